What follows belongs to an exercise in optimizing a design on an open flow for small area and a short achievable clock period; a production flow would make more cautious choices. Where RTL was checked, it was by simulation tests only, not by an equivalence proof against the original. Order is by start time. A run may have started before the one above it ended, and the first run may already hold edits. Some runs may be left out. An edit can pass the tests and still lose a function that they never use. No functional check of the RTL was part of runs 2 to 5, 7, 16, 21, 25, 30 and 31.

`flow/design.v`:
```
module bitonic_comp #(parameter DATA_WIDTH = 8, POLARITY = 0)
(clk, reset, valid, A, B, H, L, done);
input clk;
input reset;
input valid;
input [DATA_WIDTH-1:0] A;
input [DATA_WIDTH-1:0] B;
output [DATA_WIDTH-1:0] H;
output [DATA_WIDTH-1:0] L;
output done;
reg [DATA_WIDTH-1:0] H_r;
reg [DATA_WIDTH-1:0] L_r;
reg done_r;
wire comp;
assign comp = A < B;
assign H = H_r;
assign L = L_r;
assign done = done_r;
always @(posedge clk) begin
	if(reset) begin
		H_r <= 0;
		L_r <= 0;
		done_r <= 0;
	end else if(valid) begin
		if(POLARITY) begin
			H_r <= comp ? B : A;
			L_r <= comp ? A : B;
		end else begin
			H_r <= comp ? A : B;
			L_r <= comp ? B : A;
		end
		done_r <= 1;
	end else begin
		H_r <= 0;
		L_r <= 0;
		done_r <= 0;
	end
end
endmodule
module bitonic_node #(parameter DATA_WIDTH = 8, NODE_ORDER = 1, NODE_DWIDTH = 8, POLARITY = 1)
(clk, reset, valid, data_in, done, data_out);
input clk;
input reset;
input valid;
input [NODE_DWIDTH-1:0] data_in;
output done;
output [NODE_DWIDTH-1:0] data_out;
localparam NUM_COMP = 2**(NODE_ORDER-1);
genvar i_comp;
wire [NUM_COMP-1:0] nodes_done;
assign done = &nodes_done;
generate for(i_comp = 0; i_comp < NUM_COMP; i_comp = i_comp + 1) begin : comp_gen
	wire [DATA_WIDTH-1:0] A;
	wire [DATA_WIDTH-1:0] B;
	wire [DATA_WIDTH-1:0] H;
	wire [DATA_WIDTH-1:0] L;
	assign A = data_in[DATA_WIDTH*(i_comp + 1)-1-:DATA_WIDTH];
	assign B = data_in[DATA_WIDTH*(i_comp + 1 + NUM_COMP)-1-:DATA_WIDTH];
	assign data_out[DATA_WIDTH*(i_comp + 1)-1-:DATA_WIDTH] = H;
	assign data_out[DATA_WIDTH*(i_comp + 1 + NUM_COMP)-1-:DATA_WIDTH] = L;
	bitonic_comp #(.DATA_WIDTH(DATA_WIDTH), .POLARITY(POLARITY)) comp_constr (.clk(clk), .reset(reset), .valid(valid), .A(A), .B(B), .H(H), .L(L), .done(nodes_done[i_comp]));
end endgenerate
endmodule
module bitonic_block
#(parameter DATA_WIDTH = 8, BLOCK_DEPTH = 1, POLARITY = 0)
(clk, reset, data_in, valid, done, data_out);
input clk;
input reset;
input [2**BLOCK_DEPTH*DATA_WIDTH-1:0] data_in;
input valid;
output done;
output [2**BLOCK_DEPTH*DATA_WIDTH-1:0] data_out;
localparam T_WIDTH = 2**BLOCK_DEPTH*DATA_WIDTH;
localparam STATE_NUMS = $clog2(BLOCK_DEPTH + 1);
wire [T_WIDTH-1:0] bstage_outs [BLOCK_DEPTH:0];
wire [BLOCK_DEPTH:0] bstage_ready;
assign bstage_outs[0] = data_in;
assign bstage_ready[0] = valid;
assign done = bstage_ready[BLOCK_DEPTH] == 1;
assign data_out = done ? bstage_outs[BLOCK_DEPTH] : 0;
genvar i_bstage;
genvar i_node;
generate for(i_bstage = 0; i_bstage < BLOCK_DEPTH; i_bstage = i_bstage + 1) begin : bstage_gen
	localparam n_nodes = 2**i_bstage;
	wire [n_nodes-1:0] nodes_ready;
	assign bstage_ready[i_bstage + 1] = &nodes_ready;
	for(i_node = 0; i_node < n_nodes; i_node = i_node + 1) begin : node_gen
		localparam NODE_DWIDTH = DATA_WIDTH * 2**(BLOCK_DEPTH - i_bstage);
		wire [NODE_DWIDTH-1:0] node_data_in;
		assign node_data_in = bstage_outs[i_bstage][NODE_DWIDTH*(i_node+1)-1-:NODE_DWIDTH];
		wire [NODE_DWIDTH-1:0] node_data_out;
		bitonic_node #(.DATA_WIDTH(DATA_WIDTH), .NODE_ORDER(BLOCK_DEPTH - i_bstage), .NODE_DWIDTH(NODE_DWIDTH), .POLARITY(POLARITY)) node_constr (.clk(clk), .reset(reset), .valid(bstage_ready[i_bstage]), .data_in(node_data_in), .done(nodes_ready[i_node]), .data_out(node_data_out));
		assign bstage_outs[i_bstage+1][NODE_DWIDTH*(i_node+1)-1-:NODE_DWIDTH] = node_data_out;
	end
end endgenerate
endmodule
module bitonic_top
#(parameter NUM_INPUT = 16, DATA_WIDTH = 8)
(clk, reset, data_in, valid, done, data_out);
input clk;
input reset;
input [NUM_INPUT * DATA_WIDTH - 1:0] data_in;
input valid;
output done;
output [NUM_INPUT * DATA_WIDTH - 1:0] data_out;
localparam STAGES = $clog2(NUM_INPUT);
localparam ALL_WIDTH = NUM_INPUT * DATA_WIDTH;
wire [ALL_WIDTH - 1:0] stage_data [STAGES:0];
wire [STAGES:0] stage_ready;
assign stage_data[0] = data_in;
assign stage_ready[0] = valid;
assign done = stage_ready[STAGES] == 1;
assign data_out = stage_data[STAGES];
genvar i_stage;
genvar i_block;
generate for(i_stage = 0; i_stage < STAGES; i_stage = i_stage + 1) begin : stages_gen
	localparam BLOCK_COUNT = NUM_INPUT/(2**(i_stage+1));
	localparam BLOCK_DWIDTH = DATA_WIDTH*2**(i_stage+1);
	localparam BLOCK_DEPTH = i_stage + 1;
	wire [BLOCK_COUNT - 1:0] blks_done;
	assign stage_ready[i_stage+1] = &blks_done;
	for(i_block = 0; i_block < BLOCK_COUNT; i_block = i_block + 1) begin
		wire [BLOCK_DWIDTH-1:0] block_in;
		wire [BLOCK_DWIDTH-1:0] block_out;
		assign block_in = stage_data[i_stage][BLOCK_DWIDTH*(i_block+1)-1-:BLOCK_DWIDTH];
		assign stage_data[i_stage+1][BLOCK_DWIDTH*(i_block+1)-1-:BLOCK_DWIDTH] = block_out;
		bitonic_block #(.DATA_WIDTH(DATA_WIDTH), .BLOCK_DEPTH(BLOCK_DEPTH), .POLARITY(i_block%2)) blk_const (.clk(clk), .reset(reset), .data_in(block_in), .data_out(block_out), .done(blks_done[i_block]), .valid(stage_ready[i_stage]));
	end
end endgenerate
endmodule
```
`flow/run.sh`:
```
#!/bin/bash
# synth_recipe.tcl (not shown) runs the flow's synth.tcl, then flattens the netlist and writes it again
# the make line also repeats each setting of config.mk as NAME=value (left out here)
make -C /OpenROAD-flow-scripts/flow DESIGN_CONFIG=/design/flow/config.mk WORK_HOME=/design/flow/orfs CLKGATE_MAP_FILE= SYNTH_SCRIPT=/design/flow/synth_recipe.tcl finish
```
`flow/config.mk`:
```
export PLATFORM = sky130hd
export DESIGN_NAME = bitonic_top
export DESIGN_NICKNAME = bitonic_top
export VERILOG_FILES = /design/flow/design.v
export SDC_FILE = /design/flow/constraint.sdc
export NUM_CORES = 4
export LEC_CHECK = 0
export CAP_MARGIN = 20
export CORE_MARGIN = 2
export CORE_UTILIZATION = 40
export SLEW_MARGIN = 20
```
`flow/constraint.sdc`:
```
create_clock -name core_clock -period 3.0 [get_ports {clk}]
set_input_delay 0.6000 -clock core_clock [delete_from_list [all_inputs] [get_ports {clk}]]
set_output_delay 0.6000 -clock core_clock [all_outputs]
set_load 0.01 [all_outputs]
```
==> flow_summary.json, run 1 <==
{
  "outcome": "finished clean",
  "synth.net_count": 9218,
  "io_pins": 260,
  "syn_inst": 8527,
  "num_vias": 64700,
  "layout-drive-gt1-share_pct": 11.5,
  "worst_pin_slew_ns": 1.04,
  "post-route-min-period_ns": 2.80,
  "yosysMostFrequentCell": "dfxtp_1",
  "synth_top_area_share_pct": 34.2,
  "routedWlPerCell_um": 18.5,
  "coreArea_mm2": 0.188,
  "netlist_area_mm2": 0.0755,
  "vias_per_cell": 5.83,
  "cts_max_level": 4,
  "grt_start_max_net_pins": 130,
  "synth.top_cells.by_count": "dfxtp_1, nand3_1, nand2_1",
  "die_x_um": 438,
  "async_flop_share_pct": 0,
  "cp_max_fo": 129,
  "grt_pass1_wl_um": 329000,
  "antenna_found_initial": 2,
  "postCtsResizedCells": 0,
  "antenna_left": 0,
  "synth_edf_count": 0,
  "final-hold-violation-count": 0,
  "cap_violations": 0,
  "finalWeightedCongestion": 0.933,
  "max_slew_margin_pct": 30.4,
  "rrSetupSlack_ns": 0.27,
  "endpoint_kind": "output port",
  "cts.sinks": 1290,
  "drtIter0Drc": 5216,
  "placementRows": 159,
  "ctsHoldBuffers": 0,
  "port_buffers": 259,
  "syn_avg_cell_area_um2": 8.85,
  "max_freq_mhz": 358,
  "min-delay-path-class": "in -> reg",
  "yosysUniqueCellTypes": 52,
  "min_period_over_period_pct": 93.2,
  "crit_required_ns": 2.40,
  "start_util_pct": 40.2,
  "post_cts_buffers": 0,
  "crit_arrival_ns": 2.20,
  "yosysWarnings": 10,
  "yosysTopAreaCell": "dfxtp_1",
  "rsz0062_at_grt": "no",
  "clk_pin_slew_ns": 0.06,
  "place_hpwl_um": 155000,
  "finalWirelength_um": 206000,
  "cts_tree": "done",
  "ys_ff_latch": 1290,
  "finish.net_count": 9190,
  "min_from": "data_in[61]",
  "tns_ns": 0,
  "min_path_cells": 3,
  "cts_buffer_depth": 3,
  "cts_made_buffers": 144,
  "synth_area_leaders": "dfxtp_1, ha_1, nand3_1, o211ai_1, mux2i_1",
  "clk_latency_ns": 0.80,
  "worstSetupPathType": "reg -> out",
  "finalSetupViolCount": 0,
  "drc": 0,
  "synthFlopType": "dfxtp_1",
  "dieArea_mm2": 0.192,
  "critPathLaunchType": "flip-flop",
  "grt_pass1_vias": 59500,
  "seq_area_frac_synth_pct": 34.2,
  "die_h_um": 438,
  "slew_violations": 0,
  "skew_ns": 0.0262,
  "drt-pass1-iter-count": 6,
  "cts_root_buffer": "clkbuf_16",
  "reg2reg_depth": 7,
  "overflow": 0,
  "grt_usage_pct": 20.7,
  "area_growth_pct": 12.7
}
==> area by class of cell <==
class	instances	area, um^2
clock buffers	187	3980
clock inverters	78	1140
well taps	2495	3120
repair buffers	537	5170
multi-input cells	6102	44200
fillers	17900	103000
inverters	424	1620
diodes	1	2.50
flip-flops and latches	1290	25800
==> cell families (layout without fill, tap and decap cells) <==
kind of cell | Yosys count | count (layout) | share of synthesized area, %
compound gates | 2045 | 2045 | 18.8
fa+ha+maj | 560 | 560 | 9.29
buf+inv | 1135 | 1226 | 7.29
flops | 1290 | 1290 | 34.2
mux | 585 | 585 | 8.25
other cells | 0 | 1 | 0
simple gates | 2912 | 2912 | 22.1
==> stage by stage <==
step                      setup slack, ns  hold slack, ns  utilization, %  instance area (um^2)  cells
after global placement              0.144           0.477            42.6                 79900  10800
after global routing               0.0132           0.446            45.3                 85000  11100
final                               0.204           0.442            45.3                 85000  11100
after CTS                          0.0859           0.383            45.3                 85000  11100
after floorplan                     0.303           0.453               -                 75500   8527
after detailed placement           0.0877           0.479            42.6                 79900  10800
==> metal layers <==
metal | global-route usage [%] | wire, um | vias to the layer above
met2 | 34.0 | 95800 | 2045
met5 | 0 | 25 | -
met3 | 2.58 | 10200 | 322
met1 | 27.5 | 92300 | 30700
li1 | - | - | 31700
met4 | 7.96 | 7510 | 2
==> worst max-delay path, stage by stage (launching register included) <==
cell and delay [ns]:
dfxtp_2 0.34, buf_12 0.30, and2_1 0.20, clkdlybuf4s50_1 0.53
==> cells in the final DEF, fill, tap and decap left out, types with 16 or more instances in the layout <==
cell / instances
and3_4: 18
nor2_1: 24
nand4b_1: 300
buf_12: 39
o21ai_1: 26
bufinv_16: 20
nor2b_1: 48
nor3_2: 33
a21o_1: 64
o211ai_1: 533
or3_1: 241
and2_1: 296
nand3_1: 1199
inv_1: 419
a31oi_4: 33
dfxtp_1: 1286
clkdlybuf4s50_1: 259
mux2_2: 198
nand2_1: 600
ha_1: 559
o21a_2: 17
a32oi_1: 297
buf_4: 239
and3_1: 16
nand4_1: 44
a21oi_1: 532
o21ai_0: 408
mux2i_1: 354
clkinv_2: 22
nor4_2: 24
clkbuf_1: 23
a221o_1: 34
o211ai_2: 55
clkbuf_8: 19
clkbuf_16: 145
mux2_4: 21
==> how the worst max path moves through the flow <==
stage / end / slack, ns / cells after the start
final: data_out[125] / 0.20 / 3
after global routing: flip-flop / 0.01 / 8
after CTS: data_out[126] / 0.09 / 3
after detailed placement: flip-flop / 0.09 / 9
after global placement: flip-flop / 0.14 / 9
after floorplan: flip-flop / 0.30 / 13
Power of run 1 is not shown: the default activity estimate is doubtful for this run.
==> run 2, diff against run 1 <==
==> flow/design.v (replaced) <==
module bitonic_comp (A, B, lt);
input [7:0] A;
input [7:0] B;
output lt;
wire [7:0] g1 = A & ~B;
wire [7:0] p1 = A | ~B;
wire [3:0] g2, p2;
wire [1:0] g3, p3;
genvar i;
generate for (i = 0; i < 4; i = i + 1) begin : t2
	assign g2[i] = g1[2*i+1] | (p1[2*i+1] & g1[2*i]);
	assign p2[i] = g1[2*i+1] | (p1[2*i+1] & p1[2*i]);
end
for (i = 0; i < 2; i = i + 1) begin : t3
	assign g3[i] = g2[2*i+1] | (p2[2*i+1] & g2[2*i]);
	assign p3[i] = g2[2*i+1] | (p2[2*i+1] & p2[2*i]);
end endgenerate
assign lt = g3[1] | (p3[1] & g3[0]);
endmodule
module bitonic_top #(parameter NUM_INPUT = 16, DATA_WIDTH = 8)
(clk, reset, data_in, valid, done, data_out);
input clk;
input reset;
input [127:0] data_in;
input valid;
output done;
output [127:0] data_out;
reg [7:0] r0_0, r0_1, r0_2, r0_3, r0_4, r0_5, r0_6, r0_7, r0_8, r0_9, r0_10, r0_11, r0_12, r0_13, r0_14, r0_15;
always @(posedge clk) begin
	r0_0 <= data_in[7:0];
	r0_1 <= data_in[15:8];
	r0_2 <= data_in[23:16];
	r0_3 <= data_in[31:24];
	r0_4 <= data_in[39:32];
	r0_5 <= data_in[47:40];
	r0_6 <= data_in[55:48];
	r0_7 <= data_in[63:56];
	r0_8 <= data_in[71:64];
	r0_9 <= data_in[79:72];
	r0_10 <= data_in[87:80];
	r0_11 <= data_in[95:88];
	r0_12 <= data_in[103:96];
	r0_13 <= data_in[111:104];
	r0_14 <= data_in[119:112];
	r0_15 <= data_in[127:120];
end
wire c1_0_13;
bitonic_comp u1_0_13 (.A(r0_0), .B(r0_13), .lt(c1_0_13));
wire [7:0] w1_0 = c1_0_13 ? r0_13 : r0_0;
wire [7:0] w1_13 = c1_0_13 ? r0_0 : r0_13;
wire c1_1_12;
bitonic_comp u1_1_12 (.A(r0_1), .B(r0_12), .lt(c1_1_12));
wire [7:0] w1_1 = c1_1_12 ? r0_12 : r0_1;
wire [7:0] w1_12 = c1_1_12 ? r0_1 : r0_12;
wire c1_2_15;
bitonic_comp u1_2_15 (.A(r0_2), .B(r0_15), .lt(c1_2_15));
wire [7:0] w1_2 = c1_2_15 ? r0_15 : r0_2;
wire [7:0] w1_15 = c1_2_15 ? r0_2 : r0_15;
wire c1_3_14;
bitonic_comp u1_3_14 (.A(r0_3), .B(r0_14), .lt(c1_3_14));
wire [7:0] w1_3 = c1_3_14 ? r0_14 : r0_3;
wire [7:0] w1_14 = c1_3_14 ? r0_3 : r0_14;
wire c1_4_8;
bitonic_comp u1_4_8 (.A(r0_4), .B(r0_8), .lt(c1_4_8));
wire [7:0] w1_4 = c1_4_8 ? r0_8 : r0_4;
wire [7:0] w1_8 = c1_4_8 ? r0_4 : r0_8;
wire c1_5_6;
bitonic_comp u1_5_6 (.A(r0_5), .B(r0_6), .lt(c1_5_6));
wire [7:0] w1_5 = c1_5_6 ? r0_6 : r0_5;
wire [7:0] w1_6 = c1_5_6 ? r0_5 : r0_6;
wire c1_7_11;
bitonic_comp u1_7_11 (.A(r0_7), .B(r0_11), .lt(c1_7_11));
wire [7:0] w1_7 = c1_7_11 ? r0_11 : r0_7;
wire [7:0] w1_11 = c1_7_11 ? r0_7 : r0_11;
wire c1_9_10;
bitonic_comp u1_9_10 (.A(r0_9), .B(r0_10), .lt(c1_9_10));
wire [7:0] w1_9 = c1_9_10 ? r0_10 : r0_9;
wire [7:0] w1_10 = c1_9_10 ? r0_9 : r0_10;
wire c2_0_5;
bitonic_comp u2_0_5 (.A(w1_0), .B(w1_5), .lt(c2_0_5));
wire [7:0] w2_0 = c2_0_5 ? w1_5 : w1_0;
wire [7:0] w2_5 = c2_0_5 ? w1_0 : w1_5;
wire c2_1_7;
bitonic_comp u2_1_7 (.A(w1_1), .B(w1_7), .lt(c2_1_7));
wire [7:0] w2_1 = c2_1_7 ? w1_7 : w1_1;
wire [7:0] w2_7 = c2_1_7 ? w1_1 : w1_7;
wire c2_2_9;
bitonic_comp u2_2_9 (.A(w1_2), .B(w1_9), .lt(c2_2_9));
wire [7:0] w2_2 = c2_2_9 ? w1_9 : w1_2;
wire [7:0] w2_9 = c2_2_9 ? w1_2 : w1_9;
wire c2_3_4;
bitonic_comp u2_3_4 (.A(w1_3), .B(w1_4), .lt(c2_3_4));
wire [7:0] w2_3 = c2_3_4 ? w1_4 : w1_3;
wire [7:0] w2_4 = c2_3_4 ? w1_3 : w1_4;
wire c2_6_13;
bitonic_comp u2_6_13 (.A(w1_6), .B(w1_13), .lt(c2_6_13));
wire [7:0] w2_6 = c2_6_13 ? w1_13 : w1_6;
wire [7:0] w2_13 = c2_6_13 ? w1_6 : w1_13;
wire c2_8_14;
bitonic_comp u2_8_14 (.A(w1_8), .B(w1_14), .lt(c2_8_14));
wire [7:0] w2_8 = c2_8_14 ? w1_14 : w1_8;
wire [7:0] w2_14 = c2_8_14 ? w1_8 : w1_14;
wire c2_10_15;
bitonic_comp u2_10_15 (.A(w1_10), .B(w1_15), .lt(c2_10_15));
wire [7:0] w2_10 = c2_10_15 ? w1_15 : w1_10;
wire [7:0] w2_15 = c2_10_15 ? w1_10 : w1_15;
wire c2_11_12;
bitonic_comp u2_11_12 (.A(w1_11), .B(w1_12), .lt(c2_11_12));
wire [7:0] w2_11 = c2_11_12 ? w1_12 : w1_11;
wire [7:0] w2_12 = c2_11_12 ? w1_11 : w1_12;
reg [7:0] r2_0, r2_1, r2_2, r2_3, r2_4, r2_5, r2_6, r2_7, r2_8, r2_9, r2_10, r2_11, r2_12, r2_13, r2_14, r2_15;
always @(posedge clk) begin
	r2_0 <= w2_0;
	r2_1 <= w2_1;
	r2_2 <= w2_2;
	r2_3 <= w2_3;
	r2_4 <= w2_4;
	r2_5 <= w2_5;
	r2_6 <= w2_6;
	r2_7 <= w2_7;
	r2_8 <= w2_8;
	r2_9 <= w2_9;
	r2_10 <= w2_10;
	r2_11 <= w2_11;
	r2_12 <= w2_12;
	r2_13 <= w2_13;
	r2_14 <= w2_14;
	r2_15 <= w2_15;
end
wire c3_0_1;
bitonic_comp u3_0_1 (.A(r2_0), .B(r2_1), .lt(c3_0_1));
wire [7:0] w3_0 = c3_0_1 ? r2_1 : r2_0;
wire [7:0] w3_1 = c3_0_1 ? r2_0 : r2_1;
wire c3_2_3;
bitonic_comp u3_2_3 (.A(r2_2), .B(r2_3), .lt(c3_2_3));
wire [7:0] w3_2 = c3_2_3 ? r2_3 : r2_2;
wire [7:0] w3_3 = c3_2_3 ? r2_2 : r2_3;
wire c3_4_5;
bitonic_comp u3_4_5 (.A(r2_4), .B(r2_5), .lt(c3_4_5));
wire [7:0] w3_4 = c3_4_5 ? r2_5 : r2_4;
wire [7:0] w3_5 = c3_4_5 ? r2_4 : r2_5;
wire c3_6_8;
bitonic_comp u3_6_8 (.A(r2_6), .B(r2_8), .lt(c3_6_8));
wire [7:0] w3_6 = c3_6_8 ? r2_8 : r2_6;
wire [7:0] w3_8 = c3_6_8 ? r2_6 : r2_8;
wire c3_7_9;
bitonic_comp u3_7_9 (.A(r2_7), .B(r2_9), .lt(c3_7_9));
wire [7:0] w3_7 = c3_7_9 ? r2_9 : r2_7;
wire [7:0] w3_9 = c3_7_9 ? r2_7 : r2_9;
wire c3_10_11;
bitonic_comp u3_10_11 (.A(r2_10), .B(r2_11), .lt(c3_10_11));
wire [7:0] w3_10 = c3_10_11 ? r2_11 : r2_10;
wire [7:0] w3_11 = c3_10_11 ? r2_10 : r2_11;
wire c3_12_13;
bitonic_comp u3_12_13 (.A(r2_12), .B(r2_13), .lt(c3_12_13));
wire [7:0] w3_12 = c3_12_13 ? r2_13 : r2_12;
wire [7:0] w3_13 = c3_12_13 ? r2_12 : r2_13;
wire c3_14_15;
bitonic_comp u3_14_15 (.A(r2_14), .B(r2_15), .lt(c3_14_15));
wire [7:0] w3_14 = c3_14_15 ? r2_15 : r2_14;
wire [7:0] w3_15 = c3_14_15 ? r2_14 : r2_15;
wire c4_0_2;
bitonic_comp u4_0_2 (.A(w3_0), .B(w3_2), .lt(c4_0_2));
wire [7:0] w4_0 = c4_0_2 ? w3_2 : w3_0;
wire [7:0] w4_2 = c4_0_2 ? w3_0 : w3_2;
wire c4_1_3;
bitonic_comp u4_1_3 (.A(w3_1), .B(w3_3), .lt(c4_1_3));
wire [7:0] w4_1 = c4_1_3 ? w3_3 : w3_1;
wire [7:0] w4_3 = c4_1_3 ? w3_1 : w3_3;
wire c4_4_10;
bitonic_comp u4_4_10 (.A(w3_4), .B(w3_10), .lt(c4_4_10));
wire [7:0] w4_4 = c4_4_10 ? w3_10 : w3_4;
wire [7:0] w4_10 = c4_4_10 ? w3_4 : w3_10;
wire c4_5_11;
bitonic_comp u4_5_11 (.A(w3_5), .B(w3_11), .lt(c4_5_11));
wire [7:0] w4_5 = c4_5_11 ? w3_11 : w3_5;
wire [7:0] w4_11 = c4_5_11 ? w3_5 : w3_11;
wire c4_6_7;
bitonic_comp u4_6_7 (.A(w3_6), .B(w3_7), .lt(c4_6_7));
wire [7:0] w4_6 = c4_6_7 ? w3_7 : w3_6;
wire [7:0] w4_7 = c4_6_7 ? w3_6 : w3_7;
wire c4_8_9;
bitonic_comp u4_8_9 (.A(w3_8), .B(w3_9), .lt(c4_8_9));
wire [7:0] w4_8 = c4_8_9 ? w3_9 : w3_8;
wire [7:0] w4_9 = c4_8_9 ? w3_8 : w3_9;
wire c4_12_14;
bitonic_comp u4_12_14 (.A(w3_12), .B(w3_14), .lt(c4_12_14));
wire [7:0] w4_12 = c4_12_14 ? w3_14 : w3_12;
wire [7:0] w4_14 = c4_12_14 ? w3_12 : w3_14;
wire c4_13_15;
bitonic_comp u4_13_15 (.A(w3_13), .B(w3_15), .lt(c4_13_15));
wire [7:0] w4_13 = c4_13_15 ? w3_15 : w3_13;
wire [7:0] w4_15 = c4_13_15 ? w3_13 : w3_15;
reg [7:0] r4_0, r4_1, r4_2, r4_3, r4_4, r4_5, r4_6, r4_7, r4_8, r4_9, r4_10, r4_11, r4_12, r4_13, r4_14, r4_15;
always @(posedge clk) begin
	r4_0 <= w4_0;
	r4_1 <= w4_1;
	r4_2 <= w4_2;
	r4_3 <= w4_3;
	r4_4 <= w4_4;
	r4_5 <= w4_5;
	r4_6 <= w4_6;
	r4_7 <= w4_7;
	r4_8 <= w4_8;
	r4_9 <= w4_9;
	r4_10 <= w4_10;
	r4_11 <= w4_11;
	r4_12 <= w4_12;
	r4_13 <= w4_13;
	r4_14 <= w4_14;
	r4_15 <= w4_15;
end
wire c5_1_2;
bitonic_comp u5_1_2 (.A(r4_1), .B(r4_2), .lt(c5_1_2));
wire [7:0] w5_1 = c5_1_2 ? r4_2 : r4_1;
wire [7:0] w5_2 = c5_1_2 ? r4_1 : r4_2;
wire c5_3_12;
bitonic_comp u5_3_12 (.A(r4_3), .B(r4_12), .lt(c5_3_12));
wire [7:0] w5_3 = c5_3_12 ? r4_12 : r4_3;
wire [7:0] w5_12 = c5_3_12 ? r4_3 : r4_12;
wire c5_4_6;
bitonic_comp u5_4_6 (.A(r4_4), .B(r4_6), .lt(c5_4_6));
wire [7:0] w5_4 = c5_4_6 ? r4_6 : r4_4;
wire [7:0] w5_6 = c5_4_6 ? r4_4 : r4_6;
wire c5_5_7;
bitonic_comp u5_5_7 (.A(r4_5), .B(r4_7), .lt(c5_5_7));
wire [7:0] w5_5 = c5_5_7 ? r4_7 : r4_5;
wire [7:0] w5_7 = c5_5_7 ? r4_5 : r4_7;
wire c5_8_10;
bitonic_comp u5_8_10 (.A(r4_8), .B(r4_10), .lt(c5_8_10));
wire [7:0] w5_8 = c5_8_10 ? r4_10 : r4_8;
wire [7:0] w5_10 = c5_8_10 ? r4_8 : r4_10;
wire c5_9_11;
bitonic_comp u5_9_11 (.A(r4_9), .B(r4_11), .lt(c5_9_11));
wire [7:0] w5_9 = c5_9_11 ? r4_11 : r4_9;
wire [7:0] w5_11 = c5_9_11 ? r4_9 : r4_11;
wire c5_13_14;
bitonic_comp u5_13_14 (.A(r4_13), .B(r4_14), .lt(c5_13_14));
wire [7:0] w5_13 = c5_13_14 ? r4_14 : r4_13;
wire [7:0] w5_14 = c5_13_14 ? r4_13 : r4_14;
wire c6_1_4;
bitonic_comp u6_1_4 (.A(w5_1), .B(w5_4), .lt(c6_1_4));
wire [7:0] w6_1 = c6_1_4 ? w5_4 : w5_1;
wire [7:0] w6_4 = c6_1_4 ? w5_1 : w5_4;
wire c6_2_6;
bitonic_comp u6_2_6 (.A(w5_2), .B(w5_6), .lt(c6_2_6));
wire [7:0] w6_2 = c6_2_6 ? w5_6 : w5_2;
wire [7:0] w6_6 = c6_2_6 ? w5_2 : w5_6;
wire c6_5_8;
bitonic_comp u6_5_8 (.A(w5_5), .B(w5_8), .lt(c6_5_8));
wire [7:0] w6_5 = c6_5_8 ? w5_8 : w5_5;
wire [7:0] w6_8 = c6_5_8 ? w5_5 : w5_8;
wire c6_7_10;
bitonic_comp u6_7_10 (.A(w5_7), .B(w5_10), .lt(c6_7_10));
wire [7:0] w6_7 = c6_7_10 ? w5_10 : w5_7;
wire [7:0] w6_10 = c6_7_10 ? w5_7 : w5_10;
wire c6_9_13;
bitonic_comp u6_9_13 (.A(w5_9), .B(w5_13), .lt(c6_9_13));
wire [7:0] w6_9 = c6_9_13 ? w5_13 : w5_9;
wire [7:0] w6_13 = c6_9_13 ? w5_9 : w5_13;
wire c6_11_14;
bitonic_comp u6_11_14 (.A(w5_11), .B(w5_14), .lt(c6_11_14));
wire [7:0] w6_11 = c6_11_14 ? w5_14 : w5_11;
wire [7:0] w6_14 = c6_11_14 ? w5_11 : w5_14;
reg [7:0] r6_0, r6_1, r6_2, r6_3, r6_4, r6_5, r6_6, r6_7, r6_8, r6_9, r6_10, r6_11, r6_12, r6_13, r6_14, r6_15;
always @(posedge clk) begin
	r6_0 <= r4_0;
	r6_1 <= w6_1;
	r6_2 <= w6_2;
	r6_3 <= w5_3;
	r6_4 <= w6_4;
	r6_5 <= w6_5;
	r6_6 <= w6_6;
	r6_7 <= w6_7;
	r6_8 <= w6_8;
	r6_9 <= w6_9;
	r6_10 <= w6_10;
	r6_11 <= w6_11;
	r6_12 <= w5_12;
	r6_13 <= w6_13;
	r6_14 <= w6_14;
	r6_15 <= r4_15;
end
wire c7_2_4;
bitonic_comp u7_2_4 (.A(r6_2), .B(r6_4), .lt(c7_2_4));
wire [7:0] w7_2 = c7_2_4 ? r6_4 : r6_2;
wire [7:0] w7_4 = c7_2_4 ? r6_2 : r6_4;
wire c7_3_6;
bitonic_comp u7_3_6 (.A(r6_3), .B(r6_6), .lt(c7_3_6));
wire [7:0] w7_3 = c7_3_6 ? r6_6 : r6_3;
wire [7:0] w7_6 = c7_3_6 ? r6_3 : r6_6;
wire c7_9_12;
bitonic_comp u7_9_12 (.A(r6_9), .B(r6_12), .lt(c7_9_12));
wire [7:0] w7_9 = c7_9_12 ? r6_12 : r6_9;
wire [7:0] w7_12 = c7_9_12 ? r6_9 : r6_12;
wire c7_11_13;
bitonic_comp u7_11_13 (.A(r6_11), .B(r6_13), .lt(c7_11_13));
wire [7:0] w7_11 = c7_11_13 ? r6_13 : r6_11;
wire [7:0] w7_13 = c7_11_13 ? r6_11 : r6_13;
wire c8_3_5;
bitonic_comp u8_3_5 (.A(w7_3), .B(r6_5), .lt(c8_3_5));
wire [7:0] w8_3 = c8_3_5 ? r6_5 : w7_3;
wire [7:0] w8_5 = c8_3_5 ? w7_3 : r6_5;
wire c8_6_8;
bitonic_comp u8_6_8 (.A(w7_6), .B(r6_8), .lt(c8_6_8));
wire [7:0] w8_6 = c8_6_8 ? r6_8 : w7_6;
wire [7:0] w8_8 = c8_6_8 ? w7_6 : r6_8;
wire c8_7_9;
bitonic_comp u8_7_9 (.A(r6_7), .B(w7_9), .lt(c8_7_9));
wire [7:0] w8_7 = c8_7_9 ? w7_9 : r6_7;
wire [7:0] w8_9 = c8_7_9 ? r6_7 : w7_9;
wire c8_10_12;
bitonic_comp u8_10_12 (.A(r6_10), .B(w7_12), .lt(c8_10_12));
wire [7:0] w8_10 = c8_10_12 ? w7_12 : r6_10;
wire [7:0] w8_12 = c8_10_12 ? r6_10 : w7_12;
reg [7:0] r8_0, r8_1, r8_2, r8_3, r8_4, r8_5, r8_6, r8_7, r8_8, r8_9, r8_10, r8_11, r8_12, r8_13, r8_14, r8_15;
always @(posedge clk) begin
	r8_0 <= r6_0;
	r8_1 <= r6_1;
	r8_2 <= w7_2;
	r8_3 <= w8_3;
	r8_4 <= w7_4;
	r8_5 <= w8_5;
	r8_6 <= w8_6;
	r8_7 <= w8_7;
	r8_8 <= w8_8;
	r8_9 <= w8_9;
	r8_10 <= w8_10;
	r8_11 <= w7_11;
	r8_12 <= w8_12;
	r8_13 <= w7_13;
	r8_14 <= r6_14;
	r8_15 <= r6_15;
end
wire c9_3_4;
bitonic_comp u9_3_4 (.A(r8_3), .B(r8_4), .lt(c9_3_4));
wire [7:0] w9_3 = c9_3_4 ? r8_4 : r8_3;
wire [7:0] w9_4 = c9_3_4 ? r8_3 : r8_4;
wire c9_5_6;
bitonic_comp u9_5_6 (.A(r8_5), .B(r8_6), .lt(c9_5_6));
wire [7:0] w9_5 = c9_5_6 ? r8_6 : r8_5;
wire [7:0] w9_6 = c9_5_6 ? r8_5 : r8_6;
wire c9_7_8;
bitonic_comp u9_7_8 (.A(r8_7), .B(r8_8), .lt(c9_7_8));
wire [7:0] w9_7 = c9_7_8 ? r8_8 : r8_7;
wire [7:0] w9_8 = c9_7_8 ? r8_7 : r8_8;
wire c9_9_10;
bitonic_comp u9_9_10 (.A(r8_9), .B(r8_10), .lt(c9_9_10));
wire [7:0] w9_9 = c9_9_10 ? r8_10 : r8_9;
wire [7:0] w9_10 = c9_9_10 ? r8_9 : r8_10;
wire c9_11_12;
bitonic_comp u9_11_12 (.A(r8_11), .B(r8_12), .lt(c9_11_12));
wire [7:0] w9_11 = c9_11_12 ? r8_12 : r8_11;
wire [7:0] w9_12 = c9_11_12 ? r8_11 : r8_12;
wire c10_6_7;
bitonic_comp u10_6_7 (.A(w9_6), .B(w9_7), .lt(c10_6_7));
wire [7:0] w10_6 = c10_6_7 ? w9_7 : w9_6;
wire [7:0] w10_7 = c10_6_7 ? w9_6 : w9_7;
wire c10_8_9;
bitonic_comp u10_8_9 (.A(w9_8), .B(w9_9), .lt(c10_8_9));
wire [7:0] w10_8 = c10_8_9 ? w9_9 : w9_8;
wire [7:0] w10_9 = c10_8_9 ? w9_8 : w9_9;
reg [7:0] r10_0, r10_1, r10_2, r10_3, r10_4, r10_5, r10_6, r10_7, r10_8, r10_9, r10_10, r10_11, r10_12, r10_13, r10_14, r10_15;
always @(posedge clk) begin
	r10_0 <= r8_0;
	r10_1 <= r8_1;
	r10_2 <= r8_2;
	r10_3 <= w9_3;
	r10_4 <= w9_4;
	r10_5 <= w9_5;
	r10_6 <= w10_6;
	r10_7 <= w10_7;
	r10_8 <= w10_8;
	r10_9 <= w10_9;
	r10_10 <= w9_10;
	r10_11 <= w9_11;
	r10_12 <= w9_12;
	r10_13 <= r8_13;
	r10_14 <= r8_14;
	r10_15 <= r8_15;
end
reg [5:0] vpipe;
always @(posedge clk) begin
	if (reset) vpipe <= 0;
	else vpipe <= {vpipe[4:0], valid};
end
assign done = vpipe[5];
assign data_out = {r10_15, r10_14, r10_13, r10_12, r10_11, r10_10, r10_9, r10_8, r10_7, r10_6, r10_5, r10_4, r10_3, r10_2, r10_1, r10_0};
endmodule
==> flow_summary.json, run 2 <==
{
  "outcome": "failed layout checks",
  "so.violations": "negative setup slack",
  "vias_per_cell": 5.21,
  "grt_start_max_net_pins": 17,
  "grt_pass1_vias": 33700,
  "min_period_over_period_pct": 114,
  "area_growth_pct": 63.6,
  "regArea_mm2": 0.0156,
  "rsz0062_at_grt": "yes",
  "multi_input_area_mm2": 0.0249,
  "cts_root_buffer": "clkbuf_16",
  "endpoint_kind": "flip-flop",
  "grt_usage_pct": 23.8,
  "seq_area_frac_synth_pct": 42.7,
  "ctsHoldBuffers": 0,
  "min-delay-path-class": "reg -> reg",
  "ys_ff_latch": 774,
  "cts_buffer_depth": 3,
  "cap_violations": 0,
  "yosysMostFrequentCell": "dfxtp_1",
  "grt_pass1_wl_um": 178000,
  "crit_family": "adder cells",
  "layout-drive-gt1-share_pct": 46.7,
  "overflow": 0,
  "clk_pin_slew_ns": 0.06,
  "drc": 0,
  "async_flop_share_pct": 0,
  "netlist_area_mm2": 0.0363,
  "synth_edf_count": 0,
  "drt-pass1-iter-count": 6,
  "critPathBufInv": 0,
  "dp.cells": 6256,
  "finalWirelength_um": 119000,
  "cp_common_cell": "maj3_2",
  "die_h_um": 305,
  "synth.top_cells.by_count": "dfxtp_1, mux2i_1, a21oi_1",
  "cts_made_buffers": 84,
  "fillers": 7125,
  "cts_tree": "done",
  "io_pins": 260,
  "hold-worst-slack_ns": 0.318,
  "critPathLaunchType": "flip-flop",
  "dieArea_mm2": 0.0931,
  "antenna_left": 0,
  "min_from": "r8_14[0]",
  "post-route-min-period_ns": 3.42,
  "finalWeightedCongestion": 0.926,
  "final-hold-violation-count": 0,
  "synth.net_count": 3993,
  "worst_pin_slew_ns": 0.901,
  "synthFlopType": "dfxtp_1",
  "final_util_pct": 65.9,
  "min_path_cells": 0,
  "r2r_start": "r6_12[4]",
  "synth_top_area_share_pct": 42.7,
  "port_buffers": 259,
  "syn_avg_cell_area_um2": 9.39,
  "finalSetupViolCount": 301,
  "worstSetupPathType": "reg -> reg",
  "reg2reg_depth": 11,
  "crit_chain": "nand2b_4 > maj3_2 > maj3_2 > o211a_4 > mux2_4 > a2111oi_4 > o2bb2a_4 > o22ai_2 > maj3_2 > maj3_2 > mux2_4",
  "finish.net_count": 5555,
  "placementRows": 110,
  "clk_latency_ns": 0.66,
  "antenna_found_initial": 3,
  "instances_no_fill": 6666,
  "yosysWarnings": 1,
  "num_vias": 34700,
  "routedWlPerCell_um": 17.8,
  "max_freq_mhz": 292,
  "place_ws_ns": -0.607,
  "mostFrequentLayoutCell": "buf_4",
  "start_util_pct": 40.3,
  "yosysTopAreaCell": "dfxtp_1",
  "cp_slowest_stage_delay_ns": 0.40,
  "final_cell_mix": "buf_4, dfxtp_1, mux2i_1, clkdlybuf4s50_1",
  "cts.sinks": 774,
  "coreArea_mm2": 0.0900,
  "cts_max_level": 3,
  "crit_required_ns": 3.54,
  "max_slew_margin_pct": 39.3,
  "synth_area_leaders": "dfxtp_1, mux2i_1, mux2_2, maj3_1, a21oi_1",
  "holdPathEnd": "r10_14[0]",
  "die_x_um": 305,
  "slew_violations": 0,
  "yosysUniqueCellTypes": 90,
  "crit_arrival_ns": 3.97,
  "syn_inst": 3862,
  "slowest_stage": "maj3_2",
  "regToRegEndpoint": "r8_9[4]",
  "fin_ws_ns": -0.424,
  "cp_max_fo": 5,
  "place_hpwl_um": 86600,
  "rrSetupSlack_ns": -0.42,
  "drtIter0Drc": 1738,
  "skew_ns": 0.0280
}
==> run 2: how the worst max path moves through the flow <==
| stage | to | slack [ns] | cells past startpoint | start |
|---|---|---|---|---|
| floorplan | r8_7[0] | -0.34 | 12 | r6_12[4] |
| global placement | r2_4[3] | -0.54 | 13 | r0_14[1] |
| detailed placement | r2_11[2] | -0.61 | 11 | r0_12[4] |
| CTS | r8_9[1] | -0.44 | 12 | r6_12[4] |
| global route | r8_10[4] | -0.56 | 14 | r6_12[4] |
| finish | r8_9[4] | -0.42 | 11 | r6_12[4] |
==> run 2: final cells by class <==
| class | count | share of cell area [%] |
|---|---|---|
| Inverter | 232 | 1.48 |
| Multi-Input combinational cell | 2773 | 42.0 |
| Antenna cell | 1 | 0.00422 |
| Timing Repair Buffer | 1559 | 22.5 |
| Clock buffer | 105 | 4.01 |
| Tap cell | 1176 | 2.48 |
| Clock inverter | 46 | 1.18 |
| Sequential cell | 774 | 26.4 |
==> run 2: repair_timing <==
action	4_1_cts	5_1_grt
setup endpoints to repair	431	444
gates resized for setup	635	620
cloned	36	7
buffers inserted	176	108
pin swaps	239	296
==> run 2: metrics by stage <==
stage | TNS [ns] | instance area (um^2)
5_1_grt | -85.98 | 59300
4_1_cts | -38.85 | 56100
3_3_place_gp | -82.83 | 49000
3_5_place_dp | -89.97 | 49000
6_report | -47.02 | 59300
2_1_floorplan | -11.78 | 37600
==> run 2: cells by family (layout without fill, tap and decap cells) <==
logic type,count (synthesis),after routing,synth area share (%)
fa+ha+maj,161,175,4.47
compound gates,999,1000,18.2
flops,774,774,42.7
mux,623,623,17.8
simple gates,970,975,13.0
other cells,0,1,0
buf+inv,335,1942,3.81
==> run 2: metal layers <==
layer,wire [um],vias to the layer above,track usage (%)
met2,60000,782,43.0
li1,-,17200,-
met5,23,-,0
met4,4470,4,8.94
met1,50100,16500,28.7
met3,4240,243,3.12
==> run 2: worst register-to-register path: cells and delay by family, from the launching register on <==
family | cells | cell delay, ns
AND/OR/NAND/NOR | 1 | 0.12
multiplexers | 2 | 0.63
adder cells (fa/ha/maj) | 4 | 1.39
AO/OA/AOI/OAI | 4 | 0.87
flip-flops | 1 | 0.31
Power of run 2 is not shown: the default activity estimate is doubtful for this run.
## Run 3: large edit since run 2, in outline
flow/design.v: 389 -> 3676 lines; modules unchanged: 0
  bitonic_comp: edited, 19 -> 18 lines
  bitonic_top: edited, 370 -> 3658 lines, shown in part
==> module bitonic_comp as of run 3 <==
module bitonic_comp #(parameter W = 8) (A, B, gt);
input [W-1:0] A;
input [W-1:0] B;
output gt;
function automatic [1:0] gp(input integer lo, input integer n, input [W-1:0] a, input [W-1:0] b);
	reg [1:0] h, l;
	begin
		if (n == 1) gp = {a[lo] & ~b[lo], a[lo] | ~b[lo]};
		else begin
			h = gp(lo + n/2, n - n/2, a, b);
			l = gp(lo, n/2, a, b);
			gp = {h[1] | (h[0] & l[1]), h[1] | (h[0] & l[0])};
		end
	end
endfunction
wire [1:0] r = gp(0, W, A, B);
assign gt = r[1];
endmodule
==> module bitonic_top, changes in run 3, first 50 of 4010 lines <==
@@ -6,365 +6,3653 @@
 input valid;
 output done;
 output [127:0] data_out;
-reg [7:0] r0_0, r0_1, r0_2, r0_3, r0_4, r0_5, r0_6, r0_7, r0_8, r0_9, r0_10, r0_11, r0_12, r0_13, r0_14, r0_15;
+wire [0:0] in0_0 = data_in[7:7];
+wire [0:0] in0_1 = data_in[6:6];
+wire [0:0] in0_2 = data_in[5:5];
+wire [0:0] in0_3 = data_in[4:4];
+wire [0:0] in0_4 = data_in[3:3];
+wire [0:0] in0_5 = data_in[2:2];
+wire [0:0] in0_6 = data_in[1:1];
+wire [0:0] in0_7 = data_in[0:0];
+wire [0:0] in1_0 = data_in[15:15];
+wire [0:0] in1_1 = data_in[14:14];
+wire [0:0] in1_2 = data_in[13:13];
+wire [0:0] in1_3 = data_in[12:12];
+wire [0:0] in1_4 = data_in[11:11];
+wire [0:0] in1_5 = data_in[10:10];
+wire [0:0] in1_6 = data_in[9:9];
+wire [0:0] in1_7 = data_in[8:8];
+wire [0:0] in2_0 = data_in[23:23];
+wire [0:0] in2_1 = data_in[22:22];
+wire [0:0] in2_2 = data_in[21:21];
+wire [0:0] in2_3 = data_in[20:20];
+wire [0:0] in2_4 = data_in[19:19];
+wire [0:0] in2_5 = data_in[18:18];
+wire [0:0] in2_6 = data_in[17:17];
+wire [0:0] in2_7 = data_in[16:16];
+wire [0:0] in3_0 = data_in[31:31];
+wire [0:0] in3_1 = data_in[30:30];
+wire [0:0] in3_2 = data_in[29:29];
+wire [0:0] in3_3 = data_in[28:28];
+wire [0:0] in3_4 = data_in[27:27];
+wire [0:0] in3_5 = data_in[26:26];
+wire [0:0] in3_6 = data_in[25:25];
+wire [0:0] in3_7 = data_in[24:24];
+wire [0:0] in4_0 = data_in[39:39];
+wire [0:0] in4_1 = data_in[38:38];
+wire [0:0] in4_2 = data_in[37:37];
+wire [0:0] in4_3 = data_in[36:36];
+wire [0:0] in4_4 = data_in[35:35];
+wire [0:0] in4_5 = data_in[34:34];
+wire [0:0] in4_6 = data_in[33:33];
+wire [0:0] in4_7 = data_in[32:32];
+wire [0:0] in5_0 = data_in[47:47];
+wire [0:0] in5_1 = data_in[46:46];
+wire [0:0] in5_2 = data_in[45:45];
+wire [0:0] in5_3 = data_in[44:44];
+wire [0:0] in5_4 = data_in[43:43];
==> flow_summary.json, run 3 <==
{
  "endpoint_kind": "flip-flop",
  "seq_area_frac_synth_pct": 40.2,
  "grt_start_max_net_pins": 23,
  "place_hpwl_um": 102000,
  "finish.net_count": 5586,
  "routedWlPerCell_um": 18.6,
  "synth.net_count": 5393,
  "cap_violations": 0,
  "critPathLaunchType": "flip-flop",
  "cts_root_buffer": "clkbuf_16",
  "worstSetupPathType": "reg -> reg",
  "slowest_stage": "o22ai_1",
  "final-hold-violation-count": 0,
  "finalSetupViolCount": 0,
  "yosysUniqueCellTypes": 80,
  "hold-worst-slack_ns": 0.323,
  "ys_ff_latch": 861,
  "crit_arrival_ns": 3.15,
  "muxShareOfSynthArea_pct": 0.0497,
  "min_period_over_period_pct": 85.9,
  "crit_chain": "o22ai_1 > a22o_1 > o221ai_1 > a22oi_1 > a221o_1 > or3b_2 > and3_1",
  "placementRows": 120,
  "finalWirelength_um": 129000,
  "cts_made_buffers": 94,
  "max_freq_mhz": 388,
  "syn_inst": 5262,
  "layout-drive-gt1-share_pct": 6.63,
  "outcome": "finished clean",
  "synth_top_area_share_pct": 40.2,
  "slew_violations": 0,
  "area_growth_pct": 16.5,
  "min-delay-path-class": "reg -> reg",
  "final_cell_mix": "dfxtp_1, nor2_1, nand2_1, a21oi_1, inv_1",
  "die_h_um": 331,
  "synth_adder_area_share_pct": 1.99,
  "mostFrequentLayoutCell": "dfxtp_1",
  "synth-simple-area-share_pct": 21.1,
  "crit_required_ns": 3.58,
  "postCtsResizedCells": 0,
  "ctsHoldBuffers": 0,
  "start_util_pct": 40.2,
  "drt-pass1-iter-count": 6,
  "instances_no_fill": 6940,
  "antenna_found_initial": 8,
  "dp.cells": 6762,
  "clk_latency_ns": 0.69,
  "grt_pass1_vias": 35200,
  "die_x_um": 331,
  "syn_avg_cell_area_um2": 8.14,
  "worst_pin_slew_ns": 1.00,
  "final_cell_area_mm2": 0.0499,
  "skew_ns": 0.0281,
  "synth_xor_area_share_pct": 0,
  "io_pins": 260,
  "vias_per_cell": 5.71,
  "drtIter0Drc": 3492,
  "antenna_left": 0,
  "rsz0062_at_grt": "no",
  "synth_edf_count": 0,
  "cts.sinks": 861,
  "yosysTopAreaCell": "dfxtp_1",
  "num_vias": 39600,
  "clk_pin_slew_ns": 0.07,
  "overflow": 0,
  "final_util_pct": 46.8,
  "synth.top_cells.by_count": "dfxtp_1, nor2_1, nand2_1",
  "cp_max_fo": 5,
  "dieArea_mm2": 0.110,
  "netlist_area_mm2": 0.0428,
  "synth_top_family_by_area": "compound AO/OA/AOI/OAI gates",
  "largest_register_ffs": 5,
  "cts_buffer_depth": 3,
  "synth_area_leaders": "dfxtp_1, a21oi_1, nor2_1, nand2_1, o22ai_1",
  "synth_compound_area_share_pct": 30.5,
  "post_cts_buffers": 0,
  "cp_slowest_stage_delay_ns": 0.65,
  "yosysWarnings": 1,
  "post-route-min-period_ns": 2.58,
  "top_register": "vpipe",
  "grt_pass1_wl_um": 196000,
  "drc": 0,
  "cts_max_level": 3,
  "coreArea_mm2": 0.107,
  "placed_area_mm2": 0.0464,
  "synthFlopType": "dfxtp_1",
  "cts_tree": "done",
  "finalWeightedCongestion": 0.926,
  "max_slew_margin_pct": 32.5,
  "async_flop_share_pct": 0,
  "grt_usage_pct": 22.4,
  "yosysMostFrequentCell": "dfxtp_1",
  "port_buffers": 259
}
run 3: kinds of logic after synthesis:
kind of cell	count (synthesis)
AO/OA/AOI/OAI	1919
AND/OR/NAND/NOR	1825
flip-flops	861
buffers and inverters	570
adder cells (fa/ha/maj)	85
multiplexers	2
run 3: path summary, 6_finish.rpt:
check / from / end / slack [ns] / cells past startpoint
max: l1_0_13_6_y_p2 / l4_1_3_7_hi_p3 / 0.42 / 7
min: l4_13_15_0_hi_p2 / l4_13_15_0_hi_p3 / 0.32 / 0
min reg2reg: l4_13_15_0_hi_p2 / l4_13_15_0_hi_p3 / 0.32 / 0
max reg2reg: l1_0_13_6_y_p2 / l4_1_3_7_hi_p3 / 0.42 / 7
run 3: routing by layer:
| layer | global-route usage, % | vias up | routed length [um] |
|---|---|---|---|
| met3 | 2.77 | 232 | 7740 |
| met4 | 9.29 | 4 | 5270 |
| met5 | 0 | - | 27 |
| met2 | 37.4 | 1293 | 58800 |
| li1 | - | 19600 | - |
| met1 | 29.3 | 18500 | 57600 |
run 3: layout make-up:
| cell class | count | area [um^2] |
|---|---|---|
| flip-flops and latches | 861 | 17200 |
| clock inverters | 50 | 757 |
| well taps | 1403 | 1760 |
| repair buffers | 352 | 3290 |
| clock buffers | 126 | 2710 |
| fillers | 10300 | 56700 |
| multi-input cells | 3831 | 23000 |
| diodes | 2 | 5.00 |
| inverters | 315 | 1180 |
run 3: critical path: cells and delay by family (launching register included):
family	cells	cell delay, ns
DFF	1	0.30
AOI/OAI and AO/OA	5	1.55
and+or+nand+nor	2	0.62
run 3: metrics by stage:
| stage | setup slack [ns] | setup TNS [ns] |
|---|---|---|
| after detailed placement | 0.391 | 0 |
| after global routing | 0.224 | 0 |
| after global placement | -0.879 | -0.879 |
| after floorplan | 0.671 | 0 |
| final | 0.423 | 0 |
| after CTS | 0.426 | 0 |
Power of run 3 is not shown: the default activity estimate is doubtful for this run.
==> run 4, diff against run 3 <==
==> flow/design.v (replaced) <==
module bitonic_comp #(parameter W = 8) (A, B, gt);
input [W-1:0] A;
input [W-1:0] B;
output gt;
function automatic [1:0] gp(input integer lo, input integer n, input [W-1:0] a, input [W-1:0] b);
	reg [1:0] h, l;
	begin
		if (n == 1) gp = {a[lo] & ~b[lo], a[lo] | ~b[lo]};
		else begin
			h = gp(lo + n/2, n - n/2, a, b);
			l = gp(lo, n/2, a, b);
			gp = {h[1] | (h[0] & l[1]), h[1] | (h[0] & l[0])};
		end
	end
endfunction
wire [1:0] r = gp(0, W, A, B);
assign gt = r[1];
endmodule
module bitonic_top #(parameter NUM_INPUT = 16, DATA_WIDTH = 8)
(clk, reset, data_in, valid, done, data_out);
input clk;
input reset;
input [127:0] data_in;
input valid;
output done;
output [127:0] data_out;
wire [7:0] in0_0 = data_in[7:0];
wire [7:0] in1_0 = data_in[15:8];
wire [7:0] in2_0 = data_in[23:16];
wire [7:0] in3_0 = data_in[31:24];
wire [7:0] in4_0 = data_in[39:32];
wire [7:0] in5_0 = data_in[47:40];
wire [7:0] in6_0 = data_in[55:48];
wire [7:0] in7_0 = data_in[63:56];
wire [7:0] in8_0 = data_in[71:64];
wire [7:0] in9_0 = data_in[79:72];
wire [7:0] in10_0 = data_in[87:80];
wire [7:0] in11_0 = data_in[95:88];
wire [7:0] in12_0 = data_in[103:96];
wire [7:0] in13_0 = data_in[111:104];
wire [7:0] in14_0 = data_in[119:112];
wire [7:0] in15_0 = data_in[127:120];
wire l1_0_13_0_g, l1_0_13_0_l;
bitonic_comp #(.W(8)) l1_0_13_0_cg (.A(in13_0), .B(in0_0), .gt(l1_0_13_0_g));
wire [7:0] l1_0_13_0_hi = l1_0_13_0_g ? in13_0 : in0_0;
wire [7:0] l1_0_13_0_lo = l1_0_13_0_g ? in0_0 : in13_0;
wire l1_1_12_0_g, l1_1_12_0_l;
bitonic_comp #(.W(8)) l1_1_12_0_cg (.A(in12_0), .B(in1_0), .gt(l1_1_12_0_g));
wire [7:0] l1_1_12_0_hi = l1_1_12_0_g ? in12_0 : in1_0;
wire [7:0] l1_1_12_0_lo = l1_1_12_0_g ? in1_0 : in12_0;
wire l1_2_15_0_g, l1_2_15_0_l;
bitonic_comp #(.W(8)) l1_2_15_0_cg (.A(in15_0), .B(in2_0), .gt(l1_2_15_0_g));
wire [7:0] l1_2_15_0_hi = l1_2_15_0_g ? in15_0 : in2_0;
wire [7:0] l1_2_15_0_lo = l1_2_15_0_g ? in2_0 : in15_0;
wire l1_3_14_0_g, l1_3_14_0_l;
bitonic_comp #(.W(8)) l1_3_14_0_cg (.A(in14_0), .B(in3_0), .gt(l1_3_14_0_g));
wire [7:0] l1_3_14_0_hi = l1_3_14_0_g ? in14_0 : in3_0;
wire [7:0] l1_3_14_0_lo = l1_3_14_0_g ? in3_0 : in14_0;
wire l1_4_8_0_g, l1_4_8_0_l;
bitonic_comp #(.W(8)) l1_4_8_0_cg (.A(in8_0), .B(in4_0), .gt(l1_4_8_0_g));
wire [7:0] l1_4_8_0_hi = l1_4_8_0_g ? in8_0 : in4_0;
wire [7:0] l1_4_8_0_lo = l1_4_8_0_g ? in4_0 : in8_0;
wire l1_5_6_0_g, l1_5_6_0_l;
bitonic_comp #(.W(8)) l1_5_6_0_cg (.A(in6_0), .B(in5_0), .gt(l1_5_6_0_g));
wire [7:0] l1_5_6_0_hi = l1_5_6_0_g ? in6_0 : in5_0;
wire [7:0] l1_5_6_0_lo = l1_5_6_0_g ? in5_0 : in6_0;
wire l1_7_11_0_g, l1_7_11_0_l;
bitonic_comp #(.W(8)) l1_7_11_0_cg (.A(in11_0), .B(in7_0), .gt(l1_7_11_0_g));
wire [7:0] l1_7_11_0_hi = l1_7_11_0_g ? in11_0 : in7_0;
wire [7:0] l1_7_11_0_lo = l1_7_11_0_g ? in7_0 : in11_0;
wire l1_9_10_0_g, l1_9_10_0_l;
bitonic_comp #(.W(8)) l1_9_10_0_cg (.A(in10_0), .B(in9_0), .gt(l1_9_10_0_g));
wire [7:0] l1_9_10_0_hi = l1_9_10_0_g ? in10_0 : in9_0;
wire [7:0] l1_9_10_0_lo = l1_9_10_0_g ? in9_0 : in10_0;
wire l2_0_5_0_g, l2_0_5_0_l;
bitonic_comp #(.W(8)) l2_0_5_0_cg (.A(l1_5_6_0_lo_p1), .B(l1_0_13_0_lo_p1), .gt(l2_0_5_0_g));
wire [7:0] l2_0_5_0_hi = l2_0_5_0_g ? l1_5_6_0_lo_p1 : l1_0_13_0_lo_p1;
wire [7:0] l2_0_5_0_lo = l2_0_5_0_g ? l1_0_13_0_lo_p1 : l1_5_6_0_lo_p1;
wire l2_1_7_0_g, l2_1_7_0_l;
bitonic_comp #(.W(8)) l2_1_7_0_cg (.A(l1_7_11_0_lo_p1), .B(l1_1_12_0_lo_p1), .gt(l2_1_7_0_g));
wire [7:0] l2_1_7_0_hi = l2_1_7_0_g ? l1_7_11_0_lo_p1 : l1_1_12_0_lo_p1;
wire [7:0] l2_1_7_0_lo = l2_1_7_0_g ? l1_1_12_0_lo_p1 : l1_7_11_0_lo_p1;
wire l2_2_9_0_g, l2_2_9_0_l;
bitonic_comp #(.W(8)) l2_2_9_0_cg (.A(l1_9_10_0_lo_p1), .B(l1_2_15_0_lo_p1), .gt(l2_2_9_0_g));
wire [7:0] l2_2_9_0_hi = l2_2_9_0_g ? l1_9_10_0_lo_p1 : l1_2_15_0_lo_p1;
wire [7:0] l2_2_9_0_lo = l2_2_9_0_g ? l1_2_15_0_lo_p1 : l1_9_10_0_lo_p1;
wire l2_3_4_0_g, l2_3_4_0_l;
bitonic_comp #(.W(8)) l2_3_4_0_cg (.A(l1_4_8_0_lo_p1), .B(l1_3_14_0_lo_p1), .gt(l2_3_4_0_g));
wire [7:0] l2_3_4_0_hi = l2_3_4_0_g ? l1_4_8_0_lo_p1 : l1_3_14_0_lo_p1;
wire [7:0] l2_3_4_0_lo = l2_3_4_0_g ? l1_3_14_0_lo_p1 : l1_4_8_0_lo_p1;
wire l2_6_13_0_g, l2_6_13_0_l;
bitonic_comp #(.W(8)) l2_6_13_0_cg (.A(l1_0_13_0_hi_p1), .B(l1_5_6_0_hi_p1), .gt(l2_6_13_0_g));
wire [7:0] l2_6_13_0_hi = l2_6_13_0_g ? l1_0_13_0_hi_p1 : l1_5_6_0_hi_p1;
wire [7:0] l2_6_13_0_lo = l2_6_13_0_g ? l1_5_6_0_hi_p1 : l1_0_13_0_hi_p1;
wire l2_8_14_0_g, l2_8_14_0_l;
bitonic_comp #(.W(8)) l2_8_14_0_cg (.A(l1_3_14_0_hi_p1), .B(l1_4_8_0_hi_p1), .gt(l2_8_14_0_g));
wire [7:0] l2_8_14_0_hi = l2_8_14_0_g ? l1_3_14_0_hi_p1 : l1_4_8_0_hi_p1;
wire [7:0] l2_8_14_0_lo = l2_8_14_0_g ? l1_4_8_0_hi_p1 : l1_3_14_0_hi_p1;
wire l2_10_15_0_g, l2_10_15_0_l;
bitonic_comp #(.W(8)) l2_10_15_0_cg (.A(l1_2_15_0_hi_p1), .B(l1_9_10_0_hi_p1), .gt(l2_10_15_0_g));
wire [7:0] l2_10_15_0_hi = l2_10_15_0_g ? l1_2_15_0_hi_p1 : l1_9_10_0_hi_p1;
wire [7:0] l2_10_15_0_lo = l2_10_15_0_g ? l1_9_10_0_hi_p1 : l1_2_15_0_hi_p1;
wire l2_11_12_0_g, l2_11_12_0_l;
bitonic_comp #(.W(8)) l2_11_12_0_cg (.A(l1_1_12_0_hi_p1), .B(l1_7_11_0_hi_p1), .gt(l2_11_12_0_g));
wire [7:0] l2_11_12_0_hi = l2_11_12_0_g ? l1_1_12_0_hi_p1 : l1_7_11_0_hi_p1;
wire [7:0] l2_11_12_0_lo = l2_11_12_0_g ? l1_7_11_0_hi_p1 : l1_1_12_0_hi_p1;
wire l3_0_1_0_g, l3_0_1_0_l;
bitonic_comp #(.W(8)) l3_0_1_0_cg (.A(l2_1_7_0_lo_p2), .B(l2_0_5_0_lo_p2), .gt(l3_0_1_0_g));
wire [7:0] l3_0_1_0_hi = l3_0_1_0_g ? l2_1_7_0_lo_p2 : l2_0_5_0_lo_p2;
wire [7:0] l3_0_1_0_lo = l3_0_1_0_g ? l2_0_5_0_lo_p2 : l2_1_7_0_lo_p2;
wire l3_2_3_0_g, l3_2_3_0_l;
bitonic_comp #(.W(8)) l3_2_3_0_cg (.A(l2_3_4_0_lo_p2), .B(l2_2_9_0_lo_p2), .gt(l3_2_3_0_g));
wire [7:0] l3_2_3_0_hi = l3_2_3_0_g ? l2_3_4_0_lo_p2 : l2_2_9_0_lo_p2;
wire [7:0] l3_2_3_0_lo = l3_2_3_0_g ? l2_2_9_0_lo_p2 : l2_3_4_0_lo_p2;
wire l3_4_5_0_g, l3_4_5_0_l;
bitonic_comp #(.W(8)) l3_4_5_0_cg (.A(l2_0_5_0_hi_p2), .B(l2_3_4_0_hi_p2), .gt(l3_4_5_0_g));
wire [7:0] l3_4_5_0_hi = l3_4_5_0_g ? l2_0_5_0_hi_p2 : l2_3_4_0_hi_p2;
wire [7:0] l3_4_5_0_lo = l3_4_5_0_g ? l2_3_4_0_hi_p2 : l2_0_5_0_hi_p2;
wire l3_6_8_0_g, l3_6_8_0_l;
bitonic_comp #(.W(8)) l3_6_8_0_cg (.A(l2_8_14_0_lo_p2), .B(l2_6_13_0_lo_p2), .gt(l3_6_8_0_g));
wire [7:0] l3_6_8_0_hi = l3_6_8_0_g ? l2_8_14_0_lo_p2 : l2_6_13_0_lo_p2;
wire [7:0] l3_6_8_0_lo = l3_6_8_0_g ? l2_6_13_0_lo_p2 : l2_8_14_0_lo_p2;
wire l3_7_9_0_g, l3_7_9_0_l;
bitonic_comp #(.W(8)) l3_7_9_0_cg (.A(l2_2_9_0_hi_p2), .B(l2_1_7_0_hi_p2), .gt(l3_7_9_0_g));
wire [7:0] l3_7_9_0_hi = l3_7_9_0_g ? l2_2_9_0_hi_p2 : l2_1_7_0_hi_p2;
wire [7:0] l3_7_9_0_lo = l3_7_9_0_g ? l2_1_7_0_hi_p2 : l2_2_9_0_hi_p2;
wire l3_10_11_0_g, l3_10_11_0_l;
bitonic_comp #(.W(8)) l3_10_11_0_cg (.A(l2_11_12_0_lo_p2), .B(l2_10_15_0_lo_p2), .gt(l3_10_11_0_g));
wire [7:0] l3_10_11_0_hi = l3_10_11_0_g ? l2_11_12_0_lo_p2 : l2_10_15_0_lo_p2;
wire [7:0] l3_10_11_0_lo = l3_10_11_0_g ? l2_10_15_0_lo_p2 : l2_11_12_0_lo_p2;
wire l3_12_13_0_g, l3_12_13_0_l;
bitonic_comp #(.W(8)) l3_12_13_0_cg (.A(l2_6_13_0_hi_p2), .B(l2_11_12_0_hi_p2), .gt(l3_12_13_0_g));
wire [7:0] l3_12_13_0_hi = l3_12_13_0_g ? l2_6_13_0_hi_p2 : l2_11_12_0_hi_p2;
wire [7:0] l3_12_13_0_lo = l3_12_13_0_g ? l2_11_12_0_hi_p2 : l2_6_13_0_hi_p2;
wire l3_14_15_0_g, l3_14_15_0_l;
bitonic_comp #(.W(8)) l3_14_15_0_cg (.A(l2_10_15_0_hi_p2), .B(l2_8_14_0_hi_p2), .gt(l3_14_15_0_g));
wire [7:0] l3_14_15_0_hi = l3_14_15_0_g ? l2_10_15_0_hi_p2 : l2_8_14_0_hi_p2;
wire [7:0] l3_14_15_0_lo = l3_14_15_0_g ? l2_8_14_0_hi_p2 : l2_10_15_0_hi_p2;
wire l4_0_2_0_g, l4_0_2_0_l;
bitonic_comp #(.W(8)) l4_0_2_0_cg (.A(l3_2_3_0_lo_p3), .B(l3_0_1_0_lo_p3), .gt(l4_0_2_0_g));
wire [7:0] l4_0_2_0_hi = l4_0_2_0_g ? l3_2_3_0_lo_p3 : l3_0_1_0_lo_p3;
wire [7:0] l4_0_2_0_lo = l4_0_2_0_g ? l3_0_1_0_lo_p3 : l3_2_3_0_lo_p3;
wire l4_1_3_0_g, l4_1_3_0_l;
bitonic_comp #(.W(8)) l4_1_3_0_cg (.A(l3_2_3_0_hi_p3), .B(l3_0_1_0_hi_p3), .gt(l4_1_3_0_g));
wire [7:0] l4_1_3_0_hi = l4_1_3_0_g ? l3_2_3_0_hi_p3 : l3_0_1_0_hi_p3;
wire [7:0] l4_1_3_0_lo = l4_1_3_0_g ? l3_0_1_0_hi_p3 : l3_2_3_0_hi_p3;
wire l4_4_10_0_g, l4_4_10_0_l;
bitonic_comp #(.W(8)) l4_4_10_0_cg (.A(l3_10_11_0_lo_p3), .B(l3_4_5_0_lo_p3), .gt(l4_4_10_0_g));
wire [7:0] l4_4_10_0_hi = l4_4_10_0_g ? l3_10_11_0_lo_p3 : l3_4_5_0_lo_p3;
wire [7:0] l4_4_10_0_lo = l4_4_10_0_g ? l3_4_5_0_lo_p3 : l3_10_11_0_lo_p3;
wire l4_5_11_0_g, l4_5_11_0_l;
bitonic_comp #(.W(8)) l4_5_11_0_cg (.A(l3_10_11_0_hi_p3), .B(l3_4_5_0_hi_p3), .gt(l4_5_11_0_g));
wire [7:0] l4_5_11_0_hi = l4_5_11_0_g ? l3_10_11_0_hi_p3 : l3_4_5_0_hi_p3;
wire [7:0] l4_5_11_0_lo = l4_5_11_0_g ? l3_4_5_0_hi_p3 : l3_10_11_0_hi_p3;
wire l4_6_7_0_g, l4_6_7_0_l;
bitonic_comp #(.W(8)) l4_6_7_0_cg (.A(l3_7_9_0_lo_p3), .B(l3_6_8_0_lo_p3), .gt(l4_6_7_0_g));
wire [7:0] l4_6_7_0_hi = l4_6_7_0_g ? l3_7_9_0_lo_p3 : l3_6_8_0_lo_p3;
wire [7:0] l4_6_7_0_lo = l4_6_7_0_g ? l3_6_8_0_lo_p3 : l3_7_9_0_lo_p3;
wire l4_8_9_0_g, l4_8_9_0_l;
bitonic_comp #(.W(8)) l4_8_9_0_cg (.A(l3_7_9_0_hi_p3), .B(l3_6_8_0_hi_p3), .gt(l4_8_9_0_g));
wire [7:0] l4_8_9_0_hi = l4_8_9_0_g ? l3_7_9_0_hi_p3 : l3_6_8_0_hi_p3;
wire [7:0] l4_8_9_0_lo = l4_8_9_0_g ? l3_6_8_0_hi_p3 : l3_7_9_0_hi_p3;
wire l4_12_14_0_g, l4_12_14_0_l;
bitonic_comp #(.W(8)) l4_12_14_0_cg (.A(l3_14_15_0_lo_p3), .B(l3_12_13_0_lo_p3), .gt(l4_12_14_0_g));
wire [7:0] l4_12_14_0_hi = l4_12_14_0_g ? l3_14_15_0_lo_p3 : l3_12_13_0_lo_p3;
wire [7:0] l4_12_14_0_lo = l4_12_14_0_g ? l3_12_13_0_lo_p3 : l3_14_15_0_lo_p3;
wire l4_13_15_0_g, l4_13_15_0_l;
bitonic_comp #(.W(8)) l4_13_15_0_cg (.A(l3_14_15_0_hi_p3), .B(l3_12_13_0_hi_p3), .gt(l4_13_15_0_g));
wire [7:0] l4_13_15_0_hi = l4_13_15_0_g ? l3_14_15_0_hi_p3 : l3_12_13_0_hi_p3;
wire [7:0] l4_13_15_0_lo = l4_13_15_0_g ? l3_12_13_0_hi_p3 : l3_14_15_0_hi_p3;
wire l5_1_2_0_g, l5_1_2_0_l;
bitonic_comp #(.W(8)) l5_1_2_0_cg (.A(l4_0_2_0_hi_p4), .B(l4_1_3_0_lo_p4), .gt(l5_1_2_0_g));
wire [7:0] l5_1_2_0_hi = l5_1_2_0_g ? l4_0_2_0_hi_p4 : l4_1_3_0_lo_p4;
wire [7:0] l5_1_2_0_lo = l5_1_2_0_g ? l4_1_3_0_lo_p4 : l4_0_2_0_hi_p4;
wire l5_3_12_0_g, l5_3_12_0_l;
bitonic_comp #(.W(8)) l5_3_12_0_cg (.A(l4_12_14_0_lo_p4), .B(l4_1_3_0_hi_p4), .gt(l5_3_12_0_g));
wire [7:0] l5_3_12_0_hi = l5_3_12_0_g ? l4_12_14_0_lo_p4 : l4_1_3_0_hi_p4;
wire [7:0] l5_3_12_0_lo = l5_3_12_0_g ? l4_1_3_0_hi_p4 : l4_12_14_0_lo_p4;
wire l5_4_6_0_g, l5_4_6_0_l;
bitonic_comp #(.W(8)) l5_4_6_0_cg (.A(l4_6_7_0_lo_p4), .B(l4_4_10_0_lo_p4), .gt(l5_4_6_0_g));
wire [7:0] l5_4_6_0_hi = l5_4_6_0_g ? l4_6_7_0_lo_p4 : l4_4_10_0_lo_p4;
wire [7:0] l5_4_6_0_lo = l5_4_6_0_g ? l4_4_10_0_lo_p4 : l4_6_7_0_lo_p4;
wire l5_5_7_0_g, l5_5_7_0_l;
bitonic_comp #(.W(8)) l5_5_7_0_cg (.A(l4_6_7_0_hi_p4), .B(l4_5_11_0_lo_p4), .gt(l5_5_7_0_g));
wire [7:0] l5_5_7_0_hi = l5_5_7_0_g ? l4_6_7_0_hi_p4 : l4_5_11_0_lo_p4;
wire [7:0] l5_5_7_0_lo = l5_5_7_0_g ? l4_5_11_0_lo_p4 : l4_6_7_0_hi_p4;
wire l5_8_10_0_g, l5_8_10_0_l;
bitonic_comp #(.W(8)) l5_8_10_0_cg (.A(l4_4_10_0_hi_p4), .B(l4_8_9_0_lo_p4), .gt(l5_8_10_0_g));
wire [7:0] l5_8_10_0_hi = l5_8_10_0_g ? l4_4_10_0_hi_p4 : l4_8_9_0_lo_p4;
wire [7:0] l5_8_10_0_lo = l5_8_10_0_g ? l4_8_9_0_lo_p4 : l4_4_10_0_hi_p4;
wire l5_9_11_0_g, l5_9_11_0_l;
bitonic_comp #(.W(8)) l5_9_11_0_cg (.A(l4_5_11_0_hi_p4), .B(l4_8_9_0_hi_p4), .gt(l5_9_11_0_g));
wire [7:0] l5_9_11_0_hi = l5_9_11_0_g ? l4_5_11_0_hi_p4 : l4_8_9_0_hi_p4;
wire [7:0] l5_9_11_0_lo = l5_9_11_0_g ? l4_8_9_0_hi_p4 : l4_5_11_0_hi_p4;
wire l5_13_14_0_g, l5_13_14_0_l;
bitonic_comp #(.W(8)) l5_13_14_0_cg (.A(l4_12_14_0_hi_p4), .B(l4_13_15_0_lo_p4), .gt(l5_13_14_0_g));
wire [7:0] l5_13_14_0_hi = l5_13_14_0_g ? l4_12_14_0_hi_p4 : l4_13_15_0_lo_p4;
wire [7:0] l5_13_14_0_lo = l5_13_14_0_g ? l4_13_15_0_lo_p4 : l4_12_14_0_hi_p4;
wire l6_1_4_0_g, l6_1_4_0_l;
bitonic_comp #(.W(8)) l6_1_4_0_cg (.A(l5_4_6_0_lo_p5), .B(l5_1_2_0_lo_p5), .gt(l6_1_4_0_g));
wire [7:0] l6_1_4_0_hi = l6_1_4_0_g ? l5_4_6_0_lo_p5 : l5_1_2_0_lo_p5;
wire [7:0] l6_1_4_0_lo = l6_1_4_0_g ? l5_1_2_0_lo_p5 : l5_4_6_0_lo_p5;
wire l6_2_6_0_g, l6_2_6_0_l;
bitonic_comp #(.W(8)) l6_2_6_0_cg (.A(l5_4_6_0_hi_p5), .B(l5_1_2_0_hi_p5), .gt(l6_2_6_0_g));
wire [7:0] l6_2_6_0_hi = l6_2_6_0_g ? l5_4_6_0_hi_p5 : l5_1_2_0_hi_p5;
wire [7:0] l6_2_6_0_lo = l6_2_6_0_g ? l5_1_2_0_hi_p5 : l5_4_6_0_hi_p5;
wire l6_5_8_0_g, l6_5_8_0_l;
bitonic_comp #(.W(8)) l6_5_8_0_cg (.A(l5_8_10_0_lo_p5), .B(l5_5_7_0_lo_p5), .gt(l6_5_8_0_g));
wire [7:0] l6_5_8_0_hi = l6_5_8_0_g ? l5_8_10_0_lo_p5 : l5_5_7_0_lo_p5;
wire [7:0] l6_5_8_0_lo = l6_5_8_0_g ? l5_5_7_0_lo_p5 : l5_8_10_0_lo_p5;
wire l6_7_10_0_g, l6_7_10_0_l;
bitonic_comp #(.W(8)) l6_7_10_0_cg (.A(l5_8_10_0_hi_p5), .B(l5_5_7_0_hi_p5), .gt(l6_7_10_0_g));
wire [7:0] l6_7_10_0_hi = l6_7_10_0_g ? l5_8_10_0_hi_p5 : l5_5_7_0_hi_p5;
wire [7:0] l6_7_10_0_lo = l6_7_10_0_g ? l5_5_7_0_hi_p5 : l5_8_10_0_hi_p5;
wire l6_9_13_0_g, l6_9_13_0_l;
bitonic_comp #(.W(8)) l6_9_13_0_cg (.A(l5_13_14_0_lo_p5), .B(l5_9_11_0_lo_p5), .gt(l6_9_13_0_g));
wire [7:0] l6_9_13_0_hi = l6_9_13_0_g ? l5_13_14_0_lo_p5 : l5_9_11_0_lo_p5;
wire [7:0] l6_9_13_0_lo = l6_9_13_0_g ? l5_9_11_0_lo_p5 : l5_13_14_0_lo_p5;
wire l6_11_14_0_g, l6_11_14_0_l;
bitonic_comp #(.W(8)) l6_11_14_0_cg (.A(l5_13_14_0_hi_p5), .B(l5_9_11_0_hi_p5), .gt(l6_11_14_0_g));
wire [7:0] l6_11_14_0_hi = l6_11_14_0_g ? l5_13_14_0_hi_p5 : l5_9_11_0_hi_p5;
wire [7:0] l6_11_14_0_lo = l6_11_14_0_g ? l5_9_11_0_hi_p5 : l5_13_14_0_hi_p5;
wire l7_2_4_0_g, l7_2_4_0_l;
bitonic_comp #(.W(8)) l7_2_4_0_cg (.A(l6_1_4_0_hi_p6), .B(l6_2_6_0_lo_p6), .gt(l7_2_4_0_g));
wire [7:0] l7_2_4_0_hi = l7_2_4_0_g ? l6_1_4_0_hi_p6 : l6_2_6_0_lo_p6;
wire [7:0] l7_2_4_0_lo = l7_2_4_0_g ? l6_2_6_0_lo_p6 : l6_1_4_0_hi_p6;
wire l7_3_6_0_g, l7_3_6_0_l;
bitonic_comp #(.W(8)) l7_3_6_0_cg (.A(l6_2_6_0_hi_p6), .B(l5_3_12_0_lo_p6), .gt(l7_3_6_0_g));
wire [7:0] l7_3_6_0_hi = l7_3_6_0_g ? l6_2_6_0_hi_p6 : l5_3_12_0_lo_p6;
wire [7:0] l7_3_6_0_lo = l7_3_6_0_g ? l5_3_12_0_lo_p6 : l6_2_6_0_hi_p6;
wire l7_9_12_0_g, l7_9_12_0_l;
bitonic_comp #(.W(8)) l7_9_12_0_cg (.A(l5_3_12_0_hi_p6), .B(l6_9_13_0_lo_p6), .gt(l7_9_12_0_g));
wire [7:0] l7_9_12_0_hi = l7_9_12_0_g ? l5_3_12_0_hi_p6 : l6_9_13_0_lo_p6;
wire [7:0] l7_9_12_0_lo = l7_9_12_0_g ? l6_9_13_0_lo_p6 : l5_3_12_0_hi_p6;
wire l7_11_13_0_g, l7_11_13_0_l;
bitonic_comp #(.W(8)) l7_11_13_0_cg (.A(l6_9_13_0_hi_p6), .B(l6_11_14_0_lo_p6), .gt(l7_11_13_0_g));
wire [7:0] l7_11_13_0_hi = l7_11_13_0_g ? l6_9_13_0_hi_p6 : l6_11_14_0_lo_p6;
wire [7:0] l7_11_13_0_lo = l7_11_13_0_g ? l6_11_14_0_lo_p6 : l6_9_13_0_hi_p6;
wire l8_3_5_0_g, l8_3_5_0_l;
bitonic_comp #(.W(8)) l8_3_5_0_cg (.A(l6_5_8_0_lo_p7), .B(l7_3_6_0_lo_p7), .gt(l8_3_5_0_g));
wire [7:0] l8_3_5_0_hi = l8_3_5_0_g ? l6_5_8_0_lo_p7 : l7_3_6_0_lo_p7;
wire [7:0] l8_3_5_0_lo = l8_3_5_0_g ? l7_3_6_0_lo_p7 : l6_5_8_0_lo_p7;
wire l8_6_8_0_g, l8_6_8_0_l;
bitonic_comp #(.W(8)) l8_6_8_0_cg (.A(l6_5_8_0_hi_p7), .B(l7_3_6_0_hi_p7), .gt(l8_6_8_0_g));
wire [7:0] l8_6_8_0_hi = l8_6_8_0_g ? l6_5_8_0_hi_p7 : l7_3_6_0_hi_p7;
wire [7:0] l8_6_8_0_lo = l8_6_8_0_g ? l7_3_6_0_hi_p7 : l6_5_8_0_hi_p7;
wire l8_7_9_0_g, l8_7_9_0_l;
bitonic_comp #(.W(8)) l8_7_9_0_cg (.A(l7_9_12_0_lo_p7), .B(l6_7_10_0_lo_p7), .gt(l8_7_9_0_g));
wire [7:0] l8_7_9_0_hi = l8_7_9_0_g ? l7_9_12_0_lo_p7 : l6_7_10_0_lo_p7;
wire [7:0] l8_7_9_0_lo = l8_7_9_0_g ? l6_7_10_0_lo_p7 : l7_9_12_0_lo_p7;
wire l8_10_12_0_g, l8_10_12_0_l;
bitonic_comp #(.W(8)) l8_10_12_0_cg (.A(l7_9_12_0_hi_p7), .B(l6_7_10_0_hi_p7), .gt(l8_10_12_0_g));
wire [7:0] l8_10_12_0_hi = l8_10_12_0_g ? l7_9_12_0_hi_p7 : l6_7_10_0_hi_p7;
wire [7:0] l8_10_12_0_lo = l8_10_12_0_g ? l6_7_10_0_hi_p7 : l7_9_12_0_hi_p7;
wire l9_3_4_0_g, l9_3_4_0_l;
bitonic_comp #(.W(8)) l9_3_4_0_cg (.A(l7_2_4_0_hi_p8), .B(l8_3_5_0_lo_p8), .gt(l9_3_4_0_g));
wire [7:0] l9_3_4_0_hi = l9_3_4_0_g ? l7_2_4_0_hi_p8 : l8_3_5_0_lo_p8;
wire [7:0] l9_3_4_0_lo = l9_3_4_0_g ? l8_3_5_0_lo_p8 : l7_2_4_0_hi_p8;
wire l9_5_6_0_g, l9_5_6_0_l;
bitonic_comp #(.W(8)) l9_5_6_0_cg (.A(l8_6_8_0_lo_p8), .B(l8_3_5_0_hi_p8), .gt(l9_5_6_0_g));
wire [7:0] l9_5_6_0_hi = l9_5_6_0_g ? l8_6_8_0_lo_p8 : l8_3_5_0_hi_p8;
wire [7:0] l9_5_6_0_lo = l9_5_6_0_g ? l8_3_5_0_hi_p8 : l8_6_8_0_lo_p8;
wire l9_7_8_0_g, l9_7_8_0_l;
bitonic_comp #(.W(8)) l9_7_8_0_cg (.A(l8_6_8_0_hi_p8), .B(l8_7_9_0_lo_p8), .gt(l9_7_8_0_g));
wire [7:0] l9_7_8_0_hi = l9_7_8_0_g ? l8_6_8_0_hi_p8 : l8_7_9_0_lo_p8;
wire [7:0] l9_7_8_0_lo = l9_7_8_0_g ? l8_7_9_0_lo_p8 : l8_6_8_0_hi_p8;
wire l9_9_10_0_g, l9_9_10_0_l;
bitonic_comp #(.W(8)) l9_9_10_0_cg (.A(l8_10_12_0_lo_p8), .B(l8_7_9_0_hi_p8), .gt(l9_9_10_0_g));
wire [7:0] l9_9_10_0_hi = l9_9_10_0_g ? l8_10_12_0_lo_p8 : l8_7_9_0_hi_p8;
wire [7:0] l9_9_10_0_lo = l9_9_10_0_g ? l8_7_9_0_hi_p8 : l8_10_12_0_lo_p8;
wire l9_11_12_0_g, l9_11_12_0_l;
bitonic_comp #(.W(8)) l9_11_12_0_cg (.A(l8_10_12_0_hi_p8), .B(l7_11_13_0_lo_p8), .gt(l9_11_12_0_g));
wire [7:0] l9_11_12_0_hi = l9_11_12_0_g ? l8_10_12_0_hi_p8 : l7_11_13_0_lo_p8;
wire [7:0] l9_11_12_0_lo = l9_11_12_0_g ? l7_11_13_0_lo_p8 : l8_10_12_0_hi_p8;
wire l10_6_7_0_g, l10_6_7_0_l;
bitonic_comp #(.W(8)) l10_6_7_0_cg (.A(l9_7_8_0_lo_p9), .B(l9_5_6_0_hi_p9), .gt(l10_6_7_0_g));
wire [7:0] l10_6_7_0_hi = l10_6_7_0_g ? l9_7_8_0_lo_p9 : l9_5_6_0_hi_p9;
wire [7:0] l10_6_7_0_lo = l10_6_7_0_g ? l9_5_6_0_hi_p9 : l9_7_8_0_lo_p9;
wire l10_8_9_0_g, l10_8_9_0_l;
bitonic_comp #(.W(8)) l10_8_9_0_cg (.A(l9_9_10_0_lo_p9), .B(l9_7_8_0_hi_p9), .gt(l10_8_9_0_g));
wire [7:0] l10_8_9_0_hi = l10_8_9_0_g ? l9_9_10_0_lo_p9 : l9_7_8_0_hi_p9;
wire [7:0] l10_8_9_0_lo = l10_8_9_0_g ? l9_7_8_0_hi_p9 : l9_9_10_0_lo_p9;
reg [7:0] l1_5_6_0_lo_p1;
reg [7:0] l1_0_13_0_lo_p1;
reg [7:0] l1_7_11_0_lo_p1;
reg [7:0] l1_1_12_0_lo_p1;
reg [7:0] l1_9_10_0_lo_p1;
reg [7:0] l1_2_15_0_lo_p1;
reg [7:0] l1_4_8_0_lo_p1;
reg [7:0] l1_3_14_0_lo_p1;
reg [7:0] l1_0_13_0_hi_p1;
reg [7:0] l1_5_6_0_hi_p1;
reg [7:0] l1_3_14_0_hi_p1;
reg [7:0] l1_4_8_0_hi_p1;
reg [7:0] l1_2_15_0_hi_p1;
reg [7:0] l1_9_10_0_hi_p1;
reg [7:0] l1_1_12_0_hi_p1;
reg [7:0] l1_7_11_0_hi_p1;
reg [7:0] l2_1_7_0_lo_p2;
reg [7:0] l2_0_5_0_lo_p2;
reg [7:0] l2_3_4_0_lo_p2;
reg [7:0] l2_2_9_0_lo_p2;
reg [7:0] l2_0_5_0_hi_p2;
reg [7:0] l2_3_4_0_hi_p2;
reg [7:0] l2_8_14_0_lo_p2;
reg [7:0] l2_6_13_0_lo_p2;
reg [7:0] l2_2_9_0_hi_p2;
reg [7:0] l2_1_7_0_hi_p2;
reg [7:0] l2_11_12_0_lo_p2;
reg [7:0] l2_10_15_0_lo_p2;
reg [7:0] l2_6_13_0_hi_p2;
reg [7:0] l2_11_12_0_hi_p2;
reg [7:0] l2_10_15_0_hi_p2;
reg [7:0] l2_8_14_0_hi_p2;
reg [7:0] l3_2_3_0_lo_p3;
reg [7:0] l3_0_1_0_lo_p3;
reg [7:0] l3_2_3_0_hi_p3;
reg [7:0] l3_0_1_0_hi_p3;
reg [7:0] l3_10_11_0_lo_p3;
reg [7:0] l3_4_5_0_lo_p3;
reg [7:0] l3_10_11_0_hi_p3;
reg [7:0] l3_4_5_0_hi_p3;
reg [7:0] l3_7_9_0_lo_p3;
reg [7:0] l3_6_8_0_lo_p3;
reg [7:0] l3_7_9_0_hi_p3;
reg [7:0] l3_6_8_0_hi_p3;
reg [7:0] l3_14_15_0_lo_p3;
reg [7:0] l3_12_13_0_lo_p3;
reg [7:0] l3_14_15_0_hi_p3;
reg [7:0] l3_12_13_0_hi_p3;
reg [7:0] l4_0_2_0_hi_p4;
reg [7:0] l4_1_3_0_lo_p4;
reg [7:0] l4_12_14_0_lo_p4;
reg [7:0] l4_1_3_0_hi_p4;
reg [7:0] l4_6_7_0_lo_p4;
reg [7:0] l4_4_10_0_lo_p4;
reg [7:0] l4_6_7_0_hi_p4;
reg [7:0] l4_5_11_0_lo_p4;
reg [7:0] l4_4_10_0_hi_p4;
reg [7:0] l4_8_9_0_lo_p4;
reg [7:0] l4_5_11_0_hi_p4;
reg [7:0] l4_8_9_0_hi_p4;
reg [7:0] l4_12_14_0_hi_p4;
reg [7:0] l4_13_15_0_lo_p4;
reg [7:0] l5_4_6_0_lo_p5;
reg [7:0] l5_1_2_0_lo_p5;
reg [7:0] l5_4_6_0_hi_p5;
reg [7:0] l5_1_2_0_hi_p5;
reg [7:0] l5_8_10_0_lo_p5;
reg [7:0] l5_5_7_0_lo_p5;
reg [7:0] l5_8_10_0_hi_p5;
reg [7:0] l5_5_7_0_hi_p5;
reg [7:0] l5_13_14_0_lo_p5;
reg [7:0] l5_9_11_0_lo_p5;
reg [7:0] l5_13_14_0_hi_p5;
reg [7:0] l5_9_11_0_hi_p5;
reg [7:0] l6_1_4_0_hi_p6;
reg [7:0] l6_2_6_0_lo_p6;
reg [7:0] l6_2_6_0_hi_p6;
reg [7:0] l5_3_12_0_lo_p5;
reg [7:0] l5_3_12_0_lo_p6;
reg [7:0] l5_3_12_0_hi_p5;
reg [7:0] l5_3_12_0_hi_p6;
reg [7:0] l6_9_13_0_lo_p6;
reg [7:0] l6_9_13_0_hi_p6;
reg [7:0] l6_11_14_0_lo_p6;
reg [7:0] l6_5_8_0_lo_p6;
reg [7:0] l6_5_8_0_lo_p7;
reg [7:0] l7_3_6_0_lo_p7;
reg [7:0] l6_5_8_0_hi_p6;
reg [7:0] l6_5_8_0_hi_p7;
reg [7:0] l7_3_6_0_hi_p7;
reg [7:0] l7_9_12_0_lo_p7;
reg [7:0] l6_7_10_0_lo_p6;
reg [7:0] l6_7_10_0_lo_p7;
reg [7:0] l7_9_12_0_hi_p7;
reg [7:0] l6_7_10_0_hi_p6;
reg [7:0] l6_7_10_0_hi_p7;
reg [7:0] l7_2_4_0_hi_p7;
reg [7:0] l7_2_4_0_hi_p8;
reg [7:0] l8_3_5_0_lo_p8;
reg [7:0] l8_6_8_0_lo_p8;
reg [7:0] l8_3_5_0_hi_p8;
reg [7:0] l8_6_8_0_hi_p8;
reg [7:0] l8_7_9_0_lo_p8;
reg [7:0] l8_10_12_0_lo_p8;
reg [7:0] l8_7_9_0_hi_p8;
reg [7:0] l8_10_12_0_hi_p8;
reg [7:0] l7_11_13_0_lo_p7;
reg [7:0] l7_11_13_0_lo_p8;
reg [7:0] l9_7_8_0_lo_p9;
reg [7:0] l9_5_6_0_hi_p9;
reg [7:0] l9_9_10_0_lo_p9;
reg [7:0] l9_7_8_0_hi_p9;
reg [7:0] l4_0_2_0_lo_p4;
reg [7:0] l4_0_2_0_lo_p5;
reg [7:0] l4_0_2_0_lo_p6;
reg [7:0] l4_0_2_0_lo_p7;
reg [7:0] l4_0_2_0_lo_p8;
reg [7:0] l4_0_2_0_lo_p9;
reg [7:0] l4_0_2_0_lo_p10;
reg [7:0] l6_1_4_0_lo_p6;
reg [7:0] l6_1_4_0_lo_p7;
reg [7:0] l6_1_4_0_lo_p8;
reg [7:0] l6_1_4_0_lo_p9;
reg [7:0] l6_1_4_0_lo_p10;
reg [7:0] l7_2_4_0_lo_p7;
reg [7:0] l7_2_4_0_lo_p8;
reg [7:0] l7_2_4_0_lo_p9;
reg [7:0] l7_2_4_0_lo_p10;
reg [7:0] l9_3_4_0_lo_p9;
reg [7:0] l9_3_4_0_lo_p10;
reg [7:0] l9_3_4_0_hi_p9;
reg [7:0] l9_3_4_0_hi_p10;
reg [7:0] l9_5_6_0_lo_p9;
reg [7:0] l9_5_6_0_lo_p10;
reg [7:0] l10_6_7_0_lo_p10;
reg [7:0] l10_6_7_0_hi_p10;
reg [7:0] l10_8_9_0_lo_p10;
reg [7:0] l10_8_9_0_hi_p10;
reg [7:0] l9_9_10_0_hi_p9;
reg [7:0] l9_9_10_0_hi_p10;
reg [7:0] l9_11_12_0_lo_p9;
reg [7:0] l9_11_12_0_lo_p10;
reg [7:0] l9_11_12_0_hi_p9;
reg [7:0] l9_11_12_0_hi_p10;
reg [7:0] l7_11_13_0_hi_p7;
reg [7:0] l7_11_13_0_hi_p8;
reg [7:0] l7_11_13_0_hi_p9;
reg [7:0] l7_11_13_0_hi_p10;
reg [7:0] l6_11_14_0_hi_p6;
reg [7:0] l6_11_14_0_hi_p7;
reg [7:0] l6_11_14_0_hi_p8;
reg [7:0] l6_11_14_0_hi_p9;
reg [7:0] l6_11_14_0_hi_p10;
reg [7:0] l4_13_15_0_hi_p4;
reg [7:0] l4_13_15_0_hi_p5;
reg [7:0] l4_13_15_0_hi_p6;
reg [7:0] l4_13_15_0_hi_p7;
reg [7:0] l4_13_15_0_hi_p8;
reg [7:0] l4_13_15_0_hi_p9;
reg [7:0] l4_13_15_0_hi_p10;
always @(posedge clk) begin
	l1_5_6_0_lo_p1 <= l1_5_6_0_lo;
	l1_0_13_0_lo_p1 <= l1_0_13_0_lo;
	l1_7_11_0_lo_p1 <= l1_7_11_0_lo;
	l1_1_12_0_lo_p1 <= l1_1_12_0_lo;
	l1_9_10_0_lo_p1 <= l1_9_10_0_lo;
	l1_2_15_0_lo_p1 <= l1_2_15_0_lo;
	l1_4_8_0_lo_p1 <= l1_4_8_0_lo;
	l1_3_14_0_lo_p1 <= l1_3_14_0_lo;
	l1_0_13_0_hi_p1 <= l1_0_13_0_hi;
	l1_5_6_0_hi_p1 <= l1_5_6_0_hi;
	l1_3_14_0_hi_p1 <= l1_3_14_0_hi;
	l1_4_8_0_hi_p1 <= l1_4_8_0_hi;
	l1_2_15_0_hi_p1 <= l1_2_15_0_hi;
	l1_9_10_0_hi_p1 <= l1_9_10_0_hi;
	l1_1_12_0_hi_p1 <= l1_1_12_0_hi;
	l1_7_11_0_hi_p1 <= l1_7_11_0_hi;
	l2_1_7_0_lo_p2 <= l2_1_7_0_lo;
	l2_0_5_0_lo_p2 <= l2_0_5_0_lo;
	l2_3_4_0_lo_p2 <= l2_3_4_0_lo;
	l2_2_9_0_lo_p2 <= l2_2_9_0_lo;
	l2_0_5_0_hi_p2 <= l2_0_5_0_hi;
	l2_3_4_0_hi_p2 <= l2_3_4_0_hi;
	l2_8_14_0_lo_p2 <= l2_8_14_0_lo;
	l2_6_13_0_lo_p2 <= l2_6_13_0_lo;
	l2_2_9_0_hi_p2 <= l2_2_9_0_hi;
	l2_1_7_0_hi_p2 <= l2_1_7_0_hi;
	l2_11_12_0_lo_p2 <= l2_11_12_0_lo;
	l2_10_15_0_lo_p2 <= l2_10_15_0_lo;
	l2_6_13_0_hi_p2 <= l2_6_13_0_hi;
	l2_11_12_0_hi_p2 <= l2_11_12_0_hi;
	l2_10_15_0_hi_p2 <= l2_10_15_0_hi;
	l2_8_14_0_hi_p2 <= l2_8_14_0_hi;
	l3_2_3_0_lo_p3 <= l3_2_3_0_lo;
	l3_0_1_0_lo_p3 <= l3_0_1_0_lo;
	l3_2_3_0_hi_p3 <= l3_2_3_0_hi;
	l3_0_1_0_hi_p3 <= l3_0_1_0_hi;
	l3_10_11_0_lo_p3 <= l3_10_11_0_lo;
	l3_4_5_0_lo_p3 <= l3_4_5_0_lo;
	l3_10_11_0_hi_p3 <= l3_10_11_0_hi;
	l3_4_5_0_hi_p3 <= l3_4_5_0_hi;
	l3_7_9_0_lo_p3 <= l3_7_9_0_lo;
	l3_6_8_0_lo_p3 <= l3_6_8_0_lo;
	l3_7_9_0_hi_p3 <= l3_7_9_0_hi;
	l3_6_8_0_hi_p3 <= l3_6_8_0_hi;
	l3_14_15_0_lo_p3 <= l3_14_15_0_lo;
	l3_12_13_0_lo_p3 <= l3_12_13_0_lo;
	l3_14_15_0_hi_p3 <= l3_14_15_0_hi;
	l3_12_13_0_hi_p3 <= l3_12_13_0_hi;
	l4_0_2_0_hi_p4 <= l4_0_2_0_hi;
	l4_1_3_0_lo_p4 <= l4_1_3_0_lo;
	l4_12_14_0_lo_p4 <= l4_12_14_0_lo;
	l4_1_3_0_hi_p4 <= l4_1_3_0_hi;
	l4_6_7_0_lo_p4 <= l4_6_7_0_lo;
	l4_4_10_0_lo_p4 <= l4_4_10_0_lo;
	l4_6_7_0_hi_p4 <= l4_6_7_0_hi;
	l4_5_11_0_lo_p4 <= l4_5_11_0_lo;
	l4_4_10_0_hi_p4 <= l4_4_10_0_hi;
	l4_8_9_0_lo_p4 <= l4_8_9_0_lo;
	l4_5_11_0_hi_p4 <= l4_5_11_0_hi;
	l4_8_9_0_hi_p4 <= l4_8_9_0_hi;
	l4_12_14_0_hi_p4 <= l4_12_14_0_hi;
	l4_13_15_0_lo_p4 <= l4_13_15_0_lo;
	l5_4_6_0_lo_p5 <= l5_4_6_0_lo;
	l5_1_2_0_lo_p5 <= l5_1_2_0_lo;
	l5_4_6_0_hi_p5 <= l5_4_6_0_hi;
	l5_1_2_0_hi_p5 <= l5_1_2_0_hi;
	l5_8_10_0_lo_p5 <= l5_8_10_0_lo;
	l5_5_7_0_lo_p5 <= l5_5_7_0_lo;
	l5_8_10_0_hi_p5 <= l5_8_10_0_hi;
	l5_5_7_0_hi_p5 <= l5_5_7_0_hi;
	l5_13_14_0_lo_p5 <= l5_13_14_0_lo;
	l5_9_11_0_lo_p5 <= l5_9_11_0_lo;
	l5_13_14_0_hi_p5 <= l5_13_14_0_hi;
	l5_9_11_0_hi_p5 <= l5_9_11_0_hi;
	l6_1_4_0_hi_p6 <= l6_1_4_0_hi;
	l6_2_6_0_lo_p6 <= l6_2_6_0_lo;
	l6_2_6_0_hi_p6 <= l6_2_6_0_hi;
	l5_3_12_0_lo_p5 <= l5_3_12_0_lo;
	l5_3_12_0_lo_p6 <= l5_3_12_0_lo_p5;
	l5_3_12_0_hi_p5 <= l5_3_12_0_hi;
	l5_3_12_0_hi_p6 <= l5_3_12_0_hi_p5;
	l6_9_13_0_lo_p6 <= l6_9_13_0_lo;
	l6_9_13_0_hi_p6 <= l6_9_13_0_hi;
	l6_11_14_0_lo_p6 <= l6_11_14_0_lo;
	l6_5_8_0_lo_p6 <= l6_5_8_0_lo;
	l6_5_8_0_lo_p7 <= l6_5_8_0_lo_p6;
	l7_3_6_0_lo_p7 <= l7_3_6_0_lo;
	l6_5_8_0_hi_p6 <= l6_5_8_0_hi;
	l6_5_8_0_hi_p7 <= l6_5_8_0_hi_p6;
	l7_3_6_0_hi_p7 <= l7_3_6_0_hi;
	l7_9_12_0_lo_p7 <= l7_9_12_0_lo;
	l6_7_10_0_lo_p6 <= l6_7_10_0_lo;
	l6_7_10_0_lo_p7 <= l6_7_10_0_lo_p6;
	l7_9_12_0_hi_p7 <= l7_9_12_0_hi;
	l6_7_10_0_hi_p6 <= l6_7_10_0_hi;
	l6_7_10_0_hi_p7 <= l6_7_10_0_hi_p6;
	l7_2_4_0_hi_p7 <= l7_2_4_0_hi;
	l7_2_4_0_hi_p8 <= l7_2_4_0_hi_p7;
	l8_3_5_0_lo_p8 <= l8_3_5_0_lo;
	l8_6_8_0_lo_p8 <= l8_6_8_0_lo;
	l8_3_5_0_hi_p8 <= l8_3_5_0_hi;
	l8_6_8_0_hi_p8 <= l8_6_8_0_hi;
	l8_7_9_0_lo_p8 <= l8_7_9_0_lo;
	l8_10_12_0_lo_p8 <= l8_10_12_0_lo;
	l8_7_9_0_hi_p8 <= l8_7_9_0_hi;
	l8_10_12_0_hi_p8 <= l8_10_12_0_hi;
	l7_11_13_0_lo_p7 <= l7_11_13_0_lo;
	l7_11_13_0_lo_p8 <= l7_11_13_0_lo_p7;
	l9_7_8_0_lo_p9 <= l9_7_8_0_lo;
	l9_5_6_0_hi_p9 <= l9_5_6_0_hi;
	l9_9_10_0_lo_p9 <= l9_9_10_0_lo;
	l9_7_8_0_hi_p9 <= l9_7_8_0_hi;
	l4_0_2_0_lo_p4 <= l4_0_2_0_lo;
	l4_0_2_0_lo_p5 <= l4_0_2_0_lo_p4;
	l4_0_2_0_lo_p6 <= l4_0_2_0_lo_p5;
	l4_0_2_0_lo_p7 <= l4_0_2_0_lo_p6;
	l4_0_2_0_lo_p8 <= l4_0_2_0_lo_p7;
	l4_0_2_0_lo_p9 <= l4_0_2_0_lo_p8;
	l4_0_2_0_lo_p10 <= l4_0_2_0_lo_p9;
	l6_1_4_0_lo_p6 <= l6_1_4_0_lo;
	l6_1_4_0_lo_p7 <= l6_1_4_0_lo_p6;
	l6_1_4_0_lo_p8 <= l6_1_4_0_lo_p7;
	l6_1_4_0_lo_p9 <= l6_1_4_0_lo_p8;
	l6_1_4_0_lo_p10 <= l6_1_4_0_lo_p9;
	l7_2_4_0_lo_p7 <= l7_2_4_0_lo;
	l7_2_4_0_lo_p8 <= l7_2_4_0_lo_p7;
	l7_2_4_0_lo_p9 <= l7_2_4_0_lo_p8;
	l7_2_4_0_lo_p10 <= l7_2_4_0_lo_p9;
	l9_3_4_0_lo_p9 <= l9_3_4_0_lo;
	l9_3_4_0_lo_p10 <= l9_3_4_0_lo_p9;
	l9_3_4_0_hi_p9 <= l9_3_4_0_hi;
	l9_3_4_0_hi_p10 <= l9_3_4_0_hi_p9;
	l9_5_6_0_lo_p9 <= l9_5_6_0_lo;
	l9_5_6_0_lo_p10 <= l9_5_6_0_lo_p9;
	l10_6_7_0_lo_p10 <= l10_6_7_0_lo;
	l10_6_7_0_hi_p10 <= l10_6_7_0_hi;
	l10_8_9_0_lo_p10 <= l10_8_9_0_lo;
	l10_8_9_0_hi_p10 <= l10_8_9_0_hi;
	l9_9_10_0_hi_p9 <= l9_9_10_0_hi;
	l9_9_10_0_hi_p10 <= l9_9_10_0_hi_p9;
	l9_11_12_0_lo_p9 <= l9_11_12_0_lo;
	l9_11_12_0_lo_p10 <= l9_11_12_0_lo_p9;
	l9_11_12_0_hi_p9 <= l9_11_12_0_hi;
	l9_11_12_0_hi_p10 <= l9_11_12_0_hi_p9;
	l7_11_13_0_hi_p7 <= l7_11_13_0_hi;
	l7_11_13_0_hi_p8 <= l7_11_13_0_hi_p7;
	l7_11_13_0_hi_p9 <= l7_11_13_0_hi_p8;
	l7_11_13_0_hi_p10 <= l7_11_13_0_hi_p9;
	l6_11_14_0_hi_p6 <= l6_11_14_0_hi;
	l6_11_14_0_hi_p7 <= l6_11_14_0_hi_p6;
	l6_11_14_0_hi_p8 <= l6_11_14_0_hi_p7;
	l6_11_14_0_hi_p9 <= l6_11_14_0_hi_p8;
	l6_11_14_0_hi_p10 <= l6_11_14_0_hi_p9;
	l4_13_15_0_hi_p4 <= l4_13_15_0_hi;
	l4_13_15_0_hi_p5 <= l4_13_15_0_hi_p4;
	l4_13_15_0_hi_p6 <= l4_13_15_0_hi_p5;
	l4_13_15_0_hi_p7 <= l4_13_15_0_hi_p6;
	l4_13_15_0_hi_p8 <= l4_13_15_0_hi_p7;
	l4_13_15_0_hi_p9 <= l4_13_15_0_hi_p8;
	l4_13_15_0_hi_p10 <= l4_13_15_0_hi_p9;
end
reg [9:0] vpipe;
always @(posedge clk) begin
	if (reset) vpipe <= 0;
	else vpipe <= {vpipe[8:0], valid};
end
assign done = vpipe[9];
assign data_out = {l4_13_15_0_hi_p10, l6_11_14_0_hi_p10, l7_11_13_0_hi_p10, l9_11_12_0_hi_p10, l9_11_12_0_lo_p10, l9_9_10_0_hi_p10, l10_8_9_0_hi_p10, l10_8_9_0_lo_p10, l10_6_7_0_hi_p10, l10_6_7_0_lo_p10, l9_5_6_0_lo_p10, l9_3_4_0_hi_p10, l9_3_4_0_lo_p10, l7_2_4_0_lo_p10, l6_1_4_0_lo_p10, l4_0_2_0_lo_p10};
endmodule
==> flow_summary.json, run 4 <==
{
  "outcome": "finished clean",
  "synth_edf_count": 0,
  "regToRegEndpoint": "l2_3_4_0_hi_p2[0]",
  "cp_slowest_stage_delay_ns": 0.59,
  "io_pins": 260,
  "port_buffers": 259,
  "cp_max_fo": 12,
  "final_cell_area_mm2": 0.0558,
  "finalWeightedCongestion": 0.820,
  "netlist_area_mm2": 0.0466,
  "area_growth_pct": 19.9,
  "syn_avg_cell_area_um2": 12.1,
  "yosysWarnings": 2,
  "cts.sinks": 1290,
  "synth_top_family_by_area": "multiplexers",
  "slew_violations": 0,
  "worstSetupPathType": "reg -> reg",
  "coreArea_mm2": 0.116,
  "drc": 0,
  "muxShareOfSynthArea_pct": 20.8,
  "max_slew_margin_pct": 49.5,
  "critPathBufInv": 1,
  "antenna_left": 0,
  "grt_pass1_wl_um": 153000,
  "tns_ns": 0,
  "reg2reg_depth": 5,
  "place_hpwl_um": 73900,
  "start_util_pct": 40.2,
  "yosysTopAreaCell": "dfxtp_1",
  "final_cell_mix": "dfxtp_1, mux2_2, inv_1, clkdlybuf4s50_1, nor2b_1",
  "antenna_found_initial": 0,
  "cts_max_level": 4,
  "slowest_stage": "a221o_1",
  "synth_area_leaders": "dfxtp_1, mux2_2, mux2_4, maj3_1, nor2b_1",
  "postCtsResizedCells": 0,
  "rrSetupSlack_ns": 0.75,
  "grt_start_max_net_pins": 17,
  "largest_register_ffs": 10,
  "drtIter0Drc": 1263,
  "cts_tree": "done",
  "synthFlopType": "dfxtp_1",
  "overflow": 0,
  "dieArea_mm2": 0.119,
  "worst_pin_slew_ns": 0.755,
  "cts_made_buffers": 138,
  "num_vias": 27800,
  "rsz0062_at_grt": "no",
  "cts_buffer_depth": 3,
  "critPathLaunchType": "flip-flop",
  "cp.depth": 5,
  "min-delay-path-class": "reg -> reg",
  "synth.top_cells.by_count": "dfxtp_1, mux2_2, inv_1",
  "setup.worst_path.end": "l2_3_4_0_hi_p2[0]",
  "synth_xor_area_share_pct": 0,
  "endpoint_kind": "flip-flop",
  "vias_per_cell": 4.75,
  "crit_required_ns": 3.61,
  "async_flop_share_pct": 0,
  "top_register": "vpipe",
  "layout-drive-gt1-share_pct": 27.8,
  "min_period_over_period_pct": 75.1,
  "final-hold-violation-count": 0,
  "synth-simple-area-share_pct": 8.37,
  "mostFrequentLayoutCell": "dfxtp_1",
  "grt_pass1_vias": 27700,
  "die_h_um": 345,
  "die_x_um": 345,
  "synth_compound_area_share_pct": 7.51,
  "skew_ns": 0.0262,
  "startpoint": "l1_4_8_0_lo_p1[2]",
  "max_freq_mhz": 444,
  "post_cts_buffers": 0,
  "ys_ff_latch": 1290,
  "placed_area_mm2": 0.0509,
  "crit_arrival_ns": 2.87,
  "clk_pin_slew_ns": 0.06,
  "r2r_start": "l1_4_8_0_lo_p1[2]",
  "ctsHoldBuffers": 0,
  "finish.net_count": 4355,
  "min_path_cells": 0,
  "synth_top_area_share_pct": 55.4,
  "syn_inst": 3860,
  "clk_latency_ns": 0.73,
  "drt-pass1-iter-count": 5,
  "finalWirelength_um": 97200,
  "synth.net_count": 3991,
  "crit_chain": "inv_1 > a222oi_1 > a221o_1 > a221o_1 > mux2_2",
  "cap_violations": 0,
  "cp_common_cell": "a221o_1",
  "routedWlPerCell_um": 16.6,
  "yosysMostFrequentCell": "dfxtp_1",
  "cts_root_buffer": "clkbuf_16",
  "yosysUniqueCellTypes": 37,
  "crit_family": "compound AO/OA/AOI/OAI gates",
  "seq_area_frac_synth_pct": 55.4,
  "finalSetupViolCount": 0,
  "placementRows": 125,
  "grt_usage_pct": 16.1,
  "post-route-min-period_ns": 2.25,
  "synth_adder_area_share_pct": 4.41
}
==> run 4: layout make-up <==
class                           count  area (um^2)
Clock buffer                      178         3930
Tap cell                         1524         1910
Inverter                          318         1190
Fill cell                       10400        60000
Antenna cell                        1         2.50
Clock inverter                     69          947
Timing Repair Buffer              284         2780
Multi-Input combinational cell   2192        19300
Sequential cell                  1290        25800
==> run 4: per-stage QoR <==
stage	hold WS, ns	util (%)	setup slack, ns	cells
finish	0.312	48.2	0.747	5856
CTS	0.316	48.1	0.586	5855
detailed placement	0.312	43.9	0.0464	5608
global placement	0.311	43.8	0.103	5601
floorplan	0.310	-	0.779	3860
global route	0.323	48.2	0.629	5855
==> run 4: logic make-up after synthesis <==
logic type	count (synthesis)
buffers and inverters	378
adders and majority gates	201
muxes	802
AOI/OAI and AO/OA	515
and+or+nand+nor	674
DFF	1290
==> run 4: routing by layer <==
layer / wire (um) / part of all wire [%] / track usage, %
met3: 3590 / 3.7 / 2.92
met2: 46100 / 47 / 27.4
met4: 2600 / 2.7 / 5.82
met1: 44900 / 46 / 20.4
met5: 0 / 0 / 0
==> run 4: how the worst min path moves through the flow <==
stage	startpoint	to	slack, ns
after floorplan	l4_0_2_0_lo_p9[0]	l4_0_2_0_lo_p10[0]	0.31
after global placement	l7_11_13_0_lo_p7[1]	l7_11_13_0_lo_p8[1]	0.31
after detailed placement	l4_0_2_0_lo_p9[0]	l4_0_2_0_lo_p10[0]	0.31
after CTS	l7_2_4_0_lo_p8[3]	l7_2_4_0_lo_p9[3]	0.32
after global routing	l5_3_12_0_hi_p5[2]	l5_3_12_0_hi_p6[2]	0.32
final	l7_2_4_0_lo_p8[3]	l7_2_4_0_lo_p9[3]	0.31
Power of run 4 is not shown: the default activity estimate is doubtful for this run.
==> run 5, diff against run 4 <==
==> flow/design.v: back to that of run 3 <==
--- a/flow/config.mk
+++ b/flow/config.mk
@@ -7,5 +7,6 @@
 export LEC_CHECK = 0
 export CAP_MARGIN = 20
 export CORE_MARGIN = 2
-export CORE_UTILIZATION = 40
+export CORE_UTILIZATION = 55
+export SETUP_SLACK_MARGIN = 1.0
 export SLEW_MARGIN = 20
==> flow_summary.json, run 5 <==
{
  "dieArea_mm2": 0.0801,
  "synth_edf_count": 0,
  "slew_violations": 0,
  "critPathLaunchType": "flip-flop",
  "cap_violations": 0,
  "io_pins": 260,
  "port_buffers": 259,
  "yosysTopAreaCell": "dfxtp_1",
  "top_register": "vpipe",
  "crit_chain": "o22a_1 > nor4_1 > a22oi_1 > nand2_1 > nand2_1 > maj3_1 > o21bai_2",
  "min-delay-path-class": "reg -> reg",
  "layout-drive-gt1-share_pct": 27.3,
  "seq_area_frac_synth_pct": 40.2,
  "placed_area_mm2": 0.0461,
  "antenna_left": 0,
  "cts.sinks": 861,
  "finish.net_count": 5764,
  "yosysUniqueCellTypes": 80,
  "synth.top_cells.by_count": "dfxtp_1, nor2_1, nand2_1",
  "syn_inst": 5262,
  "rsz0062_at_grt": "yes",
  "drc": 0,
  "max_freq_mhz": 460,
  "synth.net_count": 5393,
  "fillers": 5862,
  "grt_start_max_net_pins": 23,
  "post-route-min-period_ns": 2.17,
  "yosysWarnings": 1,
  "die_x_um": 283,
  "synth_area_leaders": "dfxtp_1, a21oi_1, nor2_1, nand2_1, o22ai_1",
  "final_cell_mix": "dfxtp_1, nor2_1, nand2_1, inv_1, a21oi_1",
  "critPathBufInv": 0,
  "largest_register_ffs": 5,
  "cts_made_buffers": 88,
  "vias_per_cell": 6.21,
  "worst_pin_slew_ns": 0.970,
  "final-hold-violation-count": 0,
  "finalWirelength_um": 137000,
  "cp_max_fo": 10,
  "crit_required_ns": 3.58,
  "drt-pass1-iter-count": 6,
  "grt_pass1_wl_um": 200000,
  "cts_max_level": 3,
  "endpoint_kind": "flip-flop",
  "skew_ns": 0.0290,
  "cp_common_cell": "nand2_1",
  "min_period_over_period_pct": 72.4,
  "final_cell_area_mm2": 0.0563,
  "coreArea_mm2": 0.0773,
  "mostFrequentLayoutCell": "dfxtp_1",
  "ctsHoldBuffers": 0,
  "crit_arrival_ns": 2.75,
  "grt_usage_pct": 31.0,
  "finalSetupViolCount": 0,
  "netlist_area_mm2": 0.0428,
  "clk_latency_ns": 0.66,
  "outcome": "finished clean",
  "place_ws_ns": 0.0488,
  "antenna_found_initial": 5,
  "grt_pass1_vias": 36600,
  "clk_pin_slew_ns": 0.07,
  "syn_avg_cell_area_um2": 8.14,
  "die_h_um": 283,
  "finalWeightedCongestion": 0.953,
  "start_util_pct": 55.4,
  "overflow": 0,
  "max_slew_margin_pct": 35.3,
  "cp_slowest_stage_delay_ns": 0.42,
  "slowest_stage": "nor4_1",
  "ys_ff_latch": 861,
  "async_flop_share_pct": 0,
  "num_vias": 41900,
  "synth_top_area_share_pct": 40.2,
  "drtIter0Drc": 3506,
  "synthFlopType": "dfxtp_1",
  "area_growth_pct": 31.4,
  "placementRows": 102,
  "cts_buffer_depth": 3,
  "routedWlPerCell_um": 20.3,
  "fin_ws_ns": 0.828,
  "place_hpwl_um": 99800,
  "yosysMostFrequentCell": "dfxtp_1",
  "cts_tree": "done",
  "worstSetupPathType": "reg -> reg",
  "crit_family": "compound AO/OA/AOI/OAI gates",
  "cts_root_buffer": "clkbuf_16"
}
==> run 5: cell type report <==
type | instances | area, um^2 | area share [%]
multi-input cells | 3831 | 28200 | 50.2
inverters | 315 | 1180 | 2.10
clock buffers | 110 | 2430 | 4.33
repair buffers | 536 | 4640 | 8.24
flip-flops and latches | 861 | 17800 | 31.6
diodes | 4 | 10.0 | 0.0178
well taps | 1040 | 1300 | 2.31
clock inverters | 52 | 716 | 1.27
==> run 5: routing by layer <==
| layer | GRT usage [%] | vias to the layer above | part of all wire, % |
|---|---|---|---|
| li1 | - | 20000 | - |
| met1 | 39.0 | 19800 | 40 |
| met3 | 4.01 | 397 | 6.3 |
| met4 | 15.1 | 2 | 5.9 |
| met5 | 0 | - | 0.0095 |
| met2 | 52.3 | 1649 | 47 |
==> run 5: cell families (layout without fill, tap and decap cells) <==
group / after synthesis / in the layout / synth area share [%]
muxes: 2 / 2 / 0.0497
AOI/OAI and AO/OA: 1919 / 1919 / 30.5
other: 0 / 4 / 0
DFF: 861 / 861 / 40.2
adders and majority gates: 85 / 85 / 1.99
and+or+nand+nor: 1825 / 1825 / 21.1
buffers and inverters: 570 / 1013 / 6.13
==> run 5: worst reg2reg max path: stages, from the launching register on <==
cell	delay, ns
dfxtp_4	0.40
o22a_1	0.32
nor4_1	0.42
a22oi_1	0.18
nand2_1	0.16
nand2_1	0.07
maj3_1	0.38
o21bai_2	0.17
==> run 5: stage by stage <==
step                      TNS (ns)  utilization [%]  hold WS [ns]  instances
after global placement     -0.0175             59.6         0.310       6397
after floorplan                  0                -         0.310       5262
final                            0             72.8         0.318       6749
after global routing             0             72.8         0.326       6746
after detailed placement         0             59.6         0.312       6397
after CTS                        0             67.4         0.314       6634
==> run 5: worst paths after layout <==
kind                     from               end  cells after the start  slack (ns)
max            l1_9_10_2_x_p1     l3_7_9_4_y_p2                      7        0.83
min          l6_11_14_6_hi_p4  l6_11_14_6_hi_p5                      0        0.32
max reg2reg    l1_9_10_2_x_p1     l3_7_9_4_y_p2                      7        0.83
min reg2reg  l6_11_14_6_hi_p4  l6_11_14_6_hi_p5                      0        0.32
==> run 5: what timing repair did <==
item | 4_1_cts | 5_1_grt
pin swaps | 92 | 187
resized for setup | 786 | 779
setup buffers | 75 | 110
cloned | 0 | 1
setup endpoints to repair | 416 | 303
Power of run 5 is not shown: the default activity estimate is doubtful for this run.
## Run 6: large edit since run 5, in outline
flow/design.v: 3676 -> 4056 lines; modules unchanged: 1
  bitonic_top: edited, 3658 -> 4038 lines, shown in part
==> module bitonic_top, changes in run 6, first 24 of 6135 lines <==
@@ -142,28 +142,28 @@
 wire l1_0_13_1_lo = (in13_1 | l1_0_13_0_x) & (in0_1 | l1_0_13_0_y);
 wire l1_0_13_1_x = l1_0_13_0_x | (~l1_0_13_0_y & in13_1 & ~in0_1);
 wire l1_0_13_1_y = l1_0_13_0_y | (~l1_0_13_0_x & in0_1 & ~in13_1);
-wire l1_0_13_2_hi = (in13_2 & ~l1_0_13_1_y) | (in0_2 & ~l1_0_13_1_x);
-wire l1_0_13_2_lo = (in13_2 | l1_0_13_1_x) & (in0_2 | l1_0_13_1_y);
-wire l1_0_13_2_x = l1_0_13_1_x | (~l1_0_13_1_y & in13_2 & ~in0_2);
-wire l1_0_13_2_y = l1_0_13_1_y | (~l1_0_13_1_x & in0_2 & ~in13_2);
-wire l1_0_13_3_hi = (in13_3_p1 & ~l1_0_13_2_y_p1) | (in0_3_p1 & ~l1_0_13_2_x_p1);
-wire l1_0_13_3_lo = (in13_3_p1 | l1_0_13_2_x_p1) & (in0_3_p1 | l1_0_13_2_y_p1);
-wire l1_0_13_3_x = l1_0_13_2_x_p1 | (~l1_0_13_2_y_p1 & in13_3_p1 & ~in0_3_p1);
-wire l1_0_13_3_y = l1_0_13_2_y_p1 | (~l1_0_13_2_x_p1 & in0_3_p1 & ~in13_3_p1);
+wire l1_0_13_2_hi = (in13_2_p1 & ~l1_0_13_1_y_p1) | (in0_2_p1 & ~l1_0_13_1_x_p1);
+wire l1_0_13_2_lo = (in13_2_p1 | l1_0_13_1_x_p1) & (in0_2_p1 | l1_0_13_1_y_p1);
+wire l1_0_13_2_x = l1_0_13_1_x_p1 | (~l1_0_13_1_y_p1 & in13_2_p1 & ~in0_2_p1);
+wire l1_0_13_2_y = l1_0_13_1_y_p1 | (~l1_0_13_1_x_p1 & in0_2_p1 & ~in13_2_p1);
+wire l1_0_13_3_hi = (in13_3_p1 & ~l1_0_13_2_y) | (in0_3_p1 & ~l1_0_13_2_x);
+wire l1_0_13_3_lo = (in13_3_p1 | l1_0_13_2_x) & (in0_3_p1 | l1_0_13_2_y);
+wire l1_0_13_3_x = l1_0_13_2_x | (~l1_0_13_2_y & in13_3_p1 & ~in0_3_p1);
+wire l1_0_13_3_y = l1_0_13_2_y | (~l1_0_13_2_x & in0_3_p1 & ~in13_3_p1);
 wire l1_0_13_4_hi = (in13_4_p1 & ~l1_0_13_3_y) | (in0_4_p1 & ~l1_0_13_3_x);
 wire l1_0_13_4_lo = (in13_4_p1 | l1_0_13_3_x) & (in0_4_p1 | l1_0_13_3_y);
 wire l1_0_13_4_x = l1_0_13_3_x | (~l1_0_13_3_y & in13_4_p1 & ~in0_4_p1);
 wire l1_0_13_4_y = l1_0_13_3_y | (~l1_0_13_3_x & in0_4_p1 & ~in13_4_p1);
==> flow_summary.json, run 6 <==
{
  "cts_made_buffers": 105,
  "drtIter0Drc": 2966,
  "finalWirelength_um": 125000,
  "synth-simple-area-share_pct": 18.8,
  "syn_inst": 5182,
  "synth_xor_area_share_pct": 0.0385,
  "ys_ff_latch": 1052,
  "yosysTopAreaCell": "dfxtp_1",
  "grt-busiest-layer": "met2",
  "async_flop_share_pct": 0,
  "synth.net_count": 5313,
  "grt_pass1_vias": 35100,
  "antenna_found_initial": 3,
  "grt_usage_pct": 28.4,
  "layout-drive-gt1-share_pct": 7.12,
  "outcome": "finished clean",
  "min_period_over_period_pct": 67.4,
  "yosysWarnings": 1,
  "port_buffers": 259,
  "min_from": "l9_5_6_1_lo_p4",
  "reg2reg_depth": 5,
  "yosysMostFrequentCell": "dfxtp_1",
  "holdPathEnd": "l9_5_6_1_lo_p5",
  "die_x_um": 292,
  "max_freq_mhz": 494,
  "cap_violations": 0,
  "grt_use_met1_pct": 35.7,
  "dieArea_mm2": 0.0851,
  "clk_pin_slew_ns": 0.06,
  "cts_buffer_depth": 3,
  "cts_root_buffer": "clkbuf_16",
  "netlist_area_mm2": 0.0455,
  "placed_area_mm2": 0.0482,
  "rrSetupSlack_ns": 0.98,
  "slew_violations": 0,
  "antenna_left": 0,
  "critPathLaunchType": "flip-flop",
  "placementRows": 105,
  "r2r_start": "l3_6_8_2_hi_p2",
  "final_util_pct": 63.4,
  "drt-pass1-iter-count": 6,
  "crit_required_ns": 3.53,
  "synth_adder_area_share_pct": 0.352,
  "synth_edf_count": 0,
  "endpoint_kind": "flip-flop",
  "cts_tree": "done",
  "worstSetupPathType": "reg -> reg",
  "io_pins": 260,
  "routedWlPerCell_um": 19.4,
  "max_slew_margin_pct": 39.2,
  "vias_per_cell": 6.06,
  "synth_area_leaders": "dfxtp_1, nor2_1, o22ai_1, a21oi_1, nand2b_1",
  "tns_ns": 0,
  "muxShareOfSynthArea_pct": 0.0440,
  "final_cell_mix": "dfxtp_1, nor2_1, nand2_1, inv_1, a21oi_1",
  "min_path_cells": 0,
  "synth.top_cells.by_count": "dfxtp_1, nor2_1, nand2_1",
  "drc": 0,
  "worst_pin_slew_ns": 0.906,
  "final-hold-violation-count": 0,
  "min-delay-path-class": "reg -> reg",
  "seq_area_frac_synth_pct": 46.2,
  "grt_pass1_wl_um": 192000,
  "finalSetupViolCount": 0,
  "synthFlopType": "dfxtp_1",
  "overflow": 0,
  "rsz0062_at_grt": "yes",
  "finalWeightedCongestion": 0.961,
  "top_register": "vpipe",
  "start_util_pct": 55.5,
  "cp_max_fo": 6,
  "syn_avg_cell_area_um2": 8.79,
  "cts_max_level": 3,
  "place_ws_ns": 0.760,
  "yosysUniqueCellTypes": 90,
  "post-route-min-period_ns": 2.02,
  "mostFrequentLayoutCell": "dfxtp_1",
  "finish.net_count": 5449,
  "area_growth_pct": 14.2,
  "final_cell_area_mm2": 0.0520,
  "skew_ns": 0.0191,
  "fin_ws_ns": 0.977,
  "cts.sinks": 1052,
  "largest_register_ffs": 6,
  "grt_start_max_net_pins": 24,
  "crit_arrival_ns": 2.55,
  "use_met3_pct": 3.31,
  "synth_top_family_by_area": "compound AO/OA/AOI/OAI gates",
  "place_hpwl_um": 98300,
  "synth_compound_area_share_pct": 28.8,
  "grtUsageMet2_pct": 48.8,
  "regToRegEndpoint": "l5_9_11_3_lo_p3",
  "clk_latency_ns": 0.68,
  "coreArea_mm2": 0.0820,
  "die_h_um": 292,
  "synth_top_area_share_pct": 46.2,
  "num_vias": 39300,
  "fillers": 7024
}
-- run 6: through the flow --
stage | instances | hold slack (ns)
2_1_floorplan | 5182 | 0.310
3_3_place_gp | 6274 | 0.310
3_5_place_dp | 6274 | 0.312
4_1_cts | 6470 | 0.323
5_1_grt | 6475 | 0.320
6_report | 6477 | 0.319
-- run 6: timing repair --
action | in CTS | in global routing
gates resized for setup | 143 | 69
pin swaps | 1 | 3
buffers inserted | 2 | 5
cloned | 0 | 0
hold buffers | 0 | 0
endpoints found under the setup margin | 148 | 75
-- run 6: worst max-delay path, stage by stage (launching register included) --
cell,delay [ns]
dfxtp_1,0.42
nor2b_1,0.23
nor2_1,0.12
o41ai_1,0.54
nand2b_1,0.18
a21boi_0,0.38
-- run 6: per-layer routing --
layer | share of wire [%] | vias to the layer above | routed length, um
li1 | - | 19400 | -
met1 | 43 | 18400 | 53300
met2 | 47 | 1286 | 59300
met3 | 5.7 | 226 | 7150
met4 | 4.4 | 2 | 5550
met5 | 0.010 | - | 13
-- run 6: how the worst max path moves through the flow --
| stage | slack, ns | endpoint | depth (start not counted) | from |
|---|---|---|---|---|
| 6_report | 0.98 | l5_9_11_3_lo_p3 | 5 | l3_6_8_2_hi_p2 |
| 5_1_grt | 0.90 | l5_9_11_3_lo_p3 | 5 | l3_6_8_2_hi_p2 |
| 4_1_cts | 0.97 | l4_4_10_1_x_p2 | 5 | l2_3_4_0_hi_p1 |
| 3_5_place_dp | 0.76 | l4_5_11_1_y_p2 | 5 | l1_3_14_1_lo_p1 |
| 3_3_place_gp | 0.87 | l4_5_11_1_y_p2 | 5 | l1_3_14_1_lo_p1 |
| 2_1_floorplan | 1.21 | l6_7_10_2_y_p3 | 6 | l4_8_9_1_y_p2 |
-- run 6: final cells by class --
cell class | instances | area, um^2 | share of cell area [%]
Timing Repair Buffer | 283 | 2610 | 5.02
Inverter | 303 | 1140 | 2.19
Clock inverter | 59 | 673 | 1.29
Multi-Input combinational cell | 3573 | 22200 | 42.7
Tap cell | 1070 | 1340 | 2.57
Sequential cell | 1052 | 21100 | 40.5
Clock buffer | 135 | 2940 | 5.65
Antenna cell | 2 | 5.00 | 0.00962
-- run 6: kinds of logic after synthesis --
family / after synthesis
fa+ha+maj: 16
xor+xnor: 2
compound gates: 1849
buf+inv: 557
simple gates: 1704
flops: 1052
mux: 2
Power of run 6 is not shown: the default activity estimate is doubtful for this run.
==> run 7: too many edits to list; what changed since run 6 <==
flow/design.v: 4056 -> 3484 lines; modules unchanged: 1
  bitonic_top: edited, 4038 -> 3466 lines, shown in part
==> module bitonic_top as of run 7, first 54 of 3466 lines <==
module bitonic_top #(parameter NUM_INPUT = 16, DATA_WIDTH = 8)
(clk, reset, data_in, valid, done, data_out);
input clk;
input reset;
input [127:0] data_in;
input valid;
output done;
output [127:0] data_out;
wire [0:0] in0_0 = data_in[7:7];
wire [0:0] in0_1 = data_in[6:6];
wire [0:0] in0_2 = data_in[5:5];
wire [0:0] in0_3 = data_in[4:4];
wire [0:0] in0_4 = data_in[3:3];
wire [0:0] in0_5 = data_in[2:2];
wire [0:0] in0_6 = data_in[1:1];
wire [0:0] in0_7 = data_in[0:0];
wire [0:0] in1_0 = data_in[15:15];
wire [0:0] in1_1 = data_in[14:14];
wire [0:0] in1_2 = data_in[13:13];
wire [0:0] in1_3 = data_in[12:12];
wire [0:0] in1_4 = data_in[11:11];
wire [0:0] in1_5 = data_in[10:10];
wire [0:0] in1_6 = data_in[9:9];
wire [0:0] in1_7 = data_in[8:8];
wire [0:0] in2_0 = data_in[23:23];
wire [0:0] in2_1 = data_in[22:22];
wire [0:0] in2_2 = data_in[21:21];
wire [0:0] in2_3 = data_in[20:20];
wire [0:0] in2_4 = data_in[19:19];
wire [0:0] in2_5 = data_in[18:18];
wire [0:0] in2_6 = data_in[17:17];
wire [0:0] in2_7 = data_in[16:16];
wire [0:0] in3_0 = data_in[31:31];
wire [0:0] in3_1 = data_in[30:30];
wire [0:0] in3_2 = data_in[29:29];
wire [0:0] in3_3 = data_in[28:28];
wire [0:0] in3_4 = data_in[27:27];
wire [0:0] in3_5 = data_in[26:26];
wire [0:0] in3_6 = data_in[25:25];
wire [0:0] in3_7 = data_in[24:24];
wire [0:0] in4_0 = data_in[39:39];
wire [0:0] in4_1 = data_in[38:38];
wire [0:0] in4_2 = data_in[37:37];
wire [0:0] in4_3 = data_in[36:36];
wire [0:0] in4_4 = data_in[35:35];
wire [0:0] in4_5 = data_in[34:34];
wire [0:0] in4_6 = data_in[33:33];
wire [0:0] in4_7 = data_in[32:32];
wire [0:0] in5_0 = data_in[47:47];
wire [0:0] in5_1 = data_in[46:46];
wire [0:0] in5_2 = data_in[45:45];
wire [0:0] in5_3 = data_in[44:44];
wire [0:0] in5_4 = data_in[43:43];
wire [0:0] in5_5 = data_in[42:42];
removed: flow/run.sh
==> flow/flow/run.sh (new file) <==
#!/bin/bash
# Own layout flow: the standard layout, except that the synthesis maps the
# combinational logic with flow/abc.script (an area-recovering ABC script) in place of
# ORFS's speed script. Registers, their names and everything after synthesis are as in
# the standard flow.
set -euo pipefail
W=$(pwd)
{
  head -n 1 synth_recipe.tcl
  cat <<EOF
proc abc {args} {
  set i [lsearch -exact \$args -script]
  if { \$i >= 0 } { set args [lreplace \$args [expr {\$i+1}] [expr {\$i+1}] $W/flow/abc.script] }
  yosys abc {*}\$args
}
EOF
  tail -n +2 synth_recipe.tcl
} > my_synth.tcl
sed "s#SYNTH_SCRIPT=[^ ]*#SYNTH_SCRIPT=$W/my_synth.tcl#" standard.sh > my_standard.sh
grep -q "SYNTH_SCRIPT=$W/my_synth.tcl" my_standard.sh
bash my_standard.sh > flow.log 2>&1
==> flow/flow/abc.script (new file) <==
strash
dc2
strash
&get -n
&dch -f
&nf {D}
&put
==> flow/standard.sh (new file) <==
#!/bin/bash
# synth_recipe.tcl (not shown) runs the flow's synth.tcl, then flattens the netlist and writes it again
# the make line also repeats each setting of config.mk as NAME=value (left out here)
make -C /OpenROAD-flow-scripts/flow DESIGN_CONFIG=/design/flow/config.mk WORK_HOME=/design/flow/orfs CLKGATE_MAP_FILE= SYNTH_SCRIPT=/design/flow/synth_recipe.tcl "${@:-finish}"
==> flow_summary.json, run 7 <==
{
  "finalSetupViolCount": 0,
  "synth_area_leaders": "dfxtp_1, nand2_1, nor2_1, a21oi_1, o21ai_0",
  "slew_violations": 0,
  "grt_pass1_vias": 27100,
  "crit_chain": "buf_12 > nor3b_4 > nor3_4 > a21boi_2 > o31a_1 > o31ai_4 > or3_1 > a32oi_1",
  "synth_edf_count": 0,
  "num_vias": 31200,
  "synth.top_cells.by_count": "dfxtp_1, nand2_1, nor2_1",
  "clk_latency_ns": 0.63,
  "cp_max_fo": 5,
  "slowest_stage": "o31a_1",
  "overflow": 0,
  "finalWirelength_um": 101000,
  "synth_top_area_share_pct": 46.1,
  "finalWeightedCongestion": 0.970,
  "drt-pass1-iter-count": 6,
  "cts_made_buffers": 78,
  "cts_max_level": 3,
  "drc": 0,
  "largest_register_ffs": 5,
  "worst_pin_slew_ns": 0.917,
  "finish.net_count": 4556,
  "endpoint_kind": "flip-flop",
  "min_period_over_period_pct": 74.3,
  "vias_per_cell": 5.93,
  "worstSetupPathType": "reg -> reg",
  "crit_arrival_ns": 2.78,
  "outcome": "finished clean",
  "cts.sinks": 765,
  "die_h_um": 250,
  "netlist_area_mm2": 0.0333,
  "clk_pin_slew_ns": 0.06,
  "max_freq_mhz": 448,
  "cap_violations": 0,
  "critPathBufInv": 1,
  "antenna_left": 0,
  "yosysTopAreaCell": "dfxtp_1",
  "synthFlopType": "dfxtp_1",
  "post-route-min-period_ns": 2.23,
  "critPathLaunchType": "flip-flop",
  "grt_usage_pct": 28.8,
  "die_x_um": 250,
  "ys_ff_latch": 765,
  "yosysUniqueCellTypes": 59,
  "coreArea_mm2": 0.0600,
  "max_slew_margin_pct": 38.2,
  "port_buffers": 259,
  "final_cell_mix": "dfxtp_1, nand2_1, nor2_1, clkinv_1, buf_4",
  "tns_ns": 0,
  "seq_area_frac_synth_pct": 46.1,
  "final-hold-violation-count": 0,
  "synth.net_count": 4084,
  "layout-drive-gt1-share_pct": 27.5,
  "io_pins": 260,
  "syn_avg_cell_area_um2": 8.41,
  "crit_required_ns": 3.55,
  "area_growth_pct": 38.6,
  "start_util_pct": 55.4,
  "cts_buffer_depth": 3,
  "cp_slowest_stage_delay_ns": 0.36,
  "place_hpwl_um": 70000,
  "min-delay-path-class": "reg -> reg",
  "antenna_found_initial": 3,
  "crit_family": "compound AO/OA/AOI/OAI gates",
  "drtIter0Drc": 2048,
  "cts_root_buffer": "clkbuf_16",
  "mostFrequentLayoutCell": "dfxtp_1",
  "rsz0062_at_grt": "yes",
  "grt_pass1_wl_um": 143000,
  "cts_tree": "done",
  "yosysMostFrequentCell": "dfxtp_1",
  "placementRows": 90,
  "async_flop_share_pct": 0,
  "fillers": 4145,
  "routedWlPerCell_um": 19.3,
  "top_register": "vpipe",
  "syn_inst": 3953,
  "yosysWarnings": 1,
  "grt_start_max_net_pins": 17,
  "skew_ns": 0.0229,
  "dieArea_mm2": 0.0624
}
run 7: cell types whose count changed after synthesis, moves of 75 or more:
cell,change
o22ai_1,-167
nor2_1,-84
inv_1,-303
o22a_1,-75
nand2b_1,-147
dfxtp_1,-287
clkinv_1,+316
clkbuf_1,-108
nand2_1,+106
run 7: final cells by class:
class,count,area (um^2),share of cell area (%)
Inverter,316,1200,2.60
Clock buffer,104,2220,4.82
Antenna cell,1,2.50,0.00543
Tap cell,782,978,2.12
Timing Repair Buffer,520,4600,9.99
Clock inverter,36,482,1.04
Multi-Input combinational cell,2744,21000,45.5
Sequential cell,765,15600,33.9
run 7: final timing paths:
check	cells after the start	endpoint	slack [ns]	start
hold / removal	0	l6_11_14_5_hi_p5	0.32	l6_11_14_5_hi_p4
setup / recovery	8	l2_8_14_7_lo_p2	0.77	l1_4_8_2_hi_p1
setup reg to reg	8	l2_8_14_7_lo_p2	0.77	l1_4_8_2_hi_p1
hold reg to reg	0	l6_11_14_5_hi_p5	0.32	l6_11_14_5_hi_p4
run 7: cell families after synthesis:
logic type | Yosys count | synth area share (%)
buffers and inverters | 444 | 6.46
DFF | 765 | 46.1
AOI/OAI and AO/OA | 1496 | 30.5
and+or+nand+nor | 1248 | 17.0
run 7: metrics by stage:
stage	cells	util (%)	hold WS, ns	area [um^2]	setup slack, ns
after floorplan	3953	-	0.310	33400	0.935
after global placement	4880	60.2	0.310	36100	0.552
after detailed placement	4880	60.2	0.312	36100	0.454
after CTS	5108	69.3	0.325	41600	0.839
after global routing	5267	76.8	0.327	46100	0.693
final	5268	76.8	0.324	46100	0.770
run 7: what timing repair did:
item | in CTS | in global routing
endpoints found under the hold margin | 0 | 0
setup buffers | 88 | 159
setup endpoints to repair | 337 | 211
gates resized for setup | 655 | 770
hold buffers | 0 | 0
pin swaps | 115 | 224
run 7: worst register-to-register path, stage by stage (launching register included):
cell and delay [ns]:
dfxtp_4 0.35, buf_12 0.13, nor3b_4 0.31, nor3_4 0.11, a21boi_2 0.25, o31a_1 0.36, o31ai_4 0.16, or3_1 0.33
a32oi_1 0.17
run 7: routing by layer:
layer  vias up  GRT usage, %  part of all wire [%]  wire length [um]
li1      15200             -                     -                 -
met1     14800          35.5                    41             41200
met2      1023          48.9                    48             48200
met3       265          4.38                   5.9              5950
met4         2          14.6                   6.0              6060
met5         -             0                 0.013                13
Power of run 7 is not shown: the default activity estimate is doubtful for this run.
==> run 8, diff against run 7 <==
==> flow/design.v: back to that of run 6 <==
==> flow_summary.json, run 8 <==
{
  "outcome": "finished clean",
  "largest_register_ffs": 6,
  "reg2reg_depth": 4,
  "grt_pass1_vias": 28100,
  "syn_inst": 4041,
  "use_met3_pct": 3.86,
  "grt-busiest-layer": "met2",
  "fillers": 5933,
  "yosysMostFrequentCell": "dfxtp_1",
  "critPathLaunchType": "flip-flop",
  "cts_tree": "done",
  "tns_ns": 0,
  "placementRows": 98,
  "routedWlPerCell_um": 19.5,
  "num_vias": 30800,
  "min-delay-path-class": "reg -> reg",
  "drc": 0,
  "synth.top_cells.by_count": "dfxtp_1, nor2_1, nand2_1",
  "worst_pin_slew_ns": 0.998,
  "drtIter0Drc": 2226,
  "layout-drive-gt1-share_pct": 4.10,
  "cts_buffer_depth": 3,
  "cts_max_level": 3,
  "drt-pass1-iter-count": 8,
  "max_freq_mhz": 527,
  "post_cts_buffers": 0,
  "mostFrequentLayoutCell": "dfxtp_1",
  "vias_per_cell": 5.79,
  "antenna_left": 0,
  "yosysWarnings": 1,
  "synth_area_leaders": "dfxtp_1, nor2_1, nand2b_1, o22ai_1, nor3b_1",
  "yosysTopAreaCell": "dfxtp_1",
  "final_cell_mix": "dfxtp_1, nor2_1, nand2_1, nand2b_1, a21oi_1",
  "cts_root_buffer": "clkbuf_16",
  "top_register": "vpipe",
  "finalSetupViolCount": 0,
  "min_period_over_period_pct": 63.2,
  "area_growth_pct": 16.0,
  "synth.net_count": 4172,
  "crit_required_ns": 3.57,
  "cap_violations": 0,
  "synth_top_area_share_pct": 52.9,
  "rsz0062_at_grt": "no",
  "crit_arrival_ns": 2.47,
  "slew_violations": 0,
  "overflow": 0,
  "die_x_um": 273,
  "die_h_um": 273,
  "grtUsageMet2_pct": 46.0,
  "worstSetupPathType": "reg -> reg",
  "ys_ff_latch": 1052,
  "port_buffers": 259,
  "cts_made_buffers": 103,
  "yosysUniqueCellTypes": 63,
  "dieArea_mm2": 0.0745,
  "finalWeightedCongestion": 0.948,
  "synthFlopType": "dfxtp_1",
  "coreArea_mm2": 0.0716,
  "grt_pass1_wl_um": 157000,
  "clk_pin_slew_ns": 0.06,
  "synth_edf_count": 0,
  "endpoint_kind": "flip-flop",
  "final-hold-violation-count": 0,
  "max_slew_margin_pct": 32.9,
  "finish.net_count": 4414,
  "place_hpwl_um": 82600,
  "async_flop_share_pct": 0,
  "post-route-min-period_ns": 1.90,
  "grt_start_max_net_pins": 16,
  "finalWirelength_um": 104000,
  "cts.sinks": 1052,
  "seq_area_frac_synth_pct": 52.9,
  "antenna_found_initial": 3,
  "cp_max_fo": 4,
  "postCtsResizedCells": 130,
  "io_pins": 260,
  "netlist_area_mm2": 0.0398,
  "start_util_pct": 55.6,
  "grt_use_met1_pct": 36.2,
  "skew_ns": 0.0217,
  "syn_avg_cell_area_um2": 9.85,
  "clk_latency_ns": 0.67,
  "grt_usage_pct": 27.3,
  "min_path_cells": 0,
  "ctsHoldBuffers": 0
}
-- run 8: cell count changes in the layout (fill, tap and decap cells not counted), moves of 103 or more --
cell / previous run / this run
buf_4: 223 / 6
clkinv_1: 302 / 164
dfxtp_1: 619 / 1052
nand2_1: 433 / 205
nand2b_1: 41 / 198
nor3_1: 10 / 113
nor3b_1: 2 / 132
-- run 8: critical path: stages, from the launching register on --
cell and delay (ns):
dfxtp_1 0.40, nor2b_1 0.21, a2111oi_1 0.62, nor2_1 0.28, o31ai_1 0.31
-- run 8: layout make-up --
| class | count | area, um^2 | area share, % |
|---|---|---|---|
| antenna | 3 | 7.51 | 0.0163 |
| clock buffer | 142 | 2970 | 6.43 |
| clock inverter | 44 | 667 | 1.44 |
| inverter | 164 | 616 | 1.33 |
| multi-input combinational | 2697 | 17200 | 37.2 |
| sequential | 1052 | 21100 | 45.6 |
| tap | 950 | 1190 | 2.57 |
| timing repair buffer | 265 | 2480 | 5.36 |
-- run 8: logic make-up (layout without fill, tap and decap cells) --
| group | Yosys count | count (layout) | share of synthesized area [%] |
|---|---|---|---|
| AOI/OAI and AO/OA | 1373 | 1373 | 25.5 |
| buffers and inverters | 292 | 615 | 3.96 |
| DFF | 1052 | 1052 | 52.9 |
| other | 0 | 3 | 0 |
| and+or+nand+nor | 1324 | 1324 | 17.6 |
-- run 8: per-stage QoR --
step	std cells	setup slack (ns)	cell area, um^2	hold WS (ns)	util [%]
2_1_floorplan	4041	1.45	39800	0.310	-
3_3_place_gp	5128	1.01	42700	0.310	59.6
3_5_place_dp	5128	0.996	42700	0.312	59.6
4_1_cts	5314	1.02	46100	0.319	64.4
5_1_grt	5314	0.974	46200	0.326	64.5
6_report	5317	1.10	46200	0.320	64.5
-- run 8: final timing paths --
| check | slack (ns) | to | start |
|---|---|---|---|
| worst max register to register | 1.10 | l5_1_2_6_x_p4 | l2_1_7_6_lo_p3 |
| worst max-delay path | 1.10 | l5_1_2_6_x_p4 | l2_1_7_6_lo_p3 |
| worst min-delay path | 0.32 | l4_13_15_1_hi_p5 | l4_13_15_1_hi_p4 |
| worst min register to register | 0.32 | l4_13_15_1_hi_p5 | l4_13_15_1_hi_p4 |
-- run 8: routing by layer --
layer / up-vias / share of wire [%]
li1: 15400 / -
met1: 14400 / 45
met2: 807 / 46
met3: 162 / 5.6
met4: 4 / 3.1
met5: - / 0.027
Power of run 8 is not shown: the default activity estimate is doubtful for this run.
==> run 9, diff against run 8 <==
--- a/flow/config.mk
+++ b/flow/config.mk
@@ -7,6 +7,8 @@
 export LEC_CHECK = 0
 export CAP_MARGIN = 20
 export CORE_MARGIN = 2
-export CORE_UTILIZATION = 55
-export SETUP_SLACK_MARGIN = 1.0
+export CORE_UTILIZATION = 65
+export CTS_CLUSTER_DIAMETER = 60
+export CTS_CLUSTER_SIZE = 30
+export SETUP_SLACK_MARGIN = 1.3
 export SLEW_MARGIN = 20
==> flow_summary.json, run 9 <==
{
  "area_growth_pct": 12.3,
  "port_buffers": 259,
  "grt_usage_pct": 30.7,
  "seq_area_frac_synth_pct": 52.9,
  "antenna_left": 0,
  "netlist_area_mm2": 0.0398,
  "cts.sinks": 1052,
  "syn_avg_cell_area_um2": 9.85,
  "critPathLaunchType": "flip-flop",
  "crit_arrival_ns": 2.32,
  "yosysMostFrequentCell": "dfxtp_1",
  "synth.top_cells.by_count": "dfxtp_1, nor2_1, nand2_1",
  "synthFlopType": "dfxtp_1",
  "final_util_pct": 73.9,
  "finalWeightedCongestion": 0.987,
  "endpoint_kind": "flip-flop",
  "final_cell_area_mm2": 0.0447,
  "rsz0062_at_grt": "yes",
  "cts_tree": "done",
  "cts_made_buffers": 51,
  "async_flop_share_pct": 0,
  "ys_ff_latch": 1052,
  "min_from": "l4_13_15_3_hi_p4",
  "min_path_cells": 0,
  "clk_pin_slew_ns": 0.10,
  "skew_ns": 0.0298,
  "largest_register_ffs": 6,
  "place_hpwl_um": 79400,
  "r2r_start": "in10_2_p1",
  "layout-drive-gt1-share_pct": 10.0,
  "cts_max_level": 2,
  "crit_required_ns": 3.56,
  "fin_ws_ns": 1.24,
  "holdPathEnd": "l4_13_15_3_hi_p5",
  "final_cell_mix": "dfxtp_1, nor2_1, nand2_1, nand2b_1, a21oi_1",
  "grt_pass1_wl_um": 152000,
  "drc": 0,
  "dieArea_mm2": 0.0632,
  "slew_violations": 0,
  "yosysUniqueCellTypes": 63,
  "grt_start_max_net_pins": 31,
  "synth_edf_count": 0,
  "overflow": 0,
  "routedWlPerCell_um": 19.9,
  "final-hold-violation-count": 0,
  "regToRegEndpoint": "l1_9_10_4_x_p2",
  "cap_violations": 0,
  "tns_ns": 0,
  "min_period_over_period_pct": 58.6,
  "cp_max_fo": 4,
  "vias_per_cell": 6.19,
  "grt_pass1_vias": 28000,
  "outcome": "finished clean",
  "post-route-min-period_ns": 1.76,
  "max_freq_mhz": 569,
  "start_util_pct": 65.8,
  "drt-pass1-iter-count": 5,
  "cts_buffer_depth": 3,
  "finalSetupViolCount": 0,
  "synth.net_count": 4172,
  "worstSetupPathType": "reg -> reg",
  "max_slew_margin_pct": 35.3,
  "mostFrequentLayoutCell": "dfxtp_1",
  "place_ws_ns": 1.04,
  "syn_inst": 4041,
  "drtIter0Drc": 2181,
  "cts_root_buffer": "clkbuf_16",
  "top_register": "vpipe",
  "finalWirelength_um": 101000,
  "coreArea_mm2": 0.0605,
  "ctsHoldBuffers": 0,
  "synth_area_leaders": "dfxtp_1, nor2_1, nand2b_1, o22ai_1, nor3b_1",
  "placed_area_mm2": 0.0424,
  "num_vias": 31300,
  "io_pins": 260,
  "min-delay-path-class": "reg -> reg",
  "synth_top_area_share_pct": 52.9,
  "yosysWarnings": 1,
  "rrSetupSlack_ns": 1.24,
  "placementRows": 90,
  "worst_pin_slew_ns": 0.962,
  "yosysTopAreaCell": "dfxtp_1",
  "clk_latency_ns": 0.65,
  "reg2reg_depth": 4,
  "antenna_found_initial": 5,
  "finish.net_count": 4364,
  "die_x_um": 251,
  "die_h_um": 251
}
## run 9: cell counts after synthesis
No cell type changed its count.
## run 9: per-stage QoR
stage                     instances  hold WS (ns)
final                          5053         0.315
after global routing           5050         0.328
after CTS                      5046         0.321
after floorplan                4041         0.310
after global placement         4958         0.310
after detailed placement       4958         0.312
## run 9: critical path, stage by stage (launching register included)
cell	delay, ns
dfxtp_1	0.45
nor3b_4	0.30
nor3_1	0.12
a2111oi_1	0.56
a21bo_1	0.26
## run 9: cells by family (layout without fill, tap and decap cells)
family                 count (synthesis)  count (layout)  share of synthesized area [%]
buffers and inverters                292             519                           3.96
other                                  0               3                              0
AND/OR/NAND/NOR                     1324            1324                           17.6
AO/OA/AOI/OAI                       1373            1373                           25.5
flip-flops                          1052            1052                           52.9
## run 9: layout make-up
cell class | count | area, um^2
flip-flops and latches | 1052 | 21200
multi-input cells | 2697 | 17900
fillers | 4381 | 15800
repair buffers | 267 | 2260
clock buffers | 54 | 1300
well taps | 782 | 978
inverters | 164 | 616
clock inverters | 34 | 478
diodes | 3 | 7.51
## run 9: repair_timing
action | CTS | global route
endpoints found under the hold margin | 0 | 0
setup buffers | 0 | 4
pin swaps | 0 | 5
setup endpoints to repair | 218 | 325
gates resized for setup | 629 | 210
## run 9: how the worst max path moves through the flow
stage / from / endpoint / cells after the start
floorplan: l2_0_5_6_lo_p3 / l5_1_2_6_y_p4 / 4
global placement: l1_2_15_1_y_p1 / l1_2_15_4_x_p2 / 4
CTS: l10_6_7_6_hi_p6 / data_out[57] / 1
detailed placement: l1_5_6_1_y_p1 / l2_0_5_3_hi_p2 / 4
finish: in10_2_p1 / l1_9_10_4_x_p2 / 4
global route: in10_2_p1 / l1_9_10_4_x_p2 / 4
## run 9: routing by layer
| metal | vias to the layer above | wire length, um | global-route usage (%) |
|---|---|---|---|
| met5 | - | 0 | 0 |
| met1 | 14700 | 42900 | 40.2 |
| met3 | 201 | 6730 | 4.31 |
| met2 | 1059 | 47200 | 52.1 |
| met4 | 0 | 3830 | 10.9 |
| li1 | 15300 | - | - |
Power of run 9 is not shown: the default activity estimate is doubtful for this run.
==> run 10, diff against run 9 <==
--- a/flow/flow/run.sh
+++ b/flow/flow/run.sh
@@ -2,7 +2,7 @@
 # Own layout flow: the standard layout, except that the synthesis maps the
 # combinational logic with flow/abc.script (an area-recovering ABC script) in place of
 # ORFS's speed script. Registers, their names and everything after synthesis are as in
-# the standard flow.
+# the standard flow. Ports are buffered with buf_2 cells.
 set -euo pipefail
 W=$(pwd)
 {
@@ -18,4 +18,4 @@
 } > my_synth.tcl
 sed "s#SYNTH_SCRIPT=[^ ]*#SYNTH_SCRIPT=$W/my_synth.tcl#" standard.sh > my_standard.sh
 grep -q "SYNTH_SCRIPT=$W/my_synth.tcl" my_standard.sh
-bash my_standard.sh > flow.log 2>&1
+bash my_standard.sh "BUFFER_PORTS_ARGS=-buffer_cell sky130_fd_sc_hd__buf_2" finish > flow.log 2>&1
--- a/flow/config.mk
+++ b/flow/config.mk
@@ -7,8 +7,8 @@
 export LEC_CHECK = 0
 export CAP_MARGIN = 20
 export CORE_MARGIN = 2
-export CORE_UTILIZATION = 65
+export CORE_UTILIZATION = 70
 export CTS_CLUSTER_DIAMETER = 60
 export CTS_CLUSTER_SIZE = 30
-export SETUP_SLACK_MARGIN = 1.3
+export SETUP_SLACK_MARGIN = 1.6
 export SLEW_MARGIN = 20
==> flow_summary.json, run 10 <==
{
  "cts_buffer_depth": 3,
  "placementRows": 87,
  "async_flop_share_pct": 0,
  "grt_start_max_net_pins": 31,
  "placed_area_mm2": 0.0414,
  "outcome": "did not finish",
  "yosysTopAreaCell": "dfxtp_1",
  "error": "[ERROR GRT-0232] Routing congestion too high. Check the congestion heatmap in the GUI.",
  "seq_area_frac_synth_pct": 52.9,
  "synth_area_leaders": "dfxtp_1, nor2_1, nand2b_1, o22ai_1, nor3b_1",
  "synth.top_cells.by_count": "dfxtp_1, nor2_1, nand2_1",
  "io_pins": 260,
  "finalWeightedCongestion": 0.992,
  "synth.net_count": 4172,
  "dp.cells": 4929,
  "port_buffers": 259,
  "yosysWarnings": 1,
  "ys_ff_latch": 1052,
  "cts_made_buffers": 50,
  "syn_inst": 4041,
  "cts_max_level": 2,
  "netlist_area_mm2": 0.0398,
  "stop_stage": "5_1_grt",
  "synth_edf_count": 0,
  "yosysUniqueCellTypes": 63,
  "synthFlopType": "dfxtp_1",
  "cts_root_buffer": "clkbuf_16",
  "endpoint_type": "primary output",
  "place_hpwl_um": 79400,
  "syn_avg_cell_area_um2": 9.85,
  "die_h_um": 242,
  "cts.sinks": 1052,
  "ctsHoldBuffers": 0,
  "synth_top_area_share_pct": 52.9,
  "yosysMostFrequentCell": "dfxtp_1",
  "worstEndpointGrtRepair": "data_out[122]",
  "die_x_um": 242,
  "start_util_pct": 70.7
}
[run 10: cell counts after synthesis]
No cell type changed its count.
[run 10: worst min-delay path by stage]
stage / startpoint / end / slack [ns] / cells after the start
2_1_floorplan: in0_5_p1 / in0_5_p2 / 0.31 / 0
3_3_place_gp: l9_5_6_3_lo_p5 / l9_5_6_3_lo_p6 / 0.31 / 0
3_5_place_dp: in12_7_p1 / in12_7_p2 / 0.31 / 0
4_1_cts: data_in[96] / in12_7_p1 / 0.04 / 1
[run 10: cell families after synthesis]
group	after synthesis	synth area share, %
flip-flops	1052	52.9
AO/OA/AOI/OAI	1373	25.5
AND/OR/NAND/NOR	1324	17.6
buffers and inverters	292	3.96
[run 10: timing repair]
item                                    in CTS
gates resized for setup                   1174
endpoints found under the setup margin     550
setup buffers                              114
pin swaps                                  206
[run 10: through the flow]
stage / hold slack, ns / setup WS (ns)
after floorplan: 0.310 / 1.59
after global placement: 0.310 / 1.03
after detailed placement: 0.312 / 1.13
after CTS: 0.0361 / 1.27
==> run 11, diff against run 10 <==
--- a/flow/config.mk
+++ b/flow/config.mk
@@ -7,8 +7,8 @@
 export LEC_CHECK = 0
 export CAP_MARGIN = 20
 export CORE_MARGIN = 2
-export CORE_UTILIZATION = 70
+export CORE_UTILIZATION = 65
 export CTS_CLUSTER_DIAMETER = 60
 export CTS_CLUSTER_SIZE = 30
-export SETUP_SLACK_MARGIN = 1.6
+export SETUP_SLACK_MARGIN = 1.3
 export SLEW_MARGIN = 20
==> flow_summary.json, run 11 <==
{
  "finalSetupViolCount": 0,
  "regToRegEndpoint": "l4_8_9_1_hi_p2",
  "synth.net_count": 4172,
  "die_x_um": 251,
  "port_buffers": 259,
  "min_path_cells": 1,
  "syn_inst": 4041,
  "io_pins": 260,
  "skew_ns": 0.0346,
  "cts_root_buffer": "clkbuf_16",
  "num_vias": 31200,
  "cap_violations": 0,
  "min-delay-path-class": "in -> reg",
  "place_hpwl_um": 80400,
  "yosysTopAreaCell": "dfxtp_1",
  "r2r_start": "l2_2_9_0_hi_p1",
  "antenna_found_initial": 7,
  "ys_ff_latch": 1052,
  "antenna_left": 0,
  "drt-pass1-iter-count": 6,
  "drc": 0,
  "max_freq_mhz": 569,
  "synth_edf_count": 0,
  "slew_violations": 0,
  "worstSetupPathType": "reg -> reg",
  "vias_per_cell": 6.18,
  "finalWeightedCongestion": 0.956,
  "crit_required_ns": 3.48,
  "yosysMostFrequentCell": "dfxtp_1",
  "critPathLaunchType": "flip-flop",
  "setup.worst_path.end": "l4_8_9_1_hi_p2",
  "slowest_stage": "dfxtp_1",
  "rsz0062_at_grt": "yes",
  "netlist_area_mm2": 0.0398,
  "outcome": "finished clean",
  "start_util_pct": 65.8,
  "crit_arrival_ns": 2.23,
  "ctsHoldBuffers": 0,
  "clk_latency_ns": 0.66,
  "cts.sinks": 1052,
  "cp_slowest_stage_delay_ns": 0.59,
  "synthFlopType": "dfxtp_1",
  "endpoint_kind": "flip-flop",
  "largest_register_ffs": 6,
  "layout-drive-gt1-share_pct": 13.4,
  "drtIter0Drc": 2245,
  "overflow": 0,
  "placementRows": 90,
  "crit_chain": "nand2b_1 > a21boi_0 > nor2_1 > o21ai_0",
  "grt_usage_pct": 31.1,
  "synth_area_leaders": "dfxtp_1, nor2_1, nand2b_1, o22ai_1, nor3b_1",
  "post-route-min-period_ns": 1.76,
  "final-hold-violation-count": 0,
  "yosysWarnings": 1,
  "max_slew_margin_pct": 31.2,
  "mostFrequentLayoutCell": "dfxtp_1",
  "grt_pass1_vias": 28200,
  "clk_pin_slew_ns": 0.10,
  "synth_top_area_share_pct": 52.9,
  "cts_buffer_depth": 3,
  "tns_ns": 0,
  "async_flop_share_pct": 0,
  "syn_avg_cell_area_um2": 9.85,
  "area_growth_pct": 11.0,
  "cts_made_buffers": 52,
  "cts_max_level": 2,
  "finish.net_count": 4362,
  "worst_pin_slew_ns": 1.02,
  "synth.top_cells.by_count": "dfxtp_1, nor2_1, nand2_1",
  "dieArea_mm2": 0.0632,
  "die_h_um": 251,
  "top_register": "vpipe",
  "reg2reg_depth": 4,
  "min_period_over_period_pct": 58.6,
  "cp_max_fo": 10,
  "fillers": 4455,
  "rrSetupSlack_ns": 1.24,
  "coreArea_mm2": 0.0605,
  "grt_pass1_wl_um": 153000,
  "grt_start_max_net_pins": 31,
  "seq_area_frac_synth_pct": 52.9,
  "cts_tree": "done",
  "finalWirelength_um": 102000,
  "routedWlPerCell_um": 20.3,
  "final_cell_mix": "dfxtp_1, nor2_1, buf_2, nand2_1, nand2b_1",
  "startpoint": "l2_2_9_0_hi_p1",
  "yosysUniqueCellTypes": 63
}
run 11: cell counts after synthesis:
No cell type changed its count.
run 11: worst max-delay path: cells and delay by family, from the launching register on:
kind	cells	cell delay, ns
AO/OA/AOI/OAI	2	0.47
flip-flops	1	0.59
AND/OR/NAND/NOR	2	0.52
run 11: per-stage QoR:
| stage | cells | cell area (um^2) | worst slack (ns) | hold WS, ns | utilization, % |
|---|---|---|---|---|---|
| final | 5056 | 44200 | 1.24 | 0.0312 | 73.0 |
| after global routing | 5055 | 44200 | 1.19 | 0.0110 | 73.0 |
| after CTS | 5051 | 43400 | 1.21 | 0.00372 | 71.7 |
| after detailed placement | 4957 | 41100 | 1.06 | 0.312 | 68.0 |
| after global placement | 4957 | 41100 | 1.08 | 0.310 | 68.0 |
| after floorplan | 4041 | 39800 | 1.45 | 0.310 | - |
run 11: final cells by class:
cell class                      count  area, um^2  share of cell area, %
Antenna cell                        3        7.51                 0.0170
Multi-Input combinational cell   2697       18000                   40.7
Tap cell                          782         978                   2.22
Clock buffer                       59        1370                   3.10
Clock inverter                     35         490                   1.11
Inverter                          164         616                   1.39
Sequential cell                  1052       21100                   47.9
Timing Repair Buffer              264        1560                   3.53
run 11: timing repair:
item,CTS,global route
endpoints found under the hold margin,0,0
pin swaps,0,10
buffers inserted,0,2
endpoints found under the setup margin,218,347
gates resized for setup,115,207
run 11: cell families after synthesis:
group	share of synthesized area (%)
buf+inv	3.96
compound gates	25.5
simple gates	17.6
flops	52.9
run 11: how the worst min path moves through the flow:
stage                      startpoint        end  slack (ns)
after floorplan              in0_5_p1   in0_5_p2        0.31
after global routing      data_in[12]   in1_3_p1        0.01
after global placement      in13_7_p1  in13_7_p2        0.31
final                     data_in[60]   in7_3_p1        0.03
after detailed placement    in10_6_p1  in10_6_p2        0.31
after CTS                 data_in[83]  in10_4_p1       0.004
run 11: routing by layer:
metal  track usage [%]  wire length, um  part of all wire (%)  vias to the layer above
met4              12.4             4330                   4.2                        6
met5                 0               32                 0.031                        -
li1                  -                -                     -                    15300
met1              40.2            43800                    43                    14800
met2              52.6            48100                    47                      963
met3              4.53             6130                   6.0                      207
Power of run 11 is not shown: the default activity estimate is doubtful for this run.
==> run 12, diff against run 11 <==
==> flow/flow/abc.script (replaced) <==
strash
dc2
strash
&get -n
&dch -f
&nf -R 100 -p
&put
--- a/flow/config.mk
+++ b/flow/config.mk
@@ -7,8 +7,8 @@
 export LEC_CHECK = 0
 export CAP_MARGIN = 20
 export CORE_MARGIN = 2
-export CORE_UTILIZATION = 65
+export CORE_UTILIZATION = 60
 export CTS_CLUSTER_DIAMETER = 60
 export CTS_CLUSTER_SIZE = 30
-export SETUP_SLACK_MARGIN = 1.3
+export SETUP_SLACK_MARGIN = 1.5
 export SLEW_MARGIN = 20
==> flow_summary.json, run 12 <==
{
  "grt_usage_pct": 26.6,
  "endpoint_kind": "output port",
  "synth.top_cells.by_count": "dfxtp_1, nor2_1, nand2_1",
  "dieArea_mm2": 0.0658,
  "cts.sinks": 1052,
  "top_register": "vpipe",
  "max_slew_margin_pct": 56.0,
  "antenna_found_initial": 3,
  "critPathLaunchType": "flip-flop",
  "die_h_um": 257,
  "syn_avg_cell_area_um2": 8.52,
  "cts_tree": "done",
  "synth_compound_area_share_pct": 20.6,
  "cts_root_buffer": "clkbuf_16",
  "hold-worst-slack_ns": 0.0449,
  "max_freq_mhz": 590,
  "largest_register_ffs": 6,
  "post-route-min-period_ns": 1.69,
  "grt_pass1_vias": 26900,
  "crit_chain": "buf_6",
  "vias_per_cell": 5.41,
  "final-hold-violation-count": 0,
  "cts_max_level": 2,
  "drt-pass1-iter-count": 6,
  "worst_pin_slew_ns": 0.654,
  "clk_pin_slew_ns": 0.11,
  "antenna_left": 0,
  "synth_top_family_by_area": "compound AO/OA/AOI/OAI gates",
  "layout-drive-gt1-share_pct": 22.1,
  "port_buffers": 259,
  "cts_made_buffers": 52,
  "fin_ws_ns": 1.31,
  "critPathBufInv": 1,
  "drtIter0Drc": 1814,
  "coreArea_mm2": 0.0631,
  "synth_top_area_share_pct": 55.0,
  "die_x_um": 257,
  "overflow": 0,
  "cap_violations": 0,
  "grt_pass1_wl_um": 137000,
  "drc": 0,
  "start_util_pct": 60.7,
  "routedWlPerCell_um": 16.7,
  "synth.net_count": 4620,
  "crit_arrival_ns": 1.09,
  "worstSetupPathType": "reg -> out",
  "mostFrequentLayoutCell": "dfxtp_1",
  "finish.net_count": 4834,
  "synth_adder_area_share_pct": 0,
  "crit_family": "flip-flops",
  "cp_slowest_stage_delay_ns": 0.34,
  "cp_max_fo": 1,
  "skew_ns": 0.0316,
  "synth_edf_count": 0,
  "netlist_area_mm2": 0.0383,
  "tns_ns": 0,
  "outcome": "finished clean",
  "num_vias": 30200,
  "fillers": 5016,
  "finalWeightedCongestion": 0.893,
  "cts_buffer_depth": 3,
  "slowest_stage": "dfxtp_2",
  "place_ws_ns": 1.21,
  "yosysMostFrequentCell": "dfxtp_1",
  "syn_inst": 4489,
  "clk_latency_ns": 0.66,
  "finalSetupViolCount": 0,
  "final_cell_mix": "dfxtp_1, nor2_1, nand2_1, clkinv_1, a21oi_1",
  "synth_area_leaders": "dfxtp_1, nor2_1, a21oi_1, nand2_1, o21ai_0",
  "synth_xor_area_share_pct": 0,
  "min-delay-path-class": "in -> reg",
  "place_hpwl_um": 72500,
  "yosysUniqueCellTypes": 37,
  "crit_required_ns": 2.40,
  "slew_violations": 0,
  "area_growth_pct": 16.3,
  "synthFlopType": "dfxtp_1",
  "yosysTopAreaCell": "dfxtp_1",
  "yosysWarnings": 1,
  "placementRows": 92,
  "grt_start_max_net_pins": 31,
  "ys_ff_latch": 1052,
  "rrSetupSlack_ns": 1.49,
  "min_period_over_period_pct": 56.5,
  "synth-simple-area-share_pct": 17.7,
  "finalWirelength_um": 93500,
  "rsz0062_at_grt": "yes",
  "async_flop_share_pct": 0,
  "muxShareOfSynthArea_pct": 0,
  "io_pins": 260,
  "seq_area_frac_synth_pct": 55.0
}
==> run 12: cell count changes after synthesis, sizes merged, moves of 90 or more <==
cell	previous run	this run
nor2	353	623
nor3b	135	1
nand2b	198	105
nor3	113	18
clkinv	164	421
o21ai	109	327
a21o	37	136
a21oi	176	433
o31ai	111	21
nand2	205	539
==> run 12: final cells by class <==
| class | instances | area [um^2] | share of cell area (%) |
|---|---|---|---|
| clock inverter | 38 | 482 | 1.08 |
| sequential | 1052 | 21300 | 48.0 |
| tap | 846 | 1060 | 2.38 |
| multi-input combinational | 2888 | 17000 | 38.1 |
| antenna | 3 | 7.51 | 0.0169 |
| clock buffer | 55 | 1340 | 3.02 |
| inverter | 421 | 1580 | 3.55 |
| timing repair buffer | 288 | 1720 | 3.87 |
==> run 12: kinds of logic (layout without fill, tap and decap cells) <==
logic type | after synthesis | in the layout
compound gates | 1331 | 1331
flops | 1052 | 1052
other cells | 0 | 3
simple gates | 1557 | 1557
buf+inv | 549 | 802
==> run 12: path summary, 6_finish.rpt <==
| path | cells past startpoint | from | to |
|---|---|---|---|
| max | 1 | l4_13_15_6_hi_p6 | data_out[121] |
| min | 1 | data_in[101] | in12_2_p1 |
| max reg2reg | 6 | l3_0_1_2_y_p2 | l4_1_3_4_hi_p3 |
| min reg2reg | 0 | l9_11_12_2_lo_p5 | l9_11_12_2_lo_p6 |
==> run 12: what timing repair did <==
item / in CTS / in global routing
setup endpoints to repair: 316 / 469
cloned: 0 / 0
resized for setup: 228 / 643
hold buffers: 0 / 0
buffers inserted: 2 / 26
pin swaps: 5 / 57
==> run 12: through the flow <==
stage | instance area, um^2 | util, % | std cells
detailed placement | 39700 | 62.9 | 5467
finish | 44500 | 70.5 | 5591
global placement | 39700 | 62.9 | 5467
global route | 44500 | 70.5 | 5590
CTS | 42300 | 67.0 | 5562
floorplan | 38300 | - | 4489
==> run 12: metal layers <==
layer,GRT usage (%),routed length [um],vias up
met4,9.84,3690,2
met2,48.0,46000,679
met3,2.81,3710,177
met5,0,13,-
met1,32.9,40100,13900
li1,-,-,15400
Power of run 12 is not shown: the default activity estimate is doubtful for this run.
==> run 13, diff against run 12 <==
--- a/flow/config.mk
+++ b/flow/config.mk
@@ -7,8 +7,8 @@
 export LEC_CHECK = 0
 export CAP_MARGIN = 20
 export CORE_MARGIN = 2
-export CORE_UTILIZATION = 60
+export CORE_UTILIZATION = 65
 export CTS_CLUSTER_DIAMETER = 60
 export CTS_CLUSTER_SIZE = 30
-export SETUP_SLACK_MARGIN = 1.5
+export SETUP_SLACK_MARGIN = 1.15
 export SLEW_MARGIN = 20
==> flow_summary.json, run 13 <==
{
  "synth-simple-area-share_pct": 17.7,
  "fillers": 4647,
  "regArea_mm2": 0.0211,
  "num_vias": 29900,
  "placed_area_mm2": 0.0396,
  "largest_register_ffs": 6,
  "drt-pass1-iter-count": 6,
  "die_x_um": 247,
  "synth_area_leaders": "dfxtp_1, nor2_1, a21oi_1, nand2_1, o21ai_0",
  "yosysUniqueCellTypes": 37,
  "synth_edf_count": 0,
  "grt_start_max_net_pins": 31,
  "top_register": "vpipe",
  "cts_made_buffers": 50,
  "syn_inst": 4489,
  "worst_pin_slew_ns": 0.670,
  "finalSetupViolCount": 0,
  "finish.net_count": 4804,
  "mostFrequentLayoutCell": "dfxtp_1",
  "cp_max_fo": 3,
  "layout-drive-gt1-share_pct": 7.39,
  "top_layer_used": "met4",
  "antenna_left": 0,
  "place_hpwl_um": 71600,
  "multi_input_area_mm2": 0.0147,
  "antenna_found_initial": 3,
  "max_freq_mhz": 569,
  "regToRegEndpoint": "l6_9_13_5_y_p4",
  "grt_pass1_vias": 27100,
  "crit_arrival_ns": 2.31,
  "netlist_area_mm2": 0.0383,
  "synth_top_area_share_pct": 55.0,
  "syn_avg_cell_area_um2": 8.52,
  "drc": 0,
  "grt_pass1_wl_um": 136000,
  "min-delay-path-class": "in -> reg",
  "clk_pin_slew_ns": 0.11,
  "cts_tree": "done",
  "cts.sinks": 1052,
  "seq_area_frac_synth_pct": 55.0,
  "yosysTopAreaCell": "dfxtp_1",
  "finalWeightedCongestion": 0.924,
  "clk_latency_ns": 0.65,
  "routedWlPerCell_um": 16.3,
  "cp.depth": 6,
  "rrSetupSlack_ns": 1.24,
  "reg2reg_depth": 6,
  "post-route-min-period_ns": 1.76,
  "cp_slowest_stage_delay_ns": 0.45,
  "instances_no_fill": 5474,
  "yosysMostFrequentCell": "dfxtp_1",
  "dp.cells": 5386,
  "synth_top_family_by_area": "compound AO/OA/AOI/OAI gates",
  "grt_usage_pct": 28.9,
  "finalWirelength_um": 89100,
  "skew_ns": 0.0248,
  "placementRows": 88,
  "slew_violations": 0,
  "wl_met2_um": 43200,
  "muxShareOfSynthArea_pct": 0,
  "rsz0062_at_grt": "no",
  "start_util_pct": 66.1,
  "ctsHoldBuffers": 0,
  "coreArea_mm2": 0.0579,
  "synthFlopType": "dfxtp_1",
  "dieArea_mm2": 0.0608,
  "tns_ns": 0,
  "critPathLaunchType": "flip-flop",
  "final_cell_mix": "dfxtp_1, nor2_1, nand2_1, a21oi_1, clkinv_1",
  "cts_root_buffer": "clkbuf_16",
  "area_growth_pct": 8.00,
  "yosysWarnings": 1,
  "ys_ff_latch": 1052,
  "wl_met1_um": 37300,
  "vias_per_cell": 5.46,
  "crit_required_ns": 3.55,
  "wl_met3_um": 4620,
  "min_period_over_period_pct": 58.6,
  "cts_buffer_depth": 3,
  "worstSetupPathType": "reg -> reg",
  "cap_violations": 0,
  "io_pins": 260,
  "critPathBufInv": 0,
  "outcome": "finished clean",
  "final_cell_area_mm2": 0.0413,
  "cts_max_level": 2,
  "crit_chain": "nor2_1 > a21oi_1 > nand2_1 > o21ai_0 > nor2_1 > a21o_1",
  "final-hold-violation-count": 0,
  "synth_compound_area_share_pct": 20.6,
  "slowest_stage": "o21ai_0",
  "synth.net_count": 4620,
  "r2r_start": "l5_13_14_3_lo_p3",
  "cp_common_cell": "nor2_1",
  "crit_family": "compound AO/OA/AOI/OAI gates",
  "die_h_um": 247,
  "drtIter0Drc": 1877,
  "overflow": 0,
  "startpoint": "l5_13_14_3_lo_p3",
  "synth_xor_area_share_pct": 0,
  "endpoint_kind": "flip-flop",
  "async_flop_share_pct": 0,
  "port_buffers": 259,
  "synth_adder_area_share_pct": 0,
  "setup.worst_path.end": "l6_9_13_5_y_p4",
  "max_slew_margin_pct": 54.9,
  "synth.top_cells.by_count": "dfxtp_1, nor2_1, nand2_1"
}
[run 13: logic make-up (layout without fill, tap and decap cells)]
family          count (synthesis)  in the layout
buf+inv                       549            768
flops                        1052           1052
other cells                     0              1
simple gates                 1557           1557
compound gates               1331           1331
[run 13: how the worst min path moves through the flow]
stage	start	end	slack (ns)	depth (start not counted)
6_report	data_in[101]	in12_2_p1	0.04	1
5_1_grt	data_in[13]	in1_2_p1	0.02	1
4_1_cts	data_in[101]	in12_2_p1	0.02	1
3_5_place_dp	in0_6_p1	in0_6_p2	0.31	0
3_3_place_gp	l4_13_15_1_hi_p2	l4_13_15_1_hi_p3	0.31	0
2_1_floorplan	in0_5_p1	in0_5_p2	0.31	0
[run 13: area by class of cell]
| cell class | instances | share of cell area [%] |
|---|---|---|
| inverters | 421 | 3.82 |
| well taps | 765 | 2.32 |
| repair buffers | 260 | 3.15 |
| flip-flops and latches | 1052 | 51.0 |
| clock buffers | 55 | 3.15 |
| clock inverters | 32 | 1.05 |
| multi-input cells | 2888 | 35.5 |
| diodes | 1 | 0.00606 |
[run 13: stage by stage]
step,hold WS (ns),setup slack (ns),util [%]
after global placement,0.310,1.24,68.3
after floorplan,0.310,1.62,-
final,0.0410,1.24,71.4
after global routing,0.0216,1.16,71.4
after CTS,0.0186,1.16,71.3
after detailed placement,0.312,1.19,68.3
[run 13: timing repair]
action | in CTS | in global routing
buffers inserted | 0 | 0
resized for setup | 0 | 5
setup endpoints to repair | 0 | 6
[run 13: routing by layer]
| metal | GRT usage [%] | vias to the layer above |
|---|---|---|
| li1 | - | 15400 |
| met1 | 35.3 | 13500 |
| met2 | 51.4 | 763 |
| met3 | 3.15 | 178 |
| met4 | 12.8 | 0 |
| met5 | 0 | - |
Power of run 13 is not shown: the default activity estimate is doubtful for this run.
==> run 14, diff against run 13 <==
--- a/flow/config.mk
+++ b/flow/config.mk
@@ -10,5 +10,5 @@
 export CORE_UTILIZATION = 65
 export CTS_CLUSTER_DIAMETER = 60
 export CTS_CLUSTER_SIZE = 30
-export SETUP_SLACK_MARGIN = 1.15
+export SETUP_SLACK_MARGIN = 1.3
 export SLEW_MARGIN = 20
==> flow_summary.json, run 14 <==
{
  "place_hpwl_um": 71600,
  "async_flop_share_pct": 0,
  "grt-busiest-layer": "met2",
  "clk_pin_slew_ns": 0.11,
  "finalSetupViolCount": 0,
  "synth.top_cells.by_count": "dfxtp_1, nor2_1, nand2_1",
  "vias_per_cell": 5.49,
  "num_vias": 30000,
  "synthFlopType": "dfxtp_1",
  "post-route-min-period_ns": 1.69,
  "grt_start_max_net_pins": 31,
  "cp_max_fo": 1,
  "io_pins": 260,
  "cts_made_buffers": 50,
  "use_met3_pct": 3.14,
  "syn_avg_cell_area_um2": 8.52,
  "dieArea_mm2": 0.0608,
  "muxShareOfSynthArea_pct": 0,
  "die_x_um": 247,
  "netlist_area_mm2": 0.0383,
  "cap_violations": 0,
  "syn_inst": 4489,
  "start_util_pct": 66.1,
  "outcome": "finished clean",
  "crit_arrival_ns": 1.09,
  "min-delay-path-class": "in -> reg",
  "ctsHoldBuffers": 0,
  "final-hold-violation-count": 0,
  "final_cell_mix": "dfxtp_1, nor2_1, nand2_1, clkinv_1, a21oi_1",
  "post_cts_buffers": 0,
  "placementRows": 88,
  "critPathLaunchType": "flip-flop",
  "synth_xor_area_share_pct": 0,
  "seq_area_frac_synth_pct": 55.0,
  "min_period_over_period_pct": 56.5,
  "max_freq_mhz": 590,
  "grt_use_met1_pct": 35.3,
  "critPathBufInv": 1,
  "grt_usage_pct": 28.9,
  "area_growth_pct": 9.68,
  "synth_area_leaders": "dfxtp_1, nor2_1, a21oi_1, nand2_1, o21ai_0",
  "slowest_stage": "dfxtp_1",
  "grtUsageMet2_pct": 51.4,
  "synth-simple-area-share_pct": 17.7,
  "cp_slowest_stage_delay_ns": 0.33,
  "grt_pass1_wl_um": 136000,
  "max_slew_margin_pct": 56.3,
  "crit_family": "flip-flops",
  "yosysWarnings": 1,
  "overflow": 0,
  "grt_pass1_vias": 27100,
  "coreArea_mm2": 0.0579,
  "synth_adder_area_share_pct": 0,
  "worst_pin_slew_ns": 0.649,
  "port_buffers": 259,
  "mostFrequentLayoutCell": "dfxtp_1",
  "postCtsResizedCells": 43,
  "ys_ff_latch": 1052,
  "finalWeightedCongestion": 0.924,
  "synth_edf_count": 0,
  "clk_latency_ns": 0.65,
  "synth_compound_area_share_pct": 20.6,
  "yosysTopAreaCell": "dfxtp_1",
  "skew_ns": 0.0252,
  "finish.net_count": 4804,
  "largest_register_ffs": 6,
  "slew_violations": 0,
  "routedWlPerCell_um": 16.4,
  "yosysUniqueCellTypes": 37,
  "cts_buffer_depth": 3,
  "drc": 0,
  "yosysMostFrequentCell": "dfxtp_1",
  "drt-pass1-iter-count": 6,
  "cts_max_level": 2,
  "rsz0062_at_grt": "yes",
  "crit_chain": "buf_2",
  "antenna_found_initial": 3,
  "synth_top_area_share_pct": 55.0,
  "worstSetupPathType": "reg -> out",
  "tns_ns": 0,
  "endpoint_kind": "output port",
  "crit_required_ns": 2.40,
  "synth_top_family_by_area": "compound AO/OA/AOI/OAI gates",
  "final_util_pct": 72.5,
  "synth.net_count": 4620,
  "cts.sinks": 1052,
  "antenna_left": 0,
  "die_h_um": 247,
  "finalWirelength_um": 89800,
  "drtIter0Drc": 1937,
  "layout-drive-gt1-share_pct": 9.73,
  "top_register": "vpipe",
  "cts_root_buffer": "clkbuf_16",
  "cts_tree": "done"
}
-- run 14: metrics by stage --
step	instances	setup slack (ns)	hold WS [ns]	instance area [um^2]
floorplan	4489	1.62	0.310	38300
detailed placement	5386	1.19	0.312	39600
global route	5474	1.20	0.0216	42000
finish	5474	1.31	0.0425	42000
CTS	5473	1.27	0.0186	41500
global placement	5386	1.24	0.310	39600
-- run 14: kinds of logic after synthesis --
| family | count (synthesis) |
|---|---|
| AOI/OAI and AO/OA | 1331 |
| and+or+nand+nor | 1557 |
| DFF | 1052 |
| buffers and inverters | 549 |
-- run 14: path summary, 6_finish.rpt --
path                     from               end  slack (ns)  depth (start not counted)
max           l10_8_9_4_lo_p6      data_out[67]        1.31                          1
min              data_in[101]         in12_2_p1        0.04                          1
min reg2reg  l4_13_15_5_hi_p5  l4_13_15_5_hi_p6        0.32                          0
max reg2reg   l3_12_13_2_x_p2  l3_12_13_5_lo_p3        1.33                          6
-- run 14: cell type report --
type / instances / area [um^2]
sequential: 1052 / 21100
fill: 4544 / 15900
multi-input combinational: 2888 / 14900
timing repair buffer: 260 / 1640
inverter: 421 / 1580
clock buffer: 55 / 1300
tap: 765 / 957
clock inverter: 32 / 434
antenna: 1 / 2.50
-- run 14: routing by layer --
metal	up-vias	part of all wire (%)	wire [um]
li1	15400	-	-
met1	13600	41	37100
met2	833	49	43700
met3	189	5.5	4910
met4	0	4.6	4130
met5	-	0	0
Power of run 14 is not shown: the default activity estimate is doubtful for this run.
==> run 15, diff against run 14 <==
--- a/flow/config.mk
+++ b/flow/config.mk
@@ -10,5 +10,5 @@
 export CORE_UTILIZATION = 65
 export CTS_CLUSTER_DIAMETER = 60
 export CTS_CLUSTER_SIZE = 30
-export SETUP_SLACK_MARGIN = 1.3
+export SETUP_SLACK_MARGIN = 1.4
 export SLEW_MARGIN = 20
==> flow_summary.json, run 15 <==
{
  "outcome": "finished clean",
  "overflow": 0,
  "cp_max_fo": 1,
  "yosysTopAreaCell": "dfxtp_1",
  "fillers": 4431,
  "yosysWarnings": 1,
  "start_util_pct": 66.1,
  "cts_made_buffers": 50,
  "synth_top_area_share_pct": 55.0,
  "synthFlopType": "dfxtp_1",
  "netlist_area_mm2": 0.0383,
  "rsz0062_at_grt": "yes",
  "synth_edf_count": 0,
  "syn_inst": 4489,
  "post-route-min-period_ns": 1.70,
  "grt_pass1_vias": 27200,
  "clk_latency_ns": 0.65,
  "grt_start_max_net_pins": 31,
  "port_buffers": 259,
  "crit_arrival_ns": 1.10,
  "rrSetupSlack_ns": 1.37,
  "cp_slowest_stage_delay_ns": 0.33,
  "die_h_um": 247,
  "reg2reg_depth": 5,
  "clk_pin_slew_ns": 0.11,
  "cts.sinks": 1052,
  "antenna_left": 0,
  "yosysUniqueCellTypes": 37,
  "largest_register_ffs": 6,
  "critPathLaunchType": "flip-flop",
  "finalWirelength_um": 90800,
  "ys_ff_latch": 1052,
  "cts_buffer_depth": 3,
  "vias_per_cell": 5.52,
  "slew_violations": 0,
  "cts_root_buffer": "clkbuf_16",
  "worstSetupPathType": "reg -> out",
  "endpoint_kind": "output port",
  "coreArea_mm2": 0.0579,
  "cp.depth": 1,
  "max_freq_mhz": 590,
  "place_hpwl_um": 71600,
  "drtIter0Drc": 1971,
  "slowest_stage": "dfxtp_1",
  "layout-drive-gt1-share_pct": 13.2,
  "setup.worst_path.end": "data_out[67]",
  "drc": 0,
  "cts_tree": "done",
  "crit_family": "flip-flops",
  "io_pins": 260,
  "seq_area_frac_synth_pct": 55.0,
  "top_register": "vpipe",
  "min_period_over_period_pct": 56.5,
  "cts_max_level": 2,
  "antenna_found_initial": 4,
  "drt-pass1-iter-count": 6,
  "final_util_pct": 73.6,
  "worst_pin_slew_ns": 0.667,
  "finish.net_count": 4805,
  "mostFrequentLayoutCell": "dfxtp_1",
  "routedWlPerCell_um": 16.6,
  "cap_violations": 0,
  "ctsHoldBuffers": 0,
  "placementRows": 88,
  "grt_pass1_wl_um": 137000,
  "synth.top_cells.by_count": "dfxtp_1, nor2_1, nand2_1",
  "startpoint": "l10_8_9_4_lo_p6",
  "crit_chain": "buf_2",
  "die_x_um": 247,
  "num_vias": 30200,
  "grt_usage_pct": 29.0,
  "final-hold-violation-count": 0,
  "max_slew_margin_pct": 55.1,
  "dieArea_mm2": 0.0608,
  "synth_area_leaders": "dfxtp_1, nor2_1, a21oi_1, nand2_1, o21ai_0",
  "crit_required_ns": 2.40,
  "min-delay-path-class": "in -> reg",
  "tns_ns": 0,
  "async_flop_share_pct": 0,
  "synth.net_count": 4620,
  "skew_ns": 0.0193,
  "r2r_start": "in9_2_p1",
  "regToRegEndpoint": "l2_2_9_3_y_p2",
  "finalSetupViolCount": 0,
  "regArea_mm2": 0.0212,
  "area_growth_pct": 11.4,
  "critPathBufInv": 1,
  "finalWeightedCongestion": 0.924,
  "multi_input_area_mm2": 0.0155,
  "yosysMostFrequentCell": "dfxtp_1",
  "syn_avg_cell_area_um2": 8.52,
  "final_cell_mix": "dfxtp_1, nor2_1, nand2_1, clkinv_1, a21oi_1"
}
[run 15: final cells by class]
cell class	instances	share of cell area [%]
inverter	421	3.71
sequential	1052	49.6
timing repair buffer	261	3.85
tap	765	2.24
clock buffer	55	3.05
multi-input combinational	2888	36.5
clock inverter	32	1.02
antenna	3	0.0176
[run 15: per-stage QoR]
| stage | worst slack, ns | cell area (um^2) | cells | hold WS, ns |
|---|---|---|---|---|
| final | 1.30 | 42600 | 5477 | 0.0438 |
| after detailed placement | 1.19 | 39600 | 5386 | 0.312 |
| after CTS | 1.27 | 41500 | 5473 | 0.0186 |
| after floorplan | 1.62 | 38300 | 4489 | 0.310 |
| after global placement | 1.24 | 39600 | 5386 | 0.310 |
| after global routing | 1.26 | 42600 | 5475 | 0.0184 |
[run 15: cell families (layout without fill, tap and decap cells)]
group	count (synthesis)	after routing	synth area share (%)
compound gates	1331	1331	20.6
other cells	0	3	0
buf+inv	549	769	6.64
simple gates	1557	1557	17.7
flops	1052	1052	55.0
[run 15: per-layer routing]
layer	share of wire, %	routed length (um)	up-vias	global-route usage (%)
met5	0	0	-	0
met4	4.6	4140	0	12.9
met3	5.1	4650	193	3.14
met2	49	44300	808	51.5
met1	42	37700	13800	35.4
li1	-	-	15400	-
[run 15: how the worst min path moves through the flow]
stage          slack, ns        startpoint          endpoint  cells after the start
2_1_floorplan       0.31          in0_5_p1          in0_5_p2                      0
3_3_place_gp        0.31  l4_13_15_1_hi_p2  l4_13_15_1_hi_p3                      0
3_5_place_dp        0.31          in0_6_p1          in0_6_p2                      0
4_1_cts             0.02      data_in[101]         in12_2_p1                      1
5_1_grt             0.02       data_in[13]          in1_2_p1                      1
6_report            0.04      data_in[101]         in12_2_p1                      1
[run 15: what timing repair did]
| item | CTS | global route |
|---|---|---|
| resized for setup | 67 | 317 |
| buffers inserted | 0 | 1 |
| pin swaps | 0 | 5 |
| setup endpoints to repair | 157 | 358 |
Power of run 15 is not shown: the default activity estimate is doubtful for this run.
==> run 16, diff against run 15 <==
==> flow/design.v: back to that of run 3 <==
==> flow_summary.json, run 16 <==
{
  "synth_area_leaders": "dfxtp_1, nand2_1, nor2_1, a21oi_1, o21ai_0",
  "netlist_area_mm2": 0.0343,
  "error": "[ERROR DPL-0038] Utilization greater than 100%, impossible to legalize",
  "synthFlopType": "dfxtp_1",
  "start_util_pct": 65.5,
  "cts_buffer_depth": 3,
  "synth_top_area_share_pct": 50.3,
  "io_pins": 260,
  "ys_ff_latch": 861,
  "placementRows": 84,
  "place_hpwl_um": 67600,
  "async_flop_share_pct": 0,
  "synth.net_count": 4393,
  "die_h_um": 234,
  "grt_start_max_net_pins": 31,
  "worstEndpointGrtRepair": "l9_9_10_6_y_p4$_DFF_P_/D",
  "yosysUniqueCellTypes": 41,
  "outcome": "did not finish",
  "syn_avg_cell_area_um2": 8.04,
  "cts_max_level": 2,
  "yosysMostFrequentCell": "dfxtp_1",
  "seq_area_frac_synth_pct": 50.3,
  "synth_edf_count": 0,
  "ctsHoldBuffers": 0,
  "yosysWarnings": 1,
  "stop_stage": "5_1_grt",
  "synth.top_cells.by_count": "dfxtp_1, nand2_1, nor2_1",
  "die_x_um": 234,
  "cts_made_buffers": 45,
  "port_buffers": 259,
  "cts_root_buffer": "clkbuf_16",
  "cts.sinks": 861,
  "yosysTopAreaCell": "dfxtp_1",
  "endpoint_type": "register input",
  "finalWeightedCongestion": 0.924,
  "syn_inst": 4262
}
run 16: cell count changes after synthesis, moves of 19 or more:
cell / previous run / this run
a31oi_1: 23 / 42
nand2_1: 539 / 653
nor2_1: 623 / 591
a21oi_1: 433 / 410
nor3_1: 18 / 45
o22ai_1: 238 / 200
nand2b_1: 105 / 134
clkinv_1: 421 / 321
a21o_1: 136 / 52
o21ai_0: 327 / 300
a22o_1: 28 / 6
dfxtp_1: 1052 / 861
run 16: logic make-up after synthesis:
| family | Yosys count | synth area share [%] |
|---|---|---|
| flip-flops | 861 | 50.3 |
| AO/OA/AOI/OAI | 1224 | 21.1 |
| AND/OR/NAND/NOR | 1728 | 22.2 |
| buffers and inverters | 449 | 6.32 |
run 16: worst min path at each step:
stage          slack, ns             start          endpoint
3_5_place_dp        0.31   l10_8_9_1_lo_p3   l10_8_9_1_lo_p4
4_1_cts             0.04       data_in[72]          in9_7_p1
3_3_place_gp        0.31  l7_11_13_1_hi_p4  l7_11_13_1_hi_p5
2_1_floorplan       0.31          in0_7_p1          in0_7_p2
run 16: stage by stage:
step           setup slack (ns)  instances  area [um^2]  hold slack (ns)  utilization [%]
2_1_floorplan              1.26       4262        34400            0.310                -
3_3_place_gp              0.907       5082        35600            0.310             68.0
3_5_place_dp              0.869       5082        35600            0.312             68.0
4_1_cts                    1.19       5371        43800           0.0408             83.7
run 16: what timing repair did:
item / in CTS
gates resized for setup: 1444
setup buffers: 210
endpoints found under the setup margin: 471
pin swaps: 303
==> run 17, diff against run 16 <==
==> flow/design.v: back to that of run 6 <==
--- a/flow/config.mk
+++ b/flow/config.mk
@@ -8,7 +8,7 @@
 export CAP_MARGIN = 20
 export CORE_MARGIN = 2
 export CORE_UTILIZATION = 65
-export CTS_CLUSTER_DIAMETER = 60
-export CTS_CLUSTER_SIZE = 30
+export CTS_CLUSTER_DIAMETER = 45
+export CTS_CLUSTER_SIZE = 25
 export SETUP_SLACK_MARGIN = 1.4
 export SLEW_MARGIN = 20
==> flow_summary.json, run 17 <==
{
  "min-delay-path-class": "in -> reg",
  "hold-worst-slack_ns": 0.0287,
  "die_x_um": 247,
  "grt_start_max_net_pins": 25,
  "endpoint_kind": "output port",
  "synth_edf_count": 0,
  "antenna_left": 0,
  "final-hold-violation-count": 0,
  "r2r_start": "l4_4_10_4_x_p3",
  "min_from": "data_in[17]",
  "min_path_cells": 1,
  "yosysUniqueCellTypes": 37,
  "syn_inst": 4489,
  "synth_top_area_share_pct": 55.0,
  "vias_per_cell": 5.53,
  "regToRegEndpoint": "l4_4_10_7_hi_p4",
  "cap_violations": 0,
  "cts.sinks": 1052,
  "synthFlopType": "dfxtp_1",
  "synth_area_leaders": "dfxtp_1, nor2_1, a21oi_1, nand2_1, o21ai_0",
  "overflow": 0,
  "crit_family": "flip-flops",
  "netlist_area_mm2": 0.0383,
  "area_growth_pct": 16.0,
  "top_register": "vpipe",
  "synth.net_count": 4620,
  "crit_arrival_ns": 1.11,
  "port_buffers": 259,
  "num_vias": 30800,
  "io_pins": 260,
  "finalWeightedCongestion": 0.924,
  "dieArea_mm2": 0.0608,
  "max_slew_margin_pct": 56.7,
  "max_freq_mhz": 586,
  "cts_root_buffer": "clkbuf_16",
  "drc": 0,
  "reg2reg_depth": 5,
  "fin_ws_ns": 1.29,
  "skew_ns": 0.0247,
  "grt_usage_pct": 30.1,
  "tns_ns": 0,
  "worst_pin_slew_ns": 0.644,
  "async_flop_share_pct": 0,
  "worstSetupPathType": "reg -> out",
  "cp_max_fo": 1,
  "mostFrequentLayoutCell": "dfxtp_1",
  "place_ws_ns": 1.19,
  "largest_register_ffs": 6,
  "drt-pass1-iter-count": 6,
  "die_h_um": 247,
  "syn_avg_cell_area_um2": 8.52,
  "min_period_over_period_pct": 56.9,
  "slew_violations": 0,
  "synth.top_cells.by_count": "dfxtp_1, nor2_1, nand2_1",
  "start_util_pct": 66.1,
  "finish.net_count": 4852,
  "holdPathEnd": "in2_6_p1",
  "yosysTopAreaCell": "dfxtp_1",
  "cts_max_level": 3,
  "post-route-min-period_ns": 1.71,
  "final_cell_mix": "dfxtp_1, nor2_1, nand2_1, clkinv_1, a21oi_1",
  "ys_ff_latch": 1052,
  "dp.cells": 5386,
  "cts_buffer_depth": 3,
  "rsz0062_at_grt": "yes",
  "instances_no_fill": 5569,
  "slowest_stage": "dfxtp_1",
  "placementRows": 88,
  "coreArea_mm2": 0.0579,
  "critPathLaunchType": "flip-flop",
  "crit_chain": "buf_2",
  "grt_pass1_vias": 28300,
  "antenna_found_initial": 3,
  "clk_pin_slew_ns": 0.08,
  "cp_slowest_stage_delay_ns": 0.32,
  "routedWlPerCell_um": 17.0,
  "clk_latency_ns": 0.66,
  "grt_pass1_wl_um": 142000,
  "seq_area_frac_synth_pct": 55.0,
  "cts_made_buffers": 96,
  "cts_tree": "done",
  "layout-drive-gt1-share_pct": 14.8,
  "finalWirelength_um": 94400,
  "critPathBufInv": 1,
  "outcome": "finished clean",
  "finalSetupViolCount": 0,
  "yosysMostFrequentCell": "dfxtp_1",
  "place_hpwl_um": 71600,
  "crit_required_ns": 2.40,
  "drtIter0Drc": 2182,
  "rrSetupSlack_ns": 1.41,
  "yosysWarnings": 1
}
==> run 17: cell types whose count changed after synthesis, moves of 29 or more <==
cell / change
nand2b_1: -29
clkinv_1: +100
o22ai_1: +38
dfxtp_1: +191
nor2_1: +32
nand2_1: -114
a21o_1: +84
==> run 17: layer usage <==
metal	global-route usage (%)	wire length, um
met5	0	0
met4	13.2	4290
met3	4.04	4870
met2	54.1	46900
met1	35.8	38400
==> run 17: worst max path at each step <==
stage | from | to | slack [ns] | depth (start not counted)
4_1_cts | l4_13_15_1_hi_p6 | data_out[126] | 1.26 | 1
6_report | l7_11_13_4_hi_p6 | data_out[107] | 1.29 | 1
5_1_grt | l9_11_12_1_hi_p6 | data_out[102] | 1.24 | 1
3_5_place_dp | l5_1_2_0_y_p2 | l5_1_2_3_x_p3 | 1.19 | 6
2_1_floorplan | l4_13_15_1_lo_p2 | l5_13_14_3_x_p3 | 1.62 | 6
3_3_place_gp | l5_1_2_0_y_p2 | l5_1_2_3_x_p3 | 1.24 | 6
==> run 17: cell families after synthesis <==
kind of cell | after synthesis | synth area share [%]
AND/OR/NAND/NOR | 1557 | 17.7
AO/OA/AOI/OAI | 1331 | 20.6
flip-flops | 1052 | 55.0
buffers and inverters | 549 | 6.64
==> run 17: repair_timing <==
item | in CTS | in global routing
pin swaps | 0 | 5
gates resized for setup | 73 | 309
hold buffers | 0 | 0
setup endpoints to repair | 170 | 356
buffers inserted | 0 | 2
==> run 17: area by class of cell <==
class                   instances  area (um^2)
repair buffers                262         1660
fillers                      4118        13500
clock inverters                77         1000
flip-flops and latches       1052        21200
diodes                          1         2.50
well taps                     765          957
multi-input cells            2888        15500
clock buffers                 103         2490
inverters                     421         1580
==> run 17: per-stage QoR <==
stage | instance area, um^2 | util, %
floorplan | 38300 | -
global placement | 39600 | 68.3
detailed placement | 39600 | 68.3
CTS | 43300 | 74.8
global route | 44400 | 76.6
finish | 44400 | 76.6
Power of run 17 is not shown: the default activity estimate is doubtful for this run.
==> run 18, diff against run 17 <==
--- a/flow/config.mk
+++ b/flow/config.mk
@@ -8,7 +8,8 @@
 export CAP_MARGIN = 20
 export CORE_MARGIN = 2
 export CORE_UTILIZATION = 65
-export CTS_CLUSTER_DIAMETER = 45
-export CTS_CLUSTER_SIZE = 25
+export CTS_CLUSTER_DIAMETER = 60
+export CTS_CLUSTER_SIZE = 30
+export PLACE_DENSITY = 0.75
 export SETUP_SLACK_MARGIN = 1.4
 export SLEW_MARGIN = 20
==> flow_summary.json, run 18 <==
{
  "outcome": "finished clean",
  "yosysWarnings": 1,
  "final_cell_area_mm2": 0.0426,
  "synth.top_cells.by_count": "dfxtp_1, nor2_1, nand2_1",
  "drc": 0,
  "cts_max_level": 2,
  "post-route-min-period_ns": 1.70,
  "clk_pin_slew_ns": 0.11,
  "slowest_stage": "dfxtp_1",
  "io_pins": 260,
  "mostFrequentLayoutCell": "dfxtp_1",
  "min-delay-path-class": "in -> reg",
  "grt_pass1_wl_um": 137000,
  "start_util_pct": 66.1,
  "overflow": 0,
  "cts_made_buffers": 50,
  "rsz0062_at_grt": "yes",
  "rrSetupSlack_ns": 1.37,
  "yosysUniqueCellTypes": 37,
  "finalSetupViolCount": 0,
  "drt-pass1-iter-count": 6,
  "placed_area_mm2": 0.0396,
  "crit_required_ns": 2.40,
  "coreArea_mm2": 0.0579,
  "synth.net_count": 4620,
  "yosysMostFrequentCell": "dfxtp_1",
  "die_h_um": 247,
  "cp.depth": 1,
  "top_register": "vpipe",
  "cp_slowest_stage_delay_ns": 0.33,
  "area_growth_pct": 11.4,
  "yosysTopAreaCell": "dfxtp_1",
  "syn_avg_cell_area_um2": 8.52,
  "max_slew_margin_pct": 55.1,
  "finalWirelength_um": 90800,
  "grt_pass1_vias": 27200,
  "crit_family": "flip-flops",
  "cts.sinks": 1052,
  "grt_start_max_net_pins": 31,
  "reg2reg_depth": 5,
  "dieArea_mm2": 0.0608,
  "crit_arrival_ns": 1.10,
  "cts_buffer_depth": 3,
  "largest_register_ffs": 6,
  "finish.net_count": 4805,
  "cap_violations": 0,
  "cp_max_fo": 1,
  "placementRows": 88,
  "async_flop_share_pct": 0,
  "cts_tree": "done",
  "worst_pin_slew_ns": 0.667,
  "antenna_found_initial": 4,
  "place_hpwl_um": 71600,
  "routedWlPerCell_um": 16.6,
  "synth_edf_count": 0,
  "cts_root_buffer": "clkbuf_16",
  "final_util_pct": 73.6,
  "final-hold-violation-count": 0,
  "synth_area_leaders": "dfxtp_1, nor2_1, a21oi_1, nand2_1, o21ai_0",
  "antenna_left": 0,
  "netlist_area_mm2": 0.0383,
  "fillers": 4431,
  "layout-drive-gt1-share_pct": 13.2,
  "vias_per_cell": 5.52,
  "grt_usage_pct": 29.0,
  "syn_inst": 4489,
  "drtIter0Drc": 1971,
  "ctsHoldBuffers": 0,
  "synthFlopType": "dfxtp_1",
  "skew_ns": 0.0193,
  "worstSetupPathType": "reg -> out",
  "die_x_um": 247,
  "final_cell_mix": "dfxtp_1, nor2_1, nand2_1, clkinv_1, a21oi_1",
  "num_vias": 30200,
  "ys_ff_latch": 1052,
  "max_freq_mhz": 590,
  "clk_latency_ns": 0.65,
  "tns_ns": 0,
  "critPathBufInv": 1,
  "endpoint_kind": "output port",
  "seq_area_frac_synth_pct": 55.0,
  "port_buffers": 259,
  "slew_violations": 0,
  "critPathLaunchType": "flip-flop",
  "min_path_cells": 1,
  "finalWeightedCongestion": 0.924,
  "crit_chain": "buf_2",
  "synth_top_area_share_pct": 55.0,
  "min_period_over_period_pct": 56.5
}
run 18: timing repair:
item,4_1_cts,5_1_grt
setup buffers,0,1
endpoints found under the setup margin,157,358
pin swaps,0,5
gates resized for setup,67,317
run 18: per-layer routing:
layer / global-route usage, % / routed length [um] / up-vias
li1: - / - / 15400
met1: 35.4 / 37700 / 13800
met2: 51.5 / 44300 / 808
met3: 3.14 / 4650 / 193
met4: 12.9 / 4140 / 0
met5: 0 / 0 / -
run 18: final timing paths:
check              startpoint               end
max reg2reg          in9_2_p1     l2_2_9_3_y_p2
min              data_in[101]         in12_2_p1
min reg2reg  l4_13_15_5_hi_p5  l4_13_15_5_hi_p6
max           l10_8_9_4_lo_p6      data_out[67]
run 18: through the flow:
stage | setup WS [ns] | cells | hold slack, ns
floorplan | 1.62 | 4489 | 0.310
global placement | 1.24 | 5386 | 0.310
detailed placement | 1.19 | 5386 | 0.312
CTS | 1.27 | 5473 | 0.0186
global route | 1.26 | 5475 | 0.0184
finish | 1.30 | 5477 | 0.0438
run 18: cell families after synthesis:
logic type,synth area share (%)
and+or+nand+nor,17.7
buffers and inverters,6.64
AOI/OAI and AO/OA,20.6
DFF,55.0
run 18: layout make-up:
| type | instances | area, um^2 | share of cell area, % |
|---|---|---|---|
| multi-input cells | 2888 | 15500 | 36.5 |
| flip-flops and latches | 1052 | 21200 | 49.6 |
| inverters | 421 | 1580 | 3.71 |
| repair buffers | 261 | 1640 | 3.85 |
| clock inverters | 32 | 434 | 1.02 |
| clock buffers | 55 | 1300 | 3.05 |
| diodes | 3 | 7.51 | 0.0176 |
| well taps | 765 | 957 | 2.24 |
Power of run 18 is not shown: the default activity estimate is doubtful for this run.
==> run 19, diff against run 18 <==
--- a/flow/config.mk
+++ b/flow/config.mk
@@ -8,8 +8,7 @@
 export CAP_MARGIN = 20
 export CORE_MARGIN = 2
 export CORE_UTILIZATION = 65
-export CTS_CLUSTER_DIAMETER = 60
-export CTS_CLUSTER_SIZE = 30
-export PLACE_DENSITY = 0.75
+export CTS_CLUSTER_DIAMETER = 70
+export CTS_CLUSTER_SIZE = 36
 export SETUP_SLACK_MARGIN = 1.4
 export SLEW_MARGIN = 20
==> flow_summary.json, run 19 <==
{
  "netlist_area_mm2": 0.0383,
  "synthFlopType": "dfxtp_1",
  "rsz0062_at_grt": "yes",
  "syn_inst": 4489,
  "cp_common_cell": "nand2_1",
  "synth.net_count": 4620,
  "slew_violations": 0,
  "placementRows": 88,
  "startpoint": "l1_1_12_1_hi_p1",
  "place_hpwl_um": 71600,
  "crit_required_ns": 3.52,
  "synth.top_cells.by_count": "dfxtp_1, nor2_1, nand2_1",
  "finalSetupViolCount": 0,
  "synth_xor_area_share_pct": 0,
  "async_flop_share_pct": 0,
  "antenna_left": 0,
  "largest_register_ffs": 6,
  "worstSetupPathType": "reg -> reg",
  "port_buffers": 259,
  "endpoint_kind": "flip-flop",
  "tns_ns": 0,
  "drt-pass1-iter-count": 6,
  "cts_max_level": 2,
  "num_vias": 30200,
  "yosysUniqueCellTypes": 37,
  "grt_pass1_wl_um": 136000,
  "grt_start_max_net_pins": 37,
  "vias_per_cell": 5.52,
  "cap_violations": 0,
  "max_slew_margin_pct": 54.1,
  "die_h_um": 247,
  "min-delay-path-class": "in -> reg",
  "muxShareOfSynthArea_pct": 0,
  "die_x_um": 247,
  "start_util_pct": 66.1,
  "coreArea_mm2": 0.0579,
  "synth_edf_count": 0,
  "final_cell_mix": "dfxtp_1, nor2_1, nand2_1, clkinv_1, a21oi_1",
  "skew_ns": 0.0253,
  "grt_pass1_vias": 27100,
  "final-hold-violation-count": 0,
  "io_pins": 260,
  "mostFrequentLayoutCell": "dfxtp_1",
  "cts_made_buffers": 43,
  "finalWirelength_um": 91000,
  "cp_slowest_stage_delay_ns": 0.46,
  "worst_pin_slew_ns": 0.682,
  "critPathLaunchType": "flip-flop",
  "cp_max_fo": 4,
  "drtIter0Drc": 2072,
  "crit_chain": "clkinv_1 > a21oi_2 > nand2_1 > nand2_1 > nand2_1 > o21ai_0",
  "post-route-min-period_ns": 1.69,
  "max_freq_mhz": 592,
  "slowest_stage": "dfxtp_1",
  "routedWlPerCell_um": 16.7,
  "yosysWarnings": 1,
  "layout-drive-gt1-share_pct": 13.2,
  "synth_top_family_by_area": "compound AO/OA/AOI/OAI gates",
  "synth_compound_area_share_pct": 20.6,
  "cts.sinks": 1052,
  "seq_area_frac_synth_pct": 55.0,
  "clk_pin_slew_ns": 0.12,
  "syn_avg_cell_area_um2": 8.52,
  "synth_adder_area_share_pct": 0,
  "outcome": "finished clean",
  "cts_buffer_depth": 3,
  "ys_ff_latch": 1052,
  "yosysMostFrequentCell": "dfxtp_1",
  "drc": 0,
  "grt_usage_pct": 28.9,
  "finalWeightedCongestion": 0.924,
  "crit_arrival_ns": 2.21,
  "min_period_over_period_pct": 56.3,
  "finish.net_count": 4799,
  "synth_area_leaders": "dfxtp_1, nor2_1, a21oi_1, nand2_1, o21ai_0",
  "area_growth_pct": 11.1,
  "yosysTopAreaCell": "dfxtp_1",
  "cts_tree": "done",
  "cts_root_buffer": "clkbuf_16",
  "antenna_found_initial": 2,
  "overflow": 0,
  "synth_top_area_share_pct": 55.0,
  "clk_latency_ns": 0.64,
  "r2r_start": "l1_1_12_1_hi_p1",
  "min_from": "data_in[89]",
  "top_register": "vpipe",
  "synth-simple-area-share_pct": 17.7,
  "dieArea_mm2": 0.0608
}
## run 19: cell types whose count changed in the layout (fill, tap and decap cells not counted), sizes merged
cell      delta
clkbuf       -8
clkinv       -5
clkinvlp     -2
diode        -2
buf          +1
bufinv       +1
inv          -1
## run 19: layout make-up
class,count,area [um^2]
Fill cell,4412,15400
Inverter,421,1580
Sequential cell,1052,21200
Tap cell,765,957
Clock inverter,25,453
Antenna cell,1,2.50
Multi-Input combinational cell,2888,15600
Clock buffer,47,1130
Timing Repair Buffer,262,1630
## run 19: per-stage QoR
| step | cells | setup WS (ns) | area, um^2 | hold slack [ns] | util, % |
|---|---|---|---|---|---|
| final | 5461 | 1.31 | 42500 | 0.0566 | 73.4 |
| after global routing | 5460 | 1.26 | 42500 | 0.0388 | 73.4 |
| after CTS | 5458 | 1.28 | 41400 | 0.0360 | 71.5 |
| after detailed placement | 5386 | 1.19 | 39600 | 0.312 | 68.3 |
| after global placement | 5386 | 1.24 | 39600 | 0.310 | 68.3 |
| after floorplan | 4489 | 1.62 | 38300 | 0.310 | - |
## run 19: kinds of logic (layout without fill, tap and decap cells)
group           Yosys count  count (layout)
flops                  1052            1052
compound gates         1331            1331
other cells               0               1
simple gates           1557            1557
buf+inv                 549             755
## run 19: per-layer routing
metal	GRT usage (%)	up-vias	share of wire (%)
met3	3.06	185	5.1
met5	0	-	0
met2	51.9	796	49
met4	12.2	0	4.5
met1	35.2	13800	42
li1	-	15400	-
## run 19: what timing repair did
action | in CTS | in global routing
pin swaps | 0 | 4
hold buffers | 0 | 0
setup endpoints to repair | 172 | 362
resized for setup | 71 | 326
setup buffers | 0 | 2
## run 19: final timing paths
kind                     endpoint  slack (ns)  cells after the start
hold reg to reg    l4_0_2_3_lo_p5        0.33                      0
setup / recovery  l2_11_12_3_x_p2        1.31                      6
setup reg to reg  l2_11_12_3_x_p2        1.31                      6
hold / removal          in11_6_p1        0.06                      1
## run 19: critical path: cells and delay by family, from the launching register on
| kind | cells | cell delay, ns |
|---|---|---|
| AOI/OAI and AO/OA | 2 | 0.61 |
| buffers and inverters | 1 | 0.18 |
| DFF | 1 | 0.46 |
| and+or+nand+nor | 3 | 0.34 |
Power of run 19 is not shown: the default activity estimate is doubtful for this run.
--- run 20: outline of the changes from run 19 ---
flow/design.v: 4056 -> 3772 lines; modules unchanged: 1
  bitonic_top: edited, 4038 -> 3754 lines, shown in part
==> module bitonic_top as of run 20, first 54 of 3754 lines <==
module bitonic_top #(parameter NUM_INPUT = 16, DATA_WIDTH = 8)
(clk, reset, data_in, valid, done, data_out);
input clk;
input reset;
input [127:0] data_in;
input valid;
output done;
output [127:0] data_out;
wire [0:0] in0_0 = data_in[7:7];
wire [0:0] in0_1 = data_in[6:6];
wire [0:0] in0_2 = data_in[5:5];
wire [0:0] in0_3 = data_in[4:4];
wire [0:0] in0_4 = data_in[3:3];
wire [0:0] in0_5 = data_in[2:2];
wire [0:0] in0_6 = data_in[1:1];
wire [0:0] in0_7 = data_in[0:0];
wire [0:0] in1_0 = data_in[15:15];
wire [0:0] in1_1 = data_in[14:14];
wire [0:0] in1_2 = data_in[13:13];
wire [0:0] in1_3 = data_in[12:12];
wire [0:0] in1_4 = data_in[11:11];
wire [0:0] in1_5 = data_in[10:10];
wire [0:0] in1_6 = data_in[9:9];
wire [0:0] in1_7 = data_in[8:8];
wire [0:0] in2_0 = data_in[23:23];
wire [0:0] in2_1 = data_in[22:22];
wire [0:0] in2_2 = data_in[21:21];
wire [0:0] in2_3 = data_in[20:20];
wire [0:0] in2_4 = data_in[19:19];
wire [0:0] in2_5 = data_in[18:18];
wire [0:0] in2_6 = data_in[17:17];
wire [0:0] in2_7 = data_in[16:16];
wire [0:0] in3_0 = data_in[31:31];
wire [0:0] in3_1 = data_in[30:30];
wire [0:0] in3_2 = data_in[29:29];
wire [0:0] in3_3 = data_in[28:28];
wire [0:0] in3_4 = data_in[27:27];
wire [0:0] in3_5 = data_in[26:26];
wire [0:0] in3_6 = data_in[25:25];
wire [0:0] in3_7 = data_in[24:24];
wire [0:0] in4_0 = data_in[39:39];
wire [0:0] in4_1 = data_in[38:38];
wire [0:0] in4_2 = data_in[37:37];
wire [0:0] in4_3 = data_in[36:36];
wire [0:0] in4_4 = data_in[35:35];
wire [0:0] in4_5 = data_in[34:34];
wire [0:0] in4_6 = data_in[33:33];
wire [0:0] in4_7 = data_in[32:32];
wire [0:0] in5_0 = data_in[47:47];
wire [0:0] in5_1 = data_in[46:46];
wire [0:0] in5_2 = data_in[45:45];
wire [0:0] in5_3 = data_in[44:44];
wire [0:0] in5_4 = data_in[43:43];
wire [0:0] in5_5 = data_in[42:42];
--- a/flow/config.mk
+++ b/flow/config.mk
@@ -8,7 +8,7 @@
 export CAP_MARGIN = 20
 export CORE_MARGIN = 2
 export CORE_UTILIZATION = 65
-export CTS_CLUSTER_DIAMETER = 70
-export CTS_CLUSTER_SIZE = 36
+export CTS_CLUSTER_DIAMETER = 60
+export CTS_CLUSTER_SIZE = 30
 export SETUP_SLACK_MARGIN = 1.4
 export SLEW_MARGIN = 20
==> flow_summary.json, run 20 <==
{
  "outcome": "finished clean",
  "dieArea_mm2": 0.0564,
  "netlist_area_mm2": 0.0354,
  "largest_register_ffs": 5,
  "rsz0062_at_grt": "yes",
  "ctsHoldBuffers": 0,
  "multi_input_area_mm2": 0.0157,
  "layout-drive-gt1-share_pct": 13.5,
  "crit_required_ns": 3.50,
  "yosysWarnings": 1,
  "yosysMostFrequentCell": "dfxtp_1",
  "fillers": 4217,
  "cts_max_level": 2,
  "place_ws_ns": 0.966,
  "cts.sinks": 909,
  "top_register": "vpipe",
  "grt_pass1_wl_um": 133000,
  "async_flop_share_pct": 0,
  "cts_tree": "done",
  "finalWeightedCongestion": 0.952,
  "yosysUniqueCellTypes": 37,
  "final_cell_area_mm2": 0.0396,
  "slowest_stage": "dfxtp_1",
  "synth_area_leaders": "dfxtp_1, nor2_1, a21oi_1, nand2_1, o22ai_1",
  "fin_ws_ns": 1.30,
  "cp_slowest_stage_delay_ns": 0.40,
  "synth_edf_count": 0,
  "finalSetupViolCount": 0,
  "grt_pass1_vias": 26800,
  "max_slew_margin_pct": 44.9,
  "instances_no_fill": 5256,
  "cts_made_buffers": 47,
  "finalWirelength_um": 88100,
  "skew_ns": 0.0263,
  "crit_chain": "nor2_1 > a21oi_1 > nor2b_2 > nand2_1 > a31oi_1",
  "critPathLaunchType": "flip-flop",
  "min-delay-path-class": "in -> reg",
  "vias_per_cell": 5.63,
  "drc": 0,
  "min_period_over_period_pct": 56.7,
  "synthFlopType": "dfxtp_1",
  "worst_pin_slew_ns": 0.819,
  "worstSetupPathType": "reg -> reg",
  "coreArea_mm2": 0.0539,
  "overflow": 0,
  "die_h_um": 238,
  "syn_avg_cell_area_um2": 8.17,
  "cts_root_buffer": "clkbuf_16",
  "max_freq_mhz": 588,
  "start_util_pct": 65.7,
  "cap_violations": 0,
  "dp.cells": 5167,
  "drtIter0Drc": 1924,
  "syn_inst": 4340,
  "clk_pin_slew_ns": 0.10,
  "synth.top_cells.by_count": "dfxtp_1, nor2_1, nand2_1",
  "ys_ff_latch": 909,
  "cts_buffer_depth": 3,
  "grt_usage_pct": 30.2,
  "yosysTopAreaCell": "dfxtp_1",
  "clk_latency_ns": 0.63,
  "final_cell_mix": "dfxtp_1, nor2_1, nand2_1, clkinv_1, a21oi_1",
  "r2r_start": "l3_12_13_4_y_p2",
  "port_buffers": 259,
  "synth_top_area_share_pct": 51.3,
  "min_path_cells": 1,
  "grt_start_max_net_pins": 31,
  "placed_area_mm2": 0.0367,
  "drt-pass1-iter-count": 5,
  "placementRows": 85,
  "regToRegEndpoint": "l3_12_13_7_lo_p3",
  "antenna_found_initial": 5,
  "min_from": "data_in[10]",
  "cp_max_fo": 4,
  "routedWlPerCell_um": 16.8,
  "reg2reg_depth": 5,
  "place_hpwl_um": 70400,
  "endpoint_kind": "flip-flop",
  "regArea_mm2": 0.0183,
  "synth.net_count": 4471,
  "crit_arrival_ns": 2.20,
  "num_vias": 29600,
  "finish.net_count": 4658,
  "tns_ns": 0,
  "final-hold-violation-count": 0,
  "area_growth_pct": 11.6,
  "slew_violations": 0,
  "post-route-min-period_ns": 1.70,
  "io_pins": 260,
  "mostFrequentLayoutCell": "dfxtp_1",
  "die_x_um": 238,
  "antenna_left": 0,
  "holdPathEnd": "in1_5_p1",
  "rrSetupSlack_ns": 1.30,
  "seq_area_frac_synth_pct": 51.3
}
run 20: changes by cell type in the layout (fill, tap and decap cells not counted), sizes merged, moves of 7 or more:
cell,previous run,this run
or2,20,9
o22a,11,22
nand2,539,549
nand2b,105,88
clkbuf,47,54
nor3,18,27
dfxtp,1052,909
a21oi,433,463
a22oi,47,37
clkinv,429,407
o21ai,327,284
nor2b,177,193
run 20: worst max path at each step:
stage	startpoint	endpoint	slack, ns	depth (start not counted)
after detailed placement	data_in[87]	l2_2_9_2_x_p1	0.97	7
after CTS	l4_0_2_4_lo_p5	data_out[3]	1.28	1
final	l3_12_13_4_y_p2	l3_12_13_7_lo_p3	1.30	5
after global placement	data_in[7]	l1_0_13_3_x_p1	1.02	9
after floorplan	data_in[103]	l2_11_12_2_y_p1	1.36	6
after global routing	l3_12_13_4_x_p2	l3_12_13_7_lo_p3	1.25	6
run 20: repair_timing:
action / in CTS / in global routing
endpoints found under the setup margin: 172 / 305
setup buffers: 2 / 5
cloned: 0 / 0
resized for setup: 84 / 274
pin swaps: 4 / 12
run 20: layout make-up:
cell class                      count  area share (%)
Tap cell                          696            2.20
Clock buffer                       54            3.20
Timing Repair Buffer              266            3.99
Inverter                          398            3.78
Antenna cell                        2          0.0126
Clock inverter                     26           0.844
Multi-Input combinational cell   2905            39.7
Sequential cell                   909            46.2
run 20: stage by stage:
step                      utilization [%]  hold WS [ns]
final                                73.4        0.0664
after global routing                 73.4        0.0444
after CTS                            71.5        0.0431
after detailed placement             68.0         0.312
after global placement               68.0         0.310
after floorplan                         -         0.310
run 20: cell families (layout without fill, tap and decap cells):
group	Yosys count	count (layout)	share of synthesized area (%)
AND/OR/NAND/NOR	1563	1563	19.1
AO/OA/AOI/OAI	1342	1342	22.6
flip-flops	909	909	51.3
buffers and inverters	526	744	6.93
other	0	2	0
run 20: layer usage:
| layer | GRT usage [%] | vias to the layer above | part of all wire [%] |
|---|---|---|---|
| li1 | - | 15000 | - |
| met1 | 36.3 | 13500 | 41 |
| met2 | 54.5 | 816 | 49 |
| met3 | 4.23 | 191 | 5.6 |
| met4 | 12.2 | 6 | 4.3 |
| met5 | 0 | - | 0.039 |
run 20: worst max-delay path: cells and delay by family (launching register included):
family          cells  cell delay [ns]
compound gates      2             0.71
simple gates        3             0.46
flops               1             0.40
Power of run 20 is not shown: the default activity estimate is doubtful for this run.
--- run 21: outline of the changes from run 20 ---
flow/design.v: 3772 -> 3708 lines; modules unchanged: 1
  bitonic_top: edited, 3754 -> 3690 lines, shown in part
==> module bitonic_top, changes in run 21, first 28 of 4466 lines <==
@@ -162,8 +162,8 @@
 wire l1_0_13_6_lo = (in13_6_p1 | l1_0_13_5_x) & (in0_6_p1 | l1_0_13_5_y);
 wire l1_0_13_6_x = l1_0_13_5_x | (~l1_0_13_5_y & in13_6_p1 & ~in0_6_p1);
 wire l1_0_13_6_y = l1_0_13_5_y | (~l1_0_13_5_x & in0_6_p1 & ~in13_6_p1);
-wire l1_0_13_7_hi = (in13_7_p2 & ~l1_0_13_6_y_p2) | (in0_7_p2 & ~l1_0_13_6_x_p2);
-wire l1_0_13_7_lo = (in13_7_p2 | l1_0_13_6_x_p2) & (in0_7_p2 | l1_0_13_6_y_p2);
+wire l1_0_13_7_hi = (in13_7_p1 & ~l1_0_13_6_y) | (in0_7_p1 & ~l1_0_13_6_x);
+wire l1_0_13_7_lo = (in13_7_p1 | l1_0_13_6_x) & (in0_7_p1 | l1_0_13_6_y);
 wire l1_1_12_0_hi = in12_0 | in1_0;
 wire l1_1_12_0_lo = in12_0 & in1_0;
 wire l1_1_12_0_x = in12_0 & ~in1_0;
@@ -192,8 +192,8 @@
 wire l1_1_12_6_lo = (in12_6_p1 | l1_1_12_5_x) & (in1_6_p1 | l1_1_12_5_y);
 wire l1_1_12_6_x = l1_1_12_5_x | (~l1_1_12_5_y & in12_6_p1 & ~in1_6_p1);
 wire l1_1_12_6_y = l1_1_12_5_y | (~l1_1_12_5_x & in1_6_p1 & ~in12_6_p1);
-wire l1_1_12_7_hi = (in12_7_p2 & ~l1_1_12_6_y_p2) | (in1_7_p2 & ~l1_1_12_6_x_p2);
-wire l1_1_12_7_lo = (in12_7_p2 | l1_1_12_6_x_p2) & (in1_7_p2 | l1_1_12_6_y_p2);
+wire l1_1_12_7_hi = (in12_7_p1 & ~l1_1_12_6_y) | (in1_7_p1 & ~l1_1_12_6_x);
+wire l1_1_12_7_lo = (in12_7_p1 | l1_1_12_6_x) & (in1_7_p1 | l1_1_12_6_y);
 wire l1_2_15_0_hi = in15_0 | in2_0;
 wire l1_2_15_0_lo = in15_0 & in2_0;
 wire l1_2_15_0_x = in15_0 & ~in2_0;
@@ -222,8 +222,8 @@
 wire l1_2_15_6_lo = (in15_6_p1 | l1_2_15_5_x) & (in2_6_p1 | l1_2_15_5_y);
 wire l1_2_15_6_x = l1_2_15_5_x | (~l1_2_15_5_y & in15_6_p1 & ~in2_6_p1);
 wire l1_2_15_6_y = l1_2_15_5_y | (~l1_2_15_5_x & in2_6_p1 & ~in15_6_p1);
-wire l1_2_15_7_hi = (in15_7_p2 & ~l1_2_15_6_y_p2) | (in2_7_p2 & ~l1_2_15_6_x_p2);
-wire l1_2_15_7_lo = (in15_7_p2 | l1_2_15_6_x_p2) & (in2_7_p2 | l1_2_15_6_y_p2);
==> flow_summary.json, run 21 <==
{
  "outcome": "did not finish",
  "stop_stage": "5_1_grt",
  "error": "[ERROR GRT-0232] Routing congestion too high. Check the congestion heatmap in the GUI.",
  "yosysMostFrequentCell": "dfxtp_1",
  "placementRows": 84,
  "cts_max_level": 2,
  "cts_root_buffer": "clkbuf_16",
  "synth_top_area_share_pct": 50.6,
  "place_ws_ns": 0.712,
  "port_buffers": 259,
  "endpoint_type": "register input",
  "synth_edf_count": 0,
  "cts.sinks": 877,
  "async_flop_share_pct": 0,
  "yosysWarnings": 1,
  "finalWeightedCongestion": 0.907,
  "synthFlopType": "dfxtp_1",
  "place_hpwl_um": 69400,
  "io_pins": 260,
  "dp.cells": 5149,
  "synth.net_count": 4460,
  "synth.top_cells.by_count": "dfxtp_1, nand2_1, nor2_1",
  "yosysUniqueCellTypes": 38,
  "worstEndpointGrtRepair": "l2_1_7_6_lo_p2$_DFF_P_/D",
  "yosysTopAreaCell": "dfxtp_1",
  "cts_made_buffers": 48,
  "synth_area_leaders": "dfxtp_1, nand2_1, nor2_1, a21oi_1, o21ai_0",
  "cts_buffer_depth": 3,
  "netlist_area_mm2": 0.0347,
  "syn_inst": 4329,
  "syn_avg_cell_area_um2": 8.01,
  "seq_area_frac_synth_pct": 50.6,
  "die_x_um": 235,
  "grt_start_max_net_pins": 31,
  "placed_area_mm2": 0.0359,
  "die_h_um": 235,
  "ys_ff_latch": 877,
  "start_util_pct": 65.8
}
==> run 21: how the worst max path moves through the flow <==
stage,start,end,slack [ns],cells after the start
2_1_floorplan,l3_7_9_1_lo_p1,l4_6_7_4_x_p2,1.37,8
3_3_place_gp,data_in[87],l3_10_11_1_y_p1,0.71,7
3_5_place_dp,data_in[79],l3_10_11_1_y_p1,0.71,7
4_1_cts,l3_7_9_1_lo_p1,l4_6_7_4_x_p2,1.24,8
==> run 21: through the flow <==
| step | util (%) | hold WS (ns) |
|---|---|---|
| after global placement | 68.2 | 0.310 |
| after CTS | 77.4 | 0.0276 |
| after detailed placement | 68.2 | 0.312 |
| after floorplan | - | 0.310 |
==> run 21: cells by family after synthesis <==
family                 after synthesis  synth area share [%]
and+or+nand+nor                   1680                  21.0
DFF                                877                  50.6
buffers and inverters              514                  6.95
AOI/OAI and AO/OA                 1258                  21.4
==> run 21: timing repair <==
action	4_1_cts
resized for setup	730
hold buffers	0
endpoints found under the setup margin	315
pin swaps	119
setup buffers	94
endpoints found under the hold margin	0
==> run 22, diff against run 21 <==
==> flow/design.v: back to that of run 20 <==
--- a/flow/config.mk
+++ b/flow/config.mk
@@ -10,5 +10,5 @@
 export CORE_UTILIZATION = 65
 export CTS_CLUSTER_DIAMETER = 60
 export CTS_CLUSTER_SIZE = 30
-export SETUP_SLACK_MARGIN = 1.4
+export SETUP_SLACK_MARGIN = 1.5
 export SLEW_MARGIN = 20
==> flow_summary.json, run 22 <==
{
  "endpoint_kind": "output port",
  "drc": 0,
  "synth.top_cells.by_count": "dfxtp_1, nor2_1, nand2_1",
  "seq_area_frac_synth_pct": 51.3,
  "routedWlPerCell_um": 17.6,
  "multi_input_area_mm2": 0.0173,
  "grt_pass1_wl_um": 138000,
  "final_cell_mix": "dfxtp_1, nand2_1, nor2_1, clkinv_1, a21oi_1",
  "cts.sinks": 909,
  "num_antenna_cells": 0,
  "cp_slowest_stage_delay_ns": 0.34,
  "synth.net_count": 4471,
  "finalSetupViolCount": 0,
  "die_x_um": 238,
  "synth_edf_count": 0,
  "grt_start_max_net_pins": 31,
  "clk_latency_ns": 0.63,
  "ctsHoldBuffers": 0,
  "max_slew_margin_pct": 45.6,
  "post-route-min-period_ns": 1.68,
  "vias_per_cell": 5.70,
  "layout-drive-gt1-share_pct": 23.5,
  "regArea_mm2": 0.0184,
  "tns_ns": 0,
  "yosysMostFrequentCell": "dfxtp_1",
  "finalWirelength_um": 93000,
  "final-hold-violation-count": 0,
  "top_register": "vpipe",
  "syn_avg_cell_area_um2": 8.17,
  "clk_pin_slew_ns": 0.10,
  "min-delay-path-class": "in -> reg",
  "yosysWarnings": 1,
  "antenna_left": 0,
  "yosysUniqueCellTypes": 37,
  "critPathLaunchType": "flip-flop",
  "start_util_pct": 65.7,
  "overflow": 0,
  "port_buffers": 259,
  "max_freq_mhz": 595,
  "rsz0062_at_grt": "yes",
  "io_pins": 260,
  "slew_violations": 0,
  "yosysTopAreaCell": "dfxtp_1",
  "place_hpwl_um": 71000,
  "slowest_stage": "dfxtp_2",
  "placementRows": 85,
  "syn_inst": 4340,
  "worstSetupPathType": "reg -> out",
  "worst_pin_slew_ns": 0.809,
  "synthFlopType": "dfxtp_1",
  "cts_root_buffer": "clkbuf_16",
  "coreArea_mm2": 0.0539,
  "synth_top_area_share_pct": 51.3,
  "async_flop_share_pct": 0,
  "netlist_area_mm2": 0.0354,
  "cp_max_fo": 1,
  "drtIter0Drc": 1961,
  "critPathBufInv": 1,
  "num_vias": 30200,
  "min_period_over_period_pct": 56.0,
  "cts_made_buffers": 47,
  "antenna_found_initial": 3,
  "largest_register_ffs": 5,
  "crit_arrival_ns": 1.08,
  "dieArea_mm2": 0.0564,
  "outcome": "finished clean",
  "cts_buffer_depth": 3,
  "grt_usage_pct": 31.4,
  "cap_violations": 0,
  "cts_max_level": 2,
  "grt_pass1_vias": 27600,
  "drt-pass1-iter-count": 5,
  "crit_chain": "buf_6",
  "ys_ff_latch": 909,
  "synth_area_leaders": "dfxtp_1, nor2_1, a21oi_1, nand2_1, o22ai_1",
  "finalWeightedCongestion": 0.918,
  "finish.net_count": 4696,
  "mostFrequentLayoutCell": "dfxtp_1",
  "crit_family": "flip-flops",
  "cts_tree": "done",
  "area_growth_pct": 17.6,
  "crit_required_ns": 2.40,
  "skew_ns": 0.0207,
  "fillers": 3795,
  "die_h_um": 238
}
==> run 22: changes by cell type after synthesis, sizes merged, moves of 12 or more <==
| cell | before | now |
|---|---|---|
| a21o | 90 | 141 |
| a21oi | 434 | 463 |
| a22o | 14 | 29 |
| a31oi | 30 | 18 |
| clkinv | 386 | 398 |
| dfxtp | 877 | 909 |
| nand2 | 629 | 549 |
| nand2b | 113 | 88 |
| nor2b | 174 | 193 |
| nor3 | 51 | 27 |
| o21ai | 308 | 284 |
| o22ai | 204 | 242 |
==> run 22: timing repair <==
action | 4_1_cts | 5_1_grt
resized for setup | 233 | 603
buffers inserted | 12 | 33
hold endpoints to repair | 0 | 0
endpoints found under the setup margin | 275 | 410
pin swaps | 15 | 74
==> run 22: kinds of logic after synthesis <==
group | after synthesis | share of synthesized area [%]
buffers and inverters | 526 | 6.93
AO/OA/AOI/OAI | 1342 | 22.6
flip-flops | 909 | 51.3
AND/OR/NAND/NOR | 1563 | 19.1
==> run 22: final cells by class <==
| type | count | area share (%) |
|---|---|---|
| multi-input cells | 2905 | 41.6 |
| clock inverters | 31 | 1.00 |
| flip-flops and latches | 909 | 44.2 |
| clock buffers | 53 | 3.05 |
| well taps | 696 | 2.09 |
| repair buffers | 304 | 4.42 |
| inverters | 398 | 3.59 |
==> run 22: metrics by stage <==
stage                     utilization, %  setup WS (ns)  std cells  hold slack [ns]  area [um^2]
after floorplan                        -           1.36       4340            0.310        35700
after detailed placement            68.4           1.03       5167            0.312        36900
after global placement              68.4           1.04       5167            0.309        36900
after CTS                           73.1           1.29       5263           0.0425        39400
after global routing                77.3           1.27       5296           0.0398        41700
final                               77.3           1.32       5296           0.0589        41700
==> run 22: final timing paths <==
kind | startpoint | endpoint | slack [ns] | depth (start not counted)
worst max-delay path | l6_1_4_0_lo_p5 | data_out[15] | 1.32 | 1
worst min register to register | l4_13_15_3_hi_p4 | l4_13_15_3_hi_p5 | 0.32 | 0
worst max register to register | l6_5_8_3_lo_p3 | l9_5_6_4_y_p4 | 1.41 | 6
worst min-delay path | data_in[1] | in0_6_p1 | 0.06 | 1
==> run 22: metal layers <==
metal | track usage [%] | wire, um
met1 | 37.8 | 38200
met2 | 56.8 | 46200
met3 | 3.62 | 4470
met4 | 13.1 | 4140
met5 | 0 | 13
Power of run 22 is not shown: the default activity estimate is doubtful for this run.
==> run 23, diff against run 22 <==
--- a/flow/config.mk
+++ b/flow/config.mk
@@ -10,5 +10,5 @@
 export CORE_UTILIZATION = 65
 export CTS_CLUSTER_DIAMETER = 60
 export CTS_CLUSTER_SIZE = 30
-export SETUP_SLACK_MARGIN = 1.5
+export SETUP_SLACK_MARGIN = 1.2
 export SLEW_MARGIN = 20
==> flow_summary.json, run 23 <==
{
  "cap_violations": 0,
  "final_cell_area_mm2": 0.0386,
  "mostFrequentLayoutCell": "dfxtp_1",
  "die_x_um": 238,
  "antenna_left": 0,
  "place_hpwl_um": 70400,
  "port_buffers": 259,
  "netlist_area_mm2": 0.0354,
  "synthFlopType": "dfxtp_1",
  "max_freq_mhz": 549,
  "syn_avg_cell_area_um2": 8.17,
  "slew_violations": 0,
  "yosysWarnings": 1,
  "grt_start_max_net_pins": 31,
  "dieArea_mm2": 0.0564,
  "yosysTopAreaCell": "dfxtp_1",
  "final_util_pct": 71.5,
  "ctsHoldBuffers": 0,
  "post-route-min-period_ns": 1.82,
  "skew_ns": 0.0377,
  "tns_ns": 0,
  "drc": 0,
  "grt_pass1_wl_um": 134000,
  "cts_tree": "done",
  "placed_area_mm2": 0.0367,
  "cts_root_buffer": "clkbuf_16",
  "synth_adder_area_share_pct": 0,
  "post_cts_buffers": 0,
  "synth_top_area_share_pct": 51.3,
  "synth_xor_area_share_pct": 0,
  "synth_top_family_by_area": "compound AO/OA/AOI/OAI gates",
  "rsz0062_at_grt": "yes",
  "grt_pass1_vias": 26700,
  "slowest_stage": "dfxtp_1",
  "yosysMostFrequentCell": "dfxtp_1",
  "die_h_um": 238,
  "largest_register_ffs": 5,
  "clk_pin_slew_ns": 0.10,
  "syn_inst": 4340,
  "routedWlPerCell_um": 16.6,
  "coreArea_mm2": 0.0539,
  "grt_usage_pct": 30.4,
  "worstSetupPathType": "reg -> reg",
  "outcome": "finished clean",
  "overflow": 0,
  "cp_max_fo": 5,
  "ys_ff_latch": 909,
  "yosysUniqueCellTypes": 37,
  "synth.net_count": 4471,
  "min-delay-path-class": "in -> reg",
  "critPathLaunchType": "flip-flop",
  "final-hold-violation-count": 0,
  "clk_latency_ns": 0.64,
  "crit_arrival_ns": 2.30,
  "synth.top_cells.by_count": "dfxtp_1, nor2_1, nand2_1",
  "finalSetupViolCount": 0,
  "muxShareOfSynthArea_pct": 0,
  "cts_max_level": 2,
  "finish.net_count": 4652,
  "min_period_over_period_pct": 60.7,
  "antenna_found_initial": 3,
  "top_register": "vpipe",
  "cts_made_buffers": 48,
  "max_slew_margin_pct": 47.7,
  "cts.sinks": 909,
  "synth-simple-area-share_pct": 19.1,
  "crit_required_ns": 3.48,
  "finalWirelength_um": 87200,
  "endpoint_kind": "flip-flop",
  "synth_area_leaders": "dfxtp_1, nor2_1, a21oi_1, nand2_1, o22ai_1",
  "cp_slowest_stage_delay_ns": 0.37,
  "placementRows": 85,
  "finalWeightedCongestion": 0.908,
  "num_vias": 29500,
  "final_cell_mix": "dfxtp_1, nor2_1, nand2_1, a21oi_1, clkinv_1",
  "async_flop_share_pct": 0,
  "cts_buffer_depth": 3,
  "worst_pin_slew_ns": 0.778,
  "io_pins": 260,
  "layout-drive-gt1-share_pct": 8.12,
  "crit_chain": "o22ai_1 > nor2_1 > a21oi_1 > nand2_1 > o21ai_0",
  "start_util_pct": 65.7,
  "vias_per_cell": 5.61,
  "synth_compound_area_share_pct": 22.6,
  "drtIter0Drc": 2040,
  "synth_edf_count": 0,
  "seq_area_frac_synth_pct": 51.3,
  "area_growth_pct": 8.78,
  "drt-pass1-iter-count": 6
}
==> run 23: path summary, 6_finish.rpt <==
path	start	end	slack, ns	cells past startpoint
max reg2reg	l5_4_6_2_y_p2	l6_1_4_4_y_p3	1.18	5
min	data_in[82]	in10_5_p1	0.06	1
min reg2reg	l4_0_2_3_lo_p2	l4_0_2_3_lo_p3	0.31	0
max	l5_4_6_2_y_p2	l6_1_4_4_y_p3	1.18	5
==> run 23: critical path, delay by kind of cell, from the launching register on <==
| family | cells | cell delay [ns] |
|---|---|---|
| flip-flops | 1 | 0.37 |
| AO/OA/AOI/OAI | 3 | 1.07 |
| AND/OR/NAND/NOR | 2 | 0.23 |
==> run 23: what timing repair did <==
item                                    CTS  global route
endpoints found under the setup margin    1            30
gates resized for setup                   1            36
pin swaps                                 0             0
==> run 23: cell type report <==
type / instances / area, um^2
clock inverters: 37 / 582
clock buffers: 50 / 1230
inverters: 398 / 1490
fillers: 4290 / 15400
well taps: 696 / 871
flip-flops and latches: 909 / 18200
diodes: 3 / 7.51
repair buffers: 259 / 1300
multi-input cells: 2905 / 14900
==> run 23: metal layers <==
metal | global-route usage (%) | up-vias | share of wire, %
li1 | - | 15000 | -
met1 | 37.2 | 13400 | 42
met2 | 54.5 | 837 | 48
met3 | 3.41 | 203 | 5.4
met4 | 12.3 | 2 | 4.1
met5 | 0 | - | 0.015
==> run 23: per-stage QoR <==
stage	hold WS, ns	worst slack (ns)	std cells
after floorplan	0.310	1.29	4340
final	0.0585	1.18	5257
after CTS	0.0284	1.21	5254
after detailed placement	0.312	0.851	5167
after global routing	0.0350	1.13	5254
after global placement	0.310	0.879	5167
==> run 23: cell families (layout without fill, tap and decap cells) <==
family	Yosys count	after routing
AOI/OAI and AO/OA	1342	1342
buffers and inverters	526	744
DFF	909	909
other	0	3
and+or+nand+nor	1563	1563
Power of run 23 is not shown: the default activity estimate is doubtful for this run.
==> run 24, diff against run 23 <==
--- a/flow/config.mk
+++ b/flow/config.mk
@@ -10,5 +10,5 @@
 export CORE_UTILIZATION = 65
 export CTS_CLUSTER_DIAMETER = 60
 export CTS_CLUSTER_SIZE = 30
-export SETUP_SLACK_MARGIN = 1.2
+export SETUP_SLACK_MARGIN = 1.1
 export SLEW_MARGIN = 20
==> flow_summary.json, run 24 <==
{
  "outcome": "finished clean",
  "clk_pin_slew_ns": 0.10,
  "overflow": 0,
  "synth.top_cells.by_count": "dfxtp_1, nor2_1, nand2_1",
  "use_met3_pct": 3.41,
  "fin_ws_ns": 1.17,
  "dp.cells": 5167,
  "cp_slowest_stage_delay_ns": 0.38,
  "ys_ff_latch": 909,
  "crit_family": "compound AO/OA/AOI/OAI gates",
  "synth_area_leaders": "dfxtp_1, nor2_1, a21oi_1, nand2_1, o22ai_1",
  "crit_chain": "o22ai_1 > nor2_1 > a21oi_1 > nand2_1 > o21ai_0",
  "rrSetupSlack_ns": 1.17,
  "grt-busiest-layer": "met2",
  "yosysWarnings": 1,
  "min_from": "data_in[82]",
  "mostFrequentLayoutCell": "dfxtp_1",
  "worst_pin_slew_ns": 0.792,
  "cap_violations": 0,
  "reg2reg_depth": 5,
  "synthFlopType": "dfxtp_1",
  "synth_top_area_share_pct": 51.3,
  "top_register": "vpipe",
  "cts_max_level": 2,
  "fillers": 4302,
  "min_period_over_period_pct": 61.0,
  "synth.net_count": 4471,
  "port_buffers": 259,
  "cp_max_fo": 5,
  "r2r_start": "l5_4_6_2_y_p2",
  "syn_avg_cell_area_um2": 8.17,
  "largest_register_ffs": 5,
  "grtUsageMet2_pct": 54.5,
  "routedWlPerCell_um": 16.6,
  "drc": 0,
  "clk_latency_ns": 0.64,
  "critPathBufInv": 0,
  "cts_root_buffer": "clkbuf_16",
  "skew_ns": 0.0360,
  "seq_area_frac_synth_pct": 51.3,
  "drtIter0Drc": 2031,
  "cts_buffer_depth": 3,
  "syn_inst": 4340,
  "finalWeightedCongestion": 0.908,
  "finalSetupViolCount": 0,
  "antenna_found_initial": 3,
  "layout-drive-gt1-share_pct": 7.68,
  "start_util_pct": 65.7,
  "crit_required_ns": 3.48,
  "final-hold-violation-count": 0,
  "holdPathEnd": "in10_5_p1",
  "netlist_area_mm2": 0.0354,
  "endpoint_kind": "flip-flop",
  "finish.net_count": 4652,
  "slowest_stage": "o21ai_0",
  "die_x_um": 238,
  "post-route-min-period_ns": 1.83,
  "antenna_left": 0,
  "crit_arrival_ns": 2.31,
  "cts_tree": "done",
  "grt_pass1_wl_um": 134000,
  "worstSetupPathType": "reg -> reg",
  "dieArea_mm2": 0.0564,
  "io_pins": 260,
  "rsz0062_at_grt": "yes",
  "coreArea_mm2": 0.0539,
  "max_freq_mhz": 546,
  "async_flop_share_pct": 0,
  "synth_edf_count": 0,
  "min_path_cells": 1,
  "place_hpwl_um": 70400,
  "cts.sinks": 909,
  "min-delay-path-class": "in -> reg",
  "grt_pass1_vias": 26700,
  "grt_usage_pct": 30.4,
  "final_cell_mix": "dfxtp_1, nor2_1, nand2_1, a21oi_1, clkinv_1",
  "critPathLaunchType": "flip-flop",
  "finalWirelength_um": 87000,
  "tns_ns": 0,
  "grt_start_max_net_pins": 31,
  "grt_use_met1_pct": 37.2,
  "num_vias": 29400,
  "slew_violations": 0,
  "vias_per_cell": 5.59,
  "yosysTopAreaCell": "dfxtp_1",
  "drt-pass1-iter-count": 5,
  "place_ws_ns": 0.851,
  "yosysUniqueCellTypes": 37,
  "die_h_um": 238,
  "cts_made_buffers": 48,
  "area_growth_pct": 8.55,
  "instances_no_fill": 5256,
  "final_util_pct": 71.4,
  "regToRegEndpoint": "l6_1_4_4_y_p3",
  "yosysMostFrequentCell": "dfxtp_1",
  "placementRows": 85,
  "max_slew_margin_pct": 46.7
}
-- run 24: changes by cell type in the layout (fill, tap and decap cells not counted), moves of 2 or more --
cell     before  now
dfxtp_2       4    2
a21oi_2       8    2
nor2_2        4    0
o22ai_1     237  242
dfxtp_1     905  907
o22ai_2       5    0
o21ai_0     272  283
a21oi_1     455  461
nor2_1      619  623
o21ai_1      11    1
-- run 24: area by class of cell --
class                   count  area (um^2)  share of cell area, %
clock buffers              50         1230                   3.19
repair buffers            259         1300                   3.37
clock inverters            37          582                   1.51
inverters                 398         1490                   3.88
multi-input cells        2905        14800                   38.5
flip-flops and latches    909        18200                   47.3
well taps                 696          871                   2.26
diodes                      2         5.00                 0.0130
-- run 24: cell families (layout without fill, tap and decap cells) --
group / Yosys count / after routing / share of synthesized area [%]
flops: 909 / 909 / 51.3
simple gates: 1563 / 1563 / 19.1
other cells: 0 / 2 / 0
compound gates: 1342 / 1342 / 22.6
buf+inv: 526 / 744 / 6.93
-- run 24: worst max path at each step --
stage / start / to / slack (ns) / cells past startpoint
4_1_cts: l6_5_8_3_lo_p3 / l9_5_6_4_y_p4 / 1.16 / 6
3_3_place_gp: data_in[71] / l2_3_4_2_x_p1 / 0.88 / 7
2_1_floorplan: data_in[87] / l2_2_9_2_x_p1 / 1.29 / 6
6_report: l5_4_6_2_y_p2 / l6_1_4_4_y_p3 / 1.17 / 5
5_1_grt: l4_6_7_3_lo_p2 / l6_2_6_4_x_p3 / 1.08 / 6
3_5_place_dp: data_in[71] / l2_3_4_2_x_p1 / 0.85 / 7
-- run 24: layer usage --
layer	vias up	wire, um
met5	-	13
met4	2	3490
met3	189	4650
met2	836	42200
met1	13300	36600
li1	15000	-
-- run 24: metrics by stage --
stage	hold WS, ns	cell area (um^2)
5_1_grt	0.0350	38500
2_1_floorplan	0.310	35400
6_report	0.0593	38500
4_1_cts	0.0284	38500
3_5_place_dp	0.312	36700
3_3_place_gp	0.310	36700
-- run 24: what timing repair did --
action / CTS / global route
resized for setup: 0 / 5
setup buffers: 0 / 0
endpoints found under the setup margin: 0 / 4
hold buffers: 0 / 0
Power of run 24 is not shown: the default activity estimate is doubtful for this run.
==> run 25: too many edits to list; what changed since run 24 <==
flow/design.v: 3772 -> 3736 lines; modules unchanged: 1
  bitonic_top: edited, 3754 -> 3718 lines, shown in part
==> module bitonic_top, changes in run 25, first 24 of 5604 lines <==
@@ -150,20 +150,20 @@
 wire l1_0_13_3_lo = (in13_3 | l1_0_13_2_x) & (in0_3 | l1_0_13_2_y);
 wire l1_0_13_3_x = l1_0_13_2_x | (~l1_0_13_2_y & in13_3 & ~in0_3);
 wire l1_0_13_3_y = l1_0_13_2_y | (~l1_0_13_2_x & in0_3 & ~in13_3);
-wire l1_0_13_4_hi = (in13_4_p1 & ~l1_0_13_3_y_p1) | (in0_4_p1 & ~l1_0_13_3_x_p1);
-wire l1_0_13_4_lo = (in13_4_p1 | l1_0_13_3_x_p1) & (in0_4_p1 | l1_0_13_3_y_p1);
-wire l1_0_13_4_x = l1_0_13_3_x_p1 | (~l1_0_13_3_y_p1 & in13_4_p1 & ~in0_4_p1);
-wire l1_0_13_4_y = l1_0_13_3_y_p1 | (~l1_0_13_3_x_p1 & in0_4_p1 & ~in13_4_p1);
-wire l1_0_13_5_hi = (in13_5_p1 & ~l1_0_13_4_y) | (in0_5_p1 & ~l1_0_13_4_x);
-wire l1_0_13_5_lo = (in13_5_p1 | l1_0_13_4_x) & (in0_5_p1 | l1_0_13_4_y);
-wire l1_0_13_5_x = l1_0_13_4_x | (~l1_0_13_4_y & in13_5_p1 & ~in0_5_p1);
-wire l1_0_13_5_y = l1_0_13_4_y | (~l1_0_13_4_x & in0_5_p1 & ~in13_5_p1);
+wire l1_0_13_4_hi = (in13_4 & ~l1_0_13_3_y) | (in0_4 & ~l1_0_13_3_x);
+wire l1_0_13_4_lo = (in13_4 | l1_0_13_3_x) & (in0_4 | l1_0_13_3_y);
+wire l1_0_13_4_x = l1_0_13_3_x | (~l1_0_13_3_y & in13_4 & ~in0_4);
+wire l1_0_13_4_y = l1_0_13_3_y | (~l1_0_13_3_x & in0_4 & ~in13_4);
+wire l1_0_13_5_hi = (in13_5_p1 & ~l1_0_13_4_y_p1) | (in0_5_p1 & ~l1_0_13_4_x_p1);
+wire l1_0_13_5_lo = (in13_5_p1 | l1_0_13_4_x_p1) & (in0_5_p1 | l1_0_13_4_y_p1);
+wire l1_0_13_5_x = l1_0_13_4_x_p1 | (~l1_0_13_4_y_p1 & in13_5_p1 & ~in0_5_p1);
+wire l1_0_13_5_y = l1_0_13_4_y_p1 | (~l1_0_13_4_x_p1 & in0_5_p1 & ~in13_5_p1);
 wire l1_0_13_6_hi = (in13_6_p1 & ~l1_0_13_5_y) | (in0_6_p1 & ~l1_0_13_5_x);
 wire l1_0_13_6_lo = (in13_6_p1 | l1_0_13_5_x) & (in0_6_p1 | l1_0_13_5_y);
 wire l1_0_13_6_x = l1_0_13_5_x | (~l1_0_13_5_y & in13_6_p1 & ~in0_6_p1);
 wire l1_0_13_6_y = l1_0_13_5_y | (~l1_0_13_5_x & in0_6_p1 & ~in13_6_p1);
--- a/flow/config.mk
+++ b/flow/config.mk
@@ -10,5 +10,5 @@
 export CORE_UTILIZATION = 65
 export CTS_CLUSTER_DIAMETER = 60
 export CTS_CLUSTER_SIZE = 30
-export SETUP_SLACK_MARGIN = 1.1
+export SETUP_SLACK_MARGIN = 1.3
 export SLEW_MARGIN = 20
==> flow_summary.json, run 25 <==
{
  "syn_inst": 4337,
  "min_period_over_period_pct": 57.0,
  "port_buffers": 259,
  "async_flop_share_pct": 0,
  "ctsHoldBuffers": 0,
  "die_h_um": 236,
  "yosysMostFrequentCell": "dfxtp_1",
  "antenna_left": 0,
  "cts.sinks": 891,
  "coreArea_mm2": 0.0535,
  "skew_ns": 0.0360,
  "routedWlPerCell_um": 16.7,
  "max_freq_mhz": 585,
  "overflow": 0,
  "synthFlopType": "dfxtp_1",
  "finalWeightedCongestion": 0.962,
  "min_from": "data_in[33]",
  "finalWirelength_um": 88200,
  "clk_pin_slew_ns": 0.10,
  "synth.net_count": 4468,
  "fin_ws_ns": 1.29,
  "crit_arrival_ns": 2.22,
  "grt_usage_pct": 30.4,
  "ys_ff_latch": 891,
  "drt-pass1-iter-count": 6,
  "crit_family": "compound AO/OA/AOI/OAI gates",
  "vias_per_cell": 5.55,
  "clk_latency_ns": 0.64,
  "antenna_found_initial": 10,
  "synth_edf_count": 0,
  "placementRows": 85,
  "tns_ns": 0,
  "worst_pin_slew_ns": 0.588,
  "cp_slowest_stage_delay_ns": 0.43,
  "cp_max_fo": 3,
  "yosysWarnings": 1,
  "rsz0062_at_grt": "yes",
  "drc": 0,
  "final_cell_mix": "dfxtp_1, nor2_1, nand2_1, clkinv_1, a21oi_1",
  "fillers": 4124,
  "final-hold-violation-count": 0,
  "start_util_pct": 65.4,
  "cts_buffer_depth": 3,
  "final_util_pct": 73.5,
  "seq_area_frac_synth_pct": 51.0,
  "regArea_mm2": 0.0179,
  "crit_chain": "clkinv_1 > a21oi_1 > o31a_1 > nand2_1 > o21ai_0",
  "worstSetupPathType": "reg -> reg",
  "synth_area_leaders": "dfxtp_1, nor2_1, nand2_1, a21oi_1, o21ai_0",
  "crit_required_ns": 3.51,
  "outcome": "finished clean",
  "num_vias": 29300,
  "multi_input_area_mm2": 0.0158,
  "synth_top_area_share_pct": 51.0,
  "grt_pass1_wl_um": 132000,
  "die_x_um": 236,
  "slowest_stage": "dfxtp_1",
  "grt_pass1_vias": 26300,
  "max_slew_margin_pct": 60.4,
  "grt_start_max_net_pins": 31,
  "syn_avg_cell_area_um2": 8.07,
  "r2r_start": "l3_0_1_2_y_p1",
  "place_ws_ns": 0.638,
  "mostFrequentLayoutCell": "dfxtp_1",
  "dieArea_mm2": 0.0557,
  "cts_root_buffer": "clkbuf_16",
  "synth.top_cells.by_count": "dfxtp_1, nor2_1, nand2_1",
  "instances_no_fill": 5277,
  "endpoint_kind": "flip-flop",
  "dp.cells": 5167,
  "area_growth_pct": 12.4,
  "startpoint": "l3_0_1_2_y_p1",
  "io_pins": 260,
  "yosysTopAreaCell": "dfxtp_1",
  "netlist_area_mm2": 0.0350,
  "cts_max_level": 2,
  "drtIter0Drc": 1880,
  "place_hpwl_um": 70800,
  "post-route-min-period_ns": 1.71,
  "cts_made_buffers": 47,
  "top_register": "vpipe",
  "finish.net_count": 4672,
  "slew_violations": 0,
  "critPathLaunchType": "flip-flop",
  "finalSetupViolCount": 0,
  "largest_register_ffs": 5,
  "cts_tree": "done",
  "layout-drive-gt1-share_pct": 13.3,
  "cap_violations": 0,
  "critPathBufInv": 1,
  "yosysUniqueCellTypes": 37,
  "min-delay-path-class": "in -> reg"
}
run 25: cell count changes after synthesis, moves of 25 or more:
cell,change
nor2_1,+30
o21ai_0,+31
nand2b_1,+25
o22ai_1,-30
nand2_1,+60
nor2b_1,-33
a21oi_1,-45
run 25: layout make-up:
cell class,count,area share (%)
diodes,5,0.0318
clock buffers,50,3.04
clock inverters,34,1.12
inverters,383,3.66
multi-input cells,2935,40.1
flip-flops and latches,891,45.5
well taps,696,2.21
repair buffers,283,4.40
run 25: cells by family after synthesis:
logic type	synth area share, %
flops	51.0
compound gates	21.8
simple gates	20.4
buf+inv	6.85
run 25: metrics by stage:
step                hold WS, ns  area [um^2]
global placement          0.310        36800
finish                   0.0565        39300
CTS                      0.0295        38500
detailed placement        0.312        36800
global route             0.0357        39300
floorplan                 0.310        35500
run 25: worst paths after layout:
path / endpoint / slack [ns] / cells after the start
hold / removal: in4_6_p1 / 0.06 / 1
setup / recovery: l4_1_3_4_x_p2 / 1.29 / 5
hold reg to reg: l6_11_14_1_hi_p5 / 0.32 / 0
setup reg to reg: l4_1_3_4_x_p2 / 1.29 / 5
run 25: per-layer routing:
| metal | global-route usage (%) | vias up | share of wire (%) |
|---|---|---|---|
| met5 | 0 | - | 0.052 |
| met4 | 13.7 | 6 | 4.5 |
| met3 | 3.35 | 195 | 5.3 |
| met2 | 53.5 | 838 | 48 |
| met1 | 37.5 | 13300 | 42 |
| li1 | - | 14900 | - |
run 25: what timing repair did:
| action | 4_1_cts | 5_1_grt |
|---|---|---|
| resized for setup | 41 | 175 |
| endpoints found under the setup margin | 75 | 215 |
| pin swaps | 0 | 21 |
| endpoints found under the hold margin | 0 | 0 |
| buffers inserted | 0 | 21 |
Power of run 25 is not shown: the default activity estimate is doubtful for this run.
==> run 26, diff against run 25 <==
==> flow/design.v: back to that of run 20 <==
==> flow_summary.json, run 26 <==
{
  "outcome": "finished clean",
  "worstSetupPathType": "reg -> out",
  "place_hpwl_um": 70500,
  "synth_edf_count": 0,
  "synth_top_area_share_pct": 51.3,
  "fin_ws_ns": 1.31,
  "antenna_left": 0,
  "area_growth_pct": 10.2,
  "cap_violations": 0,
  "skew_ns": 0.0347,
  "yosysMostFrequentCell": "dfxtp_1",
  "grt_usage_pct": 30.3,
  "min_period_over_period_pct": 56.3,
  "synth.top_cells.by_count": "dfxtp_1, nor2_1, nand2_1",
  "drt-pass1-iter-count": 6,
  "routedWlPerCell_um": 16.7,
  "finish.net_count": 4652,
  "ctsHoldBuffers": 0,
  "slowest_stage": "dfxtp_1",
  "crit_required_ns": 2.40,
  "antenna_found_initial": 11,
  "cts_root_buffer": "clkbuf_16",
  "syn_inst": 4340,
  "max_slew_margin_pct": 42.4,
  "seq_area_frac_synth_pct": 51.3,
  "dieArea_mm2": 0.0564,
  "slew_violations": 0,
  "finalWeightedCongestion": 0.908,
  "async_flop_share_pct": 0,
  "worst_pin_slew_ns": 0.855,
  "synth.net_count": 4471,
  "final_cell_mix": "dfxtp_1, nor2_1, nand2_1, a21oi_1, clkinv_1",
  "drc": 0,
  "cp_slowest_stage_delay_ns": 0.33,
  "min-delay-path-class": "in -> reg",
  "critPathLaunchType": "flip-flop",
  "port_buffers": 259,
  "regArea_mm2": 0.0183,
  "yosysTopAreaCell": "dfxtp_1",
  "crit_family": "flip-flops",
  "tns_ns": 0,
  "regToRegEndpoint": "l6_1_4_4_x_p3",
  "grt_pass1_wl_um": 133000,
  "layout-drive-gt1-share_pct": 10.6,
  "grt_pass1_vias": 26600,
  "yosysUniqueCellTypes": 37,
  "cts_buffer_depth": 3,
  "ys_ff_latch": 909,
  "rrSetupSlack_ns": 1.32,
  "crit_arrival_ns": 1.09,
  "holdPathEnd": "in8_6_p1",
  "finalSetupViolCount": 0,
  "grt_start_max_net_pins": 31,
  "num_vias": 29500,
  "cts_made_buffers": 48,
  "die_h_um": 238,
  "yosysWarnings": 1,
  "finalWirelength_um": 88100,
  "endpoint_kind": "output port",
  "placementRows": 85,
  "clk_latency_ns": 0.64,
  "largest_register_ffs": 5,
  "synth_area_leaders": "dfxtp_1, nor2_1, a21oi_1, nand2_1, o22ai_1",
  "top_register": "vpipe",
  "min_path_cells": 1,
  "coreArea_mm2": 0.0539,
  "cts.sinks": 909,
  "r2r_start": "l5_1_2_2_y_p2",
  "vias_per_cell": 5.60,
  "place_ws_ns": 0.957,
  "post-route-min-period_ns": 1.69,
  "cts_tree": "done",
  "start_util_pct": 65.7,
  "multi_input_area_mm2": 0.0152,
  "clk_pin_slew_ns": 0.10,
  "crit_chain": "buf_2",
  "syn_avg_cell_area_um2": 8.17,
  "max_freq_mhz": 592,
  "rsz0062_at_grt": "yes",
  "io_pins": 260,
  "reg2reg_depth": 5,
  "critPathBufInv": 1,
  "die_x_um": 238,
  "final-hold-violation-count": 0,
  "synthFlopType": "dfxtp_1",
  "netlist_area_mm2": 0.0354,
  "cp_max_fo": 1,
  "mostFrequentLayoutCell": "dfxtp_1",
  "final_cell_area_mm2": 0.0391,
  "min_from": "data_in[65]",
  "fillers": 4296,
  "cts_max_level": 2,
  "overflow": 0,
  "placed_area_mm2": 0.0367,
  "drtIter0Drc": 1888
}
run 26: changes by cell type in the layout (fill, tap and decap cells not counted), sizes merged, moves of 7 or more:
cell | previous run | this run
a21o | 117 | 141
a21oi | 418 | 463
buf | 272 | 259
clkbuf | 61 | 54
clkinv | 395 | 412
dfxtp | 891 | 909
nand2 | 609 | 549
nand2b | 113 | 88
nor2 | 653 | 623
nor2b | 160 | 193
o21ai | 315 | 284
o22ai | 212 | 242
or2 | 26 | 9
run 26: how the worst max path moves through the flow:
stage	start	end	cells after the start
after floorplan	data_in[103]	l2_11_12_2_y_p1	6
after global placement	data_in[95]	l1_7_11_3_y_p1	9
after detailed placement	data_in[95]	l1_7_11_3_y_p1	9
after CTS	l10_8_9_1_hi_p5	data_out[78]	1
after global routing	l10_8_9_3_x_p4	l10_8_9_7_lo_p5	9
final	l9_3_4_2_hi_p5	data_out[37]	1
run 26: metal layers:
layer | up-vias | routed length [um] | share of wire [%] | global-route usage (%)
met4 | 12 | 3100 | 3.5 | 10.5
met1 | 13500 | 36800 | 42 | 36.7
met3 | 178 | 4610 | 5.2 | 4.25
met2 | 812 | 43500 | 49 | 54.9
met5 | - | 77 | 0.087 | 0
li1 | 15000 | - | - | -
run 26: stage by stage:
step / cells / hold WS, ns / util [%]
after detailed placement: 5167 / 0.312 / 68.0
after CTS: 5255 / 0.0259 / 71.4
after global routing: 5257 / 0.0263 / 72.4
final: 5259 / 0.0536 / 72.4
after floorplan: 4340 / 0.310 / -
after global placement: 5167 / 0.310 / 68.0
run 26: logic make-up (layout without fill, tap and decap cells):
logic type             after synthesis  count (layout)  share of synthesized area (%)
AND/OR/NAND/NOR                   1563            1563                           19.1
AO/OA/AOI/OAI                     1342            1342                           22.6
flip-flops                         909             909                           51.3
buffers and inverters              526             745                           6.93
other                                0               4                              0
run 26: timing repair:
item,in CTS,in global routing
resized for setup,51,162
setup buffers,0,0
pin swaps,0,1
setup endpoints to repair,67,174
cloned,0,0
endpoints found under the hold margin,0,0
run 26: cell type report:
class / count / share of cell area [%]
clock buffers: 54 / 3.24
multi-input cells: 2905 / 38.8
flip-flops and latches: 909 / 46.8
diodes: 4 / 0.0256
well taps: 696 / 2.23
inverters: 398 / 3.82
repair buffers: 259 / 4.04
clock inverters: 34 / 1.07
Power of run 26 is not shown: the default activity estimate is doubtful for this run.
==> run 27, diff against run 26 <==
--- a/flow/config.mk
+++ b/flow/config.mk
@@ -7,7 +7,7 @@
 export LEC_CHECK = 0
 export CAP_MARGIN = 20
 export CORE_MARGIN = 2
-export CORE_UTILIZATION = 65
+export CORE_UTILIZATION = 70
 export CTS_CLUSTER_DIAMETER = 60
 export CTS_CLUSTER_SIZE = 30
 export SETUP_SLACK_MARGIN = 1.3
==> flow_summary.json, run 27 <==
{
  "cts_tree": "done",
  "largest_register_ffs": 5,
  "cts_max_level": 2,
  "coreArea_mm2": 0.0501,
  "min_from": "data_in[41]",
  "finalWirelength_um": 90300,
  "placementRows": 82,
  "grt_usage_pct": 33.0,
  "yosysMostFrequentCell": "dfxtp_1",
  "drc": 0,
  "critPathLaunchType": "flip-flop",
  "final-hold-violation-count": 0,
  "crit_arrival_ns": 2.27,
  "post-route-min-period_ns": 1.75,
  "synth_area_leaders": "dfxtp_1, nor2_1, a21oi_1, nand2_1, o22ai_1",
  "grt_pass1_vias": 27300,
  "start_util_pct": 70.8,
  "yosysTopAreaCell": "dfxtp_1",
  "synth_adder_area_share_pct": 0,
  "drt-pass1-iter-count": 6,
  "outcome": "finished clean",
  "grt_pass1_wl_um": 136000,
  "startpoint": "l1_4_8_3_y_p1",
  "mostFrequentLayoutCell": "dfxtp_1",
  "die_h_um": 229,
  "min_period_over_period_pct": 58.3,
  "synth_top_area_share_pct": 51.3,
  "synth-simple-area-share_pct": 19.1,
  "antenna_left": 0,
  "die_x_um": 229,
  "place_hpwl_um": 70600,
  "final_cell_mix": "dfxtp_1, nor2_1, nand2_1, a21oi_1, clkinv_1",
  "async_flop_share_pct": 0,
  "endpoint_kind": "flip-flop",
  "grt_start_max_net_pins": 31,
  "slew_violations": 0,
  "synth_compound_area_share_pct": 22.6,
  "vias_per_cell": 5.74,
  "routedWlPerCell_um": 17.3,
  "num_vias": 30000,
  "synth_top_family_by_area": "compound AO/OA/AOI/OAI gates",
  "max_freq_mhz": 572,
  "netlist_area_mm2": 0.0354,
  "r2r_start": "l1_4_8_3_y_p1",
  "finalSetupViolCount": 0,
  "tns_ns": 0,
  "cts_made_buffers": 46,
  "skew_ns": 0.0192,
  "fillers": 3694,
  "synth.top_cells.by_count": "dfxtp_1, nor2_1, nand2_1",
  "layout-drive-gt1-share_pct": 10.3,
  "cap_violations": 0,
  "clk_latency_ns": 0.63,
  "area_growth_pct": 9.69,
  "seq_area_frac_synth_pct": 51.3,
  "antenna_found_initial": 3,
  "overflow": 0,
  "synth_edf_count": 0,
  "synth.net_count": 4471,
  "ctsHoldBuffers": 0,
  "worst_pin_slew_ns": 0.807,
  "cts.sinks": 909,
  "max_slew_margin_pct": 45.7,
  "yosysUniqueCellTypes": 37,
  "io_pins": 260,
  "cp_max_fo": 4,
  "port_buffers": 259,
  "top_register": "vpipe",
  "finish.net_count": 4653,
  "clk_pin_slew_ns": 0.10,
  "finalWeightedCongestion": 0.943,
  "crit_required_ns": 3.52,
  "cts_root_buffer": "clkbuf_16",
  "cts_buffer_depth": 3,
  "ys_ff_latch": 909,
  "syn_inst": 4340,
  "worstSetupPathType": "reg -> reg",
  "dieArea_mm2": 0.0525,
  "min-delay-path-class": "in -> reg",
  "rsz0062_at_grt": "yes",
  "synthFlopType": "dfxtp_1",
  "synth_xor_area_share_pct": 0,
  "drtIter0Drc": 2491,
  "syn_avg_cell_area_um2": 8.17,
  "yosysWarnings": 1,
  "muxShareOfSynthArea_pct": 0
}
==> run 27: changes by cell type in the layout (fill, tap and decap cells not counted), moves of 4 or more <==
cell	previous run	this run
o22ai_1	214	222
buf_6	45	35
clkinv_8	9	4
o22ai_2	28	20
buf_2	214	224
inv_16	0	5
dfxtp_2	57	53
==> run 27: cell families (layout without fill, tap and decap cells) <==
kind of cell           Yosys count  in the layout
flip-flops                     909            909
other                            0              1
AO/OA/AOI/OAI                 1342           1342
buffers and inverters          526            741
AND/OR/NAND/NOR               1563           1563
==> run 27: cell type report <==
class	instances	area [um^2]	area share (%)
timing repair buffer	262	1540	3.95
antenna	1	2.50	0.00644
clock inverter	33	438	1.13
multi-input combinational	2905	15100	38.9
clock buffer	48	1190	3.06
inverter	398	1490	3.84
tap	672	841	2.16
sequential	909	18300	47.0
==> run 27: final timing paths <==
path / end / slack (ns) / depth (start not counted)
hold reg to reg: l4_13_15_2_hi_p5 / 0.33 / 0
hold / removal: in5_6_p1 / 0.06 / 1
setup reg to reg: l2_8_14_5_y_p2 / 1.25 / 5
setup / recovery: l2_8_14_5_y_p2 / 1.25 / 5
==> run 27: per-layer routing <==
metal	vias up	share of wire [%]	global-route usage [%]
met4	2	4.5	14.0
met2	1038	49	59.6
li1	15000	-	-
met5	-	0.012	0
met1	13800	41	39.3
met3	220	5.9	4.63
==> run 27: per-stage QoR <==
stage	setup slack [ns]	utilization [%]	hold WS [ns]	cell area (um^2)	instances
5_1_grt	1.19	77.7	0.0408	38900	5227
6_report	1.25	77.7	0.0597	38900	5228
3_3_place_gp	0.985	73.1	0.310	36600	5143
4_1_cts	1.26	76.6	0.0373	38400	5224
2_1_floorplan	1.32	-	0.310	35400	4340
3_5_place_dp	0.957	73.1	0.312	36600	5143
==> run 27: worst max-delay path: stages (launching register included) <==
cell	delay, ns
dfxtp_1	0.50
nor2_1	0.08
a21o_1	0.26
o22ai_1	0.40
nand2_1	0.13
o21ai_0	0.27
==> run 27: what timing repair did <==
item | in CTS | in global routing
endpoints found under the hold margin | 0 | 0
gates resized for setup | 47 | 149
endpoints found under the setup margin | 40 | 153
setup buffers | 0 | 3
pin swaps | 0 | 8
Power of run 27 is not shown: the default activity estimate is doubtful for this run.
==> run 28, diff against run 27 <==
--- a/flow/config.mk
+++ b/flow/config.mk
@@ -7,8 +7,8 @@
 export LEC_CHECK = 0
 export CAP_MARGIN = 20
 export CORE_MARGIN = 2
-export CORE_UTILIZATION = 70
+export CORE_UTILIZATION = 65
 export CTS_CLUSTER_DIAMETER = 60
 export CTS_CLUSTER_SIZE = 30
-export SETUP_SLACK_MARGIN = 1.3
+export SETUP_SLACK_MARGIN = 1.35
 export SLEW_MARGIN = 20
==> flow_summary.json, run 28 <==
{
  "min-delay-path-class": "in -> reg",
  "coreArea_mm2": 0.0539,
  "finalSetupViolCount": 0,
  "yosysTopAreaCell": "dfxtp_1",
  "clk_pin_slew_ns": 0.10,
  "yosysMostFrequentCell": "dfxtp_1",
  "syn_inst": 4340,
  "drtIter0Drc": 2014,
  "seq_area_frac_synth_pct": 51.3,
  "rsz0062_at_grt": "yes",
  "tns_ns": 0,
  "synth_edf_count": 0,
  "final-hold-violation-count": 0,
  "max_freq_mhz": 587,
  "max_slew_margin_pct": 37.3,
  "cp_slowest_stage_delay_ns": 0.37,
  "dieArea_mm2": 0.0564,
  "endpoint_kind": "output port",
  "ys_ff_latch": 909,
  "critPathLaunchType": "flip-flop",
  "grt_usage_pct": 30.8,
  "cts_max_level": 2,
  "worstSetupPathType": "reg -> out",
  "largest_register_ffs": 5,
  "yosysUniqueCellTypes": 37,
  "instances_no_fill": 5258,
  "cts_made_buffers": 48,
  "cts_root_buffer": "clkbuf_16",
  "slew_violations": 0,
  "grt_pass1_wl_um": 136000,
  "slowest_stage": "dfxtp_2",
  "worst_pin_slew_ns": 0.931,
  "cts_tree": "done",
  "synth_top_area_share_pct": 51.3,
  "antenna_found_initial": 8,
  "mostFrequentLayoutCell": "dfxtp_1",
  "regArea_mm2": 0.0183,
  "crit_chain": "buf_6",
  "syn_avg_cell_area_um2": 8.17,
  "start_util_pct": 65.7,
  "cp_max_fo": 1,
  "area_growth_pct": 11.1,
  "finalWeightedCongestion": 0.917,
  "netlist_area_mm2": 0.0354,
  "grt_start_max_net_pins": 31,
  "fin_ws_ns": 1.30,
  "fillers": 4157,
  "cts_buffer_depth": 3,
  "final_cell_mix": "dfxtp_1, nor2_1, nand2_1, a21oi_1, clkinv_1",
  "finalWirelength_um": 89400,
  "final_cell_area_mm2": 0.0394,
  "placed_area_mm2": 0.0367,
  "top_register": "vpipe",
  "yosysWarnings": 1,
  "outcome": "finished clean",
  "placementRows": 85,
  "critPathBufInv": 1,
  "min_period_over_period_pct": 56.8,
  "post-route-min-period_ns": 1.70,
  "die_x_um": 238,
  "overflow": 0,
  "cts.sinks": 909,
  "routedWlPerCell_um": 17.0,
  "place_ws_ns": 0.934,
  "io_pins": 260,
  "grt_pass1_vias": 26900,
  "synthFlopType": "dfxtp_1",
  "synth_area_leaders": "dfxtp_1, nor2_1, a21oi_1, nand2_1, o22ai_1",
  "port_buffers": 259,
  "multi_input_area_mm2": 0.0154,
  "dp.cells": 5167,
  "drt-pass1-iter-count": 7,
  "async_flop_share_pct": 0,
  "antenna_left": 0,
  "cap_violations": 0,
  "crit_family": "flip-flops",
  "crit_arrival_ns": 1.10,
  "drc": 0,
  "crit_required_ns": 2.40,
  "die_h_um": 238,
  "num_vias": 29600,
  "clk_latency_ns": 0.63,
  "layout-drive-gt1-share_pct": 11.9,
  "synth.net_count": 4471,
  "vias_per_cell": 5.64,
  "finish.net_count": 4655,
  "synth.top_cells.by_count": "dfxtp_1, nor2_1, nand2_1",
  "skew_ns": 0.0260,
  "place_hpwl_um": 70900
}
==> run 28: metal layers <==
layer	wire length, um	track usage [%]	up-vias	part of all wire (%)
met3	4940	3.59	190	5.5
li1	-	-	15000	-
met2	43800	55.9	857	49
met4	3740	11.2	8	4.2
met1	36900	37.7	13600	41
met5	50	0	-	0.056
==> run 28: area by class of cell <==
| cell class | instances | share of cell area, % |
|---|---|---|
| tap | 696 | 2.21 |
| antenna | 5 | 0.0318 |
| multi-input combinational | 2905 | 39.1 |
| clock inverter | 32 | 1.11 |
| sequential | 909 | 46.4 |
| clock buffer | 51 | 3.18 |
| inverter | 398 | 3.79 |
| timing repair buffer | 262 | 4.16 |
==> run 28: final timing paths <==
path                                  startpoint                to  slack, ns  depth (start not counted)
worst min register to register  l4_13_15_5_hi_p4  l4_13_15_5_hi_p5       0.32                          0
worst max-delay path            l4_13_15_4_hi_p5     data_out[123]       1.30                          1
worst max register to register     l6_1_4_1_x_p2     l6_1_4_4_y_p3       1.32                          6
worst min-delay path                 data_in[81]         in10_6_p1       0.07                          1
==> run 28: timing repair <==
action	CTS	global route
pin swaps	0	5
hold buffers	0	0
cloned	0	0
buffers inserted	0	3
resized for setup	66	222
hold endpoints to repair	0	0
endpoints found under the setup margin	153	257
==> run 28: metrics by stage <==
step / hold slack (ns) / utilization (%)
floorplan: 0.310 / -
global placement: 0.310 / 68.0
detailed placement: 0.312 / 68.0
CTS: 0.0437 / 71.5
global route: 0.0454 / 73.0
finish: 0.0656 / 73.1
==> run 28: cells by family (layout without fill, tap and decap cells) <==
kind of cell           count (synthesis)  after routing  share of synthesized area [%]
and+or+nand+nor                     1563           1563                           19.1
AOI/OAI and AO/OA                   1342           1342                           22.6
DFF                                  909            909                           51.3
buffers and inverters                526            743                           6.93
other                                  0              5                              0
Power of run 28 is not shown: the default activity estimate is doubtful for this run.
==> run 29, diff against run 28 <==
--- a/flow/config.mk
+++ b/flow/config.mk
@@ -10,5 +10,6 @@
 export CORE_UTILIZATION = 65
 export CTS_CLUSTER_DIAMETER = 60
 export CTS_CLUSTER_SIZE = 30
-export SETUP_SLACK_MARGIN = 1.35
+export GPL_ROUTABILITY_DRIVEN = 0
+export SETUP_SLACK_MARGIN = 1.3
 export SLEW_MARGIN = 20
==> flow_summary.json, run 29 <==
{
  "yosysUniqueCellTypes": 37,
  "grt_usage_pct": 30.1,
  "num_vias": 29400,
  "netlist_area_mm2": 0.0354,
  "place_hpwl_um": 70200,
  "min_path_cells": 1,
  "yosysMostFrequentCell": "dfxtp_1",
  "cap_violations": 0,
  "placementRows": 85,
  "synth_edf_count": 0,
  "place_ws_ns": 0.968,
  "holdPathEnd": "in8_7_p1",
  "cts_made_buffers": 48,
  "placed_area_mm2": 0.0367,
  "die_x_um": 238,
  "slowest_stage": "dfxtp_1",
  "yosysTopAreaCell": "dfxtp_1",
  "synth.net_count": 4471,
  "fin_ws_ns": 1.31,
  "cts_max_level": 2,
  "syn_inst": 4340,
  "crit_required_ns": 3.52,
  "antenna_found_initial": 4,
  "r2r_start": "l6_2_6_1_y_p2",
  "cts_buffer_depth": 3,
  "mostFrequentLayoutCell": "dfxtp_1",
  "drt-pass1-iter-count": 6,
  "cp_slowest_stage_delay_ns": 0.37,
  "crit_family": "compound AO/OA/AOI/OAI gates",
  "port_buffers": 259,
  "grt_pass1_wl_um": 133000,
  "area_growth_pct": 10.2,
  "critPathBufInv": 0,
  "final_cell_mix": "dfxtp_1, nor2_1, nand2_1, a21oi_1, clkinv_1",
  "synth_top_area_share_pct": 51.3,
  "crit_arrival_ns": 2.21,
  "synth_area_leaders": "dfxtp_1, nor2_1, a21oi_1, nand2_1, o22ai_1",
  "max_freq_mhz": 591,
  "final_cell_area_mm2": 0.0391,
  "synth.top_cells.by_count": "dfxtp_1, nor2_1, nand2_1",
  "ys_ff_latch": 909,
  "cts_tree": "done",
  "cp_common_cell": "nor2_1",
  "skew_ns": 0.0258,
  "finalWirelength_um": 87500,
  "cp_max_fo": 4,
  "start_util_pct": 65.7,
  "overflow": 0,
  "cts.sinks": 909,
  "post-route-min-period_ns": 1.69,
  "regToRegEndpoint": "l6_2_6_4_x_p3",
  "startpoint": "l6_2_6_1_y_p2",
  "grt_pass1_vias": 26600,
  "die_h_um": 238,
  "drc": 0,
  "critPathLaunchType": "flip-flop",
  "min_period_over_period_pct": 56.4,
  "layout-drive-gt1-share_pct": 10.4,
  "worst_pin_slew_ns": 0.831,
  "min-delay-path-class": "in -> reg",
  "synthFlopType": "dfxtp_1",
  "drtIter0Drc": 2152,
  "outcome": "finished clean",
  "top_register": "vpipe",
  "endpoint_kind": "flip-flop",
  "vias_per_cell": 5.60,
  "worstSetupPathType": "reg -> reg",
  "yosysWarnings": 1,
  "routedWlPerCell_um": 16.6,
  "crit_chain": "nor2_1 > a21o_1 > nor2_1 > a21oi_1 > nand2_1 > o21ai_1",
  "cts_root_buffer": "clkbuf_16",
  "tns_ns": 0,
  "slew_violations": 0,
  "finalSetupViolCount": 0,
  "min_from": "data_in[64]",
  "syn_avg_cell_area_um2": 8.17,
  "coreArea_mm2": 0.0539,
  "seq_area_frac_synth_pct": 51.3,
  "dieArea_mm2": 0.0564,
  "rsz0062_at_grt": "yes",
  "io_pins": 260,
  "grt_start_max_net_pins": 31,
  "finish.net_count": 4654,
  "largest_register_ffs": 5,
  "rrSetupSlack_ns": 1.31,
  "clk_pin_slew_ns": 0.11,
  "clk_latency_ns": 0.63,
  "async_flop_share_pct": 0,
  "max_slew_margin_pct": 44.1,
  "antenna_left": 0,
  "final-hold-violation-count": 0,
  "reg2reg_depth": 6
}
## run 29: cell counts after synthesis
No cell type changed its count.
## run 29: worst max path at each step
stage,to,slack [ns],cells past startpoint
floorplan,l2_11_12_2_y_p1,1.32,6
global placement,l1_7_11_3_x_p1,1.03,9
detailed placement,l1_5_6_3_y_p1,0.97,9
CTS,data_out[121],1.28,1
global route,l6_2_6_4_y_p3,1.24,6
finish,l6_2_6_4_x_p3,1.31,6
## run 29: metal layers
layer	up-vias	wire, um	global-route usage (%)
li1	15000	-	-
met1	13500	37000	36.8
met2	777	42600	53.6
met3	192	4270	3.68
met4	6	3680	12.2
met5	-	33	0
## run 29: final cells by class
cell class	count	area (um^2)
flip-flops and latches	909	18300
diodes	1	2.50
clock inverters	36	507
repair buffers	261	1570
clock buffers	50	1230
multi-input cells	2905	15100
fillers	4230	14900
well taps	696	871
inverters	398	1490
## run 29: worst reg2reg max path: stages, from the launching register on
cell and delay [ns]:
dfxtp_1 0.37, nor2_1 0.26, a21o_1 0.18, nor2_1 0.06, a21oi_1 0.33, nand2_1 0.13
o21ai_1 0.25
## run 29: cells by family after synthesis
family	share of synthesized area, %
compound gates	22.6
buf+inv	6.93
flops	51.3
simple gates	19.1
## run 29: repair_timing
item                       4_1_cts  5_1_grt
pin swaps                        0        5
hold buffers                     0        0
gates resized for setup         46      148
gates cloned                     0        0
setup endpoints to repair       53      168
buffers inserted                 0        2
## run 29: per-stage QoR
stage | std cells | util, % | hold WS (ns)
2_1_floorplan | 4340 | - | 0.310
3_3_place_gp | 5167 | 68.0 | 0.310
3_5_place_dp | 5167 | 68.0 | 0.312
4_1_cts | 5253 | 71.5 | 0.0281
5_1_grt | 5255 | 72.4 | 0.0271
6_report | 5256 | 72.4 | 0.0551
Power of run 29 is not shown: the default activity estimate is doubtful for this run.
--- run 30: outline of the changes from run 29 ---
flow/design.v: 3772 -> 3372 lines; modules unchanged: 1
  bitonic_top: edited, 3754 -> 3354 lines, shown in part
==> module bitonic_top, changes in run 30, first 24 of 5485 lines <==
@@ -150,20 +150,20 @@
 wire l1_0_13_3_lo = (in13_3 | l1_0_13_2_x) & (in0_3 | l1_0_13_2_y);
 wire l1_0_13_3_x = l1_0_13_2_x | (~l1_0_13_2_y & in13_3 & ~in0_3);
 wire l1_0_13_3_y = l1_0_13_2_y | (~l1_0_13_2_x & in0_3 & ~in13_3);
-wire l1_0_13_4_hi = (in13_4_p1 & ~l1_0_13_3_y_p1) | (in0_4_p1 & ~l1_0_13_3_x_p1);
-wire l1_0_13_4_lo = (in13_4_p1 | l1_0_13_3_x_p1) & (in0_4_p1 | l1_0_13_3_y_p1);
-wire l1_0_13_4_x = l1_0_13_3_x_p1 | (~l1_0_13_3_y_p1 & in13_4_p1 & ~in0_4_p1);
-wire l1_0_13_4_y = l1_0_13_3_y_p1 | (~l1_0_13_3_x_p1 & in0_4_p1 & ~in13_4_p1);
-wire l1_0_13_5_hi = (in13_5_p1 & ~l1_0_13_4_y) | (in0_5_p1 & ~l1_0_13_4_x);
-wire l1_0_13_5_lo = (in13_5_p1 | l1_0_13_4_x) & (in0_5_p1 | l1_0_13_4_y);
-wire l1_0_13_5_x = l1_0_13_4_x | (~l1_0_13_4_y & in13_5_p1 & ~in0_5_p1);
-wire l1_0_13_5_y = l1_0_13_4_y | (~l1_0_13_4_x & in0_5_p1 & ~in13_5_p1);
+wire l1_0_13_4_hi = (in13_4 & ~l1_0_13_3_y) | (in0_4 & ~l1_0_13_3_x);
+wire l1_0_13_4_lo = (in13_4 | l1_0_13_3_x) & (in0_4 | l1_0_13_3_y);
+wire l1_0_13_4_x = l1_0_13_3_x | (~l1_0_13_3_y & in13_4 & ~in0_4);
+wire l1_0_13_4_y = l1_0_13_3_y | (~l1_0_13_3_x & in0_4 & ~in13_4);
+wire l1_0_13_5_hi = (in13_5_p1 & ~l1_0_13_4_y_p1) | (in0_5_p1 & ~l1_0_13_4_x_p1);
+wire l1_0_13_5_lo = (in13_5_p1 | l1_0_13_4_x_p1) & (in0_5_p1 | l1_0_13_4_y_p1);
+wire l1_0_13_5_x = l1_0_13_4_x_p1 | (~l1_0_13_4_y_p1 & in13_5_p1 & ~in0_5_p1);
+wire l1_0_13_5_y = l1_0_13_4_y_p1 | (~l1_0_13_4_x_p1 & in0_5_p1 & ~in13_5_p1);
 wire l1_0_13_6_hi = (in13_6_p1 & ~l1_0_13_5_y) | (in0_6_p1 & ~l1_0_13_5_x);
 wire l1_0_13_6_lo = (in13_6_p1 | l1_0_13_5_x) & (in0_6_p1 | l1_0_13_5_y);
 wire l1_0_13_6_x = l1_0_13_5_x | (~l1_0_13_5_y & in13_6_p1 & ~in0_6_p1);
 wire l1_0_13_6_y = l1_0_13_5_y | (~l1_0_13_5_x & in0_6_p1 & ~in13_6_p1);
--- a/flow/config.mk
+++ b/flow/config.mk
@@ -7,9 +7,8 @@
 export LEC_CHECK = 0
 export CAP_MARGIN = 20
 export CORE_MARGIN = 2
-export CORE_UTILIZATION = 65
+export CORE_UTILIZATION = 60
 export CTS_CLUSTER_DIAMETER = 60
 export CTS_CLUSTER_SIZE = 30
-export GPL_ROUTABILITY_DRIVEN = 0
-export SETUP_SLACK_MARGIN = 1.3
+export SETUP_SLACK_MARGIN = 1.1
 export SLEW_MARGIN = 20
==> flow_summary.json, run 30 <==
{
  "ys_ff_latch": 708,
  "coreArea_mm2": 0.0513,
  "skew_ns": 0.0314,
  "fillers": 4245,
  "finish.net_count": 4485,
  "place_hpwl_um": 67900,
  "vias_per_cell": 5.61,
  "rsz0062_at_grt": "yes",
  "layout-drive-gt1-share_pct": 20.6,
  "crit_required_ns": 3.55,
  "async_flop_share_pct": 0,
  "tns_ns": 0,
  "drtIter0Drc": 1733,
  "seq_area_frac_synth_pct": 45.5,
  "netlist_area_mm2": 0.0312,
  "post-route-min-period_ns": 1.98,
  "fin_ws_ns": 1.02,
  "cts_buffer_depth": 3,
  "clk_pin_slew_ns": 0.10,
  "cp_max_fo": 5,
  "synth.top_cells.by_count": "dfxtp_1, nand2_1, nor2_1",
  "cts.sinks": 708,
  "largest_register_ffs": 4,
  "io_pins": 260,
  "min-delay-path-class": "in -> reg",
  "num_vias": 28400,
  "drc": 0,
  "slew_violations": 0,
  "cts_max_level": 2,
  "final_cell_mix": "dfxtp_1, nand2_1, nor2_1, clkinv_1, a21oi_1",
  "grt_usage_pct": 30.4,
  "die_x_um": 232,
  "grt_pass1_wl_um": 127000,
  "antenna_found_initial": 9,
  "placementRows": 83,
  "finalWirelength_um": 86300,
  "grt_pass1_vias": 25000,
  "synth_top_area_share_pct": 45.5,
  "outcome": "finished clean",
  "finalSetupViolCount": 0,
  "crit_arrival_ns": 2.53,
  "max_freq_mhz": 505,
  "port_buffers": 259,
  "syn_avg_cell_area_um2": 7.56,
  "drt-pass1-iter-count": 6,
  "cap_violations": 0,
  "place_ws_ns": 0.465,
  "dp.cells": 4946,
  "instances_no_fill": 5070,
  "top_register": "vpipe",
  "regArea_mm2": 0.0143,
  "yosysWarnings": 1,
  "mostFrequentLayoutCell": "dfxtp_1",
  "synth_area_leaders": "dfxtp_1, nand2_1, nor2_1, a21oi_1, o21ai_0",
  "yosysTopAreaCell": "dfxtp_1",
  "endpoint_kind": "flip-flop",
  "multi_input_area_mm2": 0.0171,
  "cts_tree": "done",
  "cts_root_buffer": "clkbuf_16",
  "grt_start_max_net_pins": 31,
  "finalWeightedCongestion": 0.946,
  "dieArea_mm2": 0.0538,
  "worstSetupPathType": "reg -> reg",
  "worst_pin_slew_ns": 0.626,
  "synthFlopType": "dfxtp_1",
  "syn_inst": 4126,
  "max_slew_margin_pct": 57.9,
  "routedWlPerCell_um": 17.0,
  "overflow": 0,
  "cts_made_buffers": 42,
  "start_util_pct": 60.8,
  "die_h_um": 232,
  "critPathLaunchType": "flip-flop",
  "final-hold-violation-count": 0,
  "ctsHoldBuffers": 0,
  "final_util_pct": 71.5,
  "synth.net_count": 4257,
  "yosysUniqueCellTypes": 39,
  "clk_latency_ns": 0.63,
  "area_growth_pct": 17.7,
  "min_period_over_period_pct": 65.9,
  "antenna_left": 0,
  "yosysMostFrequentCell": "dfxtp_1",
  "synth_edf_count": 0
}
## run 30: cell count changes in the layout (fill, tap and decap cells not counted), sizes merged, moves of 16 or more
cell    previous run  this run
nor2b            193       165
nand2b            88       133
o22a              22        38
a22o              29         5
dfxtp            909       708
o21ai            284       323
and2              31        48
clkinv           412       332
buf              261       312
or2                9        31
o22ai            242       199
a21oi            463       432
a21o             141        45
nand2            549       635
## run 30: path summary, 6_finish.rpt
check / startpoint / to / slack (ns) / depth (start not counted)
hold reg to reg: l6_11_14_5_hi_p3 / l6_11_14_5_hi_p4 / 0.31 / 0
setup / recovery: l1_1_12_4_hi_p1 / l4_4_10_5_x_p2 / 1.02 / 6
setup reg to reg: l1_1_12_4_hi_p1 / l4_4_10_5_x_p2 / 1.02 / 6
hold / removal: data_in[65] / in8_6_p1 / 0.09 / 1
## run 30: critical path: stages, from the launching register on
cell     delay, ns
dfxtp_2       0.37
o22ai_2       0.34
nand2_1       0.18
o21ai_4       0.24
o22ai_2       0.19
or3_1         0.41
o21ai_0       0.19
## run 30: through the flow
stage | hold slack [ns] | instance area [um^2]
2_1_floorplan | 0.310 | 31200
3_3_place_gp | 0.310 | 32400
3_5_place_dp | 0.312 | 32400
4_1_cts | 0.0565 | 34600
5_1_grt | 0.0641 | 36700
6_report | 0.0879 | 36700
## run 30: cells by family (layout without fill, tap and decap cells)
group                  Yosys count  count (layout)  share of synthesized area (%)
AO/OA/AOI/OAI                 1234            1234                           23.2
AND/OR/NAND/NOR               1731            1731                           24.4
flip-flops                     708             708                           45.5
other                            0               3                              0
buffers and inverters          453             714                           7.00
## run 30: cell type report
type / instances / area share [%]
multi-input cells: 2965 / 46.5
flip-flops and latches: 708 / 38.9
repair buffers: 312 / 4.62
inverters: 325 / 3.33
clock buffers: 46 / 2.99
well taps: 680 / 2.32
clock inverters: 31 / 1.31
diodes: 3 / 0.0205
## run 30: layer usage
layer	track usage, %	share of wire, %
met5	0	0.057
met4	10.4	3.8
met3	4.70	5.9
met2	53.6	49
met1	37.8	42
## run 30: repair_timing
item / in CTS / in global routing
resized for setup: 199 / 502
pin swaps: 14 / 58
setup endpoints to repair: 148 / 292
setup buffers: 12 / 32
Power of run 30 is not shown: the default activity estimate is doubtful for this run.
==> run 31, diff against run 30 <==
--- a/flow/config.mk
+++ b/flow/config.mk
@@ -10,5 +10,5 @@
 export CORE_UTILIZATION = 60
 export CTS_CLUSTER_DIAMETER = 60
 export CTS_CLUSTER_SIZE = 30
-export SETUP_SLACK_MARGIN = 1.1
+export SETUP_SLACK_MARGIN = 1.25
 export SLEW_MARGIN = 20
==> flow_summary.json, run 31 <==
{
  "top_register": "vpipe",
  "antenna_left": 0,
  "mostFrequentLayoutCell": "nand2_1",
  "seq_area_frac_synth_pct": 45.5,
  "tns_ns": 0,
  "drc": 0,
  "die_x_um": 232,
  "dp.cells": 4942,
  "post-route-min-period_ns": 1.96,
  "die_h_um": 232,
  "synth_top_area_share_pct": 45.5,
  "cts_max_level": 2,
  "io_pins": 260,
  "syn_inst": 4126,
  "routedWlPerCell_um": 18.6,
  "placementRows": 83,
  "grt_pass1_wl_um": 133000,
  "critPathLaunchType": "flip-flop",
  "rsz0062_at_grt": "yes",
  "vias_per_cell": 5.85,
  "min_path_cells": 1,
  "area_growth_pct": 31.8,
  "final_cell_mix": "nand2_1, dfxtp_1, nor2_1, clkinv_1, buf_2",
  "dieArea_mm2": 0.0538,
  "cts_tree": "done",
  "async_flop_share_pct": 0,
  "cts_made_buffers": 42,
  "finish.net_count": 4659,
  "antenna_found_initial": 9,
  "crit_chain": "nor2_1 > nor2_1 > nor2b_2 > a21oi_4 > a31oi_4 > nand2_1 > clkinv_1 > o21a_1",
  "grt_usage_pct": 31.6,
  "regArea_mm2": 0.0146,
  "min-delay-path-class": "in -> reg",
  "drt-pass1-iter-count": 6,
  "start_util_pct": 60.8,
  "yosysTopAreaCell": "dfxtp_1",
  "cp_slowest_stage_delay_ns": 0.39,
  "cts_buffer_depth": 3,
  "ys_ff_latch": 708,
  "endpoint_kind": "flip-flop",
  "multi_input_area_mm2": 0.0197,
  "drtIter0Drc": 2281,
  "cp_common_cell": "nor2_1",
  "max_slew_margin_pct": 60.5,
  "clk_pin_slew_ns": 0.10,
  "finalWeightedCongestion": 0.965,
  "outcome": "finished clean",
  "max_freq_mhz": 510,
  "r2r_start": "l8_3_5_1_x_p2",
  "instances_no_fill": 5249,
  "final-hold-violation-count": 0,
  "overflow": 0,
  "slew_violations": 0,
  "finalWirelength_um": 97900,
  "grt_pass1_vias": 26400,
  "num_vias": 30700,
  "fillers": 3383,
  "min_from": "data_in[74]",
  "synthFlopType": "dfxtp_1",
  "syn_avg_cell_area_um2": 7.56,
  "cap_violations": 0,
  "cp_max_fo": 4,
  "clk_latency_ns": 0.63,
  "reg2reg_depth": 8,
  "crit_arrival_ns": 2.46,
  "layout-drive-gt1-share_pct": 36.3,
  "worst_pin_slew_ns": 0.591,
  "rrSetupSlack_ns": 1.04,
  "yosysWarnings": 1,
  "worstSetupPathType": "reg -> reg",
  "regToRegEndpoint": "l9_3_4_4_x_p3",
  "cts.sinks": 708,
  "largest_register_ffs": 4,
  "synth_edf_count": 0,
  "grt_start_max_net_pins": 31,
  "port_buffers": 259,
  "netlist_area_mm2": 0.0312,
  "coreArea_mm2": 0.0513,
  "yosysMostFrequentCell": "dfxtp_1",
  "crit_required_ns": 3.50,
  "slowest_stage": "dfxtp_1",
  "yosysUniqueCellTypes": 39,
  "synth_area_leaders": "dfxtp_1, nand2_1, nor2_1, a21oi_1, o21ai_0",
  "synth.net_count": 4257,
  "finalSetupViolCount": 0,
  "ctsHoldBuffers": 0,
  "holdPathEnd": "in9_5_p1",
  "skew_ns": 0.0341,
  "place_hpwl_um": 67900,
  "min_period_over_period_pct": 65.3,
  "synth.top_cells.by_count": "dfxtp_1, nand2_1, nor2_1",
  "cts_root_buffer": "clkbuf_16"
}
-- run 31: changes by cell type in the layout (fill, tap and decap cells not counted), sizes merged --
cell | before | now
diode | 3 | 8
clkinvlp | 3 | 1
buf | 312 | 473
inv | 19 | 34
clkinv | 332 | 320
clkbuf | 46 | 60
bufinv | 2 | 0
-- run 31: worst max path at each step --
stage                             endpoint  slack (ns)           start
after global placement     l3_14_15_2_y_p1        0.58     data_in[87]
after detailed placement    l1_9_10_4_y_p1        0.60     data_in[79]
final                        l9_3_4_4_x_p3        1.04   l8_3_5_1_x_p2
after floorplan           l3_12_13_2_lo_p1        1.16    data_in[111]
after CTS                   l4_4_10_5_x_p2        1.14   l3_4_5_2_x_p1
after global routing         l9_3_4_4_x_p3        0.99  l6_5_8_2_lo_p2
-- run 31: cells by family (layout without fill, tap and decap cells) --
logic type             after synthesis  in the layout  synth area share [%]
other                                0              8                     0
flip-flops                         708            708                  45.5
AO/OA/AOI/OAI                     1234           1234                  23.2
AND/OR/NAND/NOR                   1731           1731                  24.4
buffers and inverters              453            888                  7.00
-- run 31: layout make-up --
| type | instances | area share [%] |
|---|---|---|
| Antenna cell | 8 | 0.0487 |
| Clock buffer | 47 | 2.78 |
| Clock inverter | 30 | 1.08 |
| Inverter | 325 | 2.98 |
| Multi-Input combinational cell | 2965 | 48.0 |
| Sequential cell | 708 | 35.6 |
| Tap cell | 680 | 2.07 |
| Timing Repair Buffer | 486 | 7.49 |
-- run 31: critical path, delay by kind of cell, from the launching register on --
kind | cells | cell delay, ns
and+or+nand+nor | 4 | 0.68
DFF | 1 | 0.39
AOI/OAI and AO/OA | 3 | 0.65
buffers and inverters | 1 | 0.13
-- run 31: metrics by stage --
step           cell area, um^2  setup slack [ns]  util [%]  hold slack [ns]
6_report                 41100              1.04      80.1           0.0712
5_1_grt                  41100             0.990      80.1           0.0585
4_1_cts                  36800              1.14      71.7           0.0541
3_5_place_dp             32800             0.595      63.9            0.312
3_3_place_gp             32800             0.584      63.9            0.310
2_1_floorplan            31600              1.16         -            0.310
-- run 31: what timing repair did --
action,4_1_cts,5_1_grt
setup buffers,73,149
setup endpoints to repair,217,318
gates resized for setup,571,919
gates cloned,0,0
pin swaps,74,258
-- run 31: per-layer routing --
layer,global-route usage [%],vias up,wire length (um)
met5,0,-,65
met4,14.0,10,6330
met3,4.08,398,6740
met2,56.2,1298,47300
met1,38.1,14200,37500
li1,-,14700,-
Power of run 31 is not shown: the default activity estimate is doubtful for this run.

[static timing again, ports no longer ideal]
No port has a modelled driver above. Below, the same layouts with a new extraction and two added sets of constraints. Step 1: set_driving_cell puts a clkbuf_16 on clk and a buf_2 on each other input, an assumption about the parent block. Step 2 also shifts input and output timing later by t, the mid clock arrival at the registers, as if the neighbouring blocks saw the same clock. Three values: ideal, step 1, step 2; two values: the first two.
| run | shift t [ns] | setup WS [ns] | hold slack, ns |
|---|---|---|---|
| run 1 | 0.888 | 0.204 / 0.109 / 0.057 | 0.442 / 0.369 / 0.482 |
| run 2 | 0.726 | -0.424 / -0.424 / -0.424 | 0.318 / 0.318 / 0.318 |
| run 3 | 0.752 | 0.423 / 0.423 / 0.298 | 0.323 / 0.304 / 0.323 |
| run 4 | 0.784 | 0.747 / 0.726 / 0.018 | 0.312 / 0.312 / 0.312 |
| run 5 | 0.720 | 0.828 / 0.828 / 0.467 | 0.318 / 0.318 / 0.318 |
| run 6 | 0.738 | 0.977 / 0.977 / 0.977 | 0.319 / 0.313 / 0.319 |
| run 7 | 0.682 | 0.770 / 0.770 / 0.312 | 0.324 / 0.324 / 0.324 |
| run 8 | 0.727 | 1.103 / 1.077 / 1.103 | 0.320 / 0.320 / 0.320 |
| run 9 | 0.697 | 1.243 / 1.232 / 1.233 | 0.315 / 0.315 / 0.315 |
| run 11 | 0.710 | 1.242 / 1.213 / 1.242 | 0.031 / -0.014 / 0.329 |
| run 12 | 0.711 | 1.305 / 1.238 / 1.476 | 0.045 / -0.003 / 0.326 |
| run 13 | 0.700 | 1.243 / 1.227 / 1.243 | 0.041 / -0.002 / 0.321 |
| run 14 | 0.697 | 1.306 / 1.243 / 1.332 | 0.043 / 0.000 / 0.319 |
| run 15 | 0.700 | 1.304 / 1.240 / 1.369 | 0.044 / 0.000 / 0.322 |
| run 17 | 0.715 | 1.294 / 1.231 / 1.409 | 0.029 / -0.012 / 0.319 |
| run 18 | 0.700 | 1.304 / 1.240 / 1.369 | 0.044 / 0.000 / 0.322 |
| run 19 | 0.687 | 1.310 / 1.248 / 1.310 | 0.057 / 0.012 / 0.330 |
| run 20 | 0.674 | 1.300 / 1.246 / 0.841 | 0.066 / 0.027 / 0.311 |
| run 22 | 0.682 | 1.321 / 1.261 / 0.988 | 0.059 / 0.020 / 0.322 |
| run 23 | 0.683 | 1.180 / 1.180 / 0.815 | 0.058 / 0.019 / 0.311 |
| run 24 | 0.681 | 1.169 / 1.169 / 0.837 | 0.059 / 0.020 / 0.311 |
| run 25 | 0.684 | 1.290 / 1.229 / 0.661 | 0.057 / 0.019 / 0.315 |
| run 26 | 0.682 | 1.310 / 1.248 / 0.919 | 0.054 / 0.014 / 0.313 |
| run 27 | 0.694 | 1.252 / 1.219 / 0.868 | 0.060 / 0.012 / 0.328 |
| run 28 | 0.680 | 1.296 / 1.232 / 0.886 | 0.066 / 0.022 / 0.320 |
| run 29 | 0.683 | 1.309 / 1.247 / 0.910 | 0.055 / 0.018 / 0.321 |
| run 30 | 0.676 | 1.022 / 1.022 / 0.521 | 0.088 / 0.047 / 0.310 |
| run 31 | 0.674 | 1.041 / 1.041 / 0.545 | 0.071 / 0.030 / 0.320 |
For run 4, which loses most, drivers alone change the setup slack by -0.021 ns; drivers and shift together by -0.729 ns.
